What follows belongs to an exercise in optimizing a design on an open flow for small area; a production flow would make more cautious choices.
Where RTL was checked, it was by simulation tests only, not by an equivalence proof against the original.
The runs stand in the order in which they began. Some may have run side by side, so a run need not build on the results above it, and the first need not be the original design.
Not every run is shown, and edits may drop behaviour that the tests do not exercise.
The RTL of runs 9, 16, 20 and 26 was laid out without a check of its function.
Power figures rest on the tool's default switching activity, not on a simulated workload.

File: design/flow/config.mk
export PLATFORM = sky130hd
export DESIGN_NAME = DotProduct
export DESIGN_NICKNAME = DotProduct
export VERILOG_FILES = /design/flow/design.v
export SDC_FILE = /design/flow/constraint.sdc
export NUM_CORES = 4
export LEC_CHECK = 0
export CAP_MARGIN = 20
export CORE_MARGIN = 2
export CORE_UTILIZATION = 40
export PLACE_DENSITY = 0.6
export SLEW_MARGIN = 20
File: design/flow/run.sh
#!/bin/bash
# synth_recipe.tcl (not shown) runs the flow's synth.tcl, then flattens the netlist and writes it again
# the make line also repeats each setting of config.mk as NAME=value (left out here)
make -C /OpenROAD-flow-scripts/flow DESIGN_CONFIG=/design/flow/config.mk WORK_HOME=/design/flow/orfs CLKGATE_MAP_FILE= SYNTH_SCRIPT=/design/flow/synth_recipe.tcl finish
File: design/flow/design.v
module synBusSatRnd ( inp, outp);
   parameter inp_width = 16;
   parameter out_width = 16;
   parameter infrac = 0;
   parameter outfrac = 0;
   parameter round = 0;
   parameter sat = 0;
   parameter datatype = "SS";
   input [inp_width-1:0] inp; 
   output reg [out_width-1:0] outp;
   parameter signed inputIntWidth = inp_width - infrac;
   parameter signed outputIntWidth = out_width - outfrac;
   parameter doRnd = (round >= 1) && ( infrac > outfrac);
   parameter rounded = doRnd ? 1 : 0;
   parameter doSat = (sat == 1) && ( datatype == "SU" || ( rounded + (datatype == "US" ? 1 : 0) + inputIntWidth) > outputIntWidth  );
   parameter maximumWidth = inputIntWidth + outputIntWidth + infrac + outfrac + 2;
   parameter shiftLeftAmount = outfrac - infrac;
   parameter ShiftOutputWidth = maximumWidth + (shiftLeftAmount < 0 ? shiftLeftAmount : 0);
   wire [maximumWidth - 1 : 0] rndInput;
   wire [maximumWidth - 1 : 0] rndOutput;
   wire [ShiftOutputWidth - 1 : 0] shiftOutput;
   generate
	  begin
		 if ( datatype == "SU" || datatype == "SS" )
		   assign rndInput = $signed(inp);
		 else
		   assign rndInput = $unsigned(inp);
		 if (doRnd )
		   begin
			  if(round == 1 || ((datatype=="US" || datatype=="UU") && round==5))   
				begin
				   if( shiftLeftAmount == -1)
					 assign rndOutput = rndInput + { 1'b1 };
				   else
					 assign rndOutput = rndInput + { 1'b1, { -shiftLeftAmount-1{1'b0} } };
				end
			  else
				if (round==4)  
				  begin
					 assign rndOutput = rndInput + { -shiftLeftAmount{1'b1} };
				  end
				else
				  if (round==3)	 
					begin
					   if ( datatype == "SS" || datatype == "SU")
						 assign rndOutput = rndInput + { -shiftLeftAmount{rndInput[ maximumWidth-1]} };
					   else
						 assign rndOutput = rndInput;
					end
				  else
					if(round==2)  
					  begin
						 if( shiftLeftAmount == -1)		
						   assign rndOutput = (rndInput & {1'b1}  ) == { 1'b1 } ? 
											  rndInput + rndInput[1]: 
											  rndInput + { 1'b1};		     
						 else
						   assign rndOutput = (rndInput & { (-shiftLeftAmount) {1'b1} } ) == { 1'b1, { (-shiftLeftAmount  - 1) {1'b0} } } ? 
											  rndInput + {rndInput[ -shiftLeftAmount ] , { -shiftLeftAmount -1 {1'b0}}}: 
											  rndInput + { 1'b1, { - shiftLeftAmount - 1 {1'b0} } };
 					  end
					else
					  if(round==5)  
						begin
						   if( shiftLeftAmount == -1)					    
							 assign rndOutput =rndInput[maximumWidth-1]?
											   rndInput : 
											   rndInput + { 1'b1}; 
						   else
							 assign rndOutput =rndInput[maximumWidth-1]?
											   rndInput + { -shiftLeftAmount-1{1'b1} }: 
											   rndInput + { 1'b1, { - shiftLeftAmount - 1 {1'b0} } }; 				  
						end
           end
		 else
		   assign rndOutput = rndInput;     
		 if ( shiftLeftAmount < 0 )
		   assign shiftOutput = rndOutput[maximumWidth -1 : - shiftLeftAmount];
		 else
		   assign shiftOutput = rndOutput << shiftLeftAmount;
	  end
   endgenerate
   generate
	  begin
		 always@(shiftOutput)
		   if ( doSat )
			 begin
				if ( datatype == "SS" && ( { ShiftOutputWidth - out_width {shiftOutput[ ShiftOutputWidth- 1]}} != shiftOutput[ShiftOutputWidth - 2 : out_width - 1] ) )
				  begin
					 if ( shiftOutput[ ShiftOutputWidth- 1] == 1)
					   outp = { 1'b1, { out_width - 1 {1'b0} } };
					 else
					   outp = { 1'b0, { out_width - 1 {1'b1}}};
				  end
				else if ( datatype == "SU" && ( { ShiftOutputWidth - out_width {1'b0}} != shiftOutput[ShiftOutputWidth - 1 : out_width] ) )
				  begin
					 if ( shiftOutput[ ShiftOutputWidth- 1] == 1)
					   outp = { out_width {1'b0} };
					 else
					   outp = { out_width {1'b1} };
				  end
				else if ( datatype == "UU" && ( { ShiftOutputWidth - out_width {1'b0}} != shiftOutput[ShiftOutputWidth - 1 : out_width] ) )
				  outp = { out_width {1'b1} };
				else if ( datatype == "US" && ( { ShiftOutputWidth - out_width + 1 {1'b0}} != shiftOutput[ShiftOutputWidth - 1 : out_width - 1] ) )
				  outp = { 1'b0, { out_width - 1 {1'b1}}};
				else
				  outp = shiftOutput[out_width - 1 : 0];
			 end
		   else
			 outp = shiftOutput[out_width - 1 : 0];
	  end
   endgenerate
endmodule  
module singleDelayWithEnableGeneric(clk, grst, rst, en, inp,outp);
   parameter   bitwidth = 16;
   input  clk, grst, rst, en;
   input [bitwidth-1:0] inp;
   output [bitwidth-1:0] outp;
   reg [bitwidth-1:0] 	 outreg;
   always @(posedge clk)
     begin
        if (grst==1)
          outreg <= {bitwidth{1'b0}};
        else if (rst==1)
          outreg <= {bitwidth{1'b0}};
        else if (en)
          outreg <= inp;
     end
   assign outp = outreg;
endmodule  
module synDelayWithEnableGeneric(clk, grst, rst, en, inp,outp);
   parameter   preferRAMImpl = 1;
   parameter   bitwidth = 16;
   parameter   delaylength = 100;
   parameter decompRegs = 2;
   parameter decompThresholdMin = 9;
   parameter ramThreshold = 68;
   parameter forceRAMThreshold = 4000;
   parameter cntWidth = ((delaylength) <= (1<<0) ? 0 : (delaylength) <= (1<<1) ? 1 :
						(delaylength) <= (1<<2) ? 2 : (delaylength) <= (1<<3) ? 3 :
						(delaylength) <= (1<<4) ? 4 : (delaylength) <= (1<<5) ? 5 :
						(delaylength) <= (1<<6) ? 6 : (delaylength) <= (1<<7) ? 7 :
						(delaylength) <= (1<<8) ? 8 : (delaylength) <= (1<<9) ? 9 :
						(delaylength) <= (1<<10) ? 10 : (delaylength) <= (1<<11) ? 11 :
						(delaylength) <= (1<<12) ? 12 : (delaylength) <= (1<<13) ? 13 :
						(delaylength) <= (1<<14) ? 14 : (delaylength) <= (1<<15) ? 15 :
						(delaylength) <= (1<<16) ? 16 : (delaylength) <= (1<<17) ? 17 :
						(delaylength) <= (1<<18) ? 18 : (delaylength) <= (1<<19) ? 19 :
						(delaylength) <= (1<<20) ? 20 : (delaylength) <= (1<<21) ? 21 :
						(delaylength) <= (1<<22) ? 22 : (delaylength) <= (1<<23) ? 23 :
						(delaylength) <= (1<<24) ? 24 : (delaylength) <= (1<<25) ? 25 :
						(delaylength) <= (1<<26) ? 26 : (delaylength) <= (1<<27) ? 27 :
						(delaylength) <= (1<<28) ? 28 : (delaylength) <= (1<<29) ? 29 :
						(delaylength) <= (1<<30) ? 30 : (delaylength) <= (1<<31) ? 31 : 32);
   parameter decompThresholdBW = (64 / bitwidth) + 2*decompRegs;
   parameter delayNRLen = delaylength-2*decompRegs > 0 ? delaylength-2*decompRegs : 0;
   parameter resetType = "synch";
   input  clk, grst, rst, en;
   input [bitwidth-1:0] inp;
   output [bitwidth-1:0] outp;
   reg [bitwidth-1:0] 	 delayline [0:delaylength-1];
   reg [bitwidth-1:0] 	 delayLineClip [0:delayNRLen-1];
   reg [bitwidth-1:0] 	 regsL [0:decompRegs-1];
   reg [bitwidth-1:0] 	 regsR [0:decompRegs-1];
   reg [cntWidth-1:0] 	 cnt;
   reg 					 resetExpired;
   reg 					 cntDone;
   generate
	  begin: GenBlock
		 if ( resetType == "asynch" )
		   begin : asynch_implementation
			  if ((preferRAMImpl == 1 && delaylength > ramThreshold) || (delaylength > forceRAMThreshold && preferRAMImpl != 2 ) )
				begin: implementRAM
				   integer i;
				   always @ (posedge clk)
					 begin
						if (grst==1)
						  begin
							 resetExpired <= 1'b0;
							 cnt <= {cntWidth{1'b0}};
							 for (i=0; i < decompRegs; i=i+1)
							   begin
								  regsL[i] <= {bitwidth{1'b0}};
								  regsR[i] <= {bitwidth{1'b0}};
							   end
						  end
						else if (rst==1)
						  begin
							 resetExpired <= 1'b0;
							 cnt <= {cntWidth{1'b0}};
							 for (i=0; i < decompRegs; i=i+1)
							   begin
								  regsL[i] <= {bitwidth{1'b0}};
								  regsR[i] <= {bitwidth{1'b0}};
							   end
						  end
						else if (en)
						  begin
							 if (cnt == delayNRLen - 1) 
							   begin
								  resetExpired <= 1'b1;
								  cnt <= {cntWidth{1'b0}};
							   end
							 else
							   cnt <= cnt + 1;
							 regsL[0] <= inp;
							 for (i=1; i < decompRegs; i=i+1)
							   begin
								  regsL[i] <= regsL[i-1];
								  regsR[i] <= regsR[i-1];
							   end
							 regsR[0] <= resetExpired ? delayLineClip[cnt] : 0;
						  end
					 end  
				   always @ (posedge clk)
					 begin     
						if(grst==1)
						  begin
							 for (i=0; i < delayNRLen; i=i+1)
							   delayLineClip[i] <= 0;
						  end
						else if (en)
      					  delayLineClip[cnt] <= regsL[decompRegs-1];   
					 end 
				   assign outp = regsR[decompRegs-1];
				end
			  else if(preferRAMImpl == 0 && delaylength >= decompThresholdMin && delaylength >= decompThresholdBW)
				begin : norstshift
				   integer i;
				   always @ (posedge clk)
					 begin
						if(grst==1)
						  begin
							 cnt <= $unsigned(0);
							 cntDone <= 1'b0;
							 for (i=0; i < decompRegs; i=i+1)
							   begin
								  regsL[i] <= {bitwidth{1'b0}};
								  regsR[i] <= {bitwidth{1'b0}};
							   end
						  end
						else if(rst==1)
						  begin
							 cnt <= $unsigned(0);
							 cntDone <= 1'b0;
							 for (i=0; i < decompRegs; i=i+1)
							   begin
								  regsL[i] <= {bitwidth{1'b0}};
								  regsR[i] <= {bitwidth{1'b0}};
							   end
						  end
						else if(en)
						  begin
							 if(cnt == $unsigned(delayNRLen-1))
							   cntDone <= 1'b1;
							 if(!cntDone)
							   cnt <= cnt + 1;
							 regsL[0] <= inp;
							 for (i=1; i < decompRegs; i=i+1)
							   begin
								  regsL[i] <= regsL[i-1];
								  regsR[i] <= regsR[i-1];
							   end
							 regsR[0] <= (cntDone) ? delayLineClip[delayNRLen-1] : {bitwidth{1'b0}};
						  end
					 end  
				   always @ (posedge clk)
					 begin     
						if(grst==1)
						  begin
							 for (i=0; i < delayNRLen; i=i+1)
							   delayLineClip[i] <= 0;
						  end
						else if (en) 
						  begin
							 for (i=1; i < delayNRLen; i=i+1)
							   delayLineClip[i] <= delayLineClip[i-1];
							 delayLineClip[0] <= regsL[decompRegs-1];
						  end
					 end
				   assign outp = regsR[decompRegs-1];
				end  
			  else if(delaylength > 0 || preferRAMImpl == 2)
				begin : RegisterStyle
				   integer i;
				   always @(posedge clk)
					 begin
						if (grst==1)
						  for (i = 0; i < delaylength; i = i + 1)
							delayline[i] <= {bitwidth{1'b0}};
						else if (rst==1)
						  for (i = 0; i < delaylength; i = i + 1)
							delayline[i] <= {bitwidth{1'b0}};
						else if (en)
						  begin
							 for(i = delaylength-1; i>=1; i=i-1)
							   delayline[i] <= delayline[i-1];
							 delayline[0] <= inp;
						  end 
					 end
				   assign outp = delayline[delaylength-1];
				end  
			  else
				begin : nodelay
				   assign outp = inp;
				end
		   end  
		 if ( resetType == "synch" )
		   begin : synch_implementation
			  if ((preferRAMImpl == 1 && delaylength > ramThreshold) || (delaylength > forceRAMThreshold && preferRAMImpl != 2 ) )
				begin: implementRAM
				   integer i;
				   always @ (posedge clk)
					 begin
						if (grst==1 || rst==1)
						  begin
							 resetExpired <= 1'b0;
							 cnt <= {cntWidth{1'b0}};
							 for (i=0; i < decompRegs; i=i+1)
							   begin
								  regsL[i] <= {bitwidth{1'b0}};
								  regsR[i] <= {bitwidth{1'b0}};
							   end
						  end
						else if (en)
						  begin
							 if (cnt == delayNRLen - 1) 
							   begin
								  resetExpired <= 1'b1;
								  cnt <= {cntWidth{1'b0}};
							   end
							 else
							   cnt <= cnt + 1;
							 regsL[0] <= inp;
							 for (i=1; i < decompRegs; i=i+1)
							   begin
								  regsL[i] <= regsL[i-1];
								  regsR[i] <= regsR[i-1];
							   end
							 regsR[0] <= resetExpired ? delayLineClip[cnt] : 0;
						  end
					 end  
				   always @ (posedge clk)
					 begin
						if (grst==1)
						  for (i=0; i < delayNRLen; i=i+1)
							delayLineClip[i] <= 0;
						else if (en)
      					  delayLineClip[cnt] <= regsL[decompRegs-1];             
					 end 
				   assign outp = regsR[decompRegs-1];
				end
			  else if(preferRAMImpl == 0 && delaylength >= decompThresholdMin && delaylength >= decompThresholdBW)
				begin : norstshift
				   integer i;
				   always @ (posedge clk)
					 begin
						if(grst==1 || rst==1)
						  begin
							 cnt <= $unsigned(0);
							 cntDone <= 1'b0;
							 for (i=0; i < decompRegs; i=i+1)
							   begin
								  regsL[i] <= {bitwidth{1'b0}};
								  regsR[i] <= {bitwidth{1'b0}};
							   end
						  end
						else if(en)
						  begin
							 if(cnt == $unsigned(delayNRLen-1))
							   cntDone <= 1'b1;
							 if(!cntDone)
							   cnt <= cnt + 1;
							 regsL[0] <= inp;
							 for (i=1; i < decompRegs; i=i+1)
							   begin
								  regsL[i] <= regsL[i-1];
								  regsR[i] <= regsR[i-1];
							   end
							 regsR[0] <= (cntDone) ? delayLineClip[delayNRLen-1] : {bitwidth{1'b0}};
						  end
					 end  
				   always @ (posedge clk)
					 begin
						if (grst==1)
						  for (i=0; i < delayNRLen; i=i+1)
							delayLineClip[i] <= 0;
						else if (en) 
						  begin
							 for (i=1; i < delayNRLen; i=i+1)
							   delayLineClip[i] <= delayLineClip[i-1];
							 delayLineClip[0] <= regsL[decompRegs-1];
						  end
					 end
				   assign outp = regsR[decompRegs-1];
				end  
			  else if(delaylength > 0 || preferRAMImpl == 2)
				begin : RegisterStyle
				   integer i;
				   always @(posedge clk)
					 begin
						if (grst==1 || rst==1)
						  for (i = 0; i < delaylength; i = i + 1)
							delayline[i] <= {bitwidth{1'b0}};
						else if (en)
						  begin
							 for(i = delaylength-1; i>=1; i=i-1)
							   delayline[i] <= delayline[i-1];
							 delayline[0] <= inp;
						  end 
					 end
				   assign outp = delayline[delaylength-1];
				end  
			  else
				begin : nodelay
				   assign outp = inp;
				end
		   end  
	  end  
   endgenerate
endmodule
module synDelayWithEnable(clk, grst, rst, en, inp,outp);
   parameter  preferRAMImpl = 1;
   parameter  bitwidth = 16;
   parameter  delaylength = 100;
   input  clk, grst, rst, en;
   input [bitwidth-1:0] inp;
   output [bitwidth-1:0] outp;
   generate
      begin: GenBlock
		 if (delaylength == 0)
		   assign outp = inp;
		 else if (delaylength == 1)
		   singleDelayWithEnableGeneric #( .bitwidth(bitwidth)) theDelay ( .clk(clk), .en(en), .grst(grst), .rst(rst), .inp(inp), .outp(outp) );
		 else
		   synDelayWithEnableGeneric #( .bitwidth(bitwidth), .delaylength(delaylength), .preferRAMImpl(preferRAMImpl) ) theDelay ( .clk(clk), .en(en), .grst(grst), .rst(rst), .inp(inp), .outp(outp) );
      end  
   endgenerate
endmodule
module FixedPointMultiplier (
  input clk,
  input GlobalReset,
  input [18:0] WeightPort,  
  input [9:0] PixelPort,  
  output [25:0] Output_syn  
);
wire [25:0] N_1;  
wire [9:0] N_2;  
wire [18:0] N_3;  
wire [0:0] GlobalEnableSignal1;  
wire GlobalResetSel;
  wire GlobalEnable1;
  assign GlobalEnable1 = 1;
  assign GlobalEnableSignal1 = GlobalEnable1;
  assign N_3 = WeightPort;
  assign N_2 = PixelPort;
assign Output_syn = N_1;
  generate
  begin: Multiplier_25b_18f_block
    wire signed [28:0] tmpOut;
    wire signed [9:0] tmpin1;
    wire signed [18:0] tmpin2;
    wire signed [9:0] tmpin1_dly;
    wire signed [18:0] tmpin2_dly;
    wire signed [28:0] med;
    assign med = tmpOut ;
    synDelayWithEnable #( .bitwidth(26), .preferRAMImpl(2), .delaylength(5) ) multOut_block ( .clk(clk), .en(GlobalEnable1), .grst(GlobalResetSel), .rst(1'b0), .inp(med[25:0]), .outp(N_1) );
    assign tmpin1 = $signed(N_2);
    assign tmpin2 = $signed(N_3);
    synDelayWithEnable #( .bitwidth(10), .preferRAMImpl(2), .delaylength(1) ) multInp1_block ( .clk(clk), .en(GlobalEnable1), .grst(GlobalResetSel), .rst(1'b0), .inp(tmpin1), .outp(tmpin1_dly) );
    synDelayWithEnable #( .bitwidth(19), .preferRAMImpl(2), .delaylength(1) ) multInp2_block ( .clk(clk), .en(GlobalEnable1), .grst(GlobalResetSel), .rst(1'b0), .inp(tmpin2), .outp(tmpin2_dly) );
    assign tmpOut = tmpin1_dly * tmpin2_dly;
  end  
  endgenerate
assign GlobalResetSel = GlobalReset;
endmodule
module FixedPointAdder (
  input clk,
  input GlobalReset,
  input [25:0] Port2,  
  input [25:0] Port1,  
  output [25:0] Output_syn  
);
wire [25:0] N_1;  
wire [25:0] N_2;  
wire [25:0] N_3;  
wire [0:0] GlobalEnableSignal1;  
wire GlobalResetSel;
  wire GlobalEnable1;
  assign GlobalEnable1 = 1;
  assign GlobalEnableSignal1 = GlobalEnable1;
  assign N_3 = Port2;
  assign N_2 = Port1;
assign Output_syn = N_1;
  generate
  begin: Adder_26b_18f_block
    wire enab;
    wire [26:0] tmpOut;
    wire signed [26:0] tmp_N_2_0;
    wire signed [26:0] tmp_N_3_1;
    wire [26:0] tmpOutPre;
    assign  enab= GlobalEnable1;
    assign tmp_N_2_0 = ($signed(N_2) << 0);
    assign tmp_N_3_1 = ($signed(N_3) << 0);
    assign  tmpOutPre =   tmp_N_2_0 + tmp_N_3_1;
    synDelayWithEnable #( .bitwidth(27), .preferRAMImpl(2), .delaylength(2) ) delayForLatency_block ( .clk(clk), .en(enab), .grst(GlobalResetSel), .rst(1'b0), .inp(tmpOutPre), .outp(tmpOut) );
    synBusSatRnd #( .inp_width(27), .out_width(26), .infrac(18), .outfrac(18), .round(0), .sat(0), .datatype("SS") )
    sat_tmpOut ( .inp(tmpOut), .outp(N_1) );
  end  
  endgenerate
assign GlobalResetSel = GlobalReset;
endmodule
module DotProduct(
   input clk,
   input GlobalReset,
   input [18:0] A_0,
   input [18:0] A_1,
   input [18:0] A_2,
   input [18:0] A_3,
   input [18:0] A_4,
   input [18:0] A_5,
   input [18:0] A_6,
   input [18:0] A_7,
   input [18:0] A_8,
   input [18:0] A_9,
   input [9:0] B_0,
   input [9:0] B_1,
   input [9:0] B_2,
   input [9:0] B_3,
   input [9:0] B_4,
   input [9:0] B_5,
   input [9:0] B_6,
   input [9:0] B_7,
   input [9:0] B_8,
   input [9:0] B_9,
   output [25:0] value);
   reg[18:0] A;
   reg[9:0] B;
   reg[25:0] intermediateAdds[0:4];
   wire[25:0] FPMAns;
   reg[25:0] addInput [0:1];
   wire[25:0] FPAAns;
   assign value = intermediateAdds[4];
   FixedPointMultiplier FPM1(.clk(clk),
                        .GlobalReset(GlobalReset),
                        .WeightPort(A),
                        .PixelPort(B),
                        .Output_syn(FPMAns));
   FixedPointAdder FPA1(.clk(clk),
                    .GlobalReset(GlobalReset),
                    .Port2(addInput[1]),
                    .Port1(addInput[0]),
                    .Output_syn(FPAAns));
   reg[4:0] switchCounter;
   always@(posedge clk)begin
       if(GlobalReset == 1'b1)begin
           A <= A_0;
           B <= B_0;
           addInput[0] <= 26'b0;
           addInput[1] <= 26'b0;
           switchCounter <= 5'b00000;
           intermediateAdds[0] <= 26'b0;
           intermediateAdds[1] <= 26'b0;
           intermediateAdds[2] <= 26'b0;
           intermediateAdds[3] <= 26'b0;
           intermediateAdds[4] <= 26'b0;
       end else begin
           case(switchCounter)
               0: begin
                   A <= A_0;
                   B <= B_0;
               end
               1: begin
                   A <= A_1;
                   B <= B_1; 
               end
               2: begin
                   A <= A_2;
                   B <= B_2; 
               end
               3: begin
                   A <= A_3;
                   B <= B_3; 
               end
               4: begin
                   A <= A_4;
                   B <= B_4; 
               end
               5: begin
                   A <= A_5;
                   B <= B_5; 
               end
               6: begin
                   A <= A_6;
                   B <= B_6; 
               end
               7: begin
                   A <= A_7;
                   B <= B_7; 
               end
               8: begin
                   A <= A_8;
                   B <= B_8; 
               end
               9: begin
                   A <= A_9;
                   B <= B_9; 
               end
               default: begin
                   A <= A;
                   B <= B;
               end
           endcase
           if(switchCounter <= 5'd16 && switchCounter >= 5'd7 && switchCounter % 2'd2 == 1'd0)begin
              addInput[0] <= FPMAns; 
           end else if(switchCounter <= 5'd16 && switchCounter >= 5'd7 && switchCounter % 2'd2 == 1'd1)begin
              addInput[1] <= FPMAns; 
           end
           if(switchCounter == 5'd18)begin
              addInput[0] <= intermediateAdds[0];
              addInput[1] <= intermediateAdds[1];
           end else if(switchCounter == 5'd20)begin
              addInput[0] <= intermediateAdds[2];
              addInput[1] <= intermediateAdds[3]; 
           end else if(switchCounter == 5'd22)begin
               addInput[0] <= intermediateAdds[0];
               addInput[1] <= intermediateAdds[4];
           end else if(switchCounter == 5'd26)begin
               addInput[0] <= intermediateAdds[1]; 
               addInput[1] <= intermediateAdds[2];
           end else if(switchCounter == 5'd29)begin
               switchCounter <= 5'd0;
           end
           if(switchCounter >= 5'd11 && (switchCounter - 5'd11) % 2'd2 == 1'd0)begin
               intermediateAdds[(switchCounter - 5'd11) % 5'd10 >> 1'd1] <= FPAAns;
           end
           switchCounter <= switchCounter + 1;
       end
   end
endmodule
File: design/flow/constraint.sdc
create_clock -name core_clock -period 6.0 [get_ports {clk}]
set_input_delay 1.2000 -clock core_clock [delete_from_list [all_inputs] [get_ports {clk}]]
set_output_delay 1.2000 -clock core_clock [all_outputs]
set_load 0.01 [all_outputs]
==> results.json, run 1 <==
{
  "status": "complete, no violations",
  "critical_path_class": "reg -> reg",
  "worst_pin_slew_ns": 1.091,
  "synth.distinct_cells": 92,
  "grtUsageTotal_pct": 23.05,
  "p_per_area_nw_per_um2": 288.3,
  "cts.sinks": 427,
  "post_cts_buffers": 0,
  "io_pins": 318,
  "viasPerCell": 5.364,
  "synth_area_um2": 25600,
  "power.internal_w": 0.006020,
  "cp_cell_sequence": "buf_4 > nand2_1 > fa_1 > fa_1 > inv_1 > fa_1 > fa_1 > inv_1 > fa_1 > inv_1 > ha_1 > or3_1 > nand2b_1 > o211a_1 > a2111oi_1 > o21ba_2 > nor3_1",
  "wl_per_cell_um": 20.65,
  "drc": 0,
  "dieArea_um2": 66040,
  "start_util_pct": 40.51,
  "cts_tree": "done",
  "p_switching_w": 0.002935,
  "finalHoldViolCount": 0,
  "max_stage_delay_ns": 0.54,
  "synthesis.nets": 3134,
  "syn_area_per_cell_um2": 9.843,
  "cp_max_fo": 13,
  "drtAntennaViolNets": 0,
  "crit_top_cell": "fa_1",
  "synth_simple_gate_area_share_pct": 18.41,
  "drive_gt1_share_pct": 8.877,
  "critPathTopFamily": "adder cells",
  "clkPwrFrac_pct": 32.1,
  "coreArea_um2": 63200,
  "cp_slowest_cell": "fa_1",
  "globalplace.congestion": 0.8852,
  "ir_worst_vdd_v": 0.0002091,
  "grt_max_degree": 217,
  "clkTransAtPathRegs_ns": 0.07,
  "dieHeight_um": 257.0,
  "rows": 92,
  "crit_path_end_kind": "flop",
  "max_freq_ghz": 0.1785,
  "crit_required_ns": 6.42,
  "synth_fa_ha_area_share_pct": 16.15,
  "io_buffers": 317,
  "path_buf_inv": 4,
  "synthMuxAreaShare_pct": 2.654,
  "clk_latency_ns": 0.60,
  "ys_seq_elements": 427,
  "pwr-share-seq_pct": 37.7,
  "synth_compound_area_share_pct": 14.97,
  "clock_path_buffers": 3,
  "grt_pass1_wl_um": 119100,
  "drv_cap": 0,
  "finalSetupTns_ns": 0,
  "combPwrFrac_pct": 30.2,
  "htreeDepth": 2,
  "min_period_ns": 5.602,
  "place_hpwl_um": 55420,
  "cts_root_buf": "clkbuf_16",
  "first_iter_violations": 1373,
  "hp-class": "reg -> reg",
  "startpoint_type": "flop",
  "final_nets": 3377,
  "firstDrtPassIters": 6,
  "swShare_pct": 32.77,
  "grt-ovfl-total": 0,
  "leakage_nw": 11.98,
  "slew_viol_final": 0,
  "antenna_found_initial": 4,
  "synth_top_family_by_area": "simple AND/OR/NAND/NOR gates",
  "ys_warn_count": 10,
  "synth_ff_type": "dfxtp_1",
  "cp.arrival_ns": 6.03,
  "vias": 20020,
  "cts_hold_buf": 0,
  "synth_edf_count": 159,
  "syn2layout_area_growth_pct": 21.34,
  "async_flop_share_pct": 0,
  "min_period_over_period_pct": 93.36,
  "utilization_pct": 49.16,
  "synth-xor-area-share_pct": 1.603,
  "max_slew_margin_pct": 27.23,
  "synthCells": 2601,
  "first_global_vias": 21000,
  "cts_inserted_buffers": 48,
  "yosysSeqAreaShare_pct": 39.61,
  "mostFrequentLayoutCell": "clkdlybuf4s50_1",
  "drt_wl_total_um": 77090,
  "rrSetupSlack_ns": 0.40,
  "setup_viol": 0,
  "rsz0062_at_grt": "no",
  "die_x_um": 257.0,
  "finalClockSkew_ns": 0.01872,
  "final_cell_mix": "316 x clkdlybuf4s50_1, 267 x dfxtp_1, 227 x inv_1, 201 x nand2_1, 187 x nor2b_1"
}
power groups by stage:
| stage | registers (W) | logic, W | clock network, W |
|---|---|---|---|
| finish | 0.00338 | 0.00271 | 0.00287 |
| global placement | 0.00344 | 0.00267 | 0 |
| floorplan | 0.00334 | 0.00197 | 0 |
| global route | 0.00340 | 0.00307 | 0.00305 |
| detailed placement | 0.00344 | 0.00271 | 0 |
| CTS | 0.00338 | 0.00272 | 0.00293 |
through the flow:
stage | std cells | instance area, µm² | hold WS, ns | total power, W | worst slack (ns)
2_1_floorplan | 2601 | 25600 | 0.4138 | 0.005309 | 0.5299
3_3_place_gp | 3639 | 29500 | 0.4172 | 0.006104 | 0.4392
3_5_place_dp | 3640 | 29520 | 0.4204 | 0.006152 | 0.3157
4_1_cts | 3730 | 31060 | 0.4318 | 0.009032 | 0.2905
5_1_grt | 3733 | 31060 | 0.4372 | 0.009522 | 0.04460
6_report | 3733 | 31060 | 0.4235 | 0.008955 | 0.3983
layer usage:
| metal | wire length, µm | track usage (%) | vias up | share of wire (%) |
|---|---|---|---|---|
| li1 | - | - | 9428 | - |
| met4 | 2621 | 8.140 | 0 | 3.4 |
| met5 | 0 | 0 | - | 0 |
| met2 | 38170 | 40.84 | 707 | 50 |
| met1 | 31780 | 28.30 | 9766 | 41 |
| met3 | 4515 | 3.645 | 122 | 5.9 |
cells by family after synthesis:
family,count (synthesis)
muxes,67
xor gates and xnor gates,41
AOI/OAI and AO/OA,559
buffers and inverters,406
adders and majority gates,241
and+or+nand+nor,860
DFF,427
what timing repair did:
item                                   CTS  global route
resized for setup                        0             1
setup endpoints to repair                0             1
endpoints found under the hold margin    0             0
synth_stat cells, types with 54 or more instances:
| library cell | n | area, µm² |
|---|---|---|
| dfxtp_1 | 268 | 5365 |
| inv_1 | 227 | 852.1 |
| nand2_1 | 201 | 754.5 |
| nor2b_1 | 187 | 1170 |
| a21oi_1 | 179 | 895.9 |
| nor2_1 | 160 | 600.6 |
| edfxtp_1 | 159 | 4775 |
| fa_1 | 149 | 2983 |
| clkbuf_1 | 119 | 446.7 |
| and2_1 | 94 | 588.1 |
| ha_1 | 92 | 1151 |
| o21ai_0 | 74 | 370.4 |
| nor3_2 | 70 | 700.7 |
| mux2i_1 | 63 | 630.6 |
| a221oi_1 | 54 | 473.0 |
area by class of cell:
class | count | area, µm²
repair buffers | 369 | 3583
clock inverters | 26 | 207.7
fillers | 5783 | 32130
diodes | 3 | 7.507
inverters | 230 | 863.3
clock buffers | 64 | 1333
well taps | 846 | 1059
flip-flops and latches | 427 | 10140
multi-input cells | 1768 | 13870
worst paths after layout:
| path | endpoint | start | depth (start not counted) |
|---|---|---|---|
| worst min-delay path | flop | flop | 1 |
| worst min register to register | flop | flop | 1 |
| worst max register to register | flop | flop | 17 |
| worst max-delay path | flop | flop | 17 |
==> run 2, diff against run 1 <==
==> design/flow/design.v (replaced) <==
module DotProduct(
   input clk,
   input GlobalReset,
   input [18:0] A_0,
   input [18:0] A_1,
   input [18:0] A_2,
   input [18:0] A_3,
   input [18:0] A_4,
   input [18:0] A_5,
   input [18:0] A_6,
   input [18:0] A_7,
   input [18:0] A_8,
   input [18:0] A_9,
   input [9:0] B_0,
   input [9:0] B_1,
   input [9:0] B_2,
   input [9:0] B_3,
   input [9:0] B_4,
   input [9:0] B_5,
   input [9:0] B_6,
   input [9:0] B_7,
   input [9:0] B_8,
   input [9:0] B_9,
   output [25:0] value);
   reg  [4:0] ph;
   always @(posedge clk)
      if (GlobalReset) ph <= 5'd0;
      else             ph <= ph + 5'd1;
   wire [9:0] sel;
   genvar gi;
   generate for (gi = 0; gi < 10; gi = gi + 1) begin : g_sel
      assign sel[gi] = (ph == gi);
   end endgenerate
   wire active = (ph < 5'd10);
   wire first  = (ph == 5'd0);
   wire [18:0] a = ({19{sel[0]}} & A_0) | ({19{sel[1]}} & A_1) | ({19{sel[2]}} & A_2)
                 | ({19{sel[3]}} & A_3) | ({19{sel[4]}} & A_4) | ({19{sel[5]}} & A_5)
                 | ({19{sel[6]}} & A_6) | ({19{sel[7]}} & A_7) | ({19{sel[8]}} & A_8)
                 | ({19{sel[9]}} & A_9);
   wire [9:0]  b = ({10{sel[0]}} & B_0) | ({10{sel[1]}} & B_1) | ({10{sel[2]}} & B_2)
                 | ({10{sel[3]}} & B_3) | ({10{sel[4]}} & B_4) | ({10{sel[5]}} & B_5)
                 | ({10{sel[6]}} & B_6) | ({10{sel[7]}} & B_7) | ({10{sel[8]}} & B_8)
                 | ({10{sel[9]}} & B_9);
   reg  [25:0] acc;
   reg  [6:0] cf;
   reg  [25:0] value_r;
   assign value = value_r;
   wire [25:0] accf = first ? 26'd24117248 : acc;
   wire [19:0] ax = {a[18], a};
   wire [20:0] ax2 = {a[18], a, 1'b0};
   wire [10:0] bx = {b, 1'b0};
   wire one0 = bx[1] ^ bx[0];
   wire two0 = (bx[2] & ~bx[1] & ~bx[0]) | (~bx[2] & bx[1] & bx[0]);
   wire neg0 = bx[2];
   wire [19:0] x0 = ({20{one0}} & ax | {20{two0}} & ax2[19:0]) ^ {20{neg0}};
   wire ns0 = active & ~x0[19];
   wire one1 = bx[3] ^ bx[2];
   wire two1 = (bx[4] & ~bx[3] & ~bx[2]) | (~bx[4] & bx[3] & bx[2]);
   wire neg1 = bx[4];
   wire [19:0] x1 = ({20{one1}} & ax | {20{two1}} & ax2[19:0]) ^ {20{neg1}};
   wire ns1 = active & ~x1[19];
   wire one2 = bx[5] ^ bx[4];
   wire two2 = (bx[6] & ~bx[5] & ~bx[4]) | (~bx[6] & bx[5] & bx[4]);
   wire neg2 = bx[6];
   wire [19:0] x2 = ({20{one2}} & ax | {20{two2}} & ax2[19:0]) ^ {20{neg2}};
   wire ns2 = active & ~x2[19];
   wire one3 = bx[7] ^ bx[6];
   wire two3 = (bx[8] & ~bx[7] & ~bx[6]) | (~bx[8] & bx[7] & bx[6]);
   wire neg3 = bx[8];
   wire [19:0] x3 = ({20{one3}} & ax | {20{two3}} & ax2[19:0]) ^ {20{neg3}};
   wire ns3 = active & ~x3[19];
   wire one4 = bx[9] ^ bx[8];
   wire two4 = (bx[10] & ~bx[9] & ~bx[8]) | (~bx[10] & bx[9] & bx[8]);
   wire neg4 = bx[10];
   wire [19:0] x4 = ({20{one4}} & ax | {20{two4}} & ax2[19:0]) ^ {20{neg4}};
   wire ns4 = active & ~x4[19];
  wire fs_0_0, fc_0_0;
  assign fs_0_0 = accf[0] ^ neg0 ^ x0[0];
  assign fc_0_0 = (accf[0] & neg0) | (accf[0] & x0[0]) | (neg0 & x0[0]);
  wire fs_1_1, fc_1_1;
  assign fs_1_1 = accf[1] ^ x0[1] ^ fc_0_0;
  assign fc_1_1 = (accf[1] & x0[1]) | (accf[1] & fc_0_0) | (x0[1] & fc_0_0);
  wire fs_2_2, fc_2_2;
  assign fs_2_2 = accf[2] ^ neg1 ^ x0[2];
  assign fc_2_2 = (accf[2] & neg1) | (accf[2] & x0[2]) | (neg1 & x0[2]);
  wire fs_2_3, fc_2_3;
  assign fs_2_3 = x1[0] ^ fs_2_2 ^ fc_1_1;
  assign fc_2_3 = (x1[0] & fs_2_2) | (x1[0] & fc_1_1) | (fs_2_2 & fc_1_1);
  wire fs_3_4, fc_3_4;
  assign fs_3_4 = accf[3] ^ x0[3] ^ x1[1];
  assign fc_3_4 = (accf[3] & x0[3]) | (accf[3] & x1[1]) | (x0[3] & x1[1]);
  wire fs_3_5, fc_3_5;
  assign fs_3_5 = fc_2_2 ^ fs_3_4 ^ fc_2_3;
  assign fc_3_5 = (fc_2_2 & fs_3_4) | (fc_2_2 & fc_2_3) | (fs_3_4 & fc_2_3);
  wire fs_4_6, fc_4_6;
  assign fs_4_6 = accf[4] ^ neg2 ^ x0[4];
  assign fc_4_6 = (accf[4] & neg2) | (accf[4] & x0[4]) | (neg2 & x0[4]);
  wire fs_4_7, fc_4_7;
  assign fs_4_7 = x1[2] ^ x2[0] ^ fc_3_4;
  assign fc_4_7 = (x1[2] & x2[0]) | (x1[2] & fc_3_4) | (x2[0] & fc_3_4);
  wire fs_4_8, fc_4_8;
  assign fs_4_8 = fs_4_6 ^ fs_4_7 ^ fc_3_5;
  assign fc_4_8 = (fs_4_6 & fs_4_7) | (fs_4_6 & fc_3_5) | (fs_4_7 & fc_3_5);
  wire fs_5_9, fc_5_9;
  assign fs_5_9 = accf[5] ^ x0[5] ^ x1[3];
  assign fc_5_9 = (accf[5] & x0[5]) | (accf[5] & x1[3]) | (x0[5] & x1[3]);
  wire fs_5_10, fc_5_10;
  assign fs_5_10 = x2[1] ^ fc_4_6 ^ fs_5_9;
  assign fc_5_10 = (x2[1] & fc_4_6) | (x2[1] & fs_5_9) | (fc_4_6 & fs_5_9);
  wire fs_5_11, fc_5_11;
  assign fs_5_11 = fc_4_7 ^ fs_5_10 ^ fc_4_8;
  assign fc_5_11 = (fc_4_7 & fs_5_10) | (fc_4_7 & fc_4_8) | (fs_5_10 & fc_4_8);
  wire fs_6_12, fc_6_12;
  assign fs_6_12 = accf[6] ^ cf[0] ^ neg3;
  assign fc_6_12 = (accf[6] & cf[0]) | (accf[6] & neg3) | (cf[0] & neg3);
  wire fs_6_13, fc_6_13;
  assign fs_6_13 = x0[6] ^ x1[4] ^ x2[2];
  assign fc_6_13 = (x0[6] & x1[4]) | (x0[6] & x2[2]) | (x1[4] & x2[2]);
  wire fs_6_14, fc_6_14;
  assign fs_6_14 = x3[0] ^ fs_6_12 ^ fc_5_9;
  assign fc_6_14 = (x3[0] & fs_6_12) | (x3[0] & fc_5_9) | (fs_6_12 & fc_5_9);
  wire fs_6_15, fc_6_15;
  assign fs_6_15 = fs_6_13 ^ fc_5_10 ^ fs_6_14;
  assign fc_6_15 = (fs_6_13 & fc_5_10) | (fs_6_13 & fs_6_14) | (fc_5_10 & fs_6_14);
  wire fs_7_16, fc_7_16;
  assign fs_7_16 = accf[7] ^ x0[7] ^ x1[5];
  assign fc_7_16 = (accf[7] & x0[7]) | (accf[7] & x1[5]) | (x0[7] & x1[5]);
  wire fs_7_17, fc_7_17;
  assign fs_7_17 = x2[3] ^ x3[1] ^ fc_6_12;
  assign fc_7_17 = (x2[3] & x3[1]) | (x2[3] & fc_6_12) | (x3[1] & fc_6_12);
  wire fs_7_18, fc_7_18;
  assign fs_7_18 = fc_6_13 ^ fs_7_16 ^ fs_7_17;
  assign fc_7_18 = (fc_6_13 & fs_7_16) | (fc_6_13 & fs_7_17) | (fs_7_16 & fs_7_17);
  wire fs_7_19, fc_7_19;
  assign fs_7_19 = fc_6_14 ^ fs_7_18 ^ fc_6_15;
  assign fc_7_19 = (fc_6_14 & fs_7_18) | (fc_6_14 & fc_6_15) | (fs_7_18 & fc_6_15);
  wire fs_8_20, fc_8_20;
  assign fs_8_20 = accf[8] ^ neg4 ^ x0[8];
  assign fc_8_20 = (accf[8] & neg4) | (accf[8] & x0[8]) | (neg4 & x0[8]);
  wire fs_8_21, fc_8_21;
  assign fs_8_21 = x1[6] ^ x2[4] ^ x3[2];
  assign fc_8_21 = (x1[6] & x2[4]) | (x1[6] & x3[2]) | (x2[4] & x3[2]);
  wire fs_8_22, fc_8_22;
  assign fs_8_22 = x4[0] ^ fc_7_16 ^ fc_7_17;
  assign fc_8_22 = (x4[0] & fc_7_16) | (x4[0] & fc_7_17) | (fc_7_16 & fc_7_17);
  wire fs_8_23, fc_8_23;
  assign fs_8_23 = fs_8_20 ^ fs_8_21 ^ fc_7_18;
  assign fc_8_23 = (fs_8_20 & fs_8_21) | (fs_8_20 & fc_7_18) | (fs_8_21 & fc_7_18);
  wire fs_8_24, fc_8_24;
  assign fs_8_24 = fs_8_22 ^ fs_8_23 ^ fc_7_19;
  assign fc_8_24 = (fs_8_22 & fs_8_23) | (fs_8_22 & fc_7_19) | (fs_8_23 & fc_7_19);
  wire fs_9_25, fc_9_25;
  assign fs_9_25 = accf[9] ^ x0[9] ^ x1[7];
  assign fc_9_25 = (accf[9] & x0[9]) | (accf[9] & x1[7]) | (x0[9] & x1[7]);
  wire fs_9_26, fc_9_26;
  assign fs_9_26 = x2[5] ^ x3[3] ^ x4[1];
  assign fc_9_26 = (x2[5] & x3[3]) | (x2[5] & x4[1]) | (x3[3] & x4[1]);
  wire fs_9_27, fc_9_27;
  assign fs_9_27 = fc_8_20 ^ fc_8_21 ^ fs_9_25;
  assign fc_9_27 = (fc_8_20 & fc_8_21) | (fc_8_20 & fs_9_25) | (fc_8_21 & fs_9_25);
  wire fs_9_28, fc_9_28;
  assign fs_9_28 = fs_9_26 ^ fc_8_22 ^ fs_9_27;
  assign fc_9_28 = (fs_9_26 & fc_8_22) | (fs_9_26 & fs_9_27) | (fc_8_22 & fs_9_27);
  wire fs_9_29, fc_9_29;
  assign fs_9_29 = fc_8_23 ^ fs_9_28 ^ fc_8_24;
  assign fc_9_29 = (fc_8_23 & fs_9_28) | (fc_8_23 & fc_8_24) | (fs_9_28 & fc_8_24);
  wire fs_10_30, fc_10_30;
  assign fs_10_30 = accf[10] ^ cf[1] ^ x0[10];
  assign fc_10_30 = (accf[10] & cf[1]) | (accf[10] & x0[10]) | (cf[1] & x0[10]);
  wire fs_10_31, fc_10_31;
  assign fs_10_31 = x1[8] ^ x2[6] ^ x3[4];
  assign fc_10_31 = (x1[8] & x2[6]) | (x1[8] & x3[4]) | (x2[6] & x3[4]);
  wire fs_10_32, fc_10_32;
  assign fs_10_32 = x4[2] ^ fc_9_25 ^ fc_9_26;
  assign fc_10_32 = (x4[2] & fc_9_25) | (x4[2] & fc_9_26) | (fc_9_25 & fc_9_26);
  wire fs_10_33, fc_10_33;
  assign fs_10_33 = fs_10_30 ^ fs_10_31 ^ fc_9_27;
  assign fc_10_33 = (fs_10_30 & fs_10_31) | (fs_10_30 & fc_9_27) | (fs_10_31 & fc_9_27);
  wire fs_10_34, fc_10_34;
  assign fs_10_34 = fs_10_32 ^ fs_10_33 ^ fc_9_28;
  assign fc_10_34 = (fs_10_32 & fs_10_33) | (fs_10_32 & fc_9_28) | (fs_10_33 & fc_9_28);
  wire fs_11_35, fc_11_35;
  assign fs_11_35 = accf[11] ^ x0[11] ^ x1[9];
  assign fc_11_35 = (accf[11] & x0[11]) | (accf[11] & x1[9]) | (x0[11] & x1[9]);
  wire fs_11_36, fc_11_36;
  assign fs_11_36 = x2[7] ^ x3[5] ^ x4[3];
  assign fc_11_36 = (x2[7] & x3[5]) | (x2[7] & x4[3]) | (x3[5] & x4[3]);
  wire fs_11_37, fc_11_37;
  assign fs_11_37 = fc_10_30 ^ fc_10_31 ^ fs_11_35;
  assign fc_11_37 = (fc_10_30 & fc_10_31) | (fc_10_30 & fs_11_35) | (fc_10_31 & fs_11_35);
  wire fs_11_38, fc_11_38;
  assign fs_11_38 = fs_11_36 ^ fc_10_32 ^ fs_11_37;
  assign fc_11_38 = (fs_11_36 & fc_10_32) | (fs_11_36 & fs_11_37) | (fc_10_32 & fs_11_37);
  wire fs_11_39, fc_11_39;
  assign fs_11_39 = fc_10_33 ^ fs_11_38 ^ fc_10_34;
  assign fc_11_39 = (fc_10_33 & fs_11_38) | (fc_10_33 & fc_10_34) | (fs_11_38 & fc_10_34);
  wire fs_12_40, fc_12_40;
  assign fs_12_40 = accf[12] ^ x0[12] ^ x1[10];
  assign fc_12_40 = (accf[12] & x0[12]) | (accf[12] & x1[10]) | (x0[12] & x1[10]);
  wire fs_12_41, fc_12_41;
  assign fs_12_41 = x2[8] ^ x3[6] ^ x4[4];
  assign fc_12_41 = (x2[8] & x3[6]) | (x2[8] & x4[4]) | (x3[6] & x4[4]);
  wire fs_12_42, fc_12_42;
  assign fs_12_42 = fc_11_35 ^ fc_11_36 ^ fs_12_40;
  assign fc_12_42 = (fc_11_35 & fc_11_36) | (fc_11_35 & fs_12_40) | (fc_11_36 & fs_12_40);
  wire fs_12_43, fc_12_43;
  assign fs_12_43 = fs_12_41 ^ fc_11_37 ^ fs_12_42;
  assign fc_12_43 = (fs_12_41 & fc_11_37) | (fs_12_41 & fs_12_42) | (fc_11_37 & fs_12_42);
  wire fs_12_44, fc_12_44;
  assign fs_12_44 = fc_11_38 ^ fs_12_43 ^ fc_11_39;
  assign fc_12_44 = (fc_11_38 & fs_12_43) | (fc_11_38 & fc_11_39) | (fs_12_43 & fc_11_39);
  wire fs_13_45, fc_13_45;
  assign fs_13_45 = accf[13] ^ cf[2] ^ x0[13];
  assign fc_13_45 = (accf[13] & cf[2]) | (accf[13] & x0[13]) | (cf[2] & x0[13]);
  wire fs_13_46, fc_13_46;
  assign fs_13_46 = x1[11] ^ x2[9] ^ x3[7];
  assign fc_13_46 = (x1[11] & x2[9]) | (x1[11] & x3[7]) | (x2[9] & x3[7]);
  wire fs_13_47, fc_13_47;
  assign fs_13_47 = x4[5] ^ fc_12_40 ^ fc_12_41;
  assign fc_13_47 = (x4[5] & fc_12_40) | (x4[5] & fc_12_41) | (fc_12_40 & fc_12_41);
  wire fs_13_48, fc_13_48;
  assign fs_13_48 = fs_13_45 ^ fs_13_46 ^ fc_12_42;
  assign fc_13_48 = (fs_13_45 & fs_13_46) | (fs_13_45 & fc_12_42) | (fs_13_46 & fc_12_42);
  wire fs_13_49, fc_13_49;
  assign fs_13_49 = fs_13_47 ^ fs_13_48 ^ fc_12_43;
  assign fc_13_49 = (fs_13_47 & fs_13_48) | (fs_13_47 & fc_12_43) | (fs_13_48 & fc_12_43);
  wire fs_14_50, fc_14_50;
  assign fs_14_50 = accf[14] ^ x0[14] ^ x1[12];
  assign fc_14_50 = (accf[14] & x0[14]) | (accf[14] & x1[12]) | (x0[14] & x1[12]);
  wire fs_14_51, fc_14_51;
  assign fs_14_51 = x2[10] ^ x3[8] ^ x4[6];
  assign fc_14_51 = (x2[10] & x3[8]) | (x2[10] & x4[6]) | (x3[8] & x4[6]);
  wire fs_14_52, fc_14_52;
  assign fs_14_52 = fc_13_45 ^ fc_13_46 ^ fs_14_50;
  assign fc_14_52 = (fc_13_45 & fc_13_46) | (fc_13_45 & fs_14_50) | (fc_13_46 & fs_14_50);
  wire fs_14_53, fc_14_53;
  assign fs_14_53 = fs_14_51 ^ fc_13_47 ^ fs_14_52;
  assign fc_14_53 = (fs_14_51 & fc_13_47) | (fs_14_51 & fs_14_52) | (fc_13_47 & fs_14_52);
  wire fs_14_54, fc_14_54;
  assign fs_14_54 = fc_13_48 ^ fs_14_53 ^ fc_13_49;
  assign fc_14_54 = (fc_13_48 & fs_14_53) | (fc_13_48 & fc_13_49) | (fs_14_53 & fc_13_49);
  wire fs_15_55, fc_15_55;
  assign fs_15_55 = accf[15] ^ x0[15] ^ x1[13];
  assign fc_15_55 = (accf[15] & x0[15]) | (accf[15] & x1[13]) | (x0[15] & x1[13]);
  wire fs_15_56, fc_15_56;
  assign fs_15_56 = x2[11] ^ x3[9] ^ x4[7];
  assign fc_15_56 = (x2[11] & x3[9]) | (x2[11] & x4[7]) | (x3[9] & x4[7]);
  wire fs_15_57, fc_15_57;
  assign fs_15_57 = fc_14_50 ^ fc_14_51 ^ fs_15_55;
  assign fc_15_57 = (fc_14_50 & fc_14_51) | (fc_14_50 & fs_15_55) | (fc_14_51 & fs_15_55);
  wire fs_15_58, fc_15_58;
  assign fs_15_58 = fs_15_56 ^ fc_14_52 ^ fs_15_57;
  assign fc_15_58 = (fs_15_56 & fc_14_52) | (fs_15_56 & fs_15_57) | (fc_14_52 & fs_15_57);
  wire fs_15_59, fc_15_59;
  assign fs_15_59 = fc_14_53 ^ fs_15_58 ^ fc_14_54;
  assign fc_15_59 = (fc_14_53 & fs_15_58) | (fc_14_53 & fc_14_54) | (fs_15_58 & fc_14_54);
  wire fs_16_60, fc_16_60;
  assign fs_16_60 = accf[16] ^ cf[3] ^ x0[16];
  assign fc_16_60 = (accf[16] & cf[3]) | (accf[16] & x0[16]) | (cf[3] & x0[16]);
  wire fs_16_61, fc_16_61;
  assign fs_16_61 = x1[14] ^ x2[12] ^ x3[10];
  assign fc_16_61 = (x1[14] & x2[12]) | (x1[14] & x3[10]) | (x2[12] & x3[10]);
  wire fs_16_62, fc_16_62;
  assign fs_16_62 = x4[8] ^ fc_15_55 ^ fc_15_56;
  assign fc_16_62 = (x4[8] & fc_15_55) | (x4[8] & fc_15_56) | (fc_15_55 & fc_15_56);
  wire fs_16_63, fc_16_63;
  assign fs_16_63 = fs_16_60 ^ fs_16_61 ^ fc_15_57;
  assign fc_16_63 = (fs_16_60 & fs_16_61) | (fs_16_60 & fc_15_57) | (fs_16_61 & fc_15_57);
  wire fs_16_64, fc_16_64;
  assign fs_16_64 = fs_16_62 ^ fs_16_63 ^ fc_15_58;
  assign fc_16_64 = (fs_16_62 & fs_16_63) | (fs_16_62 & fc_15_58) | (fs_16_63 & fc_15_58);
  wire fs_17_65, fc_17_65;
  assign fs_17_65 = accf[17] ^ x0[17] ^ x1[15];
  assign fc_17_65 = (accf[17] & x0[17]) | (accf[17] & x1[15]) | (x0[17] & x1[15]);
  wire fs_17_66, fc_17_66;
  assign fs_17_66 = x2[13] ^ x3[11] ^ x4[9];
  assign fc_17_66 = (x2[13] & x3[11]) | (x2[13] & x4[9]) | (x3[11] & x4[9]);
  wire fs_17_67, fc_17_67;
  assign fs_17_67 = fc_16_60 ^ fc_16_61 ^ fs_17_65;
  assign fc_17_67 = (fc_16_60 & fc_16_61) | (fc_16_60 & fs_17_65) | (fc_16_61 & fs_17_65);
  wire fs_17_68, fc_17_68;
  assign fs_17_68 = fs_17_66 ^ fc_16_62 ^ fs_17_67;
  assign fc_17_68 = (fs_17_66 & fc_16_62) | (fs_17_66 & fs_17_67) | (fc_16_62 & fs_17_67);
  wire fs_17_69, fc_17_69;
  assign fs_17_69 = fc_16_63 ^ fs_17_68 ^ fc_16_64;
  assign fc_17_69 = (fc_16_63 & fs_17_68) | (fc_16_63 & fc_16_64) | (fs_17_68 & fc_16_64);
  wire fs_18_70, fc_18_70;
  assign fs_18_70 = accf[18] ^ x0[18] ^ x1[16];
  assign fc_18_70 = (accf[18] & x0[18]) | (accf[18] & x1[16]) | (x0[18] & x1[16]);
  wire fs_18_71, fc_18_71;
  assign fs_18_71 = x2[14] ^ x3[12] ^ x4[10];
  assign fc_18_71 = (x2[14] & x3[12]) | (x2[14] & x4[10]) | (x3[12] & x4[10]);
  wire fs_18_72, fc_18_72;
  assign fs_18_72 = fc_17_65 ^ fc_17_66 ^ fs_18_70;
  assign fc_18_72 = (fc_17_65 & fc_17_66) | (fc_17_65 & fs_18_70) | (fc_17_66 & fs_18_70);
  wire fs_18_73, fc_18_73;
  assign fs_18_73 = fs_18_71 ^ fc_17_67 ^ fs_18_72;
  assign fc_18_73 = (fs_18_71 & fc_17_67) | (fs_18_71 & fs_18_72) | (fc_17_67 & fs_18_72);
  wire fs_18_74, fc_18_74;
  assign fs_18_74 = fc_17_68 ^ fs_18_73 ^ fc_17_69;
  assign fc_18_74 = (fc_17_68 & fs_18_73) | (fc_17_68 & fc_17_69) | (fs_18_73 & fc_17_69);
  wire fs_19_75, fc_19_75;
  assign fs_19_75 = accf[19] ^ cf[4] ^ ns0;
  assign fc_19_75 = (accf[19] & cf[4]) | (accf[19] & ns0) | (cf[4] & ns0);
  wire fs_19_76, fc_19_76;
  assign fs_19_76 = x1[17] ^ x2[15] ^ x3[13];
  assign fc_19_76 = (x1[17] & x2[15]) | (x1[17] & x3[13]) | (x2[15] & x3[13]);
  wire fs_19_77, fc_19_77;
  assign fs_19_77 = x4[11] ^ fc_18_70 ^ fc_18_71;
  assign fc_19_77 = (x4[11] & fc_18_70) | (x4[11] & fc_18_71) | (fc_18_70 & fc_18_71);
  wire fs_19_78, fc_19_78;
  assign fs_19_78 = fs_19_75 ^ fs_19_76 ^ fc_18_72;
  assign fc_19_78 = (fs_19_75 & fs_19_76) | (fs_19_75 & fc_18_72) | (fs_19_76 & fc_18_72);
  wire fs_19_79, fc_19_79;
  assign fs_19_79 = fs_19_77 ^ fs_19_78 ^ fc_18_73;
  assign fc_19_79 = (fs_19_77 & fs_19_78) | (fs_19_77 & fc_18_73) | (fs_19_78 & fc_18_73);
  wire fs_20_80, fc_20_80;
  assign fs_20_80 = accf[20] ^ x1[18] ^ x2[16];
  assign fc_20_80 = (accf[20] & x1[18]) | (accf[20] & x2[16]) | (x1[18] & x2[16]);
  wire fs_20_81, fc_20_81;
  assign fs_20_81 = x3[14] ^ x4[12] ^ fc_19_75;
  assign fc_20_81 = (x3[14] & x4[12]) | (x3[14] & fc_19_75) | (x4[12] & fc_19_75);
  wire fs_20_82, fc_20_82;
  assign fs_20_82 = fc_19_76 ^ fs_20_80 ^ fc_19_77;
  assign fc_20_82 = (fc_19_76 & fs_20_80) | (fc_19_76 & fc_19_77) | (fs_20_80 & fc_19_77);
  wire fs_20_83, fc_20_83;
  assign fs_20_83 = fs_20_81 ^ fc_19_78 ^ fs_20_82;
  assign fc_20_83 = (fs_20_81 & fc_19_78) | (fs_20_81 & fs_20_82) | (fc_19_78 & fs_20_82);
  wire hs_20_0, hc_20_0;
  assign hs_20_0 = fs_20_83 ^ fc_19_79;
  assign hc_20_0 = fs_20_83 & fc_19_79;
  wire fs_21_84, fc_21_84;
  assign fs_21_84 = accf[21] ^ ns1 ^ x2[17];
  assign fc_21_84 = (accf[21] & ns1) | (accf[21] & x2[17]) | (ns1 & x2[17]);
  wire fs_21_85, fc_21_85;
  assign fs_21_85 = x3[15] ^ x4[13] ^ fc_20_80;
  assign fc_21_85 = (x3[15] & x4[13]) | (x3[15] & fc_20_80) | (x4[13] & fc_20_80);
  wire fs_21_86, fc_21_86;
  assign fs_21_86 = fs_21_84 ^ fc_20_81 ^ fs_21_85;
  assign fc_21_86 = (fs_21_84 & fc_20_81) | (fs_21_84 & fs_21_85) | (fc_20_81 & fs_21_85);
  wire fs_21_87, fc_21_87;
  assign fs_21_87 = fc_20_82 ^ fs_21_86 ^ fc_20_83;
  assign fc_21_87 = (fc_20_82 & fs_21_86) | (fc_20_82 & fc_20_83) | (fs_21_86 & fc_20_83);
  wire hs_21_1, hc_21_1;
  assign hs_21_1 = hc_20_0 ^ fs_21_87;
  assign hc_21_1 = hc_20_0 & fs_21_87;
  wire fs_22_88, fc_22_88;
  assign fs_22_88 = accf[22] ^ cf[5] ^ x2[18];
  assign fc_22_88 = (accf[22] & cf[5]) | (accf[22] & x2[18]) | (cf[5] & x2[18]);
  wire fs_22_89, fc_22_89;
  assign fs_22_89 = x3[16] ^ x4[14] ^ fc_21_84;
  assign fc_22_89 = (x3[16] & x4[14]) | (x3[16] & fc_21_84) | (x4[14] & fc_21_84);
  wire fs_22_90, fc_22_90;
  assign fs_22_90 = fs_22_88 ^ fc_21_85 ^ fs_22_89;
  assign fc_22_90 = (fs_22_88 & fc_21_85) | (fs_22_88 & fs_22_89) | (fc_21_85 & fs_22_89);
  wire fs_22_91, fc_22_91;
  assign fs_22_91 = fc_21_86 ^ fs_22_90 ^ fc_21_87;
  assign fc_22_91 = (fc_21_86 & fs_22_90) | (fc_21_86 & fc_21_87) | (fs_22_90 & fc_21_87);
  wire fs_23_92, fc_23_92;
  assign fs_23_92 = accf[23] ^ cf[6] ^ ns2;
  assign fc_23_92 = (accf[23] & cf[6]) | (accf[23] & ns2) | (cf[6] & ns2);
  wire fs_23_93, fc_23_93;
  assign fs_23_93 = x3[17] ^ x4[15] ^ fc_22_88;
  assign fc_23_93 = (x3[17] & x4[15]) | (x3[17] & fc_22_88) | (x4[15] & fc_22_88);
  wire fs_23_94, fc_23_94;
  assign fs_23_94 = fs_23_92 ^ fc_22_89 ^ fs_23_93;
  assign fc_23_94 = (fs_23_92 & fc_22_89) | (fs_23_92 & fs_23_93) | (fc_22_89 & fs_23_93);
  wire hs_23_2, hc_23_2;
  assign hs_23_2 = fc_22_90 ^ fs_23_94;
  assign hc_23_2 = fc_22_90 & fs_23_94;
  wire fs_24_95, fc_24_95;
  assign fs_24_95 = accf[24] ^ x3[18] ^ x4[16];
  assign fc_24_95 = (accf[24] & x3[18]) | (accf[24] & x4[16]) | (x3[18] & x4[16]);
  wire fs_24_96, fc_24_96;
  assign fs_24_96 = fc_23_92 ^ fs_24_95 ^ fc_23_93;
  assign fc_24_96 = (fc_23_92 & fs_24_95) | (fc_23_92 & fc_23_93) | (fs_24_95 & fc_23_93);
  wire fs_24_97, fc_24_97;
  assign fs_24_97 = fc_23_94 ^ fs_24_96 ^ hc_23_2;
  assign fc_24_97 = (fc_23_94 & fs_24_96) | (fc_23_94 & hc_23_2) | (fs_24_96 & hc_23_2);
  wire fs_25_98, fc_25_98;
  assign fs_25_98 = accf[25] ^ ns3 ^ x4[17];
  assign fc_25_98 = (accf[25] & ns3) | (accf[25] & x4[17]) | (ns3 & x4[17]);
  wire fs_25_99, fc_25_99;
  assign fs_25_99 = fc_24_95 ^ fs_25_98 ^ fc_24_96;
  assign fc_25_99 = (fc_24_95 & fs_25_98) | (fc_24_95 & fc_24_96) | (fs_25_98 & fc_24_96);
  wire hs_25_3, hc_25_3;
  assign hs_25_3 = fs_25_99 ^ fc_24_97;
  assign hc_25_3 = fs_25_99 & fc_24_97;
   wire [25:0] sum = {hs_25_3, fs_24_97, hs_23_2, fs_22_91, hs_21_1, hs_20_0, fs_19_79, fs_18_74, fs_17_69, fs_16_64, fs_15_59, fs_14_54, fs_13_49, fs_12_44, fs_11_39, fs_10_34, fs_9_29, fs_8_24, fs_7_19, fs_6_15, fs_5_11, fs_4_8, fs_3_5, fs_2_3, fs_1_1, fs_0_0};
   wire [6:0] cnext = {fc_22_91, hc_21_1, fc_18_74, fc_15_59, fc_12_44, fc_9_29, fc_5_11};
   always @(posedge clk) begin
      acc <= sum;
      cf <= (GlobalReset | ph == 5'd31) ? 7'd0 : cnext;
      if (ph == 5'd29) value_r <= acc;
   end
endmodule
==> run 2 against run 1 <==
Against the previous run:
- register-to-register slack worse by 0.20 ns
- sequential share of layout area decreased by 22 points
- area after synthesis down 61%
- worst hold slack improved by 0.0045 ns
- clock-buffer cell count fell by 54
- critical path type is now in -> reg
- largest cell class unchanged
- largest power group is now combinational logic
==> results.json, run 2 <==
{
  "status": "complete, no violations",
  "rows": 57,
  "clk_latency_ns": 0.34,
  "start_util_pct": 40.70,
  "startpoint_type": "input port",
  "ir_worst_vdd_v": 0.0004178,
  "coreArea_um2": 24320,
  "placed_area_um2": 14660,
  "synth_fa_ha_area_share_pct": 20.73,
  "synthTopCellsByCount": "118 x nand2_1, 102 x inv_1, 101 x o21ai_0, 97 x fa_1",
  "cts_root_buf": "clkbuf_16",
  "synthCells": 1222,
  "antenna_found_initial": 3,
  "clkTransAtPathRegs_ns": 0.06,
  "syn_area_per_cell_um2": 8.100,
  "yosysSeqAreaShare_pct": 15.57,
  "cp.arrival_ns": 6.10,
  "min_period_ns": 5.831,
  "grt_max_degree": 35,
  "globalplace.congestion": 0.9736,
  "final_nets": 2033,
  "min_period_over_period_pct": 97.18,
  "utilization_pct": 61.85,
  "synth_compound_area_share_pct": 33.09,
  "dieHeight_um": 161.3,
  "synthMuxAreaShare_pct": 1.062,
  "power.internal_w": 0.003487,
  "htreeDepth": 3,
  "pwr-share-seq_pct": 11.5,
  "io_buffers": 317,
  "drtAntennaViolNets": 0,
  "critical_path_class": "in -> reg",
  "max_slew_margin_pct": 43.00,
  "vias": 11790,
  "cts_tree": "done",
  "slew_viol_final": 0,
  "dieArea_um2": 26020,
  "synth.most_common_cell": "nand2_1",
  "synth_simple_gate_area_share_pct": 16.27,
  "setup_ws_ns": 0.1692,
  "synth_ff_type": "dfxtp_1",
  "viasPerCell": 5.988,
  "cts.sinks": 64,
  "yosysTopAreaCell": "fa_1",
  "synth.distinct_cells": 75,
  "finalHoldViolCount": 0,
  "grtUsageTotal_pct": 36.85,
  "setup_viol": 0,
  "worst_pin_slew_ns": 0.8518,
  "drive_gt1_share_pct": 18.40,
  "synth-xor-area-share_pct": 1.492,
  "crit_required_ns": 6.27,
  "synthesis.nets": 1619,
  "cts_inserted_buffers": 9,
  "mostFrequentLayoutCell": "clkdlybuf4s50_1",
  "drt_wl_total_um": 48430,
  "grt-ovfl-total": 0,
  "swShare_pct": 49.11,
  "first_global_vias": 11730,
  "wl_per_cell_um": 24.61,
  "place_hpwl_um": 40440,
  "hp-class": "reg -> reg",
  "finalClockSkew_ns": 0.007564,
  "die_x_um": 161.3,
  "p_switching_w": 0.003365,
  "cp_max_fo": 12,
  "drc": 0,
  "fin_area_um2": 15040,
  "leakage_nw": 5.941,
  "synth_top_family_by_area": "compound AO/OA/AOI/OAI gates",
  "max_freq_ghz": 0.1715,
  "p_per_area_nw_per_um2": 455.5,
  "io_pins": 318,
  "reg.largest.list": "acc x26, value_r x26, cf x7",
  "crit_path_end_kind": "flop",
  "ys_warn_count": 1,
  "pre_cts_slack_ns": -0.2975,
  "synth_area_um2": 9898,
  "clock_path_buffers": 2,
  "combPwrFrac_pct": 81.5,
  "synth.top_cell.area_share_pct": 19.62,
  "syn2layout_area_growth_pct": 51.97,
  "grt_pass1_wl_um": 72200,
  "drv_cap": 0,
  "firstDrtPassIters": 9,
  "clkPwrFrac_pct": 7.1,
  "finalSetupTns_ns": 0,
  "ys_seq_elements": 64,
  "power_w": 0.006852,
  "synth_edf_count": 26,
  "first_iter_violations": 1480,
  "synth_area_leaders": "fa_1 20%, edfxtp_1 7.9%, dfxtp_1 7.7%, a22oi_1 5.7%, o21ai_0 5.1%",
  "final_cell_mix": "317 x clkdlybuf4s50_1, 208 x buf_4, 117 x nand2_1, 102 x inv_1, 101 x o21ai_0",
  "async_flop_share_pct": 0,
  "rsz0062_at_grt": "no"
}
-- run 2: metal layers --
| metal | GRT usage (%) | share of wire (%) | up-vias |
|---|---|---|---|
| li1 | - | - | 5329 |
| met1 | 50.72 | 41 | 5647 |
| met2 | 58.06 | 45 | 739 |
| met3 | 9.142 | 11 | 70 |
| met4 | 9.497 | 2.4 | 0 |
| met5 | 0 | 0 | - |
-- run 2: area by class of cell --
type	instances	area (µm²)
diodes	3	7.507
clock buffers	10	229.0
clock inverters	6	45.04
fillers	2144	9278
inverters	105	396.6
multi-input cells	911	7335
flip-flops and latches	64	1541
well taps	324	405.4
repair buffers	545	5082
-- run 2: power by group through the flow --
stage / clock network (W) / logic, W / registers, W
after CTS: 0.000493 / 0.00556 / 0.000787
final: 0.000485 / 0.00558 / 0.000786
after global placement: 0 / 0.00529 / 0.000788
after global routing: 0.000507 / 0.00644 / 0.000799
after floorplan: 0 / 0.00368 / 0.000765
after detailed placement: 0 / 0.00556 / 0.000792
-- run 2: cells by family after synthesis --
family	after synthesis
DFF	64
xor gates and xnor gates	16
buffers and inverters	247
AOI/OAI and AO/OA	474
adders and majority gates	106
and+or+nand+nor	305
muxes	10
-- run 2: worst paths after layout --
check                           startpoint           to  slack, ns  cells after the start
worst max register to register       ph[0]        cf[2]       0.20                     21
worst min register to register     acc[16]  value_r[16]       0.43                      0
worst max-delay path                B_8[4]      acc[25]       0.17                     21
worst min-delay path               acc[16]  value_r[16]       0.43                      0
-- run 2: worst max-delay path, stage by stage --
cell and delay (ns):
clkdlybuf4s50_1 0.40, a222oi_1 0.42, nand3_2 0.18, nor2_4 0.23, buf_12 0.13, nor2_4 0.06, nand2_1 0.06, a31oi_1 0.10
a221o_1 0.33, fa_2 0.39, fa_1 0.54, inv_1 0.06, fa_1 0.54, ha_1 0.16, inv_1 0.06, fa_1 0.43
xor2_1 0.20, xnor2_1 0.15, xnor2_1 0.16, xnor2_1 0.16, xnor2_1 0.14
-- run 2: through the flow --
step,hold slack (ns),cells
after global placement,0.4056,1948
after CTS,0.4310,1964
after detailed placement,0.4113,1948
after floorplan,0.4005,1222
final,0.4280,1968
after global routing,0.4470,1968
-- run 2: timing repair --
item,in CTS,in global routing
buffers inserted,0,1
endpoints found under the setup margin,0,12
gates resized for setup,0,24
hold buffers,0,0
==> run 3, diff against run 2 <==
--- a/design/flow/design.v
+++ b/design/flow/design.v
@@ -42,7 +42,7 @@
                  | ({10{sel[6]}} & B_6) | ({10{sel[7]}} & B_7) | ({10{sel[8]}} & B_8)
                  | ({10{sel[9]}} & B_9);
    reg  [25:0] acc;
-   reg  [6:0] cf;
+   reg  [9:0] cf;
    reg  [25:0] value_r;
    assign value = value_r;
    wire [25:0] accf = first ? 26'd24117248 : acc;
@@ -123,11 +123,11 @@
   assign fs_6_15 = fs_6_13 ^ fc_5_10 ^ fs_6_14;
   assign fc_6_15 = (fs_6_13 & fc_5_10) | (fs_6_13 & fs_6_14) | (fc_5_10 & fs_6_14);
   wire fs_7_16, fc_7_16;
-  assign fs_7_16 = accf[7] ^ x0[7] ^ x1[5];
-  assign fc_7_16 = (accf[7] & x0[7]) | (accf[7] & x1[5]) | (x0[7] & x1[5]);
+  assign fs_7_16 = accf[7] ^ fc_6_12 ^ x0[7];
+  assign fc_7_16 = (accf[7] & fc_6_12) | (accf[7] & x0[7]) | (fc_6_12 & x0[7]);
   wire fs_7_17, fc_7_17;
-  assign fs_7_17 = x2[3] ^ x3[1] ^ fc_6_12;
-  assign fc_7_17 = (x2[3] & x3[1]) | (x2[3] & fc_6_12) | (x3[1] & fc_6_12);
+  assign fs_7_17 = x1[5] ^ x2[3] ^ x3[1];
+  assign fc_7_17 = (x1[5] & x2[3]) | (x1[5] & x3[1]) | (x2[3] & x3[1]);
   wire fs_7_18, fc_7_18;
   assign fs_7_18 = fc_6_13 ^ fs_7_16 ^ fs_7_17;
   assign fc_7_18 = (fc_6_13 & fs_7_16) | (fc_6_13 & fs_7_17) | (fs_7_16 & fs_7_17);
@@ -150,50 +150,50 @@
   assign fs_8_24 = fs_8_22 ^ fs_8_23 ^ fc_7_19;
   assign fc_8_24 = (fs_8_22 & fs_8_23) | (fs_8_22 & fc_7_19) | (fs_8_23 & fc_7_19);
   wire fs_9_25, fc_9_25;
-  assign fs_9_25 = accf[9] ^ x0[9] ^ x1[7];
-  assign fc_9_25 = (accf[9] & x0[9]) | (accf[9] & x1[7]) | (x0[9] & x1[7]);
+  assign fs_9_25 = accf[9] ^ cf[1] ^ x0[9];
+  assign fc_9_25 = (accf[9] & cf[1]) | (accf[9] & x0[9]) | (cf[1] & x0[9]);
   wire fs_9_26, fc_9_26;
-  assign fs_9_26 = x2[5] ^ x3[3] ^ x4[1];
-  assign fc_9_26 = (x2[5] & x3[3]) | (x2[5] & x4[1]) | (x3[3] & x4[1]);
+  assign fs_9_26 = x1[7] ^ x2[5] ^ x3[3];
+  assign fc_9_26 = (x1[7] & x2[5]) | (x1[7] & x3[3]) | (x2[5] & x3[3]);
   wire fs_9_27, fc_9_27;
-  assign fs_9_27 = fc_8_20 ^ fc_8_21 ^ fs_9_25;
-  assign fc_9_27 = (fc_8_20 & fc_8_21) | (fc_8_20 & fs_9_25) | (fc_8_21 & fs_9_25);
+  assign fs_9_27 = x4[1] ^ fc_8_20 ^ fc_8_21;
+  assign fc_9_27 = (x4[1] & fc_8_20) | (x4[1] & fc_8_21) | (fc_8_20 & fc_8_21);
   wire fs_9_28, fc_9_28;
-  assign fs_9_28 = fs_9_26 ^ fc_8_22 ^ fs_9_27;
-  assign fc_9_28 = (fs_9_26 & fc_8_22) | (fs_9_26 & fs_9_27) | (fc_8_22 & fs_9_27);
+  assign fs_9_28 = fs_9_25 ^ fs_9_26 ^ fc_8_22;
+  assign fc_9_28 = (fs_9_25 & fs_9_26) | (fs_9_25 & fc_8_22) | (fs_9_26 & fc_8_22);
   wire fs_9_29, fc_9_29;
-  assign fs_9_29 = fc_8_23 ^ fs_9_28 ^ fc_8_24;
-  assign fc_9_29 = (fc_8_23 & fs_9_28) | (fc_8_23 & fc_8_24) | (fs_9_28 & fc_8_24);
+  assign fs_9_29 = fs_9_27 ^ fc_8_23 ^ fs_9_28;
+  assign fc_9_29 = (fs_9_27 & fc_8_23) | (fs_9_27 & fs_9_28) | (fc_8_23 & fs_9_28);
   wire fs_10_30, fc_10_30;
-  assign fs_10_30 = accf[10] ^ cf[1] ^ x0[10];
-  assign fc_10_30 = (accf[10] & cf[1]) | (accf[10] & x0[10]) | (cf[1] & x0[10]);
+  assign fs_10_30 = accf[10] ^ x0[10] ^ x1[8];
+  assign fc_10_30 = (accf[10] & x0[10]) | (accf[10] & x1[8]) | (x0[10] & x1[8]);
   wire fs_10_31, fc_10_31;
-  assign fs_10_31 = x1[8] ^ x2[6] ^ x3[4];
-  assign fc_10_31 = (x1[8] & x2[6]) | (x1[8] & x3[4]) | (x2[6] & x3[4]);
+  assign fs_10_31 = x2[6] ^ x3[4] ^ x4[2];
+  assign fc_10_31 = (x2[6] & x3[4]) | (x2[6] & x4[2]) | (x3[4] & x4[2]);
   wire fs_10_32, fc_10_32;
-  assign fs_10_32 = x4[2] ^ fc_9_25 ^ fc_9_26;
-  assign fc_10_32 = (x4[2] & fc_9_25) | (x4[2] & fc_9_26) | (fc_9_25 & fc_9_26);
+  assign fs_10_32 = fc_9_25 ^ fc_9_26 ^ fs_10_30;
+  assign fc_10_32 = (fc_9_25 & fc_9_26) | (fc_9_25 & fs_10_30) | (fc_9_26 & fs_10_30);
   wire fs_10_33, fc_10_33;
-  assign fs_10_33 = fs_10_30 ^ fs_10_31 ^ fc_9_27;
-  assign fc_10_33 = (fs_10_30 & fs_10_31) | (fs_10_30 & fc_9_27) | (fs_10_31 & fc_9_27);
+  assign fs_10_33 = fs_10_31 ^ fc_9_27 ^ fs_10_32;
+  assign fc_10_33 = (fs_10_31 & fc_9_27) | (fs_10_31 & fs_10_32) | (fc_9_27 & fs_10_32);
   wire fs_10_34, fc_10_34;
-  assign fs_10_34 = fs_10_32 ^ fs_10_33 ^ fc_9_28;
-  assign fc_10_34 = (fs_10_32 & fs_10_33) | (fs_10_32 & fc_9_28) | (fs_10_33 & fc_9_28);
+  assign fs_10_34 = fc_9_28 ^ fs_10_33 ^ fc_9_29;
+  assign fc_10_34 = (fc_9_28 & fs_10_33) | (fc_9_28 & fc_9_29) | (fs_10_33 & fc_9_29);
   wire fs_11_35, fc_11_35;
-  assign fs_11_35 = accf[11] ^ x0[11] ^ x1[9];
-  assign fc_11_35 = (accf[11] & x0[11]) | (accf[11] & x1[9]) | (x0[11] & x1[9]);
+  assign fs_11_35 = accf[11] ^ cf[2] ^ x0[11];
+  assign fc_11_35 = (accf[11] & cf[2]) | (accf[11] & x0[11]) | (cf[2] & x0[11]);
   wire fs_11_36, fc_11_36;
-  assign fs_11_36 = x2[7] ^ x3[5] ^ x4[3];
-  assign fc_11_36 = (x2[7] & x3[5]) | (x2[7] & x4[3]) | (x3[5] & x4[3]);
+  assign fs_11_36 = x1[9] ^ x2[7] ^ x3[5];
+  assign fc_11_36 = (x1[9] & x2[7]) | (x1[9] & x3[5]) | (x2[7] & x3[5]);
   wire fs_11_37, fc_11_37;
-  assign fs_11_37 = fc_10_30 ^ fc_10_31 ^ fs_11_35;
-  assign fc_11_37 = (fc_10_30 & fc_10_31) | (fc_10_30 & fs_11_35) | (fc_10_31 & fs_11_35);
+  assign fs_11_37 = x4[3] ^ fc_10_30 ^ fc_10_31;
+  assign fc_11_37 = (x4[3] & fc_10_30) | (x4[3] & fc_10_31) | (fc_10_30 & fc_10_31);
   wire fs_11_38, fc_11_38;
-  assign fs_11_38 = fs_11_36 ^ fc_10_32 ^ fs_11_37;
-  assign fc_11_38 = (fs_11_36 & fc_10_32) | (fs_11_36 & fs_11_37) | (fc_10_32 & fs_11_37);
+  assign fs_11_38 = fs_11_35 ^ fs_11_36 ^ fc_10_32;
+  assign fc_11_38 = (fs_11_35 & fs_11_36) | (fs_11_35 & fc_10_32) | (fs_11_36 & fc_10_32);
   wire fs_11_39, fc_11_39;
-  assign fs_11_39 = fc_10_33 ^ fs_11_38 ^ fc_10_34;
-  assign fc_11_39 = (fc_10_33 & fs_11_38) | (fc_10_33 & fc_10_34) | (fs_11_38 & fc_10_34);
+  assign fs_11_39 = fs_11_37 ^ fc_10_33 ^ fs_11_38;
+  assign fc_11_39 = (fs_11_37 & fc_10_33) | (fs_11_37 & fs_11_38) | (fc_10_33 & fs_11_38);
   wire fs_12_40, fc_12_40;
   assign fs_12_40 = accf[12] ^ x0[12] ^ x1[10];
   assign fc_12_40 = (accf[12] & x0[12]) | (accf[12] & x1[10]) | (x0[12] & x1[10]);
@@ -210,8 +210,8 @@
   assign fs_12_44 = fc_11_38 ^ fs_12_43 ^ fc_11_39;
   assign fc_12_44 = (fc_11_38 & fs_12_43) | (fc_11_38 & fc_11_39) | (fs_12_43 & fc_11_39);
   wire fs_13_45, fc_13_45;
-  assign fs_13_45 = accf[13] ^ cf[2] ^ x0[13];
-  assign fc_13_45 = (accf[13] & cf[2]) | (accf[13] & x0[13]) | (cf[2] & x0[13]);
+  assign fs_13_45 = accf[13] ^ cf[3] ^ x0[13];
+  assign fc_13_45 = (accf[13] & cf[3]) | (accf[13] & x0[13]) | (cf[3] & x0[13]);
   wire fs_13_46, fc_13_46;
   assign fs_13_46 = x1[11] ^ x2[9] ^ x3[7];
   assign fc_13_46 = (x1[11] & x2[9]) | (x1[11] & x3[7]) | (x2[9] & x3[7]);
@@ -222,8 +222,8 @@
   assign fs_13_48 = fs_13_45 ^ fs_13_46 ^ fc_12_42;
   assign fc_13_48 = (fs_13_45 & fs_13_46) | (fs_13_45 & fc_12_42) | (fs_13_46 & fc_12_42);
   wire fs_13_49, fc_13_49;
-  assign fs_13_49 = fs_13_47 ^ fs_13_48 ^ fc_12_43;
-  assign fc_13_49 = (fs_13_47 & fs_13_48) | (fs_13_47 & fc_12_43) | (fs_13_48 & fc_12_43);
+  assign fs_13_49 = fs_13_47 ^ fc_12_43 ^ fs_13_48;
+  assign fc_13_49 = (fs_13_47 & fc_12_43) | (fs_13_47 & fs_13_48) | (fc_12_43 & fs_13_48);
   wire fs_14_50, fc_14_50;
   assign fs_14_50 = accf[14] ^ x0[14] ^ x1[12];
   assign fc_14_50 = (accf[14] & x0[14]) | (accf[14] & x1[12]) | (x0[14] & x1[12]);
@@ -240,50 +240,50 @@
   assign fs_14_54 = fc_13_48 ^ fs_14_53 ^ fc_13_49;
   assign fc_14_54 = (fc_13_48 & fs_14_53) | (fc_13_48 & fc_13_49) | (fs_14_53 & fc_13_49);
   wire fs_15_55, fc_15_55;
-  assign fs_15_55 = accf[15] ^ x0[15] ^ x1[13];
-  assign fc_15_55 = (accf[15] & x0[15]) | (accf[15] & x1[13]) | (x0[15] & x1[13]);
+  assign fs_15_55 = accf[15] ^ cf[4] ^ x0[15];
+  assign fc_15_55 = (accf[15] & cf[4]) | (accf[15] & x0[15]) | (cf[4] & x0[15]);
   wire fs_15_56, fc_15_56;
-  assign fs_15_56 = x2[11] ^ x3[9] ^ x4[7];
-  assign fc_15_56 = (x2[11] & x3[9]) | (x2[11] & x4[7]) | (x3[9] & x4[7]);
+  assign fs_15_56 = x1[13] ^ x2[11] ^ x3[9];
+  assign fc_15_56 = (x1[13] & x2[11]) | (x1[13] & x3[9]) | (x2[11] & x3[9]);
   wire fs_15_57, fc_15_57;
-  assign fs_15_57 = fc_14_50 ^ fc_14_51 ^ fs_15_55;
-  assign fc_15_57 = (fc_14_50 & fc_14_51) | (fc_14_50 & fs_15_55) | (fc_14_51 & fs_15_55);
+  assign fs_15_57 = x4[7] ^ fc_14_50 ^ fc_14_51;
+  assign fc_15_57 = (x4[7] & fc_14_50) | (x4[7] & fc_14_51) | (fc_14_50 & fc_14_51);
   wire fs_15_58, fc_15_58;
-  assign fs_15_58 = fs_15_56 ^ fc_14_52 ^ fs_15_57;
-  assign fc_15_58 = (fs_15_56 & fc_14_52) | (fs_15_56 & fs_15_57) | (fc_14_52 & fs_15_57);
+  assign fs_15_58 = fs_15_55 ^ fs_15_56 ^ fc_14_52;
+  assign fc_15_58 = (fs_15_55 & fs_15_56) | (fs_15_55 & fc_14_52) | (fs_15_56 & fc_14_52);
   wire fs_15_59, fc_15_59;
-  assign fs_15_59 = fc_14_53 ^ fs_15_58 ^ fc_14_54;
-  assign fc_15_59 = (fc_14_53 & fs_15_58) | (fc_14_53 & fc_14_54) | (fs_15_58 & fc_14_54);
+  assign fs_15_59 = fs_15_57 ^ fc_14_53 ^ fs_15_58;
+  assign fc_15_59 = (fs_15_57 & fc_14_53) | (fs_15_57 & fs_15_58) | (fc_14_53 & fs_15_58);
   wire fs_16_60, fc_16_60;
-  assign fs_16_60 = accf[16] ^ cf[3] ^ x0[16];
-  assign fc_16_60 = (accf[16] & cf[3]) | (accf[16] & x0[16]) | (cf[3] & x0[16]);
+  assign fs_16_60 = accf[16] ^ x0[16] ^ x1[14];
+  assign fc_16_60 = (accf[16] & x0[16]) | (accf[16] & x1[14]) | (x0[16] & x1[14]);
   wire fs_16_61, fc_16_61;
-  assign fs_16_61 = x1[14] ^ x2[12] ^ x3[10];
-  assign fc_16_61 = (x1[14] & x2[12]) | (x1[14] & x3[10]) | (x2[12] & x3[10]);
+  assign fs_16_61 = x2[12] ^ x3[10] ^ x4[8];
+  assign fc_16_61 = (x2[12] & x3[10]) | (x2[12] & x4[8]) | (x3[10] & x4[8]);
   wire fs_16_62, fc_16_62;
-  assign fs_16_62 = x4[8] ^ fc_15_55 ^ fc_15_56;
-  assign fc_16_62 = (x4[8] & fc_15_55) | (x4[8] & fc_15_56) | (fc_15_55 & fc_15_56);
+  assign fs_16_62 = fc_15_55 ^ fc_15_56 ^ fs_16_60;
+  assign fc_16_62 = (fc_15_55 & fc_15_56) | (fc_15_55 & fs_16_60) | (fc_15_56 & fs_16_60);
   wire fs_16_63, fc_16_63;
-  assign fs_16_63 = fs_16_60 ^ fs_16_61 ^ fc_15_57;
-  assign fc_16_63 = (fs_16_60 & fs_16_61) | (fs_16_60 & fc_15_57) | (fs_16_61 & fc_15_57);
+  assign fs_16_63 = fs_16_61 ^ fc_15_57 ^ fs_16_62;
+  assign fc_16_63 = (fs_16_61 & fc_15_57) | (fs_16_61 & fs_16_62) | (fc_15_57 & fs_16_62);
   wire fs_16_64, fc_16_64;
-  assign fs_16_64 = fs_16_62 ^ fs_16_63 ^ fc_15_58;
-  assign fc_16_64 = (fs_16_62 & fs_16_63) | (fs_16_62 & fc_15_58) | (fs_16_63 & fc_15_58);
+  assign fs_16_64 = fc_15_58 ^ fs_16_63 ^ fc_15_59;
+  assign fc_16_64 = (fc_15_58 & fs_16_63) | (fc_15_58 & fc_15_59) | (fs_16_63 & fc_15_59);
   wire fs_17_65, fc_17_65;
-  assign fs_17_65 = accf[17] ^ x0[17] ^ x1[15];
-  assign fc_17_65 = (accf[17] & x0[17]) | (accf[17] & x1[15]) | (x0[17] & x1[15]);
+  assign fs_17_65 = accf[17] ^ cf[5] ^ x0[17];
+  assign fc_17_65 = (accf[17] & cf[5]) | (accf[17] & x0[17]) | (cf[5] & x0[17]);
   wire fs_17_66, fc_17_66;
-  assign fs_17_66 = x2[13] ^ x3[11] ^ x4[9];
-  assign fc_17_66 = (x2[13] & x3[11]) | (x2[13] & x4[9]) | (x3[11] & x4[9]);
+  assign fs_17_66 = x1[15] ^ x2[13] ^ x3[11];
+  assign fc_17_66 = (x1[15] & x2[13]) | (x1[15] & x3[11]) | (x2[13] & x3[11]);
   wire fs_17_67, fc_17_67;
-  assign fs_17_67 = fc_16_60 ^ fc_16_61 ^ fs_17_65;
-  assign fc_17_67 = (fc_16_60 & fc_16_61) | (fc_16_60 & fs_17_65) | (fc_16_61 & fs_17_65);
+  assign fs_17_67 = x4[9] ^ fc_16_60 ^ fc_16_61;
+  assign fc_17_67 = (x4[9] & fc_16_60) | (x4[9] & fc_16_61) | (fc_16_60 & fc_16_61);
   wire fs_17_68, fc_17_68;
-  assign fs_17_68 = fs_17_66 ^ fc_16_62 ^ fs_17_67;
-  assign fc_17_68 = (fs_17_66 & fc_16_62) | (fs_17_66 & fs_17_67) | (fc_16_62 & fs_17_67);
+  assign fs_17_68 = fs_17_65 ^ fs_17_66 ^ fc_16_62;
+  assign fc_17_68 = (fs_17_65 & fs_17_66) | (fs_17_65 & fc_16_62) | (fs_17_66 & fc_16_62);
   wire fs_17_69, fc_17_69;
-  assign fs_17_69 = fc_16_63 ^ fs_17_68 ^ fc_16_64;
-  assign fc_17_69 = (fc_16_63 & fs_17_68) | (fc_16_63 & fc_16_64) | (fs_17_68 & fc_16_64);
+  assign fs_17_69 = fs_17_67 ^ fc_16_63 ^ fs_17_68;
+  assign fc_17_69 = (fs_17_67 & fc_16_63) | (fs_17_67 & fs_17_68) | (fc_16_63 & fs_17_68);
   wire fs_18_70, fc_18_70;
   assign fs_18_70 = accf[18] ^ x0[18] ^ x1[16];
   assign fc_18_70 = (accf[18] & x0[18]) | (accf[18] & x1[16]) | (x0[18] & x1[16]);
@@ -300,8 +300,8 @@
   assign fs_18_74 = fc_17_68 ^ fs_18_73 ^ fc_17_69;
   assign fc_18_74 = (fc_17_68 & fs_18_73) | (fc_17_68 & fc_17_69) | (fs_18_73 & fc_17_69);
   wire fs_19_75, fc_19_75;
-  assign fs_19_75 = accf[19] ^ cf[4] ^ ns0;
-  assign fc_19_75 = (accf[19] & cf[4]) | (accf[19] & ns0) | (cf[4] & ns0);
+  assign fs_19_75 = accf[19] ^ cf[6] ^ ns0;
+  assign fc_19_75 = (accf[19] & cf[6]) | (accf[19] & ns0) | (cf[6] & ns0);
   wire fs_19_76, fc_19_76;
   assign fs_19_76 = x1[17] ^ x2[15] ^ x3[13];
   assign fc_19_76 = (x1[17] & x2[15]) | (x1[17] & x3[13]) | (x2[15] & x3[13]);
@@ -312,8 +312,8 @@
   assign fs_19_78 = fs_19_75 ^ fs_19_76 ^ fc_18_72;
   assign fc_19_78 = (fs_19_75 & fs_19_76) | (fs_19_75 & fc_18_72) | (fs_19_76 & fc_18_72);
   wire fs_19_79, fc_19_79;
-  assign fs_19_79 = fs_19_77 ^ fs_19_78 ^ fc_18_73;
-  assign fc_19_79 = (fs_19_77 & fs_19_78) | (fs_19_77 & fc_18_73) | (fs_19_78 & fc_18_73);
+  assign fs_19_79 = fs_19_77 ^ fc_18_73 ^ fs_19_78;
+  assign fc_19_79 = (fs_19_77 & fc_18_73) | (fs_19_77 & fs_19_78) | (fc_18_73 & fs_19_78);
   wire fs_20_80, fc_20_80;
   assign fs_20_80 = accf[20] ^ x1[18] ^ x2[16];
   assign fc_20_80 = (accf[20] & x1[18]) | (accf[20] & x2[16]) | (x1[18] & x2[16]);
@@ -327,38 +327,38 @@
   assign fs_20_83 = fs_20_81 ^ fc_19_78 ^ fs_20_82;
   assign fc_20_83 = (fs_20_81 & fc_19_78) | (fs_20_81 & fs_20_82) | (fc_19_78 & fs_20_82);
   wire hs_20_0, hc_20_0;
-  assign hs_20_0 = fs_20_83 ^ fc_19_79;
-  assign hc_20_0 = fs_20_83 & fc_19_79;
+  assign hs_20_0 = fc_19_79 ^ fs_20_83;
+  assign hc_20_0 = fc_19_79 & fs_20_83;
   wire fs_21_84, fc_21_84;
-  assign fs_21_84 = accf[21] ^ ns1 ^ x2[17];
-  assign fc_21_84 = (accf[21] & ns1) | (accf[21] & x2[17]) | (ns1 & x2[17]);
+  assign fs_21_84 = accf[21] ^ cf[7] ^ ns1;
+  assign fc_21_84 = (accf[21] & cf[7]) | (accf[21] & ns1) | (cf[7] & ns1);
   wire fs_21_85, fc_21_85;
-  assign fs_21_85 = x3[15] ^ x4[13] ^ fc_20_80;
-  assign fc_21_85 = (x3[15] & x4[13]) | (x3[15] & fc_20_80) | (x4[13] & fc_20_80);
+  assign fs_21_85 = x2[17] ^ x3[15] ^ x4[13];
+  assign fc_21_85 = (x2[17] & x3[15]) | (x2[17] & x4[13]) | (x3[15] & x4[13]);
   wire fs_21_86, fc_21_86;
-  assign fs_21_86 = fs_21_84 ^ fc_20_81 ^ fs_21_85;
-  assign fc_21_86 = (fs_21_84 & fc_20_81) | (fs_21_84 & fs_21_85) | (fc_20_81 & fs_21_85);
+  assign fs_21_86 = fc_20_80 ^ fs_21_84 ^ fs_21_85;
+  assign fc_21_86 = (fc_20_80 & fs_21_84) | (fc_20_80 & fs_21_85) | (fs_21_84 & fs_21_85);
   wire fs_21_87, fc_21_87;
-  assign fs_21_87 = fc_20_82 ^ fs_21_86 ^ fc_20_83;
-  assign fc_21_87 = (fc_20_82 & fs_21_86) | (fc_20_82 & fc_20_83) | (fs_21_86 & fc_20_83);
+  assign fs_21_87 = fc_20_81 ^ fs_21_86 ^ fc_20_82;
+  assign fc_21_87 = (fc_20_81 & fs_21_86) | (fc_20_81 & fc_20_82) | (fs_21_86 & fc_20_82);
   wire hs_21_1, hc_21_1;
-  assign hs_21_1 = hc_20_0 ^ fs_21_87;
-  assign hc_21_1 = hc_20_0 & fs_21_87;
+  assign hs_21_1 = fc_20_83 ^ fs_21_87;
+  assign hc_21_1 = fc_20_83 & fs_21_87;
   wire fs_22_88, fc_22_88;
-  assign fs_22_88 = accf[22] ^ cf[5] ^ x2[18];
-  assign fc_22_88 = (accf[22] & cf[5]) | (accf[22] & x2[18]) | (cf[5] & x2[18]);
+  assign fs_22_88 = accf[22] ^ x2[18] ^ x3[16];
+  assign fc_22_88 = (accf[22] & x2[18]) | (accf[22] & x3[16]) | (x2[18] & x3[16]);
   wire fs_22_89, fc_22_89;
-  assign fs_22_89 = x3[16] ^ x4[14] ^ fc_21_84;
-  assign fc_22_89 = (x3[16] & x4[14]) | (x3[16] & fc_21_84) | (x4[14] & fc_21_84);
+  assign fs_22_89 = x4[14] ^ fc_21_84 ^ fc_21_85;
+  assign fc_22_89 = (x4[14] & fc_21_84) | (x4[14] & fc_21_85) | (fc_21_84 & fc_21_85);
   wire fs_22_90, fc_22_90;
-  assign fs_22_90 = fs_22_88 ^ fc_21_85 ^ fs_22_89;
-  assign fc_22_90 = (fs_22_88 & fc_21_85) | (fs_22_88 & fs_22_89) | (fc_21_85 & fs_22_89);
+  assign fs_22_90 = fs_22_88 ^ fc_21_86 ^ fs_22_89;
+  assign fc_22_90 = (fs_22_88 & fc_21_86) | (fs_22_88 & fs_22_89) | (fc_21_86 & fs_22_89);
   wire fs_22_91, fc_22_91;
-  assign fs_22_91 = fc_21_86 ^ fs_22_90 ^ fc_21_87;
-  assign fc_22_91 = (fc_21_86 & fs_22_90) | (fc_21_86 & fc_21_87) | (fs_22_90 & fc_21_87);
+  assign fs_22_91 = fs_22_90 ^ fc_21_87 ^ hc_21_1;
+  assign fc_22_91 = (fs_22_90 & fc_21_87) | (fs_22_90 & hc_21_1) | (fc_21_87 & hc_21_1);
   wire fs_23_92, fc_23_92;
-  assign fs_23_92 = accf[23] ^ cf[6] ^ ns2;
-  assign fc_23_92 = (accf[23] & cf[6]) | (accf[23] & ns2) | (cf[6] & ns2);
+  assign fs_23_92 = accf[23] ^ cf[8] ^ ns2;
+  assign fc_23_92 = (accf[23] & cf[8]) | (accf[23] & ns2) | (cf[8] & ns2);
   wire fs_23_93, fc_23_93;
   assign fs_23_93 = x3[17] ^ x4[15] ^ fc_22_88;
   assign fc_23_93 = (x3[17] & x4[15]) | (x3[17] & fc_22_88) | (x4[15] & fc_22_88);
@@ -377,20 +377,21 @@
   wire fs_24_97, fc_24_97;
   assign fs_24_97 = fc_23_94 ^ fs_24_96 ^ hc_23_2;
   assign fc_24_97 = (fc_23_94 & fs_24_96) | (fc_23_94 & hc_23_2) | (fs_24_96 & hc_23_2);
-  wire fs_25_98, fc_25_98;
-  assign fs_25_98 = accf[25] ^ ns3 ^ x4[17];
-  assign fc_25_98 = (accf[25] & ns3) | (accf[25] & x4[17]) | (ns3 & x4[17]);
-  wire fs_25_99, fc_25_99;
-  assign fs_25_99 = fc_24_95 ^ fs_25_98 ^ fc_24_96;
-  assign fc_25_99 = (fc_24_95 & fs_25_98) | (fc_24_95 & fc_24_96) | (fs_25_98 & fc_24_96);
-  wire hs_25_3, hc_25_3;
-  assign hs_25_3 = fs_25_99 ^ fc_24_97;
-  assign hc_25_3 = fs_25_99 & fc_24_97;
-   wire [25:0] sum = {hs_25_3, fs_24_97, hs_23_2, fs_22_91, hs_21_1, hs_20_0, fs_19_79, fs_18_74, fs_17_69, fs_16_64, fs_15_59, fs_14_54, fs_13_49, fs_12_44, fs_11_39, fs_10_34, fs_9_29, fs_8_24, fs_7_19, fs_6_15, fs_5_11, fs_4_8, fs_3_5, fs_2_3, fs_1_1, fs_0_0};
-   wire [6:0] cnext = {fc_22_91, hc_21_1, fc_18_74, fc_15_59, fc_12_44, fc_9_29, fc_5_11};
+  wire xs_25_3;
+  assign xs_25_3 = accf[25] ^ cf[9];
+  wire xs_25_4;
+  assign xs_25_4 = xs_25_3 ^ ns3;
+  wire xs_25_5;
+  assign xs_25_5 = x4[17] ^ xs_25_4;
+  wire xs_25_6;
+  assign xs_25_6 = xs_25_5 ^ fc_24_95;
+  wire xs_25_7;
+  assign xs_25_7 = xs_25_6 ^ fc_24_96;
+   wire [25:0] sum = {xs_25_7, fs_24_97, hs_23_2, fs_22_91, hs_21_1, hs_20_0, fs_19_79, fs_18_74, fs_17_69, fs_16_64, fs_15_59, fs_14_54, fs_13_49, fs_12_44, fs_11_39, fs_10_34, fs_9_29, fs_8_24, fs_7_19, fs_6_15, fs_5_11, fs_4_8, fs_3_5, fs_2_3, fs_1_1, fs_0_0};
+   wire [9:0] cnext = {fc_24_97, fc_22_91, hc_20_0, fc_18_74, fc_16_64, fc_14_54, fc_12_44, fc_10_34, fc_8_24, fc_5_11};
    always @(posedge clk) begin
       acc <= sum;
-      cf <= (GlobalReset | ph == 5'd31) ? 7'd0 : cnext;
+      cf <= (GlobalReset | ph == 5'd31) ? 10'd0 : cnext;
       if (ph == 5'd29) value_r <= acc;
    end
 endmodule
==> design/flow/flow/run.sh (new file) <==
#!/bin/bash
# Standard ORFS flow (standard.sh), with the port buffers made from the
# smallest buffer cell instead of ORFS's default choice. ORFS writes each
# step's own log under orfs/logs/; make's output goes to make_finish.log.
set -euo pipefail
bash standard.sh BUFFER_PORTS_ARGS="-buffer_cell sky130_fd_sc_hd__buf_1" finish > make_finish.log 2>&1
==> design/flow/standard.sh (new file) <==
#!/bin/bash
# synth_recipe.tcl (not shown) runs the flow's synth.tcl, then flattens the netlist and writes it again
# the make line also repeats each setting of config.mk as NAME=value (left out here)
make -C /OpenROAD-flow-scripts/flow DESIGN_CONFIG=/design/flow/config.mk WORK_HOME=/design/flow/orfs CLKGATE_MAP_FILE= SYNTH_SCRIPT=/design/flow/synth_recipe.tcl "${@:-finish}"
removed: design/flow/run.sh
==> run 3 against run 2 <==
Against the previous run:
- still clean on timing, DRC and antenna
- combinational power down 19%
- wire length down 11%
- clock power grew 18%
- first-iteration DRC count decreased by 3.9%
- area after synthesis decreased by 3.4%
- critical path depth is 1 lower
- total power down 14%
- synthesized cell count decreased by 7.5%
- clock-buffer cell count shrank 1
==> results.json, run 3 <==
{
  "max_slew_margin_pct": 30.62,
  "firstDrtPassIters": 8,
  "drc": 0,
  "dieArea_um2": 25160,
  "io_buffers": 317,
  "clk_latency_ns": 0.36,
  "first_global_vias": 10280,
  "drtAntennaViolNets": 0,
  "synth_fa_ha_area_share_pct": 21.37,
  "io_pins": 318,
  "max_freq_ghz": 0.1746,
  "synthCells": 1130,
  "status": "complete, no violations",
  "min_period_ns": 5.726,
  "syn_area_per_cell_um2": 8.463,
  "first_iter_violations": 1422,
  "viasPerCell": 6.183,
  "utilization_pct": 48.59,
  "place_hpwl_um": 34380,
  "cts.sinks": 67,
  "fin_area_um2": 11410,
  "worst_pin_slew_ns": 1.037,
  "nFillCells": 2394,
  "synth.distinct_cells": 73,
  "grt_pass1_wl_um": 63140,
  "final_nets": 1809,
  "hp-class": "reg -> reg",
  "synth.top_cell.area_share_pct": 20.10,
  "synth_top_family_by_area": "compound AO/OA/AOI/OAI gates",
  "dieHeight_um": 158.6,
  "multi_input_area_um2": 6909,
  "cts_tree": "done",
  "synth_compound_area_share_pct": 34.72,
  "min_period_over_period_pct": 95.44,
  "crit_required_ns": 6.24,
  "drv_cap": 0,
  "rows": 56,
  "cts_inserted_buffers": 9,
  "synth_ff_type": "dfxtp_1",
  "synth_simple_gate_area_share_pct": 13.96,
  "drt_wl_total_um": 42970,
  "grtUsageTotal_pct": 34.22,
  "syn2layout_area_growth_pct": 19.27,
  "crit_path_end_kind": "flop",
  "stdcell_count": 1740,
  "mostFrequentLayoutCell": "buf_1",
  "rsz0062_at_grt": "no",
  "coreArea_um2": 23470,
  "synthMuxAreaShare_pct": 0.2093,
  "synth.most_common_cell": "a22oi_1",
  "cp.arrival_ns": 5.97,
  "grt_max_degree": 35,
  "finalHoldViolCount": 0,
  "synth_area_um2": 9563,
  "htreeDepth": 3,
  "grt-ovfl-total": 0,
  "ys_seq_elements": 67,
  "p_switching_w": 0.002968,
  "async_flop_share_pct": 0,
  "pwr-share-seq_pct": 13.5,
  "slew_viol_final": 0,
  "p_per_area_nw_per_um2": 516.2,
  "yosysTopAreaCell": "fa_1",
  "synth_area_leaders": "fa_1 20%, a22oi_1 11%, dfxtp_1 8.6%, edfxtp_1 8.2%, a21oi_1 4.6%",
  "finalSetupTns_ns": 0,
  "synthesis.nets": 1526,
  "die_x_um": 158.6,
  "globalplace.congestion": 1.003,
  "synthTopCellsByCount": "136 x a22oi_1, 96 x fa_1, 96 x inv_1, 88 x a21oi_1, 65 x o22ai_1",
  "setup_viol": 0,
  "cp_max_fo": 28,
  "ys_warn_count": 1,
  "finalClockSkew_ns": 0.01258,
  "power_w": 0.005888,
  "clkTransAtPathRegs_ns": 0.07,
  "drive_gt1_share_pct": 10.37,
  "clock_path_buffers": 2,
  "critical_path_class": "reg -> reg",
  "cts_root_buf": "clkbuf_16",
  "clkPwrFrac_pct": 9.7,
  "place_inst": 1721,
  "wl_per_cell_um": 24.70,
  "power.internal_w": 0.002920,
  "synth_edf_count": 26,
  "leakage_nw": 4.241,
  "start_util_pct": 40.74,
  "reg.largest.list": "acc x26, value_r x26, cf x10",
  "swShare_pct": 50.41,
  "synth-xor-area-share_pct": 1.544,
  "ff_latch_area_um2": 1602,
  "startpoint_type": "flop",
  "yosysSeqAreaShare_pct": 16.75,
  "combPwrFrac_pct": 76.8,
  "final_cell_mix": "317 x buf_1, 136 x a22oi_1, 96 x inv_1, 96 x fa_1, 88 x a21oi_1",
  "vias": 10760,
  "ir_worst_vdd_v": 0.0002713,
  "antenna_found_initial": 4,
  "placed_area_um2": 11080
}
## run 3: final timing paths
check,start,to,slack (ns),cells past startpoint
setup reg to reg,ph[2],cf[3],0.27,20
hold / removal,acc[14],value_r[14],0.42,0
hold reg to reg,acc[14],value_r[14],0.42,0
setup / recovery,ph[2],cf[3],0.27,20
## run 3: worst max-delay path: stages (launching register included)
cell and delay, ns:
dfxtp_1 0.60, buf_4 0.24, and4bb_1 0.42, buf_4 0.35
a22oi_1 0.16, and4_1 0.28, buf_6 0.20, nand2_2 0.25
o22ai_1 0.14, o21ai_1 0.13, o221ai_1 0.24, fa_1 0.60
inv_1 0.06, fa_1 0.53, inv_1 0.06, fa_1 0.44
inv_1 0.09, fa_1 0.17, inv_1 0.06, fa_1 0.43
and2_1 0.15
## run 3: metrics by stage
| step | hold WS (ns) | worst slack (ns) |
|---|---|---|
| global route | 0.4258 | 0.03377 |
| finish | 0.4207 | 0.2738 |
| CTS | 0.4242 | 0.2762 |
| global placement | 0.4051 | 0.3334 |
| detailed placement | 0.4089 | 0.3169 |
| floorplan | 0.4005 | 0.8960 |
## run 3: cells by family (layout without fill, tap and decap cells)
kind of cell               Yosys count  after routing
AOI/OAI and AO/OA                  489            489
xor gates and xnor gates            16             16
adders and majority gates          106            106
buffers and inverters              224            512
DFF                                 67             67
muxes                                2              2
other                                0              3
and+or+nand+nor                    226            226
## run 3: area by class of cell
type	count	area share [%]
Clock buffer	9	1.975
Tap cell	319	3.499
Timing Repair Buffer	397	15.84
Multi-Input combinational cell	839	60.58
Clock inverter	7	0.7350
Inverter	99	3.269
Antenna cell	3	0.06582
Sequential cell	67	14.04
## run 3: power by group through the flow
stage | Clock, W | Sequential [W] | Combinational [W]
final | 0.000570 | 0.000793 | 0.00452
after global routing | 0.000596 | 0.000807 | 0.00530
after CTS | 0.000580 | 0.000795 | 0.00454
after detailed placement | 0 | 0.000803 | 0.00448
after global placement | 0 | 0.000797 | 0.00436
after floorplan | 0 | 0.000780 | 0.00335
## run 3: what timing repair did
item | CTS | global route
hold buffers | 0 | 0
setup endpoints to repair | 0 | 5
setup buffers | 0 | 0
gates resized for setup | 0 | 2
## run 3: routing by layer
| metal | wire, µm | vias to the layer above | track usage (%) |
|---|---|---|---|
| li1 | - | 4772 | - |
| met1 | 17540 | 5137 | 46.39 |
| met2 | 18740 | 739 | 51.66 |
| met3 | 4921 | 108 | 9.418 |
| met4 | 1748 | 2 | 13.56 |
| met5 | 17 | - | 0 |
==> run 4, diff against run 3 <==
==> design/flow/run.sh (new file) <==
#!/bin/bash
# synth_recipe.tcl (not shown) runs the flow's synth.tcl, then flattens the netlist and writes it again
# the make line also repeats each setting of config.mk as NAME=value (left out here)
make -C /OpenROAD-flow-scripts/flow DESIGN_CONFIG=/design/flow/config.mk WORK_HOME=/design/flow/orfs CLKGATE_MAP_FILE= SYNTH_SCRIPT=/design/flow/synth_recipe.tcl finish
removed: design/flow/flow/run.sh
removed: design/flow/standard.sh
==> run 4 against run 3 <==
Against the previous run:
- critical path type unchanged
- utilization increased by 9.1 points
- synthesized cell count unchanged
- via count fell by 1.2%
- sequential power about the same
- non-clock buffer count is 20 higher
- global-route usage up 0.98 points
- worst setup slack gained 0.015 ns
- clock power fell by 3.9%
- still clean on timing, DRC and antenna
- sequential share of layout area is 2.2 points lower
- critical path depth down 1
- die area stayed put
- first-iteration DRC count fell by 2.3%
==> results.json, run 4 <==
{
  "syn2layout_area_growth_pct": 41.65,
  "finalHoldViolCount": 0,
  "syn_area_per_cell_um2": 8.463,
  "async_flop_share_pct": 0,
  "yosysTopAreaCell": "fa_1",
  "synth.distinct_cells": 73,
  "pwr-share-seq_pct": 13.0,
  "cp_max_fo": 24,
  "drtAntennaViolNets": 0,
  "fin_area_um2": 13550,
  "antenna_found_initial": 4,
  "setup_viol": 0,
  "reg.largest.list": "acc x26, value_r x26, cf x10",
  "max_stage_delay_ns": 0.69,
  "min_period_over_period_pct": 95.19,
  "synth_ff_type": "dfxtp_1",
  "p_switching_w": 0.002970,
  "crit_path_end_kind": "flop",
  "synth.most_common_cell": "a22oi_1",
  "clk_latency_ns": 0.35,
  "synth.top_cell.area_share_pct": 20.10,
  "wl_per_cell_um": 25.02,
  "grt_max_degree": 30,
  "cts-resized-gates": 0,
  "drive_gt1_share_pct": 11.61,
  "grt-ovfl-total": 0,
  "hp-class": "reg -> reg",
  "finalClockSkew_ns": 0.009114,
  "final_cell_mix": "317 x clkdlybuf4s50_1, 136 x a22oi_1, 98 x buf_4, 96 x inv_1, 96 x fa_1",
  "p_per_area_nw_per_um2": 449.0,
  "grt_pass1_wl_um": 64980,
  "min_period_ns": 5.711,
  "ys_warn_count": 1,
  "leakage_nw": 5.204,
  "mostFrequentLayoutCell": "clkdlybuf4s50_1",
  "cts_hold_buf": 0,
  "synth_area_leaders": "fa_1 20%, a22oi_1 11%, dfxtp_1 8.6%, edfxtp_1 8.2%, a21oi_1 4.6%",
  "ff_latch_area_um2": 1602,
  "rsz0062_at_grt": "no",
  "clkTransAtPathRegs_ns": 0.06,
  "critical_path_class": "reg -> reg",
  "ir_worst_vdd_v": 0.0002916,
  "clock_path_buffers": 2,
  "viasPerCell": 6.037,
  "drc": 0,
  "combPwrFrac_pct": 77.9,
  "synth_compound_area_share_pct": 34.72,
  "cts.sinks": 67,
  "vias": 10630,
  "synthTopCellsByCount": "136 x a22oi_1, 96 x fa_1, 96 x inv_1, 88 x a21oi_1, 65 x o22ai_1",
  "coreArea_um2": 23470,
  "power.internal_w": 0.003113,
  "synthMuxAreaShare_pct": 0.2093,
  "final_nets": 1829,
  "drt_wl_total_um": 44060,
  "startpoint_type": "flop",
  "post_cts_buffers": 0,
  "die_x_um": 158.6,
  "cp_cell_sequence": "buf_4 > nor4b_4 > buf_4 > a221oi_1 > and4_1 > inv_2 > o21ai_0 > o21ai_1 > a22oi_1 > o21ai_1 > fa_1 > inv_1 > fa_1 > fa_1 > inv_1 > fa_1 > ha_1 > fa_1 > and2_1",
  "dieArea_um2": 25160,
  "crit_required_ns": 6.25,
  "slew_viol_final": 0,
  "synth_area_um2": 9563,
  "cp.arrival_ns": 5.96,
  "first_iter_violations": 1389,
  "rows": 56,
  "cts_root_buf": "clkbuf_16",
  "crit_top_cell": "fa_1",
  "cts_inserted_buffers": 9,
  "yosysSeqAreaShare_pct": 16.75,
  "ys_seq_elements": 67,
  "dieHeight_um": 158.6,
  "grtUsageTotal_pct": 35.20,
  "drv_cap": 0,
  "synth_top_family_by_area": "compound AO/OA/AOI/OAI gates",
  "worst_pin_slew_ns": 0.9506,
  "synthCells": 1130,
  "io_buffers": 317,
  "cp_slowest_cell": "nor4b_4",
  "synth_fa_ha_area_share_pct": 21.37,
  "synthesis.nets": 1526,
  "cts_tree": "done",
  "globalplace.congestion": 0.9811,
  "firstDrtPassIters": 6,
  "place_hpwl_um": 35960,
  "finalSetupTns_ns": 0,
  "status": "complete, no violations",
  "synth-xor-area-share_pct": 1.544,
  "multi_input_area_um2": 6909,
  "placed_area_um2": 13230,
  "synth_edf_count": 26,
  "htreeDepth": 3,
  "start_util_pct": 40.74,
  "max_slew_margin_pct": 36.39,
  "clkPwrFrac_pct": 9.0,
  "swShare_pct": 48.82,
  "io_pins": 318,
  "max_freq_ghz": 0.1751,
  "nFillCells": 2164,
  "synth_simple_gate_area_share_pct": 13.96,
  "first_global_vias": 10670
}
run 4: cell counts after synthesis:
No cell type changed its count.
run 4: cell type report:
class	count	share of cell area [%]
diodes	4	0.07390
clock buffers	10	1.764
clock inverters	6	0.4803
inverters	99	2.753
multi-input cells	839	51.01
flip-flops and latches	67	11.82
well taps	319	2.947
repair buffers	417	29.15
run 4: kinds of logic after synthesis:
kind of cell,count (synthesis)
AO/OA/AOI/OAI,489
XOR/XNOR,16
adder cells (fa/ha/maj),106
buffers and inverters,224
flip-flops,67
multiplexers,2
AND/OR/NAND/NOR,226
run 4: per-layer routing:
metal	routed length (µm)	track usage (%)
met3	4551	9.744
met5	71	2.277
met2	19960	55.00
met1	18080	46.41
met4	1393	12.70
run 4: metrics by stage:
stage	cells	util [%]	total power, W	setup WS (ns)	hold slack (ns)
after CTS	1757	57.67	0.006109	0.3402	0.4175
after global routing	1761	57.71	0.006885	0.03078	0.4268
after global placement	1741	56.37	0.005327	0.07770	0.4064
after detailed placement	1741	56.37	0.005540	0.06377	0.4046
final	1761	57.71	0.006082	0.2885	0.4164
after floorplan	1130	-	0.004125	0.8960	0.4005
run 4: power by group through the flow:
stage,Combinational (W),Sequential [W],Clock (W)
finish,0.00474,0.000794,0.000548
global route,0.00551,0.000806,0.000573
CTS,0.00476,0.000795,0.000555
detailed placement,0.00474,0.000801,0
global placement,0.00453,0.000797,0
floorplan,0.00335,0.000780,0
run 4: final timing paths:
kind          start          to  slack (ns)  cells past startpoint
min          acc[9]  value_r[9]        0.42                      0
min reg2reg  acc[9]  value_r[9]        0.42                      0
max           ph[3]       cf[8]        0.29                     19
max reg2reg   ph[3]       cf[8]        0.29                     19
run 4: worst max-delay path: cells and delay by family, from the launching register on:
| kind | cells | cell delay [ns] |
|---|---|---|
| AO/OA/AOI/OAI | 5 | 0.75 |
| adder cells (fa/ha/maj) | 6 | 2.15 |
| buffers and inverters | 5 | 1.16 |
| flip-flops | 1 | 0.45 |
| AND/OR/NAND/NOR | 3 | 1.07 |
==> run 5, diff against run 4 <==
==> design/flow/flow/run.sh (new file) <==
#!/bin/bash
# Standard ORFS flow (standard.sh) with two changes:
#  - synthesis maps logic with ABC's area mapper (flow/abc.script) instead of
#    ORFS's delay-oriented script; everything else in synthesis is unchanged
#    (synth_recipe.tcl and ORFS's synth.tcl, with only the abc call edited);
#  - the port buffers are made from the smallest buffer cell.
# ORFS writes each step's own log under orfs/logs/; make's output goes to
# make_finish.log.
set -euo pipefail
HERE=$PWD
sed "s#^  log_cmd abc {\*}\$abc_args\$#  log_cmd abc {*}[lreplace \$abc_args 1 1 $HERE/flow/abc.script]#" \
  "$FLOW_HOME/scripts/synth.tcl" > synth_custom.tcl
grep -q "flow/abc.script" synth_custom.tcl
sed "s#\$::env(SCRIPTS_DIR)/synth.tcl#$HERE/synth_custom.tcl#" synth_recipe.tcl > synth_recipe_custom.tcl
grep -q "synth_custom.tcl" synth_recipe_custom.tcl
bash standard.sh SYNTH_SCRIPT=$HERE/synth_recipe_custom.tcl \
  BUFFER_PORTS_ARGS="-buffer_cell sky130_fd_sc_hd__buf_1" ${FLOW_EXTRA:-} finish > make_finish.log 2>&1
==> design/flow/flow/abc.script (new file) <==
strash; &get -n; &st; &dch; &nf -R 1000; &put; topo; stime -c
==> design/flow/standard.sh (new file) <==
#!/bin/bash
# synth_recipe.tcl (not shown) runs the flow's synth.tcl, then flattens the netlist and writes it again
# the make line also repeats each setting of config.mk as NAME=value (left out here)
make -C /OpenROAD-flow-scripts/flow DESIGN_CONFIG=/design/flow/config.mk WORK_HOME=/design/flow/orfs CLKGATE_MAP_FILE= SYNTH_SCRIPT=/design/flow/synth_recipe.tcl "${@:-finish}"
removed: design/flow/run.sh
==> run 5 against run 4 <==
Against the previous run:
- first-iteration DRC count shrank 11%
- flip-flop and latch count did not move
- die area is 23% lower
==> results.json, run 5 <==
{
  "startpoint_type": "flop",
  "worst_pin_slew_ns": 0.7762,
  "fin_area_um2": 9823,
  "hp-class": "reg -> reg",
  "combPwrFrac_pct": 79.3,
  "io_pins": 318,
  "setup_ws_ns": 0.3054,
  "p_switching_w": 0.003182,
  "slew_viol_final": 0,
  "synthesis.nets": 1161,
  "htreeDepth": 3,
  "leakage_nw": 3.499,
  "clkTransAtPathRegs_ns": 0.06,
  "synth.top_cell.area_share_pct": 26.25,
  "swShare_pct": 48.01,
  "synth_edf_count": 26,
  "synthCells": 765,
  "mostFrequentLayoutCell": "buf_1",
  "first_iter_violations": 1235,
  "dieHeight_um": 139.3,
  "cts_tree": "done",
  "status": "complete, no violations",
  "firstDrtPassIters": 9,
  "min_period_over_period_pct": 94.91,
  "grt-ovfl-total": 0,
  "dieArea_um2": 19400,
  "syn_area_per_cell_um2": 9.571,
  "ys_warn_count": 1,
  "grt_pass1_wl_um": 46550,
  "cp.arrival_ns": 5.93,
  "cp_max_fo": 18,
  "final_nets": 1563,
  "cts.sinks": 67,
  "drtAntennaViolNets": 0,
  "synth_area_um2": 7322,
  "wl_per_cell_um": 21.86,
  "drive_gt1_share_pct": 9.386,
  "ir_worst_vdd_v": 0.0003578,
  "grt_max_degree": 30,
  "synth_area_leaders": "fa_1 26%, dfxtp_1 11%, a222oi_1 11%, edfxtp_1 11%, xnor2_1 11%",
  "drv_cap": 0,
  "finalSetupTns_ns": 0,
  "io_buffers": 317,
  "max_stage_delay_ns": 0.45,
  "rows": 49,
  "grtUsageTotal_pct": 31.34,
  "max_freq_ghz": 0.1756,
  "critPathTopFamily": "adder cells",
  "synth_ff_type": "dfxtp_1",
  "drc": 0,
  "drt_wl_total_um": 30640,
  "synthTopCellsByCount": "99 x clkinv_1, 97 x nand2_1, 96 x fa_1, 88 x o22ai_1, 88 x xnor2_1",
  "crit_path_end_kind": "flop",
  "p_per_area_nw_per_um2": 674.7,
  "path_buf_inv": 5,
  "finalHoldViolCount": 0,
  "start_util_pct": 40.76,
  "yosysSeqAreaShare_pct": 21.87,
  "reg.largest.list": "acc x26, value_r x26, cf x10",
  "cp_cell_sequence": "clkinv_1 > ha_1 > nand2b_1 > nor3_4 > buf_6 > a222oi_1 > nand3_1 > a221o_1 > a221o_1 > a21oi_4 > nor3b_2 > a21oi_4 > buf_12 > o22ai_1 > xnor2_1 > fa_1 > clkinv_1 > fa_1 > fa_1 > clkinv_1 > fa_1 > ha_1 > fa_1 > and2_0",
  "critical_path_class": "reg -> reg",
  "syn2layout_area_growth_pct": 34.16,
  "rsz0062_at_grt": "yes",
  "first_global_vias": 8126,
  "coreArea_um2": 17960,
  "finalClockSkew_ns": 0.005473,
  "vias": 8193,
  "final_cell_mix": "317 x buf_1, 99 x clkinv_1, 96 x fa_1, 95 x nand2_1, 88 x o22ai_1",
  "cp_slowest_cell": "fa_1",
  "clkPwrFrac_pct": 8.0,
  "yosysTopAreaCell": "fa_1",
  "place_hpwl_um": 25180,
  "setup_viol": 0,
  "antenna_found_initial": 0,
  "pwr-share-seq_pct": 12.8,
  "utilization_pct": 54.68,
  "nFillCells": 1747,
  "min_period_ns": 5.695,
  "clk_latency_ns": 0.34,
  "cts_inserted_buffers": 9,
  "die_x_um": 139.3,
  "max_slew_margin_pct": 48.25,
  "synth.most_common_cell": "clkinv_1",
  "crit_top_cell": "fa_1",
  "ys_seq_elements": 67,
  "viasPerCell": 5.844,
  "synth.distinct_cells": 31,
  "async_flop_share_pct": 0,
  "crit_required_ns": 6.23,
  "power.internal_w": 0.003446,
  "globalplace.congestion": 0.9902,
  "pre_cts_slack_ns": 0.04713,
  "placed_area_um2": 9503,
  "clock_path_buffers": 2,
  "cts_root_buf": "clkbuf_16"
}
## run 5: metrics by stage
stage                     instances  power, W  hold slack [ns]
final                          1402  0.006628           0.4257
after global routing           1401  0.007656           0.4348
after CTS                      1399  0.006742           0.4265
after detailed placement       1383  0.006161           0.4111
after global placement         1382  0.005932           0.4045
after floorplan                 765  0.004860           0.3995
## run 5: what timing repair did
| item | CTS | global route |
|---|---|---|
| hold buffers | 0 | 0 |
| setup endpoints to repair | 0 | 10 |
| setup buffers | 0 | 1 |
| resized for setup | 0 | 2 |
## run 5: path summary, 6_finish.rpt
path                              start          end  slack (ns)  depth (start not counted)
worst min-delay path            acc[12]  value_r[12]        0.43                          0
worst min register to register  acc[12]  value_r[12]        0.43                          0
worst max register to register    ph[1]        cf[8]        0.31                         24
worst max-delay path              ph[1]        cf[8]        0.31                         24
## run 5: cell families after synthesis
| logic type | after synthesis | share of synthesized area (%) |
|---|---|---|
| buffers and inverters | 99 | 5.075 |
| AND/OR/NAND/NOR | 195 | 11.76 |
| XOR/XNOR | 109 | 13.04 |
| AO/OA/AOI/OAI | 190 | 20.51 |
| adder cells (fa/ha/maj) | 105 | 27.75 |
| flip-flops | 67 | 21.87 |
## run 5: worst register-to-register path, delay by kind of cell (launching register included)
kind	cells	cell delay (ns)
AO/OA/AOI/OAI	6	1.44
AND/OR/NAND/NOR	5	0.62
flip-flops	1	0.36
buffers and inverters	5	0.65
adder cells (fa/ha/maj)	7	2.31
XOR/XNOR	1	0.19
## run 5: area by class of cell
class	instances	area (µm²)	share of cell area, %
Antenna cell	1	2.502	0.02547
Clock buffer	11	242.7	2.471
Clock inverter	5	52.55	0.5350
Inverter	99	372.9	3.796
Multi-Input combinational cell	599	5498	55.97
Sequential cell	67	1603	16.32
Tap cell	229	286.5	2.917
Timing Repair Buffer	391	1765	17.97
## run 5: power by group through the flow
stage	combinational, W	sequential (W)	clock (W)
floorplan	0.00403	0.000827	0
global placement	0.00508	0.000848	0
global route	0.00624	0.000859	0.000556
finish	0.00525	0.000845	0.000527
CTS	0.00535	0.000847	0.000542
detailed placement	0.00531	0.000854	0
## run 5: per-layer routing
metal / GRT usage, % / vias up / share of wire (%)
met5: 0 / - / 0
met4: 8.240 / 0 / 2.5
met3: 9.670 / 49 / 14
met1: 43.05 / 3937 / 40
li1: - / 3618 / -
met2: 48.27 / 589 / 44
==> run 6, diff against run 5 <==
==> design/flow/flow/abc.script (replaced) <==
strash; dch; amap; topo; stime -c
==> run 6 against run 5 <==
Against the previous run:
- still clean on timing, DRC and antenna
- largest cell class unchanged
- clock skew grew 0.011 ns
- critical path type unchanged
- worst hold slack worse by 0.0065 ns
- flip-flop and latch count stayed put
- highest routed layer is now met5
- non-clock buffer count grew 7
==> results.json, run 6 <==
{
  "status": "complete, no violations",
  "clkTransAtPathRegs_ns": 0.06,
  "utilization_pct": 56.44,
  "cts_hold_buf": 0,
  "drt_wl_total_um": 34890,
  "hp-class": "reg -> reg",
  "cp_slowest_cell": "fa_1",
  "cp.arrival_ns": 5.80,
  "critical_path_class": "reg -> reg",
  "final_nets": 1710,
  "p_switching_w": 0.002919,
  "grtUsageTotal_pct": 35.99,
  "crit_path_end_kind": "flop",
  "io_buffers": 317,
  "ir_worst_vdd_v": 0.0004443,
  "mostFrequentLayoutCell": "buf_1",
  "worst_pin_slew_ns": 0.7466,
  "min_period_over_period_pct": 93.01,
  "nFillCells": 1746,
  "max_stage_delay_ns": 0.56,
  "dieHeight_um": 140.2,
  "swShare_pct": 47.92,
  "cts.sinks": 67,
  "grt_pass1_wl_um": 52660,
  "vias": 8924,
  "synth_edf_count": 26,
  "synthCells": 905,
  "die_x_um": 140.2,
  "synth_area_um2": 7425,
  "synth.distinct_cells": 29,
  "final_cell_mix": "317 x buf_1, 135 x nand2_1, 95 x clkinv_1, 93 x nor2_1, 80 x o22ai_1",
  "coreArea_um2": 18090,
  "clkPwrFrac_pct": 9.2,
  "finalClockSkew_ns": 0.01695,
  "start_util_pct": 41.05,
  "ys_warn_count": 1,
  "grt_max_degree": 33,
  "first_global_vias": 8884,
  "power.internal_w": 0.003172,
  "cts_root_buf": "clkbuf_16",
  "synthTopCellsByCount": "136 x nand2_1, 127 x clkinv_1, 96 x fa_1, 95 x nor2_1, 90 x o22ai_1",
  "crit_required_ns": 6.21,
  "max_freq_ghz": 0.1792,
  "p_per_area_nw_per_um2": 596.7,
  "wl_per_cell_um": 22.53,
  "finalHoldViolCount": 0,
  "slew_viol_final": 0,
  "synthesis.nets": 1301,
  "startpoint_type": "flop",
  "cts_tree": "done",
  "syn_area_per_cell_um2": 8.204,
  "pre_cts_slack_ns": 0.1275,
  "multi_input_area_um2": 5640,
  "syn2layout_area_growth_pct": 37.48,
  "synth_ff_type": "dfxtp_1",
  "clock_path_buffers": 2,
  "finalSetupTns_ns": 0,
  "yosysTopAreaCell": "fa_1",
  "htreeDepth": 3,
  "reg.largest.list": "acc x26, value_r x26, cf x10",
  "async_flop_share_pct": 0,
  "placed_area_um2": 9853,
  "setup_viol": 0,
  "drive_gt1_share_pct": 14.71,
  "fin_area_um2": 10210,
  "yosysSeqAreaShare_pct": 21.57,
  "rsz0062_at_grt": "no",
  "synth_area_leaders": "fa_1 26%, dfxtp_1 11%, edfxtp_1 11%, o22ai_1 7.6%, nand2_1 6.9%",
  "whs_ns": 0.4191,
  "ys_seq_elements": 67,
  "combPwrFrac_pct": 77.5,
  "max_slew_margin_pct": 50.04,
  "drv_cap": 0,
  "first_iter_violations": 994,
  "drc": 0,
  "cp_max_fo": 27,
  "min_period_ns": 5.580,
  "firstDrtPassIters": 10,
  "r2r-start": "ph[0]",
  "holdCritStartpoint": "acc[11]",
  "setup_ws_ns": 0.4195,
  "cts_inserted_buffers": 9,
  "pwr-share-seq_pct": 13.3,
  "globalplace.congestion": 0.9532,
  "leakage_nw": 3.614,
  "dieArea_um2": 19670,
  "synth.most_common_cell": "nand2_1",
  "place_hpwl_um": 28350,
  "antenna_found_initial": 3,
  "viasPerCell": 5.761,
  "rows": 49,
  "io_pins": 318,
  "ff_latch_area_um2": 1602,
  "synth.top_cell.area_share_pct": 25.88,
  "drtAntennaViolNets": 0,
  "grt-ovfl-total": 0,
  "cp_cell_sequence": "clkinv_1 > ha_1 > nand4_1 > clkinv_1 > buf_4 > a222oi_1 > nand3_2 > clkinv_1 > buf_4 > nor2_1 > a21oi_1 > buf_12 > o22ai_1 > nor2_1 > a21oi_1 > fa_1 > clkinv_2 > fa_1 > fa_1 > ha_2 > fa_2",
  "clk_latency_ns": 0.35,
  "critical_path.startpoint": "ph[0]"
}
## run 6: cell types whose count changed after synthesis, sizes merged, moves of 7 or more
cell / previous run / this run
a222oi: 81 / 48
nor2b: 2 / 27
nand2: 97 / 136
clkinv: 99 / 127
and2: 28 / 0
o21ai: 2 / 50
a22oi: 0 / 28
nand2b: 7 / 0
xnor2: 88 / 0
nor2: 42 / 95
xor2: 21 / 1
a21oi: 9 / 60
o2111ai: 0 / 8
nand3: 6 / 21
## run 6: per-stage QoR
| stage | power (W) | instances |
|---|---|---|
| after floorplan | 0.004336 | 905 |
| after global placement | 0.005378 | 1529 |
| after detailed placement | 0.005519 | 1530 |
| after CTS | 0.006151 | 1546 |
| after global routing | 0.006956 | 1548 |
| final | 0.006091 | 1549 |
## run 6: final cells by class
type                       count  area share, %
antenna                        1        0.02452
clock buffer                   9          2.206
clock inverter                 7         0.7600
inverter                     127          5.112
multi-input combinational    711          55.26
sequential                    67          15.69
tap                          229          2.807
timing repair buffer         398          18.14
## run 6: logic make-up (layout without fill, tap and decap cells)
| logic type | after synthesis | in the layout | synth area share [%] |
|---|---|---|---|
| AOI/OAI and AO/OA | 304 | 304 | 27.44 |
| xor gates and xnor gates | 1 | 1 | 0.1180 |
| adders and majority gates | 104 | 104 | 27.23 |
| buffers and inverters | 127 | 541 | 6.421 |
| DFF | 67 | 67 | 21.57 |
| other | 0 | 1 | 0 |
| and+or+nand+nor | 302 | 302 | 17.22 |
## run 6: final timing paths
path | slack [ns] | to | depth (start not counted)
worst max-delay path | 0.42 | acc[22] | 21
worst min-delay path | 0.42 | value_r[11] | 0
worst max register to register | 0.42 | acc[22] | 21
worst min register to register | 0.42 | value_r[11] | 0
## run 6: power groups by stage
| stage | sequential (W) | combinational (W) | clock (W) |
|---|---|---|---|
| 2_1_floorplan | 0.000784 | 0.00355 | 0 |
| 3_3_place_gp | 0.000817 | 0.00456 | 0 |
| 3_5_place_dp | 0.000820 | 0.00470 | 0 |
| 4_1_cts | 0.000812 | 0.00477 | 0.000568 |
| 5_1_grt | 0.000826 | 0.00554 | 0.000590 |
| 6_report | 0.000812 | 0.00472 | 0.000559 |
## run 6: timing repair
item,4_1_cts,5_1_grt
setup buffers,0,2
setup endpoints to repair,0,15
gates resized for setup,0,7
## run 6: critical path: cells and delay by family, from the launching register on
family / cells / cell delay [ns]
simple gates: 4 / 0.53
compound gates: 4 / 0.90
buf+inv: 7 / 1.19
fa+ha+maj: 6 / 2.41
flops: 1 / 0.39
## run 6: per-layer routing
layer,vias up,wire length [µm],track usage [%]
met4,4,798,8.347
li1,4131,-,-
met3,59,4767,15.56
met1,4160,14330,47.99
met5,-,23,0
met2,570,14970,54.41
==> run 7, diff against run 6 <==
--- a/design/flow/design.v
+++ b/design/flow/design.v
@@ -26,13 +26,13 @@
    always @(posedge clk)
       if (GlobalReset) ph <= 5'd0;
       else             ph <= ph + 5'd1;
-   wire [9:0] sel;
-   genvar gi;
-   generate for (gi = 0; gi < 10; gi = gi + 1) begin : g_sel
-      assign sel[gi] = (ph == gi);
-   end endgenerate
-   wire active = (ph < 5'd10);
-   wire first  = (ph == 5'd0);
+   reg  [9:0] selr;
+   always @(posedge clk)
+      if (GlobalReset) selr <= 10'd1;
+      else             selr <= {selr[8:0], ph == 5'd31};
+   wire [9:0] sel = selr;
+   wire active = |selr;
+   wire first  = selr[0];
    wire [18:0] a = ({19{sel[0]}} & A_0) | ({19{sel[1]}} & A_1) | ({19{sel[2]}} & A_2)
                  | ({19{sel[3]}} & A_3) | ({19{sel[4]}} & A_4) | ({19{sel[5]}} & A_5)
                  | ({19{sel[6]}} & A_6) | ({19{sel[7]}} & A_7) | ({19{sel[8]}} & A_8)
@@ -46,6 +46,7 @@
    reg  [25:0] value_r;
    assign value = value_r;
    wire [25:0] accf = first ? 26'd24117248 : acc;
+   wire [9:0] cff = cf & {10{~first}};
    wire [19:0] ax = {a[18], a};
    wire [20:0] ax2 = {a[18], a, 1'b0};
    wire [10:0] bx = {b, 1'b0};
@@ -111,8 +112,8 @@
   assign fs_5_11 = fc_4_7 ^ fs_5_10 ^ fc_4_8;
   assign fc_5_11 = (fc_4_7 & fs_5_10) | (fc_4_7 & fc_4_8) | (fs_5_10 & fc_4_8);
   wire fs_6_12, fc_6_12;
-  assign fs_6_12 = accf[6] ^ cf[0] ^ neg3;
-  assign fc_6_12 = (accf[6] & cf[0]) | (accf[6] & neg3) | (cf[0] & neg3);
+  assign fs_6_12 = accf[6] ^ cff[0] ^ neg3;
+  assign fc_6_12 = (accf[6] & cff[0]) | (accf[6] & neg3) | (cff[0] & neg3);
   wire fs_6_13, fc_6_13;
   assign fs_6_13 = x0[6] ^ x1[4] ^ x2[2];
   assign fc_6_13 = (x0[6] & x1[4]) | (x0[6] & x2[2]) | (x1[4] & x2[2]);
@@ -150,8 +151,8 @@
   assign fs_8_24 = fs_8_22 ^ fs_8_23 ^ fc_7_19;
   assign fc_8_24 = (fs_8_22 & fs_8_23) | (fs_8_22 & fc_7_19) | (fs_8_23 & fc_7_19);
   wire fs_9_25, fc_9_25;
-  assign fs_9_25 = accf[9] ^ cf[1] ^ x0[9];
-  assign fc_9_25 = (accf[9] & cf[1]) | (accf[9] & x0[9]) | (cf[1] & x0[9]);
+  assign fs_9_25 = accf[9] ^ cff[1] ^ x0[9];
+  assign fc_9_25 = (accf[9] & cff[1]) | (accf[9] & x0[9]) | (cff[1] & x0[9]);
   wire fs_9_26, fc_9_26;
   assign fs_9_26 = x1[7] ^ x2[5] ^ x3[3];
   assign fc_9_26 = (x1[7] & x2[5]) | (x1[7] & x3[3]) | (x2[5] & x3[3]);
@@ -180,8 +181,8 @@
   assign fs_10_34 = fc_9_28 ^ fs_10_33 ^ fc_9_29;
   assign fc_10_34 = (fc_9_28 & fs_10_33) | (fc_9_28 & fc_9_29) | (fs_10_33 & fc_9_29);
   wire fs_11_35, fc_11_35;
-  assign fs_11_35 = accf[11] ^ cf[2] ^ x0[11];
-  assign fc_11_35 = (accf[11] & cf[2]) | (accf[11] & x0[11]) | (cf[2] & x0[11]);
+  assign fs_11_35 = accf[11] ^ cff[2] ^ x0[11];
+  assign fc_11_35 = (accf[11] & cff[2]) | (accf[11] & x0[11]) | (cff[2] & x0[11]);
   wire fs_11_36, fc_11_36;
   assign fs_11_36 = x1[9] ^ x2[7] ^ x3[5];
   assign fc_11_36 = (x1[9] & x2[7]) | (x1[9] & x3[5]) | (x2[7] & x3[5]);
@@ -210,8 +211,8 @@
   assign fs_12_44 = fc_11_38 ^ fs_12_43 ^ fc_11_39;
   assign fc_12_44 = (fc_11_38 & fs_12_43) | (fc_11_38 & fc_11_39) | (fs_12_43 & fc_11_39);
   wire fs_13_45, fc_13_45;
-  assign fs_13_45 = accf[13] ^ cf[3] ^ x0[13];
-  assign fc_13_45 = (accf[13] & cf[3]) | (accf[13] & x0[13]) | (cf[3] & x0[13]);
+  assign fs_13_45 = accf[13] ^ cff[3] ^ x0[13];
+  assign fc_13_45 = (accf[13] & cff[3]) | (accf[13] & x0[13]) | (cff[3] & x0[13]);
   wire fs_13_46, fc_13_46;
   assign fs_13_46 = x1[11] ^ x2[9] ^ x3[7];
   assign fc_13_46 = (x1[11] & x2[9]) | (x1[11] & x3[7]) | (x2[9] & x3[7]);
@@ -240,8 +241,8 @@
   assign fs_14_54 = fc_13_48 ^ fs_14_53 ^ fc_13_49;
   assign fc_14_54 = (fc_13_48 & fs_14_53) | (fc_13_48 & fc_13_49) | (fs_14_53 & fc_13_49);
   wire fs_15_55, fc_15_55;
-  assign fs_15_55 = accf[15] ^ cf[4] ^ x0[15];
-  assign fc_15_55 = (accf[15] & cf[4]) | (accf[15] & x0[15]) | (cf[4] & x0[15]);
+  assign fs_15_55 = accf[15] ^ cff[4] ^ x0[15];
+  assign fc_15_55 = (accf[15] & cff[4]) | (accf[15] & x0[15]) | (cff[4] & x0[15]);
   wire fs_15_56, fc_15_56;
   assign fs_15_56 = x1[13] ^ x2[11] ^ x3[9];
   assign fc_15_56 = (x1[13] & x2[11]) | (x1[13] & x3[9]) | (x2[11] & x3[9]);
@@ -270,8 +271,8 @@
   assign fs_16_64 = fc_15_58 ^ fs_16_63 ^ fc_15_59;
   assign fc_16_64 = (fc_15_58 & fs_16_63) | (fc_15_58 & fc_15_59) | (fs_16_63 & fc_15_59);
   wire fs_17_65, fc_17_65;
-  assign fs_17_65 = accf[17] ^ cf[5] ^ x0[17];
-  assign fc_17_65 = (accf[17] & cf[5]) | (accf[17] & x0[17]) | (cf[5] & x0[17]);
+  assign fs_17_65 = accf[17] ^ cff[5] ^ x0[17];
+  assign fc_17_65 = (accf[17] & cff[5]) | (accf[17] & x0[17]) | (cff[5] & x0[17]);
   wire fs_17_66, fc_17_66;
   assign fs_17_66 = x1[15] ^ x2[13] ^ x3[11];
   assign fc_17_66 = (x1[15] & x2[13]) | (x1[15] & x3[11]) | (x2[13] & x3[11]);
@@ -300,8 +301,8 @@
   assign fs_18_74 = fc_17_68 ^ fs_18_73 ^ fc_17_69;
   assign fc_18_74 = (fc_17_68 & fs_18_73) | (fc_17_68 & fc_17_69) | (fs_18_73 & fc_17_69);
   wire fs_19_75, fc_19_75;
-  assign fs_19_75 = accf[19] ^ cf[6] ^ ns0;
-  assign fc_19_75 = (accf[19] & cf[6]) | (accf[19] & ns0) | (cf[6] & ns0);
+  assign fs_19_75 = accf[19] ^ cff[6] ^ ns0;
+  assign fc_19_75 = (accf[19] & cff[6]) | (accf[19] & ns0) | (cff[6] & ns0);
   wire fs_19_76, fc_19_76;
   assign fs_19_76 = x1[17] ^ x2[15] ^ x3[13];
   assign fc_19_76 = (x1[17] & x2[15]) | (x1[17] & x3[13]) | (x2[15] & x3[13]);
@@ -330,8 +331,8 @@
   assign hs_20_0 = fc_19_79 ^ fs_20_83;
   assign hc_20_0 = fc_19_79 & fs_20_83;
   wire fs_21_84, fc_21_84;
-  assign fs_21_84 = accf[21] ^ cf[7] ^ ns1;
-  assign fc_21_84 = (accf[21] & cf[7]) | (accf[21] & ns1) | (cf[7] & ns1);
+  assign fs_21_84 = accf[21] ^ cff[7] ^ ns1;
+  assign fc_21_84 = (accf[21] & cff[7]) | (accf[21] & ns1) | (cff[7] & ns1);
   wire fs_21_85, fc_21_85;
   assign fs_21_85 = x2[17] ^ x3[15] ^ x4[13];
   assign fc_21_85 = (x2[17] & x3[15]) | (x2[17] & x4[13]) | (x3[15] & x4[13]);
@@ -357,8 +358,8 @@
   assign fs_22_91 = fs_22_90 ^ fc_21_87 ^ hc_21_1;
   assign fc_22_91 = (fs_22_90 & fc_21_87) | (fs_22_90 & hc_21_1) | (fc_21_87 & hc_21_1);
   wire fs_23_92, fc_23_92;
-  assign fs_23_92 = accf[23] ^ cf[8] ^ ns2;
-  assign fc_23_92 = (accf[23] & cf[8]) | (accf[23] & ns2) | (cf[8] & ns2);
+  assign fs_23_92 = accf[23] ^ cff[8] ^ ns2;
+  assign fc_23_92 = (accf[23] & cff[8]) | (accf[23] & ns2) | (cff[8] & ns2);
   wire fs_23_93, fc_23_93;
   assign fs_23_93 = x3[17] ^ x4[15] ^ fc_22_88;
   assign fc_23_93 = (x3[17] & x4[15]) | (x3[17] & fc_22_88) | (x4[15] & fc_22_88);
@@ -378,7 +379,7 @@
   assign fs_24_97 = fc_23_94 ^ fs_24_96 ^ hc_23_2;
   assign fc_24_97 = (fc_23_94 & fs_24_96) | (fc_23_94 & hc_23_2) | (fs_24_96 & hc_23_2);
   wire xs_25_3;
-  assign xs_25_3 = accf[25] ^ cf[9];
+  assign xs_25_3 = accf[25] ^ cff[9];
   wire xs_25_4;
   assign xs_25_4 = xs_25_3 ^ ns3;
   wire xs_25_5;
@@ -391,7 +392,7 @@
    wire [9:0] cnext = {fc_24_97, fc_22_91, hc_20_0, fc_18_74, fc_16_64, fc_14_54, fc_12_44, fc_10_34, fc_8_24, fc_5_11};
    always @(posedge clk) begin
       acc <= sum;
-      cf <= (GlobalReset | ph == 5'd31) ? 10'd0 : cnext;
+      cf <= cnext;
       if (ph == 5'd29) value_r <= acc;
    end
 endmodule
==> design/flow/flow/abc.script (replaced) <==
strash; &get -n; &st; &dch; &nf -R 1000; &put; topo; stime -c
==> run 7 against run 6 <==
Against the previous run:
- combinational power is 38% lower
- largest cell class unchanged
- still clean
- largest power group unchanged
- wire length is 15% lower
- clock-buffer cell count is the same
- highest routed layer is now met4
- via count fell by 14%
- cell count is 15% lower
- die area is essentially flat
- clock power down 3%
- worst hold slack improved by 0.0033 ns
- fmax increased by 3.3%
==> results.json, run 7 <==
{
  "status": "complete, no violations",
  "final_nets": 1480,
  "cp.arrival_ns": 5.63,
  "grt_pass1_wl_um": 45330,
  "antenna_found_initial": 2,
  "ys_seq_elements": 77,
  "power_w": 0.004351,
  "place_hpwl_um": 23920,
  "vias": 7714,
  "worst_pin_slew_ns": 0.8661,
  "globalplace.congestion": 0.9498,
  "io_buffers": 317,
  "nFillCells": 1698,
  "syn2layout_area_growth_pct": 31.45,
  "first_iter_violations": 947,
  "reg2reg_to": "acc[14]",
  "use_met1_pct": 40.58,
  "cp_max_fo": 15,
  "coreArea_um2": 18090,
  "async_flop_share_pct": 0,
  "grt_max_degree": 57,
  "cts.sinks": 77,
  "start_util_pct": 41.02,
  "rows": 49,
  "worstHoldEndpoint": "value_r[12]",
  "r2r_cells": 17,
  "synth.most_common_cell": "fa_1",
  "crit_top_cell": "fa_1",
  "synthTopCellsByCount": "96 x fa_1, 94 x clkinv_1, 89 x o22ai_1, 88 x xnor2_1, 83 x a222oi_1",
  "drtAntennaViolNets": 0,
  "htreeDepth": 3,
  "ys_warn_count": 1,
  "drv_cap": 0,
  "cts_inserted_buffers": 9,
  "utilization_pct": 53.93,
  "cp_slowest_cell": "fa_1",
  "synth_area_um2": 7420,
  "max_slew_margin_pct": 42.18,
  "finalHoldViolCount": 0,
  "min_period_over_period_pct": 90.05,
  "holdCritStartpoint": "acc[12]",
  "dieArea_um2": 19650,
  "yosysSeqAreaShare_pct": 24.28,
  "wl_per_cell_um": 22.43,
  "clk_latency_ns": 0.35,
  "grt-ovfl-total": 0,
  "dieHeight_um": 140.2,
  "synth_edf_count": 26,
  "grtUsageTotal_pct": 30.65,
  "setup_viol": 0,
  "cts_tree": "done",
  "crit_required_ns": 6.23,
  "mostFrequentLayoutCell": "buf_1",
  "firstDrtPassIters": 8,
  "reg.largest.list": "acc x26, value_r x26",
  "ir_worst_vdd_v": 0.0002454,
  "crit_path_end_kind": "flop",
  "finalSetupTns_ns": 0,
  "grt-busiest-layer": "met2",
  "cts-resized-gates": 0,
  "drc": 0,
  "rsz0062_at_grt": "no",
  "synth_ff_type": "dfxtp_1",
  "drive_gt1_share_pct": 10.36,
  "clkTransAtPathRegs_ns": 0.06,
  "max_stage_delay_ns": 0.51,
  "synthCells": 711,
  "viasPerCell": 5.840,
  "synthesis.nets": 1105,
  "p_per_area_nw_per_um2": 446.1,
  "first_global_vias": 7931,
  "holdPathStages": 0,
  "post_cts_buffers": 0,
  "synth.top_cell.area_share_pct": 25.90,
  "final_cell_mix": "317 x buf_1, 86 x xnor2_1, 83 x a222oi_1, 83 x o22ai_1, 82 x clkinv_1",
  "clock_path_buffers": 2,
  "cp_cell_sequence": "buf_1 > a222oi_1 > nand4_1 > a221o_1 > a221oi_4 > clkinv_4 > and3_4 > a21oi_4 > o22ai_1 > xnor2_1 > fa_1 > clkinv_1 > fa_1 > fa_1 > fa_1 > clkinv_1 > fa_1",
  "finalClockSkew_ns": 0.003961,
  "yosysTopAreaCell": "fa_1",
  "slew_viol_final": 0,
  "min_period_ns": 5.403,
  "max_freq_ghz": 0.1851,
  "cts_root_buf": "clkbuf_16",
  "syn_area_per_cell_um2": 10.44,
  "hp-class": "reg -> reg",
  "cts_hold_buf": 0,
  "synth.distinct_cells": 29,
  "grtUsageMet2_pct": 46.00,
  "rrSetupSlack_ns": 0.98,
  "use_met3_pct": 12.24,
  "critical_path_class": "in -> reg",
  "drt_wl_total_um": 29630,
  "leakage_nw": 3.262,
  "die_x_um": 140.2,
  "synth_area_leaders": "fa_1 26%, dfxtp_1 14%, a222oi_1 11%, edfxtp_1 11%, xnor2_1 10%",
  "io_pins": 318,
  "startpoint_type": "input port",
  "r2r-start": "selr[4]"
}
## run 7: cell types whose count changed after synthesis, sizes merged, moves of 33 or more
| cell | change |
|---|---|
| nor2 | -76 |
| xnor2 | +88 |
| o21ai | -47 |
| clkinv | -33 |
| a21oi | -51 |
| a222oi | +35 |
| nand2 | -121 |
## run 7: report_power, final
| part | internal, W | switching [W] | total [W] |
|---|---|---|---|
| Clock | 0.000319 | 0.000222 | 0.000542 |
| Sequential | 0.000788 | 0.0000671 | 0.000855 |
| Combinational | 0.00134 | 0.00162 | 0.00295 |
## run 7: routing by layer
layer  vias to the layer above  wire length (µm)
met5                         -                 0
met4                         0               799
met3                        53              3847
met2                       483             12950
met1                      3724             12030
li1                       3454                 -
## run 7: area by class of cell
| type | instances | area, µm² | area share (%) |
|---|---|---|---|
| sequential | 77 | 1803 | 18.49 |
| clock buffer | 9 | 225.2 | 2.309 |
| clock inverter | 7 | 66.31 | 0.6799 |
| timing repair buffer | 364 | 1555 | 15.95 |
| multi-input combinational | 540 | 5443 | 55.81 |
| tap | 229 | 286.5 | 2.938 |
| inverter | 94 | 371.6 | 3.810 |
| antenna | 1 | 2.502 | 0.02566 |
## run 7: worst max-delay path by stage
stage / start / end / slack [ns] / depth (start not counted)
after global placement: B_2[5] / acc[18] / 0.32 / 17
after floorplan: B_2[5] / acc[18] / -0.11 / 16
after detailed placement: B_2[5] / acc[18] / 0.25 / 17
after CTS: B_2[5] / acc[16] / 0.62 / 17
final: B_2[5] / acc[18] / 0.60 / 17
after global routing: B_2[5] / acc[16] / 0.33 / 17
## run 7: through the flow
step           hold slack (ns)  cell area (µm²)  instances  setup slack (ns)
2_1_floorplan           0.4005             7616        711           -0.1113
3_3_place_gp            0.4065             9459       1304            0.3180
3_5_place_dp            0.4085             9459       1304            0.2549
4_1_cts                 0.4232             9751       1320            0.6244
5_1_grt                 0.4261             9753       1321            0.3325
6_report                0.4224             9753       1321            0.5968
## run 7: cell families after synthesis
| family | Yosys count | share of synthesized area (%) |
|---|---|---|
| xor+xnor | 107 | 12.63 |
| flops | 77 | 24.28 |
| mux | 2 | 0.2698 |
| fa+ha+maj | 103 | 27.05 |
| simple gates | 113 | 8.331 |
| buf+inv | 94 | 4.756 |
| compound gates | 215 | 22.68 |
## run 7: critical path, delay by kind of cell
kind / cells / cell delay [ns]
adders and majority gates: 5 / 1.96
xor gates and xnor gates: 1 / 0.25
buffers and inverters: 4 / 0.35
and+or+nand+nor: 2 / 0.36
AOI/OAI and AO/OA: 5 / 1.50
==> run 8, diff against run 7 <==
--- a/design/flow/config.mk
+++ b/design/flow/config.mk
@@ -8,5 +8,6 @@
 export CAP_MARGIN = 20
 export CORE_MARGIN = 2
 export CORE_UTILIZATION = 40
+export CTS_BUF_LIST = sky130_fd_sc_hd__clkbuf_4 sky130_fd_sc_hd__clkbuf_8
 export PLACE_DENSITY = 0.6
 export SLEW_MARGIN = 20
==> run 8 against run 7 <==
Against the previous run:
- still clean
- synthesized cell count unchanged
- clock skew increased by 0.0094 ns
- sequential share of layout area is 0.19 points higher
- utilization fell by 0.56 points
- largest cell class unchanged
==> results.json, run 8 <==
{
  "status": "complete, no violations",
  "ir_worst_vdd_v": 0.0002327,
  "cts_root_buf": "clkbuf_8",
  "crit_path_end_kind": "flop",
  "cp.arrival_ns": 5.60,
  "synth.most_common_cell": "fa_1",
  "power_w": 0.004204,
  "first_iter_violations": 971,
  "io_buffers": 317,
  "fin_area_um2": 9652,
  "cp_max_fo": 15,
  "rows": 49,
  "synth.distinct_cells": 29,
  "final_cell_mix": "317 x buf_1, 86 x xnor2_1, 83 x a222oi_1, 83 x o22ai_1, 82 x clkinv_1",
  "wl_per_cell_um": 22.41,
  "htreeDepth": 3,
  "cts-resized-gates": 0,
  "cts_inserted_buffers": 9,
  "hp-class": "reg -> reg",
  "cts_tree": "done",
  "synth_ff_type": "dfxtp_1",
  "antenna_found_initial": 2,
  "finalSetupTns_ns": 0,
  "synthesis.nets": 1105,
  "globalplace.congestion": 0.9498,
  "cp_slowest_cell": "fa_1",
  "post_cts_buffers": 0,
  "cts.sinks": 77,
  "reg.largest.list": "acc x26, value_r x26",
  "firstDrtPassIters": 7,
  "grt-ovfl-total": 0,
  "drtAntennaViolNets": 0,
  "clkTransAtPathRegs_ns": 0.08,
  "place_inst": 1304,
  "finalHoldViolCount": 0,
  "max_slew_margin_pct": 40.42,
  "vias": 7682,
  "ys_warn_count": 1,
  "drc": 0,
  "holdPathStages": 0,
  "mostFrequentLayoutCell": "buf_1",
  "drive_gt1_share_pct": 10.36,
  "critical_path_class": "in -> reg",
  "nFillCells": 1696,
  "cp_cell_sequence": "buf_1 > a222oi_1 > nand4_1 > a221o_1 > a221oi_4 > clkinv_4 > and3_4 > a21oi_4 > o22ai_1 > xnor2_1 > fa_1 > clkinv_1 > fa_1 > fa_1 > fa_1 > clkinv_1 > fa_1",
  "slew_viol_final": 0,
  "min_period_ns": 5.329,
  "synthTopCellsByCount": "96 x fa_1, 94 x clkinv_1, 89 x o22ai_1, 88 x xnor2_1, 83 x a222oi_1",
  "yosysTopAreaCell": "fa_1",
  "max_freq_ghz": 0.1877,
  "grt_max_degree": 57,
  "grtUsageTotal_pct": 30.59,
  "grt_pass1_wl_um": 45290,
  "yosysSeqAreaShare_pct": 24.28,
  "die_x_um": 140.2,
  "cts_hold_buf": 0,
  "async_flop_share_pct": 0,
  "setup_viol": 0,
  "crit_required_ns": 6.27,
  "rrSetupSlack_ns": 0.97,
  "pre_cts_slack_ns": 0.2549,
  "dieArea_um2": 19650,
  "coreArea_um2": 18090,
  "min_period_over_period_pct": 88.82,
  "io_pins": 318,
  "leakage_nw": 3.216,
  "p_per_area_nw_per_um2": 435.5,
  "stdcell_count": 1321,
  "r2r_cells": 17,
  "drt_wl_total_um": 29600,
  "setup_ws_ns": 0.6711,
  "synth_area_leaders": "fa_1 26%, dfxtp_1 14%, a222oi_1 11%, edfxtp_1 11%, xnor2_1 10%",
  "synth.top_cell.area_share_pct": 25.90,
  "ys_seq_elements": 77,
  "syn2layout_area_growth_pct": 30.08,
  "drv_cap": 0,
  "first_global_vias": 7903,
  "clk_latency_ns": 0.39,
  "synth_edf_count": 26,
  "final_nets": 1480,
  "syn_area_per_cell_um2": 10.44,
  "place_hpwl_um": 23920,
  "clock_path_buffers": 2,
  "rsz0062_at_grt": "no",
  "startpoint_type": "input port",
  "start_util_pct": 41.02,
  "max_stage_delay_ns": 0.51,
  "finalClockSkew_ns": 0.01336,
  "synth_area_um2": 7420,
  "crit_top_cell": "fa_1",
  "placed_area_um2": 9459,
  "synthCells": 711,
  "viasPerCell": 5.815,
  "worst_pin_slew_ns": 0.8925,
  "dieHeight_um": 140.2
}
run 8: cell counts after synthesis:
No cell type changed its count.
run 8: per-layer routing:
layer | part of all wire [%] | GRT usage [%] | vias up
li1 | - | - | 3446
met1 | 41 | 40.56 | 3715
met2 | 44 | 46.10 | 467
met3 | 13 | 13.03 | 54
met4 | 2.4 | 8.240 | 0
met5 | 0 | 0 | -
run 8: kinds of logic (layout without fill, tap and decap cells):
kind of cell               Yosys count  count (layout)  share of synthesized area [%]
DFF                                 77              77                          24.28
buffers and inverters               94             474                          4.756
adders and majority gates          103             103                          27.05
other                                0               1                              0
muxes                                2               2                         0.2698
and+or+nand+nor                    113             113                          8.331
xor gates and xnor gates           107             107                          12.63
AOI/OAI and AO/OA                  215             215                          22.68
run 8: critical path: cells and delay by family:
kind / cells / cell delay, ns
xor+xnor: 1 / 0.24
simple gates: 2 / 0.36
compound gates: 5 / 1.48
buf+inv: 4 / 0.34
fa+ha+maj: 5 / 1.95
run 8: final timing paths:
kind | start | end
setup reg to reg | selr[4] | acc[16]
hold reg to reg | acc[12] | value_r[12]
hold / removal | acc[12] | value_r[12]
setup / recovery | B_2[5] | acc[18]
run 8: power by group:
part | leakage [nW] | switching (W) | total, W | internal, W
clock network | 0.0988 | 0.000211 | 0.000401 | 0.000190
logic | 2.46 | 0.00161 | 0.00295 | 0.00134
registers | 0.660 | 0.0000668 | 0.000853 | 0.000786
run 8: stage by stage:
stage	hold slack (ns)	util (%)
after detailed placement	0.4085	52.30
final	0.4268	53.37
after global placement	0.4065	52.30
after CTS	0.4288	53.35
after floorplan	0.4005	-
after global routing	0.4328	53.37
run 8: layout make-up:
| type | instances | area [µm²] | area share [%] |
|---|---|---|---|
| multi-input cells | 540 | 5443 | 56.39 |
| flip-flops and latches | 77 | 1803 | 18.68 |
| repair buffers | 364 | 1555 | 16.11 |
| inverters | 94 | 371.6 | 3.850 |
| well taps | 229 | 286.5 | 2.969 |
| clock buffers | 9 | 123.9 | 1.283 |
| clock inverters | 7 | 66.31 | 0.6871 |
| diodes | 1 | 2.502 | 0.02593 |
==> run 9, diff against run 8 <==
--- a/design/flow/design.v
+++ b/design/flow/design.v
@@ -42,11 +42,11 @@
                  | ({10{sel[6]}} & B_6) | ({10{sel[7]}} & B_7) | ({10{sel[8]}} & B_8)
                  | ({10{sel[9]}} & B_9);
    reg  [25:0] acc;
-   reg  [9:0] cf;
+   reg  [5:0] cf;
    reg  [25:0] value_r;
    assign value = value_r;
    wire [25:0] accf = first ? 26'd24117248 : acc;
-   wire [9:0] cff = cf & {10{~first}};
+   wire [5:0] cff = cf & {6{~first}};
    wire [19:0] ax = {a[18], a};
    wire [20:0] ax2 = {a[18], a, 1'b0};
    wire [10:0] bx = {b, 1'b0};
@@ -112,29 +112,29 @@
   assign fs_5_11 = fc_4_7 ^ fs_5_10 ^ fc_4_8;
   assign fc_5_11 = (fc_4_7 & fs_5_10) | (fc_4_7 & fc_4_8) | (fs_5_10 & fc_4_8);
   wire fs_6_12, fc_6_12;
-  assign fs_6_12 = accf[6] ^ cff[0] ^ neg3;
-  assign fc_6_12 = (accf[6] & cff[0]) | (accf[6] & neg3) | (cff[0] & neg3);
+  assign fs_6_12 = accf[6] ^ neg3 ^ x0[6];
+  assign fc_6_12 = (accf[6] & neg3) | (accf[6] & x0[6]) | (neg3 & x0[6]);
   wire fs_6_13, fc_6_13;
-  assign fs_6_13 = x0[6] ^ x1[4] ^ x2[2];
-  assign fc_6_13 = (x0[6] & x1[4]) | (x0[6] & x2[2]) | (x1[4] & x2[2]);
+  assign fs_6_13 = x1[4] ^ x2[2] ^ x3[0];
+  assign fc_6_13 = (x1[4] & x2[2]) | (x1[4] & x3[0]) | (x2[2] & x3[0]);
   wire fs_6_14, fc_6_14;
-  assign fs_6_14 = x3[0] ^ fs_6_12 ^ fc_5_9;
-  assign fc_6_14 = (x3[0] & fs_6_12) | (x3[0] & fc_5_9) | (fs_6_12 & fc_5_9);
+  assign fs_6_14 = fc_5_9 ^ fs_6_12 ^ fs_6_13;
+  assign fc_6_14 = (fc_5_9 & fs_6_12) | (fc_5_9 & fs_6_13) | (fs_6_12 & fs_6_13);
   wire fs_6_15, fc_6_15;
-  assign fs_6_15 = fs_6_13 ^ fc_5_10 ^ fs_6_14;
-  assign fc_6_15 = (fs_6_13 & fc_5_10) | (fs_6_13 & fs_6_14) | (fc_5_10 & fs_6_14);
+  assign fs_6_15 = fc_5_10 ^ fs_6_14 ^ fc_5_11;
+  assign fc_6_15 = (fc_5_10 & fs_6_14) | (fc_5_10 & fc_5_11) | (fs_6_14 & fc_5_11);
   wire fs_7_16, fc_7_16;
-  assign fs_7_16 = accf[7] ^ fc_6_12 ^ x0[7];
-  assign fc_7_16 = (accf[7] & fc_6_12) | (accf[7] & x0[7]) | (fc_6_12 & x0[7]);
+  assign fs_7_16 = accf[7] ^ cff[0] ^ x0[7];
+  assign fc_7_16 = (accf[7] & cff[0]) | (accf[7] & x0[7]) | (cff[0] & x0[7]);
   wire fs_7_17, fc_7_17;
   assign fs_7_17 = x1[5] ^ x2[3] ^ x3[1];
   assign fc_7_17 = (x1[5] & x2[3]) | (x1[5] & x3[1]) | (x2[3] & x3[1]);
   wire fs_7_18, fc_7_18;
-  assign fs_7_18 = fc_6_13 ^ fs_7_16 ^ fs_7_17;
-  assign fc_7_18 = (fc_6_13 & fs_7_16) | (fc_6_13 & fs_7_17) | (fs_7_16 & fs_7_17);
+  assign fs_7_18 = fc_6_12 ^ fc_6_13 ^ fs_7_16;
+  assign fc_7_18 = (fc_6_12 & fc_6_13) | (fc_6_12 & fs_7_16) | (fc_6_13 & fs_7_16);
   wire fs_7_19, fc_7_19;
-  assign fs_7_19 = fc_6_14 ^ fs_7_18 ^ fc_6_15;
-  assign fc_7_19 = (fc_6_14 & fs_7_18) | (fc_6_14 & fc_6_15) | (fs_7_18 & fc_6_15);
+  assign fs_7_19 = fs_7_17 ^ fc_6_14 ^ fs_7_18;
+  assign fc_7_19 = (fs_7_17 & fc_6_14) | (fs_7_17 & fs_7_18) | (fc_6_14 & fs_7_18);
   wire fs_8_20, fc_8_20;
   assign fs_8_20 = accf[8] ^ neg4 ^ x0[8];
   assign fc_8_20 = (accf[8] & neg4) | (accf[8] & x0[8]) | (neg4 & x0[8]);
@@ -148,23 +148,23 @@
   assign fs_8_23 = fs_8_20 ^ fs_8_21 ^ fc_7_18;
   assign fc_8_23 = (fs_8_20 & fs_8_21) | (fs_8_20 & fc_7_18) | (fs_8_21 & fc_7_18);
   wire fs_8_24, fc_8_24;
-  assign fs_8_24 = fs_8_22 ^ fs_8_23 ^ fc_7_19;
-  assign fc_8_24 = (fs_8_22 & fs_8_23) | (fs_8_22 & fc_7_19) | (fs_8_23 & fc_7_19);
+  assign fs_8_24 = fs_8_22 ^ fc_7_19 ^ fs_8_23;
+  assign fc_8_24 = (fs_8_22 & fc_7_19) | (fs_8_22 & fs_8_23) | (fc_7_19 & fs_8_23);
   wire fs_9_25, fc_9_25;
-  assign fs_9_25 = accf[9] ^ cff[1] ^ x0[9];
-  assign fc_9_25 = (accf[9] & cff[1]) | (accf[9] & x0[9]) | (cff[1] & x0[9]);
+  assign fs_9_25 = accf[9] ^ x0[9] ^ x1[7];
+  assign fc_9_25 = (accf[9] & x0[9]) | (accf[9] & x1[7]) | (x0[9] & x1[7]);
   wire fs_9_26, fc_9_26;
-  assign fs_9_26 = x1[7] ^ x2[5] ^ x3[3];
-  assign fc_9_26 = (x1[7] & x2[5]) | (x1[7] & x3[3]) | (x2[5] & x3[3]);
+  assign fs_9_26 = x2[5] ^ x3[3] ^ x4[1];
+  assign fc_9_26 = (x2[5] & x3[3]) | (x2[5] & x4[1]) | (x3[3] & x4[1]);
   wire fs_9_27, fc_9_27;
-  assign fs_9_27 = x4[1] ^ fc_8_20 ^ fc_8_21;
-  assign fc_9_27 = (x4[1] & fc_8_20) | (x4[1] & fc_8_21) | (fc_8_20 & fc_8_21);
+  assign fs_9_27 = fc_8_20 ^ fc_8_21 ^ fs_9_25;
+  assign fc_9_27 = (fc_8_20 & fc_8_21) | (fc_8_20 & fs_9_25) | (fc_8_21 & fs_9_25);
   wire fs_9_28, fc_9_28;
-  assign fs_9_28 = fs_9_25 ^ fs_9_26 ^ fc_8_22;
-  assign fc_9_28 = (fs_9_25 & fs_9_26) | (fs_9_25 & fc_8_22) | (fs_9_26 & fc_8_22);
+  assign fs_9_28 = fs_9_26 ^ fc_8_22 ^ fs_9_27;
+  assign fc_9_28 = (fs_9_26 & fc_8_22) | (fs_9_26 & fs_9_27) | (fc_8_22 & fs_9_27);
   wire fs_9_29, fc_9_29;
-  assign fs_9_29 = fs_9_27 ^ fc_8_23 ^ fs_9_28;
-  assign fc_9_29 = (fs_9_27 & fc_8_23) | (fs_9_27 & fs_9_28) | (fc_8_23 & fs_9_28);
+  assign fs_9_29 = fc_8_23 ^ fs_9_28 ^ fc_8_24;
+  assign fc_9_29 = (fc_8_23 & fs_9_28) | (fc_8_23 & fc_8_24) | (fs_9_28 & fc_8_24);
   wire fs_10_30, fc_10_30;
   assign fs_10_30 = accf[10] ^ x0[10] ^ x1[8];
   assign fc_10_30 = (accf[10] & x0[10]) | (accf[10] & x1[8]) | (x0[10] & x1[8]);
@@ -181,8 +181,8 @@
   assign fs_10_34 = fc_9_28 ^ fs_10_33 ^ fc_9_29;
   assign fc_10_34 = (fc_9_28 & fs_10_33) | (fc_9_28 & fc_9_29) | (fs_10_33 & fc_9_29);
   wire fs_11_35, fc_11_35;
-  assign fs_11_35 = accf[11] ^ cff[2] ^ x0[11];
-  assign fc_11_35 = (accf[11] & cff[2]) | (accf[11] & x0[11]) | (cff[2] & x0[11]);
+  assign fs_11_35 = accf[11] ^ cff[1] ^ x0[11];
+  assign fc_11_35 = (accf[11] & cff[1]) | (accf[11] & x0[11]) | (cff[1] & x0[11]);
   wire fs_11_36, fc_11_36;
   assign fs_11_36 = x1[9] ^ x2[7] ^ x3[5];
   assign fc_11_36 = (x1[9] & x2[7]) | (x1[9] & x3[5]) | (x2[7] & x3[5]);
@@ -211,50 +211,50 @@
   assign fs_12_44 = fc_11_38 ^ fs_12_43 ^ fc_11_39;
   assign fc_12_44 = (fc_11_38 & fs_12_43) | (fc_11_38 & fc_11_39) | (fs_12_43 & fc_11_39);
   wire fs_13_45, fc_13_45;
-  assign fs_13_45 = accf[13] ^ cff[3] ^ x0[13];
-  assign fc_13_45 = (accf[13] & cff[3]) | (accf[13] & x0[13]) | (cff[3] & x0[13]);
+  assign fs_13_45 = accf[13] ^ x0[13] ^ x1[11];
+  assign fc_13_45 = (accf[13] & x0[13]) | (accf[13] & x1[11]) | (x0[13] & x1[11]);
   wire fs_13_46, fc_13_46;
-  assign fs_13_46 = x1[11] ^ x2[9] ^ x3[7];
-  assign fc_13_46 = (x1[11] & x2[9]) | (x1[11] & x3[7]) | (x2[9] & x3[7]);
+  assign fs_13_46 = x2[9] ^ x3[7] ^ x4[5];
+  assign fc_13_46 = (x2[9] & x3[7]) | (x2[9] & x4[5]) | (x3[7] & x4[5]);
   wire fs_13_47, fc_13_47;
-  assign fs_13_47 = x4[5] ^ fc_12_40 ^ fc_12_41;
-  assign fc_13_47 = (x4[5] & fc_12_40) | (x4[5] & fc_12_41) | (fc_12_40 & fc_12_41);
+  assign fs_13_47 = fc_12_40 ^ fc_12_41 ^ fs_13_45;
+  assign fc_13_47 = (fc_12_40 & fc_12_41) | (fc_12_40 & fs_13_45) | (fc_12_41 & fs_13_45);
   wire fs_13_48, fc_13_48;
-  assign fs_13_48 = fs_13_45 ^ fs_13_46 ^ fc_12_42;
-  assign fc_13_48 = (fs_13_45 & fs_13_46) | (fs_13_45 & fc_12_42) | (fs_13_46 & fc_12_42);
+  assign fs_13_48 = fs_13_46 ^ fc_12_42 ^ fs_13_47;
+  assign fc_13_48 = (fs_13_46 & fc_12_42) | (fs_13_46 & fs_13_47) | (fc_12_42 & fs_13_47);
   wire fs_13_49, fc_13_49;
-  assign fs_13_49 = fs_13_47 ^ fc_12_43 ^ fs_13_48;
-  assign fc_13_49 = (fs_13_47 & fc_12_43) | (fs_13_47 & fs_13_48) | (fc_12_43 & fs_13_48);
+  assign fs_13_49 = fc_12_43 ^ fs_13_48 ^ fc_12_44;
+  assign fc_13_49 = (fc_12_43 & fs_13_48) | (fc_12_43 & fc_12_44) | (fs_13_48 & fc_12_44);
   wire fs_14_50, fc_14_50;
-  assign fs_14_50 = accf[14] ^ x0[14] ^ x1[12];
-  assign fc_14_50 = (accf[14] & x0[14]) | (accf[14] & x1[12]) | (x0[14] & x1[12]);
+  assign fs_14_50 = accf[14] ^ cff[2] ^ x0[14];
+  assign fc_14_50 = (accf[14] & cff[2]) | (accf[14] & x0[14]) | (cff[2] & x0[14]);
   wire fs_14_51, fc_14_51;
-  assign fs_14_51 = x2[10] ^ x3[8] ^ x4[6];
-  assign fc_14_51 = (x2[10] & x3[8]) | (x2[10] & x4[6]) | (x3[8] & x4[6]);
+  assign fs_14_51 = x1[12] ^ x2[10] ^ x3[8];
+  assign fc_14_51 = (x1[12] & x2[10]) | (x1[12] & x3[8]) | (x2[10] & x3[8]);
   wire fs_14_52, fc_14_52;
-  assign fs_14_52 = fc_13_45 ^ fc_13_46 ^ fs_14_50;
-  assign fc_14_52 = (fc_13_45 & fc_13_46) | (fc_13_45 & fs_14_50) | (fc_13_46 & fs_14_50);
+  assign fs_14_52 = x4[6] ^ fc_13_45 ^ fc_13_46;
+  assign fc_14_52 = (x4[6] & fc_13_45) | (x4[6] & fc_13_46) | (fc_13_45 & fc_13_46);
   wire fs_14_53, fc_14_53;
-  assign fs_14_53 = fs_14_51 ^ fc_13_47 ^ fs_14_52;
-  assign fc_14_53 = (fs_14_51 & fc_13_47) | (fs_14_51 & fs_14_52) | (fc_13_47 & fs_14_52);
+  assign fs_14_53 = fs_14_50 ^ fs_14_51 ^ fc_13_47;
+  assign fc_14_53 = (fs_14_50 & fs_14_51) | (fs_14_50 & fc_13_47) | (fs_14_51 & fc_13_47);
   wire fs_14_54, fc_14_54;
-  assign fs_14_54 = fc_13_48 ^ fs_14_53 ^ fc_13_49;
-  assign fc_14_54 = (fc_13_48 & fs_14_53) | (fc_13_48 & fc_13_49) | (fs_14_53 & fc_13_49);
+  assign fs_14_54 = fs_14_52 ^ fc_13_48 ^ fs_14_53;
+  assign fc_14_54 = (fs_14_52 & fc_13_48) | (fs_14_52 & fs_14_53) | (fc_13_48 & fs_14_53);
   wire fs_15_55, fc_15_55;
-  assign fs_15_55 = accf[15] ^ cff[4] ^ x0[15];
-  assign fc_15_55 = (accf[15] & cff[4]) | (accf[15] & x0[15]) | (cff[4] & x0[15]);
+  assign fs_15_55 = accf[15] ^ x0[15] ^ x1[13];
+  assign fc_15_55 = (accf[15] & x0[15]) | (accf[15] & x1[13]) | (x0[15] & x1[13]);
   wire fs_15_56, fc_15_56;
-  assign fs_15_56 = x1[13] ^ x2[11] ^ x3[9];
-  assign fc_15_56 = (x1[13] & x2[11]) | (x1[13] & x3[9]) | (x2[11] & x3[9]);
+  assign fs_15_56 = x2[11] ^ x3[9] ^ x4[7];
+  assign fc_15_56 = (x2[11] & x3[9]) | (x2[11] & x4[7]) | (x3[9] & x4[7]);
   wire fs_15_57, fc_15_57;
-  assign fs_15_57 = x4[7] ^ fc_14_50 ^ fc_14_51;
-  assign fc_15_57 = (x4[7] & fc_14_50) | (x4[7] & fc_14_51) | (fc_14_50 & fc_14_51);
+  assign fs_15_57 = fc_14_50 ^ fc_14_51 ^ fs_15_55;
+  assign fc_15_57 = (fc_14_50 & fc_14_51) | (fc_14_50 & fs_15_55) | (fc_14_51 & fs_15_55);
   wire fs_15_58, fc_15_58;
-  assign fs_15_58 = fs_15_55 ^ fs_15_56 ^ fc_14_52;
-  assign fc_15_58 = (fs_15_55 & fs_15_56) | (fs_15_55 & fc_14_52) | (fs_15_56 & fc_14_52);
+  assign fs_15_58 = fs_15_56 ^ fc_14_52 ^ fs_15_57;
+  assign fc_15_58 = (fs_15_56 & fc_14_52) | (fs_15_56 & fs_15_57) | (fc_14_52 & fs_15_57);
   wire fs_15_59, fc_15_59;
-  assign fs_15_59 = fs_15_57 ^ fc_14_53 ^ fs_15_58;
-  assign fc_15_59 = (fs_15_57 & fc_14_53) | (fs_15_57 & fs_15_58) | (fc_14_53 & fs_15_58);
+  assign fs_15_59 = fc_14_53 ^ fs_15_58 ^ fc_14_54;
+  assign fc_15_59 = (fc_14_53 & fs_15_58) | (fc_14_53 & fc_14_54) | (fs_15_58 & fc_14_54);
   wire fs_16_60, fc_16_60;
   assign fs_16_60 = accf[16] ^ x0[16] ^ x1[14];
   assign fc_16_60 = (accf[16] & x0[16]) | (accf[16] & x1[14]) | (x0[16] & x1[14]);
@@ -271,8 +271,8 @@
   assign fs_16_64 = fc_15_58 ^ fs_16_63 ^ fc_15_59;
   assign fc_16_64 = (fc_15_58 & fs_16_63) | (fc_15_58 & fc_15_59) | (fs_16_63 & fc_15_59);
   wire fs_17_65, fc_17_65;
-  assign fs_17_65 = accf[17] ^ cff[5] ^ x0[17];
-  assign fc_17_65 = (accf[17] & cff[5]) | (accf[17] & x0[17]) | (cff[5] & x0[17]);
+  assign fs_17_65 = accf[17] ^ cff[3] ^ x0[17];
+  assign fc_17_65 = (accf[17] & cff[3]) | (accf[17] & x0[17]) | (cff[3] & x0[17]);
   wire fs_17_66, fc_17_66;
   assign fs_17_66 = x1[15] ^ x2[13] ^ x3[11];
   assign fc_17_66 = (x1[15] & x2[13]) | (x1[15] & x3[11]) | (x2[13] & x3[11]);
@@ -301,65 +301,65 @@
   assign fs_18_74 = fc_17_68 ^ fs_18_73 ^ fc_17_69;
   assign fc_18_74 = (fc_17_68 & fs_18_73) | (fc_17_68 & fc_17_69) | (fs_18_73 & fc_17_69);
   wire fs_19_75, fc_19_75;
-  assign fs_19_75 = accf[19] ^ cff[6] ^ ns0;
-  assign fc_19_75 = (accf[19] & cff[6]) | (accf[19] & ns0) | (cff[6] & ns0);
+  assign fs_19_75 = accf[19] ^ ns0 ^ x1[17];
+  assign fc_19_75 = (accf[19] & ns0) | (accf[19] & x1[17]) | (ns0 & x1[17]);
   wire fs_19_76, fc_19_76;
-  assign fs_19_76 = x1[17] ^ x2[15] ^ x3[13];
-  assign fc_19_76 = (x1[17] & x2[15]) | (x1[17] & x3[13]) | (x2[15] & x3[13]);
+  assign fs_19_76 = x2[15] ^ x3[13] ^ x4[11];
+  assign fc_19_76 = (x2[15] & x3[13]) | (x2[15] & x4[11]) | (x3[13] & x4[11]);
   wire fs_19_77, fc_19_77;
-  assign fs_19_77 = x4[11] ^ fc_18_70 ^ fc_18_71;
-  assign fc_19_77 = (x4[11] & fc_18_70) | (x4[11] & fc_18_71) | (fc_18_70 & fc_18_71);
+  assign fs_19_77 = fc_18_70 ^ fc_18_71 ^ fs_19_75;
+  assign fc_19_77 = (fc_18_70 & fc_18_71) | (fc_18_70 & fs_19_75) | (fc_18_71 & fs_19_75);
   wire fs_19_78, fc_19_78;
-  assign fs_19_78 = fs_19_75 ^ fs_19_76 ^ fc_18_72;
-  assign fc_19_78 = (fs_19_75 & fs_19_76) | (fs_19_75 & fc_18_72) | (fs_19_76 & fc_18_72);
+  assign fs_19_78 = fs_19_76 ^ fc_18_72 ^ fs_19_77;
+  assign fc_19_78 = (fs_19_76 & fc_18_72) | (fs_19_76 & fs_19_77) | (fc_18_72 & fs_19_77);
   wire fs_19_79, fc_19_79;
-  assign fs_19_79 = fs_19_77 ^ fc_18_73 ^ fs_19_78;
-  assign fc_19_79 = (fs_19_77 & fc_18_73) | (fs_19_77 & fs_19_78) | (fc_18_73 & fs_19_78);
+  assign fs_19_79 = fc_18_73 ^ fs_19_78 ^ fc_18_74;
+  assign fc_19_79 = (fc_18_73 & fs_19_78) | (fc_18_73 & fc_18_74) | (fs_19_78 & fc_18_74);
   wire fs_20_80, fc_20_80;
-  assign fs_20_80 = accf[20] ^ x1[18] ^ x2[16];
-  assign fc_20_80 = (accf[20] & x1[18]) | (accf[20] & x2[16]) | (x1[18] & x2[16]);
+  assign fs_20_80 = accf[20] ^ cff[4] ^ x1[18];
+  assign fc_20_80 = (accf[20] & cff[4]) | (accf[20] & x1[18]) | (cff[4] & x1[18]);
   wire fs_20_81, fc_20_81;
-  assign fs_20_81 = x3[14] ^ x4[12] ^ fc_19_75;
-  assign fc_20_81 = (x3[14] & x4[12]) | (x3[14] & fc_19_75) | (x4[12] & fc_19_75);
+  assign fs_20_81 = x2[16] ^ x3[14] ^ x4[12];
+  assign fc_20_81 = (x2[16] & x3[14]) | (x2[16] & x4[12]) | (x3[14] & x4[12]);
   wire fs_20_82, fc_20_82;
-  assign fs_20_82 = fc_19_76 ^ fs_20_80 ^ fc_19_77;
-  assign fc_20_82 = (fc_19_76 & fs_20_80) | (fc_19_76 & fc_19_77) | (fs_20_80 & fc_19_77);
+  assign fs_20_82 = fc_19_75 ^ fc_19_76 ^ fs_20_80;
+  assign fc_20_82 = (fc_19_75 & fc_19_76) | (fc_19_75 & fs_20_80) | (fc_19_76 & fs_20_80);
   wire fs_20_83, fc_20_83;
-  assign fs_20_83 = fs_20_81 ^ fc_19_78 ^ fs_20_82;
-  assign fc_20_83 = (fs_20_81 & fc_19_78) | (fs_20_81 & fs_20_82) | (fc_19_78 & fs_20_82);
+  assign fs_20_83 = fs_20_81 ^ fc_19_77 ^ fs_20_82;
+  assign fc_20_83 = (fs_20_81 & fc_19_77) | (fs_20_81 & fs_20_82) | (fc_19_77 & fs_20_82);
   wire hs_20_0, hc_20_0;
-  assign hs_20_0 = fc_19_79 ^ fs_20_83;
-  assign hc_20_0 = fc_19_79 & fs_20_83;
+  assign hs_20_0 = fc_19_78 ^ fs_20_83;
+  assign hc_20_0 = fc_19_78 & fs_20_83;
   wire fs_21_84, fc_21_84;
-  assign fs_21_84 = accf[21] ^ cff[7] ^ ns1;
-  assign fc_21_84 = (accf[21] & cff[7]) | (accf[21] & ns1) | (cff[7] & ns1);
+  assign fs_21_84 = accf[21] ^ ns1 ^ x2[17];
+  assign fc_21_84 = (accf[21] & ns1) | (accf[21] & x2[17]) | (ns1 & x2[17]);
   wire fs_21_85, fc_21_85;
-  assign fs_21_85 = x2[17] ^ x3[15] ^ x4[13];
-  assign fc_21_85 = (x2[17] & x3[15]) | (x2[17] & x4[13]) | (x3[15] & x4[13]);
+  assign fs_21_85 = x3[15] ^ x4[13] ^ fc_20_80;
+  assign fc_21_85 = (x3[15] & x4[13]) | (x3[15] & fc_20_80) | (x4[13] & fc_20_80);
   wire fs_21_86, fc_21_86;
-  assign fs_21_86 = fc_20_80 ^ fs_21_84 ^ fs_21_85;
-  assign fc_21_86 = (fc_20_80 & fs_21_84) | (fc_20_80 & fs_21_85) | (fs_21_84 & fs_21_85);
+  assign fs_21_86 = fc_20_81 ^ fs_21_84 ^ fc_20_82;
+  assign fc_21_86 = (fc_20_81 & fs_21_84) | (fc_20_81 & fc_20_82) | (fs_21_84 & fc_20_82);
   wire fs_21_87, fc_21_87;
-  assign fs_21_87 = fc_20_81 ^ fs_21_86 ^ fc_20_82;
-  assign fc_21_87 = (fc_20_81 & fs_21_86) | (fc_20_81 & fc_20_82) | (fs_21_86 & fc_20_82);
+  assign fs_21_87 = fs_21_85 ^ fc_20_83 ^ fs_21_86;
+  assign fc_21_87 = (fs_21_85 & fc_20_83) | (fs_21_85 & fs_21_86) | (fc_20_83 & fs_21_86);
   wire hs_21_1, hc_21_1;
-  assign hs_21_1 = fc_20_83 ^ fs_21_87;
-  assign hc_21_1 = fc_20_83 & fs_21_87;
+  assign hs_21_1 = hc_20_0 ^ fs_21_87;
+  assign hc_21_1 = hc_20_0 & fs_21_87;
   wire fs_22_88, fc_22_88;
   assign fs_22_88 = accf[22] ^ x2[18] ^ x3[16];
   assign fc_22_88 = (accf[22] & x2[18]) | (accf[22] & x3[16]) | (x2[18] & x3[16]);
   wire fs_22_89, fc_22_89;
-  assign fs_22_89 = x4[14] ^ fc_21_84 ^ fc_21_85;
-  assign fc_22_89 = (x4[14] & fc_21_84) | (x4[14] & fc_21_85) | (fc_21_84 & fc_21_85);
+  assign fs_22_89 = x4[14] ^ fc_21_84 ^ fs_22_88;
+  assign fc_22_89 = (x4[14] & fc_21_84) | (x4[14] & fs_22_88) | (fc_21_84 & fs_22_88);
   wire fs_22_90, fc_22_90;
-  assign fs_22_90 = fs_22_88 ^ fc_21_86 ^ fs_22_89;
-  assign fc_22_90 = (fs_22_88 & fc_21_86) | (fs_22_88 & fs_22_89) | (fc_21_86 & fs_22_89);
+  assign fs_22_90 = fc_21_85 ^ fs_22_89 ^ fc_21_86;
+  assign fc_22_90 = (fc_21_85 & fs_22_89) | (fc_21_85 & fc_21_86) | (fs_22_89 & fc_21_86);
   wire fs_22_91, fc_22_91;
-  assign fs_22_91 = fs_22_90 ^ fc_21_87 ^ hc_21_1;
-  assign fc_22_91 = (fs_22_90 & fc_21_87) | (fs_22_90 & hc_21_1) | (fc_21_87 & hc_21_1);
+  assign fs_22_91 = fc_21_87 ^ fs_22_90 ^ hc_21_1;
+  assign fc_22_91 = (fc_21_87 & fs_22_90) | (fc_21_87 & hc_21_1) | (fs_22_90 & hc_21_1);
   wire fs_23_92, fc_23_92;
-  assign fs_23_92 = accf[23] ^ cff[8] ^ ns2;
-  assign fc_23_92 = (accf[23] & cff[8]) | (accf[23] & ns2) | (cff[8] & ns2);
+  assign fs_23_92 = accf[23] ^ cff[5] ^ ns2;
+  assign fc_23_92 = (accf[23] & cff[5]) | (accf[23] & ns2) | (cff[5] & ns2);
   wire fs_23_93, fc_23_93;
   assign fs_23_93 = x3[17] ^ x4[15] ^ fc_22_88;
   assign fc_23_93 = (x3[17] & x4[15]) | (x3[17] & fc_22_88) | (x4[15] & fc_22_88);
@@ -367,8 +367,8 @@
   assign fs_23_94 = fs_23_92 ^ fc_22_89 ^ fs_23_93;
   assign fc_23_94 = (fs_23_92 & fc_22_89) | (fs_23_92 & fs_23_93) | (fc_22_89 & fs_23_93);
   wire hs_23_2, hc_23_2;
-  assign hs_23_2 = fc_22_90 ^ fs_23_94;
-  assign hc_23_2 = fc_22_90 & fs_23_94;
+  assign hs_23_2 = fs_23_94 ^ fc_22_90;
+  assign hc_23_2 = fs_23_94 & fc_22_90;
   wire fs_24_95, fc_24_95;
   assign fs_24_95 = accf[24] ^ x3[18] ^ x4[16];
   assign fc_24_95 = (accf[24] & x3[18]) | (accf[24] & x4[16]) | (x3[18] & x4[16]);
@@ -379,17 +379,17 @@
   assign fs_24_97 = fc_23_94 ^ fs_24_96 ^ hc_23_2;
   assign fc_24_97 = (fc_23_94 & fs_24_96) | (fc_23_94 & hc_23_2) | (fs_24_96 & hc_23_2);
   wire xs_25_3;
-  assign xs_25_3 = accf[25] ^ cff[9];
+  assign xs_25_3 = accf[25] ^ ns3;
   wire xs_25_4;
-  assign xs_25_4 = xs_25_3 ^ ns3;
+  assign xs_25_4 = x4[17] ^ xs_25_3;
   wire xs_25_5;
-  assign xs_25_5 = x4[17] ^ xs_25_4;
+  assign xs_25_5 = xs_25_4 ^ fc_24_95;
   wire xs_25_6;
-  assign xs_25_6 = xs_25_5 ^ fc_24_95;
+  assign xs_25_6 = xs_25_5 ^ fc_24_96;
   wire xs_25_7;
-  assign xs_25_7 = xs_25_6 ^ fc_24_96;
+  assign xs_25_7 = xs_25_6 ^ fc_24_97;
    wire [25:0] sum = {xs_25_7, fs_24_97, hs_23_2, fs_22_91, hs_21_1, hs_20_0, fs_19_79, fs_18_74, fs_17_69, fs_16_64, fs_15_59, fs_14_54, fs_13_49, fs_12_44, fs_11_39, fs_10_34, fs_9_29, fs_8_24, fs_7_19, fs_6_15, fs_5_11, fs_4_8, fs_3_5, fs_2_3, fs_1_1, fs_0_0};
-   wire [9:0] cnext = {fc_24_97, fc_22_91, hc_20_0, fc_18_74, fc_16_64, fc_14_54, fc_12_44, fc_10_34, fc_8_24, fc_5_11};
+   wire [5:0] cnext = {fc_22_91, fc_19_79, fc_16_64, fc_13_49, fc_10_34, fc_6_15};
    always @(posedge clk) begin
       acc <= sum;
       cf <= cnext;
==> run 9 against run 8 <==
Against the previous run:
- register-to-register slack got worse by 0.42 ns
- highest routed layer unchanged
- fmax fell by 8.3%
- critical endpoint is now acc[25]
- sequential share of layout area fell by 0.98 points
- wire length rose by 1.3%
==> results.json, run 9 <==
{
  "fin_area_um2": 9736,
  "synth.top_cell.area_share_pct": 26.37,
  "setup_viol": 0,
  "combPwrFrac_pct": 74.6,
  "whs_ns": 0.4249,
  "path_buf_inv": 8,
  "first_global_vias": 8093,
  "nFillCells": 1766,
  "async_flop_share_pct": 0,
  "start_util_pct": 40.85,
  "drive_gt1_share_pct": 10.51,
  "clkTransAtPathRegs_ns": 0.07,
  "vias": 7924,
  "rsz0062_at_grt": "yes",
  "ys_seq_elements": 73,
  "synthTopCellsByCount": "107 x clkinv_1, 97 x fa_1, 89 x o22ai_1, 83 x a222oi_1, 82 x xnor2_1",
  "cts_inserted_buffers": 9,
  "clock_path_buffers": 2,
  "dieHeight_um": 139.7,
  "place_hpwl_um": 24710,
  "mostFrequentLayoutCell": "buf_1",
  "crit_top_cell": "xnor2_1",
  "ys_warn_count": 1,
  "cts_tree": "done",
  "rrSetupSlack_ns": 0.55,
  "viasPerCell": 5.861,
  "multi_input_area_um2": 5351,
  "synth.distinct_cells": 30,
  "final_cell_mix": "317 x buf_1, 105 x clkinv_1, 89 x fa_1, 85 x o22ai_1, 83 x a222oi_1",
  "clk_latency_ns": 0.37,
  "drtAntennaViolNets": 0,
  "slew_viol_final": 0,
  "cts.sinks": 73,
  "max_slew_margin_pct": 44.98,
  "syn_area_per_cell_um2": 10.33,
  "synth_edf_count": 26,
  "htreeDepth": 3,
  "ir_worst_vdd_v": 0.0002886,
  "drt_wl_total_um": 29990,
  "critPathTopFamily": "adder cells",
  "grt-ovfl-total": 0,
  "ff_latch_area_um2": 1723,
  "yosysSeqAreaShare_pct": 23.38,
  "p_per_area_nw_per_um2": 466.8,
  "dieArea_um2": 19510,
  "synthesis.nets": 1108,
  "yosysTopAreaCell": "fa_1",
  "grtUsageTotal_pct": 30.86,
  "drc": 0,
  "wl_per_cell_um": 22.18,
  "first_iter_violations": 1215,
  "firstDrtPassIters": 12,
  "grt_pass1_wl_um": 45400,
  "cp_max_fo": 18,
  "power.internal_w": 0.002438,
  "min_period_ns": 5.813,
  "io_pins": 318,
  "max_stage_delay_ns": 0.44,
  "synth_ff_type": "dfxtp_1",
  "min_period_over_period_pct": 96.88,
  "finalHoldViolCount": 0,
  "finalClockSkew_ns": 0.01381,
  "drv_cap": 0,
  "leakage_nw": 3.323,
  "antenna_found_initial": 0,
  "hp-class": "reg -> reg",
  "globalplace.congestion": 0.9393,
  "p_switching_w": 0.002107,
  "status": "complete, no violations",
  "cts_root_buf": "clkbuf_8",
  "io_buffers": 317,
  "pwr-share-seq_pct": 17.8,
  "synthCells": 713,
  "crit_required_ns": 6.29,
  "coreArea_um2": 18020,
  "synth.most_common_cell": "clkinv_1",
  "placed_area_um2": 9492,
  "final_nets": 1513,
  "reg.largest.list": "acc x26, value_r x26, selr x10",
  "antenna_cells": 0,
  "worst_pin_slew_ns": 0.8253,
  "cp.arrival_ns": 6.10,
  "syn2layout_area_growth_pct": 32.22,
  "cp_slowest_cell": "a222oi_1",
  "grt-busiest-layer": "met2",
  "use_met3_pct": 14.28,
  "swShare_pct": 46.35,
  "startpoint_type": "input port",
  "max_freq_ghz": 0.1720,
  "synth_area_leaders": "fa_1 26%, dfxtp_1 13%, a222oi_1 11%, edfxtp_1 11%, xnor2_1 9.8%",
  "grt_max_degree": 32,
  "crit_path_end_kind": "flop",
  "critical_path_class": "in -> reg",
  "die_x_um": 139.7,
  "cts_hold_buf": 0,
  "grtUsageMet2_pct": 48.58,
  "synth_area_um2": 7363,
  "rows": 49,
  "clkPwrFrac_pct": 7.5,
  "use_met1_pct": 37.10
}
[run 9: cell types whose count changed after synthesis, sizes merged, moves of 4 or more]
cell,delta
clkinv,+13
nor2b,-4
nand2,-5
xor2,+4
dfxtp,-4
xnor2,-6
[run 9: logic make-up after synthesis]
logic type	count (synthesis)	share of synthesized area [%]
AOI/OAI and AO/OA	217	23.14
buffers and inverters	107	5.455
and+or+nand+nor	107	8.003
xor gates and xnor gates	105	12.49
adders and majority gates	103	27.39
DFF	73	23.38
muxes	1	0.1359
[run 9: power by group through the flow]
stage | Clock (W) | Sequential [W] | Combinational, W
floorplan | 0 | 0.000806 | 0.00255
global placement | 0 | 0.000820 | 0.00325
detailed placement | 0 | 0.000821 | 0.00336
CTS | 0.000352 | 0.000812 | 0.00344
global route | 0.000373 | 0.000824 | 0.00401
finish | 0.000341 | 0.000811 | 0.00339
[run 9: stage by stage]
stage | TNS (ns) | total power [W] | utilization [%] | instances | worst slack (ns)
global route | -0.09916 | 0.005203 | 54.01 | 1352 | -0.05653
global placement | -0.2181 | 0.004074 | 52.66 | 1333 | -0.1161
floorplan | -3.265 | 0.003355 | - | 713 | -0.6080
detailed placement | -0.3760 | 0.004180 | 52.66 | 1333 | -0.1676
finish | 0 | 0.004545 | 54.01 | 1352 | 0.1873
CTS | 0 | 0.004606 | 53.56 | 1349 | 0.1871
[run 9: worst paths after layout]
kind | from | to | depth (start not counted)
max | B_4[3] | acc[25] | 28
max reg2reg | selr[3] | acc[25] | 24
min reg2reg | acc[11] | value_r[11] | 0
min | acc[11] | value_r[11] | 0
[run 9: area by class of cell]
class                   instances  area share, %
clock buffers                  11          1.427
inverters                     107          4.228
repair buffers                394          18.49
well taps                     229          2.943
multi-input cells             533          54.97
clock inverters                 5         0.2442
flip-flops and latches         73          17.70
[run 9: timing repair]
action,4_1_cts,5_1_grt
setup endpoints to repair,0,3
buffers inserted,0,3
resized for setup,0,11
[run 9: routing by layer]
metal / wire length (µm) / vias up
li1: - / 3504
met1: 11360 / 3842
met2: 13530 / 517
met3: 4038 / 61
met4: 1062 / 0
met5: 0 / -
==> run 10, diff against run 9 <==
==> design/flow/design.v: back to that of run 7 <==
--- a/design/flow/flow/run.sh
+++ b/design/flow/flow/run.sh
@@ -3,6 +3,8 @@
 #  - synthesis maps logic with ABC's area mapper (flow/abc.script) instead of
 #    ORFS's delay-oriented script; everything else in synthesis is unchanged
 #    (synth_recipe.tcl and ORFS's synth.tcl, with only the abc call edited);
+#  - Yosys synth runs without its own early abc pass (SYNTH_ARGS=-noabc), so
+#    the full adders written in the RTL reach extract_fa unchanged;
 #  - the port buffers are made from the smallest buffer cell.
 # ORFS writes each step's own log under orfs/logs/; make's output goes to
 # make_finish.log.
@@ -14,4 +16,4 @@
 sed "s#\$::env(SCRIPTS_DIR)/synth.tcl#$HERE/synth_custom.tcl#" synth_recipe.tcl > synth_recipe_custom.tcl
 grep -q "synth_custom.tcl" synth_recipe_custom.tcl
 bash standard.sh SYNTH_SCRIPT=$HERE/synth_recipe_custom.tcl \
-  BUFFER_PORTS_ARGS="-buffer_cell sky130_fd_sc_hd__buf_1" ${FLOW_EXTRA:-} finish > make_finish.log 2>&1
+  SYNTH_ARGS=-noabc BUFFER_PORTS_ARGS="-buffer_cell sky130_fd_sc_hd__buf_1" ${FLOW_EXTRA:-} finish > make_finish.log 2>&1
==> run 10 against run 9 <==
Against the previous run:
- area after synthesis fell by 3.4%
- critical path type unchanged
- global-route usage rose by 0.47 points
- design area fell by 5.5%
- total power fell by 13%
- register-to-register slack improved by 0.13 ns
- largest cell class unchanged
- clock skew fell by 0.0035 ns
- flip-flop and latch count rose by 4
- non-clock buffer count fell by 41
- sequential power rose by 5.9%
- utilization fell by 0.99 points
- critical endpoint is now acc[14]
- clock power rose by about 10%
==> results.json, run 10 <==
{
  "status": "complete, no violations",
  "min_period_ns": 5.408,
  "io_buffers": 317,
  "setup_viol": 0,
  "synth.most_common_cell": "xnor2_1",
  "cts_hold_buf": 0,
  "yosysSeqAreaShare_pct": 25.32,
  "r2r_cells": 14,
  "slew_viol_final": 0,
  "grtUsageTotal_pct": 31.33,
  "post_cts_buffers": 0,
  "clkTransAtPathRegs_ns": 0.08,
  "async_flop_share_pct": 0,
  "antenna_found_initial": 5,
  "whs_ns": 0.4323,
  "rrSetupSlack_ns": 0.68,
  "cp.arrival_ns": 5.68,
  "dieArea_um2": 18870,
  "power_w": 0.003940,
  "utilization_pct": 53.02,
  "critical_path_class": "in -> reg",
  "p_per_area_nw_per_um2": 428.2,
  "ff_latch_area_um2": 1803,
  "grt_pass1_wl_um": 42980,
  "clk_latency_ns": 0.40,
  "ys_warn_count": 1,
  "multi_input_area_um2": 5435,
  "drt_wl_total_um": 28630,
  "clock_path_buffers": 2,
  "final_cell_mix": "317 x buf_1, 99 x xnor2_1, 85 x o22ai_1, 81 x a222oi_1, 80 x fa_1",
  "startpoint_type": "input port",
  "synthesis.nets": 1015,
  "ir_worst_vdd_v": 0.0002494,
  "nFillCells": 1665,
  "rsz0062_at_grt": "no",
  "crit_required_ns": 6.28,
  "start_util_pct": 41.00,
  "final_nets": 1379,
  "syn_area_per_cell_um2": 11.51,
  "grt-ovfl-total": 0,
  "finalHoldViolCount": 0,
  "leakage_nw": 2.986,
  "firstDrtPassIters": 12,
  "synth_area_leaders": "fa_1 28%, dfxtp_1 14%, xnor2_1 12%, a222oi_1 11%, edfxtp_1 11%",
  "htreeDepth": 3,
  "worst_pin_slew_ns": 0.9540,
  "hp-class": "reg -> reg",
  "first_global_vias": 7429,
  "cts_tree": "done",
  "synth.distinct_cells": 28,
  "min_period_over_period_pct": 90.13,
  "yosysTopAreaCell": "fa_1",
  "max_stage_delay_ns": 0.47,
  "io_pins": 318,
  "drc": 0,
  "max_freq_ghz": 0.1849,
  "reg.largest.list": "acc x26, value_r x26",
  "mostFrequentLayoutCell": "buf_1",
  "setup_ws_ns": 0.5922,
  "synth_ff_type": "dfxtp_1",
  "viasPerCell": 6.068,
  "cp_slowest_cell": "fa_1",
  "dieHeight_um": 137.4,
  "coreArea_um2": 17360,
  "synth_area_um2": 7116,
  "syn2layout_area_growth_pct": 29.33,
  "max_slew_margin_pct": 36.39,
  "synth_edf_count": 26,
  "drv_cap": 0,
  "place_hpwl_um": 22990,
  "drtAntennaViolNets": 0,
  "pre_cts_slack_ns": 0.1806,
  "cp_cell_sequence": "buf_1 > a222oi_1 > nand4_1 > a221o_1 > a221oi_4 > buf_4 > buf_4 > o21ai_2 > o22ai_1 > xnor2_1 > fa_1 > fa_1 > fa_1 > fa_1 > fa_1",
  "synthCells": 618,
  "holdPathStages": 0,
  "ys_seq_elements": 77,
  "cts_inserted_buffers": 9,
  "globalplace.congestion": 0.9784,
  "wl_per_cell_um": 23.53,
  "die_x_um": 137.4,
  "cp_max_fo": 19,
  "crit_top_cell": "fa_1",
  "synth.top_cell.area_share_pct": 27.57,
  "finalSetupTns_ns": 0,
  "cts.sinks": 77,
  "drive_gt1_share_pct": 8.815,
  "first_iter_violations": 1038,
  "cts-resized-gates": 0,
  "crit_path_end_kind": "flop",
  "cts_root_buf": "clkbuf_8",
  "vias": 7385,
  "finalClockSkew_ns": 0.01028,
  "rows": 48,
  "synthTopCellsByCount": "100 x xnor2_1, 98 x fa_1, 89 x o22ai_1, 81 x a222oi_1, 51 x dfxtp_1",
  "grt_max_degree": 31
}
run 10: cell types whose count changed in the layout (fill, tap and decap cells not counted), sizes merged, moves of 5 or more:
cell,previous run,this run
clkinv,111,10
nand2b,10,0
diode,0,5
nor2b,29,40
buf,394,353
nor2,20,14
xnor2,82,100
xor2,23,5
run 10: cell type report:
cell class | count | area share [%]
diodes | 5 | 0.1360
clock buffers | 9 | 1.346
clock inverters | 7 | 0.6390
inverters | 7 | 0.2991
multi-input cells | 534 | 59.06
flip-flops and latches | 77 | 19.59
well taps | 225 | 3.059
repair buffers | 353 | 15.87
run 10: report_power, final:
| part | total, W | internal (W) | switching [W] |
|---|---|---|---|
| combinational | 0.00271 | 0.00130 | 0.00140 |
| sequential | 0.000859 | 0.000794 | 0.0000647 |
| clock | 0.000376 | 0.000154 | 0.000222 |
run 10: worst paths after layout:
check,end,from
worst min-delay path,value_r[11],acc[11]
worst max register to register,acc[14],selr[2]
worst max-delay path,acc[14],B_2[5]
worst min register to register,value_r[11],acc[11]
run 10: worst max-delay path: cells and delay by family:
kind            cells  cell delay (ns)
fa+ha+maj           5             2.22
simple gates        1             0.16
compound gates      5             1.43
xor+xnor            1             0.11
buf+inv             3             0.54
run 10: cell families (layout without fill, tap and decap cells):
family / count (synthesis) / in the layout / synth area share, %
xor+xnor: 105 / 105 / 12.92
buf+inv: 7 / 376 / 0.3693
other cells: 0 / 5 / 0
mux: 2 / 2 / 0.2814
compound gates: 219 / 219 / 24.11
simple gates: 103 / 103 / 8.194
fa+ha+maj: 105 / 105 / 28.80
flops: 77 / 77 / 25.32
run 10: per-stage QoR:
stage	area (µm²)	instances
after floorplan	7264	618
after global placement	9007	1196
after detailed placement	9007	1196
after CTS	9190	1212
after global routing	9203	1217
final	9203	1217
run 10: metal layers:
metal,global-route usage [%],vias up,part of all wire [%]
li1,-,3237,-
met1,38.45,3652,38
met2,50.97,425,48
met3,6.843,71,7.7
met4,17.93,0,5.9
met5,0,-,0
==> run 11, diff against run 10 <==
--- a/design/flow/config.mk
+++ b/design/flow/config.mk
@@ -9,5 +9,6 @@
 export CORE_MARGIN = 2
 export CORE_UTILIZATION = 40
 export CTS_BUF_LIST = sky130_fd_sc_hd__clkbuf_4 sky130_fd_sc_hd__clkbuf_8
+export GPL_TIMING_DRIVEN = 0
 export PLACE_DENSITY = 0.6
 export SLEW_MARGIN = 20
==> run 11 against run 10 <==
Against the previous run:
- sequential power increased by 1%
- synthesized cell count stayed put
- wire length grew 3.1%
- flip-flop and latch count did not move
- register-to-register slack worse by 0.30 ns
- via count fell by 1.7%
- first-iteration DRC count decreased by 9.5%
- critical endpoint is now acc[16]
- largest cell class unchanged
- largest power group unchanged
==> results.json, run 11 <==
{
  "status": "complete, no violations",
  "critical_path_class": "in -> reg",
  "synthTopCellsByCount": "100 x xnor2_1, 98 x fa_1, 89 x o22ai_1, 81 x a222oi_1, 51 x dfxtp_1",
  "crit_path_end_kind": "flop",
  "cts.sinks": 77,
  "utilization_pct": 53.31,
  "cts_root_buf": "clkbuf_8",
  "final_cell_mix": "317 x buf_1, 98 x xnor2_1, 85 x o22ai_1, 81 x a222oi_1, 80 x fa_1",
  "grt_pass1_wl_um": 43460,
  "cts_tree": "done",
  "vias": 7260,
  "synth.distinct_cells": 28,
  "reg.largest.list": "acc x26, value_r x26",
  "drtAntennaViolNets": 0,
  "startpoint_type": "input port",
  "finalHoldViolCount": 0,
  "final_nets": 1362,
  "leakage_nw": 2.956,
  "synthesis.nets": 1015,
  "max_slew_margin_pct": 35.00,
  "synthCells": 618,
  "htreeDepth": 3,
  "cts_inserted_buffers": 9,
  "max_freq_ghz": 0.1729,
  "drc": 0,
  "antenna_found_initial": 1,
  "ys_warn_count": 1,
  "first_iter_violations": 939,
  "worst_pin_slew_ns": 0.9702,
  "hp-class": "reg -> reg",
  "max_stage_delay_ns": 0.55,
  "synth_area_leaders": "fa_1 28%, dfxtp_1 14%, xnor2_1 12%, a222oi_1 11%, edfxtp_1 11%",
  "cp_max_fo": 20,
  "synth_edf_count": 26,
  "cp_cell_sequence": "buf_1 > a222oi_1 > nand4_1 > a221o_1 > a221oi_4 > buf_8 > buf_6 > xor2_4 > o22ai_1 > xnor2_1 > fa_1 > fa_1 > fa_1 > fa_1 > fa_1",
  "stdcell_count": 1195,
  "synth.top_cell.area_share_pct": 27.57,
  "grt_max_degree": 67,
  "viasPerCell": 6.075,
  "p_per_area_nw_per_um2": 426.8,
  "wl_per_cell_um": 24.69,
  "synth.most_common_cell": "xnor2_1",
  "power_w": 0.003949,
  "yosysSeqAreaShare_pct": 25.32,
  "drive_gt1_share_pct": 8.763,
  "cp_slowest_cell": "xor2_4",
  "place_hpwl_um": 22490,
  "crit_required_ns": 6.26,
  "setup_viol": 0,
  "syn_area_per_cell_um2": 11.51,
  "drt_wl_total_um": 29510,
  "min_period_over_period_pct": 96.38,
  "place_inst": 1170,
  "synth_area_um2": 7116,
  "cts_hold_buf": 0,
  "syn2layout_area_growth_pct": 30.03,
  "finalSetupTns_ns": 0,
  "clkTransAtPathRegs_ns": 0.08,
  "clock_path_buffers": 2,
  "io_pins": 318,
  "cp.arrival_ns": 6.04,
  "ir_worst_vdd_v": 0.0001941,
  "dieArea_um2": 18870,
  "finalClockSkew_ns": 0.01121,
  "dieHeight_um": 137.4,
  "drv_cap": 0,
  "io_buffers": 317,
  "die_x_um": 137.4,
  "crit_top_cell": "fa_1",
  "first_global_vias": 7413,
  "synth_ff_type": "dfxtp_1",
  "clk_latency_ns": 0.38,
  "rsz0062_at_grt": "no",
  "slew_viol_final": 0,
  "async_flop_share_pct": 0,
  "mostFrequentLayoutCell": "buf_1",
  "grt-ovfl-total": 0,
  "globalplace.congestion": 0.8913,
  "min_period_ns": 5.783,
  "antenna_cells": 0,
  "start_util_pct": 41.00,
  "grtUsageTotal_pct": 31.95,
  "rows": 48,
  "firstDrtPassIters": 9,
  "coreArea_um2": 17360,
  "ys_seq_elements": 77,
  "yosysTopAreaCell": "fa_1"
}
run 11: cell types whose count changed in the layout (fill, tap and decap cells not counted), sizes merged:
cell | before | now
o21ai | 5 | 6
buf | 353 | 335
diode | 5 | 0
inv | 2 | 1
clkbuf | 9 | 10
run 11: timing repair:
action,CTS,global route
setup buffers,1,7
endpoints found under the setup margin,18,10
pin swaps,0,2
cloned,0,1
resized for setup,5,3
run 11: final timing paths:
kind	start	endpoint	slack [ns]	cells after the start
max	B_2[5]	acc[16]	0.22	15
min	acc[8]	value_r[8]	0.43	0
max reg2reg	selr[1]	acc[16]	0.38	14
min reg2reg	acc[8]	value_r[8]	0.43	0
run 11: critical path, delay by kind of cell:
kind / cells / cell delay (ns)
compound gates: 4 / 1.11
fa+ha+maj: 5 / 2.26
buf+inv: 3 / 0.46
simple gates: 1 / 0.26
xor+xnor: 2 / 0.73
run 11: final cells by class:
type                       instances  area [µm²]
clock inverter                     6       38.79
tap                              225       281.5
timing repair buffer             335        1451
inverter                           7       31.28
sequential                        77        1817
fill                            1627        8104
clock buffer                      10       131.4
multi-input combinational        535        5502
run 11: kinds of logic (layout without fill, tap and decap cells):
logic type      Yosys count  after routing  synth area share (%)
flops                    77             77                 25.32
simple gates            103            103                 8.194
compound gates          219            220                 24.11
xor+xnor                105            105                 12.92
buf+inv                   7            358                0.3693
mux                       2              2                0.2814
fa+ha+maj               105            105                 28.80
run 11: power by group:
part / total [W] / switching, W / leakage, nW / internal [W]
clock: 0.000359 / 0.000205 / 0.0875 / 0.000154
sequential: 0.000871 / 0.0000774 / 0.664 / 0.000794
combinational: 0.00272 / 0.00141 / 2.20 / 0.00131
run 11: stage by stage:
stage / worst slack (ns) / instance area (µm²) / hold slack (ns)
floorplan: -0.2347 / 7264 / 0.4005
global placement: -1.597 / 8736 / 0.4055
detailed placement: -0.8256 / 8957 / 0.4126
CTS: 0.09387 / 9164 / 0.4329
global route: 0.007085 / 9253 / 0.4510
finish: 0.2172 / 9253 / 0.4297
run 11: metal layers:
metal  track usage (%)  share of wire [%]  vias to the layer above
met1             39.71                 38                     3541
li1                  -                  -                     3201
met2             50.28                 47                      454
met5                 0                  0                        -
met4             20.85                6.7                        0
met3             6.806                8.3                       64
==> run 12, diff against run 11 <==
--- a/design/flow/flow/run.sh
+++ b/design/flow/flow/run.sh
@@ -1,5 +1,5 @@
 #!/bin/bash
-# Standard ORFS flow (standard.sh) with two changes:
+# Standard ORFS flow (standard.sh) with these changes:
 #  - synthesis maps logic with ABC's area mapper (flow/abc.script) instead of
 #    ORFS's delay-oriented script; everything else in synthesis is unchanged
 #    (synth_recipe.tcl and ORFS's synth.tcl, with only the abc call edited);
--- a/design/flow/config.mk
+++ b/design/flow/config.mk
@@ -9,6 +9,5 @@
 export CORE_MARGIN = 2
 export CORE_UTILIZATION = 40
 export CTS_BUF_LIST = sky130_fd_sc_hd__clkbuf_4 sky130_fd_sc_hd__clkbuf_8
-export GPL_TIMING_DRIVEN = 0
 export PLACE_DENSITY = 0.6
 export SLEW_MARGIN = 20
==> run 12 against run 11 <==
Against the previous run:
- utilization is 0.29 points lower
- critical path depth stayed put
- first-iteration DRC count grew 11%
- clock skew is 0.00093 ns lower
- sequential share of layout area about the same
- largest cell class unchanged
- cell count rose by 1.8%
- via count grew 1.7%
- wire length shrank 3.0%
- clock-buffer cell count down 1
- total power decreased by 0.22%
- worst setup slack improved by 0.37 ns
==> results.json, run 12 <==
{
  "synth_area_leaders": "fa_1 28%, dfxtp_1 14%, xnor2_1 12%, a222oi_1 11%, edfxtp_1 11%",
  "syn_area_per_cell_um2": 11.51,
  "final_cell_mix": "317 x buf_1, 99 x xnor2_1, 85 x o22ai_1, 81 x a222oi_1, 80 x fa_1",
  "start_util_pct": 41.00,
  "clkTransAtPathRegs_ns": 0.08,
  "min_period_over_period_pct": 90.13,
  "crit_required_ns": 6.28,
  "ir_worst_vdd_v": 0.0002494,
  "leakage_nw": 2.986,
  "max_slew_margin_pct": 36.39,
  "r2r-start": "selr[2]",
  "rrSetupSlack_ns": 0.68,
  "ys_seq_elements": 77,
  "cts_root_buf": "clkbuf_8",
  "drive_gt1_share_pct": 8.815,
  "first_iter_violations": 1038,
  "hp-class": "reg -> reg",
  "final_nets": 1379,
  "worst_pin_slew_ns": 0.9540,
  "synthTopCellsByCount": "100 x xnor2_1, 98 x fa_1, 89 x o22ai_1, 81 x a222oi_1, 51 x dfxtp_1",
  "reg.largest.list": "acc x26, value_r x26",
  "finalHoldViolCount": 0,
  "synth_ff_type": "dfxtp_1",
  "synth_area_um2": 7116,
  "cp.arrival_ns": 5.68,
  "finalClockSkew_ns": 0.01028,
  "reg2reg_to": "acc[14]",
  "synthesis.nets": 1015,
  "ys_warn_count": 1,
  "yosysSeqAreaShare_pct": 25.32,
  "rows": 48,
  "use_met3_pct": 6.843,
  "worstHoldEndpoint": "value_r[11]",
  "first_global_vias": 7429,
  "r2r_cells": 14,
  "p_per_area_nw_per_um2": 428.2,
  "grt_max_degree": 31,
  "io_pins": 318,
  "globalplace.congestion": 0.9784,
  "antenna_found_initial": 5,
  "synth_edf_count": 26,
  "clk_latency_ns": 0.40,
  "status": "complete, no violations",
  "grtUsageMet2_pct": 50.97,
  "cts_inserted_buffers": 9,
  "viasPerCell": 6.068,
  "clock_path_buffers": 2,
  "use_met1_pct": 38.45,
  "htreeDepth": 3,
  "coreArea_um2": 17360,
  "post_cts_buffers": 0,
  "cts-resized-gates": 0,
  "drt_wl_total_um": 28630,
  "dieHeight_um": 137.4,
  "setup_viol": 0,
  "slew_viol_final": 0,
  "drtAntennaViolNets": 0,
  "cp_max_fo": 19,
  "synth.top_cell.area_share_pct": 27.57,
  "mostFrequentLayoutCell": "buf_1",
  "whs_ns": 0.4323,
  "io_buffers": 317,
  "finalSetupTns_ns": 0,
  "cts.sinks": 77,
  "min_period_ns": 5.408,
  "cts_hold_buf": 0,
  "vias": 7385,
  "grtUsageTotal_pct": 31.33,
  "holdCritStartpoint": "acc[11]",
  "drv_cap": 0,
  "synth.distinct_cells": 28,
  "holdPathStages": 0,
  "async_flop_share_pct": 0,
  "die_x_um": 137.4,
  "grt_pass1_wl_um": 42980,
  "drc": 0,
  "firstDrtPassIters": 12,
  "critical_path_class": "in -> reg",
  "syn2layout_area_growth_pct": 29.33,
  "cts_tree": "done",
  "max_freq_ghz": 0.1849,
  "place_hpwl_um": 22990,
  "yosysTopAreaCell": "fa_1",
  "crit_path_end_kind": "flop",
  "synthCells": 618,
  "rsz0062_at_grt": "no",
  "synth.most_common_cell": "xnor2_1",
  "grt-ovfl-total": 0,
  "startpoint_type": "input port",
  "dieArea_um2": 18870,
  "grt-busiest-layer": "met2",
  "wl_per_cell_um": 23.53
}
## run 12: cell counts after synthesis
No cell type changed its count.
## run 12: critical path, cell delays in order
cell and delay, ns:
buf_1 0.08, a222oi_1 0.32, nand4_1 0.16, a221o_1 0.32
a221oi_4 0.26, buf_4 0.20, buf_4 0.26, o21ai_2 0.29
o22ai_1 0.24, xnor2_1 0.11, fa_1 0.43, fa_1 0.42
fa_1 0.47, fa_1 0.45, fa_1 0.45
## run 12: cell families (layout without fill, tap and decap cells)
group | after synthesis | in the layout | synth area share [%]
buffers and inverters | 7 | 376 | 0.3693
adder cells (fa/ha/maj) | 105 | 105 | 28.80
multiplexers | 2 | 2 | 0.2814
AO/OA/AOI/OAI | 219 | 219 | 24.11
AND/OR/NAND/NOR | 103 | 103 | 8.194
other | 0 | 5 | 0
flip-flops | 77 | 77 | 25.32
XOR/XNOR | 105 | 105 | 12.92
## run 12: how the worst max path moves through the flow
stage / slack, ns / cells after the start / to / from
after global routing: 0.30 / 15 / acc[16] / B_2[5]
after detailed placement: 0.18 / 15 / acc[14] / B_2[5]
after CTS: 0.60 / 15 / acc[14] / B_2[5]
after global placement: 0.29 / 15 / acc[14] / B_2[5]
final: 0.59 / 15 / acc[14] / B_2[5]
after floorplan: -0.23 / 13 / acc[14] / B_2[5]
## run 12: where the power goes
part | leakage, nW | switching, W | total, W | internal (W)
combinational | 2.24 | 0.00140 | 0.00271 | 0.00130
sequential | 0.660 | 0.0000647 | 0.000859 | 0.000794
clock | 0.0865 | 0.000222 | 0.000376 | 0.000154
total | 2.99 | 0.00169 | 0.00394 | 0.00225
## run 12: final cells by class
class	count	area (µm²)
Clock buffer	9	123.9
Antenna cell	5	12.51
Clock inverter	7	58.81
Tap cell	225	281.5
Fill cell	1665	8154
Multi-Input combinational cell	534	5435
Sequential cell	77	1803
Inverter	7	27.53
Timing Repair Buffer	353	1460
## run 12: metal layers
| metal | vias up | part of all wire, % |
|---|---|---|
| li1 | 3237 | - |
| met1 | 3652 | 38 |
| met2 | 425 | 48 |
| met3 | 71 | 7.7 |
| met4 | 0 | 5.9 |
| met5 | - | 0 |
## run 12: stage by stage
stage	setup slack, ns	std cells	cell area (µm²)	util, %	total power (W)
after floorplan	-0.2347	618	7264	-	0.002856
after global placement	0.2914	1196	9007	51.90	0.003514
after detailed placement	0.1806	1196	9007	51.90	0.003580
after CTS	0.5970	1212	9190	52.95	0.004003
after global routing	0.2985	1217	9203	53.02	0.004476
final	0.5922	1217	9203	53.02	0.003940
==> run 13, diff against run 12 <==
--- a/design/flow/flow/run.sh
+++ b/design/flow/flow/run.sh
@@ -5,6 +5,8 @@
 #    (synth_recipe.tcl and ORFS's synth.tcl, with only the abc call edited);
 #  - Yosys synth runs without its own early abc pass (SYNTH_ARGS=-noabc), so
 #    the full adders written in the RTL reach extract_fa unchanged;
+#  - timing-driven global placement does not keep the resizer changes it
+#    makes while placing (GPL_KEEP_OVERFLOW=0);
 #  - the port buffers are made from the smallest buffer cell.
 # ORFS writes each step's own log under orfs/logs/; make's output goes to
 # make_finish.log.
@@ -16,4 +18,4 @@
 sed "s#\$::env(SCRIPTS_DIR)/synth.tcl#$HERE/synth_custom.tcl#" synth_recipe.tcl > synth_recipe_custom.tcl
 grep -q "synth_custom.tcl" synth_recipe_custom.tcl
 bash standard.sh SYNTH_SCRIPT=$HERE/synth_recipe_custom.tcl \
-  SYNTH_ARGS=-noabc BUFFER_PORTS_ARGS="-buffer_cell sky130_fd_sc_hd__buf_1" ${FLOW_EXTRA:-} finish > make_finish.log 2>&1
+  SYNTH_ARGS=-noabc GPL_KEEP_OVERFLOW=0 BUFFER_PORTS_ARGS="-buffer_cell sky130_fd_sc_hd__buf_1" ${FLOW_EXTRA:-} finish > make_finish.log 2>&1
==> run 13 against run 12 <==
Against the previous run:
- total power grew 0.69%
- wire length grew 1.3%
- fmax fell by 4.8%
- first-iteration DRC count rose by 1.7%
- area after synthesis did not move
- still clean
- cell count shrank 2.1%
- critical endpoint unchanged
- worst hold slack worse by 0.0075 ns
- design area is 0.49% lower
- register-to-register slack worse by 0.19 ns
==> results.json, run 13 <==
{
  "slew_viol_final": 0,
  "synth_edf_count": 26,
  "dieHeight_um": 137.4,
  "nFillCells": 1629,
  "max_slew_margin_pct": 40.03,
  "globalplace.congestion": 0.9656,
  "syn_area_per_cell_um2": 11.51,
  "utilization_pct": 52.76,
  "cts_inserted_buffers": 9,
  "final_nets": 1354,
  "async_flop_share_pct": 0,
  "leakage_nw": 2.917,
  "cp_max_fo": 20,
  "drc": 0,
  "ys_warn_count": 1,
  "firstDrtPassIters": 13,
  "reg.largest.list": "acc x26, value_r x26",
  "clock_path_buffers": 2,
  "start_util_pct": 41.00,
  "whs_ns": 0.4248,
  "crit_path_end_kind": "flop",
  "vias": 7123,
  "ys_seq_elements": 77,
  "synth_ff_type": "dfxtp_1",
  "synthesis.nets": 1015,
  "syn2layout_area_growth_pct": 28.70,
  "die_x_um": 137.4,
  "rsz0062_at_grt": "no",
  "finalClockSkew_ns": 0.01581,
  "synth_area_leaders": "fa_1 28%, dfxtp_1 14%, xnor2_1 12%, a222oi_1 11%, edfxtp_1 11%",
  "drv_cap": 0,
  "yosysSeqAreaShare_pct": 25.32,
  "rows": 48,
  "htreeDepth": 3,
  "dieArea_um2": 18870,
  "final_cell_mix": "317 x buf_1, 98 x xnor2_1, 85 x o22ai_1, 81 x a222oi_1, 80 x fa_1",
  "coreArea_um2": 17360,
  "viasPerCell": 5.981,
  "synth.most_common_cell": "xnor2_1",
  "crit_required_ns": 6.26,
  "antenna_found_initial": 5,
  "grtUsageTotal_pct": 31.34,
  "clkTransAtPathRegs_ns": 0.10,
  "hp-class": "reg -> reg",
  "io_buffers": 317,
  "pre_cts_slack_ns": -0.6676,
  "cts_root_buf": "clkbuf_8",
  "worst_pin_slew_ns": 0.8989,
  "cts_tree": "done",
  "startpoint_type": "input port",
  "first_iter_violations": 1056,
  "min_period_ns": 5.681,
  "cp.arrival_ns": 5.94,
  "grt-ovfl-total": 0,
  "ir_worst_vdd_v": 0.0002175,
  "drive_gt1_share_pct": 7.900,
  "critical_path_class": "in -> reg",
  "setup_ws_ns": 0.3187,
  "drt_wl_total_um": 29010,
  "first_global_vias": 7120,
  "wl_per_cell_um": 24.36,
  "finalHoldViolCount": 0,
  "status": "complete, no violations",
  "synth.top_cell.area_share_pct": 27.57,
  "synthTopCellsByCount": "100 x xnor2_1, 98 x fa_1, 89 x o22ai_1, 81 x a222oi_1, 51 x dfxtp_1",
  "setup_viol": 0,
  "cts.sinks": 77,
  "mostFrequentLayoutCell": "buf_1",
  "synth.distinct_cells": 28,
  "grt_pass1_wl_um": 42410,
  "max_freq_ghz": 0.1760,
  "drtAntennaViolNets": 0,
  "io_pins": 318,
  "synthCells": 618,
  "grt_max_degree": 37,
  "synth_area_um2": 7116,
  "p_per_area_nw_per_um2": 433.2,
  "min_period_over_period_pct": 94.69,
  "clk_latency_ns": 0.39,
  "yosysTopAreaCell": "fa_1",
  "place_hpwl_um": 22540
}
==> run 13: cell counts after synthesis <==
No cell type changed its count.
==> run 13: logic make-up (layout without fill, tap and decap cells) <==
group,Yosys count,in the layout,synth area share (%)
AOI/OAI and AO/OA,219,219,24.11
adders and majority gates,105,105,28.80
xor gates and xnor gates,105,105,12.92
and+or+nand+nor,103,103,8.194
DFF,77,77,25.32
buffers and inverters,7,351,0.3693
muxes,2,2,0.2814
other,0,4,0
==> run 13: worst max-delay path, stage by stage <==
cell      delay [ns]
buf_1           0.07
a222oi_1        0.31
nand4_1         0.15
a221o_1         0.31
a221oi_4        0.35
buf_8           0.22
xor2_2          0.71
o22ai_1         0.18
xnor2_1         0.19
fa_1            0.43
fa_1            0.42
fa_1            0.48
fa_1            0.45
fa_1            0.46
==> run 13: worst paths after layout <==
| path | cells past startpoint | startpoint | to | slack (ns) |
|---|---|---|---|---|
| min | 0 | acc[17] | value_r[17] | 0.42 |
| min reg2reg | 0 | acc[17] | value_r[17] | 0.42 |
| max | 14 | B_2[5] | acc[14] | 0.32 |
| max reg2reg | 13 | selr[2] | acc[14] | 0.49 |
==> run 13: repair_timing <==
| item | 4_1_cts | 5_1_grt |
|---|---|---|
| hold buffers | 0 | 0 |
| setup buffers | 0 | 2 |
| setup endpoints to repair | 15 | 4 |
| gates resized for setup | 4 | 0 |
| pin swaps | 0 | 1 |
==> run 13: final cells by class <==
| class | count | area, µm² | share of cell area (%) |
|---|---|---|---|
| diodes | 4 | 10.01 | 0.1093 |
| multi-input cells | 534 | 5470 | 59.73 |
| inverters | 7 | 27.53 | 0.3006 |
| clock inverters | 7 | 63.81 | 0.6968 |
| flip-flops and latches | 77 | 1817 | 19.84 |
| clock buffers | 9 | 123.9 | 1.353 |
| repair buffers | 328 | 1364 | 14.89 |
| well taps | 225 | 281.5 | 3.074 |
==> run 13: metal layers <==
| metal | track usage [%] | routed length, µm | up-vias | share of wire, % |
|---|---|---|---|---|
| met5 | 0 | 0 | - | 0 |
| met3 | 5.887 | 2067 | 69 | 7.1 |
| met4 | 18.16 | 1538 | 0 | 5.3 |
| li1 | - | - | 3187 | - |
| met1 | 38.94 | 11340 | 3452 | 39 |
| met2 | 51.02 | 14070 | 415 | 48 |
==> run 13: per-stage QoR <==
step                      area, µm²  setup TNS [ns]  power, W  cells
after floorplan                7264          -1.708  0.002856    618
after global placement         8736          -32.52  0.003490   1160
after detailed placement       8915          -11.70  0.003579   1169
after CTS                      9120               0  0.003997   1185
after global routing           9155               0  0.004425   1190
final                          9158               0  0.003967   1191
==> run 13: where the power goes <==
group | total (W) | switching (W) | internal, W
registers | 0.000878 | 0.0000844 | 0.000794
clock network | 0.000397 | 0.000238 | 0.000159
logic | 0.00269 | 0.00139 | 0.00130
total | 0.00397 | 0.00172 | 0.00225
==> run 14, diff against run 13 <==
--- a/design/flow/flow/run.sh
+++ b/design/flow/flow/run.sh
@@ -7,6 +7,8 @@
 #    the full adders written in the RTL reach extract_fa unchanged;
 #  - timing-driven global placement does not keep the resizer changes it
 #    makes while placing (GPL_KEEP_OVERFLOW=0);
+#  - the floorplan step only removes buffers instead of repairing timing
+#    before placement (REMOVE_ABC_BUFFERS=1); later steps repair as usual;
 #  - the port buffers are made from the smallest buffer cell.
 # ORFS writes each step's own log under orfs/logs/; make's output goes to
 # make_finish.log.
@@ -18,4 +20,4 @@
 sed "s#\$::env(SCRIPTS_DIR)/synth.tcl#$HERE/synth_custom.tcl#" synth_recipe.tcl > synth_recipe_custom.tcl
 grep -q "synth_custom.tcl" synth_recipe_custom.tcl
 bash standard.sh SYNTH_SCRIPT=$HERE/synth_recipe_custom.tcl \
-  SYNTH_ARGS=-noabc GPL_KEEP_OVERFLOW=0 BUFFER_PORTS_ARGS="-buffer_cell sky130_fd_sc_hd__buf_1" ${FLOW_EXTRA:-} finish > make_finish.log 2>&1
+  SYNTH_ARGS=-noabc GPL_KEEP_OVERFLOW=0 REMOVE_ABC_BUFFERS=1 BUFFER_PORTS_ARGS="-buffer_cell sky130_fd_sc_hd__buf_1" ${FLOW_EXTRA:-} finish > make_finish.log 2>&1
--- a/design/flow/config.mk
+++ b/design/flow/config.mk
@@ -5,9 +5,9 @@
 export SDC_FILE = /design/flow/constraint.sdc
 export NUM_CORES = 4
 export LEC_CHECK = 0
-export CAP_MARGIN = 20
+export CAP_MARGIN = 5
 export CORE_MARGIN = 2
 export CORE_UTILIZATION = 40
 export CTS_BUF_LIST = sky130_fd_sc_hd__clkbuf_4 sky130_fd_sc_hd__clkbuf_8
 export PLACE_DENSITY = 0.6
-export SLEW_MARGIN = 20
+export SLEW_MARGIN = 5
==> run 14 against run 13 <==
Against the previous run:
- still clean
- register-to-register slack got worse by 0.22 ns
- utilization about the same
- synthesized cell count stayed put
- critical path type unchanged
- largest cell class unchanged
==> results.json, run 14 <==
{
  "setup_viol": 0,
  "cp_max_fo": 14,
  "grt-ovfl-total": 0,
  "io_buffers": 317,
  "worst_pin_slew_ns": 1.210,
  "critPathTopFamily": "adder cells",
  "r2r_cells": 15,
  "whs_ns": 0.4261,
  "final_nets": 1366,
  "htreeDepth": 3,
  "place_inst": 1166,
  "cts_root_buf": "clkbuf_8",
  "io_pins": 318,
  "rsz0062_at_grt": "no",
  "cp_slowest_cell": "fa_1",
  "finalHoldViolCount": 0,
  "dieHeight_um": 137.4,
  "dieArea_um2": 18870,
  "setup_ws_ns": 0.1721,
  "cts_inserted_buffers": 9,
  "die_x_um": 137.4,
  "synth_edf_count": 26,
  "grtUsageTotal_pct": 31.34,
  "synth.distinct_cells": 28,
  "nFillCells": 1599,
  "path_buf_inv": 4,
  "synth.most_common_cell": "xnor2_1",
  "firstDrtPassIters": 12,
  "min_period_ns": 5.828,
  "cts_hold_buf": 0,
  "ys_warn_count": 1,
  "clock_path_buffers": 2,
  "rrSetupSlack_ns": 0.27,
  "crit_path_end_kind": "flop",
  "coreArea_um2": 17360,
  "clk_latency_ns": 0.38,
  "yosysSeqAreaShare_pct": 25.32,
  "globalplace.congestion": 0.9733,
  "multi_input_area_um2": 5405,
  "cts_tree": "done",
  "drc": 0,
  "critical_path_class": "in -> reg",
  "drtAntennaViolNets": 0,
  "holdPathStages": 0,
  "leakage_nw": 2.979,
  "synth_area_leaders": "fa_1 28%, dfxtp_1 14%, xnor2_1 12%, a222oi_1 11%, edfxtp_1 11%",
  "clkTransAtPathRegs_ns": 0.08,
  "finalClockSkew_ns": 0.01331,
  "synth.top_cell.area_share_pct": 27.57,
  "status": "complete, no violations",
  "drv_cap": 0,
  "drt_wl_total_um": 29050,
  "viasPerCell": 6.018,
  "cp_cell_sequence": "buf_1 > a222oi_1 > a21boi_1 > and3_4 > clkinvlp_4 > a21oi_1 > o21ai_4 > buf_12 > buf_4 > o22ai_1 > xnor2_1 > fa_1 > fa_1 > fa_1 > fa_1 > fa_1",
  "wl_per_cell_um": 24.18,
  "crit_required_ns": 6.25,
  "first_global_vias": 7239,
  "place_hpwl_um": 22040,
  "grt_max_degree": 38,
  "synthTopCellsByCount": "100 x xnor2_1, 98 x fa_1, 89 x o22ai_1, 81 x a222oi_1, 51 x dfxtp_1",
  "antenna_found_initial": 2,
  "min_period_over_period_pct": 97.13,
  "first_iter_violations": 1271,
  "synth_ff_type": "dfxtp_1",
  "max_freq_ghz": 0.1716,
  "stdcell_count": 1201,
  "vias": 7228,
  "grt_pass1_wl_um": 42840,
  "ir_worst_vdd_v": 0.0001708,
  "placed_area_um2": 8751,
  "slew_viol_final": 0,
  "fin_area_um2": 9165,
  "final_cell_mix": "317 x buf_1, 98 x xnor2_1, 98 x fa_1, 89 x o22ai_1, 81 x a222oi_1",
  "cp.arrival_ns": 6.08,
  "max_slew_margin_pct": 19.33,
  "synthCells": 618,
  "critical_path_depth": 16,
  "synth_area_um2": 7116,
  "startpoint_type": "input port",
  "drive_gt1_share_pct": 6.571,
  "reg.largest.list": "acc x26, value_r x26",
  "mostFrequentLayoutCell": "buf_1",
  "hp-class": "reg -> reg",
  "yosysTopAreaCell": "fa_1",
  "start_util_pct": 41.00,
  "rows": 48,
  "crit_top_cell": "fa_1",
  "ff_latch_area_um2": 1814,
  "syn_area_per_cell_um2": 11.51,
  "cts.sinks": 77,
  "p_per_area_nw_per_um2": 432.8,
  "ys_seq_elements": 77,
  "max_stage_delay_ns": 0.51,
  "pre_cts_slack_ns": -0.9829,
  "async_flop_share_pct": 0,
  "syn2layout_area_growth_pct": 28.80
}
run 14: stage by stage:
stage          TNS (ns)  power, W  utilization (%)
6_report              0  0.003967            52.80
5_1_grt               0  0.004535            52.80
4_1_cts        -0.05558  0.004015            51.92
2_1_floorplan    -78.93  0.002784                -
3_5_place_dp     -17.45  0.003530            50.42
3_3_place_gp    -131.77  0.003395            49.47
run 14: logic make-up after synthesis:
family                     count (synthesis)  share of synthesized area, %
AOI/OAI and AO/OA                        219                         24.11
and+or+nand+nor                          103                         8.194
DFF                                       77                         25.32
xor gates and xnor gates                 105                         12.92
adders and majority gates                105                         28.80
muxes                                      2                        0.2814
buffers and inverters                      7                        0.3693
run 14: final cells by class:
type | count | area share (%)
clock buffer | 10 | 1.433
sequential | 77 | 19.80
clock inverter | 6 | 1.038
multi-input combinational | 535 | 58.98
inverter | 7 | 0.3276
tap | 225 | 3.072
antenna | 2 | 0.05461
timing repair buffer | 339 | 15.30
run 14: power breakdown:
group	leakage, nW	switching, W	internal [W]
clock	0.116	0.000216	0.000244
sequential	0.664	0.0000828	0.000794
combinational	2.20	0.00137	0.00126
run 14: path summary, 6_finish.rpt:
| path | start | end |
|---|---|---|
| worst min register to register | acc[11] | value_r[11] |
| worst max-delay path | B_2[3] | acc[8] |
| worst max register to register | selr[0] | acc[8] |
| worst min-delay path | acc[11] | value_r[11] |
run 14: worst reg2reg max path: cells and delay by family (launching register included):
| kind | cells | cell delay [ns] |
|---|---|---|
| AO/OA/AOI/OAI | 4 | 1.24 |
| XOR/XNOR | 1 | 0.17 |
| adder cells (fa/ha/maj) | 5 | 2.37 |
| buffers and inverters | 4 | 0.83 |
| flip-flops | 1 | 0.51 |
| AND/OR/NAND/NOR | 1 | 0.48 |
run 14: metal layers:
| metal | track usage (%) | vias to the layer above | wire length (µm) |
|---|---|---|---|
| met5 | 0 | - | 0 |
| met4 | 19.24 | 0 | 1846 |
| met3 | 5.040 | 74 | 2127 |
| met2 | 51.77 | 446 | 13990 |
| met1 | 38.39 | 3492 | 11080 |
| li1 | - | 3216 | - |
run 14: what timing repair did:
item	in CTS	in global routing
endpoints found under the hold margin	0	0
endpoints found under the setup margin	27	15
resized for setup	8	5
buffers inserted	0	16
gates cloned	0	1
pin swaps	1	3
==> run 15, diff against run 14 <==
--- a/design/flow/flow/run.sh
+++ b/design/flow/flow/run.sh
@@ -7,8 +7,6 @@
 #    the full adders written in the RTL reach extract_fa unchanged;
 #  - timing-driven global placement does not keep the resizer changes it
 #    makes while placing (GPL_KEEP_OVERFLOW=0);
-#  - the floorplan step only removes buffers instead of repairing timing
-#    before placement (REMOVE_ABC_BUFFERS=1); later steps repair as usual;
 #  - the port buffers are made from the smallest buffer cell.
 # ORFS writes each step's own log under orfs/logs/; make's output goes to
 # make_finish.log.
@@ -20,4 +18,4 @@
 sed "s#\$::env(SCRIPTS_DIR)/synth.tcl#$HERE/synth_custom.tcl#" synth_recipe.tcl > synth_recipe_custom.tcl
 grep -q "synth_custom.tcl" synth_recipe_custom.tcl
 bash standard.sh SYNTH_SCRIPT=$HERE/synth_recipe_custom.tcl \
-  SYNTH_ARGS=-noabc GPL_KEEP_OVERFLOW=0 REMOVE_ABC_BUFFERS=1 BUFFER_PORTS_ARGS="-buffer_cell sky130_fd_sc_hd__buf_1" ${FLOW_EXTRA:-} finish > make_finish.log 2>&1
+  SYNTH_ARGS=-noabc GPL_KEEP_OVERFLOW=0 BUFFER_PORTS_ARGS="-buffer_cell sky130_fd_sc_hd__buf_1" ${FLOW_EXTRA:-} finish > make_finish.log 2>&1
==> run 15 against run 14 <==
Against the previous run:
- highest routed layer unchanged
- via count rose by 0.25%
- total power fell by 0.14%
- fmax is 2.3% higher
- critical path type unchanged
- die area stayed put
- still clean on timing, DRC and antenna
==> results.json, run 15 <==
{
  "status": "complete, no violations",
  "wl_per_cell_um": 24.30,
  "globalplace.congestion": 0.9656,
  "leakage_nw": 2.902,
  "r2r-start": "selr[0]",
  "cp_max_fo": 22,
  "slew_viol_final": 0,
  "cp.arrival_ns": 6.03,
  "clkTransAtPathRegs_ns": 0.10,
  "final_nets": 1351,
  "syn_area_per_cell_um2": 11.51,
  "grt_pass1_wl_um": 42490,
  "mostFrequentLayoutCell": "buf_1",
  "finalSetupTns_ns": 0,
  "power.internal_w": 0.002272,
  "cts.sinks": 77,
  "drtAntennaViolNets": 0,
  "power_w": 0.003961,
  "synth_ff_type": "dfxtp_1",
  "place_inst": 1165,
  "final_cell_mix": "317 x buf_1, 98 x xnor2_1, 85 x o22ai_1, 81 x a222oi_1, 80 x fa_1",
  "drive_gt1_share_pct": 7.508,
  "pwr-share-seq_pct": 22.2,
  "finalClockSkew_ns": 0.01266,
  "whs_ns": 0.4256,
  "max_freq_ghz": 0.1755,
  "io_buffers": 317,
  "critical_path_class": "in -> reg",
  "firstDrtPassIters": 8,
  "io_pins": 318,
  "dieArea_um2": 18870,
  "setup_viol": 0,
  "cts_inserted_buffers": 9,
  "antenna_found_initial": 3,
  "hp-class": "reg -> reg",
  "p_per_area_nw_per_um2": 434.4,
  "synth.top_cell.area_share_pct": 27.57,
  "p_switching_w": 0.001689,
  "vias": 7246,
  "crit_end": "acc[8]",
  "synthesis.nets": 1015,
  "cts_tree": "done",
  "ys_seq_elements": 77,
  "htreeDepth": 3,
  "syn2layout_area_growth_pct": 28.15,
  "stdcell_count": 1189,
  "yosysTopAreaCell": "fa_1",
  "place_hpwl_um": 22220,
  "min_period_ns": 5.699,
  "synth.most_common_cell": "xnor2_1",
  "pre_cts_slack_ns": -0.6850,
  "startpoint_type": "input port",
  "holdCritStartpoint": "acc[17]",
  "setup_ws_ns": 0.3014,
  "synthTopCellsByCount": "100 x xnor2_1, 98 x fa_1, 89 x o22ai_1, 81 x a222oi_1, 51 x dfxtp_1",
  "async_flop_share_pct": 0,
  "cts_root_buf": "clkbuf_8",
  "first_iter_violations": 931,
  "clock_path_buffers": 2,
  "worst_pin_slew_ns": 1.179,
  "finalHoldViolCount": 0,
  "rows": 48,
  "start_util_pct": 41.00,
  "r2r_cells": 14,
  "reg2reg_to": "acc[8]",
  "grtUsageTotal_pct": 31.24,
  "clkPwrFrac_pct": 10.8,
  "synth_area_um2": 7116,
  "viasPerCell": 6.094,
  "synthCells": 618,
  "crit_path_end_kind": "flop",
  "cts_hold_buf": 0,
  "min_period_over_period_pct": 94.98,
  "grt-ovfl-total": 0,
  "first_global_vias": 7185,
  "synth.distinct_cells": 28,
  "synth_edf_count": 26,
  "drv_cap": 0,
  "drc": 0,
  "grt_max_degree": 37,
  "crit_required_ns": 6.33,
  "rrSetupSlack_ns": 0.48,
  "ys_warn_count": 1,
  "dieHeight_um": 137.4,
  "ir_worst_vdd_v": 0.0002087,
  "yosysSeqAreaShare_pct": 25.32,
  "clk_latency_ns": 0.38,
  "die_x_um": 137.4,
  "rsz0062_at_grt": "no",
  "synth_area_leaders": "fa_1 28%, dfxtp_1 14%, xnor2_1 12%, a222oi_1 11%, edfxtp_1 11%",
  "critical_path.startpoint": "B_2[3]",
  "coreArea_um2": 17360,
  "combPwrFrac_pct": 67.0,
  "drt_wl_total_um": 28890,
  "swShare_pct": 42.64,
  "max_slew_margin_pct": 21.37,
  "holdPathStages": 0,
  "reg.largest.list": "acc x26, value_r x26"
}
[run 15: metal layers]
metal	GRT usage (%)	part of all wire (%)	vias up	routed length (µm)
met1	39.02	38	3558	11060
met3	5.923	7.8	64	2257
met4	18.33	5.7	0	1659
met5	0	0	-	0
li1	-	-	3183	-
met2	50.47	48	441	13920
[run 15: cells by family after synthesis]
kind of cell	after synthesis	share of synthesized area, %
flops	77	25.32
fa+ha+maj	105	28.80
simple gates	103	8.194
buf+inv	7	0.3693
compound gates	219	24.11
xor+xnor	105	12.92
mux	2	0.2814
[run 15: power by group through the flow]
| stage | combinational [W] | sequential [W] | clock (W) |
|---|---|---|---|
| 2_1_floorplan | 0.00201 | 0.000847 | 0 |
| 3_3_place_gp | 0.00260 | 0.000888 | 0 |
| 3_5_place_dp | 0.00268 | 0.000888 | 0 |
| 4_1_cts | 0.00270 | 0.000878 | 0.000441 |
| 5_1_grt | 0.00309 | 0.000894 | 0.000454 |
| 6_report | 0.00265 | 0.000879 | 0.000429 |
[run 15: layout make-up]
cell class,instances,area [µm²]
repair buffers,325,1310
clock buffers,9,123.9
diodes,5,12.51
fillers,1632,8238
multi-input cells,534,5469
well taps,225,281.5
inverters,7,27.53
clock inverters,7,80.08
flip-flops and latches,77,1814
[run 15: critical path, stage by stage]
cell and delay [ns]:
buf_1 0.07, a222oi_1 0.37, a21boi_0 0.21, and3_4 0.49, clkinv_1 0.38, a21oi_1 0.32
o21ai_4 0.10, buf_12 0.17, o22ai_1 0.16, xnor2_1 0.16, fa_1 0.48, fa_1 0.46
fa_1 0.47, fa_1 0.44, fa_1 0.54
[run 15: repair_timing]
item,in CTS,in global routing
gates cloned,0,0
pin swaps,0,1
gates resized for setup,5,0
endpoints found under the setup margin,19,3
setup buffers,2,1
[run 15: metrics by stage]
| stage | area (µm²) | util (%) |
|---|---|---|
| global route | 9114 | 52.51 |
| detailed placement | 8842 | 50.94 |
| global placement | 8736 | 50.33 |
| floorplan | 7264 | - |
| CTS | 9080 | 52.31 |
| finish | 9119 | 52.54 |
[run 15: how the worst min path moves through the flow]
stage	to
3_3_place_gp	value_r[1]
3_5_place_dp	value_r[17]
5_1_grt	value_r[11]
4_1_cts	value_r[17]
6_report	value_r[17]
2_1_floorplan	value_r[0]
==> run 16, diff against run 15 <==
==> design/flow/design.v (replaced) <==
module DotProduct(
   input clk,
   input GlobalReset,
   input [18:0] A_0,
   input [18:0] A_1,
   input [18:0] A_2,
   input [18:0] A_3,
   input [18:0] A_4,
   input [18:0] A_5,
   input [18:0] A_6,
   input [18:0] A_7,
   input [18:0] A_8,
   input [18:0] A_9,
   input [9:0] B_0,
   input [9:0] B_1,
   input [9:0] B_2,
   input [9:0] B_3,
   input [9:0] B_4,
   input [9:0] B_5,
   input [9:0] B_6,
   input [9:0] B_7,
   input [9:0] B_8,
   input [9:0] B_9,
   output [25:0] value);
   reg  [4:0] ph;
   always @(posedge clk)
      if (GlobalReset) ph <= 5'd0;
      else             ph <= ph + 5'd1;
   reg  [9:0] selr;
   always @(posedge clk)
      if (GlobalReset) selr <= 10'd1;
      else             selr <= {selr[8:0], ph == 5'd31};
   wire [9:0] sel = selr;
   wire active = |selr;
   wire first  = selr[0];
   wire [18:0] a = ({19{sel[0]}} & A_0) | ({19{sel[1]}} & A_1) | ({19{sel[2]}} & A_2)
                 | ({19{sel[3]}} & A_3) | ({19{sel[4]}} & A_4) | ({19{sel[5]}} & A_5)
                 | ({19{sel[6]}} & A_6) | ({19{sel[7]}} & A_7) | ({19{sel[8]}} & A_8)
                 | ({19{sel[9]}} & A_9);
   wire [9:0]  b = ({10{sel[0]}} & B_0) | ({10{sel[1]}} & B_1) | ({10{sel[2]}} & B_2)
                 | ({10{sel[3]}} & B_3) | ({10{sel[4]}} & B_4) | ({10{sel[5]}} & B_5)
                 | ({10{sel[6]}} & B_6) | ({10{sel[7]}} & B_7) | ({10{sel[8]}} & B_8)
                 | ({10{sel[9]}} & B_9);
   reg  [25:0] acc;
   reg  [10:0] cf;
   reg  [25:0] value_r;
   assign value = value_r;
   wire [25:0] accf = first ? 26'd24117248 : acc;
   wire [10:0] cff = cf & {11{~first}};
   wire [19:0] ax = {a[18], a};
   wire [20:0] ax2 = {a[18], a, 1'b0};
   wire [10:0] bx = {b, 1'b0};
   wire one0 = bx[1] ^ bx[0];
   wire two0 = (bx[2] & ~bx[1] & ~bx[0]) | (~bx[2] & bx[1] & bx[0]);
   wire neg0 = bx[2];
   wire [19:0] x0 = ({20{one0}} & ax | {20{two0}} & ax2[19:0]) ^ {20{neg0}};
   wire ns0 = active & ~x0[19];
   wire one1 = bx[3] ^ bx[2];
   wire two1 = (bx[4] & ~bx[3] & ~bx[2]) | (~bx[4] & bx[3] & bx[2]);
   wire neg1 = bx[4];
   wire [19:0] x1 = ({20{one1}} & ax | {20{two1}} & ax2[19:0]) ^ {20{neg1}};
   wire ns1 = active & ~x1[19];
   wire one2 = bx[5] ^ bx[4];
   wire two2 = (bx[6] & ~bx[5] & ~bx[4]) | (~bx[6] & bx[5] & bx[4]);
   wire neg2 = bx[6];
   wire [19:0] x2 = ({20{one2}} & ax | {20{two2}} & ax2[19:0]) ^ {20{neg2}};
   wire ns2 = active & ~x2[19];
   wire one3 = bx[7] ^ bx[6];
   wire two3 = (bx[8] & ~bx[7] & ~bx[6]) | (~bx[8] & bx[7] & bx[6]);
   wire neg3 = bx[8];
   wire [19:0] x3 = ({20{one3}} & ax | {20{two3}} & ax2[19:0]) ^ {20{neg3}};
   wire ns3 = active & ~x3[19];
   wire one4 = bx[9] ^ bx[8];
   wire two4 = (bx[10] & ~bx[9] & ~bx[8]) | (~bx[10] & bx[9] & bx[8]);
   wire neg4 = bx[10];
   wire [19:0] x4 = ({20{one4}} & ax | {20{two4}} & ax2[19:0]) ^ {20{neg4}};
   wire ns4 = active & ~x4[19];
  wire fs_0_0, fc_0_0;
  assign fs_0_0 = accf[0] ^ neg0 ^ x0[0];
  assign fc_0_0 = (accf[0] & neg0) | (accf[0] & x0[0]) | (neg0 & x0[0]);
  wire fs_1_1, fc_1_1;
  assign fs_1_1 = accf[1] ^ x0[1] ^ fc_0_0;
  assign fc_1_1 = (accf[1] & x0[1]) | (accf[1] & fc_0_0) | (x0[1] & fc_0_0);
  wire fs_2_2, fc_2_2;
  assign fs_2_2 = accf[2] ^ neg1 ^ x0[2];
  assign fc_2_2 = (accf[2] & neg1) | (accf[2] & x0[2]) | (neg1 & x0[2]);
  wire fs_2_3, fc_2_3;
  assign fs_2_3 = x1[0] ^ fs_2_2 ^ fc_1_1;
  assign fc_2_3 = (x1[0] & fs_2_2) | (x1[0] & fc_1_1) | (fs_2_2 & fc_1_1);
  wire fs_3_4, fc_3_4;
  assign fs_3_4 = accf[3] ^ x0[3] ^ x1[1];
  assign fc_3_4 = (accf[3] & x0[3]) | (accf[3] & x1[1]) | (x0[3] & x1[1]);
  wire fs_3_5, fc_3_5;
  assign fs_3_5 = fc_2_2 ^ fs_3_4 ^ fc_2_3;
  assign fc_3_5 = (fc_2_2 & fs_3_4) | (fc_2_2 & fc_2_3) | (fs_3_4 & fc_2_3);
  wire fs_4_6, fc_4_6;
  assign fs_4_6 = accf[4] ^ neg2 ^ x0[4];
  assign fc_4_6 = (accf[4] & neg2) | (accf[4] & x0[4]) | (neg2 & x0[4]);
  wire fs_4_7, fc_4_7;
  assign fs_4_7 = x1[2] ^ x2[0] ^ fc_3_4;
  assign fc_4_7 = (x1[2] & x2[0]) | (x1[2] & fc_3_4) | (x2[0] & fc_3_4);
  wire fs_4_8, fc_4_8;
  assign fs_4_8 = fs_4_6 ^ fs_4_7 ^ fc_3_5;
  assign fc_4_8 = (fs_4_6 & fs_4_7) | (fs_4_6 & fc_3_5) | (fs_4_7 & fc_3_5);
  wire fs_5_9, fc_5_9;
  assign fs_5_9 = accf[5] ^ cff[0] ^ x0[5];
  assign fc_5_9 = (accf[5] & cff[0]) | (accf[5] & x0[5]) | (cff[0] & x0[5]);
  wire fs_5_10, fc_5_10;
  assign fs_5_10 = x1[3] ^ x2[1] ^ fc_4_6;
  assign fc_5_10 = (x1[3] & x2[1]) | (x1[3] & fc_4_6) | (x2[1] & fc_4_6);
  wire fs_5_11, fc_5_11;
  assign fs_5_11 = fs_5_9 ^ fc_4_7 ^ fs_5_10;
  assign fc_5_11 = (fs_5_9 & fc_4_7) | (fs_5_9 & fs_5_10) | (fc_4_7 & fs_5_10);
  wire fs_6_12, fc_6_12;
  assign fs_6_12 = accf[6] ^ neg3 ^ x0[6];
  assign fc_6_12 = (accf[6] & neg3) | (accf[6] & x0[6]) | (neg3 & x0[6]);
  wire fs_6_13, fc_6_13;
  assign fs_6_13 = x1[4] ^ x2[2] ^ x3[0];
  assign fc_6_13 = (x1[4] & x2[2]) | (x1[4] & x3[0]) | (x2[2] & x3[0]);
  wire fs_6_14, fc_6_14;
  assign fs_6_14 = fc_5_9 ^ fs_6_12 ^ fs_6_13;
  assign fc_6_14 = (fc_5_9 & fs_6_12) | (fc_5_9 & fs_6_13) | (fs_6_12 & fs_6_13);
  wire fs_6_15, fc_6_15;
  assign fs_6_15 = fc_5_10 ^ fs_6_14 ^ fc_5_11;
  assign fc_6_15 = (fc_5_10 & fs_6_14) | (fc_5_10 & fc_5_11) | (fs_6_14 & fc_5_11);
  wire fs_7_16, fc_7_16;
  assign fs_7_16 = accf[7] ^ x0[7] ^ x1[5];
  assign fc_7_16 = (accf[7] & x0[7]) | (accf[7] & x1[5]) | (x0[7] & x1[5]);
  wire fs_7_17, fc_7_17;
  assign fs_7_17 = x2[3] ^ x3[1] ^ fc_6_12;
  assign fc_7_17 = (x2[3] & x3[1]) | (x2[3] & fc_6_12) | (x3[1] & fc_6_12);
  wire fs_7_18, fc_7_18;
  assign fs_7_18 = fc_6_13 ^ fs_7_16 ^ fc_6_14;
  assign fc_7_18 = (fc_6_13 & fs_7_16) | (fc_6_13 & fc_6_14) | (fs_7_16 & fc_6_14);
  wire fs_7_19, fc_7_19;
  assign fs_7_19 = fs_7_17 ^ fs_7_18 ^ fc_6_15;
  assign fc_7_19 = (fs_7_17 & fs_7_18) | (fs_7_17 & fc_6_15) | (fs_7_18 & fc_6_15);
  wire fs_8_20, fc_8_20;
  assign fs_8_20 = accf[8] ^ cff[1] ^ neg4;
  assign fc_8_20 = (accf[8] & cff[1]) | (accf[8] & neg4) | (cff[1] & neg4);
  wire fs_8_21, fc_8_21;
  assign fs_8_21 = x0[8] ^ x1[6] ^ x2[4];
  assign fc_8_21 = (x0[8] & x1[6]) | (x0[8] & x2[4]) | (x1[6] & x2[4]);
  wire fs_8_22, fc_8_22;
  assign fs_8_22 = x3[2] ^ x4[0] ^ fs_8_20;
  assign fc_8_22 = (x3[2] & x4[0]) | (x3[2] & fs_8_20) | (x4[0] & fs_8_20);
  wire fs_8_23, fc_8_23;
  assign fs_8_23 = fc_7_16 ^ fs_8_21 ^ fs_8_22;
  assign fc_8_23 = (fc_7_16 & fs_8_21) | (fc_7_16 & fs_8_22) | (fs_8_21 & fs_8_22);
  wire fs_8_24, fc_8_24;
  assign fs_8_24 = fc_7_17 ^ fs_8_23 ^ fc_7_18;
  assign fc_8_24 = (fc_7_17 & fs_8_23) | (fc_7_17 & fc_7_18) | (fs_8_23 & fc_7_18);
  wire fs_9_25, fc_9_25;
  assign fs_9_25 = accf[9] ^ fc_8_20 ^ x0[9];
  assign fc_9_25 = (accf[9] & fc_8_20) | (accf[9] & x0[9]) | (fc_8_20 & x0[9]);
  wire fs_9_26, fc_9_26;
  assign fs_9_26 = x1[7] ^ x2[5] ^ x3[3];
  assign fc_9_26 = (x1[7] & x2[5]) | (x1[7] & x3[3]) | (x2[5] & x3[3]);
  wire fs_9_27, fc_9_27;
  assign fs_9_27 = x4[1] ^ fc_8_21 ^ fc_8_22;
  assign fc_9_27 = (x4[1] & fc_8_21) | (x4[1] & fc_8_22) | (fc_8_21 & fc_8_22);
  wire fs_9_28, fc_9_28;
  assign fs_9_28 = fs_9_25 ^ fs_9_26 ^ fc_8_23;
  assign fc_9_28 = (fs_9_25 & fs_9_26) | (fs_9_25 & fc_8_23) | (fs_9_26 & fc_8_23);
  wire fs_9_29, fc_9_29;
  assign fs_9_29 = fs_9_27 ^ fs_9_28 ^ fc_8_24;
  assign fc_9_29 = (fs_9_27 & fs_9_28) | (fs_9_27 & fc_8_24) | (fs_9_28 & fc_8_24);
  wire fs_10_30, fc_10_30;
  assign fs_10_30 = accf[10] ^ cff[2] ^ x0[10];
  assign fc_10_30 = (accf[10] & cff[2]) | (accf[10] & x0[10]) | (cff[2] & x0[10]);
  wire fs_10_31, fc_10_31;
  assign fs_10_31 = x1[8] ^ x2[6] ^ x3[4];
  assign fc_10_31 = (x1[8] & x2[6]) | (x1[8] & x3[4]) | (x2[6] & x3[4]);
  wire fs_10_32, fc_10_32;
  assign fs_10_32 = x4[2] ^ fc_9_25 ^ fc_9_26;
  assign fc_10_32 = (x4[2] & fc_9_25) | (x4[2] & fc_9_26) | (fc_9_25 & fc_9_26);
  wire fs_10_33, fc_10_33;
  assign fs_10_33 = fs_10_30 ^ fs_10_31 ^ fc_9_27;
  assign fc_10_33 = (fs_10_30 & fs_10_31) | (fs_10_30 & fc_9_27) | (fs_10_31 & fc_9_27);
  wire fs_10_34, fc_10_34;
  assign fs_10_34 = fs_10_32 ^ fs_10_33 ^ fc_9_28;
  assign fc_10_34 = (fs_10_32 & fs_10_33) | (fs_10_32 & fc_9_28) | (fs_10_33 & fc_9_28);
  wire fs_11_35, fc_11_35;
  assign fs_11_35 = accf[11] ^ x0[11] ^ x1[9];
  assign fc_11_35 = (accf[11] & x0[11]) | (accf[11] & x1[9]) | (x0[11] & x1[9]);
  wire fs_11_36, fc_11_36;
  assign fs_11_36 = x2[7] ^ x3[5] ^ x4[3];
  assign fc_11_36 = (x2[7] & x3[5]) | (x2[7] & x4[3]) | (x3[5] & x4[3]);
  wire fs_11_37, fc_11_37;
  assign fs_11_37 = fc_10_30 ^ fc_10_31 ^ fs_11_35;
  assign fc_11_37 = (fc_10_30 & fc_10_31) | (fc_10_30 & fs_11_35) | (fc_10_31 & fs_11_35);
  wire fs_11_38, fc_11_38;
  assign fs_11_38 = fs_11_36 ^ fc_10_32 ^ fs_11_37;
  assign fc_11_38 = (fs_11_36 & fc_10_32) | (fs_11_36 & fs_11_37) | (fc_10_32 & fs_11_37);
  wire fs_11_39, fc_11_39;
  assign fs_11_39 = fc_10_33 ^ fs_11_38 ^ fc_10_34;
  assign fc_11_39 = (fc_10_33 & fs_11_38) | (fc_10_33 & fc_10_34) | (fs_11_38 & fc_10_34);
  wire fs_12_40, fc_12_40;
  assign fs_12_40 = accf[12] ^ cff[3] ^ x0[12];
  assign fc_12_40 = (accf[12] & cff[3]) | (accf[12] & x0[12]) | (cff[3] & x0[12]);
  wire fs_12_41, fc_12_41;
  assign fs_12_41 = x1[10] ^ x2[8] ^ x3[6];
  assign fc_12_41 = (x1[10] & x2[8]) | (x1[10] & x3[6]) | (x2[8] & x3[6]);
  wire fs_12_42, fc_12_42;
  assign fs_12_42 = x4[4] ^ fc_11_35 ^ fc_11_36;
  assign fc_12_42 = (x4[4] & fc_11_35) | (x4[4] & fc_11_36) | (fc_11_35 & fc_11_36);
  wire fs_12_43, fc_12_43;
  assign fs_12_43 = fs_12_40 ^ fs_12_41 ^ fc_11_37;
  assign fc_12_43 = (fs_12_40 & fs_12_41) | (fs_12_40 & fc_11_37) | (fs_12_41 & fc_11_37);
  wire fs_12_44, fc_12_44;
  assign fs_12_44 = fs_12_42 ^ fc_11_38 ^ fs_12_43;
  assign fc_12_44 = (fs_12_42 & fc_11_38) | (fs_12_42 & fs_12_43) | (fc_11_38 & fs_12_43);
  wire fs_13_45, fc_13_45;
  assign fs_13_45 = accf[13] ^ x0[13] ^ x1[11];
  assign fc_13_45 = (accf[13] & x0[13]) | (accf[13] & x1[11]) | (x0[13] & x1[11]);
  wire fs_13_46, fc_13_46;
  assign fs_13_46 = x2[9] ^ x3[7] ^ x4[5];
  assign fc_13_46 = (x2[9] & x3[7]) | (x2[9] & x4[5]) | (x3[7] & x4[5]);
  wire fs_13_47, fc_13_47;
  assign fs_13_47 = fc_12_40 ^ fc_12_41 ^ fs_13_45;
  assign fc_13_47 = (fc_12_40 & fc_12_41) | (fc_12_40 & fs_13_45) | (fc_12_41 & fs_13_45);
  wire fs_13_48, fc_13_48;
  assign fs_13_48 = fs_13_46 ^ fc_12_42 ^ fs_13_47;
  assign fc_13_48 = (fs_13_46 & fc_12_42) | (fs_13_46 & fs_13_47) | (fc_12_42 & fs_13_47);
  wire fs_13_49, fc_13_49;
  assign fs_13_49 = fc_12_43 ^ fs_13_48 ^ fc_12_44;
  assign fc_13_49 = (fc_12_43 & fs_13_48) | (fc_12_43 & fc_12_44) | (fs_13_48 & fc_12_44);
  wire fs_14_50, fc_14_50;
  assign fs_14_50 = accf[14] ^ cff[4] ^ x0[14];
  assign fc_14_50 = (accf[14] & cff[4]) | (accf[14] & x0[14]) | (cff[4] & x0[14]);
  wire fs_14_51, fc_14_51;
  assign fs_14_51 = x1[12] ^ x2[10] ^ x3[8];
  assign fc_14_51 = (x1[12] & x2[10]) | (x1[12] & x3[8]) | (x2[10] & x3[8]);
  wire fs_14_52, fc_14_52;
  assign fs_14_52 = x4[6] ^ fc_13_45 ^ fc_13_46;
  assign fc_14_52 = (x4[6] & fc_13_45) | (x4[6] & fc_13_46) | (fc_13_45 & fc_13_46);
  wire fs_14_53, fc_14_53;
  assign fs_14_53 = fs_14_50 ^ fs_14_51 ^ fc_13_47;
  assign fc_14_53 = (fs_14_50 & fs_14_51) | (fs_14_50 & fc_13_47) | (fs_14_51 & fc_13_47);
  wire fs_14_54, fc_14_54;
  assign fs_14_54 = fs_14_52 ^ fc_13_48 ^ fs_14_53;
  assign fc_14_54 = (fs_14_52 & fc_13_48) | (fs_14_52 & fs_14_53) | (fc_13_48 & fs_14_53);
  wire fs_15_55, fc_15_55;
  assign fs_15_55 = accf[15] ^ x0[15] ^ x1[13];
  assign fc_15_55 = (accf[15] & x0[15]) | (accf[15] & x1[13]) | (x0[15] & x1[13]);
  wire fs_15_56, fc_15_56;
  assign fs_15_56 = x2[11] ^ x3[9] ^ x4[7];
  assign fc_15_56 = (x2[11] & x3[9]) | (x2[11] & x4[7]) | (x3[9] & x4[7]);
  wire fs_15_57, fc_15_57;
  assign fs_15_57 = fc_14_50 ^ fc_14_51 ^ fs_15_55;
  assign fc_15_57 = (fc_14_50 & fc_14_51) | (fc_14_50 & fs_15_55) | (fc_14_51 & fs_15_55);
  wire fs_15_58, fc_15_58;
  assign fs_15_58 = fs_15_56 ^ fc_14_52 ^ fs_15_57;
  assign fc_15_58 = (fs_15_56 & fc_14_52) | (fs_15_56 & fs_15_57) | (fc_14_52 & fs_15_57);
  wire fs_15_59, fc_15_59;
  assign fs_15_59 = fc_14_53 ^ fs_15_58 ^ fc_14_54;
  assign fc_15_59 = (fc_14_53 & fs_15_58) | (fc_14_53 & fc_14_54) | (fs_15_58 & fc_14_54);
  wire fs_16_60, fc_16_60;
  assign fs_16_60 = accf[16] ^ cff[5] ^ x0[16];
  assign fc_16_60 = (accf[16] & cff[5]) | (accf[16] & x0[16]) | (cff[5] & x0[16]);
  wire fs_16_61, fc_16_61;
  assign fs_16_61 = x1[14] ^ x2[12] ^ x3[10];
  assign fc_16_61 = (x1[14] & x2[12]) | (x1[14] & x3[10]) | (x2[12] & x3[10]);
  wire fs_16_62, fc_16_62;
  assign fs_16_62 = x4[8] ^ fc_15_55 ^ fc_15_56;
  assign fc_16_62 = (x4[8] & fc_15_55) | (x4[8] & fc_15_56) | (fc_15_55 & fc_15_56);
  wire fs_16_63, fc_16_63;
  assign fs_16_63 = fs_16_60 ^ fs_16_61 ^ fc_15_57;
  assign fc_16_63 = (fs_16_60 & fs_16_61) | (fs_16_60 & fc_15_57) | (fs_16_61 & fc_15_57);
  wire fs_16_64, fc_16_64;
  assign fs_16_64 = fs_16_62 ^ fc_15_58 ^ fs_16_63;
  assign fc_16_64 = (fs_16_62 & fc_15_58) | (fs_16_62 & fs_16_63) | (fc_15_58 & fs_16_63);
  wire fs_17_65, fc_17_65;
  assign fs_17_65 = accf[17] ^ x0[17] ^ x1[15];
  assign fc_17_65 = (accf[17] & x0[17]) | (accf[17] & x1[15]) | (x0[17] & x1[15]);
  wire fs_17_66, fc_17_66;
  assign fs_17_66 = x2[13] ^ x3[11] ^ x4[9];
  assign fc_17_66 = (x2[13] & x3[11]) | (x2[13] & x4[9]) | (x3[11] & x4[9]);
  wire fs_17_67, fc_17_67;
  assign fs_17_67 = fc_16_60 ^ fc_16_61 ^ fs_17_65;
  assign fc_17_67 = (fc_16_60 & fc_16_61) | (fc_16_60 & fs_17_65) | (fc_16_61 & fs_17_65);
  wire fs_17_68, fc_17_68;
  assign fs_17_68 = fs_17_66 ^ fc_16_62 ^ fs_17_67;
  assign fc_17_68 = (fs_17_66 & fc_16_62) | (fs_17_66 & fs_17_67) | (fc_16_62 & fs_17_67);
  wire fs_17_69, fc_17_69;
  assign fs_17_69 = fc_16_63 ^ fs_17_68 ^ fc_16_64;
  assign fc_17_69 = (fc_16_63 & fs_17_68) | (fc_16_63 & fc_16_64) | (fs_17_68 & fc_16_64);
  wire fs_18_70, fc_18_70;
  assign fs_18_70 = accf[18] ^ cff[6] ^ x0[18];
  assign fc_18_70 = (accf[18] & cff[6]) | (accf[18] & x0[18]) | (cff[6] & x0[18]);
  wire fs_18_71, fc_18_71;
  assign fs_18_71 = x1[16] ^ x2[14] ^ x3[12];
  assign fc_18_71 = (x1[16] & x2[14]) | (x1[16] & x3[12]) | (x2[14] & x3[12]);
  wire fs_18_72, fc_18_72;
  assign fs_18_72 = x4[10] ^ fc_17_65 ^ fc_17_66;
  assign fc_18_72 = (x4[10] & fc_17_65) | (x4[10] & fc_17_66) | (fc_17_65 & fc_17_66);
  wire fs_18_73, fc_18_73;
  assign fs_18_73 = fs_18_70 ^ fs_18_71 ^ fc_17_67;
  assign fc_18_73 = (fs_18_70 & fs_18_71) | (fs_18_70 & fc_17_67) | (fs_18_71 & fc_17_67);
  wire fs_18_74, fc_18_74;
  assign fs_18_74 = fs_18_72 ^ fc_17_68 ^ fs_18_73;
  assign fc_18_74 = (fs_18_72 & fc_17_68) | (fs_18_72 & fs_18_73) | (fc_17_68 & fs_18_73);
  wire fs_19_75, fc_19_75;
  assign fs_19_75 = accf[19] ^ ns0 ^ x1[17];
  assign fc_19_75 = (accf[19] & ns0) | (accf[19] & x1[17]) | (ns0 & x1[17]);
  wire fs_19_76, fc_19_76;
  assign fs_19_76 = x2[15] ^ x3[13] ^ x4[11];
  assign fc_19_76 = (x2[15] & x3[13]) | (x2[15] & x4[11]) | (x3[13] & x4[11]);
  wire fs_19_77, fc_19_77;
  assign fs_19_77 = fc_18_70 ^ fc_18_71 ^ fs_19_75;
  assign fc_19_77 = (fc_18_70 & fc_18_71) | (fc_18_70 & fs_19_75) | (fc_18_71 & fs_19_75);
  wire fs_19_78, fc_19_78;
  assign fs_19_78 = fs_19_76 ^ fc_18_72 ^ fs_19_77;
  assign fc_19_78 = (fs_19_76 & fc_18_72) | (fs_19_76 & fs_19_77) | (fc_18_72 & fs_19_77);
  wire fs_19_79, fc_19_79;
  assign fs_19_79 = fc_18_73 ^ fs_19_78 ^ fc_18_74;
  assign fc_19_79 = (fc_18_73 & fs_19_78) | (fc_18_73 & fc_18_74) | (fs_19_78 & fc_18_74);
  wire fs_20_80, fc_20_80;
  assign fs_20_80 = accf[20] ^ cff[7] ^ x1[18];
  assign fc_20_80 = (accf[20] & cff[7]) | (accf[20] & x1[18]) | (cff[7] & x1[18]);
  wire fs_20_81, fc_20_81;
  assign fs_20_81 = x2[16] ^ x3[14] ^ x4[12];
  assign fc_20_81 = (x2[16] & x3[14]) | (x2[16] & x4[12]) | (x3[14] & x4[12]);
  wire fs_20_82, fc_20_82;
  assign fs_20_82 = fc_19_75 ^ fc_19_76 ^ fs_20_80;
  assign fc_20_82 = (fc_19_75 & fc_19_76) | (fc_19_75 & fs_20_80) | (fc_19_76 & fs_20_80);
  wire fs_20_83, fc_20_83;
  assign fs_20_83 = fs_20_81 ^ fc_19_77 ^ fs_20_82;
  assign fc_20_83 = (fs_20_81 & fc_19_77) | (fs_20_81 & fs_20_82) | (fc_19_77 & fs_20_82);
  wire hs_20_0, hc_20_0;
  assign hs_20_0 = fc_19_78 ^ fs_20_83;
  assign hc_20_0 = fc_19_78 & fs_20_83;
  wire fs_21_84, fc_21_84;
  assign fs_21_84 = accf[21] ^ ns1 ^ x2[17];
  assign fc_21_84 = (accf[21] & ns1) | (accf[21] & x2[17]) | (ns1 & x2[17]);
  wire fs_21_85, fc_21_85;
  assign fs_21_85 = x3[15] ^ x4[13] ^ fc_20_80;
  assign fc_21_85 = (x3[15] & x4[13]) | (x3[15] & fc_20_80) | (x4[13] & fc_20_80);
  wire fs_21_86, fc_21_86;
  assign fs_21_86 = fc_20_81 ^ fs_21_84 ^ fc_20_82;
  assign fc_21_86 = (fc_20_81 & fs_21_84) | (fc_20_81 & fc_20_82) | (fs_21_84 & fc_20_82);
  wire fs_21_87, fc_21_87;
  assign fs_21_87 = fs_21_85 ^ fc_20_83 ^ fs_21_86;
  assign fc_21_87 = (fs_21_85 & fc_20_83) | (fs_21_85 & fs_21_86) | (fc_20_83 & fs_21_86);
  wire hs_21_1, hc_21_1;
  assign hs_21_1 = hc_20_0 ^ fs_21_87;
  assign hc_21_1 = hc_20_0 & fs_21_87;
  wire fs_22_88, fc_22_88;
  assign fs_22_88 = accf[22] ^ cff[8] ^ x2[18];
  assign fc_22_88 = (accf[22] & cff[8]) | (accf[22] & x2[18]) | (cff[8] & x2[18]);
  wire fs_22_89, fc_22_89;
  assign fs_22_89 = x3[16] ^ x4[14] ^ fc_21_84;
  assign fc_22_89 = (x3[16] & x4[14]) | (x3[16] & fc_21_84) | (x4[14] & fc_21_84);
  wire fs_22_90, fc_22_90;
  assign fs_22_90 = fs_22_88 ^ fc_21_85 ^ fs_22_89;
  assign fc_22_90 = (fs_22_88 & fc_21_85) | (fs_22_88 & fs_22_89) | (fc_21_85 & fs_22_89);
  wire fs_22_91, fc_22_91;
  assign fs_22_91 = fc_21_86 ^ fs_22_90 ^ fc_21_87;
  assign fc_22_91 = (fc_21_86 & fs_22_90) | (fc_21_86 & fc_21_87) | (fs_22_90 & fc_21_87);
  wire fs_23_92, fc_23_92;
  assign fs_23_92 = accf[23] ^ cff[9] ^ ns2;
  assign fc_23_92 = (accf[23] & cff[9]) | (accf[23] & ns2) | (cff[9] & ns2);
  wire fs_23_93, fc_23_93;
  assign fs_23_93 = x3[17] ^ x4[15] ^ fc_22_88;
  assign fc_23_93 = (x3[17] & x4[15]) | (x3[17] & fc_22_88) | (x4[15] & fc_22_88);
  wire fs_23_94, fc_23_94;
  assign fs_23_94 = fs_23_92 ^ fc_22_89 ^ fs_23_93;
  assign fc_23_94 = (fs_23_92 & fc_22_89) | (fs_23_92 & fs_23_93) | (fc_22_89 & fs_23_93);
  wire hs_23_2, hc_23_2;
  assign hs_23_2 = fc_22_90 ^ fs_23_94;
  assign hc_23_2 = fc_22_90 & fs_23_94;
  wire fs_24_95, fc_24_95;
  assign fs_24_95 = accf[24] ^ x3[18] ^ x4[16];
  assign fc_24_95 = (accf[24] & x3[18]) | (accf[24] & x4[16]) | (x3[18] & x4[16]);
  wire fs_24_96, fc_24_96;
  assign fs_24_96 = fc_23_92 ^ fs_24_95 ^ fc_23_93;
  assign fc_24_96 = (fc_23_92 & fs_24_95) | (fc_23_92 & fc_23_93) | (fs_24_95 & fc_23_93);
  wire fs_24_97, fc_24_97;
  assign fs_24_97 = fs_24_96 ^ fc_23_94 ^ hc_23_2;
  assign fc_24_97 = (fs_24_96 & fc_23_94) | (fs_24_96 & hc_23_2) | (fc_23_94 & hc_23_2);
  wire xs_25_3;
  assign xs_25_3 = accf[25] ^ cff[10];
  wire xs_25_4;
  assign xs_25_4 = xs_25_3 ^ ns3;
  wire xs_25_5;
  assign xs_25_5 = x4[17] ^ xs_25_4;
  wire xs_25_6;
  assign xs_25_6 = xs_25_5 ^ fc_24_95;
  wire xs_25_7;
  assign xs_25_7 = xs_25_6 ^ fc_24_96;
   wire [25:0] sum = {xs_25_7, fs_24_97, hs_23_2, fs_22_91, hs_21_1, hs_20_0, fs_19_79, fs_18_74, fs_17_69, fs_16_64, fs_15_59, fs_14_54, fs_13_49, fs_12_44, fs_11_39, fs_10_34, fs_9_29, fs_8_24, fs_7_19, fs_6_15, fs_5_11, fs_4_8, fs_3_5, fs_2_3, fs_1_1, fs_0_0};
   wire [10:0] cnext = {fc_24_97, fc_22_91, hc_21_1, fc_19_79, fc_17_69, fc_15_59, fc_13_49, fc_11_39, fc_9_29, fc_7_19, fc_4_8};
   always @(posedge clk) begin
      acc <= sum;
      cf <= cnext;
      if (ph == 5'd29) value_r <= acc;
   end
endmodule
==> run 16 against run 15 <==
Against the previous run:
- worst hold slack improved by 0.0027 ns
- worst setup slack worse by 0.074 ns
- design area rose by 0.67%
- die area is 0.39% higher
- critical path depth down 3
- clock-buffer cell count increased by 1
- sequential share of layout area up 0.099 points
- still clean
- via count is 1.1% lower
- clock power decreased by 4%
- flip-flop and latch count is 1 higher
- critical endpoint is now acc[9]
- utilization grew 0.35 points
==> results.json, run 16 <==
{
  "syn_area_per_cell_um2": 11.49,
  "vias": 7168,
  "dieArea_um2": 18950,
  "die_x_um": 137.6,
  "ys_warn_count": 1,
  "yosysTopAreaCell": "fa_1",
  "max_freq_ghz": 0.1732,
  "clk_latency_ns": 0.39,
  "firstDrtPassIters": 10,
  "drv_cap": 0,
  "final_cell_mix": "317 x buf_1, 100 x xnor2_1, 81 x a222oi_1, 78 x o22ai_1, 67 x fa_1",
  "rows": 48,
  "cp_cell_sequence": "buf_1 > a222oi_1 > a21boi_0 > and3_1 > nand2_2 > o22ai_1 > xnor2_1 > fa_1 > fa_1 > fa_1 > fa_1 > fa_1",
  "cts_hold_buf": 0,
  "p_switching_w": 0.001691,
  "pwr-share-seq_pct": 22.3,
  "ir_worst_vdd_v": 0.0002070,
  "startpoint_type": "input port",
  "max_slew_margin_pct": 13.89,
  "setup_ws_ns": 0.2274,
  "synthTopCellsByCount": "103 x xnor2_1, 98 x fa_1, 89 x o22ai_1, 81 x a222oi_1, 52 x dfxtp_1",
  "leakage_nw": 2.912,
  "coreArea_um2": 17360,
  "cp.arrival_ns": 6.10,
  "start_util_pct": 41.16,
  "syn2layout_area_growth_pct": 28.49,
  "pre_cts_slack_ns": -0.6547,
  "p_per_area_nw_per_um2": 435.8,
  "crit_required_ns": 6.33,
  "cts_tree": "done",
  "fin_area_um2": 9180,
  "rsz0062_at_grt": "no",
  "ys_seq_elements": 78,
  "synth.top_cell.area_share_pct": 27.46,
  "finalSetupTns_ns": 0,
  "dieHeight_um": 137.6,
  "clkPwrFrac_pct": 10.3,
  "clkTransAtPathRegs_ns": 0.09,
  "setup_viol": 0,
  "antenna_found_initial": 0,
  "antenna_cells": 0,
  "cts_inserted_buffers": 9,
  "max_stage_delay_ns": 0.74,
  "whs_ns": 0.4283,
  "critical_path_class": "in -> reg",
  "finalHoldViolCount": 0,
  "first_global_vias": 7241,
  "status": "complete, no violations",
  "reg.largest.list": "acc x26, value_r x26, cf x11",
  "synth_area_leaders": "fa_1 27%, dfxtp_1 15%, xnor2_1 13%, a222oi_1 11%, edfxtp_1 11%",
  "min_period_over_period_pct": 96.21,
  "yosysSeqAreaShare_pct": 25.50,
  "synth_area_um2": 7144,
  "first_iter_violations": 874,
  "io_buffers": 317,
  "crit_path_end_kind": "flop",
  "utilization_pct": 52.89,
  "hp-class": "reg -> reg",
  "synthCells": 622,
  "synthesis.nets": 1019,
  "grtUsageTotal_pct": 31.25,
  "synth.most_common_cell": "xnor2_1",
  "grt-ovfl-total": 0,
  "io_pins": 318,
  "synth.distinct_cells": 27,
  "placed_area_um2": 8955,
  "wl_per_cell_um": 24.20,
  "finalClockSkew_ns": 0.01783,
  "final_nets": 1353,
  "combPwrFrac_pct": 67.5,
  "cp_slowest_cell": "and3_1",
  "clock_path_buffers": 2,
  "power.internal_w": 0.002310,
  "htreeDepth": 3,
  "worst_pin_slew_ns": 1.285,
  "drtAntennaViolNets": 0,
  "crit_top_cell": "fa_1",
  "slew_viol_final": 0,
  "swShare_pct": 42.27,
  "drt_wl_total_um": 28700,
  "min_period_ns": 5.773,
  "mostFrequentLayoutCell": "buf_1",
  "drc": 0,
  "grt_max_degree": 68,
  "cts_root_buf": "clkbuf_8",
  "synth_ff_type": "dfxtp_1",
  "place_hpwl_um": 21470,
  "globalplace.congestion": 0.9105,
  "cts.sinks": 78,
  "cp_max_fo": 20,
  "drive_gt1_share_pct": 9.365,
  "viasPerCell": 6.044,
  "synth_edf_count": 26,
  "async_flop_share_pct": 0,
  "grt_pass1_wl_um": 43040
}
## run 16: cell count changes after synthesis, sizes merged, moves of 2 or more
cell / previous run / this run
a22oi: 3 / 0
xnor2: 100 / 103
nand2: 9 / 14
a211oi: 3 / 1
## run 16: stage by stage
step                power, W  std cells
floorplan           0.002930        622
global placement    0.003536       1164
detailed placement  0.003633       1169
CTS                 0.004058       1185
global route        0.004504       1186
finish              0.004001       1186
## run 16: what timing repair did
action	CTS	global route
setup buffers	0	1
resized for setup	5	1
setup endpoints to repair	22	13
## run 16: area by class of cell
type | count | area, µm²
inverter | 7 | 28.78
tap | 225 | 281.5
clock inverter | 6 | 62.56
timing repair buffer | 323 | 1285
fill | 1645 | 8177
sequential | 78 | 1836
clock buffer | 10 | 131.4
multi-input combinational | 537 | 5555
## run 16: cells by family after synthesis
logic type | share of synthesized area, %
simple gates | 8.476
buf+inv | 0.3678
fa+ha+maj | 28.69
compound gates | 23.57
flops | 25.50
xor+xnor | 13.12
mux | 0.2802
## run 16: path summary, 6_finish.rpt
| check | from | end | slack, ns | cells past startpoint |
|---|---|---|---|---|
| worst min register to register | acc[13] | value_r[13] | 0.43 | 0 |
| worst max register to register | selr[3] | acc[9] | 0.32 | 13 |
| worst max-delay path | B_2[0] | acc[9] | 0.23 | 12 |
| worst min-delay path | acc[13] | value_r[13] | 0.43 | 0 |
## run 16: critical path, delay by kind of cell
kind            cells  cell delay, ns
simple gates        2            1.18
compound gates      3            1.08
buf+inv             1            0.12
xor+xnor            1            0.17
fa+ha+maj           5            2.33
## run 16: power by group through the flow
stage	logic, W	registers (W)	clock network [W]
2_1_floorplan	0.00207	0.000855	0
3_3_place_gp	0.00263	0.000903	0
3_5_place_dp	0.00273	0.000901	0
4_1_cts	0.00274	0.000891	0.000422
5_1_grt	0.00316	0.000909	0.000440
6_report	0.00270	0.000891	0.000410
## run 16: per-layer routing
layer | track usage (%) | vias up | part of all wire (%)
li1 | - | 3181 | -
met1 | 42.61 | 3529 | 41
met2 | 47.60 | 421 | 45
met3 | 10.26 | 37 | 12
met4 | 8.763 | 0 | 1.8
met5 | 0 | - | 0
==> run 17, diff against run 16 <==
==> design/flow/design.v: back to that of run 7 <==
--- a/design/flow/flow/run.sh
+++ b/design/flow/flow/run.sh
@@ -7,6 +7,8 @@
 #    the full adders written in the RTL reach extract_fa unchanged;
 #  - timing-driven global placement does not keep the resizer changes it
 #    makes while placing (GPL_KEEP_OVERFLOW=0);
+#  - after global routing, cells on paths with positive slack are downsized
+#    (RECOVER_POWER=100);
 #  - the port buffers are made from the smallest buffer cell.
 # ORFS writes each step's own log under orfs/logs/; make's output goes to
 # make_finish.log.
@@ -18,4 +20,4 @@
 sed "s#\$::env(SCRIPTS_DIR)/synth.tcl#$HERE/synth_custom.tcl#" synth_recipe.tcl > synth_recipe_custom.tcl
 grep -q "synth_custom.tcl" synth_recipe_custom.tcl
 bash standard.sh SYNTH_SCRIPT=$HERE/synth_recipe_custom.tcl \
-  SYNTH_ARGS=-noabc GPL_KEEP_OVERFLOW=0 BUFFER_PORTS_ARGS="-buffer_cell sky130_fd_sc_hd__buf_1" ${FLOW_EXTRA:-} finish > make_finish.log 2>&1
+  SYNTH_ARGS=-noabc GPL_KEEP_OVERFLOW=0 RECOVER_POWER=100 BUFFER_PORTS_ARGS="-buffer_cell sky130_fd_sc_hd__buf_1" ${FLOW_EXTRA:-} finish > make_finish.log 2>&1
==> run 17 against run 16 <==
Against the previous run:
- global-route usage about the same
- largest cell class unchanged
- synthesized cell count decreased by 0.64%
- critical path type unchanged
- highest routed layer unchanged
- total power decreased by 1.5%
- worst hold slack about the same
- worst setup slack improved by 0.032 ns
- sequential power decreased by 1%
==> results.json, run 17 <==
{
  "synth_ff_type": "dfxtp_1",
  "cts_root_buf": "clkbuf_8",
  "rsz0062_at_grt": "no",
  "yosysTopAreaCell": "fa_1",
  "max_freq_ghz": 0.1742,
  "io_buffers": 317,
  "use_met1_pct": 39.02,
  "grt_max_degree": 37,
  "dieHeight_um": 137.4,
  "worst_pin_slew_ns": 1.173,
  "finalClockSkew_ns": 0.01362,
  "wl_per_cell_um": 24.25,
  "ys_warn_count": 1,
  "globalplace.congestion": 0.9656,
  "cp_max_fo": 19,
  "syn_area_per_cell_um2": 11.51,
  "synth.most_common_cell": "xnor2_1",
  "setup_ws_ns": 0.2595,
  "cts_inserted_buffers": 9,
  "yosysSeqAreaShare_pct": 25.32,
  "ir_worst_vdd_v": 0.0002084,
  "synth_area_leaders": "fa_1 28%, dfxtp_1 14%, xnor2_1 12%, a222oi_1 11%, edfxtp_1 11%",
  "grtUsageMet2_pct": 50.47,
  "synth_edf_count": 26,
  "ys_seq_elements": 77,
  "async_flop_share_pct": 0,
  "start_util_pct": 41.00,
  "startpoint_type": "input port",
  "synthCells": 618,
  "pre_cts_slack_ns": -0.6850,
  "leakage_nw": 2.901,
  "synthesis.nets": 1015,
  "fin_area_um2": 9091,
  "synthTopCellsByCount": "100 x xnor2_1, 98 x fa_1, 89 x o22ai_1, 81 x a222oi_1, 51 x dfxtp_1",
  "slew_viol_final": 0,
  "cts_hold_buf": 0,
  "p_per_area_nw_per_um2": 433.6,
  "reg.largest.list": "acc x26, value_r x26",
  "grt-busiest-layer": "met2",
  "syn2layout_area_growth_pct": 27.77,
  "whs_ns": 0.4282,
  "use_met3_pct": 5.923,
  "drive_gt1_share_pct": 6.882,
  "critical_path_class": "in -> reg",
  "rows": 48,
  "hp-class": "reg -> reg",
  "drtAntennaViolNets": 0,
  "drv_cap": 0,
  "coreArea_um2": 17360,
  "synth_area_um2": 7116,
  "grt_pass1_wl_um": 42490,
  "clock_path_buffers": 2,
  "min_period_over_period_pct": 95.68,
  "final_cell_mix": "316 x buf_1, 98 x xnor2_1, 86 x o22ai_1, 84 x fa_1, 81 x a222oi_1",
  "first_global_vias": 7185,
  "max_slew_margin_pct": 21.82,
  "viasPerCell": 6.075,
  "die_x_um": 137.4,
  "synth.top_cell.area_share_pct": 27.57,
  "drt_wl_total_um": 28840,
  "antenna_found_initial": 3,
  "cts_tree": "done",
  "io_pins": 318,
  "crit_required_ns": 6.33,
  "firstDrtPassIters": 14,
  "drc": 0,
  "grtUsageTotal_pct": 31.24,
  "placed_area_um2": 8842,
  "clk_latency_ns": 0.38,
  "place_hpwl_um": 22220,
  "mostFrequentLayoutCell": "buf_1",
  "crit_path_end_kind": "flop",
  "dieArea_um2": 18870,
  "grt-ovfl-total": 0,
  "synth.distinct_cells": 28,
  "finalHoldViolCount": 0,
  "final_nets": 1351,
  "min_period_ns": 5.741,
  "htreeDepth": 3,
  "status": "complete, no violations",
  "first_iter_violations": 864,
  "cp.arrival_ns": 6.07,
  "clkTransAtPathRegs_ns": 0.09,
  "setup_viol": 0,
  "cts.sinks": 77,
  "vias": 7223
}
-- run 17: cell count changes after synthesis, sizes merged, moves of 2 or more --
cell and delta:
nand2 -5, a22oi +3, xnor2 -3, a211oi +2
-- run 17: path summary, 6_finish.rpt --
| path | slack [ns] | cells after the start | to | startpoint |
|---|---|---|---|---|
| worst min-delay path | 0.43 | 0 | value_r[17] | acc[17] |
| worst min register to register | 0.43 | 0 | value_r[17] | acc[17] |
| worst max register to register | 0.44 | 14 | acc[22] | selr[0] |
| worst max-delay path | 0.26 | 15 | acc[22] | B_2[7] |
-- run 17: kinds of logic (layout without fill, tap and decap cells) --
| family | Yosys count | count (layout) | share of synthesized area [%] |
|---|---|---|---|
| buffers and inverters | 7 | 348 | 0.3693 |
| AND/OR/NAND/NOR | 103 | 103 | 8.194 |
| multiplexers | 2 | 2 | 0.2814 |
| XOR/XNOR | 105 | 105 | 12.92 |
| other | 0 | 5 | 0 |
| AO/OA/AOI/OAI | 219 | 219 | 24.11 |
| adder cells (fa/ha/maj) | 105 | 105 | 28.80 |
| flip-flops | 77 | 77 | 25.32 |
-- run 17: stage by stage --
stage | power (W) | TNS (ns) | instances | utilization, %
floorplan | 0.002856 | -1.708 | 618 | -
global placement | 0.003490 | -32.52 | 1160 | 50.33
detailed placement | 0.003566 | -12.12 | 1165 | 50.94
CTS | 0.004019 | 0 | 1183 | 52.31
global route | 0.004419 | 0 | 1187 | 52.35
finish | 0.003942 | 0 | 1189 | 52.38
-- run 17: timing repair --
action | in CTS | in global routing
endpoints found under the setup margin | 19 | 3
cloned | 0 | 0
pin swaps | 0 | 1
gates resized for setup | 5 | 0
setup buffers | 2 | 1
endpoints found under the hold margin | 0 | 0
-- run 17: final cells by class --
| type | count | area, µm² |
|---|---|---|
| multi-input cells | 534 | 5441 |
| flip-flops and latches | 77 | 1814 |
| clock buffers | 9 | 123.9 |
| repair buffers | 325 | 1310 |
| inverters | 7 | 27.53 |
| clock inverters | 7 | 80.08 |
| fillers | 1638 | 8265 |
| diodes | 5 | 12.51 |
| well taps | 225 | 281.5 |
-- run 17: power by group --
group          total, W  internal [W]  switching, W
Sequential     0.000878      0.000794     0.0000844
Clock          0.000431      0.000199      0.000231
Combinational   0.00263       0.00127       0.00137
Total           0.00394       0.00226       0.00168
-- run 17: critical path, stage by stage --
cell and delay [ns]:
buf_1 0.07, a222oi_1 0.33, nand4_1 0.14, a221o_1 0.32, a221oi_4 0.65, mux2i_1 0.19, o21ai_2 0.34, o22ai_1 0.21
xnor2_1 0.22, fa_2 0.38, fa_1 0.42, fa_1 0.47, fa_2 0.40, ha_2 0.18, fa_2 0.52
-- run 17: per-layer routing --
metal | wire length, µm | part of all wire (%)
met1 | 11050 | 38
met5 | 0 | 0
met3 | 2249 | 7.8
met2 | 13880 | 48
met4 | 1662 | 5.8
==> run 18, diff against run 17 <==
--- a/design/flow/config.mk
+++ b/design/flow/config.mk
@@ -7,7 +7,7 @@
 export LEC_CHECK = 0
 export CAP_MARGIN = 5
 export CORE_MARGIN = 2
-export CORE_UTILIZATION = 40
+export CORE_UTILIZATION = 50
 export CTS_BUF_LIST = sky130_fd_sc_hd__clkbuf_4 sky130_fd_sc_hd__clkbuf_8
-export PLACE_DENSITY = 0.6
+export PLACE_DENSITY = 0.7
 export SLEW_MARGIN = 5
==> run 18 against run 17 <==
Against the previous run:
- non-clock buffer count is 12 higher
- still clean on timing, DRC and antenna
- cell count fell by 3.1%
- synthesized cell count unchanged
- critical endpoint unchanged
- highest routed layer is now met5
==> results.json, run 18 <==
{
  "synth_area_leaders": "fa_1 28%, dfxtp_1 14%, xnor2_1 12%, a222oi_1 11%, edfxtp_1 11%",
  "ys_warn_count": 1,
  "path_buf_inv": 3,
  "synthesis.nets": 1015,
  "reg2reg_to": "acc[12]",
  "wl_met1_um": 11270,
  "htreeDepth": 3,
  "synthTopCellsByCount": "100 x xnor2_1, 98 x fa_1, 89 x o22ai_1, 81 x a222oi_1, 51 x dfxtp_1",
  "io_pins": 318,
  "async_flop_share_pct": 0,
  "wl_per_cell_um": 26.74,
  "leakage_nw": 2.999,
  "cts_root_buf": "clkbuf_8",
  "max_freq_ghz": 0.1706,
  "critPathTopFamily": "adder cells",
  "rows": 43,
  "start_util_pct": 51.26,
  "min_period_ns": 5.862,
  "yosysTopAreaCell": "fa_1",
  "cp_cell_sequence": "buf_1 > a222oi_1 > and3_4 > clkinv_1 > a21oi_1 > o21ai_4 > buf_4 > a21oi_1 > xnor2_1 > nor2_1 > fa_1 > fa_1 > fa_1 > ha_2 > fa_2",
  "max_stage_delay_ns": 0.76,
  "clkTransAtPathRegs_ns": 0.08,
  "pwr-share-seq_pct": 20.5,
  "top_layer": "met5",
  "synthCells": 618,
  "coreArea_um2": 13880,
  "drtAntennaViolNets": 0,
  "place_inst": 1121,
  "first_iter_violations": 1213,
  "antenna_cells": 0,
  "clock_path_buffers": 2,
  "worst_pin_slew_ns": 1.413,
  "p_switching_w": 0.001778,
  "synth_ff_type": "dfxtp_1",
  "firstDrtPassIters": 13,
  "stdcell_count": 1152,
  "cts.sinks": 77,
  "cts_tree": "done",
  "final_nets": 1364,
  "drc": 0,
  "combPwrFrac_pct": 67.0,
  "status": "complete, no violations",
  "wl_met2_um": 14140,
  "cp_slowest_cell": "a222oi_1",
  "place_hpwl_um": 23210,
  "clk_latency_ns": 0.38,
  "drv_cap": 0,
  "max_slew_margin_pct": 5.792,
  "globalplace.congestion": 1.050,
  "viasPerCell": 6.701,
  "die_x_um": 123.3,
  "fin_area_um2": 9241,
  "grt_max_degree": 40,
  "pre_cts_slack_ns": -0.8560,
  "clkPwrFrac_pct": 12.5,
  "synth_edf_count": 26,
  "crit_end": "acc[22]",
  "nFillCells": 1106,
  "power.internal_w": 0.002500,
  "ff_latch_area_um2": 1812,
  "antenna_found_initial": 1,
  "syn_area_per_cell_um2": 11.51,
  "p_per_area_nw_per_um2": 462.8,
  "reg.largest.list": "acc x26, value_r x26",
  "finalClockSkew_ns": 0.01087,
  "setup_viol": 0,
  "hp-class": "reg -> reg",
  "cts_inserted_buffers": 9,
  "mostFrequentLayoutCell": "buf_1",
  "finalHoldViolCount": 0,
  "final_cell_mix": "316 x buf_1, 98 x xnor2_1, 85 x o22ai_1, 81 x a222oi_1, 80 x fa_1",
  "dieHeight_um": 123.3,
  "first_global_vias": 7586,
  "synth.distinct_cells": 28,
  "crit_path_end_kind": "flop",
  "synth_area_um2": 7116,
  "cp.arrival_ns": 6.19,
  "r2r-start": "selr[3]",
  "cp_max_fo": 12,
  "multi_input_area_um2": 5493,
  "synth.most_common_cell": "xnor2_1",
  "io_buffers": 317,
  "vias": 7719,
  "drt_wl_total_um": 30810,
  "ys_seq_elements": 77,
  "ir_worst_vdd_v": 0.0002511,
  "crit_required_ns": 6.32,
  "dieArea_um2": 15200,
  "swShare_pct": 41.56,
  "rrSetupSlack_ns": 0.20,
  "slew_viol_final": 0,
  "grt-ovfl-total": 0,
  "synth.top_cell.area_share_pct": 27.57,
  "setup_ws_ns": 0.1382,
  "met3_length_um": 4381,
  "grtUsageTotal_pct": 40.24,
  "syn2layout_area_growth_pct": 29.88,
  "finalSetupTns_ns": 0,
  "critical_path.startpoint": "B_9[3]",
  "min_period_over_period_pct": 97.70,
  "r2r_cells": 12,
  "grt_pass1_wl_um": 44250,
  "crit_top_cell": "fa_1",
  "yosysSeqAreaShare_pct": 25.32,
  "critical_path_depth": 15,
  "startpoint_type": "input port",
  "placed_area_um2": 8810,
  "critical_path_class": "in -> reg",
  "drive_gt1_share_pct": 8.642
}
run 18: worst min path at each step:
| stage | start | to | cells past startpoint | slack (ns) |
|---|---|---|---|---|
| after floorplan | acc[0] | value_r[0] | 0 | 0.40 |
| after global placement | acc[11] | value_r[11] | 0 | 0.41 |
| after detailed placement | acc[1] | value_r[1] | 0 | 0.41 |
| after CTS | acc[1] | value_r[1] | 0 | 0.43 |
| after global routing | acc[21] | value_r[21] | 0 | 0.45 |
| final | acc[1] | value_r[1] | 0 | 0.43 |
run 18: stage by stage:
| stage | hold slack [ns] | util, % | power, W |
|---|---|---|---|
| after floorplan | 0.4005 | - | 0.002856 |
| after global placement | 0.4065 | 62.53 | 0.003517 |
| after detailed placement | 0.4071 | 63.47 | 0.003698 |
| after CTS | 0.4296 | 65.81 | 0.004273 |
| after global routing | 0.4451 | 66.58 | 0.004718 |
| final | 0.4320 | 66.58 | 0.004277 |
run 18: power groups by stage:
| stage | registers [W] | clock network (W) | logic [W] |
|---|---|---|---|
| floorplan | 0.000847 | 0 | 0.00201 |
| global placement | 0.000883 | 0 | 0.00263 |
| detailed placement | 0.000884 | 0 | 0.00281 |
| CTS | 0.000874 | 0.000540 | 0.00286 |
| global route | 0.000889 | 0.000563 | 0.00327 |
| finish | 0.000877 | 0.000536 | 0.00286 |
run 18: what timing repair did:
| item | 4_1_cts | 5_1_grt |
|---|---|---|
| hold buffers | 0 | 0 |
| gates resized for setup | 6 | 5 |
| cloned | 0 | 1 |
| pin swaps | 0 | 5 |
| endpoints found under the setup margin | 29 | 22 |
| setup buffers | 3 | 11 |
run 18: cells by family (layout without fill, tap and decap cells):
| logic type | count (synthesis) | in the layout | share of synthesized area [%] |
|---|---|---|---|
| AO/OA/AOI/OAI | 219 | 219 | 24.11 |
| adder cells (fa/ha/maj) | 105 | 105 | 28.80 |
| buffers and inverters | 7 | 360 | 0.3693 |
| XOR/XNOR | 105 | 105 | 12.92 |
| multiplexers | 2 | 2 | 0.2814 |
| AND/OR/NAND/NOR | 103 | 104 | 8.194 |
| flip-flops | 77 | 77 | 25.32 |
run 18: worst register-to-register path, cell delays in order, from the launching register on:
cell	delay, ns
dfxtp_1	0.75
a222oi_1	0.72
a21boi_0	0.24
and3_4	0.52
xor2_2	0.59
buf_6	0.25
o22ai_1	0.11
xnor2_1	0.22
fa_1	0.46
fa_1	0.43
fa_1	0.52
fa_1	0.40
fa_1	0.46
run 18: layout make-up:
class / count / area share [%]
Clock buffer: 12 / 1.652
Clock inverter: 4 / 1.300
Inverter: 7 / 0.3385
Multi-Input combinational cell: 535 / 59.44
Sequential cell: 77 / 19.60
Tap cell: 180 / 2.437
Timing Repair Buffer: 337 / 15.23
run 18: routing by layer:
metal | vias to the layer above | global-route usage [%]
met5 | - | 0
met4 | 2 | 10.09
met1 | 3771 | 51.24
li1 | 3212 | -
met2 | 647 | 64.87
met3 | 87 | 15.13
==> run 19, diff against run 18 <==
--- a/design/flow/config.mk
+++ b/design/flow/config.mk
@@ -7,7 +7,7 @@
 export LEC_CHECK = 0
 export CAP_MARGIN = 5
 export CORE_MARGIN = 2
-export CORE_UTILIZATION = 50
+export CORE_UTILIZATION = 40
 export CTS_BUF_LIST = sky130_fd_sc_hd__clkbuf_4 sky130_fd_sc_hd__clkbuf_8
-export PLACE_DENSITY = 0.7
+export PLACE_DENSITY = 0.75
 export SLEW_MARGIN = 5
==> run 19 against run 18 <==
Against the previous run:
- first-iteration DRC count shrank 1.1%
- still clean on timing, DRC and antenna
- clock-buffer cell count down 3
- design area down 0.57%
- synthesized cell count is the same
- fmax fell by 1.4%
- non-clock buffer count is 5 lower
- worst setup slack got worse by 0.086 ns
- highest routed layer is now met4
- sequential share of layout area up 0.14 points
- sequential power about the same
- via count is 4.8% lower
- area after synthesis is the same
- register-to-register slack gained 0.04 ns
==> results.json, run 19 <==
{
  "cts_root_buf": "clkbuf_8",
  "crit_path_end_kind": "flop",
  "grt-ovfl-total": 0,
  "first_global_vias": 7445,
  "firstDrtPassIters": 9,
  "synthesis.nets": 1015,
  "status": "complete, no violations",
  "rsz0062_at_grt": "no",
  "stdcell_count": 1193,
  "ir_worst_vdd_v": 0.0002367,
  "syn2layout_area_growth_pct": 29.14,
  "grt_max_degree": 43,
  "synth_ff_type": "dfxtp_1",
  "drt_wl_total_um": 29360,
  "yosysTopAreaCell": "fa_1",
  "synth.most_common_cell": "xnor2_1",
  "finalHoldViolCount": 0,
  "ys_warn_count": 1,
  "dieHeight_um": 137.4,
  "synth.top_cell.area_share_pct": 27.57,
  "finalSetupTns_ns": 0,
  "cts_tree": "done",
  "max_freq_ghz": 0.1681,
  "final_nets": 1359,
  "max_stage_delay_ns": 0.76,
  "drtAntennaViolNets": 0,
  "drc": 0,
  "io_buffers": 317,
  "synthCells": 618,
  "cts_hold_buf": 0,
  "ys_seq_elements": 77,
  "antenna_found_initial": 2,
  "pwr-share-seq_pct": 21.4,
  "globalplace.congestion": 0.9970,
  "crit_top_cell": "fa_1",
  "drv_cap": 0,
  "vias": 7352,
  "die_x_um": 137.4,
  "hp-class": "reg -> reg",
  "final_cell_mix": "316 x buf_1, 98 x xnor2_1, 85 x o22ai_1, 81 x a222oi_1, 81 x fa_1",
  "io_pins": 318,
  "startpoint_type": "input port",
  "finalClockSkew_ns": 0.008522,
  "clock_path_buffers": 2,
  "clkTransAtPathRegs_ns": 0.08,
  "cp_max_fo": 17,
  "cts_inserted_buffers": 9,
  "htreeDepth": 3,
  "synth.distinct_cells": 28,
  "holdCritStartpoint": "acc[10]",
  "place_inst": 1166,
  "setup_viol": 0,
  "first_iter_violations": 1200,
  "nFillCells": 1569,
  "rows": 48,
  "clk_latency_ns": 0.38,
  "power.internal_w": 0.002363,
  "synth_edf_count": 26,
  "coreArea_um2": 17360,
  "swShare_pct": 42.11,
  "synthTopCellsByCount": "100 x xnor2_1, 98 x fa_1, 89 x o22ai_1, 81 x a222oi_1, 51 x dfxtp_1",
  "combPwrFrac_pct": 67.9,
  "cp.arrival_ns": 6.28,
  "p_per_area_nw_per_um2": 444.1,
  "critical_path_class": "in -> reg",
  "reg.largest.list": "acc x26, value_r x26",
  "synth_area_leaders": "fa_1 28%, dfxtp_1 14%, xnor2_1 12%, a222oi_1 11%, edfxtp_1 11%",
  "r2r-start": "selr[9]",
  "crit_required_ns": 6.33,
  "synth_area_um2": 7116,
  "place_hpwl_um": 21880,
  "worst_pin_slew_ns": 1.194,
  "max_slew_margin_pct": 20.40,
  "whs_ns": 0.4278,
  "mostFrequentLayoutCell": "buf_1",
  "p_switching_w": 0.001718,
  "cp_slowest_cell": "a222oi_1",
  "min_period_over_period_pct": 99.12,
  "dieArea_um2": 18870,
  "grtUsageTotal_pct": 31.82,
  "cp_cell_sequence": "buf_1 > a222oi_1 > and3_4 > clkinv_1 > o21ai_0 > buf_12 > o22ai_1 > xnor2_1 > fa_1 > fa_1 > fa_1 > fa_1 > fa_1",
  "use_met1_pct": 38.25,
  "start_util_pct": 41.00,
  "drive_gt1_share_pct": 8.066,
  "critical_path.startpoint": "B_6[3]",
  "grt_pass1_wl_um": 43390,
  "clkPwrFrac_pct": 10.7,
  "utilization_pct": 52.94,
  "use_met3_pct": 6.255,
  "slew_viol_final": 0,
  "cts.sinks": 77,
  "viasPerCell": 6.163,
  "leakage_nw": 2.937,
  "grt-busiest-layer": "met2",
  "wl_per_cell_um": 24.61,
  "yosysSeqAreaShare_pct": 25.32,
  "syn_area_per_cell_um2": 11.51,
  "grtUsageMet2_pct": 52.40,
  "async_flop_share_pct": 0,
  "min_period_ns": 5.947
}
## run 19: cell counts after synthesis
No cell type changed its count.
## run 19: routing by layer
layer | wire, µm | vias to the layer above
met5 | 0 | -
met4 | 1804 | 0
met3 | 2542 | 74
met2 | 14200 | 485
met1 | 10820 | 3590
li1 | - | 3203
## run 19: cell type report
type / instances / area (µm²) / area share (%)
sequential: 77 / 1814 / 19.74
tap: 225 / 281.5 / 3.064
clock inverter: 7 / 97.59 / 1.062
multi-input combinational: 535 / 5475 / 59.59
antenna: 1 / 2.502 / 0.02723
inverter: 7 / 27.53 / 0.2996
timing repair buffer: 332 / 1366 / 14.87
clock buffer: 9 / 123.9 / 1.348
## run 19: stage by stage
step	setup slack [ns]	instance area [µm²]	total power (W)
floorplan	-0.2347	7264	0.002856
global placement	-1.326	8736	0.003435
detailed placement	-0.8869	8864	0.003648
CTS	0.05635	9143	0.004126
global route	0.02092	9186	0.004553
finish	0.05252	9189	0.004081
## run 19: worst paths after layout
kind	to	slack [ns]	cells past startpoint
min	value_r[10]	0.43	0
max reg2reg	acc[8]	0.24	12
min reg2reg	value_r[10]	0.43	0
max	acc[8]	0.05	13
## run 19: timing repair
item	4_1_cts	5_1_grt
endpoints found under the setup margin	27	13
cloned	0	1
resized for setup	5	2
pin swaps	0	3
buffers inserted	4	5
## run 19: worst max-delay path, delay by kind of cell
family	cells	cell delay, ns
adders and majority gates	5	2.36
AOI/OAI and AO/OA	3	1.32
buffers and inverters	3	0.67
and+or+nand+nor	1	0.52
xor gates and xnor gates	1	0.20
## run 19: kinds of logic (layout without fill, tap and decap cells)
family          count (synthesis)  after routing  synth area share [%]
flops                          77             77                 25.32
buf+inv                         7            355                0.3693
simple gates                  103            104                 8.194
mux                             2              2                0.2814
compound gates                219            219                 24.11
other cells                     0              1                     0
xor+xnor                      105            105                 12.92
fa+ha+maj                     105            105                 28.80
## run 19: power groups by stage
stage	clock network, W	logic (W)	registers [W]
floorplan	0	0.00201	0.000847
detailed placement	0	0.00277	0.000882
global route	0.000472	0.00320	0.000886
CTS	0.000450	0.00280	0.000874
finish	0.000438	0.00277	0.000874
global placement	0	0.00255	0.000882
==> run 20, diff against run 19 <==
--- a/design/flow/design.v
+++ b/design/flow/design.v
@@ -26,13 +26,13 @@
    always @(posedge clk)
       if (GlobalReset) ph <= 5'd0;
       else             ph <= ph + 5'd1;
-   reg  [9:0] selr;
-   always @(posedge clk)
-      if (GlobalReset) selr <= 10'd1;
-      else             selr <= {selr[8:0], ph == 5'd31};
-   wire [9:0] sel = selr;
-   wire active = |selr;
-   wire first  = selr[0];
+   wire [9:0] sel;
+   genvar gi;
+   generate for (gi = 0; gi < 10; gi = gi + 1) begin : g_sel
+      assign sel[gi] = (ph == gi);
+   end endgenerate
+   wire active = (ph < 5'd10);
+   wire first  = (ph == 5'd0);
    wire [18:0] a = ({19{sel[0]}} & A_0) | ({19{sel[1]}} & A_1) | ({19{sel[2]}} & A_2)
                  | ({19{sel[3]}} & A_3) | ({19{sel[4]}} & A_4) | ({19{sel[5]}} & A_5)
                  | ({19{sel[6]}} & A_6) | ({19{sel[7]}} & A_7) | ({19{sel[8]}} & A_8)
@@ -42,39 +42,47 @@
                  | ({10{sel[6]}} & B_6) | ({10{sel[7]}} & B_7) | ({10{sel[8]}} & B_8)
                  | ({10{sel[9]}} & B_9);
    reg  [25:0] acc;
-   reg  [9:0] cf;
+   reg  [2:0] cf;
    reg  [25:0] value_r;
    assign value = value_r;
-   wire [25:0] accf = first ? 26'd24117248 : acc;
-   wire [9:0] cff = cf & {10{~first}};
-   wire [19:0] ax = {a[18], a};
-   wire [20:0] ax2 = {a[18], a, 1'b0};
-   wire [10:0] bx = {b, 1'b0};
+   reg  [18:0] ar;
+   reg  [9:0]  br;
+   always @(posedge clk) begin
+      ar <= a;
+      br <= b;
+   end
+   wire activem = (ph >= 5'd1) && (ph <= 5'd10);
+   wire firstm  = (ph == 5'd1);
+   wire [25:0] accf = firstm ? 26'd24117248 : acc;
+   wire [2:0] cff = cf & {3{~firstm}};
+   wire [19:0] ax = {ar[18], ar};
+   wire [20:0] ax2 = {ar[18], ar, 1'b0};
+   wire [10:0] bx = {br, 1'b0};
    wire one0 = bx[1] ^ bx[0];
    wire two0 = (bx[2] & ~bx[1] & ~bx[0]) | (~bx[2] & bx[1] & bx[0]);
    wire neg0 = bx[2];
    wire [19:0] x0 = ({20{one0}} & ax | {20{two0}} & ax2[19:0]) ^ {20{neg0}};
-   wire ns0 = active & ~x0[19];
+   wire ns0 = activem & ~x0[19];
    wire one1 = bx[3] ^ bx[2];
    wire two1 = (bx[4] & ~bx[3] & ~bx[2]) | (~bx[4] & bx[3] & bx[2]);
    wire neg1 = bx[4];
    wire [19:0] x1 = ({20{one1}} & ax | {20{two1}} & ax2[19:0]) ^ {20{neg1}};
-   wire ns1 = active & ~x1[19];
+   wire ns1 = activem & ~x1[19];
    wire one2 = bx[5] ^ bx[4];
    wire two2 = (bx[6] & ~bx[5] & ~bx[4]) | (~bx[6] & bx[5] & bx[4]);
    wire neg2 = bx[6];
    wire [19:0] x2 = ({20{one2}} & ax | {20{two2}} & ax2[19:0]) ^ {20{neg2}};
-   wire ns2 = active & ~x2[19];
+   wire ns2 = activem & ~x2[19];
    wire one3 = bx[7] ^ bx[6];
    wire two3 = (bx[8] & ~bx[7] & ~bx[6]) | (~bx[8] & bx[7] & bx[6]);
    wire neg3 = bx[8];
    wire [19:0] x3 = ({20{one3}} & ax | {20{two3}} & ax2[19:0]) ^ {20{neg3}};
-   wire ns3 = active & ~x3[19];
+   wire ns3 = activem & ~x3[19];
    wire one4 = bx[9] ^ bx[8];
    wire two4 = (bx[10] & ~bx[9] & ~bx[8]) | (~bx[10] & bx[9] & bx[8]);
    wire neg4 = bx[10];
    wire [19:0] x4 = ({20{one4}} & ax | {20{two4}} & ax2[19:0]) ^ {20{neg4}};
-   wire ns4 = active & ~x4[19];
+   wire ns4 = activem & ~x4[19];
   wire fs_0_0, fc_0_0;
   assign fs_0_0 = accf[0] ^ neg0 ^ x0[0];
   assign fc_0_0 = (accf[0] & neg0) | (accf[0] & x0[0]) | (neg0 & x0[0]);
@@ -112,29 +120,29 @@
   assign fs_5_11 = fc_4_7 ^ fs_5_10 ^ fc_4_8;
   assign fc_5_11 = (fc_4_7 & fs_5_10) | (fc_4_7 & fc_4_8) | (fs_5_10 & fc_4_8);
   wire fs_6_12, fc_6_12;
-  assign fs_6_12 = accf[6] ^ cff[0] ^ neg3;
-  assign fc_6_12 = (accf[6] & cff[0]) | (accf[6] & neg3) | (cff[0] & neg3);
+  assign fs_6_12 = accf[6] ^ neg3 ^ x0[6];
+  assign fc_6_12 = (accf[6] & neg3) | (accf[6] & x0[6]) | (neg3 & x0[6]);
   wire fs_6_13, fc_6_13;
-  assign fs_6_13 = x0[6] ^ x1[4] ^ x2[2];
-  assign fc_6_13 = (x0[6] & x1[4]) | (x0[6] & x2[2]) | (x1[4] & x2[2]);
+  assign fs_6_13 = x1[4] ^ x2[2] ^ x3[0];
+  assign fc_6_13 = (x1[4] & x2[2]) | (x1[4] & x3[0]) | (x2[2] & x3[0]);
   wire fs_6_14, fc_6_14;
-  assign fs_6_14 = x3[0] ^ fs_6_12 ^ fc_5_9;
-  assign fc_6_14 = (x3[0] & fs_6_12) | (x3[0] & fc_5_9) | (fs_6_12 & fc_5_9);
+  assign fs_6_14 = fc_5_9 ^ fs_6_12 ^ fs_6_13;
+  assign fc_6_14 = (fc_5_9 & fs_6_12) | (fc_5_9 & fs_6_13) | (fs_6_12 & fs_6_13);
   wire fs_6_15, fc_6_15;
-  assign fs_6_15 = fs_6_13 ^ fc_5_10 ^ fs_6_14;
-  assign fc_6_15 = (fs_6_13 & fc_5_10) | (fs_6_13 & fs_6_14) | (fc_5_10 & fs_6_14);
+  assign fs_6_15 = fc_5_10 ^ fs_6_14 ^ fc_5_11;
+  assign fc_6_15 = (fc_5_10 & fs_6_14) | (fc_5_10 & fc_5_11) | (fs_6_14 & fc_5_11);
   wire fs_7_16, fc_7_16;
-  assign fs_7_16 = accf[7] ^ fc_6_12 ^ x0[7];
-  assign fc_7_16 = (accf[7] & fc_6_12) | (accf[7] & x0[7]) | (fc_6_12 & x0[7]);
+  assign fs_7_16 = accf[7] ^ x0[7] ^ x1[5];
+  assign fc_7_16 = (accf[7] & x0[7]) | (accf[7] & x1[5]) | (x0[7] & x1[5]);
   wire fs_7_17, fc_7_17;
-  assign fs_7_17 = x1[5] ^ x2[3] ^ x3[1];
-  assign fc_7_17 = (x1[5] & x2[3]) | (x1[5] & x3[1]) | (x2[3] & x3[1]);
+  assign fs_7_17 = x2[3] ^ x3[1] ^ fc_6_12;
+  assign fc_7_17 = (x2[3] & x3[1]) | (x2[3] & fc_6_12) | (x3[1] & fc_6_12);
   wire fs_7_18, fc_7_18;
-  assign fs_7_18 = fc_6_13 ^ fs_7_16 ^ fs_7_17;
-  assign fc_7_18 = (fc_6_13 & fs_7_16) | (fc_6_13 & fs_7_17) | (fs_7_16 & fs_7_17);
+  assign fs_7_18 = fc_6_13 ^ fs_7_16 ^ fc_6_14;
+  assign fc_7_18 = (fc_6_13 & fs_7_16) | (fc_6_13 & fc_6_14) | (fs_7_16 & fc_6_14);
   wire fs_7_19, fc_7_19;
-  assign fs_7_19 = fc_6_14 ^ fs_7_18 ^ fc_6_15;
-  assign fc_7_19 = (fc_6_14 & fs_7_18) | (fc_6_14 & fc_6_15) | (fs_7_18 & fc_6_15);
+  assign fs_7_19 = fs_7_17 ^ fs_7_18 ^ fc_6_15;
+  assign fc_7_19 = (fs_7_17 & fs_7_18) | (fs_7_17 & fc_6_15) | (fs_7_18 & fc_6_15);
   wire fs_8_20, fc_8_20;
   assign fs_8_20 = accf[8] ^ neg4 ^ x0[8];
   assign fc_8_20 = (accf[8] & neg4) | (accf[8] & x0[8]) | (neg4 & x0[8]);
@@ -142,17 +150,17 @@
   assign fs_8_21 = x1[6] ^ x2[4] ^ x3[2];
   assign fc_8_21 = (x1[6] & x2[4]) | (x1[6] & x3[2]) | (x2[4] & x3[2]);
   wire fs_8_22, fc_8_22;
-  assign fs_8_22 = x4[0] ^ fc_7_16 ^ fc_7_17;
-  assign fc_8_22 = (x4[0] & fc_7_16) | (x4[0] & fc_7_17) | (fc_7_16 & fc_7_17);
+  assign fs_8_22 = x4[0] ^ fc_7_16 ^ fs_8_20;
+  assign fc_8_22 = (x4[0] & fc_7_16) | (x4[0] & fs_8_20) | (fc_7_16 & fs_8_20);
   wire fs_8_23, fc_8_23;
-  assign fs_8_23 = fs_8_20 ^ fs_8_21 ^ fc_7_18;
-  assign fc_8_23 = (fs_8_20 & fs_8_21) | (fs_8_20 & fc_7_18) | (fs_8_21 & fc_7_18);
+  assign fs_8_23 = fs_8_21 ^ fc_7_17 ^ fs_8_22;
+  assign fc_8_23 = (fs_8_21 & fc_7_17) | (fs_8_21 & fs_8_22) | (fc_7_17 & fs_8_22);
   wire fs_8_24, fc_8_24;
-  assign fs_8_24 = fs_8_22 ^ fs_8_23 ^ fc_7_19;
-  assign fc_8_24 = (fs_8_22 & fs_8_23) | (fs_8_22 & fc_7_19) | (fs_8_23 & fc_7_19);
+  assign fs_8_24 = fc_7_18 ^ fs_8_23 ^ fc_7_19;
+  assign fc_8_24 = (fc_7_18 & fs_8_23) | (fc_7_18 & fc_7_19) | (fs_8_23 & fc_7_19);
   wire fs_9_25, fc_9_25;
-  assign fs_9_25 = accf[9] ^ cff[1] ^ x0[9];
-  assign fc_9_25 = (accf[9] & cff[1]) | (accf[9] & x0[9]) | (cff[1] & x0[9]);
+  assign fs_9_25 = accf[9] ^ cff[0] ^ x0[9];
+  assign fc_9_25 = (accf[9] & cff[0]) | (accf[9] & x0[9]) | (cff[0] & x0[9]);
   wire fs_9_26, fc_9_26;
   assign fs_9_26 = x1[7] ^ x2[5] ^ x3[3];
   assign fc_9_26 = (x1[7] & x2[5]) | (x1[7] & x3[3]) | (x2[5] & x3[3]);
@@ -181,20 +189,20 @@
   assign fs_10_34 = fc_9_28 ^ fs_10_33 ^ fc_9_29;
   assign fc_10_34 = (fc_9_28 & fs_10_33) | (fc_9_28 & fc_9_29) | (fs_10_33 & fc_9_29);
   wire fs_11_35, fc_11_35;
-  assign fs_11_35 = accf[11] ^ cff[2] ^ x0[11];
-  assign fc_11_35 = (accf[11] & cff[2]) | (accf[11] & x0[11]) | (cff[2] & x0[11]);
+  assign fs_11_35 = accf[11] ^ x0[11] ^ x1[9];
+  assign fc_11_35 = (accf[11] & x0[11]) | (accf[11] & x1[9]) | (x0[11] & x1[9]);
   wire fs_11_36, fc_11_36;
-  assign fs_11_36 = x1[9] ^ x2[7] ^ x3[5];
-  assign fc_11_36 = (x1[9] & x2[7]) | (x1[9] & x3[5]) | (x2[7] & x3[5]);
+  assign fs_11_36 = x2[7] ^ x3[5] ^ x4[3];
+  assign fc_11_36 = (x2[7] & x3[5]) | (x2[7] & x4[3]) | (x3[5] & x4[3]);
   wire fs_11_37, fc_11_37;
-  assign fs_11_37 = x4[3] ^ fc_10_30 ^ fc_10_31;
-  assign fc_11_37 = (x4[3] & fc_10_30) | (x4[3] & fc_10_31) | (fc_10_30 & fc_10_31);
+  assign fs_11_37 = fc_10_30 ^ fc_10_31 ^ fs_11_35;
+  assign fc_11_37 = (fc_10_30 & fc_10_31) | (fc_10_30 & fs_11_35) | (fc_10_31 & fs_11_35);
   wire fs_11_38, fc_11_38;
-  assign fs_11_38 = fs_11_35 ^ fs_11_36 ^ fc_10_32;
-  assign fc_11_38 = (fs_11_35 & fs_11_36) | (fs_11_35 & fc_10_32) | (fs_11_36 & fc_10_32);
+  assign fs_11_38 = fs_11_36 ^ fc_10_32 ^ fs_11_37;
+  assign fc_11_38 = (fs_11_36 & fc_10_32) | (fs_11_36 & fs_11_37) | (fc_10_32 & fs_11_37);
   wire fs_11_39, fc_11_39;
-  assign fs_11_39 = fs_11_37 ^ fc_10_33 ^ fs_11_38;
-  assign fc_11_39 = (fs_11_37 & fc_10_33) | (fs_11_37 & fs_11_38) | (fc_10_33 & fs_11_38);
+  assign fs_11_39 = fc_10_33 ^ fs_11_38 ^ fc_10_34;
+  assign fc_11_39 = (fc_10_33 & fs_11_38) | (fc_10_33 & fc_10_34) | (fs_11_38 & fc_10_34);
   wire fs_12_40, fc_12_40;
   assign fs_12_40 = accf[12] ^ x0[12] ^ x1[10];
   assign fc_12_40 = (accf[12] & x0[12]) | (accf[12] & x1[10]) | (x0[12] & x1[10]);
@@ -211,20 +219,20 @@
   assign fs_12_44 = fc_11_38 ^ fs_12_43 ^ fc_11_39;
   assign fc_12_44 = (fc_11_38 & fs_12_43) | (fc_11_38 & fc_11_39) | (fs_12_43 & fc_11_39);
   wire fs_13_45, fc_13_45;
-  assign fs_13_45 = accf[13] ^ cff[3] ^ x0[13];
-  assign fc_13_45 = (accf[13] & cff[3]) | (accf[13] & x0[13]) | (cff[3] & x0[13]);
+  assign fs_13_45 = accf[13] ^ x0[13] ^ x1[11];
+  assign fc_13_45 = (accf[13] & x0[13]) | (accf[13] & x1[11]) | (x0[13] & x1[11]);
   wire fs_13_46, fc_13_46;
-  assign fs_13_46 = x1[11] ^ x2[9] ^ x3[7];
-  assign fc_13_46 = (x1[11] & x2[9]) | (x1[11] & x3[7]) | (x2[9] & x3[7]);
+  assign fs_13_46 = x2[9] ^ x3[7] ^ x4[5];
+  assign fc_13_46 = (x2[9] & x3[7]) | (x2[9] & x4[5]) | (x3[7] & x4[5]);
   wire fs_13_47, fc_13_47;
-  assign fs_13_47 = x4[5] ^ fc_12_40 ^ fc_12_41;
-  assign fc_13_47 = (x4[5] & fc_12_40) | (x4[5] & fc_12_41) | (fc_12_40 & fc_12_41);
+  assign fs_13_47 = fc_12_40 ^ fc_12_41 ^ fs_13_45;
+  assign fc_13_47 = (fc_12_40 & fc_12_41) | (fc_12_40 & fs_13_45) | (fc_12_41 & fs_13_45);
   wire fs_13_48, fc_13_48;
-  assign fs_13_48 = fs_13_45 ^ fs_13_46 ^ fc_12_42;
-  assign fc_13_48 = (fs_13_45 & fs_13_46) | (fs_13_45 & fc_12_42) | (fs_13_46 & fc_12_42);
+  assign fs_13_48 = fs_13_46 ^ fc_12_42 ^ fs_13_47;
+  assign fc_13_48 = (fs_13_46 & fc_12_42) | (fs_13_46 & fs_13_47) | (fc_12_42 & fs_13_47);
   wire fs_13_49, fc_13_49;
-  assign fs_13_49 = fs_13_47 ^ fc_12_43 ^ fs_13_48;
-  assign fc_13_49 = (fs_13_47 & fc_12_43) | (fs_13_47 & fs_13_48) | (fc_12_43 & fs_13_48);
+  assign fs_13_49 = fc_12_43 ^ fs_13_48 ^ fc_12_44;
+  assign fc_13_49 = (fc_12_43 & fs_13_48) | (fc_12_43 & fc_12_44) | (fs_13_48 & fc_12_44);
   wire fs_14_50, fc_14_50;
   assign fs_14_50 = accf[14] ^ x0[14] ^ x1[12];
   assign fc_14_50 = (accf[14] & x0[14]) | (accf[14] & x1[12]) | (x0[14] & x1[12]);
@@ -241,8 +249,8 @@
   assign fs_14_54 = fc_13_48 ^ fs_14_53 ^ fc_13_49;
   assign fc_14_54 = (fc_13_48 & fs_14_53) | (fc_13_48 & fc_13_49) | (fs_14_53 & fc_13_49);
   wire fs_15_55, fc_15_55;
-  assign fs_15_55 = accf[15] ^ cff[4] ^ x0[15];
-  assign fc_15_55 = (accf[15] & cff[4]) | (accf[15] & x0[15]) | (cff[4] & x0[15]);
+  assign fs_15_55 = accf[15] ^ cff[1] ^ x0[15];
+  assign fc_15_55 = (accf[15] & cff[1]) | (accf[15] & x0[15]) | (cff[1] & x0[15]);
   wire fs_15_56, fc_15_56;
   assign fs_15_56 = x1[13] ^ x2[11] ^ x3[9];
   assign fc_15_56 = (x1[13] & x2[11]) | (x1[13] & x3[9]) | (x2[11] & x3[9]);
@@ -271,20 +279,20 @@
   assign fs_16_64 = fc_15_58 ^ fs_16_63 ^ fc_15_59;
   assign fc_16_64 = (fc_15_58 & fs_16_63) | (fc_15_58 & fc_15_59) | (fs_16_63 & fc_15_59);
   wire fs_17_65, fc_17_65;
-  assign fs_17_65 = accf[17] ^ cff[5] ^ x0[17];
-  assign fc_17_65 = (accf[17] & cff[5]) | (accf[17] & x0[17]) | (cff[5] & x0[17]);
+  assign fs_17_65 = accf[17] ^ x0[17] ^ x1[15];
+  assign fc_17_65 = (accf[17] & x0[17]) | (accf[17] & x1[15]) | (x0[17] & x1[15]);
   wire fs_17_66, fc_17_66;
-  assign fs_17_66 = x1[15] ^ x2[13] ^ x3[11];
-  assign fc_17_66 = (x1[15] & x2[13]) | (x1[15] & x3[11]) | (x2[13] & x3[11]);
+  assign fs_17_66 = x2[13] ^ x3[11] ^ x4[9];
+  assign fc_17_66 = (x2[13] & x3[11]) | (x2[13] & x4[9]) | (x3[11] & x4[9]);
   wire fs_17_67, fc_17_67;
-  assign fs_17_67 = x4[9] ^ fc_16_60 ^ fc_16_61;
-  assign fc_17_67 = (x4[9] & fc_16_60) | (x4[9] & fc_16_61) | (fc_16_60 & fc_16_61);
+  assign fs_17_67 = fc_16_60 ^ fc_16_61 ^ fs_17_65;
+  assign fc_17_67 = (fc_16_60 & fc_16_61) | (fc_16_60 & fs_17_65) | (fc_16_61 & fs_17_65);
   wire fs_17_68, fc_17_68;
-  assign fs_17_68 = fs_17_65 ^ fs_17_66 ^ fc_16_62;
-  assign fc_17_68 = (fs_17_65 & fs_17_66) | (fs_17_65 & fc_16_62) | (fs_17_66 & fc_16_62);
+  assign fs_17_68 = fs_17_66 ^ fc_16_62 ^ fs_17_67;
+  assign fc_17_68 = (fs_17_66 & fc_16_62) | (fs_17_66 & fs_17_67) | (fc_16_62 & fs_17_67);
   wire fs_17_69, fc_17_69;
-  assign fs_17_69 = fs_17_67 ^ fc_16_63 ^ fs_17_68;
-  assign fc_17_69 = (fs_17_67 & fc_16_63) | (fs_17_67 & fs_17_68) | (fc_16_63 & fs_17_68);
+  assign fs_17_69 = fc_16_63 ^ fs_17_68 ^ fc_16_64;
+  assign fc_17_69 = (fc_16_63 & fs_17_68) | (fc_16_63 & fc_16_64) | (fs_17_68 & fc_16_64);
   wire fs_18_70, fc_18_70;
   assign fs_18_70 = accf[18] ^ x0[18] ^ x1[16];
   assign fc_18_70 = (accf[18] & x0[18]) | (accf[18] & x1[16]) | (x0[18] & x1[16]);
@@ -301,20 +309,20 @@
   assign fs_18_74 = fc_17_68 ^ fs_18_73 ^ fc_17_69;
   assign fc_18_74 = (fc_17_68 & fs_18_73) | (fc_17_68 & fc_17_69) | (fs_18_73 & fc_17_69);
   wire fs_19_75, fc_19_75;
-  assign fs_19_75 = accf[19] ^ cff[6] ^ ns0;
-  assign fc_19_75 = (accf[19] & cff[6]) | (accf[19] & ns0) | (cff[6] & ns0);
+  assign fs_19_75 = accf[19] ^ ns0 ^ x1[17];
+  assign fc_19_75 = (accf[19] & ns0) | (accf[19] & x1[17]) | (ns0 & x1[17]);
   wire fs_19_76, fc_19_76;
-  assign fs_19_76 = x1[17] ^ x2[15] ^ x3[13];
-  assign fc_19_76 = (x1[17] & x2[15]) | (x1[17] & x3[13]) | (x2[15] & x3[13]);
+  assign fs_19_76 = x2[15] ^ x3[13] ^ x4[11];
+  assign fc_19_76 = (x2[15] & x3[13]) | (x2[15] & x4[11]) | (x3[13] & x4[11]);
   wire fs_19_77, fc_19_77;
-  assign fs_19_77 = x4[11] ^ fc_18_70 ^ fc_18_71;
-  assign fc_19_77 = (x4[11] & fc_18_70) | (x4[11] & fc_18_71) | (fc_18_70 & fc_18_71);
+  assign fs_19_77 = fc_18_70 ^ fc_18_71 ^ fs_19_75;
+  assign fc_19_77 = (fc_18_70 & fc_18_71) | (fc_18_70 & fs_19_75) | (fc_18_71 & fs_19_75);
   wire fs_19_78, fc_19_78;
-  assign fs_19_78 = fs_19_75 ^ fs_19_76 ^ fc_18_72;
-  assign fc_19_78 = (fs_19_75 & fs_19_76) | (fs_19_75 & fc_18_72) | (fs_19_76 & fc_18_72);
+  assign fs_19_78 = fs_19_76 ^ fc_18_72 ^ fs_19_77;
+  assign fc_19_78 = (fs_19_76 & fc_18_72) | (fs_19_76 & fs_19_77) | (fc_18_72 & fs_19_77);
   wire fs_19_79, fc_19_79;
-  assign fs_19_79 = fs_19_77 ^ fc_18_73 ^ fs_19_78;
-  assign fc_19_79 = (fs_19_77 & fc_18_73) | (fs_19_77 & fs_19_78) | (fc_18_73 & fs_19_78);
+  assign fs_19_79 = fc_18_73 ^ fs_19_78 ^ fc_18_74;
+  assign fc_19_79 = (fc_18_73 & fs_19_78) | (fc_18_73 & fc_18_74) | (fs_19_78 & fc_18_74);
   wire fs_20_80, fc_20_80;
   assign fs_20_80 = accf[20] ^ x1[18] ^ x2[16];
   assign fc_20_80 = (accf[20] & x1[18]) | (accf[20] & x2[16]) | (x1[18] & x2[16]);
@@ -328,11 +336,11 @@
   assign fs_20_83 = fs_20_81 ^ fc_19_78 ^ fs_20_82;
   assign fc_20_83 = (fs_20_81 & fc_19_78) | (fs_20_81 & fs_20_82) | (fc_19_78 & fs_20_82);
   wire hs_20_0, hc_20_0;
-  assign hs_20_0 = fc_19_79 ^ fs_20_83;
-  assign hc_20_0 = fc_19_79 & fs_20_83;
+  assign hs_20_0 = fs_20_83 ^ fc_19_79;
+  assign hc_20_0 = fs_20_83 & fc_19_79;
   wire fs_21_84, fc_21_84;
-  assign fs_21_84 = accf[21] ^ cff[7] ^ ns1;
-  assign fc_21_84 = (accf[21] & cff[7]) | (accf[21] & ns1) | (cff[7] & ns1);
+  assign fs_21_84 = accf[21] ^ cff[2] ^ ns1;
+  assign fc_21_84 = (accf[21] & cff[2]) | (accf[21] & ns1) | (cff[2] & ns1);
   wire fs_21_85, fc_21_85;
   assign fs_21_85 = x2[17] ^ x3[15] ^ x4[13];
   assign fc_21_85 = (x2[17] & x3[15]) | (x2[17] & x4[13]) | (x3[15] & x4[13]);
@@ -343,8 +351,8 @@
   assign fs_21_87 = fc_20_81 ^ fs_21_86 ^ fc_20_82;
   assign fc_21_87 = (fc_20_81 & fs_21_86) | (fc_20_81 & fc_20_82) | (fs_21_86 & fc_20_82);
   wire hs_21_1, hc_21_1;
-  assign hs_21_1 = fc_20_83 ^ fs_21_87;
-  assign hc_21_1 = fc_20_83 & fs_21_87;
+  assign hs_21_1 = fs_21_87 ^ fc_20_83;
+  assign hc_21_1 = fs_21_87 & fc_20_83;
   wire fs_22_88, fc_22_88;
   assign fs_22_88 = accf[22] ^ x2[18] ^ x3[16];
   assign fc_22_88 = (accf[22] & x2[18]) | (accf[22] & x3[16]) | (x2[18] & x3[16]);
@@ -358,17 +366,17 @@
   assign fs_22_91 = fs_22_90 ^ fc_21_87 ^ hc_21_1;
   assign fc_22_91 = (fs_22_90 & fc_21_87) | (fs_22_90 & hc_21_1) | (fc_21_87 & hc_21_1);
   wire fs_23_92, fc_23_92;
-  assign fs_23_92 = accf[23] ^ cff[8] ^ ns2;
-  assign fc_23_92 = (accf[23] & cff[8]) | (accf[23] & ns2) | (cff[8] & ns2);
+  assign fs_23_92 = accf[23] ^ ns2 ^ x3[17];
+  assign fc_23_92 = (accf[23] & ns2) | (accf[23] & x3[17]) | (ns2 & x3[17]);
   wire fs_23_93, fc_23_93;
-  assign fs_23_93 = x3[17] ^ x4[15] ^ fc_22_88;
-  assign fc_23_93 = (x3[17] & x4[15]) | (x3[17] & fc_22_88) | (x4[15] & fc_22_88);
+  assign fs_23_93 = x4[15] ^ fc_22_88 ^ fs_23_92;
+  assign fc_23_93 = (x4[15] & fc_22_88) | (x4[15] & fs_23_92) | (fc_22_88 & fs_23_92);
   wire fs_23_94, fc_23_94;
-  assign fs_23_94 = fs_23_92 ^ fc_22_89 ^ fs_23_93;
-  assign fc_23_94 = (fs_23_92 & fc_22_89) | (fs_23_92 & fs_23_93) | (fc_22_89 & fs_23_93);
+  assign fs_23_94 = fc_22_89 ^ fs_23_93 ^ fc_22_90;
+  assign fc_23_94 = (fc_22_89 & fs_23_93) | (fc_22_89 & fc_22_90) | (fs_23_93 & fc_22_90);
   wire hs_23_2, hc_23_2;
-  assign hs_23_2 = fc_22_90 ^ fs_23_94;
-  assign hc_23_2 = fc_22_90 & fs_23_94;
+  assign hs_23_2 = fs_23_94 ^ fc_22_91;
+  assign hc_23_2 = fs_23_94 & fc_22_91;
   wire fs_24_95, fc_24_95;
   assign fs_24_95 = accf[24] ^ x3[18] ^ x4[16];
   assign fc_24_95 = (accf[24] & x3[18]) | (accf[24] & x4[16]) | (x3[18] & x4[16]);
@@ -376,20 +384,20 @@
   assign fs_24_96 = fc_23_92 ^ fs_24_95 ^ fc_23_93;
   assign fc_24_96 = (fc_23_92 & fs_24_95) | (fc_23_92 & fc_23_93) | (fs_24_95 & fc_23_93);
   wire fs_24_97, fc_24_97;
-  assign fs_24_97 = fc_23_94 ^ fs_24_96 ^ hc_23_2;
-  assign fc_24_97 = (fc_23_94 & fs_24_96) | (fc_23_94 & hc_23_2) | (fs_24_96 & hc_23_2);
+  assign fs_24_97 = fs_24_96 ^ fc_23_94 ^ hc_23_2;
+  assign fc_24_97 = (fs_24_96 & fc_23_94) | (fs_24_96 & hc_23_2) | (fc_23_94 & hc_23_2);
   wire xs_25_3;
-  assign xs_25_3 = accf[25] ^ cff[9];
+  assign xs_25_3 = accf[25] ^ ns3;
   wire xs_25_4;
-  assign xs_25_4 = xs_25_3 ^ ns3;
+  assign xs_25_4 = x4[17] ^ xs_25_3;
   wire xs_25_5;
-  assign xs_25_5 = x4[17] ^ xs_25_4;
+  assign xs_25_5 = xs_25_4 ^ fc_24_95;
   wire xs_25_6;
-  assign xs_25_6 = xs_25_5 ^ fc_24_95;
+  assign xs_25_6 = xs_25_5 ^ fc_24_96;
   wire xs_25_7;
-  assign xs_25_7 = xs_25_6 ^ fc_24_96;
+  assign xs_25_7 = xs_25_6 ^ fc_24_97;
    wire [25:0] sum = {xs_25_7, fs_24_97, hs_23_2, fs_22_91, hs_21_1, hs_20_0, fs_19_79, fs_18_74, fs_17_69, fs_16_64, fs_15_59, fs_14_54, fs_13_49, fs_12_44, fs_11_39, fs_10_34, fs_9_29, fs_8_24, fs_7_19, fs_6_15, fs_5_11, fs_4_8, fs_3_5, fs_2_3, fs_1_1, fs_0_0};
-   wire [9:0] cnext = {fc_24_97, fc_22_91, hc_20_0, fc_18_74, fc_16_64, fc_14_54, fc_12_44, fc_10_34, fc_8_24, fc_5_11};
+   wire [2:0] cnext = {hc_20_0, fc_14_54, fc_8_24};
    always @(posedge clk) begin
       acc <= sum;
       cf <= cnext;
--- a/design/flow/config.mk
+++ b/design/flow/config.mk
@@ -9,5 +9,5 @@
 export CORE_MARGIN = 2
 export CORE_UTILIZATION = 40
 export CTS_BUF_LIST = sky130_fd_sc_hd__clkbuf_4 sky130_fd_sc_hd__clkbuf_8
-export PLACE_DENSITY = 0.75
+export PLACE_DENSITY = 0.6
 export SLEW_MARGIN = 5
==> run 20 against run 19 <==
Against the previous run:
- first-iteration DRC count decreased by 14%
- cell count increased by 4.1%
- total power increased by 78%
- sequential share of layout area increased by 1.6 points
- critical endpoint is now acc[20]
- clock skew increased by 0.0062 ns
- global-route usage decreased by 2.6 points
- largest cell class unchanged
- worst setup slack improved by 0.21 ns
- highest routed layer unchanged
- flip-flop and latch count increased by 12
- critical path depth increased by 1
- clock power decreased by 2%
==> results.json, run 20 <==
{
  "crit_end": "acc[20]",
  "first_iter_violations": 1027,
  "cts_inserted_buffers": 9,
  "stdcell_count": 1242,
  "max_freq_ghz": 0.1742,
  "startpoint_type": "flop",
  "critical_path_class": "reg -> reg",
  "async_flop_share_pct": 0,
  "cp_max_fo": 25,
  "status": "complete, no violations",
  "setup_ws_ns": 0.2589,
  "syn_area_per_cell_um2": 11.48,
  "cts_tree": "done",
  "finalClockSkew_ns": 0.01470,
  "drc": 0,
  "power.internal_w": 0.003925,
  "first_global_vias": 7649,
  "pre_cts_slack_ns": -1.068,
  "nFillCells": 1733,
  "final_nets": 1402,
  "finalHoldViolCount": 0,
  "dieHeight_um": 141.0,
  "io_pins": 318,
  "p_per_area_nw_per_um2": 750.4,
  "synthesis.nets": 1055,
  "final_cell_mix": "317 x buf_1, 102 x xnor2_1, 98 x fa_1, 88 x a22oi_1, 87 x a222oi_1",
  "clkTransAtPathRegs_ns": 0.10,
  "rrSetupSlack_ns": 0.26,
  "min_period_ns": 5.741,
  "io_buffers": 317,
  "pwr-share-seq_pct": 17.6,
  "die_x_um": 141.0,
  "swShare_pct": 45.86,
  "synth_area_um2": 7505,
  "reg.largest.list": "acc x26, value_r x26, ar x19",
  "ys_warn_count": 1,
  "max_slew_margin_pct": 11.22,
  "yosysTopAreaCell": "fa_1",
  "grt_pass1_wl_um": 43740,
  "ir_worst_vdd_v": 0.0004544,
  "dieArea_um2": 19870,
  "r2r-start": "br[3]",
  "drive_gt1_share_pct": 5.467,
  "syn2layout_area_growth_pct": 28.74,
  "r2r_cells": 14,
  "hp-class": "reg -> reg",
  "finalSetupTns_ns": 0,
  "crit_required_ns": 6.27,
  "worst_pin_slew_ns": 1.332,
  "setup_viol": 0,
  "firstDrtPassIters": 11,
  "rows": 50,
  "cp.arrival_ns": 6.01,
  "yosysSeqAreaShare_pct": 27.21,
  "power_w": 0.007250,
  "place_inst": 1214,
  "synth_edf_count": 26,
  "grtUsageTotal_pct": 29.21,
  "combPwrFrac_pct": 76.4,
  "coreArea_um2": 18580,
  "drt_wl_total_um": 29300,
  "synthTopCellsByCount": "102 x xnor2_1, 98 x fa_1, 88 x a22oi_1, 87 x a222oi_1, 63 x dfxtp_1",
  "vias": 7527,
  "clkPwrFrac_pct": 5.9,
  "leakage_nw": 3.165,
  "synthCells": 654,
  "cts.sinks": 89,
  "drtAntennaViolNets": 0,
  "clk_latency_ns": 0.39,
  "utilization_pct": 52.00,
  "clock_path_buffers": 2,
  "htreeDepth": 3,
  "drv_cap": 0,
  "reg2reg_to": "acc[20]",
  "globalplace.congestion": 0.9064,
  "antenna_found_initial": 1,
  "grt-ovfl-total": 0,
  "synth_ff_type": "dfxtp_1",
  "synth_area_leaders": "fa_1 26%, dfxtp_1 17%, xnor2_1 12%, a222oi_1 12%, edfxtp_1 10%",
  "critical_path.startpoint": "br[3]",
  "synth.distinct_cells": 24,
  "crit_path_end_kind": "flop",
  "slew_viol_final": 0,
  "wl_per_cell_um": 23.59,
  "p_switching_w": 0.003325,
  "synth.most_common_cell": "xnor2_1",
  "min_period_over_period_pct": 95.69,
  "mostFrequentLayoutCell": "buf_1",
  "cts_root_buf": "clkbuf_8",
  "viasPerCell": 6.060,
  "grt_max_degree": 30,
  "rsz0062_at_grt": "no",
  "place_hpwl_um": 22400,
  "ys_seq_elements": 89,
  "synth.top_cell.area_share_pct": 26.14,
  "start_util_pct": 40.39
}
## run 20: cell type report
type	count	area (µm²)	share of cell area [%]
Inverter	4	15.01	0.1554
Clock inverter	7	78.83	0.8159
Tap cell	234	292.8	3.030
Antenna cell	2	5.005	0.05180
Multi-Input combinational cell	564	5649	58.47
Clock buffer	9	123.9	1.282
Timing Repair Buffer	333	1439	14.89
Sequential cell	89	2058	21.30
## run 20: worst max-delay path, cell delays in order, from the launching register on
cell,delay [ns]
dfxtp_4,0.69
xor2_4,0.46
nor2_4,0.16
buf_6,0.18
a22oi_1,0.18
xnor2_1,0.12
fa_1,0.47
fa_1,0.49
fa_1,0.41
fa_1,0.46
fa_1,0.42
fa_1,0.44
fa_1,0.42
fa_1,0.41
ha_1,0.30
## run 20: layer usage
metal | share of wire (%) | vias up | track usage, %
li1 | - | 3276 | -
met1 | 40 | 3680 | 37.33
met2 | 44 | 511 | 44.67
met3 | 13 | 60 | 12.74
met4 | 3.1 | 0 | 9.632
met5 | 0 | - | 0
## run 20: timing repair
item                                    4_1_cts  5_1_grt
resized for setup                            14        6
hold buffers                                  0        0
endpoints found under the setup margin       12        8
pin swaps                                     1        5
buffers inserted                              0        7
cloned                                        0        3
## run 20: power groups by stage
| stage | Sequential, W | Clock (W) | Combinational [W] |
|---|---|---|---|
| 2_1_floorplan | 0.00117 | 0 | 0.00419 |
| 3_3_place_gp | 0.00127 | 0 | 0.00530 |
| 3_5_place_dp | 0.00127 | 0 | 0.00554 |
| 4_1_cts | 0.00126 | 0.000443 | 0.00561 |
| 5_1_grt | 0.00130 | 0.000466 | 0.00647 |
| 6_report | 0.00128 | 0.000431 | 0.00554 |
## run 20: how the worst min path moves through the flow
stage | startpoint | to | slack (ns) | depth (start not counted)
CTS | acc[5] | value_r[5] | 0.43 | 0
floorplan | acc[0] | value_r[0] | 0.40 | 0
global placement | acc[5] | value_r[5] | 0.41 | 0
detailed placement | acc[5] | value_r[5] | 0.41 | 0
global route | acc[0] | value_r[0] | 0.45 | 0
finish | acc[5] | value_r[5] | 0.43 | 0
## run 20: logic make-up after synthesis
kind of cell,Yosys count,synth area share (%)
compound gates,185,21.21
xor+xnor,110,12.84
fa+ha+maj,109,27.98
buf+inv,4,0.2000
flops,89,27.21
mux,1,0.1500
simple gates,156,10.42
## run 20: per-stage QoR
| stage | hold WS [ns] | instance area [µm²] |
|---|---|---|
| finish | 0.4343 | 9662 |
| global route | 0.4470 | 9659 |
| CTS | 0.4319 | 9547 |
| detailed placement | 0.4118 | 9274 |
| global placement | 0.4140 | 9025 |
| floorplan | 0.4005 | 7542 |
==> run 21, diff against run 20 <==
==> design/flow/design.v: back to that of run 7 <==
--- a/design/flow/config.mk
+++ b/design/flow/config.mk
@@ -9,5 +9,5 @@
 export CORE_MARGIN = 2
 export CORE_UTILIZATION = 40
 export CTS_BUF_LIST = sky130_fd_sc_hd__clkbuf_4 sky130_fd_sc_hd__clkbuf_8
-export PLACE_DENSITY = 0.6
+export PLACE_DENSITY = 0.5
 export SLEW_MARGIN = 5
==> run 21 against run 20 <==
Against the previous run:
- still clean
- die area fell by 5.0%
- non-clock buffer count fell by 2
- design area fell by 5.1%
- area after synthesis fell by 5.2%
- critical path depth fell by 3
- via count fell by 3.5%
- first-iteration DRC count fell by 9.3%
- cell count fell by 4.1%
- register-to-register slack got worse by 0.04 ns
==> results.json, run 21 <==
{
  "status": "complete, no violations",
  "drv_cap": 0,
  "synth_simple_gate_area_share_pct": 8.194,
  "antenna_found_initial": 2,
  "hp-class": "reg -> reg",
  "synthMuxAreaShare_pct": 0.2813,
  "ys_seq_elements": 77,
  "cts_root_buf": "clkbuf_8",
  "max_stage_delay_ns": 0.83,
  "place_inst": 1165,
  "setup_viol": 0,
  "synth_top_family_by_area": "adder cells",
  "stdcell_count": 1191,
  "drc": 0,
  "syn2layout_area_growth_pct": 28.93,
  "viasPerCell": 6.097,
  "final_cell_mix": "316 x buf_1, 98 x xnor2_1, 85 x o22ai_1, 82 x fa_1, 81 x a222oi_1",
  "start_util_pct": 41.00,
  "min_period_ns": 5.819,
  "pre_cts_slack_ns": -0.8764,
  "synth.top_cell.area_share_pct": 27.57,
  "synth_area_um2": 7116,
  "r2r_cells": 10,
  "rrSetupSlack_ns": 0.22,
  "finalClockSkew_ns": 0.007916,
  "setup_ws_ns": 0.1811,
  "met3_length_um": 2026,
  "htreeDepth": 3,
  "r2r-start": "selr[1]",
  "ys_warn_count": 1,
  "max_freq_ghz": 0.1719,
  "reg2reg_to": "acc[8]",
  "slew_viol_final": 0,
  "leakage_nw": 2.933,
  "cp_slowest_cell": "and3_1",
  "globalplace.congestion": 0.9538,
  "reg.largest.list": "acc x26, value_r x26",
  "vias": 7262,
  "antenna_cells": 0,
  "grt_max_degree": 42,
  "wl_per_cell_um": 24.88,
  "grt_pass1_wl_um": 43940,
  "synth_fa_ha_area_share_pct": 28.80,
  "synth_compound_area_share_pct": 24.11,
  "dieArea_um2": 18870,
  "worst_pin_slew_ns": 1.393,
  "syn_area_per_cell_um2": 11.51,
  "critical_path_class": "in -> reg",
  "cp_max_fo": 20,
  "top_layer": "met5",
  "p_per_area_nw_per_um2": 440.0,
  "synth-xor-area-share_pct": 12.92,
  "finalHoldViolCount": 0,
  "synth.distinct_cells": 28,
  "drt_wl_total_um": 29630,
  "synthTopCellsByCount": "100 x xnor2_1, 98 x fa_1, 89 x o22ai_1, 81 x a222oi_1, 51 x dfxtp_1",
  "wl_met1_um": 10820,
  "clk_latency_ns": 0.38,
  "critical_path.startpoint": "B_9[0]",
  "drtAntennaViolNets": 0,
  "yosysSeqAreaShare_pct": 25.32,
  "ir_worst_vdd_v": 0.0002846,
  "whs_ns": 0.4299,
  "cp.arrival_ns": 6.15,
  "synth_area_leaders": "fa_1 28%, dfxtp_1 14%, xnor2_1 12%, a222oi_1 11%, edfxtp_1 11%",
  "drive_gt1_share_pct": 7.557,
  "startpoint_type": "input port",
  "grtUsageTotal_pct": 31.79,
  "synth_ff_type": "dfxtp_1",
  "mostFrequentLayoutCell": "buf_1",
  "clock_path_buffers": 2,
  "clkTransAtPathRegs_ns": 0.08,
  "firstDrtPassIters": 9,
  "coreArea_um2": 17360,
  "place_hpwl_um": 23170,
  "first_iter_violations": 931,
  "synth_edf_count": 26,
  "grt-ovfl-total": 0,
  "die_x_um": 137.4,
  "cts_hold_buf": 0,
  "io_buffers": 317,
  "max_slew_margin_pct": 7.157,
  "synth.most_common_cell": "xnor2_1",
  "io_pins": 318,
  "crit_required_ns": 6.33,
  "synthesis.nets": 1015,
  "first_global_vias": 7477,
  "cts_inserted_buffers": 9,
  "crit_end": "acc[8]",
  "min_period_over_period_pct": 96.98,
  "crit_path_end_kind": "flop",
  "async_flop_share_pct": 0,
  "wl_met2_um": 14950,
  "cp_cell_sequence": "buf_1 > a222oi_1 > and3_1 > nand2_2 > o22ai_1 > xnor2_1 > fa_1 > fa_1 > fa_1 > fa_1 > fa_1",
  "rsz0062_at_grt": "no",
  "rows": 48,
  "dieHeight_um": 137.4,
  "cts.sinks": 77,
  "yosysTopAreaCell": "fa_1",
  "power_w": 0.004037,
  "cts_tree": "done",
  "synthCells": 618,
  "final_nets": 1358,
  "crit_top_cell": "fa_1"
}
[run 21: cell count changes in the layout (fill, tap and decap cells not counted), moves of 16 or more]
cell      previous run  this run
a21boi_0             0        25
a22oi_1             88         3
and2_0              16         0
fa_1                98        82
fa_2                 0        16
nand2_1             49         8
o22ai_1              0        85
[run 21: layer usage]
| metal | track usage, % | up-vias |
|---|---|---|
| met2 | 54.20 | 453 |
| met4 | 19.30 | 4 |
| met1 | 37.68 | 3526 |
| met5 | 0 | - |
| li1 | - | 3193 |
| met3 | 4.967 | 86 |
[run 21: how the worst min path moves through the flow]
stage | from | endpoint | slack (ns) | cells past startpoint
after global routing | acc[6] | value_r[6] | 0.44 | 0
after floorplan | acc[0] | value_r[0] | 0.40 | 0
after global placement | acc[13] | value_r[13] | 0.41 | 0
final | acc[17] | value_r[17] | 0.43 | 0
after CTS | acc[20] | value_r[20] | 0.43 | 0
after detailed placement | acc[20] | value_r[20] | 0.41 | 0
[run 21: stage by stage]
step | TNS, ns | cell area (µm²) | utilization [%]
finish | 0 | 9174 | 52.85
global route | 0 | 9174 | 52.85
CTS | 0 | 9111 | 52.49
detailed placement | -17.64 | 8841 | 50.94
global placement | -34.86 | 8736 | 50.33
floorplan | -1.708 | 7264 | -
[run 21: what timing repair did]
item,CTS,global route
buffers inserted,6,2
cloned,0,1
pin swaps,2,3
endpoints found under the setup margin,29,14
resized for setup,7,7
[run 21: critical path, delay by kind of cell]
family                   cells  cell delay, ns
adder cells (fa/ha/maj)      5            2.41
AND/OR/NAND/NOR              2            1.28
AO/OA/AOI/OAI                2            0.99
XOR/XNOR                     1            0.19
buffers and inverters        1            0.08
[run 21: kinds of logic after synthesis]
family / Yosys count
compound gates: 219
xor+xnor: 105
fa+ha+maj: 105
simple gates: 103
flops: 77
buf+inv: 7
mux: 2
[run 21: cell type report]
type / count / area (µm²)
Inverter: 7 / 27.53
Clock buffer: 10 / 131.4
Timing Repair Buffer: 331 / 1379
Fill cell: 1632 / 8183
Clock inverter: 6 / 62.56
Sequential cell: 77 / 1812
Tap cell: 225 / 281.5
Multi-Input combinational cell: 535 / 5480
[run 21: where the power goes]
group          internal (W)  total (W)  switching (W)
registers          0.000794   0.000876      0.0000818
logic               0.00132    0.00276        0.00144
clock network      0.000196   0.000404       0.000208
total               0.00231    0.00404        0.00172
==> run 22, diff against run 21 <==
--- a/design/flow/flow/run.sh
+++ b/design/flow/flow/run.sh
@@ -9,6 +9,8 @@
 #    makes while placing (GPL_KEEP_OVERFLOW=0);
 #  - after global routing, cells on paths with positive slack are downsized
 #    (RECOVER_POWER=100);
+#  - clock tree synthesis adds no dummy loads (CTS_ARGS: ORFS's own
+#    arguments plus -dont_use_dummy_load);
 #  - the port buffers are made from the smallest buffer cell.
 # ORFS writes each step's own log under orfs/logs/; make's output goes to
 # make_finish.log.
@@ -20,4 +22,6 @@
 sed "s#\$::env(SCRIPTS_DIR)/synth.tcl#$HERE/synth_custom.tcl#" synth_recipe.tcl > synth_recipe_custom.tcl
 grep -q "synth_custom.tcl" synth_recipe_custom.tcl
 bash standard.sh SYNTH_SCRIPT=$HERE/synth_recipe_custom.tcl \
-  SYNTH_ARGS=-noabc GPL_KEEP_OVERFLOW=0 RECOVER_POWER=100 BUFFER_PORTS_ARGS="-buffer_cell sky130_fd_sc_hd__buf_1" ${FLOW_EXTRA:-} finish > make_finish.log 2>&1
+  SYNTH_ARGS=-noabc GPL_KEEP_OVERFLOW=0 RECOVER_POWER=100 \
+  CTS_ARGS="-sink_clustering_enable -repair_clock_nets -buf_list {sky130_fd_sc_hd__clkbuf_4 sky130_fd_sc_hd__clkbuf_8} -dont_use_dummy_load" \
+  BUFFER_PORTS_ARGS="-buffer_cell sky130_fd_sc_hd__buf_1" ${FLOW_EXTRA:-} finish > make_finish.log 2>&1
--- a/design/flow/config.mk
+++ b/design/flow/config.mk
@@ -9,5 +9,5 @@
 export CORE_MARGIN = 2
 export CORE_UTILIZATION = 40
 export CTS_BUF_LIST = sky130_fd_sc_hd__clkbuf_4 sky130_fd_sc_hd__clkbuf_8
-export PLACE_DENSITY = 0.5
+export PLACE_DENSITY = 0.6
 export SLEW_MARGIN = 5
==> run 22 against run 21 <==
Against the previous run:
- critical path depth rose by 4
- first-iteration DRC count fell by 5.0%
- critical path type unchanged
- still clean on timing, DRC and antenna
- design area fell by 1.7%
- worst setup slack improved by 0.064 ns
- synthesized cell count did not move
==> results.json, run 22 <==
{
  "async_flop_share_pct": 0,
  "cp_max_fo": 19,
  "io_buffers": 317,
  "status": "complete, no violations",
  "yosysTopAreaCell": "fa_1",
  "cp.arrival_ns": 6.07,
  "min_period_over_period_pct": 95.91,
  "setup_viol": 0,
  "grt_pass1_wl_um": 42450,
  "place_hpwl_um": 22220,
  "grt-ovfl-total": 0,
  "synth.distinct_cells": 28,
  "ys_seq_elements": 77,
  "synthCells": 618,
  "htreeDepth": 3,
  "rsz0062_at_grt": "no",
  "drtAntennaViolNets": 0,
  "critical_path_class": "in -> reg",
  "synthTopCellsByCount": "100 x xnor2_1, 98 x fa_1, 89 x o22ai_1, 81 x a222oi_1, 51 x dfxtp_1",
  "firstDrtPassIters": 11,
  "ff_latch_area_um2": 1814,
  "min_period_ns": 5.755,
  "cp_slowest_cell": "a221oi_4",
  "crit_path_end_kind": "flop",
  "cts.sinks": 77,
  "antenna_found_initial": 3,
  "synth_edf_count": 26,
  "synth.top_cell.area_share_pct": 27.57,
  "mostFrequentLayoutCell": "buf_1",
  "ir_worst_vdd_v": 0.0002109,
  "crit_required_ns": 6.31,
  "clk_latency_ns": 0.38,
  "ys_warn_count": 1,
  "hp-class": "reg -> reg",
  "max_slew_margin_pct": 21.43,
  "final_cell_mix": "316 x buf_1, 98 x xnor2_1, 85 x o22ai_1, 84 x fa_1, 81 x a222oi_1",
  "nFillCells": 1645,
  "drv_cap": 0,
  "setup_ws_ns": 0.2453,
  "cts_root_buf": "clkbuf_8",
  "syn_area_per_cell_um2": 11.51,
  "io_pins": 318,
  "multi_input_area_um2": 5448,
  "max_stage_delay_ns": 0.65,
  "drc": 0,
  "start_util_pct": 41.00,
  "worst_pin_slew_ns": 1.179,
  "coreArea_um2": 17360,
  "synth_area_um2": 7116,
  "path_buf_inv": 1,
  "reg.largest.list": "acc x26, value_r x26",
  "vias": 7253,
  "viasPerCell": 6.131,
  "rows": 48,
  "cts_inserted_buffers": 9,
  "dieArea_um2": 18870,
  "cts_hold_buf": 0,
  "utilization_pct": 51.97,
  "first_global_vias": 7180,
  "final_nets": 1351,
  "die_x_um": 137.4,
  "synthesis.nets": 1015,
  "yosysSeqAreaShare_pct": 25.32,
  "cts_tree": "done",
  "cp_cell_sequence": "buf_1 > a222oi_1 > nand4_1 > a221o_1 > a221oi_4 > mux2i_1 > o21ai_2 > o22ai_1 > xnor2_1 > fa_2 > fa_1 > fa_1 > fa_2 > ha_2 > fa_2",
  "pre_cts_slack_ns": -0.6850,
  "synth.most_common_cell": "xnor2_1",
  "dieHeight_um": 137.4,
  "max_freq_ghz": 0.1738,
  "drive_gt1_share_pct": 6.303,
  "synth_ff_type": "dfxtp_1",
  "p_per_area_nw_per_um2": 424.0,
  "clkTransAtPathRegs_ns": 0.09,
  "crit_top_cell": "fa_2",
  "synth_area_leaders": "fa_1 28%, dfxtp_1 14%, xnor2_1 12%, a222oi_1 11%, edfxtp_1 11%",
  "first_iter_violations": 884,
  "finalHoldViolCount": 0,
  "syn2layout_area_growth_pct": 26.76,
  "globalplace.congestion": 0.9656,
  "finalClockSkew_ns": 0.01952,
  "grtUsageTotal_pct": 31.27,
  "startpoint_type": "input port",
  "wl_per_cell_um": 24.47,
  "grt_max_degree": 37,
  "drt_wl_total_um": 28950,
  "rrSetupSlack_ns": 0.44,
  "leakage_nw": 2.861,
  "critPathTopFamily": "adder cells",
  "slew_viol_final": 0,
  "clock_path_buffers": 2
}
-- run 22: cell counts after synthesis --
Identical to the previous run, type by type.
-- run 22: final cells by class --
| cell class | instances | area share (%) |
|---|---|---|
| Clock buffer | 9 | 1.373 |
| Timing Repair Buffer | 325 | 14.52 |
| Tap cell | 225 | 3.121 |
| Inverter | 7 | 0.3052 |
| Sequential cell | 77 | 20.11 |
| Multi-Input combinational cell | 534 | 60.40 |
| Antenna cell | 6 | 0.1665 |
-- run 22: stage by stage --
stage	setup TNS [ns]	hold WS, ns	area [µm²]	power (W)	instances
6_report	0	0.4058	9020	0.003825	1183
5_1_grt	0	0.4368	9012	0.004310	1180
4_1_cts	0	0.4012	9000	0.003908	1176
2_1_floorplan	-1.708	0.4005	7264	0.002856	618
3_3_place_gp	-32.52	0.4050	8736	0.003490	1160
3_5_place_dp	-12.12	0.4075	8842	0.003566	1165
-- run 22: path summary, 6_finish.rpt --
path | from | to | cells past startpoint
min | acc[17] | value_r[17] | 0
max | B_2[7] | acc[22] | 15
min reg2reg | acc[17] | value_r[17] | 0
max reg2reg | selr[0] | acc[22] | 14
-- run 22: worst register-to-register path, stage by stage (launching register included) --
cell,delay (ns)
dfxtp_2,0.53
buf_12,0.28
a222oi_1,0.44
and3_4,0.53
clkinv_1,0.35
o21ai_0,0.42
buf_12,0.21
o22ai_1,0.11
xnor2_1,0.20
fa_1,0.46
fa_1,0.40
fa_1,0.47
fa_2,0.40
ha_2,0.18
fa_2,0.52
-- run 22: repair_timing --
item / CTS / global route
setup endpoints to repair: 19 / 4
gates resized for setup: 5 / 0
pin swaps: 0 / 1
setup buffers: 2 / 1
-- run 22: logic make-up after synthesis --
logic type      after synthesis  synth area share, %
compound gates              219                24.11
buf+inv                       7               0.3693
fa+ha+maj                   105                28.80
xor+xnor                    105                12.92
simple gates                103                8.194
flops                        77                25.32
mux                           2               0.2814
-- run 22: power breakdown --
part / switching [W] / internal (W)
registers: 0.0000850 / 0.000795
clock network: 0.000182 / 0.000134
logic: 0.00136 / 0.00126
-- run 22: layer usage --
metal | share of wire (%) | wire [µm] | GRT usage, % | vias to the layer above
met2 | 48 | 13940 | 50.41 | 461
met1 | 38 | 11080 | 38.93 | 3548
met5 | 0 | 0 | 0 | -
li1 | - | - | - | 3181
met3 | 7.9 | 2287 | 6.696 | 63
met4 | 5.7 | 1638 | 17.64 | 0
==> run 23, diff against run 22 <==
==> design/flow/flow/abc.script (replaced) <==
strash; dch; amap; topo; stime -c
==> run 23 against run 22 <==
Against the previous run:
- register-to-register slack worse by 0.03 ns
- global-route usage down 0.65 points
- non-clock buffer count up 8
==> results.json, run 23 <==
{
  "status": "complete, no violations",
  "nFillCells": 1673,
  "drive_gt1_share_pct": 6.415,
  "async_flop_share_pct": 0,
  "place_inst": 1267,
  "drc": 0,
  "critPathTopFamily": "adder cells",
  "first_global_vias": 7738,
  "viasPerCell": 6.129,
  "io_buffers": 317,
  "start_util_pct": 40.94,
  "reg.largest.list": "acc x26, value_r x26",
  "place_hpwl_um": 20760,
  "grt-ovfl-total": 0,
  "min_period_ns": 5.722,
  "first_iter_violations": 856,
  "slew_viol_final": 0,
  "drtAntennaViolNets": 0,
  "max_freq_ghz": 0.1748,
  "ff_latch_area_um2": 1814,
  "io_pins": 318,
  "max_slew_margin_pct": 38.41,
  "crit_required_ns": 6.26,
  "cts_root_buf": "clkbuf_8",
  "final_nets": 1459,
  "hp-class": "reg -> reg",
  "leakage_nw": 2.900,
  "syn2layout_area_growth_pct": 27.79,
  "globalplace.congestion": 0.8823,
  "min_period_over_period_pct": 95.36,
  "drv_cap": 0,
  "synthTopCellsByCount": "98 x fa_1, 98 x nor2_1, 89 x o22ai_1, 82 x a21oi_1, 81 x a222oi_1",
  "crit_top_cell": "fa_2",
  "rrSetupSlack_ns": 0.41,
  "rsz0062_at_grt": "no",
  "cp_slowest_cell": "a221o_4",
  "clkTransAtPathRegs_ns": 0.07,
  "yosysSeqAreaShare_pct": 25.36,
  "critical_path_class": "in -> reg",
  "syn_area_per_cell_um2": 9.896,
  "drt_wl_total_um": 28490,
  "synthCells": 718,
  "dieArea_um2": 18850,
  "stdcell_count": 1285,
  "synth_area_leaders": "fa_1 28%, dfxtp_1 14%, a222oi_1 11%, edfxtp_1 11%, o22ai_1 7.8%",
  "grt_pass1_wl_um": 42970,
  "pre_cts_slack_ns": -1.299,
  "dieHeight_um": 137.3,
  "startpoint_type": "input port",
  "clk_latency_ns": 0.38,
  "die_x_um": 137.3,
  "ir_worst_vdd_v": 0.0002067,
  "mostFrequentLayoutCell": "buf_1",
  "path_buf_inv": 2,
  "ys_warn_count": 1,
  "rows": 48,
  "grt_max_degree": 43,
  "synth.top_cell.area_share_pct": 27.61,
  "max_stage_delay_ns": 0.48,
  "synth_ff_type": "dfxtp_1",
  "antenna_cells": 0,
  "cts_tree": "done",
  "coreArea_um2": 17360,
  "crit_path_end_kind": "flop",
  "final_cell_mix": "316 x buf_1, 98 x nor2_1, 89 x o22ai_1, 81 x a222oi_1, 79 x a21oi_1",
  "vias": 7876,
  "p_per_area_nw_per_um2": 382.2,
  "setup_ws_ns": 0.2781,
  "firstDrtPassIters": 12,
  "cp_max_fo": 42,
  "setup_viol": 0,
  "grtUsageTotal_pct": 30.62,
  "yosysTopAreaCell": "fa_1",
  "cp.arrival_ns": 5.98,
  "worst_pin_slew_ns": 0.9239,
  "finalHoldViolCount": 0,
  "cts_hold_buf": 0,
  "clock_path_buffers": 2,
  "finalSetupTns_ns": 0,
  "antenna_found_initial": 0,
  "synth_area_um2": 7106,
  "wl_per_cell_um": 22.17,
  "synth.distinct_cells": 27,
  "finalClockSkew_ns": 0.01835,
  "htreeDepth": 3,
  "cts_inserted_buffers": 9,
  "ys_seq_elements": 77,
  "cts.sinks": 77,
  "synth_edf_count": 26,
  "utilization_pct": 52.31,
  "cp_cell_sequence": "buf_1 > a222oi_1 > nand2_1 > a221o_1 > a221o_1 > a221oi_4 > bufinv_8 > a221o_4 > o22ai_1 > a21oi_1 > fa_1 > fa_2 > fa_2 > fa_2 > ha_1 > fa_1",
  "synthesis.nets": 1115,
  "whs_ns": 0.4225,
  "multi_input_area_um2": 5430
}
-- run 23: cell count changes after synthesis, sizes merged, moves of 24 or more --
cell,previous run,this run
xnor2,100,0
nor2,14,98
a21oi,7,82
nand2,9,39
a21boi,26,0
and3,25,1
-- run 23: worst paths after layout --
check / depth (start not counted) / to / start
setup reg to reg: 17 / acc[18] / selr[0]
setup / recovery: 16 / acc[22] / B_1[7]
hold reg to reg: 0 / value_r[20] / acc[20]
hold / removal: 0 / value_r[20] / acc[20]
-- run 23: stage by stage --
step | power (W) | cell area [µm²]
floorplan | 0.002521 | 7243
global placement | 0.003140 | 8715
detailed placement | 0.003220 | 8840
CTS | 0.003566 | 9057
global route | 0.003928 | 9080
finish | 0.003471 | 9080
-- run 23: final cells by class --
class                   count  share of cell area [%]
repair buffers            333                   14.90
well taps                 225                   3.100
inverters                  13                  0.8543
multi-input cells         628                   59.80
clock buffers               9                   1.364
flip-flops and latches     77                   19.98
-- run 23: report_power, final --
group	switching (W)	internal, W
registers	0.0000857	0.000773
logic	0.00122	0.00107
clock network	0.000190	0.000134
-- run 23: what timing repair did --
item | 4_1_cts | 5_1_grt
cloned | 0 | 0
setup endpoints to repair | 31 | 15
resized for setup | 10 | 4
buffers inserted | 5 | 4
pin swaps | 3 | 0
-- run 23: per-layer routing --
metal	GRT usage [%]	routed length (µm)	vias to the layer above
met4	11.80	911	0
met3	4.967	2644	51
met2	51.35	13550	475
met5	0	0	-
li1	-	-	3616
met1	39.69	11380	3734
-- run 23: kinds of logic after synthesis --
family	synth area share (%)
fa+ha+maj	28.84
flops	25.36
simple gates	15.88
buf+inv	0.6868
compound gates	29.23
==> run 24, diff against run 23 <==
==> design/flow/flow/abc.script (replaced) <==
strash; &get -n; &st; &dch; &nf -R 1000; &put; topo; stime -c
--- a/design/flow/config.mk
+++ b/design/flow/config.mk
@@ -9,5 +9,5 @@
 export CORE_MARGIN = 2
 export CORE_UTILIZATION = 40
 export CTS_BUF_LIST = sky130_fd_sc_hd__clkbuf_4 sky130_fd_sc_hd__clkbuf_8
-export PLACE_DENSITY = 0.6
+export PLACE_DENSITY = 0.65
 export SLEW_MARGIN = 5
==> run 24 against run 23 <==
Against the previous run:
- worst setup slack worse by 0.18 ns
- fmax down 3.0%
- largest power group unchanged
- sequential share of layout area increased by 0.052 points
- wire length grew 0.72%
- critical path depth unchanged
- register-to-register slack worse by 0.11 ns
- worst hold slack worse by 0.0043 ns
- non-clock buffer count shrank 5
- synthesized cell count fell by 14%
- still clean on timing, DRC and antenna
==> results.json, run 24 <==
{
  "start_util_pct": 41.00,
  "viasPerCell": 6.144,
  "htreeDepth": 3,
  "grtUsageTotal_pct": 31.42,
  "critical_path_class": "in -> reg",
  "clk_latency_ns": 0.37,
  "finalHoldViolCount": 0,
  "worst_pin_slew_ns": 1.185,
  "drc": 0,
  "finalSetupTns_ns": 0,
  "critPathTopFamily": "adder cells",
  "rrSetupSlack_ns": 0.30,
  "place_hpwl_um": 21470,
  "clkTransAtPathRegs_ns": 0.08,
  "startpoint_type": "input port",
  "cp.arrival_ns": 6.20,
  "first_iter_violations": 845,
  "status": "complete, no violations",
  "antenna_found_initial": 0,
  "clock_path_buffers": 2,
  "wl_per_cell_um": 24.30,
  "grt_max_degree": 35,
  "ys_seq_elements": 77,
  "first_global_vias": 7380,
  "final_cell_mix": "316 x buf_1, 98 x xnor2_1, 85 x o22ai_1, 82 x fa_1, 81 x a222oi_1",
  "synth.most_common_cell": "xnor2_1",
  "drive_gt1_share_pct": 6.695,
  "ff_latch_area_um2": 1813,
  "vias": 7256,
  "synth_top_family_by_area": "adder cells",
  "synth.distinct_cells": 28,
  "stdcell_count": 1181,
  "min_period_over_period_pct": 98.28,
  "mostFrequentLayoutCell": "buf_1",
  "setup_viol": 0,
  "antenna_cells": 0,
  "synth_compound_area_share_pct": 24.11,
  "ys_warn_count": 1,
  "placed_area_um2": 8822,
  "drv_cap": 0,
  "globalplace.congestion": 0.9575,
  "path_buf_inv": 4,
  "synth_ff_type": "dfxtp_1",
  "cp_max_fo": 22,
  "synthesis.nets": 1015,
  "synthMuxAreaShare_pct": 0.2813,
  "p_per_area_nw_per_um2": 425.6,
  "cp_cell_sequence": "buf_1 > a222oi_1 > and3_4 > clkinv_1 > a21oi_1 > o21ai_4 > buf_12 > clkbuf_1 > o22ai_1 > xnor2_1 > fa_2 > fa_2 > fa_2 > fa_2 > ha_1 > fa_2",
  "yosysSeqAreaShare_pct": 25.32,
  "async_flop_share_pct": 0,
  "drt_wl_total_um": 28700,
  "finalClockSkew_ns": 0.01673,
  "hp-class": "reg -> reg",
  "place_inst": 1164,
  "yosysTopAreaCell": "fa_1",
  "leakage_nw": 2.880,
  "syn2layout_area_growth_pct": 27.18,
  "synth_area_um2": 7116,
  "crit_top_cell": "fa_2",
  "synth_area_leaders": "fa_1 28%, dfxtp_1 14%, xnor2_1 12%, a222oi_1 11%, edfxtp_1 11%",
  "utilization_pct": 52.14,
  "cts_inserted_buffers": 9,
  "cts_hold_buf": 0,
  "synth_simple_gate_area_share_pct": 8.194,
  "coreArea_um2": 17360,
  "synth-xor-area-share_pct": 12.92,
  "slew_viol_final": 0,
  "cts_tree": "done",
  "io_buffers": 317,
  "min_period_ns": 5.897,
  "rows": 48,
  "crit_path_end_kind": "flop",
  "synthTopCellsByCount": "100 x xnor2_1, 98 x fa_1, 89 x o22ai_1, 81 x a222oi_1, 51 x dfxtp_1",
  "synth_fa_ha_area_share_pct": 28.80,
  "cts.sinks": 77,
  "die_x_um": 137.4,
  "max_stage_delay_ns": 0.61,
  "cts_root_buf": "clkbuf_8",
  "fin_area_um2": 9050,
  "cp_slowest_cell": "and3_4",
  "final_nets": 1355,
  "dieArea_um2": 18870,
  "grt_pass1_wl_um": 42710,
  "ir_worst_vdd_v": 0.0002062,
  "synth.top_cell.area_share_pct": 27.57,
  "reg.largest.list": "acc x26, value_r x26",
  "firstDrtPassIters": 9,
  "max_freq_ghz": 0.1696,
  "io_pins": 318,
  "grt-ovfl-total": 0,
  "syn_area_per_cell_um2": 11.51,
  "dieHeight_um": 137.4,
  "multi_input_area_um2": 5474,
  "crit_required_ns": 6.30,
  "max_slew_margin_pct": 20.98,
  "synth_edf_count": 26,
  "rsz0062_at_grt": "no",
  "nFillCells": 1609,
  "drtAntennaViolNets": 0,
  "synthCells": 618
}
run 24: cell types whose count changed after synthesis, moves of 5 or more:
cell,previous run,this run
nor2_1,98,14
and4_1,23,1
nor2b_1,33,40
or2_0,22,5
a21boi_0,0,26
nand2_1,39,9
o21ai_0,22,5
and3_1,1,25
xnor2_1,0,100
a21oi_1,82,7
clkinv_1,13,7
xor2_1,0,5
a221o_1,8,2
run 24: path summary, 6_finish.rpt:
path / startpoint / to / cells after the start
worst min register to register: acc[1] / value_r[1] / 0
worst max register to register: selr[9] / acc[22] / 15
worst max-delay path: B_6[3] / acc[22] / 16
worst min-delay path: acc[1] / value_r[1] / 0
run 24: through the flow:
stage                     hold WS, ns  worst slack [ns]  power (W)
after floorplan                0.4005           -0.2347   0.002856
final                          0.4181            0.1031   0.003852
after detailed placement       0.4071           -0.9286   0.003587
after global placement         0.4040            -1.149   0.003458
after CTS                      0.4221           0.04729   0.003913
after global routing           0.4297           0.01436   0.004370
run 24: cells by family after synthesis:
group	Yosys count
compound gates	219
xor+xnor	105
fa+ha+maj	105
simple gates	103
flops	77
buf+inv	7
mux	2
run 24: cell type report:
| class | count | share of cell area [%] |
|---|---|---|
| Inverter | 7 | 0.3042 |
| Timing Repair Buffer | 328 | 14.70 |
| Clock buffer | 9 | 1.369 |
| Tap cell | 225 | 3.111 |
| Sequential cell | 77 | 20.03 |
| Multi-Input combinational cell | 535 | 60.49 |
run 24: worst register-to-register path, stage by stage (launching register included):
cell and delay, ns:
dfxtp_2 0.59, a222oi_1 0.76, and3_4 0.61, clkinv_1 0.39, a21oi_1 0.32, o21ai_4 0.10
buf_12 0.16, clkbuf_1 0.14, o22ai_1 0.17, xnor2_1 0.13, fa_2 0.42, fa_2 0.37
fa_2 0.40, fa_2 0.38, ha_1 0.20, fa_2 0.52
run 24: timing repair:
| item | in CTS | in global routing |
|---|---|---|
| gates resized for setup | 4 | 2 |
| setup endpoints to repair | 28 | 13 |
| setup buffers | 3 | 3 |
| gates cloned | 1 | 0 |
| pin swaps | 2 | 1 |
run 24: per-layer routing:
metal / share of wire [%] / vias to the layer above / track usage, %
li1: - / 3183 / -
met2: 47 / 460 / 50.77
met4: 8.3 / 0 / 24.05
met3: 8.1 / 86 / 4.967
met5: 0 / - / 0
met1: 37 / 3527 / 37.57
run 24: where the power goes:
| part | internal (W) | switching, W | leakage, nW |
|---|---|---|---|
| Combinational | 0.00128 | 0.00139 | 2.15 |
| Clock | 0.000134 | 0.000169 | 0.0647 |
| Sequential | 0.000795 | 0.0000819 | 0.663 |
==> run 25, diff against run 24 <==
--- a/design/flow/config.mk
+++ b/design/flow/config.mk
@@ -7,7 +7,7 @@
 export LEC_CHECK = 0
 export CAP_MARGIN = 5
 export CORE_MARGIN = 2
-export CORE_UTILIZATION = 40
+export CORE_UTILIZATION = 45
 export CTS_BUF_LIST = sky130_fd_sc_hd__clkbuf_4 sky130_fd_sc_hd__clkbuf_8
-export PLACE_DENSITY = 0.65
+export PLACE_DENSITY = 0.6
 export SLEW_MARGIN = 5
==> run 25 against run 24 <==
Against the previous run:
- clock-buffer cell count did not move
- synthesized cell count did not move
- via count rose by 2.3%
- design area rose by 0.51%
- die area fell by 11%
- clock skew rose by 0.0046 ns
- cell count fell by 0.59%
- critical path depth fell by 3
- critical endpoint unchanged
==> results.json, run 25 <==
{
  "cts_root_buf": "clkbuf_8",
  "async_flop_share_pct": 0,
  "pre_cts_slack_ns": -0.8486,
  "antenna_cells": 0,
  "grt_pass1_wl_um": 43460,
  "antenna_found_initial": 1,
  "utilization_pct": 59.40,
  "cp_slowest_cell": "a222oi_1",
  "grt-ovfl-total": 0,
  "setup_ws_ns": 0.1339,
  "clkTransAtPathRegs_ns": 0.07,
  "first_global_vias": 7428,
  "ir_worst_vdd_v": 0.0001984,
  "reg.largest.list": "acc x26, value_r x26",
  "cp.arrival_ns": 6.17,
  "synth_area_leaders": "fa_1 28%, dfxtp_1 14%, xnor2_1 12%, a222oi_1 11%, edfxtp_1 11%",
  "firstDrtPassIters": 14,
  "htreeDepth": 3,
  "synth_area_um2": 7116,
  "die_x_um": 129.7,
  "globalplace.congestion": 0.9560,
  "synth.distinct_cells": 28,
  "place_hpwl_um": 22650,
  "cp_cell_sequence": "buf_1 > a222oi_1 > and3_4 > clkinv_1 > nand2_2 > o22ai_1 > xnor2_1 > fa_1 > fa_2 > fa_2 > fa_2 > ha_2 > fa_2",
  "finalHoldViolCount": 0,
  "wl_per_cell_um": 25.24,
  "drtAntennaViolNets": 0,
  "power_w": 0.003913,
  "coreArea_um2": 15310,
  "min_period_ns": 5.866,
  "rsz0062_at_grt": "no",
  "final_nets": 1362,
  "critPathTopFamily": "adder cells",
  "place_inst": 1152,
  "drt_wl_total_um": 29630,
  "max_stage_delay_ns": 0.65,
  "startpoint_type": "input port",
  "yosysTopAreaCell": "fa_1",
  "rows": 45,
  "max_slew_margin_pct": 12.77,
  "syn_area_per_cell_um2": 11.51,
  "io_buffers": 317,
  "synthesis.nets": 1015,
  "drv_cap": 0,
  "path_buf_inv": 2,
  "setup_viol": 0,
  "synth_ff_type": "dfxtp_1",
  "crit_required_ns": 6.31,
  "viasPerCell": 6.323,
  "leakage_nw": 2.908,
  "synth.top_cell.area_share_pct": 27.57,
  "first_iter_violations": 1182,
  "cts_tree": "done",
  "cts.sinks": 77,
  "grtUsageTotal_pct": 35.20,
  "drive_gt1_share_pct": 7.684,
  "slew_viol_final": 0,
  "yosysSeqAreaShare_pct": 25.32,
  "mostFrequentLayoutCell": "buf_1",
  "finalClockSkew_ns": 0.02135,
  "final_cell_mix": "316 x buf_1, 98 x xnor2_1, 85 x o22ai_1, 81 x a222oi_1, 81 x fa_1",
  "multi_input_area_um2": 5485,
  "vias": 7423,
  "status": "complete, no violations",
  "dieArea_um2": 16830,
  "clock_path_buffers": 2,
  "crit_path_end_kind": "flop",
  "hp-class": "reg -> reg",
  "synthTopCellsByCount": "100 x xnor2_1, 98 x fa_1, 89 x o22ai_1, 81 x a222oi_1, 51 x dfxtp_1",
  "crit_top_cell": "fa_2",
  "ff_latch_area_um2": 1814,
  "synth_edf_count": 26,
  "start_util_pct": 46.46,
  "p_per_area_nw_per_um2": 430.2,
  "worst_pin_slew_ns": 1.309,
  "ys_seq_elements": 77,
  "syn2layout_area_growth_pct": 27.84,
  "clk_latency_ns": 0.38,
  "max_freq_ghz": 0.1705,
  "critical_path_class": "in -> reg",
  "drc": 0,
  "grt_max_degree": 37,
  "dieHeight_um": 129.7,
  "io_pins": 318,
  "ys_warn_count": 1,
  "cts_hold_buf": 0,
  "min_period_over_period_pct": 97.77,
  "nFillCells": 1365,
  "finalSetupTns_ns": 0,
  "stdcell_count": 1174,
  "synth.most_common_cell": "xnor2_1",
  "cp_max_fo": 23,
  "synthCells": 618,
  "cts_inserted_buffers": 9
}
[run 25: report_power, final]
group	total [W]	internal, W	switching [W]
sequential	0.000879	0.000795	0.0000844
combinational	0.00272	0.00131	0.00142
clock	0.000311	0.000134	0.000177
[run 25: path summary, 6_finish.rpt]
check | start | to | slack, ns | cells after the start
setup reg to reg | selr[6] | acc[22] | 0.34 | 12
setup / recovery | B_8[1] | acc[22] | 0.13 | 13
hold / removal | acc[19] | value_r[19] | 0.42 | 0
hold reg to reg | acc[19] | value_r[19] | 0.42 | 0
[run 25: layer usage]
metal  routed length [µm]  vias to the layer above  global-route usage, %
met5                   14                        -                      0
met4                  953                        2                  11.57
met3                 3408                       57                  8.938
met2                13580                      524                  56.05
met1                11680                     3640                  47.39
li1                     -                     3200                      -
[run 25: what timing repair did]
item	4_1_cts	5_1_grt
pin swaps	1	4
endpoints found under the setup margin	29	17
resized for setup	8	6
cloned	0	1
setup buffers	3	9
[run 25: cell type report]
type	count	share of cell area [%]
clock buffer	9	1.362
inverter	7	0.3026
multi-input combinational	535	60.30
sequential	77	19.94
tap	211	2.902
timing repair buffer	335	15.19
[run 25: cell families after synthesis]
kind of cell	share of synthesized area [%]
fa+ha+maj	28.80
buf+inv	0.3693
flops	25.32
compound gates	24.11
simple gates	8.194
xor+xnor	12.92
mux	0.2814
[run 25: through the flow]
step / cell area, µm² / hold slack [ns]
finish: 9096 / 0.4198
global route: 9096 / 0.4238
CTS: 9007 / 0.4138
detailed placement: 8828 / 0.4070
global placement: 8718 / 0.4085
floorplan: 7264 / 0.4005
==> run 26, diff against run 25 <==
==> design/flow/design.v (replaced) <==
module DotProduct(
   input clk,
   input GlobalReset,
   input [18:0] A_0,
   input [18:0] A_1,
   input [18:0] A_2,
   input [18:0] A_3,
   input [18:0] A_4,
   input [18:0] A_5,
   input [18:0] A_6,
   input [18:0] A_7,
   input [18:0] A_8,
   input [18:0] A_9,
   input [9:0] B_0,
   input [9:0] B_1,
   input [9:0] B_2,
   input [9:0] B_3,
   input [9:0] B_4,
   input [9:0] B_5,
   input [9:0] B_6,
   input [9:0] B_7,
   input [9:0] B_8,
   input [9:0] B_9,
   output [25:0] value);
   reg  [4:0] ph;
   always @(posedge clk)
      if (GlobalReset) ph <= 5'd0;
      else             ph <= ph + 5'd1;
   wire [9:0] sel;
   genvar gi;
   generate for (gi = 0; gi < 10; gi = gi + 1) begin : g_sel
      assign sel[gi] = (ph == gi);
   end endgenerate
   wire active = (ph < 5'd10);
   wire first  = (ph == 5'd0);
   wire [18:0] a = ({19{sel[0]}} & A_0) | ({19{sel[1]}} & A_1) | ({19{sel[2]}} & A_2)
                 | ({19{sel[3]}} & A_3) | ({19{sel[4]}} & A_4) | ({19{sel[5]}} & A_5)
                 | ({19{sel[6]}} & A_6) | ({19{sel[7]}} & A_7) | ({19{sel[8]}} & A_8)
                 | ({19{sel[9]}} & A_9);
   wire [9:0]  b = ({10{sel[0]}} & B_0) | ({10{sel[1]}} & B_1) | ({10{sel[2]}} & B_2)
                 | ({10{sel[3]}} & B_3) | ({10{sel[4]}} & B_4) | ({10{sel[5]}} & B_5)
                 | ({10{sel[6]}} & B_6) | ({10{sel[7]}} & B_7) | ({10{sel[8]}} & B_8)
                 | ({10{sel[9]}} & B_9);
   reg  [25:0] acc;
   reg  [10:0] cf;
   reg  [25:0] value_r;
   assign value = value_r;
   wire activem = active;
   wire firstm  = first;
   wire [25:0] accf = firstm ? 26'd24117248 : acc;
   wire [10:0] cff = cf & {11{~firstm}};
   wire [19:0] ax = {a[18], a};
   wire [20:0] ax2 = {a[18], a, 1'b0};
   wire [10:0] bx = {b, 1'b0};
   wire one0 = bx[1] ^ bx[0];
   wire two0 = (bx[2] & ~bx[1] & ~bx[0]) | (~bx[2] & bx[1] & bx[0]);
   wire neg0 = bx[2];
   wire [19:0] x0 = ({20{one0}} & ax | {20{two0}} & ax2[19:0]) ^ {20{neg0}};
   wire ns0 = activem & ~x0[19];
   wire one1 = bx[3] ^ bx[2];
   wire two1 = (bx[4] & ~bx[3] & ~bx[2]) | (~bx[4] & bx[3] & bx[2]);
   wire neg1 = bx[4];
   wire [19:0] x1 = ({20{one1}} & ax | {20{two1}} & ax2[19:0]) ^ {20{neg1}};
   wire ns1 = activem & ~x1[19];
   wire one2 = bx[5] ^ bx[4];
   wire two2 = (bx[6] & ~bx[5] & ~bx[4]) | (~bx[6] & bx[5] & bx[4]);
   wire neg2 = bx[6];
   wire [19:0] x2 = ({20{one2}} & ax | {20{two2}} & ax2[19:0]) ^ {20{neg2}};
   wire ns2 = activem & ~x2[19];
   wire one3 = bx[7] ^ bx[6];
   wire two3 = (bx[8] & ~bx[7] & ~bx[6]) | (~bx[8] & bx[7] & bx[6]);
   wire neg3 = bx[8];
   wire [19:0] x3 = ({20{one3}} & ax | {20{two3}} & ax2[19:0]) ^ {20{neg3}};
   wire ns3 = activem & ~x3[19];
   wire one4 = bx[9] ^ bx[8];
   wire two4 = (bx[10] & ~bx[9] & ~bx[8]) | (~bx[10] & bx[9] & bx[8]);
   wire neg4 = bx[10];
   wire [19:0] x4 = ({20{one4}} & ax | {20{two4}} & ax2[19:0]) ^ {20{neg4}};
   wire ns4 = activem & ~x4[19];
  wire fs_0_0, fc_0_0;
  assign fs_0_0 = accf[0] ^ neg0 ^ x0[0];
  assign fc_0_0 = (accf[0] & neg0) | (accf[0] & x0[0]) | (neg0 & x0[0]);
  wire fs_1_1, fc_1_1;
  assign fs_1_1 = accf[1] ^ x0[1] ^ fc_0_0;
  assign fc_1_1 = (accf[1] & x0[1]) | (accf[1] & fc_0_0) | (x0[1] & fc_0_0);
  wire fs_2_2, fc_2_2;
  assign fs_2_2 = accf[2] ^ neg1 ^ x0[2];
  assign fc_2_2 = (accf[2] & neg1) | (accf[2] & x0[2]) | (neg1 & x0[2]);
  wire fs_2_3, fc_2_3;
  assign fs_2_3 = x1[0] ^ fs_2_2 ^ fc_1_1;
  assign fc_2_3 = (x1[0] & fs_2_2) | (x1[0] & fc_1_1) | (fs_2_2 & fc_1_1);
  wire fs_3_4, fc_3_4;
  assign fs_3_4 = accf[3] ^ x0[3] ^ x1[1];
  assign fc_3_4 = (accf[3] & x0[3]) | (accf[3] & x1[1]) | (x0[3] & x1[1]);
  wire fs_3_5, fc_3_5;
  assign fs_3_5 = fc_2_2 ^ fs_3_4 ^ fc_2_3;
  assign fc_3_5 = (fc_2_2 & fs_3_4) | (fc_2_2 & fc_2_3) | (fs_3_4 & fc_2_3);
  wire fs_4_6, fc_4_6;
  assign fs_4_6 = accf[4] ^ neg2 ^ x0[4];
  assign fc_4_6 = (accf[4] & neg2) | (accf[4] & x0[4]) | (neg2 & x0[4]);
  wire fs_4_7, fc_4_7;
  assign fs_4_7 = x1[2] ^ x2[0] ^ fc_3_4;
  assign fc_4_7 = (x1[2] & x2[0]) | (x1[2] & fc_3_4) | (x2[0] & fc_3_4);
  wire fs_4_8, fc_4_8;
  assign fs_4_8 = fs_4_6 ^ fs_4_7 ^ fc_3_5;
  assign fc_4_8 = (fs_4_6 & fs_4_7) | (fs_4_6 & fc_3_5) | (fs_4_7 & fc_3_5);
  wire fs_5_9, fc_5_9;
  assign fs_5_9 = accf[5] ^ cff[0] ^ x0[5];
  assign fc_5_9 = (accf[5] & cff[0]) | (accf[5] & x0[5]) | (cff[0] & x0[5]);
  wire fs_5_10, fc_5_10;
  assign fs_5_10 = x1[3] ^ x2[1] ^ fc_4_6;
  assign fc_5_10 = (x1[3] & x2[1]) | (x1[3] & fc_4_6) | (x2[1] & fc_4_6);
  wire fs_5_11, fc_5_11;
  assign fs_5_11 = fs_5_9 ^ fc_4_7 ^ fs_5_10;
  assign fc_5_11 = (fs_5_9 & fc_4_7) | (fs_5_9 & fs_5_10) | (fc_4_7 & fs_5_10);
  wire fs_6_12, fc_6_12;
  assign fs_6_12 = accf[6] ^ neg3 ^ x0[6];
  assign fc_6_12 = (accf[6] & neg3) | (accf[6] & x0[6]) | (neg3 & x0[6]);
  wire fs_6_13, fc_6_13;
  assign fs_6_13 = x1[4] ^ x2[2] ^ x3[0];
  assign fc_6_13 = (x1[4] & x2[2]) | (x1[4] & x3[0]) | (x2[2] & x3[0]);
  wire fs_6_14, fc_6_14;
  assign fs_6_14 = fc_5_9 ^ fs_6_12 ^ fs_6_13;
  assign fc_6_14 = (fc_5_9 & fs_6_12) | (fc_5_9 & fs_6_13) | (fs_6_12 & fs_6_13);
  wire fs_6_15, fc_6_15;
  assign fs_6_15 = fc_5_10 ^ fs_6_14 ^ fc_5_11;
  assign fc_6_15 = (fc_5_10 & fs_6_14) | (fc_5_10 & fc_5_11) | (fs_6_14 & fc_5_11);
  wire fs_7_16, fc_7_16;
  assign fs_7_16 = accf[7] ^ x0[7] ^ x1[5];
  assign fc_7_16 = (accf[7] & x0[7]) | (accf[7] & x1[5]) | (x0[7] & x1[5]);
  wire fs_7_17, fc_7_17;
  assign fs_7_17 = x2[3] ^ x3[1] ^ fc_6_12;
  assign fc_7_17 = (x2[3] & x3[1]) | (x2[3] & fc_6_12) | (x3[1] & fc_6_12);
  wire fs_7_18, fc_7_18;
  assign fs_7_18 = fc_6_13 ^ fs_7_16 ^ fs_7_17;
  assign fc_7_18 = (fc_6_13 & fs_7_16) | (fc_6_13 & fs_7_17) | (fs_7_16 & fs_7_17);
  wire fs_7_19, fc_7_19;
  assign fs_7_19 = fc_6_14 ^ fs_7_18 ^ fc_6_15;
  assign fc_7_19 = (fc_6_14 & fs_7_18) | (fc_6_14 & fc_6_15) | (fs_7_18 & fc_6_15);
  wire fs_8_20, fc_8_20;
  assign fs_8_20 = accf[8] ^ cff[1] ^ neg4;
  assign fc_8_20 = (accf[8] & cff[1]) | (accf[8] & neg4) | (cff[1] & neg4);
  wire fs_8_21, fc_8_21;
  assign fs_8_21 = x0[8] ^ x1[6] ^ x2[4];
  assign fc_8_21 = (x0[8] & x1[6]) | (x0[8] & x2[4]) | (x1[6] & x2[4]);
  wire fs_8_22, fc_8_22;
  assign fs_8_22 = x3[2] ^ x4[0] ^ fs_8_20;
  assign fc_8_22 = (x3[2] & x4[0]) | (x3[2] & fs_8_20) | (x4[0] & fs_8_20);
  wire fs_8_23, fc_8_23;
  assign fs_8_23 = fc_7_16 ^ fs_8_21 ^ fs_8_22;
  assign fc_8_23 = (fc_7_16 & fs_8_21) | (fc_7_16 & fs_8_22) | (fs_8_21 & fs_8_22);
  wire fs_8_24, fc_8_24;
  assign fs_8_24 = fc_7_17 ^ fs_8_23 ^ fc_7_18;
  assign fc_8_24 = (fc_7_17 & fs_8_23) | (fc_7_17 & fc_7_18) | (fs_8_23 & fc_7_18);
  wire fs_9_25, fc_9_25;
  assign fs_9_25 = accf[9] ^ fc_8_20 ^ x0[9];
  assign fc_9_25 = (accf[9] & fc_8_20) | (accf[9] & x0[9]) | (fc_8_20 & x0[9]);
  wire fs_9_26, fc_9_26;
  assign fs_9_26 = x1[7] ^ x2[5] ^ x3[3];
  assign fc_9_26 = (x1[7] & x2[5]) | (x1[7] & x3[3]) | (x2[5] & x3[3]);
  wire fs_9_27, fc_9_27;
  assign fs_9_27 = x4[1] ^ fc_8_21 ^ fc_8_22;
  assign fc_9_27 = (x4[1] & fc_8_21) | (x4[1] & fc_8_22) | (fc_8_21 & fc_8_22);
  wire fs_9_28, fc_9_28;
  assign fs_9_28 = fs_9_25 ^ fs_9_26 ^ fc_8_23;
  assign fc_9_28 = (fs_9_25 & fs_9_26) | (fs_9_25 & fc_8_23) | (fs_9_26 & fc_8_23);
  wire fs_9_29, fc_9_29;
  assign fs_9_29 = fs_9_27 ^ fs_9_28 ^ fc_8_24;
  assign fc_9_29 = (fs_9_27 & fs_9_28) | (fs_9_27 & fc_8_24) | (fs_9_28 & fc_8_24);
  wire fs_10_30, fc_10_30;
  assign fs_10_30 = accf[10] ^ cff[2] ^ x0[10];
  assign fc_10_30 = (accf[10] & cff[2]) | (accf[10] & x0[10]) | (cff[2] & x0[10]);
  wire fs_10_31, fc_10_31;
  assign fs_10_31 = x1[8] ^ x2[6] ^ x3[4];
  assign fc_10_31 = (x1[8] & x2[6]) | (x1[8] & x3[4]) | (x2[6] & x3[4]);
  wire fs_10_32, fc_10_32;
  assign fs_10_32 = x4[2] ^ fc_9_25 ^ fc_9_26;
  assign fc_10_32 = (x4[2] & fc_9_25) | (x4[2] & fc_9_26) | (fc_9_25 & fc_9_26);
  wire fs_10_33, fc_10_33;
  assign fs_10_33 = fs_10_30 ^ fs_10_31 ^ fc_9_27;
  assign fc_10_33 = (fs_10_30 & fs_10_31) | (fs_10_30 & fc_9_27) | (fs_10_31 & fc_9_27);
  wire fs_10_34, fc_10_34;
  assign fs_10_34 = fs_10_32 ^ fc_9_28 ^ fs_10_33;
  assign fc_10_34 = (fs_10_32 & fc_9_28) | (fs_10_32 & fs_10_33) | (fc_9_28 & fs_10_33);
  wire fs_11_35, fc_11_35;
  assign fs_11_35 = accf[11] ^ x0[11] ^ x1[9];
  assign fc_11_35 = (accf[11] & x0[11]) | (accf[11] & x1[9]) | (x0[11] & x1[9]);
  wire fs_11_36, fc_11_36;
  assign fs_11_36 = x2[7] ^ x3[5] ^ x4[3];
  assign fc_11_36 = (x2[7] & x3[5]) | (x2[7] & x4[3]) | (x3[5] & x4[3]);
  wire fs_11_37, fc_11_37;
  assign fs_11_37 = fc_10_30 ^ fc_10_31 ^ fs_11_35;
  assign fc_11_37 = (fc_10_30 & fc_10_31) | (fc_10_30 & fs_11_35) | (fc_10_31 & fs_11_35);
  wire fs_11_38, fc_11_38;
  assign fs_11_38 = fs_11_36 ^ fc_10_32 ^ fs_11_37;
  assign fc_11_38 = (fs_11_36 & fc_10_32) | (fs_11_36 & fs_11_37) | (fc_10_32 & fs_11_37);
  wire fs_11_39, fc_11_39;
  assign fs_11_39 = fc_10_33 ^ fs_11_38 ^ fc_10_34;
  assign fc_11_39 = (fc_10_33 & fs_11_38) | (fc_10_33 & fc_10_34) | (fs_11_38 & fc_10_34);
  wire fs_12_40, fc_12_40;
  assign fs_12_40 = accf[12] ^ cff[3] ^ x0[12];
  assign fc_12_40 = (accf[12] & cff[3]) | (accf[12] & x0[12]) | (cff[3] & x0[12]);
  wire fs_12_41, fc_12_41;
  assign fs_12_41 = x1[10] ^ x2[8] ^ x3[6];
  assign fc_12_41 = (x1[10] & x2[8]) | (x1[10] & x3[6]) | (x2[8] & x3[6]);
  wire fs_12_42, fc_12_42;
  assign fs_12_42 = x4[4] ^ fc_11_35 ^ fc_11_36;
  assign fc_12_42 = (x4[4] & fc_11_35) | (x4[4] & fc_11_36) | (fc_11_35 & fc_11_36);
  wire fs_12_43, fc_12_43;
  assign fs_12_43 = fs_12_40 ^ fs_12_41 ^ fs_12_42;
  assign fc_12_43 = (fs_12_40 & fs_12_41) | (fs_12_40 & fs_12_42) | (fs_12_41 & fs_12_42);
  wire fs_12_44, fc_12_44;
  assign fs_12_44 = fc_11_37 ^ fs_12_43 ^ fc_11_38;
  assign fc_12_44 = (fc_11_37 & fs_12_43) | (fc_11_37 & fc_11_38) | (fs_12_43 & fc_11_38);
  wire fs_13_45, fc_13_45;
  assign fs_13_45 = accf[13] ^ x0[13] ^ x1[11];
  assign fc_13_45 = (accf[13] & x0[13]) | (accf[13] & x1[11]) | (x0[13] & x1[11]);
  wire fs_13_46, fc_13_46;
  assign fs_13_46 = x2[9] ^ x3[7] ^ x4[5];
  assign fc_13_46 = (x2[9] & x3[7]) | (x2[9] & x4[5]) | (x3[7] & x4[5]);
  wire fs_13_47, fc_13_47;
  assign fs_13_47 = fc_12_40 ^ fc_12_41 ^ fs_13_45;
  assign fc_13_47 = (fc_12_40 & fc_12_41) | (fc_12_40 & fs_13_45) | (fc_12_41 & fs_13_45);
  wire fs_13_48, fc_13_48;
  assign fs_13_48 = fs_13_46 ^ fc_12_42 ^ fs_13_47;
  assign fc_13_48 = (fs_13_46 & fc_12_42) | (fs_13_46 & fs_13_47) | (fc_12_42 & fs_13_47);
  wire fs_13_49, fc_13_49;
  assign fs_13_49 = fc_12_43 ^ fs_13_48 ^ fc_12_44;
  assign fc_13_49 = (fc_12_43 & fs_13_48) | (fc_12_43 & fc_12_44) | (fs_13_48 & fc_12_44);
  wire fs_14_50, fc_14_50;
  assign fs_14_50 = accf[14] ^ cff[4] ^ x0[14];
  assign fc_14_50 = (accf[14] & cff[4]) | (accf[14] & x0[14]) | (cff[4] & x0[14]);
  wire fs_14_51, fc_14_51;
  assign fs_14_51 = x1[12] ^ x2[10] ^ x3[8];
  assign fc_14_51 = (x1[12] & x2[10]) | (x1[12] & x3[8]) | (x2[10] & x3[8]);
  wire fs_14_52, fc_14_52;
  assign fs_14_52 = x4[6] ^ fc_13_45 ^ fc_13_46;
  assign fc_14_52 = (x4[6] & fc_13_45) | (x4[6] & fc_13_46) | (fc_13_45 & fc_13_46);
  wire fs_14_53, fc_14_53;
  assign fs_14_53 = fs_14_50 ^ fs_14_51 ^ fs_14_52;
  assign fc_14_53 = (fs_14_50 & fs_14_51) | (fs_14_50 & fs_14_52) | (fs_14_51 & fs_14_52);
  wire fs_14_54, fc_14_54;
  assign fs_14_54 = fc_13_47 ^ fs_14_53 ^ fc_13_48;
  assign fc_14_54 = (fc_13_47 & fs_14_53) | (fc_13_47 & fc_13_48) | (fs_14_53 & fc_13_48);
  wire fs_15_55, fc_15_55;
  assign fs_15_55 = accf[15] ^ x0[15] ^ x1[13];
  assign fc_15_55 = (accf[15] & x0[15]) | (accf[15] & x1[13]) | (x0[15] & x1[13]);
  wire fs_15_56, fc_15_56;
  assign fs_15_56 = x2[11] ^ x3[9] ^ x4[7];
  assign fc_15_56 = (x2[11] & x3[9]) | (x2[11] & x4[7]) | (x3[9] & x4[7]);
  wire fs_15_57, fc_15_57;
  assign fs_15_57 = fc_14_50 ^ fc_14_51 ^ fs_15_55;
  assign fc_15_57 = (fc_14_50 & fc_14_51) | (fc_14_50 & fs_15_55) | (fc_14_51 & fs_15_55);
  wire fs_15_58, fc_15_58;
  assign fs_15_58 = fs_15_56 ^ fc_14_52 ^ fs_15_57;
  assign fc_15_58 = (fs_15_56 & fc_14_52) | (fs_15_56 & fs_15_57) | (fc_14_52 & fs_15_57);
  wire fs_15_59, fc_15_59;
  assign fs_15_59 = fc_14_53 ^ fs_15_58 ^ fc_14_54;
  assign fc_15_59 = (fc_14_53 & fs_15_58) | (fc_14_53 & fc_14_54) | (fs_15_58 & fc_14_54);
  wire fs_16_60, fc_16_60;
  assign fs_16_60 = accf[16] ^ cff[5] ^ x0[16];
  assign fc_16_60 = (accf[16] & cff[5]) | (accf[16] & x0[16]) | (cff[5] & x0[16]);
  wire fs_16_61, fc_16_61;
  assign fs_16_61 = x1[14] ^ x2[12] ^ x3[10];
  assign fc_16_61 = (x1[14] & x2[12]) | (x1[14] & x3[10]) | (x2[12] & x3[10]);
  wire fs_16_62, fc_16_62;
  assign fs_16_62 = x4[8] ^ fc_15_55 ^ fc_15_56;
  assign fc_16_62 = (x4[8] & fc_15_55) | (x4[8] & fc_15_56) | (fc_15_55 & fc_15_56);
  wire fs_16_63, fc_16_63;
  assign fs_16_63 = fs_16_60 ^ fs_16_61 ^ fs_16_62;
  assign fc_16_63 = (fs_16_60 & fs_16_61) | (fs_16_60 & fs_16_62) | (fs_16_61 & fs_16_62);
  wire fs_16_64, fc_16_64;
  assign fs_16_64 = fc_15_57 ^ fs_16_63 ^ fc_15_58;
  assign fc_16_64 = (fc_15_57 & fs_16_63) | (fc_15_57 & fc_15_58) | (fs_16_63 & fc_15_58);
  wire fs_17_65, fc_17_65;
  assign fs_17_65 = accf[17] ^ x0[17] ^ x1[15];
  assign fc_17_65 = (accf[17] & x0[17]) | (accf[17] & x1[15]) | (x0[17] & x1[15]);
  wire fs_17_66, fc_17_66;
  assign fs_17_66 = x2[13] ^ x3[11] ^ x4[9];
  assign fc_17_66 = (x2[13] & x3[11]) | (x2[13] & x4[9]) | (x3[11] & x4[9]);
  wire fs_17_67, fc_17_67;
  assign fs_17_67 = fc_16_60 ^ fc_16_61 ^ fs_17_65;
  assign fc_17_67 = (fc_16_60 & fc_16_61) | (fc_16_60 & fs_17_65) | (fc_16_61 & fs_17_65);
  wire fs_17_68, fc_17_68;
  assign fs_17_68 = fs_17_66 ^ fc_16_62 ^ fs_17_67;
  assign fc_17_68 = (fs_17_66 & fc_16_62) | (fs_17_66 & fs_17_67) | (fc_16_62 & fs_17_67);
  wire fs_17_69, fc_17_69;
  assign fs_17_69 = fc_16_63 ^ fs_17_68 ^ fc_16_64;
  assign fc_17_69 = (fc_16_63 & fs_17_68) | (fc_16_63 & fc_16_64) | (fs_17_68 & fc_16_64);
  wire fs_18_70, fc_18_70;
  assign fs_18_70 = accf[18] ^ cff[6] ^ x0[18];
  assign fc_18_70 = (accf[18] & cff[6]) | (accf[18] & x0[18]) | (cff[6] & x0[18]);
  wire fs_18_71, fc_18_71;
  assign fs_18_71 = x1[16] ^ x2[14] ^ x3[12];
  assign fc_18_71 = (x1[16] & x2[14]) | (x1[16] & x3[12]) | (x2[14] & x3[12]);
  wire fs_18_72, fc_18_72;
  assign fs_18_72 = x4[10] ^ fc_17_65 ^ fc_17_66;
  assign fc_18_72 = (x4[10] & fc_17_65) | (x4[10] & fc_17_66) | (fc_17_65 & fc_17_66);
  wire fs_18_73, fc_18_73;
  assign fs_18_73 = fs_18_70 ^ fs_18_71 ^ fs_18_72;
  assign fc_18_73 = (fs_18_70 & fs_18_71) | (fs_18_70 & fs_18_72) | (fs_18_71 & fs_18_72);
  wire fs_18_74, fc_18_74;
  assign fs_18_74 = fc_17_67 ^ fs_18_73 ^ fc_17_68;
  assign fc_18_74 = (fc_17_67 & fs_18_73) | (fc_17_67 & fc_17_68) | (fs_18_73 & fc_17_68);
  wire fs_19_75, fc_19_75;
  assign fs_19_75 = accf[19] ^ ns0 ^ x1[17];
  assign fc_19_75 = (accf[19] & ns0) | (accf[19] & x1[17]) | (ns0 & x1[17]);
  wire fs_19_76, fc_19_76;
  assign fs_19_76 = x2[15] ^ x3[13] ^ x4[11];
  assign fc_19_76 = (x2[15] & x3[13]) | (x2[15] & x4[11]) | (x3[13] & x4[11]);
  wire fs_19_77, fc_19_77;
  assign fs_19_77 = fc_18_70 ^ fc_18_71 ^ fs_19_75;
  assign fc_19_77 = (fc_18_70 & fc_18_71) | (fc_18_70 & fs_19_75) | (fc_18_71 & fs_19_75);
  wire fs_19_78, fc_19_78;
  assign fs_19_78 = fs_19_76 ^ fc_18_72 ^ fs_19_77;
  assign fc_19_78 = (fs_19_76 & fc_18_72) | (fs_19_76 & fs_19_77) | (fc_18_72 & fs_19_77);
  wire fs_19_79, fc_19_79;
  assign fs_19_79 = fc_18_73 ^ fs_19_78 ^ fc_18_74;
  assign fc_19_79 = (fc_18_73 & fs_19_78) | (fc_18_73 & fc_18_74) | (fs_19_78 & fc_18_74);
  wire fs_20_80, fc_20_80;
  assign fs_20_80 = accf[20] ^ cff[7] ^ x1[18];
  assign fc_20_80 = (accf[20] & cff[7]) | (accf[20] & x1[18]) | (cff[7] & x1[18]);
  wire fs_20_81, fc_20_81;
  assign fs_20_81 = x2[16] ^ x3[14] ^ x4[12];
  assign fc_20_81 = (x2[16] & x3[14]) | (x2[16] & x4[12]) | (x3[14] & x4[12]);
  wire fs_20_82, fc_20_82;
  assign fs_20_82 = fc_19_75 ^ fc_19_76 ^ fs_20_80;
  assign fc_20_82 = (fc_19_75 & fc_19_76) | (fc_19_75 & fs_20_80) | (fc_19_76 & fs_20_80);
  wire fs_20_83, fc_20_83;
  assign fs_20_83 = fs_20_81 ^ fc_19_77 ^ fs_20_82;
  assign fc_20_83 = (fs_20_81 & fc_19_77) | (fs_20_81 & fs_20_82) | (fc_19_77 & fs_20_82);
  wire hs_20_0, hc_20_0;
  assign hs_20_0 = fc_19_78 ^ fs_20_83;
  assign hc_20_0 = fc_19_78 & fs_20_83;
  wire fs_21_84, fc_21_84;
  assign fs_21_84 = accf[21] ^ ns1 ^ x2[17];
  assign fc_21_84 = (accf[21] & ns1) | (accf[21] & x2[17]) | (ns1 & x2[17]);
  wire fs_21_85, fc_21_85;
  assign fs_21_85 = x3[15] ^ x4[13] ^ fc_20_80;
  assign fc_21_85 = (x3[15] & x4[13]) | (x3[15] & fc_20_80) | (x4[13] & fc_20_80);
  wire fs_21_86, fc_21_86;
  assign fs_21_86 = fc_20_81 ^ fs_21_84 ^ fs_21_85;
  assign fc_21_86 = (fc_20_81 & fs_21_84) | (fc_20_81 & fs_21_85) | (fs_21_84 & fs_21_85);
  wire fs_21_87, fc_21_87;
  assign fs_21_87 = fc_20_82 ^ fs_21_86 ^ fc_20_83;
  assign fc_21_87 = (fc_20_82 & fs_21_86) | (fc_20_82 & fc_20_83) | (fs_21_86 & fc_20_83);
  wire hs_21_1, hc_21_1;
  assign hs_21_1 = hc_20_0 ^ fs_21_87;
  assign hc_21_1 = hc_20_0 & fs_21_87;
  wire fs_22_88, fc_22_88;
  assign fs_22_88 = accf[22] ^ cff[8] ^ x2[18];
  assign fc_22_88 = (accf[22] & cff[8]) | (accf[22] & x2[18]) | (cff[8] & x2[18]);
  wire fs_22_89, fc_22_89;
  assign fs_22_89 = x3[16] ^ x4[14] ^ fc_21_84;
  assign fc_22_89 = (x3[16] & x4[14]) | (x3[16] & fc_21_84) | (x4[14] & fc_21_84);
  wire fs_22_90, fc_22_90;
  assign fs_22_90 = fs_22_88 ^ fc_21_85 ^ fs_22_89;
  assign fc_22_90 = (fs_22_88 & fc_21_85) | (fs_22_88 & fs_22_89) | (fc_21_85 & fs_22_89);
  wire fs_22_91, fc_22_91;
  assign fs_22_91 = fc_21_86 ^ fs_22_90 ^ fc_21_87;
  assign fc_22_91 = (fc_21_86 & fs_22_90) | (fc_21_86 & fc_21_87) | (fs_22_90 & fc_21_87);
  wire fs_23_92, fc_23_92;
  assign fs_23_92 = accf[23] ^ cff[9] ^ ns2;
  assign fc_23_92 = (accf[23] & cff[9]) | (accf[23] & ns2) | (cff[9] & ns2);
  wire fs_23_93, fc_23_93;
  assign fs_23_93 = x3[17] ^ x4[15] ^ fc_22_88;
  assign fc_23_93 = (x3[17] & x4[15]) | (x3[17] & fc_22_88) | (x4[15] & fc_22_88);
  wire fs_23_94, fc_23_94;
  assign fs_23_94 = fs_23_92 ^ fc_22_89 ^ fs_23_93;
  assign fc_23_94 = (fs_23_92 & fc_22_89) | (fs_23_92 & fs_23_93) | (fc_22_89 & fs_23_93);
  wire hs_23_2, hc_23_2;
  assign hs_23_2 = fc_22_90 ^ fs_23_94;
  assign hc_23_2 = fc_22_90 & fs_23_94;
  wire fs_24_95, fc_24_95;
  assign fs_24_95 = accf[24] ^ x3[18] ^ x4[16];
  assign fc_24_95 = (accf[24] & x3[18]) | (accf[24] & x4[16]) | (x3[18] & x4[16]);
  wire fs_24_96, fc_24_96;
  assign fs_24_96 = fc_23_92 ^ fs_24_95 ^ fc_23_93;
  assign fc_24_96 = (fc_23_92 & fs_24_95) | (fc_23_92 & fc_23_93) | (fs_24_95 & fc_23_93);
  wire fs_24_97, fc_24_97;
  assign fs_24_97 = fc_23_94 ^ fs_24_96 ^ hc_23_2;
  assign fc_24_97 = (fc_23_94 & fs_24_96) | (fc_23_94 & hc_23_2) | (fs_24_96 & hc_23_2);
  wire xs_25_3;
  assign xs_25_3 = accf[25] ^ cff[10];
  wire xs_25_4;
  assign xs_25_4 = xs_25_3 ^ ns3;
  wire xs_25_5;
  assign xs_25_5 = x4[17] ^ xs_25_4;
  wire xs_25_6;
  assign xs_25_6 = xs_25_5 ^ fc_24_95;
  wire xs_25_7;
  assign xs_25_7 = xs_25_6 ^ fc_24_96;
   wire [25:0] sum = {xs_25_7, fs_24_97, hs_23_2, fs_22_91, hs_21_1, hs_20_0, fs_19_79, fs_18_74, fs_17_69, fs_16_64, fs_15_59, fs_14_54, fs_13_49, fs_12_44, fs_11_39, fs_10_34, fs_9_29, fs_8_24, fs_7_19, fs_6_15, fs_5_11, fs_4_8, fs_3_5, fs_2_3, fs_1_1, fs_0_0};
   wire [10:0] cnext = {fc_24_97, fc_22_91, hc_21_1, fc_19_79, fc_17_69, fc_15_59, fc_13_49, fc_11_39, fc_9_29, fc_7_19, fc_4_8};
   always @(posedge clk) begin
      acc <= sum;
      cf <= cnext;
      if (ph == 5'd29) value_r <= acc;
   end
endmodule
--- a/design/flow/config.mk
+++ b/design/flow/config.mk
@@ -7,7 +7,7 @@
 export LEC_CHECK = 0
 export CAP_MARGIN = 5
 export CORE_MARGIN = 2
-export CORE_UTILIZATION = 45
+export CORE_UTILIZATION = 40
 export CTS_BUF_LIST = sky130_fd_sc_hd__clkbuf_4 sky130_fd_sc_hd__clkbuf_8
 export PLACE_DENSITY = 0.6
 export SLEW_MARGIN = 5
==> run 26 against run 25 <==
Against the previous run:
- the layout now fails its checks (capacitance limit, slew limit)
- worst setup slack gained 0.041 ns
- flip-flop and latch count shrank 9
- utilization shrank 4.4 points
- critical path depth grew 4
- clock-buffer cell count is the same
- area after synthesis shrank 1.4%
- fmax grew 0.70%
- global-route usage shrank 3.1 points
- non-clock buffer count grew 8
- synthesized cell count grew 8.7%
- total power grew 56%
- via count grew 1.9%
==> results.json, run 26 <==
{
  "cp_cell_sequence": "ha_1 > nand2b_1 > nor3_4 > buf_8 > a222oi_1 > nand2_1 > nor2_4 > buf_4 > xnor2_2 > buf_6 > o22ai_1 > xnor2_1 > fa_1 > fa_1 > fa_1 > fa_2 > fa_1",
  "finalClockSkew_ns": 0.01605,
  "async_flop_share_pct": 0,
  "violatedChecks": "capacitance limit, slew limit",
  "critical_path_class": "reg -> reg",
  "nFillCells": 1620,
  "mostFrequentLayoutCell": "buf_1",
  "grtUsageMet2_pct": 51.81,
  "slew_viol_final": 27,
  "synthTopCellsByCount": "104 x xnor2_1, 98 x fa_1, 91 x nand2_1, 89 x o22ai_1, 81 x a222oi_1",
  "rows": 48,
  "power_w": 0.006100,
  "p_switching_w": 0.002804,
  "hp-class": "reg -> reg",
  "ys_warn_count": 1,
  "cp_slowest_cell": "nor3_4",
  "synth_area_leaders": "fa_1 28%, xnor2_1 13%, dfxtp_1 12%, a222oi_1 12%, edfxtp_1 11%",
  "io_buffers": 317,
  "place_hpwl_um": 20880,
  "min_period_over_period_pct": 97.09,
  "htreeDepth": 3,
  "worstHoldEndpoint": "value_r[10]",
  "synth.top_cell.area_share_pct": 27.97,
  "grt-busiest-layer": "met2",
  "cts_hold_buf": 0,
  "first_global_vias": 7440,
  "p_per_area_nw_per_um2": 642.9,
  "startpoint_type": "flop",
  "r2r_cells": 17,
  "cts.sinks": 68,
  "synth_edf_count": 26,
  "cts_root_buf": "clkbuf_8",
  "rrSetupSlack_ns": 0.17,
  "synth.distinct_cells": 23,
  "combPwrFrac_pct": 80.5,
  "synthCells": 672,
  "setup_viol": 0,
  "dieHeight_um": 136.4,
  "cts_tree": "done",
  "synth_area_um2": 7015,
  "antenna_found_initial": 0,
  "drc": 0,
  "power.internal_w": 0.003295,
  "clk_latency_ns": 0.37,
  "crit_required_ns": 6.23,
  "max_stage_delay_ns": 0.76,
  "drv_cap": 1,
  "antenna_cells": 0,
  "drive_gt1_share_pct": 11.45,
  "ir_worst_vdd_v": 0.0003539,
  "r2r-start": "ph[0]",
  "grt-ovfl-total": 0,
  "max_slew_margin_pct": -69.84,
  "crit_path_end_kind": "flop",
  "whs_ns": 0.4230,
  "wl_per_cell_um": 23.25,
  "synth_ff_type": "dfxtp_1",
  "grt_pass1_wl_um": 43560,
  "leakage_nw": 3.192,
  "die_x_um": 136.4,
  "ys_seq_elements": 68,
  "coreArea_um2": 17240,
  "first_iter_violations": 1177,
  "swShare_pct": 45.97,
  "firstDrtPassIters": 9,
  "grt_max_degree": 27,
  "synthesis.nets": 1071,
  "use_met1_pct": 43.15,
  "clock_path_buffers": 2,
  "final_nets": 1432,
  "cts_inserted_buffers": 9,
  "drt_wl_total_um": 29200,
  "viasPerCell": 6.021,
  "clkTransAtPathRegs_ns": 0.08,
  "holdPathStages": 0,
  "syn2layout_area_growth_pct": 35.24,
  "reg2reg_to": "acc[19]",
  "drtAntennaViolNets": 0,
  "start_util_pct": 40.70,
  "status": "finished with violations",
  "cp_max_fo": 17,
  "yosysTopAreaCell": "fa_1",
  "globalplace.congestion": 0.8548,
  "reg.largest.list": "acc x26, value_r x26, cf x11",
  "synth.most_common_cell": "xnor2_1",
  "clkPwrFrac_pct": 4.9,
  "min_period_ns": 5.825,
  "finalSetupTns_ns": 0,
  "vias": 7563,
  "io_pins": 318,
  "holdCritStartpoint": "acc[10]",
  "final_cell_mix": "316 x buf_1, 100 x xnor2_1, 90 x nand2_1, 81 x a222oi_1, 75 x o22ai_1",
  "syn_area_per_cell_um2": 10.44,
  "use_met3_pct": 6.562,
  "max_freq_ghz": 0.1717,
  "cp.arrival_ns": 6.06,
  "grtUsageTotal_pct": 32.09,
  "critical_path.startpoint": "ph[0]",
  "worst_pin_slew_ns": 2.538,
  "pwr-share-seq_pct": 14.6,
  "yosysSeqAreaShare_pct": 23.11,
  "crit_top_cell": "fa_1",
  "finalHoldViolCount": 0,
  "dieArea_um2": 18610
}
## run 26: changes by cell type in the layout (fill, tap and decap cells not counted), sizes merged, moves of 9 or more
cell    previous run  this run
dfxtp             51        42
and3              26         0
nand2              9        91
nor2              14        56
buf              331       342
a21boi            26         0
## run 26: metal layers
metal / part of all wire, % / routed length, µm
met5: 0 / 0
met2: 46 / 13440
met4: 3.2 / 947
met1: 40 / 11810
met3: 10 / 3000
## run 26: power by group through the flow
stage	sequential [W]	combinational [W]	clock, W
floorplan	0.000861	0.00364	0
global placement	0.000892	0.00468	0
detailed placement	0.000898	0.00488	0
CTS	0.000890	0.00497	0.000307
global route	0.000905	0.00577	0.000325
finish	0.000890	0.00491	0.000300
## run 26: worst max path at each step
stage / end / slack (ns)
after floorplan: acc[13] / -0.14
after global placement: acc[22] / -2.19
after detailed placement: acc[22] / -0.82
after CTS: acc[17] / 0.02
after global routing: acc[19] / -0.002
final: acc[19] / 0.17
## run 26: final cells by class
type / instances / area (µm²) / share of cell area [%]
clock buffer: 9 / 123.9 / 1.306
sequential: 68 / 1627 / 17.14
timing repair buffer: 343 / 1574 / 16.59
inverter: 8 / 32.53 / 0.3429
multi-input combinational: 603 / 5849 / 61.65
tap: 225 / 281.5 / 2.967
## run 26: critical path, delay by kind of cell (launching register included)
kind | cells | cell delay, ns
adder cells (fa/ha/maj) | 6 | 2.33
AND/OR/NAND/NOR | 4 | 1.33
AO/OA/AOI/OAI | 2 | 0.24
XOR/XNOR | 2 | 0.61
buffers and inverters | 3 | 0.74
flip-flops | 1 | 0.40
## run 26: logic make-up after synthesis
family | synth area share, %
AND/OR/NAND/NOR | 12.02
multiplexers | 0.3032
buffers and inverters | 0.4281
adder cells (fa/ha/maj) | 29.57
flip-flops | 23.11
XOR/XNOR | 13.48
AO/OA/AOI/OAI | 21.08
## run 26: timing repair
action | 4_1_cts | 5_1_grt
setup buffers | 8 | 4
pin swaps | 9 | 1
gates cloned | 7 | 0
gates resized for setup | 6 | 13
setup endpoints to repair | 31 | 19
## run 26: per-stage QoR
stage | utilization, % | instance area (µm²) | cells | setup WS [ns]
floorplan | - | 7289 | 672 | -0.1419
global placement | 50.83 | 8761 | 1214 | -2.192
detailed placement | 52.88 | 9115 | 1228 | -0.8171
CTS | 54.53 | 9399 | 1252 | 0.02391
global route | 55.05 | 9488 | 1256 | -0.001549
finish | 55.05 | 9488 | 1256 | 0.1748
==> run 27, diff against run 26 <==
==> design/flow/design.v: back to that of run 7 <==
--- a/design/flow/config.mk
+++ b/design/flow/config.mk
@@ -7,7 +7,7 @@
 export LEC_CHECK = 0
 export CAP_MARGIN = 5
 export CORE_MARGIN = 2
-export CORE_UTILIZATION = 40
+export CORE_UTILIZATION = 35
 export CTS_BUF_LIST = sky130_fd_sc_hd__clkbuf_4 sky130_fd_sc_hd__clkbuf_8
 export PLACE_DENSITY = 0.6
 export SLEW_MARGIN = 5
==> run 27 against run 26 <==
Against the previous run:
- the run now finishes clean
- worst hold slack improved by 0.0032 ns
- die area grew 15%
- sequential power shrank 2%
- clock-buffer cell count unchanged
- cell count shrank 2.5%
==> results.json, run 27 <==
{
  "status": "complete, no violations",
  "grtUsageTotal_pct": 24.86,
  "rsz0062_at_grt": "no",
  "max_freq_ghz": 0.1742,
  "viasPerCell": 5.785,
  "start_util_pct": 35.39,
  "yosysSeqAreaShare_pct": 25.32,
  "dieHeight_um": 146.6,
  "grt_max_degree": 39,
  "cts.sinks": 77,
  "cts_inserted_buffers": 9,
  "rrSetupSlack_ns": 0.32,
  "synth_area_um2": 7116,
  "drive_gt1_share_pct": 6.499,
  "place_inst": 1213,
  "finalClockSkew_ns": 0.01731,
  "cts_tree": "done",
  "clk_latency_ns": 0.38,
  "finalHoldViolCount": 0,
  "setup_ws_ns": 0.2590,
  "clock_path_buffers": 2,
  "synth_area_leaders": "fa_1 28%, dfxtp_1 14%, xnor2_1 12%, a222oi_1 11%, edfxtp_1 11%",
  "synth.most_common_cell": "xnor2_1",
  "drt_wl_total_um": 26940,
  "r2r_cells": 15,
  "clkTransAtPathRegs_ns": 0.08,
  "globalplace.congestion": 0.8617,
  "mostFrequentLayoutCell": "buf_1",
  "io_pins": 318,
  "synth_edf_count": 26,
  "synth.top_cell.area_share_pct": 27.57,
  "io_buffers": 317,
  "synth.distinct_cells": 28,
  "synthCells": 618,
  "stdcell_count": 1224,
  "multi_input_area_um2": 5455,
  "first_iter_violations": 941,
  "setup_viol": 0,
  "async_flop_share_pct": 0,
  "die_x_um": 146.6,
  "ir_worst_vdd_v": 0.0002027,
  "drc": 0,
  "synth_fa_ha_area_share_pct": 28.80,
  "firstDrtPassIters": 10,
  "drtAntennaViolNets": 0,
  "pre_cts_slack_ns": -0.7479,
  "yosysTopAreaCell": "fa_1",
  "crit_path_end_kind": "flop",
  "antenna_cells": 0,
  "critical_path_class": "in -> reg",
  "final_cell_mix": "316 x buf_1, 98 x xnor2_1, 86 x o22ai_1, 82 x fa_1, 81 x a222oi_1",
  "syn_area_per_cell_um2": 11.51,
  "rows": 52,
  "final_nets": 1353,
  "antenna_found_initial": 0,
  "cp.arrival_ns": 6.05,
  "worst_pin_slew_ns": 1.368,
  "htreeDepth": 3,
  "slew_viol_final": 0,
  "syn2layout_area_growth_pct": 28.06,
  "reg.largest.list": "acc x26, value_r x26",
  "synth_simple_gate_area_share_pct": 8.194,
  "hp-class": "reg -> reg",
  "synth_ff_type": "dfxtp_1",
  "synth_top_family_by_area": "adder cells",
  "whs_ns": 0.4262,
  "dieArea_um2": 21490,
  "crit_required_ns": 6.31,
  "startpoint_type": "input port",
  "wl_per_cell_um": 22.01,
  "leakage_nw": 2.879,
  "utilization_pct": 45.33,
  "place_hpwl_um": 20260,
  "min_period_ns": 5.741,
  "synthTopCellsByCount": "100 x xnor2_1, 98 x fa_1, 89 x o22ai_1, 81 x a222oi_1, 51 x dfxtp_1",
  "cts_root_buf": "clkbuf_8",
  "grt_pass1_wl_um": 40970,
  "synthMuxAreaShare_pct": 0.2813,
  "ff_latch_area_um2": 1813,
  "nFillCells": 1992,
  "min_period_over_period_pct": 95.68,
  "cts_hold_buf": 0,
  "max_slew_margin_pct": 8.817,
  "cp_max_fo": 22,
  "vias": 7081,
  "coreArea_um2": 20100,
  "synth-xor-area-share_pct": 12.92,
  "ys_seq_elements": 77,
  "ys_warn_count": 1,
  "drv_cap": 0,
  "synthesis.nets": 1015,
  "synth_compound_area_share_pct": 24.11,
  "p_per_area_nw_per_um2": 428.8,
  "holdPathStages": 0,
  "grt-ovfl-total": 0,
  "first_global_vias": 7329
}
-- run 27: metal layers --
metal  vias up  track usage (%)  wire length, µm  share of wire (%)
met5         -                0                0                  0
met4         0            7.233              591                2.2
met3        32            5.625             2398                8.9
met2       424            42.93            13160                 49
met1      3448            31.20            10780                 40
li1       3177                -                -                  -
-- run 27: worst max-delay path, stage by stage --
cell	delay, ns
buf_1	0.07
a222oi_1	0.51
and3_4	0.59
clkinv_1	0.40
a21oi_1	0.33
o21ai_4	0.10
buf_12	0.17
o22ai_1	0.16
xnor2_1	0.16
fa_1	0.46
fa_2	0.36
fa_2	0.40
fa_2	0.38
ha_1	0.20
fa_2	0.52
-- run 27: per-stage QoR --
step / setup TNS (ns) / power (W) / cell area (µm²)
after global placement: -35.31 / 0.003486 / 8792
final: 0 / 0.003908 / 9112
after global routing: 0 / 0.004421 / 9112
after CTS: 0 / 0.003997 / 9092
after floorplan: -1.708 / 0.002856 / 7264
after detailed placement: -14.61 / 0.003664 / 8951
-- run 27: area by class of cell --
cell class	count	share of cell area (%)
flip-flops and latches	77	19.90
repair buffers	327	14.87
clock buffers	9	1.359
inverters	7	0.3021
well taps	270	3.707
multi-input cells	534	59.87
-- run 27: repair_timing --
action,CTS,global route
pin swaps,0,1
endpoints found under the setup margin,24,7
buffers inserted,0,2
resized for setup,4,1
cloned,0,0
-- run 27: cell families (layout without fill, tap and decap cells) --
logic type / Yosys count / count (layout)
XOR/XNOR: 105 / 105
multiplexers: 2 / 2
buffers and inverters: 7 / 343
flip-flops: 77 / 77
AO/OA/AOI/OAI: 219 / 219
adder cells (fa/ha/maj): 105 / 105
AND/OR/NAND/NOR: 103 / 103
-- run 27: final timing paths --
check | start | to
max | B_9[3] | acc[22]
min | acc[9] | value_r[9]
max reg2reg | selr[9] | acc[22]
min reg2reg | acc[9] | value_r[9]
-- run 27: power breakdown --
group          total, W  switching (W)  internal, W
combinational   0.00273        0.00141      0.00132
clock          0.000306       0.000172     0.000134
sequential     0.000873      0.0000784     0.000795
total           0.00391        0.00166      0.00225
==> run 28, diff against run 27 <==
--- a/design/flow/flow/run.sh
+++ b/design/flow/flow/run.sh
@@ -23,5 +23,5 @@
 grep -q "synth_custom.tcl" synth_recipe_custom.tcl
 bash standard.sh SYNTH_SCRIPT=$HERE/synth_recipe_custom.tcl \
   SYNTH_ARGS=-noabc GPL_KEEP_OVERFLOW=0 RECOVER_POWER=100 \
-  CTS_ARGS="-sink_clustering_enable -repair_clock_nets -buf_list {sky130_fd_sc_hd__clkbuf_4 sky130_fd_sc_hd__clkbuf_8} -dont_use_dummy_load" \
+  CTS_ARGS="-sink_clustering_enable -repair_clock_nets -buf_list {sky130_fd_sc_hd__clkbuf_8 sky130_fd_sc_hd__clkbuf_16} -dont_use_dummy_load" \
   BUFFER_PORTS_ARGS="-buffer_cell sky130_fd_sc_hd__buf_1" ${FLOW_EXTRA:-} finish > make_finish.log 2>&1
--- a/design/flow/config.mk
+++ b/design/flow/config.mk
@@ -7,7 +7,7 @@
 export LEC_CHECK = 0
 export CAP_MARGIN = 5
 export CORE_MARGIN = 2
-export CORE_UTILIZATION = 35
-export CTS_BUF_LIST = sky130_fd_sc_hd__clkbuf_4 sky130_fd_sc_hd__clkbuf_8
+export CORE_UTILIZATION = 40
+export CTS_BUF_LIST = sky130_fd_sc_hd__clkbuf_8 sky130_fd_sc_hd__clkbuf_16
 export PLACE_DENSITY = 0.6
 export SLEW_MARGIN = 5
==> run 28 against run 27 <==
Against the previous run:
- sequential share of layout area about the same
- design area up 0.15%
- critical endpoint is now acc[8]
- clock power grew about 50%
- critical path depth decreased by 2
- wire length up 7.7%
- cell count shrank 3.4%
- clock-buffer cell count unchanged
- largest cell class unchanged
- utilization rose by 7.3 points
- flip-flop and latch count stayed put
- area after synthesis unchanged
- clock skew shrank 0.0043 ns
- total power rose by 2.1%
==> results.json, run 28 <==
{
  "reg.largest.list": "acc x26, value_r x26",
  "drive_gt1_share_pct": 6.506,
  "synth_area_um2": 7116,
  "synthesis.nets": 1015,
  "synth.most_common_cell": "xnor2_1",
  "grt_pass1_wl_um": 42550,
  "setup_ws_ns": 0.2633,
  "io_buffers": 317,
  "yosysSeqAreaShare_pct": 25.32,
  "ys_seq_elements": 77,
  "syn_area_per_cell_um2": 11.51,
  "drv_cap": 0,
  "r2r-start": "selr[0]",
  "min_period_over_period_pct": 95.61,
  "clock_path_buffers": 2,
  "cp_max_fo": 19,
  "leakage_nw": 2.910,
  "clkTransAtPathRegs_ns": 0.06,
  "min_period_ns": 5.737,
  "cts_tree": "done",
  "crit_end": "acc[8]",
  "utilization_pct": 52.58,
  "crit_required_ns": 6.22,
  "syn2layout_area_growth_pct": 28.26,
  "ys_warn_count": 1,
  "antenna_found_initial": 3,
  "first_global_vias": 7212,
  "synth_ff_type": "dfxtp_1",
  "mostFrequentLayoutCell": "buf_1",
  "cts_inserted_buffers": 9,
  "viasPerCell": 6.140,
  "synth_area_leaders": "fa_1 28%, dfxtp_1 14%, xnor2_1 12%, a222oi_1 11%, edfxtp_1 11%",
  "ir_worst_vdd_v": 0.0002113,
  "globalplace.congestion": 0.9656,
  "start_util_pct": 41.00,
  "rrSetupSlack_ns": 0.34,
  "die_x_um": 137.4,
  "synth.top_cell.area_share_pct": 27.57,
  "synthCells": 618,
  "wl_per_cell_um": 24.55,
  "cts_root_buf": "clkbuf_16",
  "max_freq_ghz": 0.1743,
  "whs_ns": 0.4087,
  "pre_cts_slack_ns": -0.6850,
  "finalClockSkew_ns": 0.01301,
  "critical_path.startpoint": "B_1[3]",
  "synthTopCellsByCount": "100 x xnor2_1, 98 x fa_1, 89 x o22ai_1, 81 x a222oi_1, 51 x dfxtp_1",
  "hp-class": "reg -> reg",
  "final_nets": 1352,
  "grt_max_degree": 37,
  "dieArea_um2": 18870,
  "reg2reg_to": "acc[8]",
  "place_hpwl_um": 22220,
  "cp.arrival_ns": 5.95,
  "drt_wl_total_um": 29020,
  "grt-ovfl-total": 0,
  "cts.sinks": 77,
  "critical_path_class": "in -> reg",
  "firstDrtPassIters": 9,
  "ff_latch_area_um2": 1814,
  "coreArea_um2": 17360,
  "synth_edf_count": 26,
  "synth.distinct_cells": 28,
  "drtAntennaViolNets": 0,
  "clk_latency_ns": 0.34,
  "drc": 0,
  "rsz0062_at_grt": "no",
  "status": "complete, no violations",
  "first_iter_violations": 1066,
  "vias": 7257,
  "async_flop_share_pct": 0,
  "crit_path_end_kind": "flop",
  "nFillCells": 1635,
  "setup_viol": 0,
  "dieHeight_um": 137.4,
  "finalHoldViolCount": 0,
  "yosysTopAreaCell": "fa_1",
  "multi_input_area_um2": 5458,
  "grtUsageTotal_pct": 31.23,
  "worst_pin_slew_ns": 1.179,
  "final_cell_mix": "316 x buf_1, 98 x xnor2_1, 85 x o22ai_1, 83 x fa_1, 81 x a222oi_1",
  "startpoint_type": "input port",
  "rows": 48,
  "htreeDepth": 3,
  "io_pins": 318,
  "p_per_area_nw_per_um2": 437.2,
  "r2r_cells": 13,
  "max_slew_margin_pct": 21.38,
  "slew_viol_final": 0
}
[run 28: cell counts after synthesis]
No cell type changed its count.
[run 28: worst min-delay path by stage]
stage / from / endpoint / slack (ns) / depth (start not counted)
floorplan: acc[0] / value_r[0] / 0.40 / 0
global placement: acc[1] / value_r[1] / 0.40 / 0
detailed placement: acc[17] / value_r[17] / 0.41 / 0
CTS: acc[17] / value_r[17] / 0.41 / 0
global route: acc[11] / value_r[11] / 0.43 / 0
finish: acc[17] / value_r[17] / 0.41 / 0
[run 28: stage by stage]
stage	instances	power, W	area, µm²	setup TNS, ns
2_1_floorplan	618	0.002856	7264	-1.708
3_3_place_gp	1160	0.003490	8736	-32.52
3_5_place_dp	1165	0.003566	8842	-12.12
4_1_cts	1176	0.004057	9101	0
5_1_grt	1181	0.004469	9124	0
6_report	1182	0.003990	9126	0
[run 28: cells by family (layout without fill, tap and decap cells)]
| kind of cell | Yosys count | count (layout) | share of synthesized area (%) |
|---|---|---|---|
| fa+ha+maj | 105 | 105 | 28.80 |
| xor+xnor | 105 | 105 | 12.92 |
| mux | 2 | 2 | 0.2814 |
| other cells | 0 | 4 | 0 |
| simple gates | 103 | 104 | 8.194 |
| buf+inv | 7 | 341 | 0.3693 |
| compound gates | 219 | 219 | 24.11 |
| flops | 77 | 77 | 25.32 |
[run 28: final cells by class]
type	instances	area share, %
clock buffers	9	2.468
multi-input cells	535	59.80
repair buffers	325	14.35
inverters	7	0.3016
well taps	225	3.085
flip-flops and latches	77	19.88
diodes	4	0.1097
[run 28: repair_timing]
item,in CTS,in global routing
hold buffers,0,0
pin swaps,0,1
gates resized for setup,5,1
setup buffers,2,1
endpoints found under the setup margin,19,9
hold endpoints to repair,0,0
cloned,0,1
[run 28: critical path, cell delays in order]
cell and delay, ns:
buf_1 0.07, a222oi_1 0.68, and3_4 0.46, clkinv_1 0.28, o21ai_0 0.42, buf_12 0.21
o22ai_1 0.10, xnor2_1 0.20, fa_1 0.47, fa_1 0.47, fa_1 0.47, fa_1 0.44
fa_1 0.47
[run 28: routing by layer]
layer  vias up  track usage (%)  share of wire (%)
met5         -                0                  0
met4         0            17.58                5.6
met3        63            6.365                8.4
met2       448            50.55                 49
met1      3565            38.94                 37
li1       3181                -                  -
[run 28: power by group]
group / leakage [nW] / internal (W) / total (W) / switching, W
Clock: 0.111 / 0.000263 / 0.000460 / 0.000197
Sequential: 0.664 / 0.000795 / 0.000879 / 0.0000835
Combinational: 2.14 / 0.00128 / 0.00265 / 0.00137
Total: 2.91 / 0.00234 / 0.00399 / 0.00165

## re-timing with driven ports
In the flow no input, the clock included, has a driving cell. The finished layouts below were timed again as built, in two steps. Step 1 (the two cells are an assumption about what drives the block):
set clk [get_ports {clk}]
set_driving_cell -lib_cell sky130_fd_sc_hd__clkbuf_16 $clk
set_driving_cell -lib_cell sky130_fd_sc_hd__buf_2 [delete_from_list [all_inputs] $clk]
Step 2 times the ports against the registers' clock, not the clock port: input delays grow and output delays shrink by t, the midpoint of the rising clock arrivals with the driver on. Slacks: ideal / step 1 / step 2; pairs: ideal / step 1.
run	shift t [ns]	setup WS [ns]	worst setup path after step 2	worst register clock-pin slew, ns	cell pins on the clock port's net
run 1	0.653	0.398 / 0.398 / 0.398	register to register	0.07 / 0.07	1
run 2	0.383	0.169 / 0.190 / -0.193	input to register	0.06 / 0.06	1
run 3	0.398	0.274 / 0.274 / 0.274	register to register	0.07 / 0.07	1
run 4	0.399	0.289 / 0.289 / -0.015	input to register	0.06 / 0.06	1
run 5	0.374	0.305 / 0.305 / 0.111	input to register	0.06 / 0.06	1
run 6	0.384	0.420 / 0.420 / 0.274	input to register	0.08 / 0.08	1
run 7	0.389	0.597 / 0.618 / 0.229	input to register	0.06 / 0.06	1
run 8	0.419	0.671 / 0.686 / 0.266	input to register	0.09 / 0.09	1
run 9	0.406	0.187 / 0.205 / -0.201	input to register	0.08 / 0.08	1
run 10	0.428	0.592 / 0.598 / 0.170	input to register	0.09 / 0.09	1
run 11	0.414	0.217 / 0.221 / -0.193	input to register	0.09 / 0.09	1
run 12	0.428	0.592 / 0.598 / 0.170	input to register	0.09 / 0.09	1
run 13	0.421	0.319 / 0.324 / -0.097	input to register	0.10 / 0.10	1
run 14	0.408	0.172 / 0.189 / -0.219	input to register	0.09 / 0.09	1
run 15	0.412	0.301 / 0.315 / -0.097	input to register	0.10 / 0.10	1
run 16	0.413	0.227 / 0.238 / -0.175	input to register	0.09 / 0.09	1
run 17	0.414	0.259 / 0.274 / -0.140	input to register	0.10 / 0.10	1
run 18	0.408	0.138 / 0.155 / -0.254	input to register	0.08 / 0.08	1
run 19	0.416	0.053 / 0.070 / -0.346	input to register	0.08 / 0.08	1
run 20	0.419	0.259 / 0.259 / 0.259	register to register	0.10 / 0.10	1
run 21	0.414	0.181 / 0.190 / -0.224	input to register	0.08 / 0.08	1
run 22	0.410	0.245 / 0.260 / -0.150	input to register	0.09 / 0.09	1
run 23	0.413	0.278 / 0.290 / -0.123	input to register	0.09 / 0.09	1
run 24	0.406	0.103 / 0.121 / -0.285	input to register	0.08 / 0.08	1
run 25	0.407	0.134 / 0.150 / -0.258	input to register	0.08 / 0.08	1
run 26	0.398	0.175 / 0.175 / 0.175	register to register	0.08 / 0.08	1
run 27	0.407	0.259 / 0.279 / -0.128	input to register	0.08 / 0.08	1
run 28	0.380	0.263 / 0.285 / -0.095	input to register	0.06 / 0.06	1
Met with ideal ports but missed after step 2: setup timing in 18 of these runs.
